From an optimization exercise on the open Yosys and OpenROAD flow, aimed at small area, a short achievable clock period and few clock cycles per item; shortcuts taken in it are not production practice. In this exercise RTL edits were held to simulation tests only and were not proved equivalent to the original. Order is by start time. A run may have started before the one above it ended, and the first run may already hold edits. Some runs may be left out. An edit can pass the tests and still lose a function that they never use.

--- design/flow/design.v ---
module JAM (
    input CLK,
    input RST,
    output reg [2:0] W,
    output reg [2:0] J,
    input [6:0] Cost,
    output reg [3:0] MatchCount,
    output reg [9:0] MinCost,
    output Valid
);
reg [2:0] state_cs;
reg [2:0] state_ns;
reg [6:0] CostTable[7:0][7:0];  
reg [2:0] JOBS[7:0]; 
reg [3:0] changePoint;
reg [3:0] checkPoint; 
reg [3:0] counter;
reg [3:0] minIndex;
reg match;
localparam READ = 3'd0,WK = 3'd1,WK1 = 3'd2 ,WK2 = 3'd3,WK3 = 3'd4,WK4=3'd5,DONE = 3'd6,MATCHING = 3'd7;  
always @(posedge CLK ) begin
    if(RST)  state_cs <=READ;
    else state_cs <=state_ns;
end
always @(*) begin
    case (state_cs)
        READ:begin
            if(W==3'd7&&J==3'd7)
                state_ns = WK;
            else state_ns =READ;
        end
        WK:begin
            if(JOBS[7] > JOBS[6] ||JOBS[6] > JOBS[5] ||JOBS[5] > JOBS[4] ||JOBS[4] > JOBS[3] ||JOBS[3] > JOBS[2] ||JOBS[2] > JOBS[1] ||JOBS[1] > JOBS[0])
                state_ns = WK1;
            else if(match)state_ns = DONE;
            else state_ns = MATCHING;
        end
        WK1: state_ns = WK2;
        WK2:begin
            if(counter==3'd7)
                state_ns = WK3;
            else state_ns = WK2;
        end
        WK3: state_ns = WK4;
        WK4: state_ns = WK;
        MATCHING: state_ns = WK;
        DONE: state_ns = DONE;
        default: state_ns = READ;
    endcase
end
assign Valid = (state_cs==DONE)?1'b1:1'b0;
always @(posedge CLK) begin
    if (RST) begin
        W <= 3'd0;
        J <= 3'd0;
    end else if(state_cs==READ) begin
        if(J==3'd7)begin
            W <= W + 3'd1;
            J <= 3'd0;
        end   
        else J <= J + 3'd1;  
    end  
end
wire [7:0] tmp1 = CostTable[0][JOBS[0]] + CostTable[1][JOBS[1]];
wire [7:0] tmp2 = CostTable[2][JOBS[2]] + CostTable[3][JOBS[3]];
wire [7:0] tmp3 = CostTable[4][JOBS[4]] + CostTable[5][JOBS[5]];
wire [7:0] tmp4 = CostTable[6][JOBS[6]] + CostTable[7][JOBS[7]];
wire [8:0] tmp2_1 = tmp1 + tmp2;
wire [8:0] tmp2_2 = tmp3 + tmp4;
wire [9:0] sum = tmp2_1 + tmp2_2;
always @(posedge CLK ) begin
    if(RST)begin 
        MinCost <= 10'd1023;
        MatchCount <= 4'd0;
    end
    else if(state_cs==WK)begin
        if(!match)
            MinCost <= (sum < MinCost) ?sum:MinCost;
        else 
            MatchCount <= (sum == MinCost)?MatchCount+4'd1:MatchCount;
    end
end
always @(*) begin
    if(JOBS[7]>JOBS[6])
        changePoint = 3'd6;
    else if(JOBS[6]>JOBS[5])
        changePoint = 3'd5;
    else if(JOBS[5]>JOBS[4])
        changePoint = 3'd4;
    else if(JOBS[4]>JOBS[3])
        changePoint = 3'd3;
    else if(JOBS[3]>JOBS[2])
        changePoint = 3'd2;
    else if(JOBS[2]>JOBS[1])
        changePoint = 3'd1;
    else if(JOBS[1]>JOBS[0])
        changePoint = 3'd0;
    else changePoint = 3'd0;
end
always @(posedge CLK) begin
    if(RST)begin
        match <=1'b0;
        JOBS[0] <= 3'd0;
        JOBS[1] <= 3'd1;
        JOBS[2] <= 3'd2;
        JOBS[3] <= 3'd3;
        JOBS[4] <= 3'd4;
        JOBS[5] <= 3'd5;
        JOBS[6] <= 3'd6;
        JOBS[7] <= 3'd7;
    end
    else begin
        case (state_cs)
            READ:begin
                CostTable[W][J]<=Cost;
            end
            WK1:begin
                checkPoint <= changePoint;
                counter <=  changePoint + 3'd1;
                minIndex <= changePoint + 3'd1;
            end
            WK2:begin
                if(counter<3'd7)begin
                    if(JOBS[counter]>JOBS[counter + 3'd1]&&JOBS[counter + 3'd1]>JOBS[checkPoint])  
                        minIndex <= counter + 3'd1;
                    else minIndex <= minIndex;  
                    counter <= counter + 3'd1;        
                end
            end
            WK3:begin
                JOBS[checkPoint] <= JOBS[minIndex];
                JOBS[minIndex] <= JOBS[checkPoint];
            end
            WK4:begin
                case (checkPoint)
                    3'd0:begin
                        JOBS[1] <= JOBS[7];
                        JOBS[2] <= JOBS[6];
                        JOBS[3] <= JOBS[5];
                        JOBS[4] <= JOBS[4];
                        JOBS[5] <= JOBS[3];
                        JOBS[6] <= JOBS[2];
                        JOBS[7] <= JOBS[1];
                    end
                    3'd1:begin
                        JOBS[2] <= JOBS[7];
                        JOBS[3] <= JOBS[6];
                        JOBS[4] <= JOBS[5];
                        JOBS[5] <= JOBS[4];
                        JOBS[6] <= JOBS[3];
                        JOBS[7] <= JOBS[2];
                    end
                    3'd2:
                    begin
                        JOBS[3] <= JOBS[7];
                        JOBS[4] <= JOBS[6];
                        JOBS[5] <= JOBS[5];
                        JOBS[6] <= JOBS[4];
                        JOBS[7] <= JOBS[3];
                    end
                    3'd3:
                    begin
                        JOBS[4] <= JOBS[7];
                        JOBS[5] <= JOBS[6];
                        JOBS[6] <= JOBS[5];
                        JOBS[7] <= JOBS[4];
                    end
                    3'd4:
                    begin
                        JOBS[5] <= JOBS[7];
                        JOBS[6] <= JOBS[6];
                        JOBS[7] <= JOBS[5];
                    end
                    3'd5:
                    begin
                        JOBS[6] <= JOBS[7];
                        JOBS[7] <= JOBS[6];
                    end
                    3'd6:begin
                        JOBS[7] <= JOBS[7];
                    end
                endcase
            end
            MATCHING:begin
                match <= 1'b1;
                JOBS[0] <= 3'd0;
                JOBS[1] <= 3'd1;
                JOBS[2] <= 3'd2;
                JOBS[3] <= 3'd3;
                JOBS[4] <= 3'd4;
                JOBS[5] <= 3'd5;
                JOBS[6] <= 3'd6;
                JOBS[7] <= 3'd7;
            end
        endcase  
    end
end
endmodule
--- design/flow/run.sh ---
#!/bin/bash
# synth_recipe.tcl (not shown) runs the flow's synth.tcl, then flattens the netlist and writes it again
# the make line also repeats each setting of config.mk as NAME=value (left out here)
make -C /OpenROAD-flow-scripts/flow DESIGN_CONFIG=/design/flow/config.mk WORK_HOME=/design/flow/orfs CLKGATE_MAP_FILE= SYNTH_SCRIPT=/design/flow/synth_recipe.tcl finish
--- design/flow/config.mk ---
export PLATFORM = sky130hd
export DESIGN_NAME = JAM
export DESIGN_NICKNAME = JAM
export VERILOG_FILES = /design/flow/design.v
export SDC_FILE = /design/flow/constraint.sdc
export NUM_CORES = 4
export LEC_CHECK = 0
export CAP_MARGIN = 20
export CORE_MARGIN = 2
export CORE_UTILIZATION = 40
export PLACE_DENSITY = 0.6
export SLEW_MARGIN = 20
--- design/flow/constraint.sdc ---
create_clock -name core_clock -period 9.0 [get_ports {CLK}]
set_input_delay 1.8000 -clock core_clock [delete_from_list [all_inputs] [get_ports {CLK}]]
set_output_delay 1.8000 -clock core_clock [all_outputs]
set_load 0.01 [all_outputs]
==> impl_results.html, run 1 <==
<table>
<tr><th>Metric</th><th>Value</th></tr>
<tr><th colspan="2">Clocking</th></tr>
<tr><td>Clock transition at the registers of the reported paths</td><td>0.06 ns</td></tr>
<tr><td>Maximum count of clock buffers along a single path</td><td>3</td></tr>
<tr><td>CTS tree</td><td>built</td></tr>
<tr><td>Count of hold buffers inserted by post-cts repair</td><td>0</td></tr>
<tr><td>CTS Buf Count</td><td>54</td></tr>
<tr><td>Number of cells upsized or downsized after cts</td><td>0</td></tr>
<tr><td>Clock Root Buffer</td><td>sky130_fd_sc_hd__clkbuf_16</td></tr>
<tr><td>Maximum level of the CTS H-tree</td><td>2</td></tr>
<tr><td>Post-CTS repair timing setup buffer count</td><td>0</td></tr>
<tr><td>Total number of clock tree sinks</td><td>approximately 500</td></tr>
<tr><td>Latest clock arrival within the worst-skew pair</td><td>0.62 ns</td></tr>
<tr><th colspan="2">Timing</th></tr>
<tr><td>Setup clock skew after layout</td><td>0.0228 ns</td></tr>
<tr><td>Final-report max-slew violation count</td><td>0</td></tr>
<tr><td>Final min period</td><td>~7.1 ns</td></tr>
<tr><td>Slew at the pin closest to its max-slew limit</td><td>1.24 ns</td></tr>
<tr><td>Unrepaired setup endpoints after global routing</td><td>no</td></tr>
<tr><td>TNS Setup</td><td>0 ns</td></tr>
<tr><td>Final period utilization</td><td>between 70 and 80%</td></tr>
<tr><td>Total count of hold-check failures in the final report</td><td>0</td></tr>
<tr><td>Slew HR</td><td>between 10% and 20%</td></tr>
<tr><td>Final setup violation count</td><td>0</td></tr>
<tr><td>Maximum clock rate</td><td>between 100 and 150 MHz</td></tr>
<tr><th colspan="2">Critical path</th></tr>
<tr><td>Slowest cell on crit path</td><td>sky130_fd_sc_hd__edfxtp_1</td></tr>
<tr><td>Arrival time of the worst setup path</td><td>7.58 ns</td></tr>
<tr><td>Worst-path fanout max</td><td>13</td></tr>
<tr><td>Worst Setup End Kind</td><td>register</td></tr>
<tr><td>Critical Path, Cell by Cell</td><td>buf_4 -&gt; mux4_2 -&gt; mux2i_1 -&gt; fa_1 -&gt; inv_1 -&gt; fa_1 -&gt; fa_1 -&gt; inv_1 -&gt; fa_1 -&gt; inv_1 -&gt; ha_1 -&gt; a211oi_1 -&gt; o21bai_1 -&gt; a21oi_1 -&gt; nor2b_1 -&gt; o21ai_0 -&gt; nand2_1 -&gt; ha_1 -&gt; o211ai_1 -&gt; o31ai_4 -&gt; mux2i_1 -&gt; nand2_1</td></tr>
<tr><td>Most used cell, CP</td><td>sky130_fd_sc_hd__fa_1</td></tr>
<tr><td>Slowest Stage Delay on Critical Path</td><td>roughly 0.71 ns</td></tr>
<tr><td>Worst Path Required</td><td>9.48 ns</td></tr>
<tr><td>Crit Path Class</td><td>register to register</td></tr>
<tr><td>Type of origin of the critical path</td><td>register</td></tr>
<tr><th colspan="2">Layout</th></tr>
<tr><td>Area taken by multi-input logic gates</td><td>0.00811 mm²</td></tr>
<tr><td>Count of fill cells added during filler insertion</td><td>5112</td></tr>
<tr><td>Fraction of layout instances using a drive strength above 1</td><td>18.1%</td></tr>
<tr><td>Ant. Diodes</td><td>0</td></tr>
<tr><td>Final nets</td><td>1660</td></tr>
<tr><td>Flip-flop and latch area</td><td>0.0151 mm²</td></tr>
<tr><td>Signed area change from the synthesized netlist to the final layout</td><td>11.8%</td></tr>
<tr><td>Finished Cell Area</td><td>roughly 0.027 mm²</td></tr>
<tr><th colspan="2">Synth</th></tr>
<tr><td>Post-synthesis async set-or-reset flop share</td><td>0%</td></tr>
<tr><td>Number of instances in the synthesized netlist</td><td>about 1.5k</td></tr>
<tr><td>Biggest area consumer among synthesized cells</td><td>sky130_fd_sc_hd__edfxtp_1</td></tr>
<tr><td>Xor/xnor share of the synthesized area</td><td>0.402%</td></tr>
<tr><td>Dominant combinational cell family by area after synthesis</td><td>multiplexers</td></tr>
<tr><td>Portion of netlist area occupied by mux cells</td><td>16.0%</td></tr>
<tr><td>Most frequent cell after synthesis</td><td>sky130_fd_sc_hd__edfxtp_1</td></tr>
<tr><td>Cell types with the largest area share after synthesis</td><td>sky130_fd_sc_hd__edfxtp_1, sky130_fd_sc_hd__mux4_2, sky130_fd_sc_hd__fa_1, sky130_fd_sc_hd__ha_1, sky130_fd_sc_hd__dfxtp_1</td></tr>
<tr><td>FF+latch count, synth</td><td>515</td></tr>
<tr><td>Area share of and/or/nand/nor cells after synthesis</td><td>between 6 and 7%</td></tr>
<tr><td>Avg Synthesized Cell Area</td><td>15.8 µm²</td></tr>
<tr><td>Cell area after synthesis</td><td>between 0.02 and 0.025 mm²</td></tr>
<tr><td>Leading post-synthesis cells by instance count</td><td>sky130_fd_sc_hd__edfxtp_1, sky130_fd_sc_hd__mux4_2, sky130_fd_sc_hd__nand2_1</td></tr>
<tr><td>Area share of fa/ha/maj cells after synthesis</td><td>6.24%</td></tr>
<tr><td>Leading register cell type out of synthesis</td><td>sky130_fd_sc_hd__edfxtp_1</td></tr>
<tr><td>Count of warnings emitted by yosys</td><td>1</td></tr>
<tr><td>EDFF count, synth</td><td>482</td></tr>
<tr><td>Area share of the largest cell type after synthesis</td><td>60.3%</td></tr>
<tr><td>Count of unique library cells instantiated by Yosys</td><td>76</td></tr>
<tr><td>Mapped Nets</td><td>1620</td></tr>
<tr><td>Compound-gate portion of the synthesized area</td><td>4.20%</td></tr>
<tr><td>Sequential share of the synthesized area</td><td>between 60% and 70%</td></tr>
<tr><th colspan="2">Global routing</th></tr>
<tr><td>Initial antenna violation count</td><td>2</td></tr>
<tr><td>Met2 usage in global routing</td><td>31.0%</td></tr>
<tr><td>Met1 track demand over resource</td><td>28.0%</td></tr>
<tr><td>Overall track demand over capacity in global routing</td><td>19.8%</td></tr>
<tr><td>Wire length of the first global-routing pass</td><td>91400 µm</td></tr>
<tr><td>Met3 GRT Util</td><td>under 10%</td></tr>
<tr><td>Number of global-route vias before repair</td><td>13.8k</td></tr>
<tr><td>Busiest layer in global routing</td><td>met2</td></tr>
<tr><td>Maximum number of pins on one net before global-route repair</td><td>65</td></tr>
<tr><td>Grt ovf</td><td>0</td></tr>
<tr><th colspan="2">Placement</th></tr>
<tr><td>Final Wtd Congestion</td><td>approximately 0.9</td></tr>
<tr><td>Placed inst area</td><td>0.0251 mm²</td></tr>
<tr><td>Count of input and output buffers</td><td>29</td></tr>
<tr><td>Final HPWL DP</td><td>40500 µm</td></tr>
<tr><th colspan="2">Detailed routing</th></tr>
<tr><td>DRC</td><td>0</td></tr>
<tr><td>Final routed wirelength across all metal layers</td><td>61200 µm</td></tr>
<tr><td>Number of iterations in the first detailed-routing pass</td><td>6</td></tr>
<tr><td>Iteration-0 DRC count of the detailed router</td><td>approximately 1.5k</td></tr>
<tr><td>Total via count after detailed routing</td><td>13.7k</td></tr>
<tr><td>Antenna Violating Nets Remaining</td><td>0</td></tr>
<tr><td>WL per Instance</td><td>25.8 µm</td></tr>
<tr><td>Via density per instance</td><td>5.76</td></tr>
<tr><th colspan="2">Floorplanning</th></tr>
<tr><td>Initial Util</td><td>40.6%</td></tr>
<tr><td>Top-level I/O count</td><td>30</td></tr>
<tr><td>Std-Cell Core Area</td><td>0.0591 mm²</td></tr>
<tr><td>Die Width</td><td>about 250 µm</td></tr>
<tr><td>Vert. Die Dim</td><td>249 µm</td></tr>
<tr><td>Die area</td><td>0.0620 mm²</td></tr>
<tr><td># rows</td><td>89</td></tr>
<tr><th colspan="2">Hold path</th></tr>
<tr><td>Worst min-delay path class</td><td>register to register</td></tr>
<tr><th colspan="2">Status</th></tr>
<tr><td>Run status</td><td>complete, no violations</td></tr>
<tr><th colspan="2">Run</th></tr>
<tr><td># Max-Cap Violations</td><td>0</td></tr>
</table>
==> registers in the layout, summed over array words and instances, names as in the netlist, 4 cells and up, named ones only <==
signal,cells
MatchCount,4
MinCost,10
JOBS,24
CostTable,448
counter,4
==> per-layer routing <==
metal  wire [µm]  up-vias  share of wire [%]
met4        1730        0                2.8
met5           0        -                  0
met2       28300      650                 46
met1       26200     7001                 43
li1            -     5905                  -
met3        4960      120                8.1
==> final timing paths <==
path / start / end / slack (ns) / cells past startpoint
max: JOBS[3][0] / MinCost[5] / 1.90 / 22
min: MatchCount[3] / MatchCount[3] / 0.52 / 2
max reg2reg: JOBS[3][0] / MinCost[5] / 1.90 / 22
min reg2reg: MatchCount[3] / MatchCount[3] / 0.52 / 2
==> cells by family after synthesis <==
group	Yosys count
compound gates	152
mux	207
flops	515
simple gates	356
xor+xnor	11
fa+ha+maj	95
buf+inv	180
==> cell type report <==
class / instances / share of cell area, %
timing repair buffer: 59 / 1.95
tap: 773 / 3.61
inverter: 105 / 1.47
multi-input combinational: 821 / 30.2
clock buffer: 68 / 5.31
clock inverter: 33 / 0.998
sequential: 515 / 56.4
==> critical path: cells and delay by family (launching register included) <==
family | cells | cell delay, ns
mux | 3 | 1.24
simple gates | 3 | 0.23
compound gates | 6 | 1.67
fa+ha+maj | 6 | 2.57
buf+inv | 4 | 0.53
flops | 1 | 0.71
==> cells in the final DEF (no fill, tap or decap), types with 7 or more instances in the layout <==
cell | netlist | layout
sky130_fd_sc_hd__a211oi_1 | 9 | 9
sky130_fd_sc_hd__a21oi_1 | 36 | 36
sky130_fd_sc_hd__a22oi_1 | 7 | 7
sky130_fd_sc_hd__a31oi_1 | 11 | 11
sky130_fd_sc_hd__and2_1 | 7 | 7
sky130_fd_sc_hd__and3_1 | 11 | 11
sky130_fd_sc_hd__buf_4 | 4 | 27
sky130_fd_sc_hd__clkbuf_1 | 31 | 13
sky130_fd_sc_hd__clkbuf_16 | 0 | 55
sky130_fd_sc_hd__clkdlybuf4s50_1 | 0 | 22
sky130_fd_sc_hd__clkinv_1 | 1 | 15
sky130_fd_sc_hd__dfxtp_1 | 33 | 33
sky130_fd_sc_hd__edfxtp_1 | 482 | 482
sky130_fd_sc_hd__fa_1 | 41 | 41
sky130_fd_sc_hd__ha_1 | 54 | 54
sky130_fd_sc_hd__inv_1 | 97 | 97
sky130_fd_sc_hd__inv_2 | 7 | 7
sky130_fd_sc_hd__mux2_2 | 20 | 20
sky130_fd_sc_hd__mux2i_1 | 49 | 49
sky130_fd_sc_hd__mux4_2 | 131 | 131
sky130_fd_sc_hd__nand2_1 | 128 | 128
sky130_fd_sc_hd__nand3_1 | 17 | 17
sky130_fd_sc_hd__nand4_1 | 9 | 9
sky130_fd_sc_hd__nor2_1 | 127 | 127
sky130_fd_sc_hd__nor2b_1 | 11 | 11
sky130_fd_sc_hd__nor3_1 | 9 | 9
sky130_fd_sc_hd__o211ai_1 | 7 | 7
sky130_fd_sc_hd__o21ai_0 | 31 | 31
sky130_fd_sc_hd__o22ai_1 | 14 | 14
==> per-stage QoR <==
stage                     cells  utilization (%)  setup WS (ns)  hold WS, ns
after global placement     2268             42.4           1.46        0.500
after detailed placement   2269             42.4           1.47        0.515
after global routing       2374             45.4           1.47        0.568
after floorplan            1516                -           2.87        0.506
final                      2374             45.4           1.90        0.522
after CTS                  2370             45.3           1.41        0.530
Testbench counts, summed over its fixed seeds: cycles 5,533,992, jobs 12.
Power of run 1 is not shown: the default activity estimate is doubtful for this run.
==> inputs of run 2 (changes only) <==
==> design/flow/design.v (replaced) <==
module JAM (
    input CLK,
    input RST,
    output reg [2:0] W,
    output reg [2:0] J,
    input [6:0] Cost,
    output reg [3:0] MatchCount,
    output reg [9:0] MinCost,
    output Valid
);
localparam S_COL = 2'd0, S_ROW = 2'd1, S_SRCH = 2'd2, S_DONE = 2'd3;
reg  [1:0]  st;
reg  [55:0] v;         
reg  [55:0] u;         
reg  [6:0]  rmin;      
reg  [7:0]  used;      
reg  [69:0] P;         
reg  [20:0] jstk;      
reg  [9:0]  best;
reg         found;
reg         popm;      
reg  [1:0]  pass;
assign Valid = (st == S_DONE);
function [3:0] next_free;
    input [7:0] m;
    input [3:0] a;
    integer i;
    begin
        next_free = 4'd8;
        for (i = 7; i >= 0; i = i - 1)
            if (!m[i] && (a == 4'd8 || i > a)) next_free = i[3:0];
    end
endfunction
wire [6:0] vj = v[J*7 +: 7];
wire [6:0] uk = u[W*7 +: 7];
wire [6:0] cv = Cost - vj;
wire [6:0] cmin = (cv < rmin) ? cv : rmin;
wire [6:0] ccol = (Cost < rmin) ? Cost : rmin;
wire [6:0] r = cv - uk;
wire [9:0] pk = (W == 3'd0) ? 10'd0 : P[(W-1)*10 +: 10];
wire [9:0] s = pk + {3'd0, r};
wire [3:0] nsib = next_free(used, {1'b0, J});                
wire [7:0] used_push = used | (8'd1 << J);
wire [3:0] nchild = next_free(used_push, 4'd8);              
wire [2:0] km1 = W - 3'd1;
wire [2:0] pj = jstk[km1*3 +: 3];
wire [3:0] npar = next_free(used, {1'b0, pj});               
wire leaf = (W == 3'd7);
wire take = !popm && !leaf && (s <= best);
wire need_pop = popm || leaf || (!take && nsib[3]);
always @(posedge CLK) begin
    if (RST) begin
        st <= S_COL;
        W <= 3'd0;
        J <= 3'd0;
        MinCost <= 10'd0;
        MatchCount <= 4'd0;
    end else begin
        case (st)
        S_COL: begin
            if (W == 3'd7) begin
                v[J*7 +: 7] <= (W == 3'd0) ? Cost : ccol;
                MinCost <= MinCost + {3'd0, ccol};
                W <= 3'd0;
                J <= J + 3'd1;
                if (J == 3'd7) st <= S_ROW;
            end else begin
                rmin <= (W == 3'd0) ? Cost : ccol;
                W <= W + 3'd1;
            end
        end
        S_ROW: begin
            if (J == 3'd7) begin
                u[W*7 +: 7] <= cmin;
                MinCost <= MinCost + {3'd0, cmin};
                J <= 3'd0;
                W <= W + 3'd1;
                if (W == 3'd7) begin
                    st <= S_SRCH;
                    used <= 8'd0;
                    best <= 10'd15;
                    found <= 1'b0;
                    popm <= 1'b0;
                    pass <= 2'd0;
                    MatchCount <= 4'd0;
                end
            end else begin
                rmin <= (J == 3'd0) ? cv : cmin;
                J <= J + 3'd1;
            end
        end
        S_SRCH: begin
            if (leaf && !popm) begin
                if (s < best) begin
                    best <= s;
                    MatchCount <= 4'd1;
                    found <= 1'b1;
                end else if (s == best) begin
                    MatchCount <= MatchCount + 4'd1;
                    found <= 1'b1;
                end
            end
            if (take) begin
                jstk[W*3 +: 3] <= J;
                used <= used_push;
                P[W*10 +: 10] <= s;
                W <= W + 3'd1;
                J <= nchild[2:0];
            end else if (!need_pop) begin
                J <= nsib[2:0];
            end else if (W != 3'd0) begin
                used[pj] <= 1'b0;
                W <= km1;
                if (!npar[3]) begin
                    J <= npar[2:0];
                    popm <= 1'b0;
                end else begin
                    popm <= 1'b1;
                end
            end else if (found) begin
                MinCost <= MinCost + best;
                st <= S_DONE;
            end else begin
                pass <= pass + 2'd1;
                best <= (pass == 2'd0) ? 10'd31 : (pass == 2'd1) ? 10'd63 : 10'd1023;
                J <= 3'd0;
                used <= 8'd0;
                popm <= 1'b0;
                MatchCount <= 4'd0;
            end
        end
        default: ;
        endcase
    end
end
endmodule
==> run 2 against run 1 <==
  * Utilization is 0.28 points lower
  * Cell count is 13% higher
  * Die area is 21% lower
  * Sequential cell count is 261 lower
  * Worst hold slack worse by 0.029 ns
  * Final area is 22% lower
  * Routed wire length is 7.5% higher
  * First-iteration DRC count is 47% higher
  * Clock skew is 0.0025 ns lower
  * Largest cell class is now multi-input combinational cells
==> impl_results.html, run 2 <==
<table>
<tr><th>Metric</th><th>Value</th></tr>
<tr><th colspan="2">Detailed routing</th></tr>
<tr><td>WL per Instance</td><td>24.5 µm (-4.7%)</td></tr>
<tr><td>Antenna Violating Nets Remaining</td><td>0 (unchanged)</td></tr>
<tr><td>Number of iterations in the first detailed-routing pass</td><td>7 (+1)</td></tr>
<tr><td>Via density per instance</td><td>6.42 (+11%)</td></tr>
<tr><td>Total via count after detailed routing</td><td>17.2k (+26%)</td></tr>
<tr><td>Iteration-0 DRC count of the detailed router</td><td>2279 (+47%)</td></tr>
<tr><td>Final routed wirelength across all metal layers</td><td>65800 µm (+7.5%)</td></tr>
<tr><td>DRC</td><td>0 (unchanged)</td></tr>
<tr><th colspan="2">Synth</th></tr>
<tr><td>Sequential share of the synthesized area</td><td>39.4% (-24 points)</td></tr>
<tr><td>Avg Synthesized Cell Area</td><td>9.18 µm² (-42%)</td></tr>
<tr><td>Cell types with the largest area share after synthesis</td><td>sky130_fd_sc_hd__edfxtp_1, sky130_fd_sc_hd__nand2_1, sky130_fd_sc_hd__ha_1, sky130_fd_sc_hd__o21ai_0, sky130_fd_sc_hd__mux4_2</td></tr>
<tr><td>Biggest area consumer among synthesized cells</td><td>sky130_fd_sc_hd__edfxtp_1</td></tr>
<tr><td>Leading post-synthesis cells by instance count</td><td>sky130_fd_sc_hd__nand2_1, sky130_fd_sc_hd__edfxtp_1, sky130_fd_sc_hd__o21ai_0</td></tr>
<tr><td>Post-synthesis async set-or-reset flop share</td><td>0% (unchanged)</td></tr>
<tr><td>Count of warnings emitted by yosys</td><td>1 (unchanged)</td></tr>
<tr><td>Area share of the largest cell type after synthesis</td><td>37.1% (-23 points)</td></tr>
<tr><td>Leading register cell type out of synthesis</td><td>sky130_fd_sc_hd__edfxtp_1</td></tr>
<tr><td>Most frequent cell after synthesis</td><td>sky130_fd_sc_hd__nand2_1</td></tr>
<tr><td>Mapped Nets</td><td>2150 (+33%)</td></tr>
<tr><td>FF+latch count, synth</td><td>254 (-51%)</td></tr>
<tr><td>EDFF count, synth</td><td>232 (-52%)</td></tr>
<tr><td>Number of instances in the synthesized netlist</td><td>2046 (+35%)</td></tr>
<tr><td>Count of unique library cells instantiated by Yosys</td><td>86 (+13%)</td></tr>
<tr><td>Cell area after synthesis</td><td>0.0188 mm² (-22%)</td></tr>
<tr><th colspan="2">Clocking</th></tr>
<tr><td>Maximum level of the CTS H-tree</td><td>1 (-1)</td></tr>
<tr><td>CTS tree</td><td>built</td></tr>
<tr><td>CTS Buf Count</td><td>31 (-43%)</td></tr>
<tr><td>Clock transition at the registers of the reported paths</td><td>0.07 ns (about the same)</td></tr>
<tr><td>Latest clock arrival within the worst-skew pair</td><td>0.59 ns (-0.03 ns)</td></tr>
<tr><td>Maximum count of clock buffers along a single path</td><td>3 (unchanged)</td></tr>
<tr><td>Clock Root Buffer</td><td>sky130_fd_sc_hd__clkbuf_16</td></tr>
<tr><td>Total number of clock tree sinks</td><td>254 (-51%)</td></tr>
<tr><th colspan="2">Floorplanning</th></tr>
<tr><td>Die area</td><td>0.0487 mm² (-21%)</td></tr>
<tr><td># rows</td><td>79 (-11%)</td></tr>
<tr><td>Std-Cell Core Area</td><td>0.0465 mm² (-21%)</td></tr>
<tr><td>Die Width</td><td>221 µm (-11%)</td></tr>
<tr><td>Top-level I/O count</td><td>30 (unchanged)</td></tr>
<tr><td>Initial Util</td><td>40.4% (-0.12 points)</td></tr>
<tr><td>Vert. Die Dim</td><td>221 µm (-11%)</td></tr>
<tr><th colspan="2">Global routing</th></tr>
<tr><td>Initial antenna violation count</td><td>0 (-2)</td></tr>
<tr><td>Wire length of the first global-routing pass</td><td>100000 µm (+9.7%)</td></tr>
<tr><td>Overall track demand over capacity in global routing</td><td>26.8% (+6.9 points)</td></tr>
<tr><td>Grt ovf</td><td>0 (unchanged)</td></tr>
<tr><td>Maximum number of pins on one net before global-route repair</td><td>92 (+42%)</td></tr>
<tr><td>Number of global-route vias before repair</td><td>16.1k (+16%)</td></tr>
<tr><th colspan="2">Critical path</th></tr>
<tr><td>Launching instance or port of the critical path</td><td>W[1]</td></tr>
<tr><td>End of the critical path</td><td>MatchCount[2]</td></tr>
<tr><td>Type of origin of the critical path</td><td>register</td></tr>
<tr><td>Reg-to-reg slack, setup</td><td>0.55 ns (-1.36 ns)</td></tr>
<tr><td>Slowest Stage Delay on Critical Path</td><td>0.50 ns (-0.21 ns)</td></tr>
<tr><td>Slowest cell on crit path</td><td>sky130_fd_sc_hd__mux4_2</td></tr>
<tr><td>Endpoint of the worst-slack reg-to-reg timing path</td><td>MatchCount[2]</td></tr>
<tr><td>Worst-path fanout max</td><td>23 (+10)</td></tr>
<tr><td>Most used cell, CP</td><td>sky130_fd_sc_hd__inv_1</td></tr>
<tr><td>Arrival time of the worst setup path</td><td>8.98 ns (+1.40 ns)</td></tr>
<tr><td>Count of cells along the worst register-to-register path</td><td>36 (+64%)</td></tr>
<tr><td>R2r startpoint</td><td>W[1]</td></tr>
<tr><td>Crit Path Class</td><td>register to register</td></tr>
<tr><td>Worst Path Required</td><td>9.52 ns (+0.04 ns)</td></tr>
<tr><td>Worst Setup End Kind</td><td>register</td></tr>
<tr><th colspan="2">Hold path</th></tr>
<tr><td>Worst min-delay path class</td><td>register to register</td></tr>
<tr><th colspan="2">Placement</th></tr>
<tr><td>Count of input and output buffers</td><td>29 (unchanged)</td></tr>
<tr><td>Final Wtd Congestion</td><td>0.952 (+3.5%)</td></tr>
<tr><td>Final HPWL DP</td><td>47200 µm (+17%)</td></tr>
<tr><th colspan="2">Layout</th></tr>
<tr><td>Register ranked first by flip-flop count</td><td>P</td></tr>
<tr><td>Final nets</td><td>2152 (+30%)</td></tr>
<tr><td>Most common cell after layout, fill and taps aside</td><td>sky130_fd_sc_hd__nand2_1</td></tr>
<tr><td>Number of flip-flops in the largest register</td><td>70 (-84%)</td></tr>
<tr><td>Ant. Diodes</td><td>0 (unchanged)</td></tr>
<tr><td>Count of fill cells added during filler insertion</td><td>4507 (-12%)</td></tr>
<tr><td>Most frequent cells in the layout</td><td>sky130_fd_sc_hd__nand2_1, sky130_fd_sc_hd__edfxtp_1, sky130_fd_sc_hd__o21ai_0</td></tr>
<tr><td>Signed area change from the synthesized netlist to the final layout</td><td>11.5%</td></tr>
<tr><td>Flip-flop and latch area</td><td>0.00741 mm² (-51%)</td></tr>
<tr><td>Area taken by multi-input logic gates</td><td>0.0107 mm² (+32%)</td></tr>
<tr><td>Core utilization of the finished layout</td><td>45.1% (-0.28 points)</td></tr>
<tr><td>Fraction of layout instances using a drive strength above 1</td><td>10.4% (-7.6 points)</td></tr>
<tr><td>Top flop regs</td><td>P: 70 flops, u: 56 flops, v: 56 flops</td></tr>
<tr><th colspan="2">Timing</th></tr>
<tr><td>Unrepaired setup endpoints after global routing</td><td>no</td></tr>
<tr><td>Final-report max-slew violation count</td><td>0 (unchanged)</td></tr>
<tr><td>Slew HR</td><td>20.9% (+4.0 points)</td></tr>
<tr><td>Slew at the pin closest to its max-slew limit</td><td>1.18 ns (-0.0554 ns)</td></tr>
<tr><td>Setup clock skew after layout</td><td>0.0203 ns (-0.00253 ns)</td></tr>
<tr><td>Final setup violation count</td><td>0 (unchanged)</td></tr>
<tr><td>Total count of hold-check failures in the final report</td><td>0 (unchanged)</td></tr>
<tr><td>Final min period</td><td>8.45 ns (+1.36 ns)</td></tr>
<tr><td>Final period utilization</td><td>93.9% (+15 points)</td></tr>
<tr><td>Maximum clock rate</td><td>118 MHz (-16%)</td></tr>
<tr><th colspan="2">Run</th></tr>
<tr><td># Max-Cap Violations</td><td>0 (unchanged)</td></tr>
<tr><th colspan="2">Status</th></tr>
<tr><td>Run status</td><td>complete, no violations</td></tr>
</table>
-- run 2: stage by stage --
step / worst slack [ns] / TNS, ns / cells / area (µm²) / hold slack (ns)
floorplan: -0.0734 / -6.68 / 2046 / 19100 / 0.486
global placement: 0.206 / 0 / 2619 / 20000 / 0.476
detailed placement: 0.152 / 0 / 2619 / 20000 / 0.485
CTS: 0.328 / 0 / 2676 / 20900 / 0.496
global route: 0.0774 / 0 / 2679 / 20900 / 0.520
finish: 0.545 / 0 / 2679 / 20900 / 0.493
-- run 2: per-layer routing --
metal | GRT usage [%] | vias to the layer above | part of all wire [%]
met5 | 0 | - | 0
met4 | 6.64 | 0 | 2.5
met3 | 5.51 | 124 | 11
met2 | 38.6 | 991 | 42
met1 | 40.6 | 8313 | 45
li1 | - | 7762 | -
-- run 2: cells by family after synthesis --
logic type,Yosys count,share of synthesized area [%]
buf+inv,204,4.43
xor+xnor,33,1.78
mux,125,9.23
flops,254,39.4
fa+ha+maj,95,6.53
compound gates,652,22.4
simple gates,683,16.2
-- run 2: worst max-delay path: cells and delay by family (launching register included) --
kind,cells,cell delay [ns]
compound gates,9,1.75
xor+xnor,2,0.69
fa+ha+maj,7,1.94
buf+inv,5,0.56
flops,1,0.34
mux,2,0.96
simple gates,11,2.13
-- run 2: area by class of cell --
type | count | share of cell area [%]
sequential | 254 | 35.4
timing repair buffer | 92 | 3.82
clock inverter | 14 | 0.370
multi-input combinational | 1588 | 51.3
inverter | 81 | 1.48
tap | 607 | 3.63
clock buffer | 43 | 4.01
-- run 2: timing repair --
item | in CTS | in global routing
endpoints found under the hold margin | 0 | 0
gates resized for setup | 0 | 3
buffers inserted | 0 | 3
hold buffers | 0 | 0
setup endpoints to repair | 0 | 69
-- run 2: how the worst min path moves through the flow --
| stage | startpoint | end | slack, ns | depth (start not counted) |
|---|---|---|---|---|
| 2_1_floorplan | st[0] | st[0] | 0.49 | 2 |
| 3_3_place_gp | MinCost[9] | MinCost[9] | 0.48 | 2 |
| 3_5_place_dp | MinCost[9] | MinCost[9] | 0.48 | 2 |
| 4_1_cts | MinCost[9] | MinCost[9] | 0.50 | 2 |
| 5_1_grt | MinCost[9] | MinCost[9] | 0.52 | 2 |
| 6_report | MinCost[9] | MinCost[9] | 0.49 | 2 |
Testbench counts for the RTL of run 2, summed over its fixed seeds: cycles 6,124, jobs 12.
Power of run 2 is not shown: the default activity estimate is doubtful for this run.
==> inputs of run 3 (changes only) <==
==> design/flow/design.v (replaced) <==
module JAM (
    input CLK,
    input RST,
    output reg [2:0] W,
    output reg [2:0] J,
    input [6:0] Cost,
    output reg [3:0] MatchCount,
    output reg [9:0] MinCost,
    output Valid
);
localparam S_COL = 3'd0, S_ROW = 3'd1, S_RANK = 3'd2, S_INIT = 3'd3,
           S_SRCH = 3'd4, S_DONE = 3'd5;
reg  [2:0]  st;
reg  [6:0]  v [0:7];      
reg  [6:0]  u [0:7];      
reg  [6:0]  key [0:6];    
reg  [2:0]  rank [0:7];   
reg  [6:0]  m1, m2;       
reg  [6:0]  lastkey;
reg         rk;           
reg  [2:0]  k;            
reg  [7:0]  used;         
reg  [2:0]  jstk [0:6];   
reg  [9:0]  P;            
reg  [9:0]  best;
reg         found;
reg         popm;         
reg  [1:0]  pass;
integer i;
assign Valid = (st == S_DONE);
function [3:0] next_free;
    input [7:0] m;
    input [2:0] a;
    input       all;
    integer n;
    begin
        next_free = 4'd8;
        for (n = 7; n >= 0; n = n - 1)
            if (!m[n] && (all || n > a)) next_free = n;
    end
endfunction
function [2:0] row_at;
    input [2:0] x;
    input [23:0] rk;
    integer n;
    begin
        row_at = 3'd0;
        for (n = 0; n < 8; n = n + 1)
            if (rk[3*n +: 3] == x) row_at = n;
    end
endfunction
wire [23:0] rkv = {rank[7], rank[6], rank[5], rank[4], rank[3], rank[2], rank[1], rank[0]};
wire [6:0] vj = v[J];
wire [6:0] uw = u[W];
wire [6:0] cv = Cost - vj;            
wire       lt1 = cv < m1;
wire       lt2 = cv < m2;
wire [6:0] f1 = (J == 3'd0 || lt1) ? cv : m1;
wire [6:0] f2 = (J == 3'd0) ? 7'd127 : lt1 ? m1 : lt2 ? cv : m2;
wire [7:0]  uv = {1'b0, uw} + {1'b0, vj};
wire [10:0] d = {1'b0, best} - {1'b0, P} + {3'd0, uv};    
wire        c_le = {4'd0, Cost} <= d;
wire        c_eq = {4'd0, Cost} == d;
wire [6:0]  r = cv - uw;
wire [9:0]  s = P + {3'd0, r};
wire [9:0]  pback = P - {3'd0, r};
wire [3:0] nsib = next_free(used, J, 1'b0);
wire [7:0] used_push = used | (8'd1 << J);
wire [3:0] nchild = next_free(used_push, 3'd0, 1'b1);
wire [2:0] kup = k + 3'd1;
wire [2:0] kdn = k - 3'd1;
wire [2:0] row_up = row_at(kup, rkv);
wire [2:0] row_dn = row_at(kdn, rkv);
wire [2:0] row_0 = row_at(3'd0, rkv);
wire [2:0] jdn = jstk[kdn];
wire       leaf = (k == 3'd7);
wire [2:0] rn = W - 3'd1;
reg  [7:0] gt;
reg  [2:0] nge;
always @(*) begin
    nge = 3'd0;
    for (i = 0; i < 8; i = i + 1) begin
        gt[i] = (i < 7) && (i < rn) && (lastkey > key[i < 7 ? i : 0]);
        if (i < rn && !gt[i]) nge = nge + 3'd1;
    end
end
always @(posedge CLK) begin
    if (RST) begin
        st <= S_COL;
        W <= 3'd0;
        J <= 3'd0;
        MinCost <= 10'd0;
        MatchCount <= 4'd0;
        rk <= 1'b0;
    end else begin
        if (rk) begin
            rk <= 1'b0;
            for (i = 0; i < 8; i = i + 1)
                if (gt[i]) rank[i] <= rank[i] + 3'd1;
            rank[rn] <= nge;
            if (rn != 3'd7) key[rn] <= lastkey;
        end
        case (st)
        S_COL: begin
            if (W == 3'd0 || Cost < m1) m1 <= Cost;
            W <= W + 3'd1;
            if (W == 3'd7) begin
                v[J] <= (Cost < m1) ? Cost : m1;
                MinCost <= MinCost + ((Cost < m1) ? Cost : m1);
                J <= J + 3'd1;
                if (J == 3'd7) st <= S_ROW;
            end
        end
        S_ROW: begin
            m1 <= f1;
            m2 <= f2;
            J <= J + 3'd1;
            if (J == 3'd7) begin
                u[W] <= f1;
                MinCost <= MinCost + f1;
                lastkey <= f2 - f1;
                rk <= 1'b1;
                W <= W + 3'd1;
                if (W == 3'd7) st <= S_RANK;
            end
        end
        S_RANK: begin
            st <= S_INIT;
        end
        S_INIT: begin
            st <= S_SRCH;
            W <= row_0;
            J <= 3'd0;
            k <= 3'd0;
            used <= 8'd0;
            P <= 10'd0;
            best <= 10'd11;
            found <= 1'b0;
            popm <= 1'b0;
            pass <= 2'd0;
            MatchCount <= 4'd0;
        end
        S_SRCH: begin
            if (popm) begin
                P <= pback;
                used[J] <= 1'b0;
                if (!nsib[3]) begin
                    J <= nsib[2:0];
                    popm <= 1'b0;
                end else if (k != 3'd0) begin
                    k <= kdn;
                    W <= row_dn;
                    J <= jdn;
                end
            end else if (leaf) begin
                if (c_le) begin
                    found <= 1'b1;
                    if (c_eq) MatchCount <= MatchCount + 4'd1;
                    else begin
                        best <= s;
                        MatchCount <= 4'd1;
                    end
                end
                k <= kdn;
                W <= row_dn;
                J <= jdn;
                popm <= 1'b1;
            end else if (c_le) begin
                jstk[k] <= J;
                used <= used_push;
                P <= s;
                k <= kup;
                W <= row_up;
                J <= nchild[2:0];
            end else if (!nsib[3]) begin
                J <= nsib[2:0];
            end else if (k != 3'd0) begin
                k <= kdn;
                W <= row_dn;
                J <= jdn;
                popm <= 1'b1;
            end
            if (k == 3'd0 && nsib[3] && (popm || !c_le)) begin
                if (found) begin
                    MinCost <= MinCost + best;
                    st <= S_DONE;
                end else begin
                    pass <= pass + 2'd1;
                    best <= (pass == 2'd0) ? 10'd23 : (pass == 2'd1) ? 10'd47 : 10'd1023;
                    J <= 3'd0;
                    popm <= 1'b0;
                    MatchCount <= 4'd0;
                end
            end
        end
        default: ;
        endcase
    end
end
endmodule
==> run 3 against run 2 <==
  * Clock skew is 0.011 ns lower
  * Non-clock buffer count down 31
  * Via count down 24%
  * Final area is 1.7% lower
  * Die area fell by 1.4%
  * First-iteration DRC count down 57%
  * Sequential share of layout area is 5.3 points higher
  * Maximum frequency is 16% higher
  * Setup slack better by 1.2 ns
  * Register-to-register slack better by 1.2 ns
  * Critical endpoint is now MinCost[9]
==> impl_results.html, run 3 <==
<table>
<tr><th>Metric</th><th>Value</th></tr>
<tr><th colspan="2">Clocking</th></tr>
<tr><td>Maximum level of the CTS H-tree</td><td>1 (unchanged)</td></tr>
<tr><td>Number of cells upsized or downsized after cts</td><td>0 (unchanged)</td></tr>
<tr><td>CTS Buf Count</td><td>31 (unchanged)</td></tr>
<tr><td>Total number of clock tree sinks</td><td>289 (+14%)</td></tr>
<tr><td>Clock Root Buffer</td><td>sky130_fd_sc_hd__clkbuf_16</td></tr>
<tr><td>CTS tree</td><td>built</td></tr>
<tr><td>Latest clock arrival within the worst-skew pair</td><td>0.58 ns (about the same)</td></tr>
<tr><td>Count of hold buffers inserted by post-cts repair</td><td>0 (unchanged)</td></tr>
<tr><td>Clock transition at the registers of the reported paths</td><td>0.06 ns (about the same)</td></tr>
<tr><td>Maximum count of clock buffers along a single path</td><td>3 (unchanged)</td></tr>
<tr><td>Post-CTS repair timing setup buffer count</td><td>0 (unchanged)</td></tr>
<tr><th colspan="2">Timing</th></tr>
<tr><td>Fin worst setup slack</td><td>1.72 ns (+1.17 ns)</td></tr>
<tr><td>Slew at the pin closest to its max-slew limit</td><td>1.07 ns (-0.113 ns)</td></tr>
<tr><td>Maximum clock rate</td><td>137 MHz (+16%)</td></tr>
<tr><td>Final min period</td><td>7.28 ns (-1.17 ns)</td></tr>
<tr><td>Unrepaired setup endpoints after global routing</td><td>no</td></tr>
<tr><td>Final Hold Slack</td><td>0.541 ns (+0.0473 ns)</td></tr>
<tr><td>TNS Setup</td><td>0 ns (unchanged)</td></tr>
<tr><td>Final period utilization</td><td>80.9% (-13 points)</td></tr>
<tr><td>Final-report max-slew violation count</td><td>0 (unchanged)</td></tr>
<tr><td>Total count of hold-check failures in the final report</td><td>0 (unchanged)</td></tr>
<tr><td>Final setup violation count</td><td>0 (unchanged)</td></tr>
<tr><td>Slew HR</td><td>28.2% (+7.3 points)</td></tr>
<tr><td>Setup clock skew after layout</td><td>0.00942 ns (-0.0108 ns)</td></tr>
<tr><th colspan="2">Layout</th></tr>
<tr><td>Top flop regs</td><td>u: 56 flops, v: 56 flops, key: 49 flops</td></tr>
<tr><td>Ant. Diodes</td><td>0 (unchanged)</td></tr>
<tr><td>Signed area change from the synthesized netlist to the final layout</td><td>11.2%</td></tr>
<tr><td>Most frequent cells in the layout</td><td>sky130_fd_sc_hd__edfxtp_1, sky130_fd_sc_hd__inv_1, sky130_fd_sc_hd__ha_1</td></tr>
<tr><td>Final nets</td><td>1930 (-10%)</td></tr>
<tr><td>Fraction of layout instances using a drive strength above 1</td><td>8.67% (-1.8 points)</td></tr>
<tr><td>Most common cell after layout, fill and taps aside</td><td>sky130_fd_sc_hd__edfxtp_1</td></tr>
<tr><td>Finished Cell Area</td><td>0.0206 mm² (-1.7%)</td></tr>
<tr><th colspan="2">Critical path</th></tr>
<tr><td>Worst-path fanout max</td><td>14 (-39%)</td></tr>
<tr><td>Count of cells along the worst register-to-register path</td><td>27 (-25%)</td></tr>
<tr><td>Type of origin of the critical path</td><td>register</td></tr>
<tr><td>Worst Path Required</td><td>9.52 ns (about the same)</td></tr>
<tr><td>Arrival time of the worst setup path</td><td>7.80 ns (-1.18 ns)</td></tr>
<tr><td>Crit Path Class</td><td>register to register</td></tr>
<tr><td>Worst Setup End Kind</td><td>register</td></tr>
<tr><th colspan="2">Synth</th></tr>
<tr><td>Avg Synthesized Cell Area</td><td>10.9 µm² (+19%)</td></tr>
<tr><td>Mapped Nets</td><td>1894 (-12%)</td></tr>
<tr><td>Most frequent cell after synthesis</td><td>sky130_fd_sc_hd__edfxtp_1</td></tr>
<tr><td>FF+latch count, synth</td><td>289 (+14%)</td></tr>
<tr><td>Number of instances in the synthesized netlist</td><td>1695 (-17%)</td></tr>
<tr><td>Sequential share of the synthesized area</td><td>45.2% (+5.8 points)</td></tr>
<tr><td>Count of unique library cells instantiated by Yosys</td><td>92 (+7.0%)</td></tr>
<tr><td>EDFF count, synth</td><td>259 (+12%)</td></tr>
<tr><td>Leading post-synthesis cells by instance count</td><td>sky130_fd_sc_hd__edfxtp_1, sky130_fd_sc_hd__inv_1, sky130_fd_sc_hd__ha_1</td></tr>
<tr><td>Post-synthesis async set-or-reset flop share</td><td>0% (unchanged)</td></tr>
<tr><td>Cell area after synthesis</td><td>0.0185 mm² (-1.5%)</td></tr>
<tr><td>Count of warnings emitted by yosys</td><td>1 (unchanged)</td></tr>
<tr><td>Biggest area consumer among synthesized cells</td><td>sky130_fd_sc_hd__edfxtp_1</td></tr>
<tr><td>Leading register cell type out of synthesis</td><td>sky130_fd_sc_hd__edfxtp_1</td></tr>
<tr><td>Area share of the largest cell type after synthesis</td><td>42.0% (+4.9 points)</td></tr>
<tr><td>Cell types with the largest area share after synthesis</td><td>sky130_fd_sc_hd__edfxtp_1, sky130_fd_sc_hd__ha_1, sky130_fd_sc_hd__mux4_2, sky130_fd_sc_hd__inv_1, sky130_fd_sc_hd__dfxtp_1</td></tr>
<tr><th colspan="2">Global routing</th></tr>
<tr><td>Overall track demand over capacity in global routing</td><td>19.5% (-7.2 points)</td></tr>
<tr><td>Maximum number of pins on one net before global-route repair</td><td>35 (-62%)</td></tr>
<tr><td>Wire length of the first global-routing pass</td><td>72600 µm (-28%)</td></tr>
<tr><td>Initial antenna violation count</td><td>1 (+1)</td></tr>
<tr><td>Number of global-route vias before repair</td><td>12.8k (-20%)</td></tr>
<tr><td>Grt ovf</td><td>0 (unchanged)</td></tr>
<tr><th colspan="2">Floorplanning</th></tr>
<tr><td>Top-level I/O count</td><td>30 (unchanged)</td></tr>
<tr><td>Vert. Die Dim</td><td>219 µm (-0.72%)</td></tr>
<tr><td>Die area</td><td>0.0480 mm² (-1.4%)</td></tr>
<tr><td>Die Width</td><td>219 µm (-0.72%)</td></tr>
<tr><td># rows</td><td>78 (-1.3%)</td></tr>
<tr><td>Initial Util</td><td>40.6% (+0.18 points)</td></tr>
<tr><td>Std-Cell Core Area</td><td>0.0456 mm² (-1.9%)</td></tr>
<tr><th colspan="2">Status</th></tr>
<tr><td>Run status</td><td>complete, no violations</td></tr>
<tr><th colspan="2">Detailed routing</th></tr>
<tr><td>Total via count after detailed routing</td><td>13.0k (-24%)</td></tr>
<tr><td>WL per Instance</td><td>19.8 µm (-19%)</td></tr>
<tr><td>Via density per instance</td><td>5.52 (-14%)</td></tr>
<tr><td>Final routed wirelength across all metal layers</td><td>46600 µm (-29%)</td></tr>
<tr><td>DRC</td><td>0 (unchanged)</td></tr>
<tr><td>Iteration-0 DRC count of the detailed router</td><td>975 (-57%)</td></tr>
<tr><td>Number of iterations in the first detailed-routing pass</td><td>5 (-2)</td></tr>
<tr><td>Antenna Violating Nets Remaining</td><td>0 (unchanged)</td></tr>
<tr><th colspan="2">Placement</th></tr>
<tr><td>Final Wtd Congestion</td><td>0.930 (-2.3%)</td></tr>
<tr><td>Post-Place Worst Slack</td><td>1.35 ns (+1.20 ns)</td></tr>
<tr><td>Count of input and output buffers</td><td>29 (unchanged)</td></tr>
<tr><td>Placed inst area</td><td>0.0196 mm² (-2.1%)</td></tr>
<tr><td>Final HPWL DP</td><td>34400 µm (-27%)</td></tr>
<tr><th colspan="2">Hold path</th></tr>
<tr><td>Worst min-delay path class</td><td>register to register</td></tr>
<tr><td>Hold path cells</td><td>1 (-1)</td></tr>
<tr><th colspan="2">Run</th></tr>
<tr><td># Max-Cap Violations</td><td>0 (unchanged)</td></tr>
</table>
-- run 3: logic make-up after synthesis --
group | count (synthesis) | synth area share (%)
multiplexers | 92 | 7.19
XOR/XNOR | 83 | 4.54
AO/OA/AOI/OAI | 368 | 13.2
adder cells (fa/ha/maj) | 190 | 13.7
buffers and inverters | 240 | 4.95
AND/OR/NAND/NOR | 433 | 11.2
flip-flops | 289 | 45.2
-- run 3: path summary, 6_finish.rpt --
check	start	slack [ns]	end
max	register	1.72	MinCost[9]
min	MatchCount[0]	0.54	MatchCount[0]
max reg2reg	register	1.72	MinCost[9]
min reg2reg	MatchCount[0]	0.54	MatchCount[0]
-- run 3: cell type report --
class,count,area (µm²)
Clock buffer,46,905
Inverter,182,683
Tap cell,600,751
Fill cell,4203,25000
Sequential cell,289,8380
Clock inverter,10,105
Timing Repair Buffer,61,531
Multi-Input combinational cell,1166,9250
-- run 3: critical path: stages (launching register included) --
cell	delay, ns
sky130_fd_sc_hd__dfxtp_1	0.94
sky130_fd_sc_hd__mux4_2	0.60
sky130_fd_sc_hd__mux2i_1	0.45
sky130_fd_sc_hd__inv_1	0.10
sky130_fd_sc_hd__ha_1	0.21
sky130_fd_sc_hd__inv_1	0.07
sky130_fd_sc_hd__fa_1	0.20
sky130_fd_sc_hd__a21oi_1	0.07
sky130_fd_sc_hd__nor2b_1	0.15
sky130_fd_sc_hd__nor2_1	0.07
sky130_fd_sc_hd__xnor2_1	0.49
sky130_fd_sc_hd__ha_1	0.36
sky130_fd_sc_hd__a21oi_1	0.13
sky130_fd_sc_hd__o21a_1	0.14
sky130_fd_sc_hd__o21ai_1	0.08
sky130_fd_sc_hd__and2_1	0.27
sky130_fd_sc_hd__a21oi_1	0.58
sky130_fd_sc_hd__inv_1	0.21
sky130_fd_sc_hd__nor2_1	0.20
sky130_fd_sc_hd__a221o_1	0.18
sky130_fd_sc_hd__ha_1	0.27
sky130_fd_sc_hd__a21oi_1	0.24
sky130_fd_sc_hd__nor2b_1	0.08
sky130_fd_sc_hd__o21a_1	0.21
sky130_fd_sc_hd__o21ai_0	0.28
sky130_fd_sc_hd__a211oi_1	0.14
sky130_fd_sc_hd__or4_1	0.42
sky130_fd_sc_hd__nand2_1	0.08
-- run 3: metal layers --
metal	vias to the layer above	routed length [µm]	GRT usage [%]
li1	6217	-	-
met1	6319	20700	26.1
met2	380	22100	33.0
met3	76	2530	2.49
met4	2	1280	6.31
met5	-	8	0
-- run 3: metrics by stage --
stage,util (%),cells
floorplan,-,1695
global placement,42.9,2297
detailed placement,42.9,2297
CTS,45.2,2353
global route,45.2,2354
finish,45.2,2354
Testbench counts for the RTL of run 3, summed over its fixed seeds: cycles 3,634, jobs 12.
Power of run 3 is not shown: the default activity estimate is doubtful for this run.
==> inputs of run 4 (changes only) <==
--- a/design/flow/design.v
+++ b/design/flow/design.v
@@ -15,7 +15,9 @@
 reg  [6:0]  u [0:7];      
-reg  [6:0]  key [0:6];    
+reg  [2:0]  z [0:7];      
+reg  [3:0]  key [0:6];    
 reg  [2:0]  rank [0:7];   
 reg  [6:0]  m1, m2;       
-reg  [6:0]  lastkey;
+reg  [2:0]  z1;           
 reg         rk;           
+reg         cf;           
 reg  [2:0]  k;            
@@ -23,7 +25,4 @@
 reg  [2:0]  jstk [0:6];   
-reg  [9:0]  P;            
-reg  [9:0]  best;
-reg         found;
+reg  [9:0]  bud;          
 reg         popm;         
-reg  [1:0]  pass;
 integer i;
@@ -32,9 +31,16 @@
     input [7:0] m;
+    input [2:0] s;
     input [2:0] a;
     input       all;
+    reg   [15:0] mm;
+    reg   [7:0]  rot;
+    reg   [2:0]  pos;
     integer n;
     begin
+        mm = {m, m} >> s;
+        rot = mm[7:0];
+        pos = a - s;
         next_free = 4'd8;
         for (n = 7; n >= 0; n = n - 1)
-            if (!m[n] && (all || n > a)) next_free = n;
+            if (!rot[n] && (all || n > pos)) next_free = {1'b0, s + n[2:0]};
     end
@@ -43,3 +49,3 @@
     input [2:0] x;
-    input [23:0] rk;
+    input [23:0] rv;
     integer n;
@@ -48,3 +54,3 @@
         for (n = 0; n < 8; n = n + 1)
-            if (rk[3*n +: 3] == x) row_at = n;
+            if (rv[3*n +: 3] == x) row_at = n;
     end
@@ -57,6 +63,5 @@
 wire       lt2 = cv < m2;
-wire [6:0] f1 = (J == 3'd0 || lt1) ? cv : m1;
-wire [6:0] f2 = (J == 3'd0) ? 7'd127 : lt1 ? m1 : lt2 ? cv : m2;
+wire       new1 = (J == 3'd0) || lt1;
 wire [7:0]  uv = {1'b0, uw} + {1'b0, vj};
-wire [10:0] d = {1'b0, best} - {1'b0, P} + {3'd0, uv};    
+wire [10:0] d = {1'b0, bud} + {3'd0, uv};       
 wire        c_le = {4'd0, Cost} <= d;
@@ -64,7 +69,2 @@
 wire [6:0]  r = cv - uw;
-wire [9:0]  s = P + {3'd0, r};
-wire [9:0]  pback = P - {3'd0, r};
-wire [3:0] nsib = next_free(used, J, 1'b0);
-wire [7:0] used_push = used | (8'd1 << J);
-wire [3:0] nchild = next_free(used_push, 3'd0, 1'b1);
 wire [2:0] kup = k + 3'd1;
@@ -76,3 +76,8 @@
 wire       leaf = (k == 3'd7);
+wire [3:0] nsib = next_free(used, z[W], J, 1'b0);
+wire [7:0] used_push = used | (8'd1 << J);
+wire [3:0] nchild = next_free(used_push, z[row_up], 3'd0, 1'b1);
 wire [2:0] rn = W - 3'd1;
+wire [6:0] gap = m2 - m1;
+wire [3:0] nkey = (gap > 7'd15) ? 4'd15 : gap[3:0];
 reg  [7:0] gt;
@@ -82,3 +87,3 @@
     for (i = 0; i < 8; i = i + 1) begin
-        gt[i] = (i < 7) && (i < rn) && (lastkey > key[i < 7 ? i : 0]);
+        gt[i] = (i < 7) && (i < rn) && (nkey > key[i < 7 ? i : 0]);
         if (i < rn && !gt[i]) nge = nge + 3'd1;
@@ -94,5 +99,14 @@
         rk <= 1'b0;
+        cf <= 1'b0;
     end else begin
+        if (cf) begin
+            cf <= 1'b0;
+            v[J - 3'd1] <= m1;
+            MinCost <= MinCost + m1;
+        end
         if (rk) begin
             rk <= 1'b0;
+            u[rn] <= m1;
+            z[rn] <= z1;
+            MinCost <= MinCost + m1;
             for (i = 0; i < 8; i = i + 1)
@@ -100,3 +114,3 @@
             rank[rn] <= nge;
-            if (rn != 3'd7) key[rn] <= lastkey;
+            if (rn != 3'd7) key[rn] <= nkey;
         end
@@ -107,4 +121,3 @@
             if (W == 3'd7) begin
-                v[J] <= (Cost < m1) ? Cost : m1;
-                MinCost <= MinCost + ((Cost < m1) ? Cost : m1);
+                cf <= 1'b1;
                 J <= J + 3'd1;
@@ -114,9 +127,9 @@
         S_ROW: begin
-            m1 <= f1;
-            m2 <= f2;
+            if (new1) begin
+                m1 <= cv;
+                z1 <= J;
+            end
+            m2 <= (J == 3'd0) ? 7'd127 : lt1 ? m1 : lt2 ? cv : m2;
             J <= J + 3'd1;
             if (J == 3'd7) begin
-                u[W] <= f1;
-                MinCost <= MinCost + f1;
-                lastkey <= f2 - f1;
                 rk <= 1'b1;
@@ -132,10 +145,7 @@
             W <= row_0;
-            J <= 3'd0;
+            J <= z[row_0];
             k <= 3'd0;
             used <= 8'd0;
-            P <= 10'd0;
-            best <= 10'd11;
-            found <= 1'b0;
+            bud <= 10'd1023;
             popm <= 1'b0;
-            pass <= 2'd0;
             MatchCount <= 4'd0;
@@ -144,3 +154,3 @@
             if (popm) begin
-                P <= pback;
+                bud <= bud + r;
                 used[J] <= 1'b0;
@@ -156,6 +166,5 @@
                 if (c_le) begin
-                    found <= 1'b1;
                     if (c_eq) MatchCount <= MatchCount + 4'd1;
                     else begin
-                        best <= s;
+                        bud <= {3'd0, r};
                         MatchCount <= 4'd1;
@@ -170,3 +179,3 @@
                 used <= used_push;
-                P <= s;
+                bud <= bud - r;
                 k <= kup;
@@ -183,12 +192,4 @@
             if (k == 3'd0 && nsib[3] && (popm || !c_le)) begin
-                if (found) begin
-                    MinCost <= MinCost + best;
-                    st <= S_DONE;
-                end else begin
-                    pass <= pass + 2'd1;
-                    best <= (pass == 2'd0) ? 10'd23 : (pass == 2'd1) ? 10'd47 : 10'd1023;
-                    J <= 3'd0;
-                    popm <= 1'b0;
-                    MatchCount <= 4'd0;
-                end
+                MinCost <= MinCost + (popm ? bud + r : bud);
+                st <= S_DONE;
             end
==> run 4 against run 3 <==
  * First-iteration DRC count is 24% higher
  * Count of clock-buffer cells in the layout fell by 5
  * Final area fell by 0.22%
  * Still clean
  * Highest routed layer is now met4
  * Cell count grew 0.25%
  * Critical endpoint is now rank[4][1]
  * Sequential share of layout area decreased by 1.9 points
  * Die area is 0.62% higher
  * Utilization decreased by 0.77 points
==> impl_results.html, run 4 <==
<table>
<tr><th>Metric</th><th>Value</th></tr>
<tr><th colspan="2">Status</th></tr>
<tr><td>Run status</td><td>complete, no violations</td></tr>
<tr><th colspan="2">Layout</th></tr>
<tr><td>Finished Cell Area</td><td>0.0206 mm² (-0.22%)</td></tr>
<tr><td>Top flop regs</td><td>u: 56 flops, v: 56 flops, key: 28 flops</td></tr>
<tr><td>Most common cell after layout, fill and taps aside</td><td>sky130_fd_sc_hd__edfxtp_1</td></tr>
<tr><td>Fraction of layout instances using a drive strength above 1</td><td>10.2% (+1.5 points)</td></tr>
<tr><td>Most frequent cells in the layout</td><td>sky130_fd_sc_hd__edfxtp_1, sky130_fd_sc_hd__ha_1, sky130_fd_sc_hd__nor2_1</td></tr>
<tr><td>Ant. Diodes</td><td>0 (unchanged)</td></tr>
<tr><td>Final nets</td><td>1909 (-1.1%)</td></tr>
<tr><td>Signed area change from the synthesized netlist to the final layout</td><td>10.3%</td></tr>
<tr><th colspan="2">Floorplanning</th></tr>
<tr><td>Die Width</td><td>220 µm (+0.31%)</td></tr>
<tr><td>Vert. Die Dim</td><td>220 µm (+0.31%)</td></tr>
<tr><td>Initial Util</td><td>40.3% (-0.35 points)</td></tr>
<tr><td>Die area</td><td>0.0483 mm² (+0.62%)</td></tr>
<tr><td># rows</td><td>79 (+1.3%)</td></tr>
<tr><td>Std-Cell Core Area</td><td>0.0463 mm² (+1.5%)</td></tr>
<tr><td>Top-level I/O count</td><td>30 (unchanged)</td></tr>
<tr><th colspan="2">Hold path</th></tr>
<tr><td>Hold path cells</td><td>2 (+1)</td></tr>
<tr><td>Worst min-delay path class</td><td>register to register</td></tr>
<tr><td>End of the worst hold path</td><td>MatchCount[3]</td></tr>
<tr><td>Hold wc startpoint</td><td>MatchCount[3]</td></tr>
<tr><th colspan="2">Timing</th></tr>
<tr><td>Maximum clock rate</td><td>132 MHz (-4.1%)</td></tr>
<tr><td>Final setup violation count</td><td>0 (unchanged)</td></tr>
<tr><td>Slew at the pin closest to its max-slew limit</td><td>0.970 ns (-0.0991 ns)</td></tr>
<tr><td>Final-report max-slew violation count</td><td>0 (unchanged)</td></tr>
<tr><td>Slew HR</td><td>34.7% (+6.6 points)</td></tr>
<tr><td>TNS Setup</td><td>0 ns (unchanged)</td></tr>
<tr><td>Final min period</td><td>7.59 ns (+0.310 ns)</td></tr>
<tr><td>Unrepaired setup endpoints after global routing</td><td>no</td></tr>
<tr><td>Setup clock skew after layout</td><td>0.0208 ns (+0.0114 ns)</td></tr>
<tr><td>Total count of hold-check failures in the final report</td><td>0 (unchanged)</td></tr>
<tr><td>Fin worst setup slack</td><td>1.41 ns (-0.310 ns)</td></tr>
<tr><td>Final period utilization</td><td>84.3% (+3.4 points)</td></tr>
<tr><th colspan="2">Placement</th></tr>
<tr><td>Placed inst area</td><td>0.0196 mm² (about the same)</td></tr>
<tr><td>Final HPWL DP</td><td>35600 µm (+3.4%)</td></tr>
<tr><td>Count of input and output buffers</td><td>29 (unchanged)</td></tr>
<tr><td>Final Wtd Congestion</td><td>0.896 (-3.7%)</td></tr>
<tr><td>Post-Place Worst Slack</td><td>1.39 ns (+0.0461 ns)</td></tr>
<tr><th colspan="2">Synth</th></tr>
<tr><td>Avg Synthesized Cell Area</td><td>10.9 µm² (-0.20%)</td></tr>
<tr><td>EDFF count, synth</td><td>245 (-5.4%)</td></tr>
<tr><td>Number of instances in the synthesized netlist</td><td>1709 (+0.83%)</td></tr>
<tr><td>Cell area after synthesis</td><td>0.0186 mm² (+0.63%)</td></tr>
<tr><td>FF+latch count, synth</td><td>276 (-4.5%)</td></tr>
<tr><td>Count of unique library cells instantiated by Yosys</td><td>90 (-2.2%)</td></tr>
<tr><td>Leading register cell type out of synthesis</td><td>sky130_fd_sc_hd__edfxtp_1</td></tr>
<tr><td>Cell types with the largest area share after synthesis</td><td>sky130_fd_sc_hd__edfxtp_1, sky130_fd_sc_hd__ha_1, sky130_fd_sc_hd__mux4_2, sky130_fd_sc_hd__mux2i_1, sky130_fd_sc_hd__dfxtp_1</td></tr>
<tr><td>Area share of the largest cell type after synthesis</td><td>39.5% (-2.5 points)</td></tr>
<tr><td>Count of warnings emitted by yosys</td><td>1 (unchanged)</td></tr>
<tr><td>Post-synthesis async set-or-reset flop share</td><td>0% (unchanged)</td></tr>
<tr><td>Sequential share of the synthesized area</td><td>42.8% (-2.4 points)</td></tr>
<tr><td>Biggest area consumer among synthesized cells</td><td>sky130_fd_sc_hd__edfxtp_1</td></tr>
<tr><td>Mapped Nets</td><td>1887 (-0.37%)</td></tr>
<tr><td>Most frequent cell after synthesis</td><td>sky130_fd_sc_hd__edfxtp_1</td></tr>
<tr><td>Leading post-synthesis cells by instance count</td><td>sky130_fd_sc_hd__edfxtp_1, sky130_fd_sc_hd__ha_1, sky130_fd_sc_hd__nor2_1</td></tr>
<tr><th colspan="2">Clocking</th></tr>
<tr><td>Count of hold buffers inserted by post-cts repair</td><td>0 (unchanged)</td></tr>
<tr><td>Maximum count of clock buffers along a single path</td><td>3 (unchanged)</td></tr>
<tr><td>Latest clock arrival within the worst-skew pair</td><td>0.58 ns (about the same)</td></tr>
<tr><td>Maximum level of the CTS H-tree</td><td>1 (unchanged)</td></tr>
<tr><td>Total number of clock tree sinks</td><td>276 (-4.5%)</td></tr>
<tr><td>Post-CTS repair timing setup buffer count</td><td>0 (unchanged)</td></tr>
<tr><td>Clock Root Buffer</td><td>sky130_fd_sc_hd__clkbuf_16</td></tr>
<tr><td>Number of cells upsized or downsized after cts</td><td>0 (unchanged)</td></tr>
<tr><td>Clock transition at the registers of the reported paths</td><td>0.06 ns (about the same)</td></tr>
<tr><td>CTS Buf Count</td><td>31 (unchanged)</td></tr>
<tr><td>CTS tree</td><td>built</td></tr>
<tr><th colspan="2">Detailed routing</th></tr>
<tr><td>WL per Instance</td><td>20.2 µm (+1.9%)</td></tr>
<tr><td>Final routed wirelength across all metal layers</td><td>47600 µm (+2.1%)</td></tr>
<tr><td>Number of iterations in the first detailed-routing pass</td><td>7 (+2)</td></tr>
<tr><td>Via density per instance</td><td>5.70 (+3.2%)</td></tr>
<tr><td>Iteration-0 DRC count of the detailed router</td><td>1207 (+24%)</td></tr>
<tr><td>Antenna Violating Nets Remaining</td><td>0 (unchanged)</td></tr>
<tr><td>Total via count after detailed routing</td><td>13.4k (+3.5%)</td></tr>
<tr><td>DRC</td><td>0 (unchanged)</td></tr>
<tr><th colspan="2">Critical path</th></tr>
<tr><td>Reg-to-reg slack, setup</td><td>1.41 ns (-0.31 ns)</td></tr>
<tr><td>Worst-path fanout max</td><td>18 (+4)</td></tr>
<tr><td>Type of origin of the critical path</td><td>register</td></tr>
<tr><td>Slowest cell on crit path</td><td>sky130_fd_sc_hd__edfxtp_1</td></tr>
<tr><td>R2r startpoint</td><td>m1[1]</td></tr>
<tr><td>Count of cells along the worst register-to-register path</td><td>31 (+15%)</td></tr>
<tr><td>Endpoint of the worst-slack reg-to-reg timing path</td><td>rank[4][1]</td></tr>
<tr><td>Worst Path Required</td><td>9.32 ns (-0.20 ns)</td></tr>
<tr><td>Most used cell, CP</td><td>sky130_fd_sc_hd__ha_1</td></tr>
<tr><td>Worst Setup End Kind</td><td>register</td></tr>
<tr><td>Arrival time of the worst setup path</td><td>7.91 ns (+0.11 ns)</td></tr>
<tr><td>Slowest Stage Delay on Critical Path</td><td>0.68 ns (-0.26 ns)</td></tr>
<tr><td>Crit Path Class</td><td>register to register</td></tr>
<tr><th colspan="2">Run</th></tr>
<tr><td># Max-Cap Violations</td><td>0 (unchanged)</td></tr>
<tr><th colspan="2">Global routing</th></tr>
<tr><td>Grt ovf</td><td>0 (unchanged)</td></tr>
<tr><td>Wire length of the first global-routing pass</td><td>74600 µm (+2.7%)</td></tr>
<tr><td>Number of global-route vias before repair</td><td>13.1k (+2.3%)</td></tr>
<tr><td>Overall track demand over capacity in global routing</td><td>19.9% (+0.34 points)</td></tr>
<tr><td>Maximum number of pins on one net before global-route repair</td><td>34 (-2.9%)</td></tr>
<tr><td>Initial antenna violation count</td><td>0 (-1)</td></tr>
</table>
## run 4: changes by cell type after synthesis, moves of 15 or more
cell	delta
sky130_fd_sc_hd__a21o_1	-15
sky130_fd_sc_hd__a21oi_1	-17
sky130_fd_sc_hd__ha_1	-16
sky130_fd_sc_hd__inv_1	-46
sky130_fd_sc_hd__mux2i_1	+28
sky130_fd_sc_hd__nand2_1	+19
sky130_fd_sc_hd__nor2_1	-15
sky130_fd_sc_hd__xnor2_1	+22
## run 4: layout make-up
| cell class | instances | area [µm²] |
|---|---|---|
| repair buffers | 52 | 463 |
| multi-input cells | 1236 | 9870 |
| inverters | 134 | 503 |
| flip-flops and latches | 276 | 7980 |
| clock inverters | 14 | 100 |
| well taps | 607 | 759 |
| fillers | 4314 | 25700 |
| clock buffers | 41 | 876 |
## run 4: routing by layer
metal | vias up | track usage (%) | routed length (µm)
li1 | 6377 | - | -
met1 | 6619 | 27.6 | 22000
met2 | 378 | 33.3 | 22200
met3 | 70 | 2.00 | 2230
met4 | 0 | 5.03 | 1150
met5 | - | 0 | 0
## run 4: worst max-delay path by stage
stage / startpoint / endpoint / slack (ns)
finish: m1[1] / rank[4][1] / 1.41
global route: m1[1] / rank[5][2] / 0.79
CTS: m1[1] / rank[4][1] / 1.36
detailed placement: m1[1] / rank[2][1] / 1.39
global placement: m1[0] / rank[2][1] / 1.63
floorplan: m1[0] / rank[3][1] / 2.41
## run 4: critical path: cells and delay by family, from the launching register on
| kind | cells | cell delay (ns) |
|---|---|---|
| xor gates and xnor gates | 1 | 0.27 |
| DFF | 1 | 0.68 |
| AOI/OAI and AO/OA | 8 | 1.17 |
| and+or+nand+nor | 6 | 0.88 |
| buffers and inverters | 4 | 0.68 |
| adders and majority gates | 7 | 2.18 |
| muxes | 5 | 1.44 |
## run 4: per-stage QoR
step / hold slack, ns / utilization [%] / instances
3_3_place_gp: 0.500 / 42.3 / 2305
6_report: 0.531 / 44.4 / 2360
2_1_floorplan: 0.528 / - / 1709
3_5_place_dp: 0.523 / 42.3 / 2305
5_1_grt: 0.569 / 44.4 / 2360
4_1_cts: 0.541 / 44.4 / 2360
## run 4: cell families (layout without fill, tap and decap cells)
| logic type | after synthesis | in the layout | synth area share (%) |
|---|---|---|---|
| flip-flops | 276 | 276 | 42.8 |
| multiplexers | 147 | 147 | 11.0 |
| buffers and inverters | 197 | 241 | 4.33 |
| AO/OA/AOI/OAI | 391 | 391 | 14.1 |
| AND/OR/NAND/NOR | 430 | 430 | 11.0 |
| XOR/XNOR | 99 | 99 | 4.77 |
| adder cells (fa/ha/maj) | 169 | 169 | 12.0 |
Testbench counts for the RTL of run 4, summed over its fixed seeds: cycles 3,052, jobs 12.
Power of run 4 is not shown: the default activity estimate is doubtful for this run.
==> inputs of run 5 (changes only) <==
--- a/design/flow/config.mk
+++ b/design/flow/config.mk
@@ -7,2 +7,3 @@
 export LEC_CHECK = 0
+export ABC_CLOCK_PERIOD_IN_PS = 4500
 export CAP_MARGIN = 20
@@ -11,2 +12,3 @@
 export PLACE_DENSITY = 0.6
+export SETUP_SLACK_MARGIN = 4
 export SLEW_MARGIN = 20
==> run 5 against run 4 <==
  * Still clean
  * Global-route usage grew 1.3 points
  * Synthesized cell count is the same
  * Via count up 4.7%
  * Critical path depth is the same
  * First-iteration DRC count up 1.1%
  * Non-clock buffer count rose by 101
  * Register-to-register slack better by 1.3 ns
  * Synthesized area unchanged
  * Cell count rose by 4.4%
  * Die area unchanged
  * Worst hold slack got worse by 0.0078 ns
  * Routed wire length grew 8.7%
==> impl_results.html, run 5 <==
<table>
<tr><th>Metric</th><th>Value</th></tr>
<tr><th colspan="2">Detailed routing</th></tr>
<tr><td>Number of iterations in the first detailed-routing pass</td><td>5 (-2)</td></tr>
<tr><td>Total via count after detailed routing</td><td>14.1k (+4.7%)</td></tr>
<tr><td>Final routed wirelength across all metal layers</td><td>51700 µm (+8.7%)</td></tr>
<tr><td>Iteration-0 DRC count of the detailed router</td><td>1220 (+1.1%)</td></tr>
<tr><td>WL per Instance</td><td>21.0 µm (+4.1%)</td></tr>
<tr><td>Via density per instance</td><td>5.71 (+0.29%)</td></tr>
<tr><td>DRC</td><td>0 (unchanged)</td></tr>
<tr><td>Antenna Violating Nets Remaining</td><td>0 (unchanged)</td></tr>
<tr><th colspan="2">Floorplanning</th></tr>
<tr><td>Die area</td><td>0.0483 mm² (unchanged)</td></tr>
<tr><td>Initial Util</td><td>40.3% (unchanged)</td></tr>
<tr><td># rows</td><td>79 (unchanged)</td></tr>
<tr><td>Std-Cell Core Area</td><td>0.0463 mm² (unchanged)</td></tr>
<tr><td>Die Width</td><td>220 µm (unchanged)</td></tr>
<tr><td>Vert. Die Dim</td><td>220 µm (unchanged)</td></tr>
<tr><td>Top-level I/O count</td><td>30 (unchanged)</td></tr>
<tr><th colspan="2">Status</th></tr>
<tr><td>Run status</td><td>complete, no violations</td></tr>
<tr><th colspan="2">Critical path</th></tr>
<tr><td>Arrival time of the worst setup path</td><td>6.58 ns (-1.33 ns)</td></tr>
<tr><td>Number of buffer and inverter stages on the critical path</td><td>3 (-1)</td></tr>
<tr><td>Worst Setup End Kind</td><td>register</td></tr>
<tr><td>Endpoint of the worst-slack reg-to-reg timing path</td><td>rank[5][1]</td></tr>
<tr><td>Worst-path fanout max</td><td>7 (-11)</td></tr>
<tr><td>Slowest Stage Delay on Critical Path</td><td>0.40 ns (-0.28 ns)</td></tr>
<tr><td>Count of cells along the worst register-to-register path</td><td>31 (unchanged)</td></tr>
<tr><td>Cell class contributing the biggest share of worst-path delay</td><td>adder cells</td></tr>
<tr><td>Reg-to-reg slack, setup</td><td>2.75 ns (+1.34 ns)</td></tr>
<tr><td>R2r startpoint</td><td>m2[0]</td></tr>
<tr><td>Worst Path Required</td><td>9.33 ns (about the same)</td></tr>
<tr><td>Slowest cell on crit path</td><td>sky130_fd_sc_hd__edfxtp_1</td></tr>
<tr><td>Crit Path Class</td><td>register to register</td></tr>
<tr><td>Type of origin of the critical path</td><td>register</td></tr>
<tr><th colspan="2">Synth</th></tr>
<tr><td>Area share of the largest cell type after synthesis</td><td>39.5% (unchanged)</td></tr>
<tr><td>Number of instances in the synthesized netlist</td><td>1709 (unchanged)</td></tr>
<tr><td>Biggest area consumer among synthesized cells</td><td>sky130_fd_sc_hd__edfxtp_1</td></tr>
<tr><td>Mapped Nets</td><td>1887 (unchanged)</td></tr>
<tr><td>Avg Synthesized Cell Area</td><td>10.9 µm² (unchanged)</td></tr>
<tr><td>Sequential share of the synthesized area</td><td>42.8% (unchanged)</td></tr>
<tr><td>EDFF count, synth</td><td>245 (unchanged)</td></tr>
<tr><td>FF+latch count, synth</td><td>276 (unchanged)</td></tr>
<tr><td>Cell types with the largest area share after synthesis</td><td>sky130_fd_sc_hd__edfxtp_1, sky130_fd_sc_hd__ha_1, sky130_fd_sc_hd__mux4_2, sky130_fd_sc_hd__mux2i_1, sky130_fd_sc_hd__dfxtp_1</td></tr>
<tr><td>Count of warnings emitted by yosys</td><td>1 (unchanged)</td></tr>
<tr><td>Cell area after synthesis</td><td>0.0186 mm² (unchanged)</td></tr>
<tr><td>Post-synthesis async set-or-reset flop share</td><td>0% (unchanged)</td></tr>
<tr><td>Count of unique library cells instantiated by Yosys</td><td>90 (unchanged)</td></tr>
<tr><td>Most frequent cell after synthesis</td><td>sky130_fd_sc_hd__edfxtp_1</td></tr>
<tr><td>Leading register cell type out of synthesis</td><td>sky130_fd_sc_hd__edfxtp_1</td></tr>
<tr><td>Leading post-synthesis cells by instance count</td><td>sky130_fd_sc_hd__edfxtp_1, sky130_fd_sc_hd__ha_1, sky130_fd_sc_hd__nor2_1</td></tr>
<tr><th colspan="2">Hold path</th></tr>
<tr><td>Hold path cells</td><td>2 (unchanged)</td></tr>
<tr><td>Worst min-delay path class</td><td>register to register</td></tr>
<tr><td>End of the worst hold path</td><td>MatchCount[3]</td></tr>
<tr><td>Hold wc startpoint</td><td>MatchCount[3]</td></tr>
<tr><th colspan="2">Layout</th></tr>
<tr><td>Signed area change from the synthesized netlist to the final layout</td><td>23.3%</td></tr>
<tr><td>Most frequent cells in the layout</td><td>sky130_fd_sc_hd__edfxtp_1, sky130_fd_sc_hd__ha_1, sky130_fd_sc_hd__nor2_1</td></tr>
<tr><td>Flip-flop and latch area</td><td>0.00799 mm² (+0.20%)</td></tr>
<tr><td>Top flop regs</td><td>u: 56 flops, v: 56 flops, key: 28 flops</td></tr>
<tr><td>Most common cell after layout, fill and taps aside</td><td>sky130_fd_sc_hd__edfxtp_1</td></tr>
<tr><td>Area taken by multi-input logic gates</td><td>0.0112 mm² (+13%)</td></tr>
<tr><td>Count of fill cells added during filler insertion</td><td>4087 (-5.3%)</td></tr>
<tr><td>Fraction of layout instances using a drive strength above 1</td><td>25.1% (+15 points)</td></tr>
<tr><td>Final nets</td><td>2010 (+5.3%)</td></tr>
<tr><td>Ant. Diodes</td><td>0 (unchanged)</td></tr>
<tr><th colspan="2">Timing</th></tr>
<tr><td>Setup clock skew after layout</td><td>0.0154 ns (-0.00541 ns)</td></tr>
<tr><td>Final min period</td><td>6.25 ns (-1.34 ns)</td></tr>
<tr><td>Slew at the pin closest to its max-slew limit</td><td>1.07 ns (+0.0956 ns)</td></tr>
<tr><td>Unrepaired setup endpoints after global routing</td><td>yes</td></tr>
<tr><td>Total count of hold-check failures in the final report</td><td>0 (unchanged)</td></tr>
<tr><td>Final setup violation count</td><td>0 (unchanged)</td></tr>
<tr><td>Final period utilization</td><td>69.5% (-15 points)</td></tr>
<tr><td>Slew HR</td><td>28.7% (-6.0 points)</td></tr>
<tr><td>Final-report max-slew violation count</td><td>0 (unchanged)</td></tr>
<tr><td>TNS Setup</td><td>0 ns (unchanged)</td></tr>
<tr><td>Maximum clock rate</td><td>160 MHz (+21%)</td></tr>
<tr><th colspan="2">Clocking</th></tr>
<tr><td>CTS Buf Count</td><td>31 (unchanged)</td></tr>
<tr><td>CTS tree</td><td>built</td></tr>
<tr><td>Clock transition at the registers of the reported paths</td><td>0.06 ns (about the same)</td></tr>
<tr><td>Maximum level of the CTS H-tree</td><td>1 (unchanged)</td></tr>
<tr><td>Latest clock arrival within the worst-skew pair</td><td>0.59 ns (about the same)</td></tr>
<tr><td>Total number of clock tree sinks</td><td>276 (unchanged)</td></tr>
<tr><td>Maximum count of clock buffers along a single path</td><td>3 (unchanged)</td></tr>
<tr><td>Clock Root Buffer</td><td>sky130_fd_sc_hd__clkbuf_16</td></tr>
<tr><th colspan="2">Placement</th></tr>
<tr><td>Final HPWL DP</td><td>35800 µm (+0.68%)</td></tr>
<tr><td>Count of input and output buffers</td><td>29 (unchanged)</td></tr>
<tr><td>Final Wtd Congestion</td><td>0.918 (+2.5%)</td></tr>
<tr><th colspan="2">Run</th></tr>
<tr><td># Max-Cap Violations</td><td>0 (unchanged)</td></tr>
<tr><th colspan="2">Global routing</th></tr>
<tr><td>Maximum number of pins on one net before global-route repair</td><td>34 (unchanged)</td></tr>
<tr><td>Number of global-route vias before repair</td><td>13.8k (+5.0%)</td></tr>
<tr><td>Initial antenna violation count</td><td>0 (unchanged)</td></tr>
<tr><td>Grt ovf</td><td>0 (unchanged)</td></tr>
<tr><td>Overall track demand over capacity in global routing</td><td>21.1% (+1.3 points)</td></tr>
<tr><td>Wire length of the first global-routing pass</td><td>79200 µm (+6.2%)</td></tr>
</table>
==> run 5: changes by cell type in the layout (fill, tap and decap cells not counted), moves of 21 or more <==
cell and delta:
sky130_fd_sc_hd__ha_4 +21, sky130_fd_sc_hd__buf_4 +69, sky130_fd_sc_hd__o21ai_0 -22, sky130_fd_sc_hd__ha_1 -25, sky130_fd_sc_hd__buf_6 +23, sky130_fd_sc_hd__a21oi_1 -21
==> run 5: what timing repair did <==
action / CTS / global route
gates resized for setup: 136 / 111
gates cloned: 0 / 3
pin swaps: 73 / 93
hold buffers: 0 / 0
setup endpoints to repair: 113 / 107
buffers inserted: 76 / 26
==> run 5: tightest hold or removal path: stages, from the launching register on <==
cell	delay, ns
sky130_fd_sc_hd__dfxtp_1	0.35
sky130_fd_sc_hd__xor2_1	0.07
sky130_fd_sc_hd__nor2_1	0.07
==> run 5: how the worst max path moves through the flow <==
stage	from	end	slack (ns)	cells past startpoint
floorplan	m1[0]	rank[2][1]	2.88	30
global placement	m1[1]	rank[4][2]	2.06	31
detailed placement	m1[1]	rank[5][2]	1.82	31
CTS	m2[0]	rank[5][1]	2.79	31
global route	m2[0]	rank[3][2]	2.41	35
finish	m2[0]	rank[5][1]	2.75	31
==> run 5: final cells by class <==
cell class	instances	area share [%]
multi-input combinational	1236	48.5
clock buffer	44	3.76
sequential	276	34.8
timing repair buffer	153	6.22
inverter	134	2.30
tap	607	3.30
clock inverter	14	1.08
==> run 5: stage by stage <==
stage / utilization, % / cells / setup WS, ns / hold WS, ns / cell area, µm²
floorplan: - / 1709 / 2.88 / 0.528 / 19000
global placement: 42.9 / 2301 / 2.06 / 0.503 / 19900
detailed placement: 42.9 / 2301 / 1.82 / 0.515 / 19900
CTS: 48.1 / 2435 / 2.79 / 0.533 / 22300
global route: 49.7 / 2464 / 2.41 / 0.586 / 23000
finish: 49.7 / 2464 / 2.75 / 0.523 / 23000
==> run 5: routing by layer <==
| layer | vias up | share of wire, % | global-route usage (%) |
|---|---|---|---|
| met5 | - | 0 | 0 |
| met4 | 0 | 2.8 | 6.15 |
| met3 | 83 | 4.4 | 2.07 |
| met2 | 410 | 48 | 35.2 |
| met1 | 6988 | 45 | 29.3 |
| li1 | 6596 | - | - |
==> run 5: logic make-up (layout without fill, tap and decap cells) <==
| family | after synthesis | count (layout) | synth area share [%] |
|---|---|---|---|
| adder cells (fa/ha/maj) | 169 | 169 | 12.0 |
| flip-flops | 276 | 276 | 42.8 |
| AND/OR/NAND/NOR | 430 | 430 | 11.0 |
| multiplexers | 147 | 147 | 11.0 |
| AO/OA/AOI/OAI | 391 | 391 | 14.1 |
| XOR/XNOR | 99 | 99 | 4.77 |
| buffers and inverters | 197 | 345 | 4.33 |
Power of run 5 is not shown: the default activity estimate is doubtful for this run.
==> inputs of run 6 (changes only) <==
==> design/flow/design.v (replaced) <==
module JAM (
    input CLK,
    input RST,
    output reg [2:0] W,
    output reg [2:0] J,
    input [6:0] Cost,
    output reg [3:0] MatchCount,
    output reg [9:0] MinCost,
    output Valid
);
localparam S_COL = 4'd0, S_ROW = 4'd1, S_RK1 = 4'd2, S_RK2 = 4'd3,
           S_RK3 = 4'd4, S_INIT = 4'd5, S_SRCH = 4'd6, S_DRAIN = 4'd7,
           S_FIN = 4'd8, S_DONE = 4'd9;
localparam K_TRY = 2'd0, K_LEAF = 2'd1, K_RR = 2'd2;
reg  [3:0]  st;
reg  [3:0]  pst;          
reg  [6:0]  v [0:7];      
reg  [6:0]  u [0:7];      
reg  [2:0]  z [0:7];      
reg  [3:0]  key [0:6];    
reg  [2:0]  rank [0:7];   
reg  [6:0]  m1, m2;       
reg  [2:0]  z1;           
reg         rk;           
reg         rk2;          
reg  [2:0]  rrow;         
reg  [3:0]  nkey;         
reg  [2:0]  k;            
reg  [7:0]  used;         
reg  [1:0]  kind;
reg  [2:0]  jstk [0:6];   
reg  [6:0]  creg;
reg  [7:0]  uvreg;        
reg  [2:0]  pw, pj, pk;
reg  [7:0]  pused;
reg  [1:0]  pkind;
reg         pvld;
reg  [9:0]  bud;          
integer i;
assign Valid = (st == S_DONE);
function [3:0] next_job;
    input [7:0] m;        
    input [2:0] zr;
    input [2:0] a;        
    input       first;    
    reg   [7:0] mz;
    integer n;
    begin
        mz = m | (8'd1 << zr);
        next_job = 4'd8;
        if (first && !m[zr]) next_job = {1'b0, zr};
        else
            for (n = 7; n >= 0; n = n - 1)
                if (!mz[n] && (first || a == zr || n > a)) next_job = n;
    end
endfunction
function [2:0] row_at;
    input [2:0] x;
    input [23:0] rv;
    integer n;
    begin
        row_at = 3'd0;
        for (n = 0; n < 8; n = n + 1)
            if (rv[3*n +: 3] == x) row_at = n;
    end
endfunction
wire [23:0] rkv = {rank[7], rank[6], rank[5], rank[4], rank[3], rank[2], rank[1], rank[0]};
wire [6:0] cmin = (pw == 3'd0 || creg < m1) ? creg : m1;
wire [6:0] cv = creg - uvreg[6:0];      
wire       lt1 = cv < m1;
wire       lt2 = cv < m2;
wire       new1 = (pj == 3'd0) || lt1;
wire [6:0] gap = m2 - m1;
reg  [7:0] gt, ge;
always @(*) begin
    for (i = 0; i < 8; i = i + 1) begin
        gt[i] = (i < 7) && (i < rrow) && (nkey > key[i < 7 ? i : 0]);
        ge[i] = (i < 7) && (i < rrow) && !(nkey > key[i < 7 ? i : 0]);
    end
end
wire [2:0] nge = ge[0] + ge[1] + ge[2] + ge[3] + ge[4] + ge[5] + ge[6];
wire [6:0] r = creg - uvreg[6:0];       
wire       le = {3'd0, r} <= bud;
wire       lt = {3'd0, r} < bud;
wire       eq = {3'd0, r} == bud;
wire       push = pvld && (pkind == K_TRY) && le;
wire [2:0] kdn = k - 3'd1;
wire [2:0] row_dn = row_at(kdn, rkv);
wire [2:0] jdn = jstk[kdn];
wire [3:0] nsib = next_job(used, z[W], J, 1'b0);
wire       has_sib = (kind != K_LEAF) && !nsib[3];
wire [2:0] kup = pk + 3'd1;
wire [2:0] row_up = row_at(kup, rkv);
wire [7:0] used_up = pused | (8'd1 << pj);
wire [3:0] nchild = next_job(used_up, z[row_up], 3'd0, 1'b1);
wire [2:0] row_0 = row_at(3'd0, rkv);
always @(posedge CLK) begin
    creg <= Cost;
    uvreg <= ((st == S_ROW) ? 8'd0 : {1'b0, u[W]}) + {1'b0, v[J]};
    pw <= W;
    pj <= J;
    pk <= k;
    pused <= used;
    pkind <= kind;
    pst <= st;
    if (RST) begin
        st <= S_COL;
        pst <= S_DONE;
        W <= 3'd0;
        J <= 3'd0;
        MinCost <= 10'd0;
        MatchCount <= 4'd0;
        rk <= 1'b0;
        rk2 <= 1'b0;
        pvld <= 1'b0;
    end else begin
        rk <= 1'b0;
        if (pst == S_COL) begin
            m1 <= cmin;
            if (pw == 3'd7) begin
                v[pj] <= cmin;
                MinCost <= MinCost + cmin;
            end
        end
        if (pst == S_ROW) begin
            if (new1) begin
                m1 <= cv;
                z1 <= pj;
            end
            m2 <= (pj == 3'd0) ? 7'd127 : lt1 ? m1 : lt2 ? cv : m2;
            if (pj == 3'd7) begin
                rk <= 1'b1;
                rrow <= pw;
            end
        end
        if (rk) begin
            u[rrow] <= m1;
            z[rrow] <= z1;
            MinCost <= MinCost + m1;
            nkey <= (gap > 7'd15) ? 4'd15 : gap[3:0];
        end
        rk2 <= rk;
        if (rk2) begin
            for (i = 0; i < 8; i = i + 1)
                if (gt[i]) rank[i] <= rank[i] + 3'd1;
            rank[rrow] <= nge;
            if (rrow != 3'd7) key[rrow] <= nkey;
        end
        if ((st == S_SRCH || st == S_DRAIN) && pvld) begin
            case (pkind)
            K_TRY:  if (le) bud <= bud - r;
            K_LEAF: if (lt) begin
                        bud <= {3'd0, r};
                        MatchCount <= 4'd1;
                    end else if (eq)
                        MatchCount <= MatchCount + 4'd1;
            default: bud <= bud + r;
            endcase
        end
        if (push) jstk[pk] <= pj;
        case (st)
        S_COL: begin
            W <= W + 3'd1;
            if (W == 3'd7) begin
                J <= J + 3'd1;
                if (J == 3'd7) st <= S_ROW;
            end
        end
        S_ROW: begin
            J <= J + 3'd1;
            if (J == 3'd7) begin
                W <= W + 3'd1;
                if (W == 3'd7) st <= S_RK1;
            end
        end
        S_RK1: st <= S_RK2;
        S_RK2: st <= S_RK3;
        S_RK3: st <= S_INIT;
        S_INIT: begin
            st <= S_SRCH;
            W <= row_0;
            J <= z[row_0];
            k <= 3'd0;
            used <= 8'd0;
            kind <= K_TRY;
            bud <= 10'd1023;
            MatchCount <= 4'd0;
            pvld <= 1'b0;
        end
        S_SRCH, S_DRAIN: begin
            if (push) begin
                k <= kup;
                used <= used_up;
                W <= row_up;
                J <= nchild[2:0];
                kind <= (kup == 3'd7) ? K_LEAF : K_TRY;
                pvld <= 1'b0;
                st <= S_SRCH;
            end else if (st == S_DRAIN) begin
                st <= S_FIN;
            end else if (has_sib) begin
                J <= nsib[2:0];
                kind <= K_TRY;
                pvld <= 1'b1;
            end else if (k != 3'd0) begin
                k <= kdn;
                used <= used & ~(8'd1 << jdn);
                W <= row_dn;
                J <= jdn;
                kind <= K_RR;
                pvld <= 1'b1;
            end else begin
                st <= S_DRAIN;
                pvld <= 1'b1;
            end
        end
        S_FIN: begin
            MinCost <= MinCost + bud;
            st <= S_DONE;
        end
        default: ;
        endcase
    end
end
endmodule
--- a/design/flow/config.mk
+++ b/design/flow/config.mk
@@ -7,3 +7,3 @@
 export LEC_CHECK = 0
-export ABC_CLOCK_PERIOD_IN_PS = 4500
+export ABC_CLOCK_PERIOD_IN_PS = 3500
 export CAP_MARGIN = 20
@@ -12,3 +12,3 @@
 export PLACE_DENSITY = 0.6
-export SETUP_SLACK_MARGIN = 4
+export SETUP_SLACK_MARGIN = 5
 export SLEW_MARGIN = 20
==> run 6 against run 5 <==
  * Synthesized area is 3.3% lower
  * Clock skew grew 0.0065 ns
  * Still clean
  * Register-to-register slack gained 2.0 ns
  * Largest cell class unchanged
  * Count of clock-buffer cells in the layout is 2 higher
  * Worst hold slack got worse by 0.16 ns
==> impl_results.html, run 6 <==
<table>
<tr><th>Metric</th><th>Value</th></tr>
<tr><th colspan="2">Floorplanning</th></tr>
<tr><td>Top-level I/O count</td><td>30 (unchanged)</td></tr>
<tr><td>Die Width</td><td>216 µm (-1.7%)</td></tr>
<tr><td># rows</td><td>77 (-2.5%)</td></tr>
<tr><td>Std-Cell Core Area</td><td>0.0443 mm² (-4.2%)</td></tr>
<tr><td>Die area</td><td>0.0467 mm² (-3.3%)</td></tr>
<tr><td>Vert. Die Dim</td><td>216 µm (-1.7%)</td></tr>
<tr><td>Initial Util</td><td>40.6% (+0.36 points)</td></tr>
<tr><th colspan="2">Global routing</th></tr>
<tr><td>Initial antenna violation count</td><td>0 (unchanged)</td></tr>
<tr><td>Overall track demand over capacity in global routing</td><td>20.0% (-1.2 points)</td></tr>
<tr><td>Wire length of the first global-routing pass</td><td>72200 µm (-8.8%)</td></tr>
<tr><td>Maximum number of pins on one net before global-route repair</td><td>25 (-26%)</td></tr>
<tr><td>Number of global-route vias before repair</td><td>12.5k (-9.6%)</td></tr>
<tr><td>Grt ovf</td><td>0 (unchanged)</td></tr>
<tr><th colspan="2">Layout</th></tr>
<tr><td>Count of fill cells added during filler insertion</td><td>3947 (-3.4%)</td></tr>
<tr><td>Final nets</td><td>1805 (-10%)</td></tr>
<tr><td>Most common cell after layout, fill and taps aside</td><td>sky130_fd_sc_hd__edfxtp_1</td></tr>
<tr><td>Top flop regs</td><td>u: 56 flops, v: 56 flops, key: 28 flops</td></tr>
<tr><td>Signed area change from the synthesized netlist to the final layout</td><td>20.5%</td></tr>
<tr><td>Ant. Diodes</td><td>0 (unchanged)</td></tr>
<tr><td>Flip-flop and latch area</td><td>0.00901 mm² (+13%)</td></tr>
<tr><td>Fraction of layout instances using a drive strength above 1</td><td>20.0% (-5.1 points)</td></tr>
<tr><td>Most frequent cells in the layout</td><td>sky130_fd_sc_hd__edfxtp_1, sky130_fd_sc_hd__nor2_1, sky130_fd_sc_hd__inv_1</td></tr>
<tr><td>Area taken by multi-input logic gates</td><td>0.00913 mm² (-18%)</td></tr>
<tr><th colspan="2">Timing</th></tr>
<tr><td>Final min period</td><td>4.24 ns (-2.01 ns)</td></tr>
<tr><td>Maximum clock rate</td><td>236 MHz (+47%)</td></tr>
<tr><td>Final setup violation count</td><td>0 (unchanged)</td></tr>
<tr><td>TNS Setup</td><td>0 ns (unchanged)</td></tr>
<tr><td>Slew at the pin closest to its max-slew limit</td><td>0.969 ns (-0.0972 ns)</td></tr>
<tr><td>Final-report max-slew violation count</td><td>0 (unchanged)</td></tr>
<tr><td>Slew HR</td><td>34.9% (+6.2 points)</td></tr>
<tr><td>Final period utilization</td><td>47.1% (-22 points)</td></tr>
<tr><td>Total count of hold-check failures in the final report</td><td>0 (unchanged)</td></tr>
<tr><td>Setup clock skew after layout</td><td>0.0219 ns (+0.00652 ns)</td></tr>
<tr><td>Unrepaired setup endpoints after global routing</td><td>yes</td></tr>
<tr><th colspan="2">Critical path</th></tr>
<tr><td>Worst Setup End Kind</td><td>register</td></tr>
<tr><td>Worst Path Required</td><td>9.41 ns (+0.08 ns)</td></tr>
<tr><td>Arrival time of the worst setup path</td><td>4.65 ns (-1.93 ns)</td></tr>
<tr><td>Worst-path fanout max</td><td>6 (-1)</td></tr>
<tr><td>Slowest cell on crit path</td><td>sky130_fd_sc_hd__edfxtp_1</td></tr>
<tr><td>Most used cell, CP</td><td>sky130_fd_sc_hd__a21o_1</td></tr>
<tr><td>Crit Path Class</td><td>register to register</td></tr>
<tr><td>Type of origin of the critical path</td><td>register</td></tr>
<tr><td>Slowest Stage Delay on Critical Path</td><td>0.41 ns (about the same)</td></tr>
<tr><th colspan="2">Clocking</th></tr>
<tr><td>CTS Buf Count</td><td>37 (+19%)</td></tr>
<tr><td>CTS tree</td><td>built</td></tr>
<tr><td>Count of hold buffers inserted by post-cts repair</td><td>0 (unchanged)</td></tr>
<tr><td>Clock transition at the registers of the reported paths</td><td>0.06 ns (about the same)</td></tr>
<tr><td>Total number of clock tree sinks</td><td>323 (+17%)</td></tr>
<tr><td>Clock Root Buffer</td><td>sky130_fd_sc_hd__clkbuf_16</td></tr>
<tr><td>Maximum level of the CTS H-tree</td><td>2 (+1)</td></tr>
<tr><td>Maximum count of clock buffers along a single path</td><td>3 (unchanged)</td></tr>
<tr><td>Latest clock arrival within the worst-skew pair</td><td>0.55 ns (-0.04 ns)</td></tr>
<tr><th colspan="2">Synth</th></tr>
<tr><td>Avg Synthesized Cell Area</td><td>11.5 µm² (+5.2%)</td></tr>
<tr><td>EDFF count, synth</td><td>253 (+3.3%)</td></tr>
<tr><td>Leading register cell type out of synthesis</td><td>sky130_fd_sc_hd__edfxtp_1</td></tr>
<tr><td>Area share of the largest cell type after synthesis</td><td>42.2% (+2.7 points)</td></tr>
<tr><td>Number of instances in the synthesized netlist</td><td>1571 (-8.1%)</td></tr>
<tr><td>FF+latch count, synth</td><td>323 (+17%)</td></tr>
<tr><td>Most frequent cell after synthesis</td><td>sky130_fd_sc_hd__edfxtp_1</td></tr>
<tr><td>Count of unique library cells instantiated by Yosys</td><td>83 (-7.8%)</td></tr>
<tr><td>Leading post-synthesis cells by instance count</td><td>sky130_fd_sc_hd__edfxtp_1, sky130_fd_sc_hd__nor2_1, sky130_fd_sc_hd__inv_1</td></tr>
<tr><td>Mapped Nets</td><td>1700 (-9.9%)</td></tr>
<tr><td>Cell area after synthesis</td><td>0.0180 mm² (-3.3%)</td></tr>
<tr><td>Count of warnings emitted by yosys</td><td>1 (unchanged)</td></tr>
<tr><td>Biggest area consumer among synthesized cells</td><td>sky130_fd_sc_hd__edfxtp_1</td></tr>
<tr><td>Cell types with the largest area share after synthesis</td><td>sky130_fd_sc_hd__edfxtp_1, sky130_fd_sc_hd__dfxtp_1, sky130_fd_sc_hd__ha_1, sky130_fd_sc_hd__mux4_2, sky130_fd_sc_hd__xnor2_1</td></tr>
<tr><td>Sequential share of the synthesized area</td><td>50.0% (+7.1 points)</td></tr>
<tr><td>Post-synthesis async set-or-reset flop share</td><td>0% (unchanged)</td></tr>
<tr><th colspan="2">Run</th></tr>
<tr><td># Max-Cap Violations</td><td>0 (unchanged)</td></tr>
<tr><th colspan="2">Detailed routing</th></tr>
<tr><td>Highest routed layer</td><td>met4</td></tr>
<tr><td>Iteration-0 DRC count of the detailed router</td><td>871 (-29%)</td></tr>
<tr><td>DRC</td><td>0 (unchanged)</td></tr>
<tr><td>WL per Instance</td><td>20.5 µm (-2.2%)</td></tr>
<tr><td>Via density per instance</td><td>5.58 (-2.3%)</td></tr>
<tr><td>Met1 Wirelength</td><td>20500 µm (-12%)</td></tr>
<tr><td>Final routed wirelength across all metal layers</td><td>47200 µm (-8.8%)</td></tr>
<tr><td>Met2 routed wirelength</td><td>22300 µm (-9.3%)</td></tr>
<tr><td>Total via count after detailed routing</td><td>12.8k (-8.9%)</td></tr>
<tr><td>Number of iterations in the first detailed-routing pass</td><td>5 (unchanged)</td></tr>
<tr><td>Detail Route met3 WL</td><td>2860 µm (+25%)</td></tr>
<tr><td>Antenna Violating Nets Remaining</td><td>0 (unchanged)</td></tr>
<tr><th colspan="2">Status</th></tr>
<tr><td>Run status</td><td>complete, no violations</td></tr>
<tr><th colspan="2">Placement</th></tr>
<tr><td>Final Wtd Congestion</td><td>0.888 (-3.3%)</td></tr>
<tr><td>Count of input and output buffers</td><td>29 (unchanged)</td></tr>
<tr><td>Final HPWL DP</td><td>32800 µm (-8.5%)</td></tr>
<tr><th colspan="2">Hold path</th></tr>
<tr><td>Worst min-delay path class</td><td>register to register</td></tr>
</table>
run 6: changes by cell type after synthesis, moves of 7 or more:
cell                       before  now
sky130_fd_sc_hd__o21ai_0       80   68
sky130_fd_sc_hd__edfxtp_1     245  253
sky130_fd_sc_hd__mux2_2        30   23
sky130_fd_sc_hd__ha_1         153  110
sky130_fd_sc_hd__a211o_1       11    3
sky130_fd_sc_hd__o211ai_1      13   26
sky130_fd_sc_hd__inv_1        132  111
sky130_fd_sc_hd__nor2b_1       36   26
sky130_fd_sc_hd__mux2i_1       71   43
sky130_fd_sc_hd__and3_1         5   15
sky130_fd_sc_hd__dfxtp_1       31   70
sky130_fd_sc_hd__a22oi_1       12    4
run 6: cell type report:
type,instances,area share [%]
multi-input combinational,1081,42.1
timing repair buffer,121,5.06
inverter,112,1.96
clock buffer,46,4.62
tap,592,3.41
clock inverter,22,1.37
sequential,323,41.5
run 6: cell families after synthesis:
group,share of synthesized area (%)
AO/OA/AOI/OAI,13.0
XOR/XNOR,4.82
adder cells (fa/ha/maj),8.75
buffers and inverters,3.70
flip-flops,50.0
multiplexers,8.97
AND/OR/NAND/NOR,10.8
run 6: final timing paths:
check,start,to,slack (ns),depth (start not counted)
worst max-delay path,m1[1],MinCost[8],4.76,26
worst min-delay path,k[1],pk[1],0.36,0
worst max register to register,m1[1],MinCost[8],4.76,26
worst min register to register,k[1],pk[1],0.36,0
run 6: repair_timing:
item	4_1_cts	5_1_grt
pin swaps	41	46
setup buffers	53	21
cloned	1	0
setup endpoints to repair	186	177
resized for setup	80	75
run 6: through the flow:
step	utilization (%)	setup WS [ns]	instance area (µm²)	instances	hold slack (ns)
floorplan	-	4.74	18100	1571	0.346
global placement	43.0	4.10	19100	2154	0.353
detailed placement	43.0	4.03	19100	2154	0.360
CTS	47.7	4.70	21200	2276	0.368
global route	49.0	4.48	21700	2297	0.387
finish	49.0	4.76	21700	2297	0.364
run 6: metal layers:
metal	track usage, %	vias up
met5	0	-
met4	7.42	0
met3	2.79	77
met2	32.6	419
met1	27.1	6280
li1	-	6042
run 6: critical path: cells and delay by family (launching register included):
| family | cells | cell delay (ns) |
|---|---|---|
| AOI/OAI and AO/OA | 13 | 1.76 |
| adders and majority gates | 2 | 0.53 |
| muxes | 2 | 0.52 |
| DFF | 1 | 0.41 |
| and+or+nand+nor | 5 | 0.37 |
| buffers and inverters | 3 | 0.34 |
| xor gates and xnor gates | 1 | 0.16 |
Testbench counts for the RTL of run 6, summed over its fixed seeds: cycles 3,785, jobs 12.
Power of run 6 is not shown: the default activity estimate is doubtful for this run.
==> inputs of run 7 (changes only) <==
--- a/design/flow/design.v
+++ b/design/flow/design.v
@@ -41,15 +41,17 @@
 function [3:0] next_job;
-    input [7:0] m;        
-    input [2:0] zr;
-    input [2:0] a;        
-    input       first;    
-    reg   [7:0] mz;
+    input [7:0] m;
+    input [2:0] s;
+    input [2:0] a;
+    input       first;
+    reg   [15:0] mm;
+    reg   [7:0]  rot;
+    reg   [2:0]  pos;
     integer n;
     begin
-        mz = m | (8'd1 << zr);
+        mm = {m, m} >> s;
+        rot = mm[7:0];
+        pos = a - s;
         next_job = 4'd8;
-        if (first && !m[zr]) next_job = {1'b0, zr};
-        else
-            for (n = 7; n >= 0; n = n - 1)
-                if (!mz[n] && (first || a == zr || n > a)) next_job = n;
+        for (n = 7; n >= 0; n = n - 1)
+            if (!rot[n] && (first || n > pos)) next_job = {1'b0, s + n[2:0]};
     end
==> run 7 against run 6 <==
  * Synthesized area up 5.8%
  * Clock skew down 0.0016 ns
  * Critical path depth down 5
==> impl_results.html, run 7 <==
<table>
<tr><th>Metric</th><th>Value</th></tr>
<tr><th colspan="2">Status</th></tr>
<tr><td>Run status</td><td>complete, no violations</td></tr>
<tr><th colspan="2">Critical path</th></tr>
<tr><td>Worst Setup End Kind</td><td>register</td></tr>
<tr><td>Type of origin of the critical path</td><td>register</td></tr>
<tr><td>Worst Path Required</td><td>9.47 ns (+0.06 ns)</td></tr>
<tr><td>Launching instance or port of the critical path</td><td>creg[0]</td></tr>
<tr><td>Count of cells along the worst register-to-register path</td><td>21 (-19%)</td></tr>
<tr><td>Worst-path fanout max</td><td>4 (-2)</td></tr>
<tr><td>Slowest cell on crit path</td><td>sky130_fd_sc_hd__or4_4</td></tr>
<tr><td>Arrival time of the worst setup path</td><td>4.87 ns (+0.22 ns)</td></tr>
<tr><td>Critical Path, Cell by Cell</td><td>inv_2 -&gt; ha_4 -&gt; inv_4 -&gt; fa_2 -&gt; a21o_1 -&gt; a21oi_2 -&gt; o21bai_1 -&gt; a21oi_2 -&gt; xnor2_2 -&gt; buf_6 -&gt; ha_4 -&gt; nor2_4 -&gt; nand4_1 -&gt; nor2_2 -&gt; o311ai_4 -&gt; buf_6 -&gt; o211a_1 -&gt; or4_4 -&gt; mux2i_2 -&gt; a211oi_2 -&gt; a31o_1</td></tr>
<tr><td>Reg-to-reg slack, setup</td><td>4.60 ns (-0.16 ns)</td></tr>
<tr><td>Endpoint of the worst-slack reg-to-reg timing path</td><td>J[1]</td></tr>
<tr><td>End of the critical path</td><td>J[1]</td></tr>
<tr><td>Slowest Stage Delay on Critical Path</td><td>0.51 ns (+0.10 ns)</td></tr>
<tr><td>Crit Path Class</td><td>register to register</td></tr>
<tr><td>R2r startpoint</td><td>creg[0]</td></tr>
<tr><th colspan="2">Clocking</th></tr>
<tr><td>Count of hold buffers inserted by post-cts repair</td><td>0 (unchanged)</td></tr>
<tr><td>Total number of clock tree sinks</td><td>323 (unchanged)</td></tr>
<tr><td>Latest clock arrival within the worst-skew pair</td><td>0.56 ns (about the same)</td></tr>
<tr><td>Maximum count of clock buffers along a single path</td><td>3 (unchanged)</td></tr>
<tr><td>Clock transition at the registers of the reported paths</td><td>0.06 ns (about the same)</td></tr>
<tr><td>Maximum level of the CTS H-tree</td><td>2 (unchanged)</td></tr>
<tr><td>CTS Buf Count</td><td>38 (+2.7%)</td></tr>
<tr><td>Clock Root Buffer</td><td>sky130_fd_sc_hd__clkbuf_16</td></tr>
<tr><td>CTS tree</td><td>built</td></tr>
<tr><th colspan="2">Layout</th></tr>
<tr><td>Fraction of layout instances using a drive strength above 1</td><td>25.0% (+5.0 points)</td></tr>
<tr><td>Top flop regs</td><td>u: 56 flops, v: 56 flops, key: 28 flops</td></tr>
<tr><td>Most frequent cells in the layout</td><td>sky130_fd_sc_hd__edfxtp_1, sky130_fd_sc_hd__buf_4, sky130_fd_sc_hd__nor2_1</td></tr>
<tr><td>Count of fill cells added during filler insertion</td><td>4149 (+5.1%)</td></tr>
<tr><td>Signed area change from the synthesized netlist to the final layout</td><td>23.7%</td></tr>
<tr><td>Ant. Diodes</td><td>0 (unchanged)</td></tr>
<tr><td>Core utilization of the finished layout</td><td>50.4% (+1.5 points)</td></tr>
<tr><td>Most common cell after layout, fill and taps aside</td><td>sky130_fd_sc_hd__edfxtp_1</td></tr>
<tr><td>Area taken by multi-input logic gates</td><td>0.0104 mm² (+14%)</td></tr>
<tr><td>Final nets</td><td>2045 (+13%)</td></tr>
<tr><td>Flip-flop and latch area</td><td>0.00902 mm² (+0.11%)</td></tr>
<tr><th colspan="2">Timing</th></tr>
<tr><td>Final period utilization</td><td>48.9% (+1.7 points)</td></tr>
<tr><td>Slew HR</td><td>27.0% (-8.0 points)</td></tr>
<tr><td>Total count of hold-check failures in the final report</td><td>0 (unchanged)</td></tr>
<tr><td>Final setup violation count</td><td>0 (unchanged)</td></tr>
<tr><td>TNS Setup</td><td>0 ns (unchanged)</td></tr>
<tr><td>Final-report max-slew violation count</td><td>0 (unchanged)</td></tr>
<tr><td>Maximum clock rate</td><td>227 MHz (-3.5%)</td></tr>
<tr><td>Final min period</td><td>4.40 ns (+0.155 ns)</td></tr>
<tr><td>Unrepaired setup endpoints after global routing</td><td>yes</td></tr>
<tr><td>Slew at the pin closest to its max-slew limit</td><td>1.09 ns (+0.126 ns)</td></tr>
<tr><td>Setup clock skew after layout</td><td>0.0203 ns (-0.00159 ns)</td></tr>
<tr><th colspan="2">Placement</th></tr>
<tr><td>Final Wtd Congestion</td><td>0.876 (-1.4%)</td></tr>
<tr><td>Final HPWL DP</td><td>36700 µm (+12%)</td></tr>
<tr><td>Count of input and output buffers</td><td>29 (unchanged)</td></tr>
<tr><th colspan="2">Detailed routing</th></tr>
<tr><td>Number of iterations in the first detailed-routing pass</td><td>5 (unchanged)</td></tr>
<tr><td>Antenna Violating Nets Remaining</td><td>0 (unchanged)</td></tr>
<tr><td>Iteration-0 DRC count of the detailed router</td><td>1003 (+15%)</td></tr>
<tr><td>WL per Instance</td><td>21.4 µm (+4.1%)</td></tr>
<tr><td>Total via count after detailed routing</td><td>14.7k (+14%)</td></tr>
<tr><td>DRC</td><td>0 (unchanged)</td></tr>
<tr><td>Final routed wirelength across all metal layers</td><td>54500 µm (+15%)</td></tr>
<tr><td>Via density per instance</td><td>5.75 (+3.0%)</td></tr>
<tr><th colspan="2">Floorplanning</th></tr>
<tr><td>Std-Cell Core Area</td><td>0.0468 mm² (+5.5%)</td></tr>
<tr><td>Top-level I/O count</td><td>30 (unchanged)</td></tr>
<tr><td>Die Width</td><td>222 µm (+2.8%)</td></tr>
<tr><td>Die area</td><td>0.0494 mm² (+5.7%)</td></tr>
<tr><td>Initial Util</td><td>40.8% (+0.13 points)</td></tr>
<tr><td>Vert. Die Dim</td><td>222 µm (+2.8%)</td></tr>
<tr><td># rows</td><td>79 (+2.6%)</td></tr>
<tr><th colspan="2">Global routing</th></tr>
<tr><td>Wire length of the first global-routing pass</td><td>84500 µm (+17%)</td></tr>
<tr><td>Grt ovf</td><td>0 (unchanged)</td></tr>
<tr><td>Maximum number of pins on one net before global-route repair</td><td>36 (+44%)</td></tr>
<tr><td>Number of global-route vias before repair</td><td>14.7k (+18%)</td></tr>
<tr><td>Initial antenna violation count</td><td>1 (+1)</td></tr>
<tr><td>Overall track demand over capacity in global routing</td><td>21.8% (+1.9 points)</td></tr>
<tr><th colspan="2">Synth</th></tr>
<tr><td>Area share of the largest cell type after synthesis</td><td>39.9% (-2.3 points)</td></tr>
<tr><td>Cell types with the largest area share after synthesis</td><td>sky130_fd_sc_hd__edfxtp_1, sky130_fd_sc_hd__ha_1, sky130_fd_sc_hd__dfxtp_1, sky130_fd_sc_hd__mux4_2, sky130_fd_sc_hd__mux2i_1</td></tr>
<tr><td>Mapped Nets</td><td>1863 (+9.6%)</td></tr>
<tr><td>Biggest area consumer among synthesized cells</td><td>sky130_fd_sc_hd__edfxtp_1</td></tr>
<tr><td>FF+latch count, synth</td><td>323 (unchanged)</td></tr>
<tr><td>Most frequent cell after synthesis</td><td>sky130_fd_sc_hd__edfxtp_1</td></tr>
<tr><td>Leading register cell type out of synthesis</td><td>sky130_fd_sc_hd__edfxtp_1</td></tr>
<tr><td>Avg Synthesized Cell Area</td><td>11.0 µm² (-3.8%)</td></tr>
<tr><td>Count of unique library cells instantiated by Yosys</td><td>84 (+1.2%)</td></tr>
<tr><td>EDFF count, synth</td><td>253 (unchanged)</td></tr>
<tr><td>Sequential share of the synthesized area</td><td>47.2% (-2.8 points)</td></tr>
<tr><td>Cell area after synthesis</td><td>0.0191 mm² (+5.8%)</td></tr>
<tr><td>Leading post-synthesis cells by instance count</td><td>sky130_fd_sc_hd__edfxtp_1, sky130_fd_sc_hd__nor2_1, sky130_fd_sc_hd__nand2_1</td></tr>
<tr><td>Number of instances in the synthesized netlist</td><td>1729 (+10%)</td></tr>
<tr><td>Post-synthesis async set-or-reset flop share</td><td>0% (unchanged)</td></tr>
<tr><td>Count of warnings emitted by yosys</td><td>1 (unchanged)</td></tr>
<tr><th colspan="2">Run</th></tr>
<tr><td># Max-Cap Violations</td><td>0 (unchanged)</td></tr>
<tr><th colspan="2">Hold path</th></tr>
<tr><td>Worst min-delay path class</td><td>register to register</td></tr>
</table>
## run 7: cell type report
cell class | count | share of cell area, %
Sequential cell | 323 | 38.2
Multi-Input combinational cell | 1227 | 44.2
Timing Repair Buffer | 214 | 7.52
Tap cell | 607 | 3.22
Inverter | 107 | 1.78
Clock buffer | 51 | 4.37
Clock inverter | 19 | 0.706
## run 7: cell families (layout without fill, tap and decap cells)
| family | after synthesis | after routing | share of synthesized area [%] |
|---|---|---|---|
| AND/OR/NAND/NOR | 475 | 475 | 11.6 |
| buffers and inverters | 182 | 391 | 3.81 |
| flip-flops | 323 | 323 | 47.2 |
| XOR/XNOR | 93 | 93 | 4.65 |
| multiplexers | 141 | 141 | 10.2 |
| adder cells (fa/ha/maj) | 125 | 125 | 8.64 |
| AO/OA/AOI/OAI | 390 | 393 | 13.9 |
## run 7: per-stage QoR
stage          hold WS (ns)  area (µm²)  setup slack, ns  instances
2_1_floorplan         0.340       19300             4.67       1729
3_3_place_gp          0.374       20200             3.38       2320
3_5_place_dp          0.380       20200             3.32       2322
4_1_cts               0.394       23000             4.64       2512
5_1_grt               0.416       23600             4.46       2548
6_report              0.412       23600             4.60       2548
## run 7: worst min path at each step
stage | start | end | cells past startpoint
3_3_place_gp | k[1] | pk[1] | 0
6_report | k[1] | pk[1] | 0
2_1_floorplan | kind[0] | pkind[0] | 0
4_1_cts | k[1] | pk[1] | 0
5_1_grt | k[1] | pk[1] | 0
3_5_place_dp | k[1] | pk[1] | 0
## run 7: metal layers
layer | GRT usage [%] | up-vias | share of wire, %
met5 | 0 | - | 0
met4 | 8.04 | 0 | 3.3
met3 | 3.02 | 113 | 5.2
met2 | 37.2 | 435 | 49
met1 | 28.3 | 7287 | 43
li1 | - | 6816 | -
## run 7: repair_timing
item / CTS / global route
pin swaps: 75 / 36
resized for setup: 132 / 58
setup endpoints to repair: 114 / 99
cloned: 4 / 1
setup buffers: 116 / 35
## run 7: worst max-delay path: cells and delay by family, from the launching register on
family | cells | cell delay, ns
AND/OR/NAND/NOR | 4 | 0.97
flip-flops | 1 | 0.33
buffers and inverters | 4 | 0.42
AO/OA/AOI/OAI | 8 | 1.48
adder cells (fa/ha/maj) | 3 | 0.74
XOR/XNOR | 1 | 0.17
multiplexers | 1 | 0.19
Testbench counts for the RTL of run 7, summed over its fixed seeds: cycles 3,440, jobs 12.
Power of run 7 is not shown: the default activity estimate is doubtful for this run.
==> inputs of run 8 (changes only) <==
--- a/design/flow/design.v
+++ b/design/flow/design.v
@@ -41,17 +41,15 @@
 function [3:0] next_job;
-    input [7:0] m;
-    input [2:0] s;
-    input [2:0] a;
-    input       first;
-    reg   [15:0] mm;
-    reg   [7:0]  rot;
-    reg   [2:0]  pos;
+    input [7:0] m;        
+    input [2:0] zr;
+    input [2:0] a;        
+    input       first;    
+    reg   [7:0] mz;
     integer n;
     begin
-        mm = {m, m} >> s;
-        rot = mm[7:0];
-        pos = a - s;
+        mz = m | (8'd1 << zr);
         next_job = 4'd8;
-        for (n = 7; n >= 0; n = n - 1)
-            if (!rot[n] && (first || n > pos)) next_job = {1'b0, s + n[2:0]};
+        if (first && !m[zr]) next_job = {1'b0, zr};
+        else
+            for (n = 7; n >= 0; n = n - 1)
+                if (!mz[n] && (first || a == zr || n > a)) next_job = n;
     end
--- a/design/flow/config.mk
+++ b/design/flow/config.mk
@@ -10,5 +10,7 @@
 export CORE_MARGIN = 2
-export CORE_UTILIZATION = 40
-export PLACE_DENSITY = 0.6
+export CORE_UTILIZATION = 60
+export GPL_TIMING_DRIVEN = 1
+export PLACE_DENSITY = 0.75
 export SETUP_SLACK_MARGIN = 5
 export SLEW_MARGIN = 20
+export TNS_END_PERCENT = 100
==> run 8 against run 7 <==
  * Non-clock buffer count is 81 lower
  * Count of clock-buffer cells in the layout shrank 7
  * Synthesized cell count shrank 9.1%
  * Still clean
  * Cell count fell by 18%
==> impl_results.html, run 8 <==
<table>
<tr><th>Metric</th><th>Value</th></tr>
<tr><th colspan="2">Layout</th></tr>
<tr><td>Count of fill cells added during filler insertion</td><td>2020 (-51%)</td></tr>
<tr><td>Final nets</td><td>1814 (-11%)</td></tr>
<tr><td>Area taken by multi-input logic gates</td><td>0.00910 mm² (-13%)</td></tr>
<tr><td>Most frequent cells in the layout</td><td>sky130_fd_sc_hd__edfxtp_1, sky130_fd_sc_hd__nor2_1, sky130_fd_sc_hd__nand2_1</td></tr>
<tr><td>Most common cell after layout, fill and taps aside</td><td>sky130_fd_sc_hd__edfxtp_1</td></tr>
<tr><td>Ant. Diodes</td><td>0 (unchanged)</td></tr>
<tr><td>Core utilization of the finished layout</td><td>71.9% (+21 points)</td></tr>
<tr><td>Flip-flop and latch area</td><td>0.00901 mm² (about the same)</td></tr>
<tr><td>Top flop regs</td><td>u: 56 flops, v: 56 flops, key: 28 flops</td></tr>
<tr><td>Signed area change from the synthesized netlist to the final layout</td><td>18.4%</td></tr>
<tr><td>Fraction of layout instances using a drive strength above 1</td><td>20.9% (-4.1 points)</td></tr>
<tr><th colspan="2">Detailed routing</th></tr>
<tr><td>Iteration-0 DRC count of the detailed router</td><td>1298 (+29%)</td></tr>
<tr><td>Via density per instance</td><td>6.34 (+10%)</td></tr>
<tr><td>Final routed wirelength across all metal layers</td><td>47000 µm (-14%)</td></tr>
<tr><td>Number of iterations in the first detailed-routing pass</td><td>6 (+1)</td></tr>
<tr><td>DRC</td><td>0 (unchanged)</td></tr>
<tr><td>Total via count after detailed routing</td><td>13.3k (-9.1%)</td></tr>
<tr><td>Antenna Violating Nets Remaining</td><td>0 (unchanged)</td></tr>
<tr><td>WL per Instance</td><td>22.4 µm (+4.6%)</td></tr>
<tr><th colspan="2">Timing</th></tr>
<tr><td>Final period utilization</td><td>48.3% (-0.54 points)</td></tr>
<tr><td>TNS Setup</td><td>0 ns (unchanged)</td></tr>
<tr><td>Final min period</td><td>4.35 ns (-0.0482 ns)</td></tr>
<tr><td>Maximum clock rate</td><td>230 MHz (+1.1%)</td></tr>
<tr><td>Final-report max-slew violation count</td><td>0 (unchanged)</td></tr>
<tr><td>Slew HR</td><td>28.0% (+1.0 points)</td></tr>
<tr><td>Total count of hold-check failures in the final report</td><td>0 (unchanged)</td></tr>
<tr><td>Unrepaired setup endpoints after global routing</td><td>yes</td></tr>
<tr><td>Slew at the pin closest to its max-slew limit</td><td>1.08 ns (-0.0164 ns)</td></tr>
<tr><td>Final setup violation count</td><td>0 (unchanged)</td></tr>
<tr><td>Setup clock skew after layout</td><td>0.0213 ns (+0.000956 ns)</td></tr>
<tr><th colspan="2">Synth</th></tr>
<tr><td>Area share of the largest cell type after synthesis</td><td>42.2% (+2.3 points)</td></tr>
<tr><td>Count of warnings emitted by yosys</td><td>1 (unchanged)</td></tr>
<tr><td>Dominant combinational cell family by area after synthesis</td><td>compound AO/OA/AOI/OAI gates</td></tr>
<tr><td>Cell types with the largest area share after synthesis</td><td>sky130_fd_sc_hd__edfxtp_1, sky130_fd_sc_hd__dfxtp_1, sky130_fd_sc_hd__ha_1, sky130_fd_sc_hd__mux4_2, sky130_fd_sc_hd__xnor2_1</td></tr>
<tr><td>Portion of netlist area occupied by mux cells</td><td>8.97% (-1.2 points)</td></tr>
<tr><td>Count of unique library cells instantiated by Yosys</td><td>83 (-1.2%)</td></tr>
<tr><td>Mapped Nets</td><td>1700 (-8.7%)</td></tr>
<tr><td>Area share of and/or/nand/nor cells after synthesis</td><td>10.8% (-0.78 points)</td></tr>
<tr><td>EDFF count, synth</td><td>253 (unchanged)</td></tr>
<tr><td>Leading register cell type out of synthesis</td><td>sky130_fd_sc_hd__edfxtp_1</td></tr>
<tr><td>Sequential share of the synthesized area</td><td>50.0% (+2.8 points)</td></tr>
<tr><td>Xor/xnor share of the synthesized area</td><td>4.82% (+0.17 points)</td></tr>
<tr><td>Compound-gate portion of the synthesized area</td><td>13.0% (-0.91 points)</td></tr>
<tr><td>Biggest area consumer among synthesized cells</td><td>sky130_fd_sc_hd__edfxtp_1</td></tr>
<tr><td>FF+latch count, synth</td><td>323 (unchanged)</td></tr>
<tr><td>Post-synthesis async set-or-reset flop share</td><td>0% (unchanged)</td></tr>
<tr><td>Number of instances in the synthesized netlist</td><td>1571 (-9.1%)</td></tr>
<tr><td>Leading post-synthesis cells by instance count</td><td>sky130_fd_sc_hd__edfxtp_1, sky130_fd_sc_hd__nor2_1, sky130_fd_sc_hd__inv_1</td></tr>
<tr><td>Area share of fa/ha/maj cells after synthesis</td><td>8.75% (+0.11 points)</td></tr>
<tr><td>Avg Synthesized Cell Area</td><td>11.5 µm² (+4.0%)</td></tr>
<tr><td>Most frequent cell after synthesis</td><td>sky130_fd_sc_hd__edfxtp_1</td></tr>
<tr><td>Cell area after synthesis</td><td>0.0180 mm² (-5.5%)</td></tr>
<tr><th colspan="2">Hold path</th></tr>
<tr><td>Worst min-delay path class</td><td>register to register</td></tr>
<tr><th colspan="2">Clocking</th></tr>
<tr><td>Maximum count of clock buffers along a single path</td><td>3 (unchanged)</td></tr>
<tr><td>Count of hold buffers inserted by post-cts repair</td><td>0 (unchanged)</td></tr>
<tr><td>CTS Buf Count</td><td>34 (-11%)</td></tr>
<tr><td>Latest clock arrival within the worst-skew pair</td><td>0.54 ns (-0.02 ns)</td></tr>
<tr><td>Maximum level of the CTS H-tree</td><td>2 (unchanged)</td></tr>
<tr><td>Clock Root Buffer</td><td>sky130_fd_sc_hd__clkbuf_16</td></tr>
<tr><td>Total number of clock tree sinks</td><td>323 (unchanged)</td></tr>
<tr><td>Clock transition at the registers of the reported paths</td><td>0.06 ns (about the same)</td></tr>
<tr><td>CTS tree</td><td>built</td></tr>
<tr><th colspan="2">Critical path</th></tr>
<tr><td>Worst Path Required</td><td>9.39 ns (-0.08 ns)</td></tr>
<tr><td>Arrival time of the worst setup path</td><td>4.74 ns (-0.13 ns)</td></tr>
<tr><td>Worst-path fanout max</td><td>6 (+2)</td></tr>
<tr><td>Crit Path Class</td><td>register to register</td></tr>
<tr><td>Worst Setup End Kind</td><td>register</td></tr>
<tr><td>Type of origin of the critical path</td><td>register</td></tr>
<tr><th colspan="2">Status</th></tr>
<tr><td>Run status</td><td>complete, no violations</td></tr>
<tr><th colspan="2">Run</th></tr>
<tr><td># Max-Cap Violations</td><td>0 (unchanged)</td></tr>
<tr><th colspan="2">Floorplanning</th></tr>
<tr><td>Die Width</td><td>177 µm (-20%)</td></tr>
<tr><td>Std-Cell Core Area</td><td>0.0296 mm² (-37%)</td></tr>
<tr><td>Die area</td><td>0.0314 mm² (-36%)</td></tr>
<tr><td>Vert. Die Dim</td><td>177 µm (-20%)</td></tr>
<tr><td>Initial Util</td><td>60.8% (+20 points)</td></tr>
<tr><td>Top-level I/O count</td><td>30 (unchanged)</td></tr>
<tr><td># rows</td><td>63 (-20%)</td></tr>
<tr><th colspan="2">Global routing</th></tr>
<tr><td>Maximum number of pins on one net before global-route repair</td><td>33 (-8.3%)</td></tr>
<tr><td>Grt ovf</td><td>0 (unchanged)</td></tr>
<tr><td>Initial antenna violation count</td><td>0 (-1)</td></tr>
<tr><td>Wire length of the first global-routing pass</td><td>72900 µm (-14%)</td></tr>
<tr><td>Overall track demand over capacity in global routing</td><td>30.0% (+8.2 points)</td></tr>
<tr><td>Number of global-route vias before repair</td><td>13.0k (-12%)</td></tr>
<tr><th colspan="2">Placement</th></tr>
<tr><td>Final HPWL DP</td><td>30800 µm (-16%)</td></tr>
<tr><td>Count of input and output buffers</td><td>29 (unchanged)</td></tr>
<tr><td>Final Wtd Congestion</td><td>0.939 (+7.3%)</td></tr>
</table>
## run 8: final cells by class
cell class | count | area share [%]
tap | 390 | 2.29
clock inverter | 18 | 0.851
inverter | 112 | 1.97
multi-input combinational | 1081 | 42.7
timing repair buffer | 133 | 5.53
clock buffer | 44 | 4.41
sequential | 323 | 42.3
## run 8: through the flow
step | area, µm² | setup WS [ns] | hold WS, ns | std cells
finish | 21300 | 4.65 | 0.400 | 2101
CTS | 20800 | 4.64 | 0.401 | 2072
global placement | 18800 | 3.85 | 0.369 | 1953
detailed placement | 18800 | 3.77 | 0.384 | 1953
global route | 21300 | 4.42 | 0.427 | 2101
floorplan | 18100 | 4.74 | 0.346 | 1571
## run 8: kinds of logic (layout without fill, tap and decap cells)
group | Yosys count | count (layout)
xor gates and xnor gates | 91 | 91
buffers and inverters | 167 | 307
DFF | 323 | 323
AOI/OAI and AO/OA | 352 | 352
adders and majority gates | 120 | 120
muxes | 108 | 108
and+or+nand+nor | 410 | 410
## run 8: timing repair
action                                 4_1_cts  5_1_grt
endpoints found under the hold margin        0        0
pin swaps                                   44       35
setup endpoints to repair                  147      146
gates cloned                                 2        0
setup buffers                               55       28
gates resized for setup                     88       64
## run 8: worst paths after layout
check / startpoint / endpoint / slack (ns) / cells past startpoint
setup / recovery: m1[1] / MinCost[8] / 4.65 / 25
hold / removal: k[1] / pk[1] / 0.40 / 0
setup reg to reg: m1[1] / MinCost[8] / 4.65 / 25
hold reg to reg: k[1] / pk[1] / 0.40 / 0
## run 8: worst max-delay path: stages (launching register included)
cell                       delay, ns
sky130_fd_sc_hd__edfxtp_1       0.42
sky130_fd_sc_hd__inv_2          0.11
sky130_fd_sc_hd__ha_4           0.20
sky130_fd_sc_hd__a21o_1         0.15
sky130_fd_sc_hd__a21o_1         0.16
sky130_fd_sc_hd__a21o_1         0.15
sky130_fd_sc_hd__a21o_1         0.16
sky130_fd_sc_hd__a21o_1         0.16
sky130_fd_sc_hd__a21oi_2        0.17
sky130_fd_sc_hd__nor2_4         0.10
sky130_fd_sc_hd__mux2_4         0.37
sky130_fd_sc_hd__mux2i_4        0.16
sky130_fd_sc_hd__o21ai_1        0.09
sky130_fd_sc_hd__ha_2           0.22
sky130_fd_sc_hd__fa_2           0.36
sky130_fd_sc_hd__a21oi_2        0.14
sky130_fd_sc_hd__o21bai_1       0.09
sky130_fd_sc_hd__a21oi_1        0.16
sky130_fd_sc_hd__nor2_1         0.07
sky130_fd_sc_hd__nor2_2         0.13
sky130_fd_sc_hd__o21bai_1       0.11
sky130_fd_sc_hd__a21oi_2        0.17
sky130_fd_sc_hd__xor2_1         0.16
sky130_fd_sc_hd__nor2_1         0.05
sky130_fd_sc_hd__a21oi_1        0.11
sky130_fd_sc_hd__nor2_1         0.05
## run 8: routing by layer
metal  track usage, %  vias to the layer above  routed length, µm
met5                0                        -                  0
met2             48.7                      616              22200
li1                 -                     6054                  -
met3             5.26                      123               3810
met4             8.57                        0               1400
met1             41.8                     6525              19600
Testbench counts for the RTL of run 8, summed over its fixed seeds: cycles 3,785, jobs 12.
Power of run 8 is not shown: the default activity estimate is doubtful for this run.
==> inputs of run 9 (changes only) <==
--- a/design/flow/design.v
+++ b/design/flow/design.v
@@ -23,2 +23,3 @@
 reg  [2:0]  z1;           
+reg         cf;           
 reg         rk;           
@@ -33,4 +34,5 @@
 reg  [7:0]  uvreg;        
-reg  [2:0]  pw, pj, pk;
-reg  [7:0]  pused;
+reg  [2:0]  pw, pj;
+reg  [2:0]  pkup, prow_up, pnchild;
+reg  [7:0]  pused_up;
 reg  [1:0]  pkind;
@@ -91,7 +93,28 @@
 wire       has_sib = (kind != K_LEAF) && !nsib[3];
-wire [2:0] kup = pk + 3'd1;
+wire [2:0] kup = k + 3'd1;
 wire [2:0] row_up = row_at(kup, rkv);
-wire [7:0] used_up = pused | (8'd1 << pj);
+wire [7:0] used_up = used | (8'd1 << J);
 wire [3:0] nchild = next_job(used_up, z[row_up], 3'd0, 1'b1);
 wire [2:0] row_0 = row_at(3'd0, rkv);
+reg [2:0] sk, sW, sJ;
+reg [7:0] sused;
+reg [1:0] skind;
+reg [3:0] sst;
+always @(*) begin
+    sk = k; sused = used; sW = W; sJ = J; skind = kind; sst = st;
+    if (st == S_DRAIN) begin
+        sst = S_FIN;
+    end else if (has_sib) begin
+        sJ = nsib[2:0];
+        skind = K_TRY;
+    end else if (k != 3'd0) begin
+        sk = kdn;
+        sused = used & ~(8'd1 << jdn);
+        sW = row_dn;
+        sJ = jdn;
+        skind = K_RR;
+    end else begin
+        sst = S_DRAIN;
+    end
+end
 always @(posedge CLK) begin
@@ -101,4 +124,6 @@
     pj <= J;
-    pk <= k;
-    pused <= used;
+    pkup <= kup;
+    prow_up <= row_up;
+    pnchild <= nchild[2:0];
+    pused_up <= used_up;
     pkind <= kind;
@@ -114,2 +139,3 @@
         rk2 <= 1'b0;
+        cf <= 1'b0;
         pvld <= 1'b0;
@@ -117,2 +143,3 @@
         rk <= 1'b0;
+        cf <= 1'b0;
         if (pst == S_COL) begin
@@ -121,5 +148,6 @@
                 v[pj] <= cmin;
-                MinCost <= MinCost + cmin;
-            end
-        end
+                cf <= 1'b1;
+            end
+        end
+        if (cf) MinCost <= MinCost + m1;
         if (pst == S_ROW) begin
@@ -159,3 +187,3 @@
         end
-        if (push) jstk[pk] <= pj;
+        if (push) jstk[pkup - 3'd1] <= pj;
         case (st)
@@ -191,25 +219,17 @@
             if (push) begin
-                k <= kup;
-                used <= used_up;
-                W <= row_up;
-                J <= nchild[2:0];
-                kind <= (kup == 3'd7) ? K_LEAF : K_TRY;
+                k <= pkup;
+                used <= pused_up;
+                W <= prow_up;
+                J <= pnchild;
+                kind <= (pkup == 3'd7) ? K_LEAF : K_TRY;
                 pvld <= 1'b0;
                 st <= S_SRCH;
-            end else if (st == S_DRAIN) begin
-                st <= S_FIN;
-            end else if (has_sib) begin
-                J <= nsib[2:0];
-                kind <= K_TRY;
+            end else begin
+                k <= sk;
+                used <= sused;
+                W <= sW;
+                J <= sJ;
+                kind <= skind;
                 pvld <= 1'b1;
-            end else if (k != 3'd0) begin
-                k <= kdn;
-                used <= used & ~(8'd1 << jdn);
-                W <= row_dn;
-                J <= jdn;
-                kind <= K_RR;
-                pvld <= 1'b1;
-            end else begin
-                st <= S_DRAIN;
-                pvld <= 1'b1;
+                st <= sst;
             end
--- a/design/flow/config.mk
+++ b/design/flow/config.mk
@@ -10,7 +10,5 @@
 export CORE_MARGIN = 2
-export CORE_UTILIZATION = 60
-export GPL_TIMING_DRIVEN = 1
-export PLACE_DENSITY = 0.75
+export CORE_UTILIZATION = 40
+export PLACE_DENSITY = 0.6
 export SETUP_SLACK_MARGIN = 5
 export SLEW_MARGIN = 20
-export TNS_END_PERCENT = 100
==> run 9 against run 8 <==
  * Still clean
  * Worst hold slack improved by 0.077 ns
  * Clock skew is 0.00078 ns higher
  * Cell count is 7.3% higher
  * Critical path type unchanged
  * Critical endpoint is now st[0]
  * Highest routed layer unchanged
==> impl_results.html, run 9 <==
<table>
<tr><th>Metric</th><th>Value</th></tr>
<tr><th colspan="2">Clocking</th></tr>
<tr><td>Maximum count of clock buffers along a single path</td><td>3 (unchanged)</td></tr>
<tr><td>Maximum level of the CTS H-tree</td><td>2 (unchanged)</td></tr>
<tr><td>CTS Buf Count</td><td>37 (+8.8%)</td></tr>
<tr><td>Total number of clock tree sinks</td><td>330 (+2.2%)</td></tr>
<tr><td>Clock Root Buffer</td><td>sky130_fd_sc_hd__clkbuf_16</td></tr>
<tr><td>Clock transition at the registers of the reported paths</td><td>0.06 ns (about the same)</td></tr>
<tr><td>Latest clock arrival within the worst-skew pair</td><td>0.54 ns (about the same)</td></tr>
<tr><td>Count of hold buffers inserted by post-cts repair</td><td>0 (unchanged)</td></tr>
<tr><td>CTS tree</td><td>built</td></tr>
<tr><th colspan="2">Critical path</th></tr>
<tr><td>Worst Path Required</td><td>9.37 ns (-0.02 ns)</td></tr>
<tr><td>Slowest Stage Delay on Critical Path</td><td>0.56 ns (+0.14 ns)</td></tr>
<tr><td>Worst Setup End Kind</td><td>register</td></tr>
<tr><td>Most used cell, CP</td><td>sky130_fd_sc_hd__buf_6</td></tr>
<tr><td>Arrival time of the worst setup path</td><td>4.68 ns (-0.06 ns)</td></tr>
<tr><td>Cell class contributing the biggest share of worst-path delay</td><td>compound AO/OA/AOI/OAI gates</td></tr>
<tr><td>Critical Path, Cell by Cell</td><td>inv_2 -&gt; ha_4 -&gt; inv_4 -&gt; fa_2 -&gt; a21o_1 -&gt; a21oi_2 -&gt; o21bai_1 -&gt; a21oi_2 -&gt; xnor2_4 -&gt; ha_4 -&gt; or4_4 -&gt; o2111ai_4 -&gt; nor2_4 -&gt; or2_4 -&gt; nand2_4 -&gt; buf_6 -&gt; buf_6 -&gt; buf_4 -&gt; buf_6 -&gt; a211oi_1 -&gt; a2111oi_0</td></tr>
<tr><td>Number of buffer and inverter stages on the critical path</td><td>6 (+5)</td></tr>
<tr><td>Worst-path fanout max</td><td>6 (unchanged)</td></tr>
<tr><td>Type of origin of the critical path</td><td>register</td></tr>
<tr><td>Crit Path Class</td><td>register to register</td></tr>
<tr><td>Slowest cell on crit path</td><td>sky130_fd_sc_hd__or4_4</td></tr>
<tr><th colspan="2">Timing</th></tr>
<tr><td>Final min period</td><td>4.30 ns (-0.0472 ns)</td></tr>
<tr><td>TNS Setup</td><td>0 ns (unchanged)</td></tr>
<tr><td>Unrepaired setup endpoints after global routing</td><td>yes</td></tr>
<tr><td>Total count of hold-check failures in the final report</td><td>0 (unchanged)</td></tr>
<tr><td>Slew HR</td><td>32.9% (+4.9 points)</td></tr>
<tr><td>Slew at the pin closest to its max-slew limit</td><td>0.997 ns (-0.0805 ns)</td></tr>
<tr><td>Final period utilization</td><td>47.8% (-0.52 points)</td></tr>
<tr><td>Maximum clock rate</td><td>232 MHz (+1.1%)</td></tr>
<tr><td>Final setup violation count</td><td>0 (unchanged)</td></tr>
<tr><td>Final-report max-slew violation count</td><td>0 (unchanged)</td></tr>
<tr><td>Final Hold Slack</td><td>0.477 ns (+0.0770 ns)</td></tr>
<tr><td>Setup clock skew after layout</td><td>0.0221 ns (+0.000775 ns)</td></tr>
<tr><th colspan="2">Run</th></tr>
<tr><td># Max-Cap Violations</td><td>0 (unchanged)</td></tr>
<tr><th colspan="2">Floorplanning</th></tr>
<tr><td>Top-level I/O count</td><td>30 (unchanged)</td></tr>
<tr><td>Initial Util</td><td>40.5% (-20 points)</td></tr>
<tr><td># rows</td><td>77 (+22%)</td></tr>
<tr><td>Die area</td><td>0.0465 mm² (+48%)</td></tr>
<tr><td>Std-Cell Core Area</td><td>0.0442 mm² (+49%)</td></tr>
<tr><td>Vert. Die Dim</td><td>216 µm (+22%)</td></tr>
<tr><td>Die Width</td><td>216 µm (+22%)</td></tr>
<tr><th colspan="2">Detailed routing</th></tr>
<tr><td>Number of iterations in the first detailed-routing pass</td><td>6 (unchanged)</td></tr>
<tr><td>Iteration-0 DRC count of the detailed router</td><td>1108 (-15%)</td></tr>
<tr><td>Final routed wirelength across all metal layers</td><td>46300 µm (-1.5%)</td></tr>
<tr><td>DRC</td><td>0 (unchanged)</td></tr>
<tr><td>Total via count after detailed routing</td><td>12.5k (-5.9%)</td></tr>
<tr><td>WL per Instance</td><td>20.5 µm (-8.2%)</td></tr>
<tr><td>Via density per instance</td><td>5.56 (-12%)</td></tr>
<tr><td>Antenna Violating Nets Remaining</td><td>0 (unchanged)</td></tr>
<tr><th colspan="2">Layout</th></tr>
<tr><td>Ant. Diodes</td><td>0 (unchanged)</td></tr>
<tr><td>Most frequent cells in the layout</td><td>sky130_fd_sc_hd__edfxtp_1, sky130_fd_sc_hd__nand2_1, sky130_fd_sc_hd__inv_1</td></tr>
<tr><td>Fraction of layout instances using a drive strength above 1</td><td>19.0% (-1.9 points)</td></tr>
<tr><td>Final nets</td><td>1766 (-2.6%)</td></tr>
<tr><td>Core utilization of the finished layout</td><td>47.6% (-24 points)</td></tr>
<tr><td>Signed area change from the synthesized netlist to the final layout</td><td>17.6%</td></tr>
<tr><td>Count of fill cells added during filler insertion</td><td>3919 (+94%)</td></tr>
<tr><td>Top flop regs</td><td>u: 56 flops, v: 56 flops, key: 28 flops</td></tr>
<tr><td>Most common cell after layout, fill and taps aside</td><td>sky130_fd_sc_hd__edfxtp_1</td></tr>
<tr><th colspan="2">Global routing</th></tr>
<tr><td>Grt ovf</td><td>0 (unchanged)</td></tr>
<tr><td>Maximum number of pins on one net before global-route repair</td><td>37 (+12%)</td></tr>
<tr><td>Number of global-route vias before repair</td><td>12.1k (-6.4%)</td></tr>
<tr><td>Initial antenna violation count</td><td>1 (+1)</td></tr>
<tr><td>Wire length of the first global-routing pass</td><td>70900 µm (-2.7%)</td></tr>
<tr><td>Overall track demand over capacity in global routing</td><td>19.5% (-10 points)</td></tr>
<tr><th colspan="2">Synth</th></tr>
<tr><td>Most frequent cell after synthesis</td><td>sky130_fd_sc_hd__edfxtp_1</td></tr>
<tr><td>Count of unique library cells instantiated by Yosys</td><td>88 (+6.0%)</td></tr>
<tr><td>Biggest area consumer among synthesized cells</td><td>sky130_fd_sc_hd__edfxtp_1</td></tr>
<tr><td>Leading post-synthesis cells by instance count</td><td>sky130_fd_sc_hd__edfxtp_1, sky130_fd_sc_hd__nor2_1, sky130_fd_sc_hd__nand2_1</td></tr>
<tr><td>Area share of the largest cell type after synthesis</td><td>42.4% (+0.24 points)</td></tr>
<tr><td>Number of instances in the synthesized netlist</td><td>1550 (-1.3%)</td></tr>
<tr><td>Leading register cell type out of synthesis</td><td>sky130_fd_sc_hd__edfxtp_1</td></tr>
<tr><td>Cell area after synthesis</td><td>0.0179 mm² (-0.58%)</td></tr>
<tr><td>Post-synthesis async set-or-reset flop share</td><td>0% (unchanged)</td></tr>
<tr><td>EDFF count, synth</td><td>253 (unchanged)</td></tr>
<tr><td>Count of warnings emitted by yosys</td><td>1 (unchanged)</td></tr>
<tr><td>Cell types with the largest area share after synthesis</td><td>sky130_fd_sc_hd__edfxtp_1, sky130_fd_sc_hd__dfxtp_1, sky130_fd_sc_hd__ha_1, sky130_fd_sc_hd__mux4_2, sky130_fd_sc_hd__a21oi_1</td></tr>
<tr><td>FF+latch count, synth</td><td>330 (+2.2%)</td></tr>
<tr><td>Sequential share of the synthesized area</td><td>51.0% (+1.1 points)</td></tr>
<tr><td>Mapped Nets</td><td>1682 (-1.1%)</td></tr>
<tr><td>Avg Synthesized Cell Area</td><td>11.6 µm² (+0.77%)</td></tr>
<tr><th colspan="2">Hold path</th></tr>
<tr><td>Worst min-delay path class</td><td>register to register</td></tr>
<tr><th colspan="2">Status</th></tr>
<tr><td>Run status</td><td>complete, no violations</td></tr>
<tr><th colspan="2">Placement</th></tr>
<tr><td>Final HPWL DP</td><td>32500 µm (+5.2%)</td></tr>
<tr><td>Final Wtd Congestion</td><td>0.924 (-1.7%)</td></tr>
<tr><td>Count of input and output buffers</td><td>29 (unchanged)</td></tr>
</table>
## run 9: cell count changes after synthesis, sizes merged, moves of 6 or more
cell / before / now
nand2: 108 / 115
and3: 15 / 5
xor2: 24 / 17
a311oi: 8 / 2
dfxtp: 70 / 77
or2: 4 / 10
nor2: 135 / 119
mux2i: 46 / 40
xnor2: 62 / 54
## run 9: final timing paths
kind	from	end	slack (ns)	cells past startpoint
worst max-delay path	creg[0]	st[0]	4.70	21
worst max register to register	creg[0]	st[0]	4.70	21
worst min-delay path	W[0]	pw[0]	0.48	0
worst min register to register	W[0]	pw[0]	0.48	0
## run 9: cell families (layout without fill, tap and decap cells)
kind of cell / count (synthesis) / after routing / share of synthesized area, %
DFF: 330 / 330 / 51.0
xor gates and xnor gates: 74 / 74 / 3.89
adders and majority gates: 123 / 123 / 9.01
buffers and inverters: 172 / 283 / 3.74
and+or+nand+nor: 398 / 399 / 10.6
muxes: 106 / 106 / 8.89
AOI/OAI and AO/OA: 347 / 347 / 12.9
## run 9: per-stage QoR
stage	instance area (µm²)	cells	setup WS (ns)
6_report	21100	2254	4.70
2_1_floorplan	18000	1550	4.81
5_1_grt	21100	2254	4.55
3_5_place_dp	19000	2132	4.21
3_3_place_gp	19000	2132	4.36
4_1_cts	20600	2228	4.66
## run 9: timing repair
action,in CTS,in global routing
buffers inserted,28,26
gates cloned,1,0
gates resized for setup,62,68
pin swaps,37,43
setup endpoints to repair,98,111
## run 9: area by class of cell
class | instances | area, µm² | area share, %
clock buffers | 50 | 975 | 4.63
clock inverters | 17 | 164 | 0.778
inverters | 112 | 427 | 2.03
multi-input cells | 1049 | 8730 | 41.5
flip-flops and latches | 330 | 9150 | 43.4
well taps | 592 | 741 | 3.52
repair buffers | 104 | 875 | 4.15
## run 9: per-layer routing
| layer | global-route usage (%) | up-vias | share of wire [%] |
|---|---|---|---|
| met5 | 0 | - | 0 |
| met4 | 5.68 | 0 | 2.7 |
| met3 | 2.88 | 80 | 5.3 |
| met2 | 32.6 | 400 | 48 |
| li1 | - | 5917 | - |
| met1 | 26.5 | 6137 | 44 |
Testbench counts for the RTL of run 9, summed over its fixed seeds: cycles 3,785, jobs 12.
Power of run 9 is not shown: the default activity estimate is doubtful for this run.
==> inputs of run 10 (changes only) <==
--- a/design/flow/design.v
+++ b/design/flow/design.v
@@ -13,3 +13,3 @@
            S_FIN = 4'd8, S_DONE = 4'd9;
-localparam K_TRY = 2'd0, K_LEAF = 2'd1, K_RR = 2'd2;
+localparam K_TRY = 3'd0, K_LEAF = 3'd1, K_RR = 3'd2, K_ZD = 3'd3, K_POP = 3'd4;
 reg  [3:0]  st;
@@ -30,3 +30,3 @@
 reg  [7:0]  used;         
-reg  [1:0]  kind;
+reg  [2:0]  kind;
 reg  [2:0]  jstk [0:6];   
@@ -37,3 +37,4 @@
 reg  [7:0]  pused_up;
-reg  [1:0]  pkind;
+reg  [2:0]  pkind;
+reg  [2:0]  pkind_up;
 reg         pvld;
@@ -92,3 +93,10 @@
 wire [3:0] nsib = next_job(used, z[W], J, 1'b0);
-wire       has_sib = (kind != K_LEAF) && !nsib[3];
+wire       has_sib = (kind == K_TRY || kind == K_RR) && !nsib[3];
+wire       zdn = (jdn == z[row_dn]);    
+reg  [3:0] low_free;                    
+always @(*) begin
+    low_free = 4'd8;
+    for (i = 7; i >= 0; i = i - 1)
+        if (!used[i]) low_free = i;
+end
 wire [2:0] kup = k + 3'd1;
@@ -97,2 +105,4 @@
 wire [3:0] nchild = next_job(used_up, z[row_up], 3'd0, 1'b1);
+wire [2:0] kind_up = (kup == 3'd7) ? K_LEAF :
+                     (nchild[2:0] == z[row_up]) ? K_ZD : K_TRY;
 wire [2:0] row_0 = row_at(3'd0, rkv);
@@ -100,3 +110,3 @@
 reg [7:0] sused;
-reg [1:0] skind;
+reg [2:0] skind;
 reg [3:0] sst;
@@ -106,2 +116,8 @@
         sst = S_FIN;
+    end else if (kind == K_ZD) begin
+        sk = kup;
+        sused = used_up;
+        sW = row_up;
+        sJ = nchild[2:0];
+        skind = kind_up;
     end else if (has_sib) begin
@@ -113,4 +129,11 @@
         sW = row_dn;
-        sJ = jdn;
-        skind = K_RR;
+        if (!zdn) begin
+            sJ = jdn;
+            skind = K_RR;
+        end else if (!low_free[3]) begin
+            sJ = low_free[2:0];
+            skind = K_TRY;
+        end else begin
+            skind = K_POP;
+        end
     end else begin
@@ -127,2 +150,3 @@
     pnchild <= nchild[2:0];
+    pkind_up <= kind_up;
     pused_up <= used_up;
@@ -184,3 +208,4 @@
                         MatchCount <= MatchCount + 4'd1;
-            default: bud <= bud + r;
+            K_RR:   bud <= bud + r;
+            default: ;
             endcase
@@ -188,2 +213,3 @@
         if (push) jstk[pkup - 3'd1] <= pj;
+        else if (st == S_SRCH && kind == K_ZD) jstk[k] <= J;
         case (st)
@@ -212,3 +238,3 @@
             used <= 8'd0;
-            kind <= K_TRY;
+            kind <= K_ZD;
             bud <= 10'd1023;
@@ -223,3 +249,3 @@
                 J <= pnchild;
-                kind <= (pkup == 3'd7) ? K_LEAF : K_TRY;
+                kind <= pkind_up;
                 pvld <= 1'b0;
==> run 10 against run 9 <==
  * Worst hold slack got worse by 0.017 ns
  * Utilization rose by 2.1 points
  * Final area is 10% higher
  * Global-route usage rose by 1.8 points
  * Clock skew is 0.0046 ns higher
  * Routed wire length increased by 15%
  * Sequential share of layout area decreased by 3.7 points
  * Sequential cell count up 4
  * Critical path depth fell by 4
  * Register-to-register slack lost 0.08 ns
  * Cell count up 9.6%
  * Maximum frequency is 1.8% lower
==> impl_results.html, run 10 <==
<table>
<tr><th>Metric</th><th>Value</th></tr>
<tr><th colspan="2">Synth</th></tr>
<tr><td>Avg Synthesized Cell Area</td><td>11.2 µm² (-3.2%)</td></tr>
<tr><td>Mapped Nets</td><td>1835 (+9.1%)</td></tr>
<tr><td>Area share of the largest cell type after synthesis</td><td>40.1% (-2.4 points)</td></tr>
<tr><td>FF+latch count, synth</td><td>334 (+1.2%)</td></tr>
<tr><td>Count of warnings emitted by yosys</td><td>1 (unchanged)</td></tr>
<tr><td>Cell types with the largest area share after synthesis</td><td>sky130_fd_sc_hd__edfxtp_1, sky130_fd_sc_hd__dfxtp_1, sky130_fd_sc_hd__ha_1, sky130_fd_sc_hd__mux4_2, sky130_fd_sc_hd__a21oi_1</td></tr>
<tr><td>Biggest area consumer among synthesized cells</td><td>sky130_fd_sc_hd__edfxtp_1</td></tr>
<tr><td>Leading post-synthesis cells by instance count</td><td>sky130_fd_sc_hd__edfxtp_1, sky130_fd_sc_hd__nand2_1, sky130_fd_sc_hd__a21oi_1</td></tr>
<tr><td>Count of unique library cells instantiated by Yosys</td><td>94 (+6.8%)</td></tr>
<tr><td>Cell area after synthesis</td><td>0.0190 mm² (+6.3%)</td></tr>
<tr><td>Most frequent cell after synthesis</td><td>sky130_fd_sc_hd__edfxtp_1</td></tr>
<tr><td>Leading register cell type out of synthesis</td><td>sky130_fd_sc_hd__edfxtp_1</td></tr>
<tr><td>Post-synthesis async set-or-reset flop share</td><td>0% (unchanged)</td></tr>
<tr><td>EDFF count, synth</td><td>254 (+0.40%)</td></tr>
<tr><td>Number of instances in the synthesized netlist</td><td>1702 (+9.8%)</td></tr>
<tr><td>Sequential share of the synthesized area</td><td>48.5% (-2.6 points)</td></tr>
<tr><th colspan="2">Global routing</th></tr>
<tr><td>Initial antenna violation count</td><td>0 (-1)</td></tr>
<tr><td>Grt ovf</td><td>0 (unchanged)</td></tr>
<tr><td>Maximum number of pins on one net before global-route repair</td><td>35 (-5.4%)</td></tr>
<tr><td>Number of global-route vias before repair</td><td>14.0k (+16%)</td></tr>
<tr><td>Wire length of the first global-routing pass</td><td>81800 µm (+15%)</td></tr>
<tr><td>Overall track demand over capacity in global routing</td><td>21.3% (+1.8 points)</td></tr>
<tr><th colspan="2">Timing</th></tr>
<tr><td>Unrepaired setup endpoints after global routing</td><td>yes</td></tr>
<tr><td>Maximum clock rate</td><td>228 MHz (-1.8%)</td></tr>
<tr><td>Setup clock skew after layout</td><td>0.0267 ns (+0.00463 ns)</td></tr>
<tr><td>Final-report max-slew violation count</td><td>0 (unchanged)</td></tr>
<tr><td>Final Hold Slack</td><td>0.460 ns (-0.0169 ns)</td></tr>
<tr><td>Final period utilization</td><td>48.7% (+0.85 points)</td></tr>
<tr><td>Slew HR</td><td>33.3% (+0.40 points)</td></tr>
<tr><td>Final setup violation count</td><td>0 (unchanged)</td></tr>
<tr><td>Total count of hold-check failures in the final report</td><td>0 (unchanged)</td></tr>
<tr><td>Fin worst setup slack</td><td>4.62 ns (-0.0768 ns)</td></tr>
<tr><td>TNS Setup</td><td>0 ns (unchanged)</td></tr>
<tr><td>Slew at the pin closest to its max-slew limit</td><td>0.993 ns (-0.00420 ns)</td></tr>
<tr><td>Final min period</td><td>4.38 ns (+0.0768 ns)</td></tr>
<tr><th colspan="2">Critical path</th></tr>
<tr><td>Critical Path, Cell by Cell</td><td>ha_4 -&gt; xnor2_4 -&gt; inv_2 -&gt; nor4_4 -&gt; nor3_4 -&gt; buf_4 -&gt; mux2i_1 -&gt; o31ai_4 -&gt; mux2i_4 -&gt; buf_4 -&gt; a2111oi_4 -&gt; a211oi_2 -&gt; a211o_1 -&gt; a21boi_1 -&gt; a21oi_2 -&gt; o2111ai_2 -&gt; a31oi_1</td></tr>
<tr><td>Worst Path Required</td><td>9.39 ns (+0.02 ns)</td></tr>
<tr><td>Slowest Stage Delay on Critical Path</td><td>0.52 ns (-0.04 ns)</td></tr>
<tr><td>Worst Setup End Kind</td><td>register</td></tr>
<tr><td>Slowest cell on crit path</td><td>sky130_fd_sc_hd__edfxtp_1</td></tr>
<tr><td>Type of origin of the critical path</td><td>register</td></tr>
<tr><td>Crit Path Class</td><td>register to register</td></tr>
<tr><td>Reg-to-reg slack, setup</td><td>4.62 ns (-0.08 ns)</td></tr>
<tr><td>Arrival time of the worst setup path</td><td>4.77 ns (+0.09 ns)</td></tr>
<tr><td>Worst-path fanout max</td><td>9 (+3)</td></tr>
<tr><td>Most used cell, CP</td><td>sky130_fd_sc_hd__buf_4</td></tr>
<tr><th colspan="2">Floorplanning</th></tr>
<tr><td>Die Width</td><td>222 µm (+3.0%)</td></tr>
<tr><td>Vert. Die Dim</td><td>222 µm (+3.0%)</td></tr>
<tr><td>Std-Cell Core Area</td><td>0.0468 mm² (+5.7%)</td></tr>
<tr><td>Die area</td><td>0.0494 mm² (+6.2%)</td></tr>
<tr><td># rows</td><td>79 (+2.6%)</td></tr>
<tr><td>Initial Util</td><td>40.7% (+0.22 points)</td></tr>
<tr><td>Top-level I/O count</td><td>30 (unchanged)</td></tr>
<tr><th colspan="2">Detailed routing</th></tr>
<tr><td>WL per Instance</td><td>21.5 µm (+4.5%)</td></tr>
<tr><td>Total via count after detailed routing</td><td>14.2k (+14%)</td></tr>
<tr><td>Via density per instance</td><td>5.76 (+3.6%)</td></tr>
<tr><td>Iteration-0 DRC count of the detailed router</td><td>1154 (+4.2%)</td></tr>
<tr><td>Final routed wirelength across all metal layers</td><td>53000 µm (+15%)</td></tr>
<tr><td>Number of iterations in the first detailed-routing pass</td><td>7 (+1)</td></tr>
<tr><td>DRC</td><td>0 (unchanged)</td></tr>
<tr><td>Antenna Violating Nets Remaining</td><td>0 (unchanged)</td></tr>
<tr><th colspan="2">Clocking</th></tr>
<tr><td>Latest clock arrival within the worst-skew pair</td><td>0.56 ns (+0.02 ns)</td></tr>
<tr><td>Count of hold buffers inserted by post-cts repair</td><td>0 (unchanged)</td></tr>
<tr><td>Maximum level of the CTS H-tree</td><td>2 (unchanged)</td></tr>
<tr><td>Maximum count of clock buffers along a single path</td><td>3 (unchanged)</td></tr>
<tr><td>CTS tree</td><td>built</td></tr>
<tr><td>Clock transition at the registers of the reported paths</td><td>0.06 ns (about the same)</td></tr>
<tr><td>Total number of clock tree sinks</td><td>334 (+1.2%)</td></tr>
<tr><td>CTS Buf Count</td><td>38 (+2.7%)</td></tr>
<tr><td>Clock Root Buffer</td><td>sky130_fd_sc_hd__clkbuf_16</td></tr>
<tr><th colspan="2">Layout</th></tr>
<tr><td>Most frequent cells in the layout</td><td>sky130_fd_sc_hd__edfxtp_1, sky130_fd_sc_hd__nand2_1, sky130_fd_sc_hd__nor2_1</td></tr>
<tr><td>Flip-flop and latch area</td><td>0.00924 mm² (+0.98%)</td></tr>
<tr><td>Signed area change from the synthesized netlist to the final layout</td><td>22.0%</td></tr>
<tr><td>Area taken by multi-input logic gates</td><td>0.0101 mm² (+16%)</td></tr>
<tr><td>Most common cell after layout, fill and taps aside</td><td>sky130_fd_sc_hd__edfxtp_1</td></tr>
<tr><td>Fraction of layout instances using a drive strength above 1</td><td>23.0% (+4.0 points)</td></tr>
<tr><td>Count of fill cells added during filler insertion</td><td>4126 (+5.3%)</td></tr>
<tr><td>Final nets</td><td>1969 (+11%)</td></tr>
<tr><td>Ant. Diodes</td><td>0 (unchanged)</td></tr>
<tr><td>Top flop regs</td><td>u: 56 flops, v: 56 flops, key: 28 flops</td></tr>
<tr><th colspan="2">Placement</th></tr>
<tr><td>Count of input and output buffers</td><td>29 (unchanged)</td></tr>
<tr><td>Final HPWL DP</td><td>35800 µm (+10%)</td></tr>
<tr><td>Final Wtd Congestion</td><td>0.885 (-4.2%)</td></tr>
<tr><td>Post-Place Worst Slack</td><td>3.90 ns (-0.308 ns)</td></tr>
<tr><th colspan="2">Hold path</th></tr>
<tr><td>Worst min-delay path class</td><td>register to register</td></tr>
<tr><th colspan="2">Run</th></tr>
<tr><td># Max-Cap Violations</td><td>0 (unchanged)</td></tr>
<tr><th colspan="2">Status</th></tr>
<tr><td>Run status</td><td>complete, no violations</td></tr>
</table>
[run 10: cell count changes after synthesis, sizes merged, moves of 6 or more]
| cell | delta |
|---|---|
| o211ai | -9 |
| a211oi | +12 |
| and3 | +7 |
| nand2 | +16 |
| inv | +7 |
| nand3 | +10 |
| buf | +6 |
| mux2i | +11 |
| or4 | -6 |
| o21ai | +18 |
| xnor2 | -6 |
| a21oi | +27 |
| nor2b | +8 |
[run 10: path summary, 6_finish.rpt]
path / start / end / cells after the start
setup / recovery: k[1] / kind[1] / 17
hold / removal: W[1] / pw[1] / 0
setup reg to reg: k[1] / kind[1] / 17
hold reg to reg: W[1] / pw[1] / 0
[run 10: layer usage]
metal | vias up | GRT usage [%] | share of wire [%] | wire length, µm
met5 | - | 0 | 0 | 0
met4 | 0 | 9.22 | 4.0 | 2100
met3 | 109 | 2.98 | 5.1 | 2700
met2 | 431 | 34.4 | 47 | 24800
met1 | 7080 | 28.8 | 44 | 23400
li1 | 6614 | - | - | -
[run 10: area by class of cell]
class                      count  share of cell area [%]
clock buffer                  48                    4.35
sequential                   334                    39.8
timing repair buffer         158                    6.09
clock inverter                19                   0.980
inverter                     119                    1.99
tap                          607                    3.27
multi-input combinational   1185                    43.6
[run 10: logic make-up (layout without fill, tap and decap cells)]
group	after synthesis	after routing	share of synthesized area (%)
AO/OA/AOI/OAI	424	425	14.6
XOR/XNOR	69	69	3.71
flip-flops	334	334	48.5
AND/OR/NAND/NOR	447	447	11.6
buffers and inverters	184	344	4.09
multiplexers	120	120	8.97
adder cells (fa/ha/maj)	124	124	8.54
[run 10: per-stage QoR]
step	utilization [%]	cell area, µm²	cells
3_3_place_gp	43.1	20200	2298
6_report	49.7	23200	2470
2_1_floorplan	-	19200	1702
5_1_grt	49.7	23200	2470
4_1_cts	49.0	22900	2458
3_5_place_dp	43.1	20200	2299
[run 10: what timing repair did]
item                                   CTS  global route
setup endpoints to repair              122            96
setup buffers                           90            11
endpoints found under the hold margin    0             0
resized for setup                      155            43
pin swaps                               69            17
gates cloned                             2             0
[run 10: worst max-delay path: cells and delay by family, from the launching register on]
| kind | cells | cell delay, ns |
|---|---|---|
| xor+xnor | 1 | 0.21 |
| mux | 2 | 0.33 |
| flops | 1 | 0.52 |
| simple gates | 2 | 0.52 |
| fa+ha+maj | 1 | 0.27 |
| buf+inv | 3 | 0.53 |
| compound gates | 8 | 1.83 |
Testbench counts for the RTL of run 10, summed over its fixed seeds: cycles 3,487, jobs 12.
Power of run 10 is not shown: the default activity estimate is doubtful for this run.
==> inputs of run 11 (changes only) <==
==> design/flow/design.v: back to that of run 9 <==
--- a/design/flow/config.mk
+++ b/design/flow/config.mk
@@ -7,3 +7,3 @@
 export LEC_CHECK = 0
-export ABC_CLOCK_PERIOD_IN_PS = 3500
+export ABC_CLOCK_PERIOD_IN_PS = 4500
 export CAP_MARGIN = 20
@@ -12,3 +12,3 @@
 export PLACE_DENSITY = 0.6
-export SETUP_SLACK_MARGIN = 5
+export SETUP_SLACK_MARGIN = 4
 export SLEW_MARGIN = 20
==> run 11 against run 10 <==
  * Still clean
  * Routed wire length shrank 16%
  * First-iteration DRC count shrank 16%
  * Via count shrank 14%
  * Critical endpoint is now pnchild[2]
==> impl_results.html, run 11 <==
<table>
<tr><th>Metric</th><th>Value</th></tr>
<tr><th colspan="2">Floorplanning</th></tr>
<tr><td># rows</td><td>77 (-2.5%)</td></tr>
<tr><td>Vert. Die Dim</td><td>216 µm (-3.0%)</td></tr>
<tr><td>Die Width</td><td>216 µm (-3.0%)</td></tr>
<tr><td>Std-Cell Core Area</td><td>0.0442 mm² (-5.4%)</td></tr>
<tr><td>Initial Util</td><td>40.5% (-0.22 points)</td></tr>
<tr><td>Die area</td><td>0.0465 mm² (-5.8%)</td></tr>
<tr><td>Top-level I/O count</td><td>30 (unchanged)</td></tr>
<tr><th colspan="2">Placement</th></tr>
<tr><td>Post-Place Worst Slack</td><td>3.29 ns (-0.613 ns)</td></tr>
<tr><td>Count of input and output buffers</td><td>29 (unchanged)</td></tr>
<tr><td>Final HPWL DP</td><td>32200 µm (-10%)</td></tr>
<tr><td>Placed inst area</td><td>0.0189 mm² (-6.5%)</td></tr>
<tr><td>Final Wtd Congestion</td><td>0.867 (-2.1%)</td></tr>
<tr><th colspan="2">Timing</th></tr>
<tr><td>Final setup violation count</td><td>0 (unchanged)</td></tr>
<tr><td>TNS Setup</td><td>0 ns (unchanged)</td></tr>
<tr><td>Slew HR</td><td>34.6% (+1.3 points)</td></tr>
<tr><td>Final min period</td><td>4.79 ns (+0.412 ns)</td></tr>
<tr><td>Unrepaired setup endpoints after global routing</td><td>yes</td></tr>
<tr><td>Final-report max-slew violation count</td><td>0 (unchanged)</td></tr>
<tr><td>Final period utilization</td><td>53.2% (+4.6 points)</td></tr>
<tr><td>Setup clock skew after layout</td><td>0.0120 ns (-0.0147 ns)</td></tr>
<tr><td>Slew at the pin closest to its max-slew limit</td><td>0.954 ns (-0.0395 ns)</td></tr>
<tr><td>Fin worst setup slack</td><td>4.21 ns (-0.412 ns)</td></tr>
<tr><td>Total count of hold-check failures in the final report</td><td>0 (unchanged)</td></tr>
<tr><td>Maximum clock rate</td><td>209 MHz (-8.6%)</td></tr>
<tr><th colspan="2">Layout</th></tr>
<tr><td>Top flop regs</td><td>u: 56 flops, v: 56 flops, key: 28 flops</td></tr>
<tr><td>Count of fill cells added during filler insertion</td><td>4009 (-2.8%)</td></tr>
<tr><td>Final nets</td><td>1712 (-13%)</td></tr>
<tr><td>Signed area change from the synthesized netlist to the final layout</td><td>12.5%</td></tr>
<tr><td>Most frequent cells in the layout</td><td>sky130_fd_sc_hd__edfxtp_1, sky130_fd_sc_hd__nor2_1, sky130_fd_sc_hd__nand2_1</td></tr>
<tr><td>Ant. Diodes</td><td>0 (unchanged)</td></tr>
<tr><td>Most common cell after layout, fill and taps aside</td><td>sky130_fd_sc_hd__edfxtp_1</td></tr>
<tr><td>Fraction of layout instances using a drive strength above 1</td><td>11.5% (-12 points)</td></tr>
<tr><td>Core utilization of the finished layout</td><td>45.5% (-4.2 points)</td></tr>
<tr><td>Finished Cell Area</td><td>0.0201 mm² (-13%)</td></tr>
<tr><th colspan="2">Detailed routing</th></tr>
<tr><td>DRC</td><td>0 (unchanged)</td></tr>
<tr><td>Number of iterations in the first detailed-routing pass</td><td>5 (-2)</td></tr>
<tr><td>Iteration-0 DRC count of the detailed router</td><td>968 (-16%)</td></tr>
<tr><td>Antenna Violating Nets Remaining</td><td>0 (unchanged)</td></tr>
<tr><td>WL per Instance</td><td>20.4 µm (-5.1%)</td></tr>
<tr><td>Final routed wirelength across all metal layers</td><td>44800 µm (-16%)</td></tr>
<tr><td>Via density per instance</td><td>5.56 (-3.5%)</td></tr>
<tr><td>Total via count after detailed routing</td><td>12.2k (-14%)</td></tr>
<tr><th colspan="2">Critical path</th></tr>
<tr><td>Worst Path Required</td><td>9.43 ns (+0.04 ns)</td></tr>
<tr><td>Crit Path Class</td><td>register to register</td></tr>
<tr><td>Type of origin of the critical path</td><td>register</td></tr>
<tr><td>Arrival time of the worst setup path</td><td>5.22 ns (+0.45 ns)</td></tr>
<tr><td>Worst Setup End Kind</td><td>register</td></tr>
<tr><td>Worst-path fanout max</td><td>18 (+9)</td></tr>
<tr><th colspan="2">Clocking</th></tr>
<tr><td>Clock Root Buffer</td><td>sky130_fd_sc_hd__clkbuf_16</td></tr>
<tr><td>Maximum level of the CTS H-tree</td><td>2 (unchanged)</td></tr>
<tr><td>CTS Buf Count</td><td>35 (-7.9%)</td></tr>
<tr><td>Count of hold buffers inserted by post-cts repair</td><td>0 (unchanged)</td></tr>
<tr><td>Clock transition at the registers of the reported paths</td><td>0.06 ns (about the same)</td></tr>
<tr><td>Latest clock arrival within the worst-skew pair</td><td>0.54 ns (-0.02 ns)</td></tr>
<tr><td>CTS tree</td><td>built</td></tr>
<tr><td>Total number of clock tree sinks</td><td>330 (-1.2%)</td></tr>
<tr><td>Maximum count of clock buffers along a single path</td><td>3 (unchanged)</td></tr>
<tr><th colspan="2">Synth</th></tr>
<tr><td>Count of unique library cells instantiated by Yosys</td><td>88 (-6.4%)</td></tr>
<tr><td>Sequential share of the synthesized area</td><td>51.0% (+2.6 points)</td></tr>
<tr><td>Cell area after synthesis</td><td>0.0179 mm² (-5.9%)</td></tr>
<tr><td>Number of instances in the synthesized netlist</td><td>1550 (-8.9%)</td></tr>
<tr><td>FF+latch count, synth</td><td>330 (-1.2%)</td></tr>
<tr><td>Area share of the largest cell type after synthesis</td><td>42.4% (+2.4 points)</td></tr>
<tr><td>Leading post-synthesis cells by instance count</td><td>sky130_fd_sc_hd__edfxtp_1, sky130_fd_sc_hd__nor2_1, sky130_fd_sc_hd__nand2_1</td></tr>
<tr><td>Mapped Nets</td><td>1682 (-8.3%)</td></tr>
<tr><td>Most frequent cell after synthesis</td><td>sky130_fd_sc_hd__edfxtp_1</td></tr>
<tr><td>Leading register cell type out of synthesis</td><td>sky130_fd_sc_hd__edfxtp_1</td></tr>
<tr><td>Post-synthesis async set-or-reset flop share</td><td>0% (unchanged)</td></tr>
<tr><td>EDFF count, synth</td><td>253 (-0.39%)</td></tr>
<tr><td>Avg Synthesized Cell Area</td><td>11.6 µm² (+3.3%)</td></tr>
<tr><td>Count of warnings emitted by yosys</td><td>1 (unchanged)</td></tr>
<tr><td>Cell types with the largest area share after synthesis</td><td>sky130_fd_sc_hd__edfxtp_1, sky130_fd_sc_hd__dfxtp_1, sky130_fd_sc_hd__ha_1, sky130_fd_sc_hd__mux4_2, sky130_fd_sc_hd__a21oi_1</td></tr>
<tr><td>Biggest area consumer among synthesized cells</td><td>sky130_fd_sc_hd__edfxtp_1</td></tr>
<tr><th colspan="2">Global routing</th></tr>
<tr><td>Initial antenna violation count</td><td>1 (+1)</td></tr>
<tr><td>Number of global-route vias before repair</td><td>12.4k (-12%)</td></tr>
<tr><td>Maximum number of pins on one net before global-route repair</td><td>37 (+5.7%)</td></tr>
<tr><td>Overall track demand over capacity in global routing</td><td>19.2% (-2.1 points)</td></tr>
<tr><td>Grt ovf</td><td>0 (unchanged)</td></tr>
<tr><td>Wire length of the first global-routing pass</td><td>69900 µm (-15%)</td></tr>
<tr><th colspan="2">Run</th></tr>
<tr><td># Max-Cap Violations</td><td>0 (unchanged)</td></tr>
<tr><th colspan="2">Hold path</th></tr>
<tr><td>Worst min-delay path class</td><td>register to register</td></tr>
<tr><th colspan="2">Status</th></tr>
<tr><td>Run status</td><td>complete, no violations</td></tr>
</table>
run 11: path summary, 6_finish.rpt:
path | startpoint | endpoint | slack (ns) | depth (start not counted)
worst min register to register | kind[1] | pkind[1] | 0.47 | 0
worst min-delay path | kind[1] | pkind[1] | 0.47 | 0
worst max-delay path | k[0] | pnchild[2] | 4.21 | 13
worst max register to register | k[0] | pnchild[2] | 4.21 | 13
run 11: cell type report:
type | instances | area (µm²) | share of cell area (%)
timing repair buffer | 52 | 463 | 2.30
inverter | 112 | 420 | 2.09
tap | 592 | 741 | 3.68
clock inverter | 15 | 161 | 0.801
clock buffer | 49 | 991 | 4.92
sequential | 330 | 9140 | 45.4
multi-input combinational | 1049 | 8220 | 40.8
run 11: routing by layer:
layer	up-vias	global-route usage (%)	wire length [µm]
met1	6029	25.5	20100
met4	0	5.89	1170
met2	318	32.6	21500
met3	71	2.71	1970
li1	5809	-	-
met5	-	0	0
run 11: worst max-delay path, stage by stage (launching register included):
cell and delay (ns):
sky130_fd_sc_hd__edfxtp_1 0.32, sky130_fd_sc_hd__buf_4 0.31, sky130_fd_sc_hd__inv_1 0.14, sky130_fd_sc_hd__ha_2 0.63
sky130_fd_sc_hd__xor2_1 0.36, sky130_fd_sc_hd__nor3_1 0.12, sky130_fd_sc_hd__or3_1 0.54, sky130_fd_sc_hd__a211oi_2 0.37
sky130_fd_sc_hd__a221oi_1 0.16, sky130_fd_sc_hd__mux2i_1 0.78, sky130_fd_sc_hd__mux2_2 0.41, sky130_fd_sc_hd__a22oi_1 0.20
sky130_fd_sc_hd__nor2b_1 0.08, sky130_fd_sc_hd__o21ai_0 0.26
run 11: cell families after synthesis:
logic type / Yosys count / synth area share, %
multiplexers: 106 / 8.89
adder cells (fa/ha/maj): 123 / 9.01
XOR/XNOR: 74 / 3.89
buffers and inverters: 172 / 3.74
flip-flops: 330 / 51.0
AO/OA/AOI/OAI: 347 / 12.9
AND/OR/NAND/NOR: 398 / 10.6
run 11: per-stage QoR:
stage / std cells / hold slack, ns
2_1_floorplan: 1550 / 0.339
3_3_place_gp: 2130 / 0.444
3_5_place_dp: 2131 / 0.433
4_1_cts: 2196 / 0.463
5_1_grt: 2199 / 0.475
6_report: 2199 / 0.467
run 11: timing repair:
action / in CTS / in global routing
pin swaps: 1 / 2
gates resized for setup: 10 / 7
gates cloned: 1 / 0
setup buffers: 0 / 3
setup endpoints to repair: 51 / 42
Testbench counts for the RTL of run 11, summed over its fixed seeds: cycles 3,785, jobs 12.
Power of run 11 is not shown: the default activity estimate is doubtful for this run.
==> inputs of run 12 (changes only) <==
--- a/design/flow/config.mk
+++ b/design/flow/config.mk
@@ -7,3 +7,3 @@
 export LEC_CHECK = 0
-export ABC_CLOCK_PERIOD_IN_PS = 4500
+export ABC_AREA = 1
 export CAP_MARGIN = 20
@@ -12,3 +12,3 @@
 export PLACE_DENSITY = 0.6
-export SETUP_SLACK_MARGIN = 4
+export SETUP_SLACK_MARGIN = 5
 export SLEW_MARGIN = 20
==> run 12 against run 11 <==
  * Synthesized area shrank 0.94%
  * Non-clock buffer count increased by 42
  * Setup slack better by 0.75 ns
  * Maximum frequency is 19% higher
  * Cell count increased by 20%
  * Via count up 14%
  * Synthesized cell count rose by 25%
  * Final area increased by 3.2%
  * Sequential cell count did not move
  * Highest routed layer unchanged
==> impl_results.html, run 12 <==
<table>
<tr><th>Metric</th><th>Value</th></tr>
<tr><th colspan="2">Status</th></tr>
<tr><td>Run status</td><td>complete, no violations</td></tr>
<tr><th colspan="2">Timing</th></tr>
<tr><td>Setup clock skew after layout</td><td>0.0219 ns (+0.00997 ns)</td></tr>
<tr><td>Slew HR</td><td>28.2% (-6.4 points)</td></tr>
<tr><td>Final setup violation count</td><td>0 (unchanged)</td></tr>
<tr><td>Unrepaired setup endpoints after global routing</td><td>yes</td></tr>
<tr><td>Final Hold Slack</td><td>0.446 ns (-0.0208 ns)</td></tr>
<tr><td>Final min period</td><td>4.04 ns (-0.751 ns)</td></tr>
<tr><td>Final period utilization</td><td>44.9% (-8.3 points)</td></tr>
<tr><td>TNS Setup</td><td>0 ns (unchanged)</td></tr>
<tr><td>Slew at the pin closest to its max-slew limit</td><td>1.07 ns (+0.117 ns)</td></tr>
<tr><td>Final-report max-slew violation count</td><td>0 (unchanged)</td></tr>
<tr><td>Maximum clock rate</td><td>247 MHz (+19%)</td></tr>
<tr><td>Total count of hold-check failures in the final report</td><td>0 (unchanged)</td></tr>
<tr><th colspan="2">Detailed routing</th></tr>
<tr><td>Final routed wirelength across all metal layers</td><td>46800 µm (+4.6%)</td></tr>
<tr><td>Antenna Violating Nets Remaining</td><td>0 (unchanged)</td></tr>
<tr><td>Number of iterations in the first detailed-routing pass</td><td>7 (+2)</td></tr>
<tr><td>Iteration-0 DRC count of the detailed router</td><td>1337 (+38%)</td></tr>
<tr><td>DRC</td><td>0 (unchanged)</td></tr>
<tr><td>Total via count after detailed routing</td><td>14.0k (+14%)</td></tr>
<tr><td>Via density per instance</td><td>5.28 (-5.0%)</td></tr>
<tr><td>WL per Instance</td><td>17.7 µm (-13%)</td></tr>
<tr><th colspan="2">Critical path</th></tr>
<tr><td>Type of origin of the critical path</td><td>register</td></tr>
<tr><td>Worst-path fanout max</td><td>7 (-11)</td></tr>
<tr><td>Cell class contributing the biggest share of worst-path delay</td><td>buffers and inverters</td></tr>
<tr><td>Slowest Stage Delay on Critical Path</td><td>0.58 ns (-0.20 ns)</td></tr>
<tr><td>Worst Setup End Kind</td><td>primary output</td></tr>
<tr><td>Crit Path Class</td><td>register to primary output</td></tr>
<tr><td>Arrival time of the worst setup path</td><td>2.24 ns (-2.98 ns)</td></tr>
<tr><td>Worst Path Required</td><td>7.20 ns (-2.23 ns)</td></tr>
<tr><td>Slowest cell on crit path</td><td>sky130_fd_sc_hd__clkdlybuf4s50_1</td></tr>
<tr><td>Number of buffer and inverter stages on the critical path</td><td>3 (+1)</td></tr>
<tr><td>Critical Path, Cell by Cell</td><td>inv_2 -&gt; nor2_1 -&gt; inv_1 -&gt; nor3_4 -&gt; clkdlybuf4s50_1</td></tr>
<tr><th colspan="2">Clocking</th></tr>
<tr><td>Maximum level of the CTS H-tree</td><td>2 (unchanged)</td></tr>
<tr><td>CTS Buf Count</td><td>37 (+5.7%)</td></tr>
<tr><td>Total number of clock tree sinks</td><td>330 (unchanged)</td></tr>
<tr><td>Clock transition at the registers of the reported paths</td><td>0.05 ns (about the same)</td></tr>
<tr><td>CTS tree</td><td>built</td></tr>
<tr><td>Maximum count of clock buffers along a single path</td><td>3 (unchanged)</td></tr>
<tr><td>Clock Root Buffer</td><td>sky130_fd_sc_hd__clkbuf_16</td></tr>
<tr><td>Latest clock arrival within the worst-skew pair</td><td>0.56 ns (+0.02 ns)</td></tr>
<tr><th colspan="2">Synth</th></tr>
<tr><td>Sequential share of the synthesized area</td><td>51.5% (+0.49 points)</td></tr>
<tr><td>Most frequent cell after synthesis</td><td>sky130_fd_sc_hd__nand2_1</td></tr>
<tr><td>Biggest area consumer among synthesized cells</td><td>sky130_fd_sc_hd__edfxtp_1</td></tr>
<tr><td>Avg Synthesized Cell Area</td><td>9.16 µm² (-21%)</td></tr>
<tr><td>Area share of the largest cell type after synthesis</td><td>42.8% (+0.40 points)</td></tr>
<tr><td>Leading register cell type out of synthesis</td><td>sky130_fd_sc_hd__edfxtp_1</td></tr>
<tr><td>EDFF count, synth</td><td>253 (unchanged)</td></tr>
<tr><td>Leading post-synthesis cells by instance count</td><td>sky130_fd_sc_hd__nand2_1, sky130_fd_sc_hd__edfxtp_1, sky130_fd_sc_hd__inv_1</td></tr>
<tr><td>Count of warnings emitted by yosys</td><td>1 (unchanged)</td></tr>
<tr><td>Number of instances in the synthesized netlist</td><td>1937 (+25%)</td></tr>
<tr><td>Cell types with the largest area share after synthesis</td><td>sky130_fd_sc_hd__edfxtp_1, sky130_fd_sc_hd__dfxtp_1, sky130_fd_sc_hd__ha_1, sky130_fd_sc_hd__nand2_1, sky130_fd_sc_hd__o21ai_0</td></tr>
<tr><td>FF+latch count, synth</td><td>330 (unchanged)</td></tr>
<tr><td>Mapped Nets</td><td>2069 (+23%)</td></tr>
<tr><td>Count of unique library cells instantiated by Yosys</td><td>57 (-35%)</td></tr>
<tr><td>Cell area after synthesis</td><td>0.0177 mm² (-0.94%)</td></tr>
<tr><td>Post-synthesis async set-or-reset flop share</td><td>0% (unchanged)</td></tr>
<tr><th colspan="2">Run</th></tr>
<tr><td># Max-Cap Violations</td><td>0 (unchanged)</td></tr>
<tr><th colspan="2">Global routing</th></tr>
<tr><td>Number of global-route vias before repair</td><td>13.0k (+5.3%)</td></tr>
<tr><td>Overall track demand over capacity in global routing</td><td>19.9% (+0.66 points)</td></tr>
<tr><td>Initial antenna violation count</td><td>0 (-1)</td></tr>
<tr><td>Maximum number of pins on one net before global-route repair</td><td>44 (+19%)</td></tr>
<tr><td>Wire length of the first global-routing pass</td><td>72100 µm (+3.2%)</td></tr>
<tr><td>Grt ovf</td><td>0 (unchanged)</td></tr>
<tr><th colspan="2">Floorplanning</th></tr>
<tr><td>Vert. Die Dim</td><td>215 µm (-0.46%)</td></tr>
<tr><td># rows</td><td>77 (unchanged)</td></tr>
<tr><td>Std-Cell Core Area</td><td>0.0440 mm² (-0.44%)</td></tr>
<tr><td>Top-level I/O count</td><td>30 (unchanged)</td></tr>
<tr><td>Die area</td><td>0.0460 mm² (-0.93%)</td></tr>
<tr><td>Die Width</td><td>215 µm (-0.46%)</td></tr>
<tr><td>Initial Util</td><td>40.3% (-0.21 points)</td></tr>
<tr><th colspan="2">Layout</th></tr>
<tr><td>Most common cell after layout, fill and taps aside</td><td>sky130_fd_sc_hd__nand2_1</td></tr>
<tr><td>Final nets</td><td>2157 (+26%)</td></tr>
<tr><td>Most frequent cells in the layout</td><td>sky130_fd_sc_hd__nand2_1, sky130_fd_sc_hd__edfxtp_1, sky130_fd_sc_hd__inv_1</td></tr>
<tr><td>Core utilization of the finished layout</td><td>47.2% (+1.6 points)</td></tr>
<tr><td>Fraction of layout instances using a drive strength above 1</td><td>12.6% (+1.1 points)</td></tr>
<tr><td>Signed area change from the synthesized netlist to the final layout</td><td>17.1%</td></tr>
<tr><td>Top flop regs</td><td>u: 56 flops, v: 56 flops, key: 28 flops</td></tr>
<tr><td>Ant. Diodes</td><td>0 (unchanged)</td></tr>
<tr><th colspan="2">Hold path</th></tr>
<tr><td>Worst min-delay path class</td><td>register to register</td></tr>
<tr><th colspan="2">Placement</th></tr>
<tr><td>Count of input and output buffers</td><td>29 (unchanged)</td></tr>
<tr><td>Final Wtd Congestion</td><td>0.884 (+2.0%)</td></tr>
<tr><td>Final HPWL DP</td><td>33300 µm (+3.5%)</td></tr>
</table>
run 12: cell types whose count changed in the layout (fill, tap and decap cells not counted), sizes merged, moves of 23 or more:
cell,before,now
nand2b,29,0
inv,114,249
o21ai,68,214
xnor2,54,20
nand2,115,366
mux4,37,0
nor2,119,202
buf,23,65
nand3,17,92
nor2b,23,0
mux2,29,0
mux2i,40,1
run 12: kinds of logic after synthesis:
family / Yosys count / share of synthesized area (%)
simple gates: 704 / 16.4
compound gates: 432 / 14.0
flops: 330 / 51.5
buf+inv: 301 / 6.57
fa+ha+maj: 123 / 9.10
xor+xnor: 46 / 2.31
mux: 1 / 0.0564
run 12: repair_timing:
action,CTS,global route
pin swaps,8,33
hold buffers,0,0
buffers inserted,22,24
gates cloned,1,0
resized for setup,51,80
endpoints found under the setup margin,149,153
run 12: metal layers:
| metal | vias up | GRT usage [%] | wire (µm) |
|---|---|---|---|
| li1 | 6801 | - | - |
| met5 | - | 0 | 0 |
| met2 | 410 | 33.0 | 22400 |
| met4 | 0 | 6.76 | 1320 |
| met3 | 84 | 2.50 | 2160 |
| met1 | 6682 | 26.9 | 21000 |
run 12: final cells by class:
cell class | count | area, µm²
clock buffer | 47 | 995
clock inverter | 20 | 229
fill | 4151 | 23300
inverter | 255 | 982
multi-input combinational | 1306 | 7860
sequential | 330 | 9140
tap | 592 | 741
timing repair buffer | 94 | 820
timing repair inverter | 1 | 7.51
run 12: through the flow:
stage	area, µm²	worst slack [ns]	std cells
after detailed placement	18700	4.12	2531
after CTS	20300	4.75	2621
after floorplan	17700	5.07	1937
after global placement	18700	4.31	2531
final	20800	4.96	2645
after global routing	20800	4.81	2645
run 12: final timing paths:
check | startpoint | endpoint | slack (ns) | cells after the start
min | kind[0] | pkind[0] | 0.45 | 0
max | st[0] | Valid | 4.96 | 5
min reg2reg | kind[0] | pkind[0] | 0.45 | 0
max reg2reg | creg[0] | k[0] | 5.05 | 22
Power of run 12 is not shown: the default activity estimate is doubtful for this run.
==> inputs of run 13 (changes only) <==
--- a/design/flow/config.mk
+++ b/design/flow/config.mk
@@ -8,3 +8,3 @@
 export ABC_AREA = 1
-export CAP_MARGIN = 20
+export CAP_MARGIN = 5
 export CORE_MARGIN = 2
@@ -13,2 +13,2 @@
 export SETUP_SLACK_MARGIN = 5
-export SLEW_MARGIN = 20
+export SLEW_MARGIN = 5
==> run 13 against run 12 <==
  * Worst hold slack worse by 0.016 ns
  * Clock skew up 0.0039 ns
  * Utilization decreased by 0.52 points
  * Still clean on timing, DRC and antenna
  * Sequential cell count is the same
  * Via count rose by 0.67%
  * Non-clock buffer count down 13
  * Register-to-register slack better by 0.05 ns
  * Cell count fell by 0.45%
  * Maximum frequency is 0.38% higher
  * Setup slack improved by 0.015 ns
  * Synthesized area stayed put
  * Final area decreased by 1.1%
==> impl_results.html, run 13 <==
<table>
<tr><th>Metric</th><th>Value</th></tr>
<tr><th colspan="2">Status</th></tr>
<tr><td>Run status</td><td>complete, no violations</td></tr>
<tr><th colspan="2">Timing</th></tr>
<tr><td>TNS Setup</td><td>0 ns (unchanged)</td></tr>
<tr><td>Setup clock skew after layout</td><td>0.0259 ns (+0.00393 ns)</td></tr>
<tr><td>Total count of hold-check failures in the final report</td><td>0 (unchanged)</td></tr>
<tr><td>Final min period</td><td>4.03 ns (-0.0153 ns)</td></tr>
<tr><td>Unrepaired setup endpoints after global routing</td><td>yes</td></tr>
<tr><td>Slew at the pin closest to its max-slew limit</td><td>1.25 ns (+0.180 ns)</td></tr>
<tr><td>Final-report max-slew violation count</td><td>0 (unchanged)</td></tr>
<tr><td>Final setup violation count</td><td>0 (unchanged)</td></tr>
<tr><td>Maximum clock rate</td><td>248 MHz (+0.38%)</td></tr>
<tr><td>Final period utilization</td><td>44.7% (-0.17 points)</td></tr>
<tr><td>Slew HR</td><td>15.7% (-13 points)</td></tr>
<tr><th colspan="2">Detailed routing</th></tr>
<tr><td>Via density per instance</td><td>5.34 (+1.1%)</td></tr>
<tr><td>WL per Instance</td><td>17.8 µm (+0.43%)</td></tr>
<tr><td>Antenna Violating Nets Remaining</td><td>0 (unchanged)</td></tr>
<tr><td>Final routed wirelength across all metal layers</td><td>46800 µm (about the same)</td></tr>
<tr><td>Iteration-0 DRC count of the detailed router</td><td>1263 (-5.5%)</td></tr>
<tr><td>Total via count after detailed routing</td><td>14.1k (+0.67%)</td></tr>
<tr><td>Number of iterations in the first detailed-routing pass</td><td>5 (-2)</td></tr>
<tr><td>DRC</td><td>0 (unchanged)</td></tr>
<tr><th colspan="2">Clocking</th></tr>
<tr><td>Total number of clock tree sinks</td><td>330 (unchanged)</td></tr>
<tr><td>Clock Root Buffer</td><td>sky130_fd_sc_hd__clkbuf_16</td></tr>
<tr><td>Maximum count of clock buffers along a single path</td><td>3 (unchanged)</td></tr>
<tr><td>CTS Buf Count</td><td>38 (+2.7%)</td></tr>
<tr><td>CTS tree</td><td>built</td></tr>
<tr><td>Maximum level of the CTS H-tree</td><td>2 (unchanged)</td></tr>
<tr><td>Clock transition at the registers of the reported paths</td><td>0.06 ns (about the same)</td></tr>
<tr><td>Count of hold buffers inserted by post-cts repair</td><td>0 (unchanged)</td></tr>
<tr><td>Latest clock arrival within the worst-skew pair</td><td>0.56 ns (about the same)</td></tr>
<tr><th colspan="2">Global routing</th></tr>
<tr><td>Grt ovf</td><td>0 (unchanged)</td></tr>
<tr><td>Number of global-route vias before repair</td><td>13.2k (+1.5%)</td></tr>
<tr><td>Wire length of the first global-routing pass</td><td>72700 µm (+0.75%)</td></tr>
<tr><td>Maximum number of pins on one net before global-route repair</td><td>44 (unchanged)</td></tr>
<tr><td>Overall track demand over capacity in global routing</td><td>19.9% (+0.056 points)</td></tr>
<tr><td>Initial antenna violation count</td><td>0 (unchanged)</td></tr>
<tr><th colspan="2">Synth</th></tr>
<tr><td>Count of unique library cells instantiated by Yosys</td><td>57 (unchanged)</td></tr>
<tr><td>Avg Synthesized Cell Area</td><td>9.16 µm² (unchanged)</td></tr>
<tr><td>Mapped Nets</td><td>2069 (unchanged)</td></tr>
<tr><td>Post-synthesis async set-or-reset flop share</td><td>0% (unchanged)</td></tr>
<tr><td>EDFF count, synth</td><td>253 (unchanged)</td></tr>
<tr><td>Biggest area consumer among synthesized cells</td><td>sky130_fd_sc_hd__edfxtp_1</td></tr>
<tr><td>Most frequent cell after synthesis</td><td>sky130_fd_sc_hd__nand2_1</td></tr>
<tr><td>Count of warnings emitted by yosys</td><td>1 (unchanged)</td></tr>
<tr><td>Area share of the largest cell type after synthesis</td><td>42.8% (unchanged)</td></tr>
<tr><td>Number of instances in the synthesized netlist</td><td>1937 (unchanged)</td></tr>
<tr><td>Leading post-synthesis cells by instance count</td><td>sky130_fd_sc_hd__nand2_1, sky130_fd_sc_hd__edfxtp_1, sky130_fd_sc_hd__inv_1</td></tr>
<tr><td>FF+latch count, synth</td><td>330 (unchanged)</td></tr>
<tr><td>Cell types with the largest area share after synthesis</td><td>sky130_fd_sc_hd__edfxtp_1, sky130_fd_sc_hd__dfxtp_1, sky130_fd_sc_hd__ha_1, sky130_fd_sc_hd__nand2_1, sky130_fd_sc_hd__o21ai_0</td></tr>
<tr><td>Leading register cell type out of synthesis</td><td>sky130_fd_sc_hd__edfxtp_1</td></tr>
<tr><td>Cell area after synthesis</td><td>0.0177 mm² (unchanged)</td></tr>
<tr><td>Sequential share of the synthesized area</td><td>51.5% (unchanged)</td></tr>
<tr><th colspan="2">Layout</th></tr>
<tr><td>Core utilization of the finished layout</td><td>46.7% (-0.52 points)</td></tr>
<tr><td>Ant. Diodes</td><td>0 (unchanged)</td></tr>
<tr><td>Most common cell after layout, fill and taps aside</td><td>sky130_fd_sc_hd__nand2_1</td></tr>
<tr><td>Top flop regs</td><td>u: 56 flops, v: 56 flops, key: 28 flops</td></tr>
<tr><td>Final nets</td><td>2144 (-0.60%)</td></tr>
<tr><td>Most frequent cells in the layout</td><td>sky130_fd_sc_hd__nand2_1, sky130_fd_sc_hd__edfxtp_1, sky130_fd_sc_hd__inv_1</td></tr>
<tr><td>Fraction of layout instances using a drive strength above 1</td><td>11.6% (-0.96 points)</td></tr>
<tr><td>Signed area change from the synthesized netlist to the final layout</td><td>15.8%</td></tr>
<tr><th colspan="2">Floorplanning</th></tr>
<tr><td>Die area</td><td>0.0460 mm² (unchanged)</td></tr>
<tr><td>Top-level I/O count</td><td>30 (unchanged)</td></tr>
<tr><td>Vert. Die Dim</td><td>215 µm (unchanged)</td></tr>
<tr><td>Initial Util</td><td>40.3% (unchanged)</td></tr>
<tr><td>Std-Cell Core Area</td><td>0.0440 mm² (unchanged)</td></tr>
<tr><td># rows</td><td>77 (unchanged)</td></tr>
<tr><td>Die Width</td><td>215 µm (unchanged)</td></tr>
<tr><th colspan="2">Critical path</th></tr>
<tr><td>Worst Path Required</td><td>9.18 ns (+1.98 ns)</td></tr>
<tr><td>Crit Path Class</td><td>input port to register</td></tr>
<tr><td>Type of origin of the critical path</td><td>input port</td></tr>
<tr><td>Worst-path fanout max</td><td>18 (+11)</td></tr>
<tr><td>Worst Setup End Kind</td><td>register</td></tr>
<tr><td>Arrival time of the worst setup path</td><td>4.21 ns (+1.97 ns)</td></tr>
<tr><th colspan="2">Placement</th></tr>
<tr><td>Final Wtd Congestion</td><td>0.884 (unchanged)</td></tr>
<tr><td>Count of input and output buffers</td><td>29 (unchanged)</td></tr>
<tr><td>Final HPWL DP</td><td>33300 µm (about the same)</td></tr>
<tr><th colspan="2">Run</th></tr>
<tr><td># Max-Cap Violations</td><td>0 (unchanged)</td></tr>
<tr><th colspan="2">Hold path</th></tr>
<tr><td>Worst min-delay path class</td><td>register to register</td></tr>
</table>
-- run 13: path summary, 6_finish.rpt --
kind,start,to,slack [ns],cells after the start
setup / recovery,RST,z[5][2],4.97,8
hold / removal,kind[1],pkind[1],0.43,0
hold reg to reg,kind[1],pkind[1],0.43,0
setup reg to reg,creg[0],J[2],5.10,25
-- run 13: critical path: stages --
cell and delay, ns:
sky130_fd_sc_hd__clkdlybuf4s50_1 0.39, sky130_fd_sc_hd__buf_4 0.21, sky130_fd_sc_hd__inv_1 0.32, sky130_fd_sc_hd__buf_4 0.35, sky130_fd_sc_hd__nand2_1 0.25, sky130_fd_sc_hd__inv_1 0.23, sky130_fd_sc_hd__nand2_1 0.16, sky130_fd_sc_hd__nor2_2 0.48
-- run 13: cell type report --
cell class / instances / area, µm²
Timing Repair Buffer: 81 / 696
Multi-Input combinational cell: 1306 / 7790
Sequential cell: 330 / 9140
Fill cell: 4211 / 23500
Inverter: 255 / 970
Clock inverter: 19 / 149
Clock buffer: 50 / 1060
Tap cell: 592 / 741
-- run 13: metrics by stage --
step / area [µm²] / hold slack (ns) / setup WS, ns / std cells
2_1_floorplan: 17700 / 0.348 / 5.07 / 1937
3_3_place_gp: 18700 / 0.405 / 4.31 / 2531
3_5_place_dp: 18700 / 0.401 / 4.08 / 2531
4_1_cts: 20200 / 0.424 / 4.87 / 2614
5_1_grt: 20500 / 0.443 / 4.81 / 2633
6_report: 20500 / 0.430 / 4.97 / 2633
-- run 13: cells by family after synthesis --
| logic type | count (synthesis) | synth area share (%) |
|---|---|---|
| simple gates | 704 | 16.4 |
| compound gates | 432 | 14.0 |
| flops | 330 | 51.5 |
| buf+inv | 301 | 6.57 |
| fa+ha+maj | 123 | 9.10 |
| xor+xnor | 46 | 2.31 |
| mux | 1 | 0.0564 |
-- run 13: repair_timing --
action / 4_1_cts / 5_1_grt
pin swaps: 4 / 26
hold endpoints to repair: 0 / 0
setup endpoints to repair: 174 / 176
resized for setup: 43 / 64
setup buffers: 14 / 19
gates cloned: 0 / 0
-- run 13: routing by layer --
metal  global-route usage [%]  routed length, µm  share of wire (%)
met4                     7.75               1510                3.2
met5                        0                  0                  0
met1                     26.8              20800                 45
met3                     3.30               2660                5.7
met2                     32.2              21800                 47
Power of run 13 is not shown: the default activity estimate is doubtful for this run.
==> inputs of run 14 (changes only) <==
--- a/design/flow/config.mk
+++ b/design/flow/config.mk
@@ -8,7 +8,7 @@
 export ABC_AREA = 1
-export CAP_MARGIN = 5
+export CAP_MARGIN = 20
 export CORE_MARGIN = 2
-export CORE_UTILIZATION = 40
-export PLACE_DENSITY = 0.6
+export CORE_UTILIZATION = 55
+export PLACE_DENSITY = 0.7
 export SETUP_SLACK_MARGIN = 5
-export SLEW_MARGIN = 5
+export SLEW_MARGIN = 20
==> run 14 against run 13 <==
  * Critical path type unchanged
  * Sequential share of layout area increased by 0.86 points
  * Clock skew decreased by 0.00086 ns
  * Die area fell by 27%
  * Synthesized cell count did not move
  * Still clean on timing, DRC and antenna
==> impl_results.html, run 14 <==
<table>
<tr><th>Metric</th><th>Value</th></tr>
<tr><th colspan="2">Status</th></tr>
<tr><td>Run status</td><td>complete, no violations</td></tr>
<tr><th colspan="2">Global routing</th></tr>
<tr><td>Number of global-route vias before repair</td><td>13.2k (+0.12%)</td></tr>
<tr><td>Wire length of the first global-routing pass</td><td>70000 µm (-3.6%)</td></tr>
<tr><td>Maximum number of pins on one net before global-route repair</td><td>44 (unchanged)</td></tr>
<tr><td>Grt ovf</td><td>0 (unchanged)</td></tr>
<tr><td>Initial antenna violation count</td><td>1 (+1)</td></tr>
<tr><td>Overall track demand over capacity in global routing</td><td>26.6% (+6.7 points)</td></tr>
<tr><th colspan="2">Clocking</th></tr>
<tr><td>Clock transition at the registers of the reported paths</td><td>0.06 ns (about the same)</td></tr>
<tr><td>Clock Root Buffer</td><td>sky130_fd_sc_hd__clkbuf_16</td></tr>
<tr><td>Maximum count of clock buffers along a single path</td><td>3 (unchanged)</td></tr>
<tr><td>CTS Buf Count</td><td>36 (-5.3%)</td></tr>
<tr><td>Total number of clock tree sinks</td><td>330 (unchanged)</td></tr>
<tr><td>CTS tree</td><td>built</td></tr>
<tr><td>Count of hold buffers inserted by post-cts repair</td><td>0 (unchanged)</td></tr>
<tr><td>Maximum level of the CTS H-tree</td><td>2 (unchanged)</td></tr>
<tr><td>Latest clock arrival within the worst-skew pair</td><td>0.55 ns (about the same)</td></tr>
<tr><th colspan="2">Hold path</th></tr>
<tr><td>Worst min-delay path class</td><td>register to register</td></tr>
<tr><th colspan="2">Synth</th></tr>
<tr><td>Leading post-synthesis cells by instance count</td><td>sky130_fd_sc_hd__nand2_1, sky130_fd_sc_hd__edfxtp_1, sky130_fd_sc_hd__inv_1</td></tr>
<tr><td>Dominant combinational cell family by area after synthesis</td><td>simple AND/OR/NAND/NOR gates</td></tr>
<tr><td>Most frequent cell after synthesis</td><td>sky130_fd_sc_hd__nand2_1</td></tr>
<tr><td>Leading register cell type out of synthesis</td><td>sky130_fd_sc_hd__edfxtp_1</td></tr>
<tr><td>Area share of fa/ha/maj cells after synthesis</td><td>9.10% (unchanged)</td></tr>
<tr><td>Xor/xnor share of the synthesized area</td><td>2.31% (unchanged)</td></tr>
<tr><td>Cell area after synthesis</td><td>0.0177 mm² (unchanged)</td></tr>
<tr><td>Portion of netlist area occupied by mux cells</td><td>0.0564% (unchanged)</td></tr>
<tr><td>Count of unique library cells instantiated by Yosys</td><td>57 (unchanged)</td></tr>
<tr><td>Mapped Nets</td><td>2069 (unchanged)</td></tr>
<tr><td>Number of instances in the synthesized netlist</td><td>1937 (unchanged)</td></tr>
<tr><td>Biggest area consumer among synthesized cells</td><td>sky130_fd_sc_hd__edfxtp_1</td></tr>
<tr><td>Cell types with the largest area share after synthesis</td><td>sky130_fd_sc_hd__edfxtp_1, sky130_fd_sc_hd__dfxtp_1, sky130_fd_sc_hd__ha_1, sky130_fd_sc_hd__nand2_1, sky130_fd_sc_hd__o21ai_0</td></tr>
<tr><td>Avg Synthesized Cell Area</td><td>9.16 µm² (unchanged)</td></tr>
<tr><td>EDFF count, synth</td><td>253 (unchanged)</td></tr>
<tr><td>Compound-gate portion of the synthesized area</td><td>14.0% (unchanged)</td></tr>
<tr><td>Post-synthesis async set-or-reset flop share</td><td>0% (unchanged)</td></tr>
<tr><td>Count of warnings emitted by yosys</td><td>1 (unchanged)</td></tr>
<tr><td>Area share of and/or/nand/nor cells after synthesis</td><td>16.4% (unchanged)</td></tr>
<tr><td>FF+latch count, synth</td><td>330 (unchanged)</td></tr>
<tr><td>Sequential share of the synthesized area</td><td>51.5% (unchanged)</td></tr>
<tr><td>Area share of the largest cell type after synthesis</td><td>42.8% (unchanged)</td></tr>
<tr><th colspan="2">Detailed routing</th></tr>
<tr><td>Via density per instance</td><td>5.71 (+6.8%)</td></tr>
<tr><td>DRC</td><td>0 (unchanged)</td></tr>
<tr><td>Number of iterations in the first detailed-routing pass</td><td>5 (unchanged)</td></tr>
<tr><td>Antenna Violating Nets Remaining</td><td>0 (unchanged)</td></tr>
<tr><td>Final routed wirelength across all metal layers</td><td>44800 µm (-4.3%)</td></tr>
<tr><td>Iteration-0 DRC count of the detailed router</td><td>1080 (-14%)</td></tr>
<tr><td>Total via count after detailed routing</td><td>13.9k (-1.3%)</td></tr>
<tr><td>WL per Instance</td><td>18.4 µm (+3.4%)</td></tr>
<tr><th colspan="2">Timing</th></tr>
<tr><td>Final-report max-slew violation count</td><td>0 (unchanged)</td></tr>
<tr><td>Setup clock skew after layout</td><td>0.0250 ns (-0.000861 ns)</td></tr>
<tr><td>Final setup violation count</td><td>0 (unchanged)</td></tr>
<tr><td>TNS Setup</td><td>0 ns (unchanged)</td></tr>
<tr><td>Maximum clock rate</td><td>254 MHz (+2.2%)</td></tr>
<tr><td>Unrepaired setup endpoints after global routing</td><td>yes</td></tr>
<tr><td>Final period utilization</td><td>43.8% (-0.97 points)</td></tr>
<tr><td>Total count of hold-check failures in the final report</td><td>0 (unchanged)</td></tr>
<tr><td>Final min period</td><td>3.94 ns (-0.0872 ns)</td></tr>
<tr><td>Slew at the pin closest to its max-slew limit</td><td>1.13 ns (-0.118 ns)</td></tr>
<tr><td>Slew HR</td><td>24.2% (+8.5 points)</td></tr>
<tr><th colspan="2">Layout</th></tr>
<tr><td>Post-route insts no fill</td><td>2435 (-7.5%)</td></tr>
<tr><td>Most frequent cells in the layout</td><td>sky130_fd_sc_hd__nand2_1, sky130_fd_sc_hd__edfxtp_1, sky130_fd_sc_hd__inv_1</td></tr>
<tr><td>Final nets</td><td>2137 (-0.33%)</td></tr>
<tr><td>Most common cell after layout, fill and taps aside</td><td>sky130_fd_sc_hd__nand2_1</td></tr>
<tr><td>Fraction of layout instances using a drive strength above 1</td><td>10.7% (-0.88 points)</td></tr>
<tr><td>Flip-flop and latch area</td><td>0.00914 mm² (unchanged)</td></tr>
<tr><td>Count of fill cells added during filler insertion</td><td>2550 (-39%)</td></tr>
<tr><td>Finished Cell Area</td><td>0.0202 mm² (-1.9%)</td></tr>
<tr><td>Top flop regs</td><td>u: 56 flops, v: 56 flops, key: 28 flops</td></tr>
<tr><td>Signed area change from the synthesized netlist to the final layout</td><td>13.6%</td></tr>
<tr><td>Area taken by multi-input logic gates</td><td>0.00778 mm² (-0.18%)</td></tr>
<tr><td>Core utilization of the finished layout</td><td>63.7% (+17 points)</td></tr>
<tr><th colspan="2">Critical path</th></tr>
<tr><td>Launching instance or port of the critical path</td><td>RST</td></tr>
<tr><td>Critical Path, Cell by Cell</td><td>dlygate4sd2_1 -&gt; inv_1 -&gt; buf_4 -&gt; nand2_1 -&gt; nor2_1 -&gt; inv_1 -&gt; o31ai_1</td></tr>
<tr><td>Worst Path Required</td><td>9.17 ns (about the same)</td></tr>
<tr><td>Count of cells along the worst register-to-register path</td><td>15 (-40%)</td></tr>
<tr><td>End of the critical path</td><td>rank[2][0]</td></tr>
<tr><td>Crit Path Class</td><td>input port to register</td></tr>
<tr><td>Worst-path fanout max</td><td>29 (+11)</td></tr>
<tr><td>Reg-to-reg slack, setup</td><td>5.13 ns (+0.03 ns)</td></tr>
<tr><td>Worst Setup End Kind</td><td>register</td></tr>
<tr><td>Slowest cell on crit path</td><td>sky130_fd_sc_hd__nor2_1</td></tr>
<tr><td>R2r startpoint</td><td>nkey[1]</td></tr>
<tr><td>Most used cell, CP</td><td>sky130_fd_sc_hd__inv_1</td></tr>
<tr><td>Slowest Stage Delay on Critical Path</td><td>0.61 ns (+0.13 ns)</td></tr>
<tr><td>Arrival time of the worst setup path</td><td>4.11 ns (-0.10 ns)</td></tr>
<tr><td>Endpoint of the worst-slack reg-to-reg timing path</td><td>rank[4][1]</td></tr>
<tr><td>Type of origin of the critical path</td><td>input port</td></tr>
<tr><th colspan="2">Floorplanning</th></tr>
<tr><td>Initial Util</td><td>56.1% (+16 points)</td></tr>
<tr><td>Std-Cell Core Area</td><td>0.0316 mm² (-28%)</td></tr>
<tr><td>Die area</td><td>0.0337 mm² (-27%)</td></tr>
<tr><td>Die Width</td><td>184 µm (-14%)</td></tr>
<tr><td># rows</td><td>65 (-16%)</td></tr>
<tr><td>Top-level I/O count</td><td>30 (unchanged)</td></tr>
<tr><td>Vert. Die Dim</td><td>184 µm (-14%)</td></tr>
<tr><th colspan="2">Run</th></tr>
<tr><td># Max-Cap Violations</td><td>0 (unchanged)</td></tr>
<tr><th colspan="2">Placement</th></tr>
<tr><td>Final HPWL DP</td><td>31800 µm (-4.6%)</td></tr>
<tr><td>Count of input and output buffers</td><td>29 (unchanged)</td></tr>
<tr><td>Placed inst area</td><td>0.0184 mm² (-1.4%)</td></tr>
<tr><td>Placed cell count</td><td>2336 (-7.7%)</td></tr>
<tr><td>Final Wtd Congestion</td><td>0.923 (+4.5%)</td></tr>
</table>
run 14: kinds of logic after synthesis:
family	Yosys count
AO/OA/AOI/OAI	432
XOR/XNOR	46
adder cells (fa/ha/maj)	123
multiplexers	1
buffers and inverters	301
AND/OR/NAND/NOR	704
flip-flops	330
run 14: repair_timing:
| item | CTS | global route |
|---|---|---|
| setup buffers | 20 | 12 |
| setup endpoints to repair | 142 | 95 |
| pin swaps | 5 | 19 |
| resized for setup | 32 | 60 |
run 14: worst min-delay path by stage:
stage / slack (ns) / from / cells after the start / to
6_report: 0.45 / MinCost[9] / 1 / MinCost[9]
5_1_grt: 0.45 / kind[1] / 0 / pkind[1]
4_1_cts: 0.45 / kind[1] / 0 / pkind[1]
3_3_place_gp: 0.42 / kind[0] / 0 / pkind[0]
2_1_floorplan: 0.35 / kind[0] / 0 / pkind[0]
3_5_place_dp: 0.42 / kind[1] / 0 / pkind[1]
run 14: layer usage:
layer	global-route usage, %	vias up	routed length (µm)
met2	45.8	486	21600
met5	0	-	0
met4	8.35	0	1210
met3	3.76	102	2730
li1	-	6772	-
met1	34.9	6534	19200
run 14: stage by stage:
stage                     hold WS [ns]  worst slack [ns]
after floorplan                  0.348              5.07
after global placement           0.424              3.98
after detailed placement         0.419              3.86
after CTS                        0.445              5.00
after global routing             0.453              4.87
final                            0.451              5.06
run 14: area by class of cell:
cell class,count,share of cell area [%]
repair buffers,76,3.19
well taps,402,2.50
clock buffers,46,4.76
diodes,1,0.0124
inverters,255,4.81
flip-flops and latches,330,45.4
clock inverters,19,0.776
multi-input cells,1306,38.6
run 14: worst max-delay path, delay by kind of cell:
| kind | cells | cell delay, ns |
|---|---|---|
| AOI/OAI and AO/OA | 1 | 0.17 |
| buffers and inverters | 4 | 1.19 |
| and+or+nand+nor | 2 | 0.93 |
Power of run 14 is not shown: the default activity estimate is doubtful for this run.
==> inputs of run 15 (changes only) <==
==> design/flow/design.v: back to that of run 10 <==
==> run 15 against run 14 <==
  * Synthesized cell count rose by 9.9%
  * Cell count is 11% higher
  * Final area is 11% higher
  * Synthesized area is 6.4% higher
  * Largest cell class unchanged
  * Clock skew rose by 0.0020 ns
  * Register-to-register slack lost 0.44 ns
  * Sequential cell count rose by 4
  * Non-clock buffer count rose by 31
  * Die area up 6.2%
  * Global-route usage rose by 2.6 points
==> impl_results.html, run 15 <==
<table>
<tr><th>Metric</th><th>Value</th></tr>
<tr><th colspan="2">Synth</th></tr>
<tr><td>Count of warnings emitted by yosys</td><td>1 (unchanged)</td></tr>
<tr><td>Cell area after synthesis</td><td>0.0189 mm² (+6.4%)</td></tr>
<tr><td>Leading post-synthesis cells by instance count</td><td>sky130_fd_sc_hd__nand2_1, sky130_fd_sc_hd__inv_1, sky130_fd_sc_hd__edfxtp_1</td></tr>
<tr><td>Count of unique library cells instantiated by Yosys</td><td>62 (+8.8%)</td></tr>
<tr><td>Sequential share of the synthesized area</td><td>48.9% (-2.6 points)</td></tr>
<tr><td>Number of instances in the synthesized netlist</td><td>2128 (+9.9%)</td></tr>
<tr><td>Biggest area consumer among synthesized cells</td><td>sky130_fd_sc_hd__edfxtp_1</td></tr>
<tr><td>Leading register cell type out of synthesis</td><td>sky130_fd_sc_hd__edfxtp_1</td></tr>
<tr><td>FF+latch count, synth</td><td>334 (+1.2%)</td></tr>
<tr><td>Most frequent cell after synthesis</td><td>sky130_fd_sc_hd__nand2_1</td></tr>
<tr><td>Mapped Nets</td><td>2261 (+9.3%)</td></tr>
<tr><td>Post-synthesis async set-or-reset flop share</td><td>0% (unchanged)</td></tr>
<tr><td>Area share of the largest cell type after synthesis</td><td>40.4% (-2.4 points)</td></tr>
<tr><td>Cell types with the largest area share after synthesis</td><td>sky130_fd_sc_hd__edfxtp_1, sky130_fd_sc_hd__dfxtp_1, sky130_fd_sc_hd__nand2_1, sky130_fd_sc_hd__ha_1, sky130_fd_sc_hd__inv_1</td></tr>
<tr><td>EDFF count, synth</td><td>254 (+0.40%)</td></tr>
<tr><td>Avg Synthesized Cell Area</td><td>8.87 µm² (-3.2%)</td></tr>
<tr><th colspan="2">Placement</th></tr>
<tr><td>Final Wtd Congestion</td><td>0.979 (+6.0%)</td></tr>
<tr><td>Count of input and output buffers</td><td>29 (unchanged)</td></tr>
<tr><td>Final HPWL DP</td><td>37100 µm (+17%)</td></tr>
<tr><th colspan="2">Layout</th></tr>
<tr><td>Signed area change from the synthesized netlist to the final layout</td><td>18.1%</td></tr>
<tr><td>Flip-flop and latch area</td><td>0.00924 mm² (+1.0%)</td></tr>
<tr><td>Most frequent cells in the layout</td><td>sky130_fd_sc_hd__nand2_1, sky130_fd_sc_hd__inv_1, sky130_fd_sc_hd__edfxtp_1</td></tr>
<tr><td>Fraction of layout instances using a drive strength above 1</td><td>14.7% (+4.0 points)</td></tr>
<tr><td>Top flop regs</td><td>u: 56 flops, v: 56 flops, key: 28 flops</td></tr>
<tr><td>Ant. Diodes</td><td>0 (-1)</td></tr>
<tr><td>Most common cell after layout, fill and taps aside</td><td>sky130_fd_sc_hd__nand2_1</td></tr>
<tr><td>Count of fill cells added during filler insertion</td><td>2615 (+2.5%)</td></tr>
<tr><td>Final nets</td><td>2357 (+10%)</td></tr>
<tr><td>Area taken by multi-input logic gates</td><td>0.00900 mm² (+16%)</td></tr>
<tr><th colspan="2">Critical path</th></tr>
<tr><td>R2r startpoint</td><td>creg[0]</td></tr>
<tr><td>Type of origin of the critical path</td><td>register</td></tr>
<tr><td>Count of cells along the worst register-to-register path</td><td>30 (+15)</td></tr>
<tr><td>Launching instance or port of the critical path</td><td>creg[0]</td></tr>
<tr><td>Worst Setup End Kind</td><td>register</td></tr>
<tr><td>Reg-to-reg slack, setup</td><td>4.69 ns (-0.44 ns)</td></tr>
<tr><td>Slowest cell on crit path</td><td>sky130_fd_sc_hd__dfxtp_2</td></tr>
<tr><td>Slowest Stage Delay on Critical Path</td><td>0.34 ns (-0.27 ns)</td></tr>
<tr><td>Worst Path Required</td><td>9.40 ns (+0.23 ns)</td></tr>
<tr><td>Cell class contributing the biggest share of worst-path delay</td><td>simple AND/OR/NAND/NOR gates</td></tr>
<tr><td>Number of buffer and inverter stages on the critical path</td><td>9 (+5)</td></tr>
<tr><td>Endpoint of the worst-slack reg-to-reg timing path</td><td>J[2]</td></tr>
<tr><td>Arrival time of the worst setup path</td><td>4.71 ns (+0.60 ns)</td></tr>
<tr><td>Crit Path Class</td><td>register to register</td></tr>
<tr><td>Total number of cells along the worst setup path</td><td>30 (+23)</td></tr>
<tr><td>Worst-path fanout max</td><td>5 (-83%)</td></tr>
<tr><td>End of the critical path</td><td>J[2]</td></tr>
<tr><th colspan="2">Hold path</th></tr>
<tr><td>Hold path cells</td><td>0 (-1)</td></tr>
<tr><td>Worst min-delay path class</td><td>register to register</td></tr>
<tr><td>Hold wc startpoint</td><td>kind[1]</td></tr>
<tr><th colspan="2">Clocking</th></tr>
<tr><td>CTS tree</td><td>built</td></tr>
<tr><td>Total number of clock tree sinks</td><td>334 (+1.2%)</td></tr>
<tr><td>Clock transition at the registers of the reported paths</td><td>0.07 ns (about the same)</td></tr>
<tr><td>Latest clock arrival within the worst-skew pair</td><td>0.54 ns (about the same)</td></tr>
<tr><td>Maximum count of clock buffers along a single path</td><td>3 (unchanged)</td></tr>
<tr><td>Count of hold buffers inserted by post-cts repair</td><td>0 (unchanged)</td></tr>
<tr><td>Clock Root Buffer</td><td>sky130_fd_sc_hd__clkbuf_16</td></tr>
<tr><td>CTS Buf Count</td><td>37 (+2.8%)</td></tr>
<tr><td>Maximum level of the CTS H-tree</td><td>2 (unchanged)</td></tr>
<tr><th colspan="2">Global routing</th></tr>
<tr><td>Initial antenna violation count</td><td>0 (-1)</td></tr>
<tr><td>Grt ovf</td><td>0 (unchanged)</td></tr>
<tr><td>Maximum number of pins on one net before global-route repair</td><td>49 (+11%)</td></tr>
<tr><td>Number of global-route vias before repair</td><td>15.1k (+14%)</td></tr>
<tr><td>Overall track demand over capacity in global routing</td><td>29.2% (+2.6 points)</td></tr>
<tr><td>Wire length of the first global-routing pass</td><td>82200 µm (+17%)</td></tr>
<tr><th colspan="2">Timing</th></tr>
<tr><td>Maximum clock rate</td><td>232 MHz (-8.6%)</td></tr>
<tr><td>TNS Setup</td><td>0 ns (unchanged)</td></tr>
<tr><td>Final min period</td><td>4.31 ns (+0.371 ns)</td></tr>
<tr><td>Setup clock skew after layout</td><td>0.0270 ns (+0.00202 ns)</td></tr>
<tr><td>Final-report max-slew violation count</td><td>0 (unchanged)</td></tr>
<tr><td>Final Hold Slack</td><td>0.392 ns (-0.0592 ns)</td></tr>
<tr><td>Final setup violation count</td><td>0 (unchanged)</td></tr>
<tr><td>Final period utilization</td><td>47.9% (+4.1 points)</td></tr>
<tr><td>Slew HR</td><td>35.0% (+11 points)</td></tr>
<tr><td>Unrepaired setup endpoints after global routing</td><td>yes</td></tr>
<tr><td>Total count of hold-check failures in the final report</td><td>0 (unchanged)</td></tr>
<tr><td>Slew at the pin closest to its max-slew limit</td><td>0.968 ns (-0.165 ns)</td></tr>
<tr><th colspan="2">Detailed routing</th></tr>
<tr><td>Via density per instance</td><td>5.85 (+2.5%)</td></tr>
<tr><td>Number of iterations in the first detailed-routing pass</td><td>5 (unchanged)</td></tr>
<tr><td>Iteration-0 DRC count of the detailed router</td><td>1423 (+32%)</td></tr>
<tr><td>Total via count after detailed routing</td><td>15.8k (+14%)</td></tr>
<tr><td>Antenna Violating Nets Remaining</td><td>0 (unchanged)</td></tr>
<tr><td>DRC</td><td>0 (unchanged)</td></tr>
<tr><td>WL per Instance</td><td>19.5 µm (+5.8%)</td></tr>
<tr><td>Final routed wirelength across all metal layers</td><td>52600 µm (+17%)</td></tr>
<tr><th colspan="2">Floorplanning</th></tr>
<tr><td>Top-level I/O count</td><td>30 (unchanged)</td></tr>
<tr><td>Die Width</td><td>189 µm (+3.1%)</td></tr>
<tr><td>Vert. Die Dim</td><td>189 µm (+3.1%)</td></tr>
<tr><td># rows</td><td>67 (+3.1%)</td></tr>
<tr><td>Std-Cell Core Area</td><td>0.0336 mm² (+6.3%)</td></tr>
<tr><td>Die area</td><td>0.0358 mm² (+6.2%)</td></tr>
<tr><td>Initial Util</td><td>56.1% (about the same)</td></tr>
<tr><th colspan="2">Status</th></tr>
<tr><td>Run status</td><td>complete, no violations</td></tr>
<tr><th colspan="2">Run</th></tr>
<tr><td># Max-Cap Violations</td><td>0 (unchanged)</td></tr>
</table>
run 15: changes by cell type after synthesis, sizes merged, moves of 4 or more:
cell    delta
or2        -5
a211oi     -5
a21oi     +27
o21ai     -28
o31ai      +8
nand3     +49
nor3      +10
nand4      +9
o211ai    +13
nor2       -4
inv       +42
nand2     +62
run 15: worst min path at each step:
stage / end
3_5_place_dp: pkind[1]
6_report: pkind[1]
3_3_place_gp: pkind[1]
5_1_grt: pkind[1]
2_1_floorplan: pkind[1]
4_1_cts: pkind[1]
run 15: kinds of logic after synthesis:
logic type | share of synthesized area [%]
buffers and inverters | 7.20
and+or+nand+nor | 19.3
DFF | 48.9
muxes | 0.0531
AOI/OAI and AO/OA | 13.7
adders and majority gates | 8.62
xor gates and xnor gates | 2.27
run 15: repair_timing:
item                                    CTS  global route
buffers inserted                         35            23
resized for setup                        68            94
endpoints found under the hold margin     0             0
pin swaps                                31            36
gates cloned                              1             1
endpoints found under the setup margin  186           185
run 15: worst register-to-register path, delay by kind of cell (launching register included):
family	cells	cell delay, ns
and+or+nand+nor	11	1.15
AOI/OAI and AO/OA	6	0.84
xor gates and xnor gates	1	0.17
DFF	1	0.34
buffers and inverters	9	0.91
adders and majority gates	3	0.76
run 15: final cells by class:
type | count | area share (%)
clock buffers | 42 | 4.33
multi-input cells | 1448 | 40.4
inverters | 296 | 5.11
clock inverters | 26 | 1.58
flip-flops and latches | 334 | 41.5
repair buffers | 107 | 4.59
well taps | 448 | 2.52
run 15: routing by layer:
layer	wire length [µm]	global-route usage, %
met1	22600	40.8
met4	1430	7.96
met5	0	0
met2	24500	47.6
met3	4050	4.60
run 15: metrics by stage:
stage / instances / cell area [µm²] / util (%) / worst slack [ns]
2_1_floorplan: 2128 / 19000 / - / 4.97
3_3_place_gp: 2572 / 19800 / 58.9 / 3.87
3_5_place_dp: 2573 / 19800 / 58.9 / 3.83
4_1_cts: 2677 / 21600 / 64.4 / 4.80
5_1_grt: 2701 / 22300 / 66.3 / 4.55
6_report: 2701 / 22300 / 66.3 / 4.69
Testbench counts for the RTL of run 15, summed over its fixed seeds: cycles 3,487, jobs 12.
Power of run 15 is not shown: the default activity estimate is doubtful for this run.
==> inputs of run 16 (changes only) <==
==> design/flow/design.v: back to that of run 9 <==
--- a/design/flow/config.mk
+++ b/design/flow/config.mk
@@ -8,7 +8,7 @@
 export ABC_AREA = 1
-export CAP_MARGIN = 20
+export CAP_MARGIN = 5
 export CORE_MARGIN = 2
-export CORE_UTILIZATION = 55
-export PLACE_DENSITY = 0.7
+export CORE_UTILIZATION = 65
+export PLACE_DENSITY = 0.8
 export SETUP_SLACK_MARGIN = 5
-export SLEW_MARGIN = 20
+export SLEW_MARGIN = 5
==> run 16 against run 15 <==
  * Non-clock buffer count decreased by 14
  * Sequential cell count shrank 4
  * Cell count decreased by 11%
  * Synthesized area fell by 6.0%
  * Via count shrank 8.1%
  * Critical path depth down 3
  * Synthesized cell count fell by 9.0%
  * Count of clock-buffer cells in the layout up 4
  * Setup slack better by 0.30 ns
==> impl_results.html, run 16 <==
<table>
<tr><th>Metric</th><th>Value</th></tr>
<tr><th colspan="2">Synth</th></tr>
<tr><td>EDFF count, synth</td><td>253 (-0.39%)</td></tr>
<tr><td>Number of instances in the synthesized netlist</td><td>1937 (-9.0%)</td></tr>
<tr><td>Avg Synthesized Cell Area</td><td>9.16 µm² (+3.3%)</td></tr>
<tr><td>FF+latch count, synth</td><td>330 (-1.2%)</td></tr>
<tr><td>Mapped Nets</td><td>2069 (-8.5%)</td></tr>
<tr><td>Leading register cell type out of synthesis</td><td>sky130_fd_sc_hd__edfxtp_1</td></tr>
<tr><td>Area share of the largest cell type after synthesis</td><td>42.8% (+2.4 points)</td></tr>
<tr><td>Count of warnings emitted by yosys</td><td>1 (unchanged)</td></tr>
<tr><td>Most frequent cell after synthesis</td><td>sky130_fd_sc_hd__nand2_1</td></tr>
<tr><td>Biggest area consumer among synthesized cells</td><td>sky130_fd_sc_hd__edfxtp_1</td></tr>
<tr><td>Cell types with the largest area share after synthesis</td><td>sky130_fd_sc_hd__edfxtp_1, sky130_fd_sc_hd__dfxtp_1, sky130_fd_sc_hd__ha_1, sky130_fd_sc_hd__nand2_1, sky130_fd_sc_hd__o21ai_0</td></tr>
<tr><td>Sequential share of the synthesized area</td><td>51.5% (+2.6 points)</td></tr>
<tr><td>Cell area after synthesis</td><td>0.0177 mm² (-6.0%)</td></tr>
<tr><td>Leading post-synthesis cells by instance count</td><td>sky130_fd_sc_hd__nand2_1, sky130_fd_sc_hd__edfxtp_1, sky130_fd_sc_hd__inv_1</td></tr>
<tr><td>Count of unique library cells instantiated by Yosys</td><td>57 (-8.1%)</td></tr>
<tr><td>Post-synthesis async set-or-reset flop share</td><td>0% (unchanged)</td></tr>
<tr><th colspan="2">Global routing</th></tr>
<tr><td>Number of global-route vias before repair</td><td>14.0k (-7.4%)</td></tr>
<tr><td>Grt ovf</td><td>0 (unchanged)</td></tr>
<tr><td>Initial antenna violation count</td><td>0 (unchanged)</td></tr>
<tr><td>Maximum number of pins on one net before global-route repair</td><td>44 (-10%)</td></tr>
<tr><td>Overall track demand over capacity in global routing</td><td>32.5% (+3.3 points)</td></tr>
<tr><td>Wire length of the first global-routing pass</td><td>72600 µm (-12%)</td></tr>
<tr><th colspan="2">Detailed routing</th></tr>
<tr><td>Via density per instance</td><td>6.06 (+3.7%)</td></tr>
<tr><td>Final routed wirelength across all metal layers</td><td>47400 µm (-9.8%)</td></tr>
<tr><td>WL per Instance</td><td>19.8 µm (+1.8%)</td></tr>
<tr><td>Detail Route met3 WL</td><td>3890 µm (-4.0%)</td></tr>
<tr><td>Antenna Violating Nets Remaining</td><td>0 (unchanged)</td></tr>
<tr><td>DRC</td><td>0 (unchanged)</td></tr>
<tr><td>Met2 routed wirelength</td><td>23300 µm (-4.9%)</td></tr>
<tr><td>Iteration-0 DRC count of the detailed router</td><td>1603 (+13%)</td></tr>
<tr><td>Met1 Wirelength</td><td>18300 µm (-19%)</td></tr>
<tr><td>Total via count after detailed routing</td><td>14.5k (-8.1%)</td></tr>
<tr><td>Highest routed layer</td><td>met4</td></tr>
<tr><td>Number of iterations in the first detailed-routing pass</td><td>8 (+3)</td></tr>
<tr><th colspan="2">Layout</th></tr>
<tr><td>Flip-flop and latch area</td><td>0.00915 mm² (-0.99%)</td></tr>
<tr><td>Area taken by multi-input logic gates</td><td>0.00780 mm² (-13%)</td></tr>
<tr><td>Most frequent cells in the layout</td><td>sky130_fd_sc_hd__nand2_1, sky130_fd_sc_hd__edfxtp_1, sky130_fd_sc_hd__inv_1</td></tr>
<tr><td>Fraction of layout instances using a drive strength above 1</td><td>11.9% (-2.8 points)</td></tr>
<tr><td>Top flop regs</td><td>u: 56 flops, v: 56 flops, key: 28 flops</td></tr>
<tr><td>Final nets</td><td>2155 (-8.6%)</td></tr>
<tr><td>Ant. Diodes</td><td>0 (unchanged)</td></tr>
<tr><td>Signed area change from the synthesized netlist to the final layout</td><td>14.7%</td></tr>
<tr><td>Count of fill cells added during filler insertion</td><td>1793 (-31%)</td></tr>
<tr><td>Most common cell after layout, fill and taps aside</td><td>sky130_fd_sc_hd__nand2_1</td></tr>
<tr><th colspan="2">Critical path</th></tr>
<tr><td>R2r startpoint</td><td>creg[0]</td></tr>
<tr><td>Count of cells along the worst register-to-register path</td><td>27 (-10%)</td></tr>
<tr><td>Reg-to-reg slack, setup</td><td>4.99 ns (+0.30 ns)</td></tr>
<tr><td>Arrival time of the worst setup path</td><td>4.41 ns (-0.30 ns)</td></tr>
<tr><td>Slowest Stage Delay on Critical Path</td><td>0.39 ns (+0.05 ns)</td></tr>
<tr><td>Worst-path fanout max</td><td>7 (+2)</td></tr>
<tr><td>Launching instance or port of the critical path</td><td>creg[0]</td></tr>
<tr><td>Crit Path Class</td><td>register to register</td></tr>
<tr><td>Worst Setup End Kind</td><td>register</td></tr>
<tr><td>Worst Path Required</td><td>9.40 ns (about the same)</td></tr>
<tr><td>Type of origin of the critical path</td><td>register</td></tr>
<tr><td>Slowest cell on crit path</td><td>sky130_fd_sc_hd__fa_2</td></tr>
<tr><th colspan="2">Timing</th></tr>
<tr><td>Final setup violation count</td><td>0 (unchanged)</td></tr>
<tr><td>TNS Setup</td><td>0 ns (unchanged)</td></tr>
<tr><td>Unrepaired setup endpoints after global routing</td><td>yes</td></tr>
<tr><td>Slew HR</td><td>16.8% (-18 points)</td></tr>
<tr><td>Total count of hold-check failures in the final report</td><td>0 (unchanged)</td></tr>
<tr><td>Maximum clock rate</td><td>250 MHz (+7.6%)</td></tr>
<tr><td>Final-report max-slew violation count</td><td>0 (unchanged)</td></tr>
<tr><td>Final period utilization</td><td>44.5% (-3.4 points)</td></tr>
<tr><td>Slew at the pin closest to its max-slew limit</td><td>1.24 ns (+0.270 ns)</td></tr>
<tr><td>Setup clock skew after layout</td><td>0.0265 ns (-0.000549 ns)</td></tr>
<tr><td>Final min period</td><td>4.01 ns (-0.304 ns)</td></tr>
<tr><th colspan="2">Floorplanning</th></tr>
<tr><td>Die area</td><td>0.0286 mm² (-20%)</td></tr>
<tr><td>Std-Cell Core Area</td><td>0.0269 mm² (-20%)</td></tr>
<tr><td>Initial Util</td><td>66.0% (+9.9 points)</td></tr>
<tr><td># rows</td><td>60 (-10%)</td></tr>
<tr><td>Top-level I/O count</td><td>30 (unchanged)</td></tr>
<tr><td>Vert. Die Dim</td><td>169 µm (-11%)</td></tr>
<tr><td>Die Width</td><td>169 µm (-11%)</td></tr>
<tr><th colspan="2">Clocking</th></tr>
<tr><td>Clock Root Buffer</td><td>sky130_fd_sc_hd__clkbuf_16</td></tr>
<tr><td>Maximum level of the CTS H-tree</td><td>2 (unchanged)</td></tr>
<tr><td>Total number of clock tree sinks</td><td>330 (-1.2%)</td></tr>
<tr><td>CTS Buf Count</td><td>36 (-2.7%)</td></tr>
<tr><td>CTS tree</td><td>built</td></tr>
<tr><td>Clock transition at the registers of the reported paths</td><td>0.06 ns (about the same)</td></tr>
<tr><td>Latest clock arrival within the worst-skew pair</td><td>0.54 ns (about the same)</td></tr>
<tr><td>Maximum count of clock buffers along a single path</td><td>3 (unchanged)</td></tr>
<tr><th colspan="2">Run</th></tr>
<tr><td># Max-Cap Violations</td><td>0 (unchanged)</td></tr>
<tr><th colspan="2">Placement</th></tr>
<tr><td>Final HPWL DP</td><td>32100 µm (-13%)</td></tr>
<tr><td>Final Wtd Congestion</td><td>0.981 (+0.27%)</td></tr>
<tr><td>Count of input and output buffers</td><td>29 (unchanged)</td></tr>
<tr><th colspan="2">Hold path</th></tr>
<tr><td>Worst min-delay path class</td><td>register to register</td></tr>
<tr><th colspan="2">Status</th></tr>
<tr><td>Run status</td><td>complete, no violations</td></tr>
</table>
run 16: cell types whose count changed after synthesis, moves of 12 or more:
cell / delta
sky130_fd_sc_hd__nand2_1: -46
sky130_fd_sc_hd__a21oi_1: -25
sky130_fd_sc_hd__nand3_1: -40
sky130_fd_sc_hd__inv_1: -46
sky130_fd_sc_hd__o211ai_1: -12
sky130_fd_sc_hd__o21ai_1: +13
sky130_fd_sc_hd__o21ai_0: +13
run 16: cell families after synthesis:
logic type / share of synthesized area, %
XOR/XNOR: 2.31
AND/OR/NAND/NOR: 16.4
multiplexers: 0.0564
buffers and inverters: 6.57
AO/OA/AOI/OAI: 14.0
flip-flops: 51.5
adder cells (fa/ha/maj): 9.10
run 16: area by class of cell:
class	count	area share [%]
Clock inverter	20	1.17
Multi-Input combinational cell	1306	38.3
Timing Repair inverter	1	0.0246
Inverter	255	4.80
Timing Repair Buffer	93	3.94
Tap cell	341	2.10
Sequential cell	330	45.0
Clock buffer	46	4.66
run 16: what timing repair did:
item	in CTS	in global routing
resized for setup	40	71
cloned	0	2
hold endpoints to repair	0	0
pin swaps	8	32
hold buffers	0	0
buffers inserted	20	30
endpoints found under the setup margin	235	155
run 16: critical path, delay by kind of cell (launching register included):
kind	cells	cell delay [ns]
xor+xnor	1	0.17
simple gates	10	1.04
fa+ha+maj	3	0.83
buf+inv	6	0.43
compound gates	7	1.06
flops	1	0.33
run 16: layer usage:
| layer | GRT usage [%] | up-vias |
|---|---|---|
| met5 | 0 | - |
| met4 | 15.1 | 0 |
| met3 | 4.83 | 139 |
| met2 | 55.7 | 756 |
| met1 | 41.0 | 6809 |
| li1 | - | 6802 |
run 16: worst min-delay path by stage:
stage               end  slack [ns]     from  cells after the start
2_1_floorplan  pkind[0]        0.35  kind[0]                      0
3_3_place_gp      pw[1]        0.44     W[1]                      0
3_5_place_dp      pw[1]        0.43     W[1]                      0
4_1_cts           pw[1]        0.45     W[1]                      0
5_1_grt           pw[1]        0.47     W[1]                      0
6_report          pw[1]        0.46     W[1]                      0
run 16: stage by stage:
stage                     instances  util [%]  instance area, µm²  setup slack [ns]  hold WS, ns
final                          2392      75.7               20300              4.99        0.464
after global routing           2392      75.7               20300              4.84        0.470
after CTS                      2360      73.8               19800              4.94        0.447
after detailed placement       2274      68.3               18300              3.83        0.435
after global placement         2274      68.3               18300              4.00        0.440
after floorplan                1937         -               17700              5.07        0.348
Testbench counts for the RTL of run 16, summed over its fixed seeds: cycles 3,785, jobs 12.
Power of run 16 is not shown: the default activity estimate is doubtful for this run.
==> inputs of run 17 (changes only) <==
==> design/flow/flow/run.sh (new file) <==
#!/bin/bash
set -euo pipefail
MARGIN=${MARGIN:-7}
sed "s/SETUP_SLACK_MARGIN=[0-9.]*/SETUP_SLACK_MARGIN=${MARGIN}/" standard.sh > standard_margin.sh
grep -q "SETUP_SLACK_MARGIN=${MARGIN}" standard_margin.sh
bash standard_margin.sh > flow.log 2>&1
==> design/flow/standard.sh (new file) <==
#!/bin/bash
# synth_recipe.tcl (not shown) runs the flow's synth.tcl, then flattens the netlist and writes it again
# the make line also repeats each setting of config.mk as NAME=value (left out here)
make -C /OpenROAD-flow-scripts/flow DESIGN_CONFIG=/design/flow/config.mk WORK_HOME=/design/flow/orfs CLKGATE_MAP_FILE= SYNTH_SCRIPT=/design/flow/synth_recipe.tcl "${@:-finish}"
--- a/design/flow/config.mk
+++ b/design/flow/config.mk
@@ -8,7 +8,7 @@
 export ABC_AREA = 1
-export CAP_MARGIN = 5
+export CAP_MARGIN = 20
 export CORE_MARGIN = 2
-export CORE_UTILIZATION = 65
-export PLACE_DENSITY = 0.8
+export CORE_UTILIZATION = 55
+export PLACE_DENSITY = 0.7
 export SETUP_SLACK_MARGIN = 5
-export SLEW_MARGIN = 5
+export SLEW_MARGIN = 20
removed: design/flow/run.sh
==> run 17 against run 16 <==
  * Critical path depth decreased by 1
  * Largest cell class is now multi-input combinational cells
  * Synthesized cell count stayed put
  * Sequential cell count did not move
==> impl_results.html, run 17 <==
<table>
<tr><th>Metric</th><th>Value</th></tr>
<tr><th colspan="2">Synth</th></tr>
<tr><td>Count of unique library cells instantiated by Yosys</td><td>57 (unchanged)</td></tr>
<tr><td>Sequential share of the synthesized area</td><td>51.5% (unchanged)</td></tr>
<tr><td>Cell types with the largest area share after synthesis</td><td>sky130_fd_sc_hd__edfxtp_1, sky130_fd_sc_hd__dfxtp_1, sky130_fd_sc_hd__ha_1, sky130_fd_sc_hd__nand2_1, sky130_fd_sc_hd__o21ai_0</td></tr>
<tr><td>Count of warnings emitted by yosys</td><td>1 (unchanged)</td></tr>
<tr><td>Most frequent cell after synthesis</td><td>sky130_fd_sc_hd__nand2_1</td></tr>
<tr><td>Cell area after synthesis</td><td>0.0177 mm² (unchanged)</td></tr>
<tr><td>Leading post-synthesis cells by instance count</td><td>sky130_fd_sc_hd__nand2_1, sky130_fd_sc_hd__edfxtp_1, sky130_fd_sc_hd__inv_1</td></tr>
<tr><td>Mapped Nets</td><td>2069 (unchanged)</td></tr>
<tr><td>Area share of the largest cell type after synthesis</td><td>42.8% (unchanged)</td></tr>
<tr><td>FF+latch count, synth</td><td>330 (unchanged)</td></tr>
<tr><td>EDFF count, synth</td><td>253 (unchanged)</td></tr>
<tr><td>Leading register cell type out of synthesis</td><td>sky130_fd_sc_hd__edfxtp_1</td></tr>
<tr><td>Biggest area consumer among synthesized cells</td><td>sky130_fd_sc_hd__edfxtp_1</td></tr>
<tr><td>Avg Synthesized Cell Area</td><td>9.16 µm² (unchanged)</td></tr>
<tr><td>Post-synthesis async set-or-reset flop share</td><td>0% (unchanged)</td></tr>
<tr><td>Number of instances in the synthesized netlist</td><td>1937 (unchanged)</td></tr>
<tr><th colspan="2">Global routing</th></tr>
<tr><td>Met1 track demand over resource</td><td>38.4% (-2.6 points)</td></tr>
<tr><td>Grt ovf</td><td>0 (unchanged)</td></tr>
<tr><td>Initial antenna violation count</td><td>2 (+2)</td></tr>
<tr><td>Number of global-route vias before repair</td><td>15.4k (+10%)</td></tr>
<tr><td>Busiest layer in global routing</td><td>met2</td></tr>
<tr><td>Met2 usage in global routing</td><td>55.8% (+0.093 points)</td></tr>
<tr><td>Overall track demand over capacity in global routing</td><td>31.9% (-0.65 points)</td></tr>
<tr><td>Met3 GRT Util</td><td>5.47% (+0.64 points)</td></tr>
<tr><td>Wire length of the first global-routing pass</td><td>82900 µm (+14%)</td></tr>
<tr><td>Maximum number of pins on one net before global-route repair</td><td>39 (-11%)</td></tr>
<tr><th colspan="2">Floorplanning</th></tr>
<tr><td>Initial Util</td><td>56.1% (-9.9 points)</td></tr>
<tr><td># rows</td><td>65 (+8.3%)</td></tr>
<tr><td>Top-level I/O count</td><td>30 (unchanged)</td></tr>
<tr><td>Std-Cell Core Area</td><td>0.0316 mm² (+18%)</td></tr>
<tr><td>Die area</td><td>0.0337 mm² (+18%)</td></tr>
<tr><td>Die Width</td><td>184 µm (+8.5%)</td></tr>
<tr><td>Vert. Die Dim</td><td>184 µm (+8.5%)</td></tr>
<tr><th colspan="2">Clocking</th></tr>
<tr><td>Latest clock arrival within the worst-skew pair</td><td>0.54 ns (about the same)</td></tr>
<tr><td>Count of hold buffers inserted by post-cts repair</td><td>0 (unchanged)</td></tr>
<tr><td>Total number of clock tree sinks</td><td>330 (unchanged)</td></tr>
<tr><td>CTS tree</td><td>built</td></tr>
<tr><td>Maximum count of clock buffers along a single path</td><td>3 (unchanged)</td></tr>
<tr><td>Clock transition at the registers of the reported paths</td><td>0.07 ns (about the same)</td></tr>
<tr><td>CTS Buf Count</td><td>36 (unchanged)</td></tr>
<tr><td>Maximum level of the CTS H-tree</td><td>2 (unchanged)</td></tr>
<tr><td>Clock Root Buffer</td><td>sky130_fd_sc_hd__clkbuf_16</td></tr>
<tr><th colspan="2">Detailed routing</th></tr>
<tr><td>Via density per instance</td><td>5.98 (-1.3%)</td></tr>
<tr><td>Antenna Violating Nets Remaining</td><td>0 (unchanged)</td></tr>
<tr><td>WL per Instance</td><td>21.9 µm (+10%)</td></tr>
<tr><td>Number of iterations in the first detailed-routing pass</td><td>9 (+1)</td></tr>
<tr><td>Total via count after detailed routing</td><td>16.0k (+11%)</td></tr>
<tr><td>Final routed wirelength across all metal layers</td><td>58600 µm (+24%)</td></tr>
<tr><td>DRC</td><td>0 (unchanged)</td></tr>
<tr><td>Iteration-0 DRC count of the detailed router</td><td>1462 (-8.8%)</td></tr>
<tr><th colspan="2">Timing</th></tr>
<tr><td>Total count of hold-check failures in the final report</td><td>0 (unchanged)</td></tr>
<tr><td>Final-report max-slew violation count</td><td>0 (unchanged)</td></tr>
<tr><td>Slew HR</td><td>30.1% (+13 points)</td></tr>
<tr><td>Slew at the pin closest to its max-slew limit</td><td>1.05 ns (-0.190 ns)</td></tr>
<tr><td>Fin worst setup slack</td><td>5.00 ns (+0.00124 ns)</td></tr>
<tr><td>Final setup violation count</td><td>0 (unchanged)</td></tr>
<tr><td>Final period utilization</td><td>44.5% (about the same)</td></tr>
<tr><td>Setup clock skew after layout</td><td>0.0206 ns (-0.00591 ns)</td></tr>
<tr><td>Final min period</td><td>4.00 ns (-0.00124 ns)</td></tr>
<tr><td>Maximum clock rate</td><td>250 MHz (about the same)</td></tr>
<tr><td>Unrepaired setup endpoints after global routing</td><td>yes</td></tr>
<tr><td>TNS Setup</td><td>0 ns (unchanged)</td></tr>
<tr><th colspan="2">Layout</th></tr>
<tr><td>Signed area change from the synthesized netlist to the final layout</td><td>39.8%</td></tr>
<tr><td>Final nets</td><td>2380 (+10%)</td></tr>
<tr><td>Most common cell after layout, fill and taps aside</td><td>sky130_fd_sc_hd__nand2_1</td></tr>
<tr><td>Fraction of layout instances using a drive strength above 1</td><td>35.5% (+24 points)</td></tr>
<tr><td>Top flop regs</td><td>u: 56 flops, v: 56 flops, key: 28 flops</td></tr>
<tr><td>Count of fill cells added during filler insertion</td><td>1837 (+2.5%)</td></tr>
<tr><td>Most frequent cells in the layout</td><td>sky130_fd_sc_hd__nand2_1, sky130_fd_sc_hd__edfxtp_1, sky130_fd_sc_hd__inv_1</td></tr>
<tr><th colspan="2">Critical path</th></tr>
<tr><td>Worst Setup End Kind</td><td>register</td></tr>
<tr><td>Crit Path Class</td><td>register to register</td></tr>
<tr><td>Launching instance or port of the critical path</td><td>creg[0]</td></tr>
<tr><td>Count of cells along the worst register-to-register path</td><td>26 (-3.7%)</td></tr>
<tr><td>End of the critical path</td><td>W[1]</td></tr>
<tr><td>Worst Path Required</td><td>9.46 ns (+0.06 ns)</td></tr>
<tr><td>R2r startpoint</td><td>creg[0]</td></tr>
<tr><td>Endpoint of the worst-slack reg-to-reg timing path</td><td>W[1]</td></tr>
<tr><td>Reg-to-reg slack, setup</td><td>5.00 ns (about the same)</td></tr>
<tr><td>Arrival time of the worst setup path</td><td>4.47 ns (+0.06 ns)</td></tr>
<tr><td>Worst-path fanout max</td><td>5 (-2)</td></tr>
<tr><td>Type of origin of the critical path</td><td>register</td></tr>
<tr><th colspan="2">Hold path</th></tr>
<tr><td>Hold wc startpoint</td><td>kind[1]</td></tr>
<tr><td>Worst min-delay path class</td><td>register to register</td></tr>
<tr><th colspan="2">Placement</th></tr>
<tr><td>Final Wtd Congestion</td><td>0.917 (-6.5%)</td></tr>
<tr><td>Final HPWL DP</td><td>32600 µm (+1.6%)</td></tr>
<tr><td>Post-Place Worst Slack</td><td>4.29 ns (+0.459 ns)</td></tr>
<tr><td>Count of input and output buffers</td><td>29 (unchanged)</td></tr>
<tr><th colspan="2">Status</th></tr>
<tr><td>Run status</td><td>complete, no violations</td></tr>
<tr><th colspan="2">Run</th></tr>
<tr><td># Max-Cap Violations</td><td>0 (unchanged)</td></tr>
</table>
run 17: worst min path at each step:
stage | to | depth (start not counted)
floorplan | pkind[0] | 0
global placement | pw[2] | 0
detailed placement | pw[2] | 0
CTS | MinCost[9] | 1
global route | pkind[1] | 0
finish | pkind[1] | 0
run 17: critical path, cell delays in order (launching register included):
cell,delay [ns]
sky130_fd_sc_hd__dfxtp_2,0.32
sky130_fd_sc_hd__inv_2,0.07
sky130_fd_sc_hd__ha_4,0.14
sky130_fd_sc_hd__inv_2,0.05
sky130_fd_sc_hd__fa_2,0.35
sky130_fd_sc_hd__a21oi_2,0.16
sky130_fd_sc_hd__o21ai_2,0.09
sky130_fd_sc_hd__a21o_1,0.18
sky130_fd_sc_hd__a21oi_2,0.18
sky130_fd_sc_hd__xnor2_2,0.18
sky130_fd_sc_hd__inv_2,0.09
sky130_fd_sc_hd__ha_4,0.33
sky130_fd_sc_hd__inv_4,0.04
sky130_fd_sc_hd__a211oi_2,0.20
sky130_fd_sc_hd__a21boi_4,0.26
sky130_fd_sc_hd__nand3_4,0.14
sky130_fd_sc_hd__nand3_4,0.12
sky130_fd_sc_hd__inv_4,0.05
sky130_fd_sc_hd__nor2_4,0.17
sky130_fd_sc_hd__buf_6,0.15
sky130_fd_sc_hd__buf_12,0.10
sky130_fd_sc_hd__nand2_4,0.05
sky130_fd_sc_hd__o2111ai_2,0.08
sky130_fd_sc_hd__o21ai_1,0.11
sky130_fd_sc_hd__nand2_1,0.11
sky130_fd_sc_hd__nand2_2,0.08
sky130_fd_sc_hd__nor2_4,0.11
run 17: cells by family (layout without fill, tap and decap cells):
family	count (synthesis)	in the layout	synth area share [%]
adder cells (fa/ha/maj)	123	123	9.10
flip-flops	330	330	51.5
buffers and inverters	301	635	6.57
AO/OA/AOI/OAI	432	433	14.0
other	0	1	0
multiplexers	1	1	0.0564
AND/OR/NAND/NOR	704	708	16.4
XOR/XNOR	46	46	2.31
run 17: metal layers:
metal  wire length (µm)  up-vias  part of all wire [%]
met4               3390        0                   5.8
li1                   -     7297                     -
met5                  0        -                     0
met3               4490      245                   7.7
met1              21400     7657                    37
met2              29300      834                    50
run 17: timing repair:
item                                    4_1_cts  5_1_grt
hold endpoints to repair                      0        0
setup buffers                               189       82
pin swaps                                   111      128
gates resized for setup                     374      276
gates cloned                                 13        0
endpoints found under the setup margin      442      436
run 17: through the flow:
stage / hold slack [ns] / utilization, % / std cells / instance area (µm²)
6_report: 0.507 / 78.4 / 2679 / 24800
5_1_grt: 0.494 / 78.4 / 2678 / 24800
4_1_cts: 0.448 / 73.0 / 2596 / 23100
3_5_place_dp: 0.408 / 60.3 / 2328 / 19100
3_3_place_gp: 0.409 / 60.3 / 2328 / 19100
2_1_floorplan: 0.348 / - / 1937 / 18600
run 17: layout make-up:
cell class | instances | area [µm²] | area share (%)
multi-input combinational | 1311 | 9670 | 39.0
sequential | 330 | 9210 | 37.1
timing repair buffer | 311 | 3150 | 12.7
inverter | 255 | 1080 | 4.36
clock buffer | 51 | 1010 | 4.06
tap | 402 | 503 | 2.03
clock inverter | 15 | 136 | 0.550
timing repair inverter | 3 | 37.5 | 0.151
antenna | 1 | 2.50 | 0.0101
Power of run 17 is not shown: the default activity estimate is doubtful for this run.
==> inputs of run 18 (changes only) <==
--- a/design/flow/design.v
+++ b/design/flow/design.v
@@ -16,4 +16,4 @@
 reg  [3:0]  pst;          
-reg  [6:0]  v [0:7];      
-reg  [6:0]  u [0:7];      
+reg  [5:0]  v [0:7];      
+reg  [5:0]  u [0:7];      
 reg  [2:0]  z [0:7];      
@@ -33,3 +33,3 @@
 reg  [6:0]  creg;
-reg  [7:0]  uvreg;        
+reg  [6:0]  uvreg;        
 reg  [2:0]  pw, pj;
@@ -70,3 +70,5 @@
 wire [6:0] cmin = (pw == 3'd0 || creg < m1) ? creg : m1;
-wire [6:0] cv = creg - uvreg[6:0];      
+wire [6:0] cv = creg - uvreg;           
+wire [5:0] m1s = (m1 > 7'd63) ? 6'd63 : m1[5:0];
+wire [5:0] cmins = (cmin > 7'd63) ? 6'd63 : cmin[5:0];
 wire       lt1 = cv < m1;
@@ -83,3 +85,3 @@
 wire [2:0] nge = ge[0] + ge[1] + ge[2] + ge[3] + ge[4] + ge[5] + ge[6];
-wire [6:0] r = creg - uvreg[6:0];       
+wire [6:0] r = creg - uvreg;            
 wire       le = {3'd0, r} <= bud;
@@ -121,3 +123,3 @@
     creg <= Cost;
-    uvreg <= ((st == S_ROW) ? 8'd0 : {1'b0, u[W]}) + {1'b0, v[J]};
+    uvreg <= ((st == S_ROW) ? 7'd0 : {1'b0, u[W]}) + {1'b0, v[J]};
     pw <= W;
@@ -147,3 +149,3 @@
             if (pw == 3'd7) begin
-                v[pj] <= cmin;
+                v[pj] <= cmins;
                 cf <= 1'b1;
@@ -151,3 +153,3 @@
         end
-        if (cf) MinCost <= MinCost + m1;
+        if (cf) MinCost <= MinCost + m1s;
         if (pst == S_ROW) begin
@@ -164,5 +166,5 @@
         if (rk) begin
-            u[rrow] <= m1;
+            u[rrow] <= m1s;
             z[rrow] <= z1;
-            MinCost <= MinCost + m1;
+            MinCost <= MinCost + m1s;
             nkey <= (gap > 7'd15) ? 4'd15 : gap[3:0];
==> design/flow/run.sh (new file) <==
#!/bin/bash
# synth_recipe.tcl (not shown) runs the flow's synth.tcl, then flattens the netlist and writes it again
# the make line also repeats each setting of config.mk as NAME=value (left out here)
make -C /OpenROAD-flow-scripts/flow DESIGN_CONFIG=/design/flow/config.mk WORK_HOME=/design/flow/orfs CLKGATE_MAP_FILE= SYNTH_SCRIPT=/design/flow/synth_recipe.tcl finish
removed: design/flow/flow/run.sh
removed: design/flow/standard.sh
==> run 18 against run 17 <==
  * Non-clock buffer count is 239 lower
  * Register-to-register slack better by 0.14 ns
  * Critical path depth down 23
  * Cell count fell by 10%
  * Worst hold slack worse by 0.074 ns
  * Utilization shrank 15 points
  * Still clean
  * Final area down 20%
==> impl_results.html, run 18 <==
<table>
<tr><th>Metric</th><th>Value</th></tr>
<tr><th colspan="2">Critical path</th></tr>
<tr><td>Worst Setup End Kind</td><td>primary output</td></tr>
<tr><td>Count of cells along the worst register-to-register path</td><td>24 (-7.7%)</td></tr>
<tr><td>Worst Path Required</td><td>7.20 ns (-2.26 ns)</td></tr>
<tr><td>Worst-path fanout max</td><td>8 (+3)</td></tr>
<tr><td>Crit Path Class</td><td>register to primary output</td></tr>
<tr><td>R2r startpoint</td><td>creg[0]</td></tr>
<tr><td>Arrival time of the worst setup path</td><td>2.07 ns (-2.40 ns)</td></tr>
<tr><td>Type of origin of the critical path</td><td>register</td></tr>
<tr><td>Reg-to-reg slack, setup</td><td>5.14 ns (+0.14 ns)</td></tr>
<tr><td>Endpoint of the worst-slack reg-to-reg timing path</td><td>W[0]</td></tr>
<tr><th colspan="2">Detailed routing</th></tr>
<tr><td>Final routed wirelength across all metal layers</td><td>46200 µm (-21%)</td></tr>
<tr><td>WL per Instance</td><td>19.2 µm (-12%)</td></tr>
<tr><td>DRC</td><td>0 (unchanged)</td></tr>
<tr><td>Iteration-0 DRC count of the detailed router</td><td>1399 (-4.3%)</td></tr>
<tr><td>Total via count after detailed routing</td><td>14.1k (-12%)</td></tr>
<tr><td>Number of iterations in the first detailed-routing pass</td><td>8 (-1)</td></tr>
<tr><td>Via density per instance</td><td>5.84 (-2.4%)</td></tr>
<tr><td>Antenna Violating Nets Remaining</td><td>0 (unchanged)</td></tr>
<tr><th colspan="2">Global routing</th></tr>
<tr><td>Initial antenna violation count</td><td>0 (-2)</td></tr>
<tr><td>Maximum number of pins on one net before global-route repair</td><td>39 (unchanged)</td></tr>
<tr><td>Number of global-route vias before repair</td><td>13.4k (-13%)</td></tr>
<tr><td>Overall track demand over capacity in global routing</td><td>27.9% (-4.0 points)</td></tr>
<tr><td>Wire length of the first global-routing pass</td><td>71900 µm (-13%)</td></tr>
<tr><td>Grt ovf</td><td>0 (unchanged)</td></tr>
<tr><th colspan="2">Synth</th></tr>
<tr><td>Avg Synthesized Cell Area</td><td>9.09 µm² (-0.76%)</td></tr>
<tr><td>Count of warnings emitted by yosys</td><td>1 (unchanged)</td></tr>
<tr><td>FF+latch count, synth</td><td>314 (-4.8%)</td></tr>
<tr><td>Area share of the largest cell type after synthesis</td><td>40.9% (-1.9 points)</td></tr>
<tr><td>Number of instances in the synthesized netlist</td><td>1914 (-1.2%)</td></tr>
<tr><td>Post-synthesis async set-or-reset flop share</td><td>0% (unchanged)</td></tr>
<tr><td>Cell types with the largest area share after synthesis</td><td>sky130_fd_sc_hd__edfxtp_1, sky130_fd_sc_hd__dfxtp_1, sky130_fd_sc_hd__ha_1, sky130_fd_sc_hd__nand2_1, sky130_fd_sc_hd__inv_1</td></tr>
<tr><td>Most frequent cell after synthesis</td><td>sky130_fd_sc_hd__nand2_1</td></tr>
<tr><td>Mapped Nets</td><td>2047 (-1.1%)</td></tr>
<tr><td>Leading register cell type out of synthesis</td><td>sky130_fd_sc_hd__edfxtp_1</td></tr>
<tr><td>Leading post-synthesis cells by instance count</td><td>sky130_fd_sc_hd__nand2_1, sky130_fd_sc_hd__edfxtp_1, sky130_fd_sc_hd__inv_1</td></tr>
<tr><td>Sequential share of the synthesized area</td><td>49.8% (-1.7 points)</td></tr>
<tr><td>EDFF count, synth</td><td>237 (-6.3%)</td></tr>
<tr><td>Cell area after synthesis</td><td>0.0174 mm² (-1.9%)</td></tr>
<tr><td>Count of unique library cells instantiated by Yosys</td><td>57 (unchanged)</td></tr>
<tr><td>Biggest area consumer among synthesized cells</td><td>sky130_fd_sc_hd__edfxtp_1</td></tr>
<tr><th colspan="2">Timing</th></tr>
<tr><td>Total count of hold-check failures in the final report</td><td>0 (unchanged)</td></tr>
<tr><td>Unrepaired setup endpoints after global routing</td><td>yes</td></tr>
<tr><td>Maximum clock rate</td><td>258 MHz (+3.5%)</td></tr>
<tr><td>Setup clock skew after layout</td><td>0.0201 ns (-0.000511 ns)</td></tr>
<tr><td>Final-report max-slew violation count</td><td>0 (unchanged)</td></tr>
<tr><td>Final Hold Slack</td><td>0.434 ns (-0.0736 ns)</td></tr>
<tr><td>Slew at the pin closest to its max-slew limit</td><td>1.03 ns (-0.0187 ns)</td></tr>
<tr><td>Fin worst setup slack</td><td>5.13 ns (+0.134 ns)</td></tr>
<tr><td>Final setup violation count</td><td>0 (unchanged)</td></tr>
<tr><td>TNS Setup</td><td>0 ns (unchanged)</td></tr>
<tr><td>Final min period</td><td>3.87 ns (-0.134 ns)</td></tr>
<tr><td>Final period utilization</td><td>43.0% (-1.5 points)</td></tr>
<tr><td>Slew HR</td><td>31.3% (+1.2 points)</td></tr>
<tr><th colspan="2">Floorplanning</th></tr>
<tr><td>Die area</td><td>0.0331 mm² (-1.9%)</td></tr>
<tr><td>Die Width</td><td>182 µm (-0.96%)</td></tr>
<tr><td>Top-level I/O count</td><td>30 (unchanged)</td></tr>
<tr><td>Initial Util</td><td>55.6% (-0.52 points)</td></tr>
<tr><td>Vert. Die Dim</td><td>182 µm (-0.96%)</td></tr>
<tr><td># rows</td><td>65 (unchanged)</td></tr>
<tr><td>Std-Cell Core Area</td><td>0.0313 mm² (-1.0%)</td></tr>
<tr><th colspan="2">Clocking</th></tr>
<tr><td>CTS Buf Count</td><td>35 (-2.8%)</td></tr>
<tr><td>Clock transition at the registers of the reported paths</td><td>0.06 ns (about the same)</td></tr>
<tr><td>Total number of clock tree sinks</td><td>314 (-4.8%)</td></tr>
<tr><td>Maximum level of the CTS H-tree</td><td>2 (unchanged)</td></tr>
<tr><td>Maximum count of clock buffers along a single path</td><td>3 (unchanged)</td></tr>
<tr><td>Clock Root Buffer</td><td>sky130_fd_sc_hd__clkbuf_16</td></tr>
<tr><td>CTS tree</td><td>built</td></tr>
<tr><td>Latest clock arrival within the worst-skew pair</td><td>0.52 ns (-0.02 ns)</td></tr>
<tr><th colspan="2">Layout</th></tr>
<tr><td>Top flop regs</td><td>u: 48 flops, v: 48 flops, key: 28 flops</td></tr>
<tr><td>Final nets</td><td>2111 (-11%)</td></tr>
<tr><td>Ant. Diodes</td><td>0 (-1)</td></tr>
<tr><td>Most common cell after layout, fill and taps aside</td><td>sky130_fd_sc_hd__nand2_1</td></tr>
<tr><td>Count of fill cells added during filler insertion</td><td>2523 (+37%)</td></tr>
<tr><td>Signed area change from the synthesized netlist to the final layout</td><td>14.2%</td></tr>
<tr><td>Fraction of layout instances using a drive strength above 1</td><td>11.4% (-24 points)</td></tr>
<tr><td>Most frequent cells in the layout</td><td>sky130_fd_sc_hd__nand2_1, sky130_fd_sc_hd__edfxtp_1, sky130_fd_sc_hd__inv_1</td></tr>
<tr><th colspan="2">Hold path</th></tr>
<tr><td>End of the worst hold path</td><td>pkind[1]</td></tr>
<tr><td>Hold wc startpoint</td><td>kind[1]</td></tr>
<tr><td>Hold path cells</td><td>0 (unchanged)</td></tr>
<tr><td>Worst min-delay path class</td><td>register to register</td></tr>
<tr><th colspan="2">Placement</th></tr>
<tr><td>Final Wtd Congestion</td><td>0.940 (+2.4%)</td></tr>
<tr><td>Count of input and output buffers</td><td>29 (unchanged)</td></tr>
<tr><td>Final HPWL DP</td><td>33000 µm (+1.0%)</td></tr>
<tr><td>Post-Place Worst Slack</td><td>3.87 ns (-0.415 ns)</td></tr>
<tr><th colspan="2">Run</th></tr>
<tr><td># Max-Cap Violations</td><td>0 (unchanged)</td></tr>
<tr><th colspan="2">Status</th></tr>
<tr><td>Run status</td><td>complete, no violations</td></tr>
</table>
-- run 18: changes by cell type after synthesis, sizes merged, moves of 9 or more --
cell	previous run	this run
nand2	366	376
edfxtp	253	237
o21ai	214	186
nor2	202	193
nand3	92	121
-- run 18: repair_timing --
action,CTS,global route
hold endpoints to repair,0,0
buffers inserted,27,10
cloned,0,0
resized for setup,39,60
endpoints found under the setup margin,266,97
pin swaps,8,21
hold buffers,0,0
-- run 18: how the worst max path moves through the flow --
stage	from	end	slack, ns	cells past startpoint
after floorplan	creg[0]	k[0]	5.07	22
after global placement	RST	u[1][5]	4.04	6
after detailed placement	RST	z[1][2]	3.87	6
after CTS	creg[2]	bud[6]	4.93	16
after global routing	creg[0]	register	4.96	23
final	st[0]	Valid	5.13	3
-- run 18: layer usage --
layer	share of wire [%]	track usage [%]	wire length, µm
met1	40	36.5	18600
met2	49	47.8	22700
met3	6.8	2.97	3150
met4	3.8	10.8	1750
met5	0	0	0
-- run 18: cells by family (layout without fill, tap and decap cells) --
group                      after synthesis  in the layout  synth area share [%]
AOI/OAI and AO/OA                      398            398                  13.3
xor gates and xnor gates                41             41                  2.24
adders and majority gates              124            124                  9.35
buffers and inverters                  296            387                  6.80
DFF                                    314            314                  49.8
and+or+nand+nor                        741            741                  18.6
-- run 18: layout make-up --
cell class              instances  area, µm²  area share (%)
flip-flops and latches        314       8660            43.6
multi-input cells            1304       7870            39.6
clock buffers                  47        993            5.00
inverters                     251        968            4.88
repair buffers                 72        646            3.25
well taps                     402        503            2.53
clock inverters                17        220            1.11
-- run 18: worst max-delay path, cell delays in order (launching register included) --
cell,delay (ns)
sky130_fd_sc_hd__dfxtp_2,0.44
sky130_fd_sc_hd__inv_1,0.18
sky130_fd_sc_hd__nor3_1,0.33
sky130_fd_sc_hd__clkdlybuf4s50_1,0.61
-- run 18: per-stage QoR --
| stage | instance area (µm²) | utilization [%] | cells |
|---|---|---|---|
| 2_1_floorplan | 17400 | - | 1914 |
| 3_3_place_gp | 18000 | 57.5 | 2306 |
| 3_5_place_dp | 18000 | 57.5 | 2306 |
| 4_1_cts | 19600 | 62.5 | 2397 |
| 5_1_grt | 19900 | 63.4 | 2407 |
| 6_report | 19900 | 63.4 | 2407 |
Testbench counts for the RTL of run 18, summed over its fixed seeds: cycles 3,785, jobs 12.
Power of run 18 is not shown: the default activity estimate is doubtful for this run.
==> inputs of run 19 (changes only) <==
--- a/design/flow/design.v
+++ b/design/flow/design.v
@@ -34,2 +34,3 @@
 reg  [6:0]  uvreg;        
+reg  [10:0] dreg;         
 reg  [2:0]  pw, pj;
@@ -86,5 +87,7 @@
 wire [6:0] r = creg - uvreg;            
-wire       le = {3'd0, r} <= bud;
-wire       lt = {3'd0, r} < bud;
-wire       eq = {3'd0, r} == bud;
+wire       le = {4'd0, creg} <= dreg;
+wire       lt = {4'd0, creg} < dreg;
+wire       eq = {4'd0, creg} == dreg;
+wire [10:0] bud_take = dreg - {4'd0, creg};
+wire [9:0] bud_next = (pvld && pkind == K_RR) ? bud + {3'd0, r} : bud;
 wire       push = pvld && (pkind == K_TRY) && le;
@@ -124,2 +127,3 @@
     uvreg <= ((st == S_ROW) ? 7'd0 : {1'b0, u[W]}) + {1'b0, v[J]};
+    dreg <= {1'b0, bud_next} + {5'd0, u[W]} + {5'd0, v[J]};
     pw <= W;
@@ -180,3 +184,3 @@
             case (pkind)
-            K_TRY:  if (le) bud <= bud - r;
+            K_TRY:  if (le) bud <= bud_take[9:0];
             K_LEAF: if (lt) begin
==> run 19 against run 18 <==
  * Synthesized cell count rose by 5.8%
  * Final area up 5.6%
  * Synthesized area is 5.0% higher
  * Worst hold slack got worse by 0.038 ns
  * Critical path type is now register to register
  * Critical endpoint is now dreg[8]
  * Highest routed layer unchanged
==> impl_results.html, run 19 <==
<table>
<tr><th>Metric</th><th>Value</th></tr>
<tr><th colspan="2">Synth</th></tr>
<tr><td>Area share of and/or/nand/nor cells after synthesis</td><td>17.2% (-1.3 points)</td></tr>
<tr><td>Cell types with the largest area share after synthesis</td><td>sky130_fd_sc_hd__edfxtp_1, sky130_fd_sc_hd__dfxtp_1, sky130_fd_sc_hd__ha_1, sky130_fd_sc_hd__nand2_1, sky130_fd_sc_hd__o21ai_0</td></tr>
<tr><td>Most frequent cell after synthesis</td><td>sky130_fd_sc_hd__nand2_1</td></tr>
<tr><td>Cell area after synthesis</td><td>0.0183 mm² (+5.0%)</td></tr>
<tr><td>Avg Synthesized Cell Area</td><td>9.02 µm² (-0.80%)</td></tr>
<tr><td>Mapped Nets</td><td>2177 (+6.4%)</td></tr>
<tr><td>Xor/xnor share of the synthesized area</td><td>2.87% (+0.63 points)</td></tr>
<tr><td>Leading post-synthesis cells by instance count</td><td>sky130_fd_sc_hd__nand2_1, sky130_fd_sc_hd__inv_1, sky130_fd_sc_hd__edfxtp_1</td></tr>
<tr><td>EDFF count, synth</td><td>237 (unchanged)</td></tr>
<tr><td>Area share of fa/ha/maj cells after synthesis</td><td>10.5% (+1.1 points)</td></tr>
<tr><td>Dominant combinational cell family by area after synthesis</td><td>simple AND/OR/NAND/NOR gates</td></tr>
<tr><td>Leading register cell type out of synthesis</td><td>sky130_fd_sc_hd__edfxtp_1</td></tr>
<tr><td>Compound-gate portion of the synthesized area</td><td>13.6% (+0.31 points)</td></tr>
<tr><td>Post-synthesis async set-or-reset flop share</td><td>0% (unchanged)</td></tr>
<tr><td>Biggest area consumer among synthesized cells</td><td>sky130_fd_sc_hd__edfxtp_1</td></tr>
<tr><td>FF+latch count, synth</td><td>325 (+3.5%)</td></tr>
<tr><td>Count of unique library cells instantiated by Yosys</td><td>62 (+8.8%)</td></tr>
<tr><td>Number of instances in the synthesized netlist</td><td>2025 (+5.8%)</td></tr>
<tr><td>Portion of netlist area occupied by mux cells</td><td>0.0548% (+0.055 points)</td></tr>
<tr><td>Count of warnings emitted by yosys</td><td>1 (unchanged)</td></tr>
<tr><td>Area share of the largest cell type after synthesis</td><td>39.0% (-1.9 points)</td></tr>
<tr><td>Sequential share of the synthesized area</td><td>48.6% (-1.1 points)</td></tr>
<tr><th colspan="2">Critical path</th></tr>
<tr><td>Type of origin of the critical path</td><td>register</td></tr>
<tr><td>Worst Path Required</td><td>9.41 ns (+2.21 ns)</td></tr>
<tr><td>Arrival time of the worst setup path</td><td>4.32 ns (+2.25 ns)</td></tr>
<tr><td>Worst-path fanout max</td><td>3 (-5)</td></tr>
<tr><td>Worst Setup End Kind</td><td>register</td></tr>
<tr><td>Reg-to-reg slack, setup</td><td>5.09 ns (-0.05 ns)</td></tr>
<tr><td>Crit Path Class</td><td>register to register</td></tr>
<tr><th colspan="2">Placement</th></tr>
<tr><td>Final Wtd Congestion</td><td>0.976 (+3.9%)</td></tr>
<tr><td>Placed cell count</td><td>2462 (+6.8%)</td></tr>
<tr><td>Final HPWL DP</td><td>34000 µm (+3.2%)</td></tr>
<tr><td>Count of input and output buffers</td><td>29 (unchanged)</td></tr>
<tr><th colspan="2">Detailed routing</th></tr>
<tr><td>Number of iterations in the first detailed-routing pass</td><td>6 (-2)</td></tr>
<tr><td>Iteration-0 DRC count of the detailed router</td><td>1309 (-6.4%)</td></tr>
<tr><td>WL per Instance</td><td>18.3 µm (-4.5%)</td></tr>
<tr><td>Final routed wirelength across all metal layers</td><td>47000 µm (+1.9%)</td></tr>
<tr><td>Via density per instance</td><td>5.67 (-2.9%)</td></tr>
<tr><td>Total via count after detailed routing</td><td>14.5k (+3.5%)</td></tr>
<tr><td>DRC</td><td>0 (unchanged)</td></tr>
<tr><td>Antenna Violating Nets Remaining</td><td>0 (unchanged)</td></tr>
<tr><th colspan="2">Global routing</th></tr>
<tr><td>Number of global-route vias before repair</td><td>14.1k (+4.8%)</td></tr>
<tr><td>Wire length of the first global-routing pass</td><td>74100 µm (+3.1%)</td></tr>
<tr><td>Initial antenna violation count</td><td>0 (unchanged)</td></tr>
<tr><td>Grt ovf</td><td>0 (unchanged)</td></tr>
<tr><td>Overall track demand over capacity in global routing</td><td>27.6% (-0.25 points)</td></tr>
<tr><td>Maximum number of pins on one net before global-route repair</td><td>38 (-2.6%)</td></tr>
<tr><th colspan="2">Floorplanning</th></tr>
<tr><td>Die area</td><td>0.0347 mm² (+4.8%)</td></tr>
<tr><td>Std-Cell Core Area</td><td>0.0326 mm² (+4.2%)</td></tr>
<tr><td>Vert. Die Dim</td><td>186 µm (+2.4%)</td></tr>
<tr><td># rows</td><td>66 (+1.5%)</td></tr>
<tr><td>Top-level I/O count</td><td>30 (unchanged)</td></tr>
<tr><td>Die Width</td><td>186 µm (+2.4%)</td></tr>
<tr><td>Initial Util</td><td>56.0% (+0.42 points)</td></tr>
<tr><th colspan="2">Layout</th></tr>
<tr><td>Fraction of layout instances using a drive strength above 1</td><td>11.9% (+0.44 points)</td></tr>
<tr><td>Core utilization of the finished layout</td><td>64.3% (+0.89 points)</td></tr>
<tr><td>Final nets</td><td>2247 (+6.4%)</td></tr>
<tr><td>Ant. Diodes</td><td>0 (unchanged)</td></tr>
<tr><td>Most common cell after layout, fill and taps aside</td><td>sky130_fd_sc_hd__nand2_1</td></tr>
<tr><td>Post-route insts no fill</td><td>2566 (+6.6%)</td></tr>
<tr><td>Signed area change from the synthesized netlist to the final layout</td><td>14.9%</td></tr>
<tr><td>Top flop regs</td><td>u: 48 flops, v: 48 flops, key: 28 flops</td></tr>
<tr><td>Most frequent cells in the layout</td><td>sky130_fd_sc_hd__nand2_1, sky130_fd_sc_hd__inv_1, sky130_fd_sc_hd__edfxtp_1</td></tr>
<tr><th colspan="2">Timing</th></tr>
<tr><td>Final period utilization</td><td>43.5% (+0.47 points)</td></tr>
<tr><td>Slew at the pin closest to its max-slew limit</td><td>1.03 ns (+0.00570 ns)</td></tr>
<tr><td>Slew HR</td><td>30.5% (-0.82 points)</td></tr>
<tr><td>Total count of hold-check failures in the final report</td><td>0 (unchanged)</td></tr>
<tr><td>Final setup violation count</td><td>0 (unchanged)</td></tr>
<tr><td>Maximum clock rate</td><td>256 MHz (-1.1%)</td></tr>
<tr><td>Final Hold Slack</td><td>0.396 ns (-0.0376 ns)</td></tr>
<tr><td>Setup clock skew after layout</td><td>0.0295 ns (+0.00945 ns)</td></tr>
<tr><td>TNS Setup</td><td>0 ns (unchanged)</td></tr>
<tr><td>Final-report max-slew violation count</td><td>0 (unchanged)</td></tr>
<tr><td>Final min period</td><td>3.91 ns (+0.0423 ns)</td></tr>
<tr><td>Unrepaired setup endpoints after global routing</td><td>yes</td></tr>
<tr><th colspan="2">Clocking</th></tr>
<tr><td>Clock transition at the registers of the reported paths</td><td>0.06 ns (about the same)</td></tr>
<tr><td>Latest clock arrival within the worst-skew pair</td><td>0.55 ns (+0.03 ns)</td></tr>
<tr><td>Maximum level of the CTS H-tree</td><td>2 (unchanged)</td></tr>
<tr><td>Maximum count of clock buffers along a single path</td><td>3 (unchanged)</td></tr>
<tr><td>CTS Buf Count</td><td>37 (+5.7%)</td></tr>
<tr><td>CTS tree</td><td>built</td></tr>
<tr><td>Clock Root Buffer</td><td>sky130_fd_sc_hd__clkbuf_16</td></tr>
<tr><td>Count of hold buffers inserted by post-cts repair</td><td>0 (unchanged)</td></tr>
<tr><td>Total number of clock tree sinks</td><td>325 (+3.5%)</td></tr>
<tr><th colspan="2">Hold path</th></tr>
<tr><td>Worst min-delay path class</td><td>register to register</td></tr>
<tr><th colspan="2">Status</th></tr>
<tr><td>Run status</td><td>complete, no violations</td></tr>
<tr><th colspan="2">Run</th></tr>
<tr><td># Max-Cap Violations</td><td>0 (unchanged)</td></tr>
</table>
[run 19: kinds of logic after synthesis]
logic type | after synthesis
buf+inv | 328
mux | 1
compound gates | 436
simple gates | 736
xor+xnor | 56
fa+ha+maj | 143
flops | 325
[run 19: timing repair]
item | CTS | global route
setup buffers | 17 | 18
pin swaps | 15 | 43
gates cloned | 0 | 1
gates resized for setup | 57 | 67
endpoints found under the setup margin | 142 | 95
[run 19: stage by stage]
stage	setup slack [ns]	cell area [µm²]
after global placement	4.27	19000
after detailed placement	4.11	19000
after CTS	5.00	20600
after global routing	4.89	21000
final	5.09	21000
after floorplan	5.05	18300
[run 19: metal layers]
layer | GRT usage, % | part of all wire (%) | up-vias
met5 | 0 | 0 | -
li1 | - | - | 7000
met2 | 47.4 | 49 | 566
met1 | 35.1 | 40 | 6817
met4 | 12.1 | 4.6 | 0
met3 | 3.74 | 6.3 | 160
[run 19: final cells by class]
class	instances	area, µm²
repair buffers	75	663
inverters	283	1100
clock buffers	44	993
multi-input cells	1372	8500
clock inverters	24	280
repair inverters	1	5.00
flip-flops and latches	325	8890
fillers	2621	11600
well taps	442	553
[run 19: path summary, 6_finish.rpt]
check	from	to	cells after the start
worst max-delay path	creg[0]	dreg[8]	20
worst min-delay path	kind[1]	pkind[1]	0
worst max register to register	creg[0]	dreg[8]	20
worst min register to register	kind[1]	pkind[1]	0
[run 19: critical path, cell delays in order, from the launching register on]
cell and delay [ns]:
sky130_fd_sc_hd__dfxtp_4 0.36, sky130_fd_sc_hd__inv_4 0.07, sky130_fd_sc_hd__ha_4 0.13, sky130_fd_sc_hd__inv_4 0.03, sky130_fd_sc_hd__fa_2 0.60, sky130_fd_sc_hd__inv_2 0.08, sky130_fd_sc_hd__fa_2 0.39, sky130_fd_sc_hd__xnor2_2 0.21
sky130_fd_sc_hd__o21ai_2 0.09, sky130_fd_sc_hd__fa_1 0.60, sky130_fd_sc_hd__inv_2 0.06, sky130_fd_sc_hd__ha_4 0.21, sky130_fd_sc_hd__nand2_2 0.06, sky130_fd_sc_hd__nor2_2 0.04, sky130_fd_sc_hd__a211oi_2 0.20, sky130_fd_sc_hd__nor2_1 0.08
sky130_fd_sc_hd__o21ai_1 0.14, sky130_fd_sc_hd__nand2_1 0.10, sky130_fd_sc_hd__nand2_1 0.09, sky130_fd_sc_hd__a21oi_2 0.07, sky130_fd_sc_hd__xor2_1 0.16
Testbench counts for the RTL of run 19, summed over its fixed seeds: cycles 3,785, jobs 12.
Power of run 19 is not shown: the default activity estimate is doubtful for this run.
==> inputs of run 20 (changes only) <==
==> design/flow/flow/run.sh (new file) <==
#!/bin/bash
set -euo pipefail
MARGIN=${MARGIN:-6.5}
sed "s/SETUP_SLACK_MARGIN=[0-9.]*/SETUP_SLACK_MARGIN=${MARGIN}/" standard.sh > standard_margin.sh
grep -q "SETUP_SLACK_MARGIN=${MARGIN}" standard_margin.sh
bash standard_margin.sh > flow.log 2>&1
==> design/flow/standard.sh (new file) <==
#!/bin/bash
# synth_recipe.tcl (not shown) runs the flow's synth.tcl, then flattens the netlist and writes it again
# the make line also repeats each setting of config.mk as NAME=value (left out here)
make -C /OpenROAD-flow-scripts/flow DESIGN_CONFIG=/design/flow/config.mk WORK_HOME=/design/flow/orfs CLKGATE_MAP_FILE= SYNTH_SCRIPT=/design/flow/synth_recipe.tcl "${@:-finish}"
removed: design/flow/run.sh
==> run 20 against run 19 <==
  * Synthesized cell count unchanged
  * Sequential share of layout area down 6.9 points
  * Highest routed layer unchanged
  * Still clean on timing, DRC and antenna
  * Die area unchanged
  * Critical endpoint is now bud[1]
  * Synthesized area unchanged
  * Final area up 21%
  * Worst hold slack better by 0.047 ns
  * Clock skew down 0.010 ns
  * Count of clock-buffer cells in the layout down 1
  * Global-route usage up 3.2 points
  * Cell count up 9.3%
  * Sequential cell count unchanged
  * Register-to-register slack about the same
==> impl_results.html, run 20 <==
<table>
<tr><th>Metric</th><th>Value</th></tr>
<tr><th colspan="2">Status</th></tr>
<tr><td>Run status</td><td>complete, no violations</td></tr>
<tr><th colspan="2">Detailed routing</th></tr>
<tr><td>DRC</td><td>0 (unchanged)</td></tr>
<tr><td>WL per Instance</td><td>20.1 µm (+9.4%)</td></tr>
<tr><td>Total via count after detailed routing</td><td>16.1k (+11%)</td></tr>
<tr><td>Final routed wirelength across all metal layers</td><td>56200 µm (+20%)</td></tr>
<tr><td>Via density per instance</td><td>5.75 (+1.5%)</td></tr>
<tr><td>Iteration-0 DRC count of the detailed router</td><td>1265 (-3.4%)</td></tr>
<tr><td>Number of iterations in the first detailed-routing pass</td><td>5 (-1)</td></tr>
<tr><td>Antenna Violating Nets Remaining</td><td>0 (unchanged)</td></tr>
<tr><th colspan="2">Timing</th></tr>
<tr><td>TNS Setup</td><td>0 ns (unchanged)</td></tr>
<tr><td>Slew HR</td><td>48.5% (+18 points)</td></tr>
<tr><td>Final min period</td><td>3.92 ns (+0.00819 ns)</td></tr>
<tr><td>Maximum clock rate</td><td>255 MHz (-0.21%)</td></tr>
<tr><td>Final period utilization</td><td>43.6% (+0.091 points)</td></tr>
<tr><td>Final setup violation count</td><td>0 (unchanged)</td></tr>
<tr><td>Setup clock skew after layout</td><td>0.0190 ns (-0.0105 ns)</td></tr>
<tr><td>Total count of hold-check failures in the final report</td><td>0 (unchanged)</td></tr>
<tr><td>Final-report max-slew violation count</td><td>0 (unchanged)</td></tr>
<tr><td>Unrepaired setup endpoints after global routing</td><td>yes</td></tr>
<tr><td>Slew at the pin closest to its max-slew limit</td><td>0.769 ns (-0.266 ns)</td></tr>
<tr><th colspan="2">Layout</th></tr>
<tr><td>Most frequent cells in the layout</td><td>sky130_fd_sc_hd__nand2_1, sky130_fd_sc_hd__edfxtp_1, sky130_fd_sc_hd__inv_1</td></tr>
<tr><td>Signed area change from the synthesized netlist to the final layout</td><td>38.6%</td></tr>
<tr><td>Most common cell after layout, fill and taps aside</td><td>sky130_fd_sc_hd__nand2_1</td></tr>
<tr><td>Post-route insts no fill</td><td>2804 (+9.3%)</td></tr>
<tr><td>Ant. Diodes</td><td>0 (unchanged)</td></tr>
<tr><td>Final nets</td><td>2488 (+11%)</td></tr>
<tr><td>Count of fill cells added during filler insertion</td><td>2071 (-21%)</td></tr>
<tr><td>Fraction of layout instances using a drive strength above 1</td><td>36.0% (+24 points)</td></tr>
<tr><td>Top flop regs</td><td>u: 48 flops, v: 48 flops, key: 28 flops</td></tr>
<tr><td>Core utilization of the finished layout</td><td>77.6% (+13 points)</td></tr>
<tr><th colspan="2">Global routing</th></tr>
<tr><td>Wire length of the first global-routing pass</td><td>82000 µm (+11%)</td></tr>
<tr><td>Grt ovf</td><td>0 (unchanged)</td></tr>
<tr><td>Initial antenna violation count</td><td>0 (unchanged)</td></tr>
<tr><td>Maximum number of pins on one net before global-route repair</td><td>38 (unchanged)</td></tr>
<tr><td>Overall track demand over capacity in global routing</td><td>30.8% (+3.2 points)</td></tr>
<tr><td>Number of global-route vias before repair</td><td>15.3k (+8.9%)</td></tr>
<tr><th colspan="2">Clocking</th></tr>
<tr><td>Clock Root Buffer</td><td>sky130_fd_sc_hd__clkbuf_16</td></tr>
<tr><td>Clock transition at the registers of the reported paths</td><td>0.06 ns (about the same)</td></tr>
<tr><td>Total number of clock tree sinks</td><td>325 (unchanged)</td></tr>
<tr><td>CTS Buf Count</td><td>35 (-5.4%)</td></tr>
<tr><td>CTS tree</td><td>built</td></tr>
<tr><td>Maximum level of the CTS H-tree</td><td>2 (unchanged)</td></tr>
<tr><td>Latest clock arrival within the worst-skew pair</td><td>0.53 ns (-0.02 ns)</td></tr>
<tr><td>Maximum count of clock buffers along a single path</td><td>3 (unchanged)</td></tr>
<tr><th colspan="2">Floorplanning</th></tr>
<tr><td># rows</td><td>66 (unchanged)</td></tr>
<tr><td>Std-Cell Core Area</td><td>0.0326 mm² (unchanged)</td></tr>
<tr><td>Initial Util</td><td>56.0% (unchanged)</td></tr>
<tr><td>Vert. Die Dim</td><td>186 µm (unchanged)</td></tr>
<tr><td>Die Width</td><td>186 µm (unchanged)</td></tr>
<tr><td>Top-level I/O count</td><td>30 (unchanged)</td></tr>
<tr><td>Die area</td><td>0.0347 mm² (unchanged)</td></tr>
<tr><th colspan="2">Synth</th></tr>
<tr><td>Most frequent cell after synthesis</td><td>sky130_fd_sc_hd__nand2_1</td></tr>
<tr><td>FF+latch count, synth</td><td>325 (unchanged)</td></tr>
<tr><td>Cell types with the largest area share after synthesis</td><td>sky130_fd_sc_hd__edfxtp_1, sky130_fd_sc_hd__dfxtp_1, sky130_fd_sc_hd__ha_1, sky130_fd_sc_hd__nand2_1, sky130_fd_sc_hd__o21ai_0</td></tr>
<tr><td>Number of instances in the synthesized netlist</td><td>2025 (unchanged)</td></tr>
<tr><td>Biggest area consumer among synthesized cells</td><td>sky130_fd_sc_hd__edfxtp_1</td></tr>
<tr><td>Leading post-synthesis cells by instance count</td><td>sky130_fd_sc_hd__nand2_1, sky130_fd_sc_hd__inv_1, sky130_fd_sc_hd__edfxtp_1</td></tr>
<tr><td>Cell area after synthesis</td><td>0.0183 mm² (unchanged)</td></tr>
<tr><td>Avg Synthesized Cell Area</td><td>9.02 µm² (unchanged)</td></tr>
<tr><td>EDFF count, synth</td><td>237 (unchanged)</td></tr>
<tr><td>Count of unique library cells instantiated by Yosys</td><td>62 (unchanged)</td></tr>
<tr><td>Sequential share of the synthesized area</td><td>48.6% (unchanged)</td></tr>
<tr><td>Mapped Nets</td><td>2177 (unchanged)</td></tr>
<tr><td>Post-synthesis async set-or-reset flop share</td><td>0% (unchanged)</td></tr>
<tr><td>Area share of the largest cell type after synthesis</td><td>39.0% (unchanged)</td></tr>
<tr><td>Leading register cell type out of synthesis</td><td>sky130_fd_sc_hd__edfxtp_1</td></tr>
<tr><td>Count of warnings emitted by yosys</td><td>1 (unchanged)</td></tr>
<tr><th colspan="2">Run</th></tr>
<tr><td># Max-Cap Violations</td><td>0 (unchanged)</td></tr>
<tr><th colspan="2">Critical path</th></tr>
<tr><td>Crit Path Class</td><td>register to register</td></tr>
<tr><td>Worst Path Required</td><td>9.36 ns (-0.05 ns)</td></tr>
<tr><td>Worst-path fanout max</td><td>3 (unchanged)</td></tr>
<tr><td>Type of origin of the critical path</td><td>register</td></tr>
<tr><td>Worst Setup End Kind</td><td>register</td></tr>
<tr><td>Arrival time of the worst setup path</td><td>4.28 ns (-0.04 ns)</td></tr>
<tr><th colspan="2">Placement</th></tr>
<tr><td>Count of input and output buffers</td><td>29 (unchanged)</td></tr>
<tr><td>Final HPWL DP</td><td>34700 µm (+2.0%)</td></tr>
<tr><td>Placed cell count</td><td>2459 (-0.12%)</td></tr>
<tr><td>Final Wtd Congestion</td><td>0.970 (-0.62%)</td></tr>
<tr><th colspan="2">Hold path</th></tr>
<tr><td>Worst min-delay path class</td><td>register to register</td></tr>
</table>
[run 20: worst paths after layout]
check / start / endpoint / slack, ns / cells after the start
hold reg to reg: kind[1] / pkind[1] / 0.44 / 0
setup / recovery: creg[0] / bud[1] / 5.08 / 25
hold / removal: kind[1] / pkind[1] / 0.44 / 0
setup reg to reg: creg[0] / bud[1] / 5.08 / 25
[run 20: area by class of cell]
| cell class | count | area (µm²) | share of cell area, % |
|---|---|---|---|
| clock buffers | 43 | 947 | 3.74 |
| clock inverters | 20 | 136 | 0.539 |
| inverters | 283 | 1210 | 4.77 |
| multi-input cells | 1375 | 10500 | 41.5 |
| flip-flops and latches | 325 | 8980 | 35.5 |
| well taps | 442 | 553 | 2.19 |
| repair buffers | 313 | 2960 | 11.7 |
| repair inverters | 3 | 23.8 | 0.0940 |
[run 20: repair_timing]
action	4_1_cts	5_1_grt
gates cloned	9	3
gates resized for setup	426	259
buffers inserted	176	94
pin swaps	126	154
hold buffers	0	0
setup endpoints to repair	419	298
[run 20: logic make-up (layout without fill, tap and decap cells)]
kind of cell | count (synthesis) | count (layout) | synth area share (%)
AOI/OAI and AO/OA | 436 | 436 | 13.6
buffers and inverters | 328 | 662 | 7.12
adders and majority gates | 143 | 143 | 10.5
and+or+nand+nor | 736 | 739 | 17.2
xor gates and xnor gates | 56 | 56 | 2.87
DFF | 325 | 325 | 48.6
muxes | 1 | 1 | 0.0548
[run 20: critical path, cell delays in order, from the launching register on]
cell and delay (ns):
sky130_fd_sc_hd__dfxtp_4 0.35, sky130_fd_sc_hd__inv_4 0.06, sky130_fd_sc_hd__ha_4 0.12, sky130_fd_sc_hd__inv_2 0.04
sky130_fd_sc_hd__fa_2 0.64, sky130_fd_sc_hd__inv_2 0.06, sky130_fd_sc_hd__buf_4 0.13, sky130_fd_sc_hd__buf_4 0.12
sky130_fd_sc_hd__buf_4 0.12, sky130_fd_sc_hd__buf_4 0.12, sky130_fd_sc_hd__buf_4 0.12, sky130_fd_sc_hd__buf_4 0.12
sky130_fd_sc_hd__buf_4 0.12, sky130_fd_sc_hd__buf_4 0.12, sky130_fd_sc_hd__buf_4 0.12, sky130_fd_sc_hd__buf_4 0.12
sky130_fd_sc_hd__buf_4 0.12, sky130_fd_sc_hd__buf_4 0.12, sky130_fd_sc_hd__buf_4 0.13, sky130_fd_sc_hd__buf_4 0.13
sky130_fd_sc_hd__buf_4 0.12, sky130_fd_sc_hd__buf_4 0.13, sky130_fd_sc_hd__buf_4 0.13, sky130_fd_sc_hd__buf_4 0.12
sky130_fd_sc_hd__buf_6 0.11, sky130_fd_sc_hd__o221ai_2 0.15
[run 20: metrics by stage]
step           setup WS, ns  hold WS, ns  cell area (µm²)
2_1_floorplan          5.36        0.348            19100
5_1_grt                4.94        0.451            25300
3_5_place_dp           4.76        0.428            19700
3_3_place_gp           4.89        0.432            19700
4_1_cts                5.23        0.436            23400
6_report               5.08        0.443            25300
[run 20: metal layers]
metal,GRT usage (%),part of all wire (%),vias up
met3,3.89,6.0,188
met1,38.0,39,7769
li1,-,-,7500
met5,0,0,-
met2,54.4,50,677
met4,13.5,5.0,0
Power of run 20 is not shown: the default activity estimate is doubtful for this run.
==> inputs of run 21 (changes only) <==
--- a/design/flow/design.v
+++ b/design/flow/design.v
@@ -34,3 +34,2 @@
 reg  [6:0]  uvreg;        
-reg  [10:0] dreg;         
 reg  [2:0]  pw, pj;
@@ -87,7 +86,5 @@
 wire [6:0] r = creg - uvreg;            
-wire       le = {4'd0, creg} <= dreg;
-wire       lt = {4'd0, creg} < dreg;
-wire       eq = {4'd0, creg} == dreg;
-wire [10:0] bud_take = dreg - {4'd0, creg};
-wire [9:0] bud_next = (pvld && pkind == K_RR) ? bud + {3'd0, r} : bud;
+wire       le = {3'd0, r} <= bud;
+wire       lt = {3'd0, r} < bud;
+wire       eq = {3'd0, r} == bud;
 wire       push = pvld && (pkind == K_TRY) && le;
@@ -127,3 +124,2 @@
     uvreg <= ((st == S_ROW) ? 7'd0 : {1'b0, u[W]}) + {1'b0, v[J]};
-    dreg <= {1'b0, bud_next} + {5'd0, u[W]} + {5'd0, v[J]};
     pw <= W;
@@ -184,3 +180,3 @@
             case (pkind)
-            K_TRY:  if (le) bud <= bud_take[9:0];
+            K_TRY:  if (le) bud <= bud - r;
             K_LEAF: if (lt) begin
--- a/design/flow/flow/run.sh
+++ b/design/flow/flow/run.sh
@@ -2,3 +2,3 @@
 set -euo pipefail
-MARGIN=${MARGIN:-6.5}
+MARGIN=${MARGIN:-6}
 sed "s/SETUP_SLACK_MARGIN=[0-9.]*/SETUP_SLACK_MARGIN=${MARGIN}/" standard.sh > standard_margin.sh
==> run 21 against run 20 <==
  * Still clean
  * Sequential cell count is 11 lower
  * Die area is 4.6% lower
  * Count of clock-buffer cells in the layout is 2 lower
  * Cell count is 10% lower
  * Global-route usage is 1.0 points lower
  * Worst hold slack worse by 0.045 ns
  * Maximum frequency is 1.9% higher
  * Sequential share of layout area is 3.7 points higher
  * Critical path depth is 2 lower
  * First-iteration DRC count is 18% higher
  * Final area is 12% lower
  * Critical path type unchanged
==> impl_results.html, run 21 <==
<table>
<tr><th>Metric</th><th>Value</th></tr>
<tr><th colspan="2">Timing</th></tr>
<tr><td>Final setup violation count</td><td>0 (unchanged)</td></tr>
<tr><td>Final-report max-slew violation count</td><td>0 (unchanged)</td></tr>
<tr><td>Final period utilization</td><td>42.8% (-0.81 points)</td></tr>
<tr><td>Setup clock skew after layout</td><td>0.0250 ns (+0.00598 ns)</td></tr>
<tr><td>Slew HR</td><td>43.2% (-5.3 points)</td></tr>
<tr><td>Unrepaired setup endpoints after global routing</td><td>yes</td></tr>
<tr><td>Maximum clock rate</td><td>260 MHz (+1.9%)</td></tr>
<tr><td>Final min period</td><td>3.85 ns (-0.0728 ns)</td></tr>
<tr><td>TNS Setup</td><td>0 ns (unchanged)</td></tr>
<tr><td>Total count of hold-check failures in the final report</td><td>0 (unchanged)</td></tr>
<tr><td>Fin worst setup slack</td><td>5.15 ns (+0.0728 ns)</td></tr>
<tr><td>Slew at the pin closest to its max-slew limit</td><td>0.851 ns (+0.0817 ns)</td></tr>
<tr><th colspan="2">Floorplanning</th></tr>
<tr><td>Std-Cell Core Area</td><td>0.0313 mm² (-4.0%)</td></tr>
<tr><td>Die Width</td><td>182 µm (-2.3%)</td></tr>
<tr><td>Vert. Die Dim</td><td>182 µm (-2.3%)</td></tr>
<tr><td>Top-level I/O count</td><td>30 (unchanged)</td></tr>
<tr><td>Initial Util</td><td>55.6% (-0.42 points)</td></tr>
<tr><td>Die area</td><td>0.0331 mm² (-4.6%)</td></tr>
<tr><td># rows</td><td>65 (-1.5%)</td></tr>
<tr><th colspan="2">Critical path</th></tr>
<tr><td>Type of origin of the critical path</td><td>register</td></tr>
<tr><td>Slowest Stage Delay on Critical Path</td><td>0.40 ns (-0.24 ns)</td></tr>
<tr><td>Number of buffer and inverter stages on the critical path</td><td>9 (-59%)</td></tr>
<tr><td>Critical Path, Cell by Cell</td><td>inv_2 -&gt; ha_4 -&gt; inv_2 -&gt; buf_4 -&gt; buf_4 -&gt; nand3_2 -&gt; nand2_1 -&gt; nand2_1 -&gt; nand2_1 -&gt; a21oi_2 -&gt; xor2_2 -&gt; inv_2 -&gt; ha_4 -&gt; inv_2 -&gt; a21oi_2 -&gt; inv_2 -&gt; a221oi_4 -&gt; inv_1 -&gt; o21ai_2 -&gt; nand2_1 -&gt; o211ai_1 -&gt; a21oi_4 -&gt; clkbuf_16</td></tr>
<tr><td>Slowest cell on crit path</td><td>sky130_fd_sc_hd__a221oi_4</td></tr>
<tr><td>Launching instance or port of the critical path</td><td>creg[0]</td></tr>
<tr><td>Cell class contributing the biggest share of worst-path delay</td><td>compound AO/OA/AOI/OAI gates</td></tr>
<tr><td>Worst Setup End Kind</td><td>register</td></tr>
<tr><td>Arrival time of the worst setup path</td><td>4.15 ns (-0.13 ns)</td></tr>
<tr><td>Worst-path fanout max</td><td>7 (+4)</td></tr>
<tr><td>Most used cell, CP</td><td>sky130_fd_sc_hd__inv_2</td></tr>
<tr><td>Crit Path Class</td><td>register to register</td></tr>
<tr><td>R2r startpoint</td><td>creg[0]</td></tr>
<tr><td>Worst Path Required</td><td>9.30 ns (-0.06 ns)</td></tr>
<tr><th colspan="2">Clocking</th></tr>
<tr><td>CTS Buf Count</td><td>35 (unchanged)</td></tr>
<tr><td>Maximum count of clock buffers along a single path</td><td>3 (unchanged)</td></tr>
<tr><td>Clock Root Buffer</td><td>sky130_fd_sc_hd__clkbuf_16</td></tr>
<tr><td>CTS tree</td><td>built</td></tr>
<tr><td>Total number of clock tree sinks</td><td>314 (-3.4%)</td></tr>
<tr><td>Latest clock arrival within the worst-skew pair</td><td>0.54 ns (about the same)</td></tr>
<tr><td>Clock transition at the registers of the reported paths</td><td>0.06 ns (about the same)</td></tr>
<tr><td>Maximum level of the CTS H-tree</td><td>2 (unchanged)</td></tr>
<tr><th colspan="2">Layout</th></tr>
<tr><td>Final nets</td><td>2226 (-11%)</td></tr>
<tr><td>Count of fill cells added during filler insertion</td><td>2220 (+7.2%)</td></tr>
<tr><td>Most frequent cells in the layout</td><td>sky130_fd_sc_hd__nand2_1, sky130_fd_sc_hd__edfxtp_1, sky130_fd_sc_hd__inv_1</td></tr>
<tr><td>Signed area change from the synthesized netlist to the final layout</td><td>27.5%</td></tr>
<tr><td>Most common cell after layout, fill and taps aside</td><td>sky130_fd_sc_hd__nand2_1</td></tr>
<tr><td>Fraction of layout instances using a drive strength above 1</td><td>25.6% (-10 points)</td></tr>
<tr><td>Top flop regs</td><td>u: 48 flops, v: 48 flops, key: 28 flops</td></tr>
<tr><th colspan="2">Detailed routing</th></tr>
<tr><td>Antenna Violating Nets Remaining</td><td>0 (unchanged)</td></tr>
<tr><td>Iteration-0 DRC count of the detailed router</td><td>1488 (+18%)</td></tr>
<tr><td>Via density per instance</td><td>5.92 (+2.8%)</td></tr>
<tr><td>Total via count after detailed routing</td><td>14.9k (-7.5%)</td></tr>
<tr><td>DRC</td><td>0 (unchanged)</td></tr>
<tr><td>Number of iterations in the first detailed-routing pass</td><td>5 (unchanged)</td></tr>
<tr><td>Final routed wirelength across all metal layers</td><td>51600 µm (-8.2%)</td></tr>
<tr><td>WL per Instance</td><td>20.5 µm (+2.0%)</td></tr>
<tr><th colspan="2">Synth</th></tr>
<tr><td>Cell types with the largest area share after synthesis</td><td>sky130_fd_sc_hd__edfxtp_1, sky130_fd_sc_hd__dfxtp_1, sky130_fd_sc_hd__ha_1, sky130_fd_sc_hd__nand2_1, sky130_fd_sc_hd__inv_1</td></tr>
<tr><td>Biggest area consumer among synthesized cells</td><td>sky130_fd_sc_hd__edfxtp_1</td></tr>
<tr><td>Count of warnings emitted by yosys</td><td>1 (unchanged)</td></tr>
<tr><td>FF+latch count, synth</td><td>314 (-3.4%)</td></tr>
<tr><td>Cell area after synthesis</td><td>0.0174 mm² (-4.7%)</td></tr>
<tr><td>Sequential share of the synthesized area</td><td>49.8% (+1.1 points)</td></tr>
<tr><td>EDFF count, synth</td><td>237 (unchanged)</td></tr>
<tr><td>Avg Synthesized Cell Area</td><td>9.09 µm² (+0.80%)</td></tr>
<tr><td>Number of instances in the synthesized netlist</td><td>1914 (-5.5%)</td></tr>
<tr><td>Count of unique library cells instantiated by Yosys</td><td>57 (-8.1%)</td></tr>
<tr><td>Mapped Nets</td><td>2047 (-6.0%)</td></tr>
<tr><td>Post-synthesis async set-or-reset flop share</td><td>0% (unchanged)</td></tr>
<tr><td>Leading register cell type out of synthesis</td><td>sky130_fd_sc_hd__edfxtp_1</td></tr>
<tr><td>Leading post-synthesis cells by instance count</td><td>sky130_fd_sc_hd__nand2_1, sky130_fd_sc_hd__edfxtp_1, sky130_fd_sc_hd__inv_1</td></tr>
<tr><td>Area share of the largest cell type after synthesis</td><td>40.9% (+1.9 points)</td></tr>
<tr><td>Most frequent cell after synthesis</td><td>sky130_fd_sc_hd__nand2_1</td></tr>
<tr><th colspan="2">Placement</th></tr>
<tr><td>Count of input and output buffers</td><td>29 (unchanged)</td></tr>
<tr><td>Final Wtd Congestion</td><td>0.895 (-7.8%)</td></tr>
<tr><td>Post-Place Worst Slack</td><td>4.69 ns (-0.0671 ns)</td></tr>
<tr><td>Final HPWL DP</td><td>33200 µm (-4.5%)</td></tr>
<tr><th colspan="2">Global routing</th></tr>
<tr><td>Grt ovf</td><td>0 (unchanged)</td></tr>
<tr><td>Wire length of the first global-routing pass</td><td>77100 µm (-6.0%)</td></tr>
<tr><td>Initial antenna violation count</td><td>1 (+1)</td></tr>
<tr><td>Maximum number of pins on one net before global-route repair</td><td>39 (+2.6%)</td></tr>
<tr><td>Number of global-route vias before repair</td><td>14.4k (-6.1%)</td></tr>
<tr><td>Overall track demand over capacity in global routing</td><td>29.8% (-1.0 points)</td></tr>
<tr><th colspan="2">Run</th></tr>
<tr><td># Max-Cap Violations</td><td>0 (unchanged)</td></tr>
<tr><th colspan="2">Hold path</th></tr>
<tr><td>Worst min-delay path class</td><td>register to register</td></tr>
<tr><td>Hold wc startpoint</td><td>kind[1]</td></tr>
<tr><th colspan="2">Status</th></tr>
<tr><td>Run status</td><td>complete, no violations</td></tr>
</table>
-- run 21: cells by family after synthesis --
| group | count (synthesis) | synth area share [%] |
|---|---|---|
| flip-flops | 314 | 49.8 |
| adder cells (fa/ha/maj) | 124 | 9.35 |
| buffers and inverters | 296 | 6.80 |
| AO/OA/AOI/OAI | 398 | 13.3 |
| XOR/XNOR | 41 | 2.24 |
| AND/OR/NAND/NOR | 741 | 18.6 |
-- run 21: repair_timing --
action                                  4_1_cts  5_1_grt
hold buffers                                  0        0
buffers inserted                             97       43
gates resized for setup                     238      166
endpoints found under the setup margin      383      217
pin swaps                                    76       57
gates cloned                                  3        6
-- run 21: area by class of cell --
class                           count  area, µm²  share of cell area, %
Antenna cell                        1       2.50                 0.0113
Clock buffer                       41        918                   4.14
Clock inverter                     23        260                   1.17
Inverter                          251       1030                   4.65
Multi-Input combinational cell   1305       8960                   40.4
Sequential cell                   314       8700                   39.2
Tap cell                          402        503                   2.27
Timing Repair Buffer              183       1790                   8.07
Timing Repair inverter              3       22.5                  0.102
-- run 21: per-layer routing --
metal	GRT usage [%]	routed length, µm
met5	0	0
met4	11.6	2300
met3	5.21	4260
met2	49.7	24600
met1	38.8	20500
-- run 21: worst paths after layout --
kind | end | slack (ns) | depth (start not counted)
setup / recovery | bud[1] | 5.15 | 23
hold / removal | pkind[1] | 0.40 | 0
setup reg to reg | bud[1] | 5.15 | 23
hold reg to reg | pkind[1] | 0.40 | 0
-- run 21: through the flow --
stage          hold WS, ns  instance area [µm²]  std cells  utilization, %
2_1_floorplan        0.348                17800       1914               -
3_3_place_gp         0.373                18400       2309            58.7
3_5_place_dp         0.378                18400       2309            58.7
4_1_cts              0.387                21300       2473            67.9
5_1_grt              0.403                22200       2522            70.8
6_report             0.398                22200       2523            70.8
Testbench counts for the RTL of run 21, summed over its fixed seeds: cycles 3,785, jobs 12.
Power of run 21 is not shown: the default activity estimate is doubtful for this run.
==> inputs of run 22 (changes only) <==
--- a/design/flow/design.v
+++ b/design/flow/design.v
@@ -13,3 +13,3 @@
            S_FIN = 4'd8, S_DONE = 4'd9;
-localparam K_TRY = 2'd0, K_LEAF = 2'd1, K_RR = 2'd2;
+localparam K_TRY = 2'd0, K_LEAF = 2'd1, K_RR = 2'd2, K_ZD = 2'd3;
 reg  [3:0]  st;
@@ -17,3 +17,3 @@
 reg  [5:0]  v [0:7];      
-reg  [5:0]  u [0:7];      
+reg  [6:0]  u [0:7];      
 reg  [2:0]  z [0:7];      
@@ -33,3 +33,4 @@
 reg  [6:0]  creg;
-reg  [6:0]  uvreg;        
+reg  [7:0]  uvreg;        
+reg  [1:0]  pkind_up;
 reg  [2:0]  pw, pj;
@@ -70,3 +71,3 @@
 wire [6:0] cmin = (pw == 3'd0 || creg < m1) ? creg : m1;
-wire [6:0] cv = creg - uvreg;           
+wire [6:0] cv = creg - uvreg[6:0];      
 wire [5:0] m1s = (m1 > 7'd63) ? 6'd63 : m1[5:0];
@@ -85,3 +86,3 @@
 wire [2:0] nge = ge[0] + ge[1] + ge[2] + ge[3] + ge[4] + ge[5] + ge[6];
-wire [6:0] r = creg - uvreg;            
+wire [6:0] r = creg - uvreg[6:0];       
 wire       le = {3'd0, r} <= bud;
@@ -94,3 +95,3 @@
 wire [3:0] nsib = next_job(used, z[W], J, 1'b0);
-wire       has_sib = (kind != K_LEAF) && !nsib[3];
+wire       has_sib = (kind == K_TRY || kind == K_RR) && !nsib[3];
 wire [2:0] kup = k + 3'd1;
@@ -99,2 +100,4 @@
 wire [3:0] nchild = next_job(used_up, z[row_up], 3'd0, 1'b1);
+wire [1:0] kind_up = (kup == 3'd7) ? K_LEAF :
+                     (nchild[2:0] == z[row_up]) ? K_ZD : K_TRY;
 wire [2:0] row_0 = row_at(3'd0, rkv);
@@ -108,2 +111,8 @@
         sst = S_FIN;
+    end else if (kind == K_ZD) begin
+        sk = kup;
+        sused = used_up;
+        sW = row_up;
+        sJ = nchild[2:0];
+        skind = kind_up;
     end else if (has_sib) begin
@@ -123,3 +132,4 @@
     creg <= Cost;
-    uvreg <= ((st == S_ROW) ? 7'd0 : {1'b0, u[W]}) + {1'b0, v[J]};
+    uvreg <= ((st == S_ROW) ? 8'd0 : {1'b0, u[W]}) + {2'b0, v[J]};
+    pkind_up <= kind_up;
     pw <= W;
@@ -166,5 +176,5 @@
         if (rk) begin
-            u[rrow] <= m1s;
+            u[rrow] <= m1;
             z[rrow] <= z1;
-            MinCost <= MinCost + m1s;
+            MinCost <= MinCost + m1;
             nkey <= (gap > 7'd15) ? 4'd15 : gap[3:0];
@@ -186,3 +196,4 @@
                         MatchCount <= MatchCount + 4'd1;
-            default: bud <= bud + r;
+            K_RR:   bud <= bud + r;
+            default: ;
             endcase
@@ -190,2 +201,3 @@
         if (push) jstk[pkup - 3'd1] <= pj;
+        else if (st == S_SRCH && kind == K_ZD) jstk[k] <= J;
         case (st)
@@ -214,3 +226,3 @@
             used <= 8'd0;
-            kind <= K_TRY;
+            kind <= K_ZD;
             bud <= 10'd1023;
@@ -225,3 +237,3 @@
                 J <= pnchild;
-                kind <= (pkup == 3'd7) ? K_LEAF : K_TRY;
+                kind <= pkind_up;
                 pvld <= 1'b0;
==> design/flow/run.sh (new file) <==
#!/bin/bash
# synth_recipe.tcl (not shown) runs the flow's synth.tcl, then flattens the netlist and writes it again
# the make line also repeats each setting of config.mk as NAME=value (left out here)
make -C /OpenROAD-flow-scripts/flow DESIGN_CONFIG=/design/flow/config.mk WORK_HOME=/design/flow/orfs CLKGATE_MAP_FILE= SYNTH_SCRIPT=/design/flow/synth_recipe.tcl finish
removed: design/flow/flow/run.sh
removed: design/flow/standard.sh
==> run 22 against run 21 <==
  * Routed wire length fell by 1.8%
  * Non-clock buffer count down 69
  * Count of clock-buffer cells in the layout increased by 5
  * Clock skew fell by 0.0034 ns
  * Register-to-register slack got worse by 0.30 ns
  * Sequential share of layout area increased by 2.4 points
  * First-iteration DRC count up 6.7%
  * Largest cell class is now sequential cells
  * Highest routed layer unchanged
==> impl_results.html, run 22 <==
<table>
<tr><th>Metric</th><th>Value</th></tr>
<tr><th colspan="2">Layout</th></tr>
<tr><td>Most frequent cells in the layout</td><td>sky130_fd_sc_hd__nand2_1, sky130_fd_sc_hd__edfxtp_1, sky130_fd_sc_hd__inv_1</td></tr>
<tr><td>Top flop regs</td><td>u: 56 flops, v: 48 flops, key: 28 flops</td></tr>
<tr><td>Most common cell after layout, fill and taps aside</td><td>sky130_fd_sc_hd__nand2_1</td></tr>
<tr><td>Register ranked first by flip-flop count</td><td>u</td></tr>
<tr><td>Count of fill cells added during filler insertion</td><td>2583 (+16%)</td></tr>
<tr><td>Fraction of layout instances using a drive strength above 1</td><td>15.0% (-11 points)</td></tr>
<tr><td>Ant. Diodes</td><td>0 (-1)</td></tr>
<tr><td>Number of flip-flops in the largest register</td><td>56</td></tr>
<tr><td>Final nets</td><td>2273 (+2.1%)</td></tr>
<tr><td>Signed area change from the synthesized netlist to the final layout</td><td>18.7%</td></tr>
<tr><th colspan="2">Critical path</th></tr>
<tr><td>Reg-to-reg slack, setup</td><td>4.85 ns (-0.30 ns)</td></tr>
<tr><td>Count of cells along the worst register-to-register path</td><td>23 (unchanged)</td></tr>
<tr><td>R2r startpoint</td><td>creg[0]</td></tr>
<tr><td>Launching instance or port of the critical path</td><td>creg[0]</td></tr>
<tr><td>Worst-path fanout max</td><td>6 (-1)</td></tr>
<tr><td>Endpoint of the worst-slack reg-to-reg timing path</td><td>jstk[6][0]</td></tr>
<tr><td>Worst Setup End Kind</td><td>register</td></tr>
<tr><td>Crit Path Class</td><td>register to register</td></tr>
<tr><td>Type of origin of the critical path</td><td>register</td></tr>
<tr><td>Worst Path Required</td><td>9.20 ns (-0.10 ns)</td></tr>
<tr><td>End of the critical path</td><td>jstk[6][0]</td></tr>
<tr><td>Arrival time of the worst setup path</td><td>4.36 ns (+0.21 ns)</td></tr>
<tr><th colspan="2">Detailed routing</th></tr>
<tr><td>Via density per instance</td><td>5.79 (-2.1%)</td></tr>
<tr><td>WL per Instance</td><td>19.4 µm (-4.9%)</td></tr>
<tr><td>DRC</td><td>0 (unchanged)</td></tr>
<tr><td>Number of iterations in the first detailed-routing pass</td><td>6 (+1)</td></tr>
<tr><td>Total via count after detailed routing</td><td>15.1k (+1.1%)</td></tr>
<tr><td>Iteration-0 DRC count of the detailed router</td><td>1587 (+6.7%)</td></tr>
<tr><td>Antenna Violating Nets Remaining</td><td>0 (unchanged)</td></tr>
<tr><td>Final routed wirelength across all metal layers</td><td>50700 µm (-1.8%)</td></tr>
<tr><th colspan="2">Global routing</th></tr>
<tr><td>Initial antenna violation count</td><td>0 (-1)</td></tr>
<tr><td>Overall track demand over capacity in global routing</td><td>29.0% (-0.75 points)</td></tr>
<tr><td>Wire length of the first global-routing pass</td><td>76500 µm (-0.72%)</td></tr>
<tr><td>Grt ovf</td><td>0 (unchanged)</td></tr>
<tr><td>Number of global-route vias before repair</td><td>14.2k (-1.7%)</td></tr>
<tr><td>Maximum number of pins on one net before global-route repair</td><td>42 (+7.7%)</td></tr>
<tr><th colspan="2">Timing</th></tr>
<tr><td>Final setup violation count</td><td>0 (unchanged)</td></tr>
<tr><td>Maximum clock rate</td><td>241 MHz (-7.3%)</td></tr>
<tr><td>Final min period</td><td>4.15 ns (+0.303 ns)</td></tr>
<tr><td>Unrepaired setup endpoints after global routing</td><td>yes</td></tr>
<tr><td>Final period utilization</td><td>46.1% (+3.4 points)</td></tr>
<tr><td>Setup clock skew after layout</td><td>0.0216 ns (-0.00344 ns)</td></tr>
<tr><td>Slew at the pin closest to its max-slew limit</td><td>1.05 ns (+0.200 ns)</td></tr>
<tr><td>Final Hold Slack</td><td>0.384 ns (-0.0139 ns)</td></tr>
<tr><td>Slew HR</td><td>29.4% (-14 points)</td></tr>
<tr><td>Total count of hold-check failures in the final report</td><td>0 (unchanged)</td></tr>
<tr><td>Final-report max-slew violation count</td><td>0 (unchanged)</td></tr>
<tr><td>TNS Setup</td><td>0 ns (unchanged)</td></tr>
<tr><th colspan="2">Synth</th></tr>
<tr><td>Count of warnings emitted by yosys</td><td>1 (unchanged)</td></tr>
<tr><td>Cell area after synthesis</td><td>0.0181 mm² (+4.0%)</td></tr>
<tr><td>Most frequent cell after synthesis</td><td>sky130_fd_sc_hd__nand2_1</td></tr>
<tr><td>Biggest area consumer among synthesized cells</td><td>sky130_fd_sc_hd__edfxtp_1</td></tr>
<tr><td>Cell types with the largest area share after synthesis</td><td>sky130_fd_sc_hd__edfxtp_1, sky130_fd_sc_hd__dfxtp_1, sky130_fd_sc_hd__ha_1, sky130_fd_sc_hd__nand2_1, sky130_fd_sc_hd__inv_1</td></tr>
<tr><td>Sequential share of the synthesized area</td><td>49.4% (-0.39 points)</td></tr>
<tr><td>Number of instances in the synthesized netlist</td><td>2027 (+5.9%)</td></tr>
<tr><td>Count of unique library cells instantiated by Yosys</td><td>62 (+8.8%)</td></tr>
<tr><td>Leading register cell type out of synthesis</td><td>sky130_fd_sc_hd__edfxtp_1</td></tr>
<tr><td>Post-synthesis async set-or-reset flop share</td><td>0% (unchanged)</td></tr>
<tr><td>Leading post-synthesis cells by instance count</td><td>sky130_fd_sc_hd__nand2_1, sky130_fd_sc_hd__inv_1, sky130_fd_sc_hd__edfxtp_1</td></tr>
<tr><td>Avg Synthesized Cell Area</td><td>8.93 µm² (-1.8%)</td></tr>
<tr><td>Area share of the largest cell type after synthesis</td><td>40.6% (-0.26 points)</td></tr>
<tr><td>Mapped Nets</td><td>2163 (+5.7%)</td></tr>
<tr><td>FF+latch count, synth</td><td>324 (+3.2%)</td></tr>
<tr><td>EDFF count, synth</td><td>245 (+3.4%)</td></tr>
<tr><th colspan="2">Clocking</th></tr>
<tr><td>Count of hold buffers inserted by post-cts repair</td><td>0 (unchanged)</td></tr>
<tr><td>Maximum count of clock buffers along a single path</td><td>3 (unchanged)</td></tr>
<tr><td>CTS Buf Count</td><td>36 (+2.9%)</td></tr>
<tr><td>CTS tree</td><td>built</td></tr>
<tr><td>Clock transition at the registers of the reported paths</td><td>0.06 ns (about the same)</td></tr>
<tr><td>Maximum level of the CTS H-tree</td><td>2 (unchanged)</td></tr>
<tr><td>Latest clock arrival within the worst-skew pair</td><td>0.53 ns (about the same)</td></tr>
<tr><td>Total number of clock tree sinks</td><td>324 (+3.2%)</td></tr>
<tr><td>Clock Root Buffer</td><td>sky130_fd_sc_hd__clkbuf_16</td></tr>
<tr><th colspan="2">Run</th></tr>
<tr><td># Max-Cap Violations</td><td>0 (unchanged)</td></tr>
<tr><th colspan="2">Floorplanning</th></tr>
<tr><td>Initial Util</td><td>55.8% (+0.22 points)</td></tr>
<tr><td>Std-Cell Core Area</td><td>0.0325 mm² (+3.6%)</td></tr>
<tr><td>Top-level I/O count</td><td>30 (unchanged)</td></tr>
<tr><td>Vert. Die Dim</td><td>185 µm (+2.0%)</td></tr>
<tr><td># rows</td><td>66 (+1.5%)</td></tr>
<tr><td>Die area</td><td>0.0344 mm² (+4.0%)</td></tr>
<tr><td>Die Width</td><td>185 µm (+2.0%)</td></tr>
<tr><th colspan="2">Placement</th></tr>
<tr><td>Count of input and output buffers</td><td>29 (unchanged)</td></tr>
<tr><td>Final Wtd Congestion</td><td>0.939 (+5.0%)</td></tr>
<tr><td>Final HPWL DP</td><td>35500 µm (+7.2%)</td></tr>
<tr><th colspan="2">Hold path</th></tr>
<tr><td>Hold path cells</td><td>0 (unchanged)</td></tr>
<tr><td>Worst min-delay path class</td><td>register to register</td></tr>
<tr><th colspan="2">Status</th></tr>
<tr><td>Run status</td><td>complete, no violations</td></tr>
</table>
==> run 22: cell types whose count changed after synthesis, moves of 6 or more <==
cell / delta
sky130_fd_sc_hd__nand2_1: +24
sky130_fd_sc_hd__nor2_1: +21
sky130_fd_sc_hd__a21oi_1: +20
sky130_fd_sc_hd__o21ai_0: +16
sky130_fd_sc_hd__inv_1: +14
sky130_fd_sc_hd__nand3_1: -11
sky130_fd_sc_hd__o21ai_1: -10
sky130_fd_sc_hd__nor3_1: +9
sky130_fd_sc_hd__o221ai_1: +9
sky130_fd_sc_hd__edfxtp_1: +8
sky130_fd_sc_hd__xor2_1: +8
sky130_fd_sc_hd__o211ai_1: +7
sky130_fd_sc_hd__o21ai_2: -7
sky130_fd_sc_hd__a31oi_1: +6
==> run 22: metal layers <==
metal	vias up	share of wire [%]	GRT usage (%)
li1	7179	-	-
met3	110	7.7	4.38
met1	7178	43	40.7
met5	-	0	0
met2	629	46	46.5
met4	0	3.1	9.27
==> run 22: how the worst min path moves through the flow <==
stage                    end    start  slack, ns
floorplan           pkind[1]  kind[1]       0.35
CTS                 pkind[1]  kind[1]       0.38
global route        pkind[1]  kind[1]       0.39
detailed placement  pkind[1]  kind[1]       0.38
finish              pkind[1]  kind[1]       0.38
global placement    pkind[1]  kind[1]       0.38
==> run 22: cell type report <==
class	count	area, µm²	share of cell area, %
well taps	442	553	2.57
repair inverters	2	16.3	0.0757
clock buffers	46	991	4.61
clock inverters	20	198	0.920
multi-input cells	1391	8700	40.5
inverters	268	1080	5.01
repair buffers	114	1020	4.73
flip-flops and latches	324	8940	41.6
==> run 22: kinds of logic (layout without fill, tap and decap cells) <==
group                    Yosys count  count (layout)  share of synthesized area (%)
AND/OR/NAND/NOR                  777             781                           18.3
adder cells (fa/ha/maj)          127             127                           9.19
XOR/XNOR                          47              47                           2.36
AO/OA/AOI/OAI                    436             436                           13.9
flip-flops                       324             324                           49.4
buffers and inverters            316             450                           6.80
==> run 22: worst max-delay path: stages (launching register included) <==
cell and delay (ns):
sky130_fd_sc_hd__dfxtp_1 0.30, sky130_fd_sc_hd__inv_2 0.06, sky130_fd_sc_hd__ha_4 0.12, sky130_fd_sc_hd__inv_2 0.04, sky130_fd_sc_hd__fa_2 0.34, sky130_fd_sc_hd__a21oi_2 0.15
sky130_fd_sc_hd__nor2_2 0.06, sky130_fd_sc_hd__o21ai_2 0.12, sky130_fd_sc_hd__nand2_1 0.08, sky130_fd_sc_hd__a21oi_2 0.17, sky130_fd_sc_hd__xor2_2 0.19, sky130_fd_sc_hd__inv_2 0.08
sky130_fd_sc_hd__ha_4 0.30, sky130_fd_sc_hd__nor4_4 0.05, sky130_fd_sc_hd__a2111oi_4 0.40, sky130_fd_sc_hd__nand3_2 0.16, sky130_fd_sc_hd__nand2_4 0.15, sky130_fd_sc_hd__inv_12 0.05
sky130_fd_sc_hd__nor3_4 0.11, sky130_fd_sc_hd__buf_6 0.17, sky130_fd_sc_hd__nand2_4 0.11, sky130_fd_sc_hd__a21oi_4 0.22, sky130_fd_sc_hd__clkinv_4 0.13, sky130_fd_sc_hd__nor3_4 0.25
==> run 22: per-stage QoR <==
| step | area (µm²) | setup slack, ns | utilization (%) | cells |
|---|---|---|---|---|
| after detailed placement | 19000 | 3.65 | 58.6 | 2463 |
| final | 21500 | 4.85 | 66.2 | 2607 |
| after global routing | 21500 | 4.62 | 66.2 | 2607 |
| after CTS | 20600 | 4.89 | 63.6 | 2556 |
| after floorplan | 18300 | 4.86 | - | 2027 |
| after global placement | 19000 | 3.85 | 58.6 | 2463 |
==> run 22: what timing repair did <==
action / in CTS / in global routing
pin swaps: 23 / 33
cloned: 3 / 3
setup buffers: 24 / 48
gates resized for setup: 64 / 93
endpoints found under the setup margin: 121 / 122
Testbench counts for the RTL of run 22, summed over its fixed seeds: cycles 3,636, jobs 12.
Power of run 22 is not shown: the default activity estimate is doubtful for this run.
==> inputs of run 23 (changes only) <==
--- a/design/flow/design.v
+++ b/design/flow/design.v
@@ -13,9 +13,8 @@
            S_FIN = 4'd8, S_DONE = 4'd9;
-localparam K_TRY = 2'd0, K_LEAF = 2'd1, K_RR = 2'd2, K_ZD = 2'd3;
+localparam K_TRY = 2'd0, K_LEAF = 2'd1, K_RR = 2'd2;
 reg  [3:0]  st;
-reg  [3:0]  pst;          
+reg         pcol, prow;   
 reg  [5:0]  v [0:7];      
-reg  [6:0]  u [0:7];      
+reg  [5:0]  u [0:7];      
 reg  [2:0]  z [0:7];      
-reg  [3:0]  key [0:6];    
 reg  [2:0]  rank [0:7];   
@@ -27,3 +26,3 @@
 reg  [2:0]  rrow;         
-reg  [3:0]  nkey;         
+reg  [2:0]  nkey;         
 reg  [2:0]  k;            
@@ -33,4 +32,3 @@
 reg  [6:0]  creg;
-reg  [7:0]  uvreg;        
-reg  [1:0]  pkind_up;
+reg  [6:0]  uvreg;        
 reg  [2:0]  pw, pj;
@@ -70,4 +68,4 @@
 wire [23:0] rkv = {rank[7], rank[6], rank[5], rank[4], rank[3], rank[2], rank[1], rank[0]};
-wire [6:0] cmin = (pw == 3'd0 || creg < m1) ? creg : m1;
-wire [6:0] cv = creg - uvreg[6:0];      
+wire [6:0] cmin = (pw == 3'd0 || lt1) ? cv : m1;    
+wire [6:0] cv = creg - uvreg;           
 wire [5:0] m1s = (m1 > 7'd63) ? 6'd63 : m1[5:0];
@@ -81,4 +79,4 @@
     for (i = 0; i < 8; i = i + 1) begin
-        gt[i] = (i < 7) && (i < rrow) && (nkey > key[i < 7 ? i : 0]);
-        ge[i] = (i < 7) && (i < rrow) && !(nkey > key[i < 7 ? i : 0]);
+        gt[i] = (i < 7) && (i < rrow) && (nkey > jstk[i < 7 ? i : 0]);
+        ge[i] = (i < 7) && (i < rrow) && !(nkey > jstk[i < 7 ? i : 0]);
     end
@@ -86,3 +84,3 @@
 wire [2:0] nge = ge[0] + ge[1] + ge[2] + ge[3] + ge[4] + ge[5] + ge[6];
-wire [6:0] r = creg - uvreg[6:0];       
+wire [6:0] r = creg - uvreg;            
 wire       le = {3'd0, r} <= bud;
@@ -95,3 +93,3 @@
 wire [3:0] nsib = next_job(used, z[W], J, 1'b0);
-wire       has_sib = (kind == K_TRY || kind == K_RR) && !nsib[3];
+wire       has_sib = (kind != K_LEAF) && !nsib[3];
 wire [2:0] kup = k + 3'd1;
@@ -100,5 +98,2 @@
 wire [3:0] nchild = next_job(used_up, z[row_up], 3'd0, 1'b1);
-wire [1:0] kind_up = (kup == 3'd7) ? K_LEAF :
-                     (nchild[2:0] == z[row_up]) ? K_ZD : K_TRY;
-wire [2:0] row_0 = row_at(3'd0, rkv);
 reg [2:0] sk, sW, sJ;
@@ -111,8 +106,2 @@
         sst = S_FIN;
-    end else if (kind == K_ZD) begin
-        sk = kup;
-        sused = used_up;
-        sW = row_up;
-        sJ = nchild[2:0];
-        skind = kind_up;
     end else if (has_sib) begin
@@ -132,4 +121,3 @@
     creg <= Cost;
-    uvreg <= ((st == S_ROW) ? 8'd0 : {1'b0, u[W]}) + {2'b0, v[J]};
-    pkind_up <= kind_up;
+    uvreg <= (st == S_COL) ? 7'd0 : ((st == S_ROW) ? 7'd0 : {1'b0, u[W]}) + {1'b0, v[J]};
     pw <= W;
@@ -141,6 +129,8 @@
     pkind <= kind;
-    pst <= st;
+    pcol <= (st == S_COL);
+    prow <= (st == S_ROW);
     if (RST) begin
         st <= S_COL;
-        pst <= S_DONE;
+        pcol <= 1'b0;
+        prow <= 1'b0;
         W <= 3'd0;
@@ -156,3 +146,3 @@
         cf <= 1'b0;
-        if (pst == S_COL) begin
+        if (pcol) begin
             m1 <= cmin;
@@ -164,3 +154,3 @@
         if (cf) MinCost <= MinCost + m1s;
-        if (pst == S_ROW) begin
+        if (prow) begin
             if (new1) begin
@@ -176,6 +166,7 @@
         if (rk) begin
-            u[rrow] <= m1;
+            u[rrow] <= m1s;
             z[rrow] <= z1;
-            MinCost <= MinCost + m1;
-            nkey <= (gap > 7'd15) ? 4'd15 : gap[3:0];
+            MinCost <= MinCost + m1s;
+            nkey <= gap[6] ? 3'd7 : gap[5] ? 3'd6 : gap[4] ? 3'd5 : gap[3] ? 3'd4 :
+                    gap[2] ? 3'd3 : gap[1] ? 3'd2 : gap[0] ? 3'd1 : 3'd0;
         end
@@ -186,3 +177,3 @@
             rank[rrow] <= nge;
-            if (rrow != 3'd7) key[rrow] <= nkey;
+            if (rrow != 3'd7) jstk[rrow] <= nkey;
         end
@@ -196,4 +187,3 @@
                         MatchCount <= MatchCount + 4'd1;
-            K_RR:   bud <= bud + r;
-            default: ;
+            default: bud <= bud + r;
             endcase
@@ -201,3 +191,2 @@
         if (push) jstk[pkup - 3'd1] <= pj;
-        else if (st == S_SRCH && kind == K_ZD) jstk[k] <= J;
         case (st)
@@ -219,10 +208,13 @@
         S_RK2: st <= S_RK3;
-        S_RK3: st <= S_INIT;
+        S_RK3: begin
+            st <= S_INIT;
+            k <= 3'd7;            
+        end
         S_INIT: begin
             st <= S_SRCH;
-            W <= row_0;
-            J <= z[row_0];
+            W <= row_up;
+            J <= z[row_up];
             k <= 3'd0;
             used <= 8'd0;
-            kind <= K_ZD;
+            kind <= K_TRY;
             bud <= 10'd1023;
@@ -237,3 +229,3 @@
                 J <= pnchild;
-                kind <= pkind_up;
+                kind <= (pkup == 3'd7) ? K_LEAF : K_TRY;
                 pvld <= 1'b0;
==> run 23 against run 22 <==
  * Still clean on timing, DRC and antenna
  * Synthesized area is 11% lower
  * Non-clock buffer count down 39
  * Sequential cell count shrank 38
  * Critical path depth unchanged
  * Count of clock-buffer cells in the layout down 7
  * Cell count is 11% lower
  * Synthesized cell count decreased by 9.1%
  * Worst hold slack better by 0.030 ns
  * Via count down 11%
  * First-iteration DRC count down 12%
  * Sequential share of layout area grew 1.0 points
  * Critical path type unchanged
  * Critical endpoint is now used[0]
==> impl_results.html, run 23 <==
<table>
<tr><th>Metric</th><th>Value</th></tr>
<tr><th colspan="2">Floorplanning</th></tr>
<tr><td>Initial Util</td><td>56.0% (+0.22 points)</td></tr>
<tr><td># rows</td><td>62 (-6.1%)</td></tr>
<tr><td>Std-Cell Core Area</td><td>0.0288 mm² (-11%)</td></tr>
<tr><td>Die area</td><td>0.0307 mm² (-11%)</td></tr>
<tr><td>Vert. Die Dim</td><td>175 µm (-5.5%)</td></tr>
<tr><td>Top-level I/O count</td><td>30 (unchanged)</td></tr>
<tr><td>Die Width</td><td>175 µm (-5.5%)</td></tr>
<tr><th colspan="2">Clocking</th></tr>
<tr><td>CTS Buf Count</td><td>31 (-14%)</td></tr>
<tr><td>Latest clock arrival within the worst-skew pair</td><td>0.59 ns (+0.06 ns)</td></tr>
<tr><td>Maximum level of the CTS H-tree</td><td>1 (-1)</td></tr>
<tr><td>CTS tree</td><td>built</td></tr>
<tr><td>Maximum count of clock buffers along a single path</td><td>3 (unchanged)</td></tr>
<tr><td>Clock transition at the registers of the reported paths</td><td>0.06 ns (about the same)</td></tr>
<tr><td>Clock Root Buffer</td><td>sky130_fd_sc_hd__clkbuf_16</td></tr>
<tr><td>Total number of clock tree sinks</td><td>286 (-12%)</td></tr>
<tr><td>Count of hold buffers inserted by post-cts repair</td><td>0 (unchanged)</td></tr>
<tr><th colspan="2">Critical path</th></tr>
<tr><td>Crit Path Class</td><td>register to register</td></tr>
<tr><td>Worst-path fanout max</td><td>8 (+2)</td></tr>
<tr><td>Reg-to-reg slack, setup</td><td>5.08 ns (+0.23 ns)</td></tr>
<tr><td>Worst Setup End Kind</td><td>register</td></tr>
<tr><td>Critical Path, Cell by Cell</td><td>inv_1 -&gt; ha_1 -&gt; fa_2 -&gt; o21ai_2 -&gt; nand2_1 -&gt; nand2_1 -&gt; a21oi_1 -&gt; xor2_2 -&gt; inv_2 -&gt; ha_4 -&gt; nor2_2 -&gt; nand3_1 -&gt; and2_4 -&gt; nand3_4 -&gt; nand3_4 -&gt; nand2_4 -&gt; inv_2 -&gt; a21oi_2 -&gt; o21ai_4 -&gt; nand3b_1 -&gt; inv_2 -&gt; nand2_2 -&gt; inv_4</td></tr>
<tr><td>Worst Path Required</td><td>9.27 ns (+0.07 ns)</td></tr>
<tr><td>Most used cell, CP</td><td>sky130_fd_sc_hd__inv_2</td></tr>
<tr><td>Arrival time of the worst setup path</td><td>4.20 ns (-0.16 ns)</td></tr>
<tr><td>Cell class contributing the biggest share of worst-path delay</td><td>simple AND/OR/NAND/NOR gates</td></tr>
<tr><td>Number of buffer and inverter stages on the critical path</td><td>5 (-1)</td></tr>
<tr><td>Slowest cell on crit path</td><td>sky130_fd_sc_hd__fa_2</td></tr>
<tr><td>Slowest Stage Delay on Critical Path</td><td>0.41 ns (about the same)</td></tr>
<tr><td>Type of origin of the critical path</td><td>register</td></tr>
<tr><th colspan="2">Global routing</th></tr>
<tr><td>Overall track demand over capacity in global routing</td><td>27.2% (-1.8 points)</td></tr>
<tr><td>Wire length of the first global-routing pass</td><td>65800 µm (-14%)</td></tr>
<tr><td>Maximum number of pins on one net before global-route repair</td><td>41 (-2.4%)</td></tr>
<tr><td>Initial antenna violation count</td><td>0 (unchanged)</td></tr>
<tr><td>Number of global-route vias before repair</td><td>12.5k (-12%)</td></tr>
<tr><td>Grt ovf</td><td>0 (unchanged)</td></tr>
<tr><th colspan="2">Layout</th></tr>
<tr><td>Final nets</td><td>2021 (-11%)</td></tr>
<tr><td>Fraction of layout instances using a drive strength above 1</td><td>10.4% (-4.6 points)</td></tr>
<tr><td>Count of fill cells added during filler insertion</td><td>2395 (-7.3%)</td></tr>
<tr><td>Top flop regs</td><td>u: 48 flops, v: 48 flops</td></tr>
<tr><td>Most common cell after layout, fill and taps aside</td><td>sky130_fd_sc_hd__nand2_1</td></tr>
<tr><td>Finished Cell Area</td><td>0.0184 mm² (-14%)</td></tr>
<tr><td>Ant. Diodes</td><td>0 (unchanged)</td></tr>
<tr><td>Signed area change from the synthesized netlist to the final layout</td><td>14.1%</td></tr>
<tr><td>Most frequent cells in the layout</td><td>sky130_fd_sc_hd__nand2_1, sky130_fd_sc_hd__inv_1, sky130_fd_sc_hd__edfxtp_1</td></tr>
<tr><th colspan="2">Synth</th></tr>
<tr><td>FF+latch count, synth</td><td>286 (-12%)</td></tr>
<tr><td>Most frequent cell after synthesis</td><td>sky130_fd_sc_hd__nand2_1</td></tr>
<tr><td>Avg Synthesized Cell Area</td><td>8.75 µm² (-2.0%)</td></tr>
<tr><td>Sequential share of the synthesized area</td><td>48.6% (-0.75 points)</td></tr>
<tr><td>Cell types with the largest area share after synthesis</td><td>sky130_fd_sc_hd__edfxtp_1, sky130_fd_sc_hd__dfxtp_1, sky130_fd_sc_hd__nand2_1, sky130_fd_sc_hd__ha_1, sky130_fd_sc_hd__o21ai_0</td></tr>
<tr><td>Cell area after synthesis</td><td>0.0161 mm² (-11%)</td></tr>
<tr><td>Leading post-synthesis cells by instance count</td><td>sky130_fd_sc_hd__nand2_1, sky130_fd_sc_hd__inv_1, sky130_fd_sc_hd__edfxtp_1</td></tr>
<tr><td>EDFF count, synth</td><td>211 (-14%)</td></tr>
<tr><td>Area share of the largest cell type after synthesis</td><td>39.3% (-1.3 points)</td></tr>
<tr><td>Count of warnings emitted by yosys</td><td>1 (unchanged)</td></tr>
<tr><td>Number of instances in the synthesized netlist</td><td>1842 (-9.1%)</td></tr>
<tr><td>Leading register cell type out of synthesis</td><td>sky130_fd_sc_hd__edfxtp_1</td></tr>
<tr><td>Post-synthesis async set-or-reset flop share</td><td>0% (unchanged)</td></tr>
<tr><td>Count of unique library cells instantiated by Yosys</td><td>59 (-4.8%)</td></tr>
<tr><td>Mapped Nets</td><td>1956 (-9.6%)</td></tr>
<tr><td>Biggest area consumer among synthesized cells</td><td>sky130_fd_sc_hd__edfxtp_1</td></tr>
<tr><th colspan="2">Timing</th></tr>
<tr><td>Unrepaired setup endpoints after global routing</td><td>no</td></tr>
<tr><td>Slew HR</td><td>32.9% (+3.5 points)</td></tr>
<tr><td>Maximum clock rate</td><td>255 MHz (+5.8%)</td></tr>
<tr><td>Slew at the pin closest to its max-slew limit</td><td>1.00 ns (-0.0488 ns)</td></tr>
<tr><td>Setup clock skew after layout</td><td>0.0251 ns (+0.00358 ns)</td></tr>
<tr><td>TNS Setup</td><td>0 ns (unchanged)</td></tr>
<tr><td>Final setup violation count</td><td>0 (unchanged)</td></tr>
<tr><td>Total count of hold-check failures in the final report</td><td>0 (unchanged)</td></tr>
<tr><td>Final min period</td><td>3.92 ns (-0.229 ns)</td></tr>
<tr><td>Final-report max-slew violation count</td><td>0 (unchanged)</td></tr>
<tr><td>Final period utilization</td><td>43.6% (-2.5 points)</td></tr>
<tr><th colspan="2">Placement</th></tr>
<tr><td>Placed inst area</td><td>0.0168 mm² (-12%)</td></tr>
<tr><td>Count of input and output buffers</td><td>29 (unchanged)</td></tr>
<tr><td>Final Wtd Congestion</td><td>0.969 (+3.2%)</td></tr>
<tr><td>Final HPWL DP</td><td>30600 µm (-14%)</td></tr>
<tr><th colspan="2">Detailed routing</th></tr>
<tr><td>Total via count after detailed routing</td><td>13.4k (-11%)</td></tr>
<tr><td>Iteration-0 DRC count of the detailed router</td><td>1399 (-12%)</td></tr>
<tr><td>WL per Instance</td><td>18.4 µm (-5.2%)</td></tr>
<tr><td>Number of iterations in the first detailed-routing pass</td><td>5 (-1)</td></tr>
<tr><td>Via density per instance</td><td>5.78 (-0.23%)</td></tr>
<tr><td>Detail Route met3 WL</td><td>3090 µm (-21%)</td></tr>
<tr><td>Antenna Violating Nets Remaining</td><td>0 (unchanged)</td></tr>
<tr><td>Met1 Wirelength</td><td>18000 µm (-18%)</td></tr>
<tr><td>DRC</td><td>0 (unchanged)</td></tr>
<tr><td>Highest routed layer</td><td>met4</td></tr>
<tr><td>Met2 routed wirelength</td><td>20000 µm (-14%)</td></tr>
<tr><td>Final routed wirelength across all metal layers</td><td>42700 µm (-16%)</td></tr>
<tr><th colspan="2">Hold path</th></tr>
<tr><td>Worst min-delay path class</td><td>register to register</td></tr>
<tr><th colspan="2">Run</th></tr>
<tr><td># Max-Cap Violations</td><td>0 (unchanged)</td></tr>
<tr><th colspan="2">Status</th></tr>
<tr><td>Run status</td><td>complete, no violations</td></tr>
</table>
## run 23: cell types whose count changed in the layout (fill, tap and decap cells not counted), sizes merged, moves of 7 or more
cell    previous run  this run
nor2             212       188
ha               117        95
nand2            405       370
inv              263       231
a21oi            133       108
buf               85        46
o221ai            13         3
o21ai            183       216
edfxtp           245       211
o211ai            26        19
nor3              32        24
## run 23: final timing paths
| path | from | endpoint | cells after the start |
|---|---|---|---|
| worst max-delay path | creg[0] | used[0] | 23 |
| worst min-delay path | kind[0] | pkind[0] | 0 |
| worst max register to register | creg[0] | used[0] | 23 |
| worst min register to register | kind[0] | pkind[0] | 0 |
## run 23: layer usage
layer  up-vias  track usage [%]
li1       6435                -
met1      6338             36.4
met2       508             44.9
met3        99             4.07
met4         0             10.3
met5         -                0
## run 23: cell type report
type                    count  area, µm²  share of cell area [%]
flip-flops and latches    286       7840                    42.6
repair inverters            1       5.00                  0.0272
well taps                 384        480                    2.61
multi-input cells        1277       7460                    40.6
inverters                 235        901                    4.90
clock inverters            19        220                    1.20
clock buffers              39        836                    4.55
repair buffers             75        644                    3.50
## run 23: stage by stage
| stage | hold WS [ns] | worst slack (ns) | std cells | utilization (%) |
|---|---|---|---|---|
| CTS | 0.410 | 5.01 | 2294 | 62.6 |
| floorplan | 0.348 | 5.07 | 1842 | - |
| detailed placement | 0.410 | 4.01 | 2226 | 58.3 |
| global route | 0.427 | 4.94 | 2316 | 63.9 |
| global placement | 0.415 | 4.23 | 2226 | 58.3 |
| finish | 0.415 | 5.08 | 2316 | 63.9 |
## run 23: logic make-up (layout without fill, tap and decap cells)
| kind of cell | count (synthesis) | after routing | share of synthesized area [%] |
|---|---|---|---|
| AO/OA/AOI/OAI | 420 | 420 | 14.8 |
| XOR/XNOR | 39 | 39 | 2.21 |
| AND/OR/NAND/NOR | 713 | 713 | 18.8 |
| adder cells (fa/ha/maj) | 105 | 105 | 8.62 |
| flip-flops | 286 | 286 | 48.6 |
| buffers and inverters | 279 | 369 | 6.89 |
## run 23: timing repair
item                                    4_1_cts  5_1_grt
resized for setup                            26       46
cloned                                        0        1
setup buffers                                10       20
endpoints found under the setup margin      232      180
pin swaps                                     5       10
Testbench counts for the RTL of run 23, summed over its fixed seeds: cycles 3,723, jobs 12.
Power of run 23 is not shown: the default activity estimate is doubtful for this run.
==> inputs of run 24 (changes only) <==
--- a/design/flow/design.v
+++ b/design/flow/design.v
@@ -19,2 +19,3 @@
 reg  [2:0]  z [0:7];      
+reg  [3:0]  key [0:6];    
 reg  [2:0]  rank [0:7];   
@@ -26,3 +27,3 @@
 reg  [2:0]  rrow;         
-reg  [2:0]  nkey;         
+reg  [3:0]  nkey;         
 reg  [2:0]  k;            
@@ -79,4 +80,4 @@
     for (i = 0; i < 8; i = i + 1) begin
-        gt[i] = (i < 7) && (i < rrow) && (nkey > jstk[i < 7 ? i : 0]);
-        ge[i] = (i < 7) && (i < rrow) && !(nkey > jstk[i < 7 ? i : 0]);
+        gt[i] = (i < 7) && (i < rrow) && (nkey > key[i < 7 ? i : 0]);
+        ge[i] = (i < 7) && (i < rrow) && !(nkey > key[i < 7 ? i : 0]);
     end
@@ -169,4 +170,3 @@
             MinCost <= MinCost + m1s;
-            nkey <= gap[6] ? 3'd7 : gap[5] ? 3'd6 : gap[4] ? 3'd5 : gap[3] ? 3'd4 :
-                    gap[2] ? 3'd3 : gap[1] ? 3'd2 : gap[0] ? 3'd1 : 3'd0;
+            nkey <= (gap > 7'd15) ? 4'd15 : gap[3:0];
         end
@@ -177,3 +177,3 @@
             rank[rrow] <= nge;
-            if (rrow != 3'd7) jstk[rrow] <= nkey;
+            if (rrow != 3'd7) key[rrow] <= nkey;
         end
==> run 24 against run 23 <==
  * Via count shrank 0.37%
  * Synthesized area up 4.2%
  * Non-clock buffer count increased by 7
  * Worst hold slack better by 0.038 ns
  * First-iteration DRC count is 3.4% lower
  * Highest routed layer unchanged
==> impl_results.html, run 24 <==
<table>
<tr><th>Metric</th><th>Value</th></tr>
<tr><th colspan="2">Status</th></tr>
<tr><td>Run status</td><td>complete, no violations</td></tr>
<tr><th colspan="2">Synth</th></tr>
<tr><td>Leading register cell type out of synthesis</td><td>sky130_fd_sc_hd__edfxtp_1</td></tr>
<tr><td>Mapped Nets</td><td>1956 (unchanged)</td></tr>
<tr><td>Most frequent cell after synthesis</td><td>sky130_fd_sc_hd__nand2_1</td></tr>
<tr><td>Count of unique library cells instantiated by Yosys</td><td>58 (-1.7%)</td></tr>
<tr><td>Cell types with the largest area share after synthesis</td><td>sky130_fd_sc_hd__edfxtp_1, sky130_fd_sc_hd__dfxtp_1, sky130_fd_sc_hd__ha_1, sky130_fd_sc_hd__nand2_1, sky130_fd_sc_hd__inv_1</td></tr>
<tr><td>Leading post-synthesis cells by instance count</td><td>sky130_fd_sc_hd__nand2_1, sky130_fd_sc_hd__edfxtp_1, sky130_fd_sc_hd__inv_1</td></tr>
<tr><td>Post-synthesis async set-or-reset flop share</td><td>0% (unchanged)</td></tr>
<tr><td>Avg Synthesized Cell Area</td><td>9.15 µm² (+4.6%)</td></tr>
<tr><td>FF+latch count, synth</td><td>312 (+9.1%)</td></tr>
<tr><td>Area share of the largest cell type after synthesis</td><td>42.4% (+3.1 points)</td></tr>
<tr><td>Sequential share of the synthesized area</td><td>51.3% (+2.7 points)</td></tr>
<tr><td>EDFF count, synth</td><td>237 (+12%)</td></tr>
<tr><td>Cell area after synthesis</td><td>0.0168 mm² (+4.2%)</td></tr>
<tr><td>Biggest area consumer among synthesized cells</td><td>sky130_fd_sc_hd__edfxtp_1</td></tr>
<tr><td>Count of warnings emitted by yosys</td><td>1 (unchanged)</td></tr>
<tr><td>Number of instances in the synthesized netlist</td><td>1835 (-0.38%)</td></tr>
<tr><th colspan="2">Detailed routing</th></tr>
<tr><td>Via density per instance</td><td>5.72 (-0.96%)</td></tr>
<tr><td>WL per Instance</td><td>18.3 µm (-0.94%)</td></tr>
<tr><td>Number of iterations in the first detailed-routing pass</td><td>7 (+2)</td></tr>
<tr><td>Final routed wirelength across all metal layers</td><td>42600 µm (-0.34%)</td></tr>
<tr><td>DRC</td><td>0 (unchanged)</td></tr>
<tr><td>Antenna Violating Nets Remaining</td><td>0 (unchanged)</td></tr>
<tr><td>Total via count after detailed routing</td><td>13.3k (-0.37%)</td></tr>
<tr><td>Iteration-0 DRC count of the detailed router</td><td>1351 (-3.4%)</td></tr>
<tr><th colspan="2">Floorplanning</th></tr>
<tr><td>Initial Util</td><td>56.2% (+0.20 points)</td></tr>
<tr><td>Die area</td><td>0.0319 mm² (+4.1%)</td></tr>
<tr><td>Vert. Die Dim</td><td>179 µm (+2.0%)</td></tr>
<tr><td>Top-level I/O count</td><td>30 (unchanged)</td></tr>
<tr><td>Die Width</td><td>179 µm (+2.0%)</td></tr>
<tr><td>Std-Cell Core Area</td><td>0.0299 mm² (+3.8%)</td></tr>
<tr><td># rows</td><td>63 (+1.6%)</td></tr>
<tr><th colspan="2">Placement</th></tr>
<tr><td>Final Wtd Congestion</td><td>0.961 (-0.87%)</td></tr>
<tr><td>Count of input and output buffers</td><td>29 (unchanged)</td></tr>
<tr><td>Final HPWL DP</td><td>29400 µm (-3.7%)</td></tr>
<tr><th colspan="2">Clocking</th></tr>
<tr><td>Latest clock arrival within the worst-skew pair</td><td>0.52 ns (-0.07 ns)</td></tr>
<tr><td>CTS tree</td><td>built</td></tr>
<tr><td>CTS Buf Count</td><td>35 (+13%)</td></tr>
<tr><td>Count of hold buffers inserted by post-cts repair</td><td>0 (unchanged)</td></tr>
<tr><td>Clock transition at the registers of the reported paths</td><td>0.07 ns (about the same)</td></tr>
<tr><td>Total number of clock tree sinks</td><td>312 (+9.1%)</td></tr>
<tr><td>Maximum level of the CTS H-tree</td><td>2 (+1)</td></tr>
<tr><td>Maximum count of clock buffers along a single path</td><td>3 (unchanged)</td></tr>
<tr><td>Clock Root Buffer</td><td>sky130_fd_sc_hd__clkbuf_16</td></tr>
<tr><th colspan="2">Hold path</th></tr>
<tr><td>Worst min-delay path class</td><td>register to register</td></tr>
<tr><td>Hold wc startpoint</td><td>MinCost[9]</td></tr>
<tr><th colspan="2">Timing</th></tr>
<tr><td>Final period utilization</td><td>44.3% (+0.75 points)</td></tr>
<tr><td>Final Hold Slack</td><td>0.453 ns (+0.0380 ns)</td></tr>
<tr><td>Final setup violation count</td><td>0 (unchanged)</td></tr>
<tr><td>Slew HR</td><td>36.4% (+3.5 points)</td></tr>
<tr><td>Total count of hold-check failures in the final report</td><td>0 (unchanged)</td></tr>
<tr><td>Maximum clock rate</td><td>251 MHz (-1.7%)</td></tr>
<tr><td>TNS Setup</td><td>0 ns (unchanged)</td></tr>
<tr><td>Final min period</td><td>3.99 ns (+0.0671 ns)</td></tr>
<tr><td>Slew at the pin closest to its max-slew limit</td><td>0.951 ns (-0.0518 ns)</td></tr>
<tr><td>Final-report max-slew violation count</td><td>0 (unchanged)</td></tr>
<tr><td>Unrepaired setup endpoints after global routing</td><td>yes</td></tr>
<tr><td>Setup clock skew after layout</td><td>0.0158 ns (-0.00934 ns)</td></tr>
<tr><th colspan="2">Critical path</th></tr>
<tr><td>Arrival time of the worst setup path</td><td>4.13 ns (-0.07 ns)</td></tr>
<tr><td>Slowest Stage Delay on Critical Path</td><td>0.64 ns (+0.23 ns)</td></tr>
<tr><td>Number of buffer and inverter stages on the critical path</td><td>4 (-1)</td></tr>
<tr><td>Worst Path Required</td><td>9.14 ns (-0.13 ns)</td></tr>
<tr><td>Most used cell, CP</td><td>sky130_fd_sc_hd__nand2_1</td></tr>
<tr><td>Launching instance or port of the critical path</td><td>RST</td></tr>
<tr><td>R2r startpoint</td><td>creg[0]</td></tr>
<tr><td>Critical Path, Cell by Cell</td><td>dlygate4sd2_1 -&gt; inv_2 -&gt; buf_4 -&gt; nand2_1 -&gt; inv_1 -&gt; nand2_1 -&gt; nor2_1</td></tr>
<tr><td>Type of origin of the critical path</td><td>input port</td></tr>
<tr><td>Slowest cell on crit path</td><td>sky130_fd_sc_hd__nor2_1</td></tr>
<tr><td>Worst Setup End Kind</td><td>register</td></tr>
<tr><td>Crit Path Class</td><td>input port to register</td></tr>
<tr><td>Worst-path fanout max</td><td>18 (+10)</td></tr>
<tr><td>Cell class contributing the biggest share of worst-path delay</td><td>buffers and inverters</td></tr>
<tr><th colspan="2">Layout</th></tr>
<tr><td>Area taken by multi-input logic gates</td><td>0.00732 mm² (-1.9%)</td></tr>
<tr><td>Count of fill cells added during filler insertion</td><td>2371 (-1.0%)</td></tr>
<tr><td>Signed area change from the synthesized netlist to the final layout</td><td>15.1%</td></tr>
<tr><td>Fraction of layout instances using a drive strength above 1</td><td>11.5% (+1.1 points)</td></tr>
<tr><td>Final nets</td><td>2035 (+0.69%)</td></tr>
<tr><td>Top flop regs</td><td>u: 48 flops, v: 48 flops, key: 28 flops</td></tr>
<tr><td>Most common cell after layout, fill and taps aside</td><td>sky130_fd_sc_hd__nand2_1</td></tr>
<tr><td>Most frequent cells in the layout</td><td>sky130_fd_sc_hd__nand2_1, sky130_fd_sc_hd__edfxtp_1, sky130_fd_sc_hd__inv_1</td></tr>
<tr><td>Flip-flop and latch area</td><td>0.00862 mm² (+10%)</td></tr>
<tr><td>Ant. Diodes</td><td>0 (unchanged)</td></tr>
<tr><th colspan="2">Global routing</th></tr>
<tr><td>Number of global-route vias before repair</td><td>12.6k (+0.95%)</td></tr>
<tr><td>Met1 track demand over resource</td><td>34.7% (-1.8 points)</td></tr>
<tr><td>Met2 usage in global routing</td><td>45.0% (+0.066 points)</td></tr>
<tr><td>Maximum number of pins on one net before global-route repair</td><td>39 (-4.9%)</td></tr>
<tr><td>Overall track demand over capacity in global routing</td><td>26.6% (-0.61 points)</td></tr>
<tr><td>Initial antenna violation count</td><td>0 (unchanged)</td></tr>
<tr><td>Busiest layer in global routing</td><td>met2</td></tr>
<tr><td>Grt ovf</td><td>0 (unchanged)</td></tr>
<tr><td>Wire length of the first global-routing pass</td><td>65900 µm (about the same)</td></tr>
<tr><td>Met3 GRT Util</td><td>3.77% (-0.29 points)</td></tr>
<tr><th colspan="2">Run</th></tr>
<tr><td># Max-Cap Violations</td><td>0 (unchanged)</td></tr>
</table>
-- run 24: final timing paths --
check / slack [ns] / depth (start not counted) / to
setup / recovery: 5.01 / 7 / u[3][0]
setup reg to reg: 5.06 / 15 / bud[9]
hold reg to reg: 0.45 / 1 / MinCost[9]
hold / removal: 0.45 / 1 / MinCost[9]
-- run 24: area by class of cell --
class | instances | share of cell area [%]
Clock inverter | 22 | 1.38
Tap cell | 390 | 2.53
Inverter | 252 | 4.99
Timing Repair Buffer | 82 | 3.68
Sequential cell | 312 | 44.6
Clock buffer | 41 | 4.87
Multi-Input combinational cell | 1231 | 37.9
-- run 24: cells by family (layout without fill, tap and decap cells) --
kind of cell	Yosys count	count (layout)	share of synthesized area, %
buffers and inverters	292	397	6.88
and+or+nand+nor	684	684	17.2
adders and majority gates	112	112	8.80
xor gates and xnor gates	43	43	2.29
DFF	312	312	51.3
AOI/OAI and AO/OA	392	392	13.5
-- run 24: repair_timing --
item	CTS	global route
setup buffers	21	24
gates resized for setup	37	55
pin swaps	8	18
setup endpoints to repair	293	177
-- run 24: through the flow --
stage	util (%)	worst slack, ns	area, µm²	cells
after CTS	63.3	4.82	18900	2306
after floorplan	-	5.06	16800	1835
after global placement	58.3	4.06	17400	2222
final	64.6	5.01	19300	2330
after detailed placement	58.3	3.91	17400	2222
after global routing	64.6	4.84	19300	2330
-- run 24: routing by layer --
metal  part of all wire [%]  wire length, µm
met1                     41            17600
met2                     47            20200
met3                    7.3             3130
met4                    4.0             1700
met5                      0                0
Testbench counts for the RTL of run 24, summed over its fixed seeds: cycles 3,785, jobs 12.
Power of run 24 is not shown: the default activity estimate is doubtful for this run.

## re-timing with driven ports
No port has a modelled driver above. Below, the same layouts with a new extraction and two added sets of constraints.
Step 1: set_driving_cell puts a clkbuf_16 on CLK and a buf_2 on each other input, an assumption about the parent block.
Step 2 times the ports against the registers' clock, not the clock port: input delays grow and output delays shrink by t, the midpoint of the rising clock arrivals with the driver on.
a / b / c = ideal ports / drivers / drivers and shift; a / b = the first two.
| run | t, ns | setup WS [ns] | worst setup path after step 2 | worst data-port slew with drivers (ns) |
|---|---|---|---|---|
| run 1 | 0.663 | 1.904 / 1.904 / 1.904 | register to register | 0.03 |
| run 2 | 0.638 | 0.545 / 0.545 / 0.497 | input to register | 0.03 |
| run 3 | 0.635 | 1.719 / 1.719 / 1.265 | input to register | 0.03 |
| run 4 | 0.619 | 1.409 / 1.409 / 1.409 | register to register | 0.04 |
| run 5 | 0.631 | 2.747 / 2.747 / 2.747 | register to register | 0.06 |
| run 6 | 0.591 | 4.757 / 4.757 / 4.306 | input to register | 0.03 |
| run 7 | 0.603 | 4.601 / 4.601 / 4.417 | input to register | 0.03 |
| run 8 | 0.578 | 4.650 / 4.650 / 4.328 | input to register | 0.04 |
| run 9 | 0.584 | 4.697 / 4.697 / 4.697 | register to register | 0.04 |
| run 10 | 0.601 | 4.620 / 4.620 / 4.620 | register to register | 0.03 |
| run 11 | 0.583 | 4.208 / 4.208 / 4.208 | register to register | 0.03 |
| run 12 | 0.609 | 4.959 / 4.903 / 4.525 | input to register | 0.06 |
| run 13 | 0.601 | 4.974 / 4.980 / 4.379 | input to register | 0.06 |
| run 14 | 0.585 | 5.061 / 5.059 / 4.474 | input to register | 0.07 |
| run 15 | 0.581 | 4.690 / 4.690 / 4.541 | input to register | 0.04 |
| run 16 | 0.578 | 4.994 / 4.994 / 4.617 | input to register | 0.05 |
| run 17 | 0.584 | 4.995 / 4.995 / 4.995 | register to register | 0.04 |
| run 18 | 0.565 | 5.129 / 5.078 / 4.637 | input to register | 0.04 |
| run 19 | 0.585 | 5.087 / 5.087 / 4.572 | input to register | 0.03 |
| run 20 | 0.570 | 5.079 / 5.079 / 5.079 | register to register | 0.04 |
| run 21 | 0.584 | 5.151 / 5.151 / 5.151 | register to register | 0.03 |
| run 22 | 0.577 | 4.848 / 4.848 / 4.316 | input to register | 0.03 |
| run 23 | 0.625 | 5.077 / 5.077 / 4.902 | input to register | 0.03 |
| run 24 | 0.567 | 5.009 / 5.044 / 4.477 | input to register | 0.03 |
After both steps setup and hold are still met in every run listed. The setup slack of run 13, which loses most, moves by +0.006 ns with the drivers and by -0.595 ns with both steps.
